Context: an optimization exercise on an open-source flow, tuned for small area. The choices shown serve that exercise and are no tape-out recipe.
Where RTL was checked, it was by simulation tests only, not by an equivalence proof against the original.
Order is by start time. A run may have started before the one above it ended, and the first run may already hold edits.
Not every run is shown, and edits may drop behaviour that the tests do not exercise.
The RTL of runs 1, 2, 12 to 14, 23 and 24 was laid out without a check of its function.
Power figures rest on the tool's default switching activity, not on a simulated workload.

$ cat design/flow/design.v
`timescale 1ns / 1ps
module fpu_fetch(
    input clk,
    input [31:0] in_operand_a,
    input [31:0] in_operand_b,
    input [1:0] in_operator,
    output reg [31:0] operand_a,
    output reg [31:0] operand_b,
    output reg [1:0] operator
    );
    always @ (posedge clk) begin
        operand_a <= in_operand_a;
        operand_b <= in_operand_b;
        operator <= in_operator;
    end
endmodule
`timescale 1ns / 1ps
module fpu_unpack(
    input clk,
    input [31:0] in_operand_a,
    input [31:0] in_operand_b,
    input [1:0] in_operator,
    output reg sign_1,
    output reg sign_2,
    output reg [7:0] exponent_1,
    output reg [7:0] exponent_2,
    output reg [23:0] mantissa_1,
    output reg [23:0] mantissa_2,
    output reg [1:0] operator
    );
    reg larger_sign;
    reg smaller_sign;
    reg [7:0] larger_exponent;
    reg [7:0] smaller_exponent;
    reg [23:0] larger_mantissa;
    reg [23:0] smaller_mantissa;
    wire sign_a, sign_b;
    wire [7:0] exponent_a, exponent_b;
    wire [22:0] mantissa_a, mantissa_b;
    assign sign_a = in_operand_a[31];
    assign sign_b = in_operand_b[31];
    assign exponent_a = in_operand_a[30:23];
    assign exponent_b = in_operand_b[30:23];
    assign mantissa_a = in_operand_a[22:0];
    assign mantissa_b = in_operand_b[22:0];
    always @ (*) begin
        case (in_operator)
            2'b00: begin
                if ((exponent_a < exponent_b) || ((exponent_a == exponent_b) && (mantissa_a < mantissa_b))) begin
                    larger_sign = sign_b;
                    larger_exponent = exponent_b;
                    larger_mantissa = {1'b1, mantissa_b};
                    smaller_sign = sign_a;
                    smaller_exponent = exponent_a;
                    smaller_mantissa = {1'b1, mantissa_a};
                end else begin
                    larger_sign = sign_a;
                    larger_exponent = exponent_a;
                    larger_mantissa = {1'b1, mantissa_a};
                    smaller_sign = sign_b;
                    smaller_exponent = exponent_b;
                    smaller_mantissa = {1'b1, mantissa_b};
                end
            end
            2'b01 : begin
                if ((exponent_a < exponent_b) || ((exponent_a == exponent_b) && (mantissa_a < mantissa_b))) begin
                    larger_sign = ~sign_b;
                    larger_exponent = exponent_b;
                    larger_mantissa = {1'b1, mantissa_b};
                    smaller_sign = sign_a;
                    smaller_exponent = exponent_a;
                    smaller_mantissa = {1'b1, mantissa_a};
                end else begin
                    larger_sign = sign_a;
                    larger_exponent = exponent_a;
                    larger_mantissa = {1'b1, mantissa_a};
                    smaller_sign = ~sign_b;
                    smaller_exponent = exponent_b;
                    smaller_mantissa = {1'b1, mantissa_b};
                end
            end
            default : begin
                larger_sign = sign_a;
                larger_exponent = exponent_a;
                larger_mantissa = {1'b1, mantissa_a};
                smaller_sign = sign_b;
                smaller_exponent = exponent_b;
                smaller_mantissa = {1'b1, mantissa_b};
            end
        endcase
    end
    always @ (posedge clk) begin
        sign_1 <= larger_sign;
        exponent_1 <= larger_exponent;
        mantissa_1 <= larger_mantissa;
        sign_2 <= smaller_sign;
        exponent_2 <= smaller_exponent;
        mantissa_2 <= smaller_mantissa;
        operator <= in_operator;
    end
endmodule
`timescale 1ns / 1ps
module fpu_align(
    input clk,
    input in_sign_1,
    input in_sign_2,
    input [7:0] in_exponent_1,
    input [7:0] in_exponent_2,
    input [23:0] in_mantissa_1,
    input [23:0] in_mantissa_2,
    input [1:0] in_operator,
    output reg sign_1,
    output reg sign_2,
    output reg [7:0] exponent,
    output reg [23:0] mantissa_1,
    output reg [23:0] mantissa_2,
    output reg [1:0] operator
    );
    reg [23:0] shifted_mantissa;
    reg [7:0] modified_exponent;
    always @ (*) begin
        case (in_operator)
            2'b00, 2'b01 : begin
                shifted_mantissa = in_mantissa_2 >> (in_exponent_1 - in_exponent_2);
                modified_exponent = in_exponent_1;
            end
            2'b10 : begin
                shifted_mantissa = in_mantissa_2;
                modified_exponent = in_exponent_1 + in_exponent_2 - 8'd127;
            end
            default: begin
                shifted_mantissa = 0;
                modified_exponent = 0;
            end
        endcase
    end
    always @ (posedge clk) begin
        sign_1 <= in_sign_1;
        sign_2 <= in_sign_2;
        exponent <= modified_exponent;
        mantissa_1 <= in_mantissa_1;
        mantissa_2 <= shifted_mantissa;
        operator <= in_operator;
    end
endmodule
`timescale 1ns / 1ps
module fpu_compute(
    input clk,
    input in_sign_1,
    input in_sign_2,
    input [7:0] in_exponent,
    input [23:0] in_mantissa_1,
    input [23:0] in_mantissa_2,
    input [1:0] in_operator,
    output reg sign,
    output reg [7:0] exponent,
    output reg [47:0] mantissa,
    output reg [1:0] operator
    );
    reg [47:0] computed_mantissa;
    reg computed_sign;
    always @ (*) begin
        case (in_operator)
            2'b00, 2'b01 : begin
                case ({in_sign_1, in_sign_2})
                    2'b00 : begin
                        computed_mantissa = in_mantissa_1 + in_mantissa_2;
                        computed_sign = 0;
                    end
                    2'b01 : begin
                        computed_mantissa = in_mantissa_1 - in_mantissa_2;
                        computed_sign = 0;
                    end
                    2'b10 : begin
                        computed_mantissa = in_mantissa_1 - in_mantissa_2;
                        computed_sign = 1;
                    end
                    2'b11 : begin
                        computed_mantissa = in_mantissa_1 + in_mantissa_2;
                        computed_sign = 1;
                    end
                endcase
            end
            2'b10 : begin
                computed_mantissa = in_mantissa_1 * in_mantissa_2;
                computed_sign =  in_sign_1 ^ in_sign_2;
            end
            default : begin
                computed_mantissa = 0;
                computed_sign = 0;
            end
        endcase
    end
    always @ (posedge clk) begin
        sign <= computed_sign;
        exponent <= in_exponent;
        mantissa <= computed_mantissa;
        operator <= in_operator;
    end
endmodule
`timescale 1ns / 1ps
module fpu_normalize(
    input clk,
    input in_sign,
    input [7:0] in_exponent,
    input [47:0] in_mantissa,
    input [1:0] in_operator,
    output reg sign,
    output reg [7:0] exponent,
    output reg [22:0] mantissa
    );
    reg [47:0] temp_mantissa;
    reg [22:0] output_mantissa;
    reg [7:0] modified_exponent;
    reg [4:0] shift_amount;
    always @ (*) begin
        temp_mantissa = 0;
        shift_amount = 0;
        case (in_operator)
            2'b00, 2'b01 : begin
                if (in_mantissa == 0) begin
                    output_mantissa = 0;
                    modified_exponent = 0;
                end else if (in_mantissa[24]) begin
                    temp_mantissa = in_mantissa >> 1;
                    output_mantissa = temp_mantissa [22:0];
                    modified_exponent = in_exponent + 1'b1;
                end else begin
                    casez (in_mantissa[23:0])
                        24'b1??????????????????????? : shift_amount = 0;
                        24'b01?????????????????????? : shift_amount = 1;
                        24'b001????????????????????? : shift_amount = 2;
                        24'b0001???????????????????? : shift_amount = 3;
                        24'b00001??????????????????? : shift_amount = 4;
                        24'b000001?????????????????? : shift_amount = 5;
                        24'b0000001????????????????? : shift_amount = 6;
                        24'b00000001???????????????? : shift_amount = 7;
                        24'b000000001??????????????? : shift_amount = 8;
                        24'b0000000001?????????????? : shift_amount = 9;
                        24'b00000000001????????????? : shift_amount = 10;
                        24'b000000000001???????????? : shift_amount = 11;
                        24'b0000000000001??????????? : shift_amount = 12;
                        24'b00000000000001?????????? : shift_amount = 13;
                        24'b000000000000001????????? : shift_amount = 14;
                        24'b0000000000000001???????? : shift_amount = 15;
                        24'b00000000000000001??????? : shift_amount = 16;
                        24'b000000000000000001?????? : shift_amount = 17;
                        24'b0000000000000000001????? : shift_amount = 18;
                        24'b00000000000000000001???? : shift_amount = 19;
                        24'b000000000000000000001??? : shift_amount = 20;
                        24'b0000000000000000000001?? : shift_amount = 21;
                        24'b00000000000000000000001? : shift_amount = 22;
                        24'b000000000000000000000001 : shift_amount = 23;
                        default: shift_amount = 0;
                    endcase
                    temp_mantissa = in_mantissa << shift_amount;
                    output_mantissa = temp_mantissa[22:0];
                    modified_exponent = in_exponent - shift_amount;
                end
            end
            2'b10 : begin
                if (in_mantissa[47]) begin
                    output_mantissa = in_mantissa[47:24];
                    modified_exponent = in_exponent + 1;
                end else begin
                    output_mantissa = in_mantissa[46:23];
                    modified_exponent = in_exponent;
                end
            end
            default: begin
                modified_exponent = 0;
                output_mantissa = 0;
            end
        endcase
    end
    always @ (posedge clk) begin
        sign <= in_sign;
        exponent <= modified_exponent;
        mantissa <= output_mantissa;
    end
endmodule
`timescale 1ns / 1ps
module fpu_top(
    input clk,
    input [31:0] a,
    input [31:0] b,
    input [1:0] op,
    output [31:0] out
    );
    wire [31:0] operand_a_S1, operand_b_S1;
    wire [1:0] operator_S1;
    fpu_fetch fetch (.clk(clk),
                     .in_operand_a(a),
                     .in_operand_b(b),
                     .in_operator(op),
                     .operand_a(operand_a_S1),
                     .operand_b(operand_b_S1),
                     .operator(operator_S1));
    wire sign_1_S2, sign_2_S2;
    wire [7:0] exponent_1_S2, exponent_2_S2;
    wire [23:0] mantissa_1_S2, mantissa_2_S2;
    wire [1:0] operator_S2;
    fpu_unpack unpack (.clk(clk),
                       .in_operand_a(operand_a_S1),
                       .in_operand_b(operand_b_S1),
                       .in_operator(operator_S1),
                       .sign_1(sign_1_S2),
                       .sign_2(sign_2_S2),
                       .exponent_1(exponent_1_S2),
                       .exponent_2(exponent_2_S2),
                       .mantissa_1(mantissa_1_S2),
                       .mantissa_2(mantissa_2_S2),
                       .operator(operator_S2));
    wire sign_1_S3, sign_2_S3;
    wire [7:0] exponent_S3;
    wire [23:0] mantissa_1_S3, mantissa_2_S3;
    wire [1:0] operator_S3;
    fpu_align align (.clk(clk),
                     .in_sign_1(sign_1_S2),
                     .in_sign_2(sign_2_S2),
                     .in_exponent_1(exponent_1_S2),
                     .in_exponent_2(exponent_2_S2),
                     .in_mantissa_1(mantissa_1_S2),
                     .in_mantissa_2(mantissa_2_S2),
                     .in_operator(operator_S2),
                     .sign_1(sign_1_S3),
                     .sign_2(sign_2_S3),
                     .exponent(exponent_S3),
                     .mantissa_1(mantissa_1_S3),
                     .mantissa_2(mantissa_2_S3),
                     .operator(operator_S3));
    wire sign_S4;
    wire [7:0] exponent_S4;
    wire [47:0] mantissa_S4;
    wire [1:0] operator_S4;
    fpu_compute compute (.clk(clk),
                         .in_sign_1(sign_1_S3),
                         .in_sign_2(sign_2_S3),
                         .in_exponent(exponent_S3),
                         .in_mantissa_1(mantissa_1_S3),
                         .in_mantissa_2(mantissa_2_S3),
                         .in_operator(operator_S3),
                         .sign(sign_S4),
                         .exponent(exponent_S4),
                         .mantissa(mantissa_S4),
                         .operator(operator_S4));
    wire out_sign;
    wire [7:0] out_exponent;
    wire [22:0] out_mantissa;
    fpu_normalize normalize (.clk(clk),
                             .in_sign(sign_S4),
                             .in_exponent(exponent_S4),
                             .in_mantissa(mantissa_S4),
                             .in_operator(operator_S4),
                             .sign(out_sign),
                             .exponent(out_exponent),
                             .mantissa(out_mantissa));
    assign out = {out_sign, out_exponent, out_mantissa};
endmodule
$ cat design/flow/run.sh
#!/bin/bash
# synth_recipe.tcl (not shown) runs the flow's synth.tcl, then flattens the netlist and writes it again
# the make line also repeats each setting of config.mk as NAME=value (left out here)
make -C /OpenROAD-flow-scripts/flow DESIGN_CONFIG=/design/flow/config.mk WORK_HOME=/design/flow/orfs CLKGATE_MAP_FILE= SYNTH_SCRIPT=/design/flow/synth_recipe.tcl finish
$ cat design/flow/config.mk
export PLATFORM = sky130hd
export DESIGN_NAME = fpu_top
export DESIGN_NICKNAME = fpu_top
export VERILOG_FILES = /design/flow/design.v
export SDC_FILE = /design/flow/constraint.sdc
export NUM_CORES = 4
export LEC_CHECK = 0
export CAP_MARGIN = 20
export CORE_MARGIN = 2
export CORE_UTILIZATION = 40
export SLEW_MARGIN = 20
$ cat design/flow/constraint.sdc
create_clock -name core_clock -period 7.5 [get_ports {clk}]
set_input_delay 1.5000 -clock core_clock [delete_from_list [all_inputs] [get_ports {clk}]]
set_output_delay 1.5000 -clock core_clock [all_outputs]
set_load 0.01 [all_outputs]
==> summary.md, run 1 <==
| Metric | Value |
|---|---|
| Status | `complete, no violations` |
| Largest net degree at the start of global routing | `55` |
| Final Hold Viols | `0` |
| Power Dens Cells | `416 nW/um^2` |
| Yosys cell types | `84` |
| Worst setup SP type | `flop` |
| Final #Nets | `4,546` |
| CP Class | `reg -> reg` |
| Crit path cell chain | `buf_4 > nand2_1 > fa_1 > fa_1 > inv_1 > fa_1 > fa_1 > fa_1 > fa_1 > inv_1 > fa_1 > inv_1 > ha_1 > and3_1 > a221o_1 > a211o_1 > o21ai_0 > a31oi_1 > or2_4 > buf_4 > a21o_1 > a21oi_1 > xor2_1 > o21ai_0` |
| Worst Path Required | `7.95 ns` |
| Worst r2r src | `align.mantissa_2[5]$_DFF_P_` |
| Port bufs | `98` |
| Worst Hold End | `align.mantissa_1[10]$_DFF_P_` |
| Site Rows | `104` |
| VDD IR max | `0.409 mV` |
| Clk root buf | `clkbuf_16` |
| Sw Ratio | `0.506` |
| R2R Setup Slk | `0.24 ns` |
| Final wirelength | `94.2 mm` |
| Initial Util | `0.405` |
| DR WL/cell | `19.6 um` |
| Syn_area_per_cell | `9.02 sq um` |
| Worst Path Arrival | `7.71 ns` |
| Register area | `5670 sq um` |
| Setup TNS | `0 ns` |
| HP Class | `reg -> reg` |
| Maxcap violations | `0` |
| Crit path max fanout | `10` |
| Most common cell after layout, fill and taps aside | `inv_1` |
| Vias per std cell | `5.24` |
| Dominant synthesized flop cell | `dfxtp_1` |
| Hold Path Depth | `0` |
| Initial antenna violation count | `0` |
| Critical hold path startpoint | `unpack.mantissa_1[10]$_DFF_P_` |
| Most frequent cells in the layout | `inv_1, fa_1, nand2_1, ha_1, dfxtp_1` |
| Slew at the pin with the worst max-slew slack | `1.03 ns` |
| Rel. slew slack | `0.313` |
| Clock group share of total power | `0.106` |
| CP dominant cell by count | `fa_1` |
| Unrepaired setup endpoints after global routing | `yes` |
| Grt total ovfl | `0` |
| Yosys Warn Count | `5` |
| CTS tree | `built` |
| Crit path time final | `7.26 ns` |
| Post-synthesis cell count | `3,627` |
| Clock Skew | `0.0153 ns` |
| First-pass GRT wire length | `151 mm` |
| Max stage delay on crit path | `0.55 ns` |
| Worst path slowest cell | `dfxtp_1` |
| Gpl congestion | `0.943` |
| DR pass1 iterations | `6` |
| Dpl cell area | `35,400 sq um` |
| DR DRC count | `0` |
| Max clock buf depth | `3` |
| Reg2Reg Depth | `24` |
| Post-synthesis sequential area ratio | `0.173` |
| Post-synth EDFFs | `0` |
| Leakage power total | `17.4 nW` |
| Post-route antenna net violation count | `0` |
| Clk latency of the worst-skew pair | `0.58 ns` |
| DIE WIDTH | `290 um` |
| Sw power | `7.71 mW` |
| Worst-path clk slew | `0.07 ns` |
| Logic gate share of total power | `0.756` |
| Int Power | `7.53 mW` |
| Setup crit end kind | `flop` |
| Multi-input gate area | `23,900 sq um` |
| HPWL Detailed | `78.4 mm` |
| Reg2reg end | `compute.mantissa[31]$_DFF_P_` |
| Core Footprint | `80,800 sq um` |
| Detailed-route via count | `25,100` |
| Seq cells post-synth | `282` |
| Fill cells | `7,810` |
| Register share of total power | `0.138` |
| Die Footprint | `84,100 sq um` |
| Fmax achieved | `138 MHz` |
| Final Instance Area | `36,600 sq um` |
| IO Pins | `99` |
| Chip Height | `290 um` |
| Initial DRC count | `1,801` |
| Crit share post-route | `0.968` |
| Gr usage total | `0.226` |
| Share of cells above drive strength 1 | `0.0824` |
| CTS sink count | `282` |
| Post-synth ARST share | `0` |
| H-tree depth | `1` |
| Final setup viols | `0` |
| Vias in the first global route | `26,000` |
| Fin. max-slew vios | `0` |
| Synthesis-to-layout area growth | `11.9%` |
| Cell Area, Synth | `32,700 sq um` |
| TritonCTS buffer count | `31` |
-- through the flow --
step                       util  setup slack (ns)  hold slack [ns]  total power [mW]  std cells
after detailed placement  0.438             0.141            0.312              13.5       4740
after CTS                 0.452             0.119            0.327              15.1       4797
final                     0.453             0.242            0.325              15.2       4799
after global routing      0.453           -0.0162            0.332              16.8       4798
after floorplan               -             0.541            0.310              9.83       3627
after global placement    0.438             0.127            0.311              13.4       4740
-- cells by family after synthesis --
kind of cell | synth area share
compound gates | 0.110
flops | 0.173
fa+ha+maj | 0.404
mux | 0.0522
buf+inv | 0.0988
xor+xnor | 0.0222
simple gates | 0.140
-- cell type report --
cell class | instances | area share
inverter | 685 | 0.0703
antenna | 1 | 0.0000684
clock buffer | 36 | 0.0231
sequential | 282 | 0.155
timing repair buffer | 221 | 0.0557
multi-input combinational | 2493 | 0.653
tap | 1060 | 0.0362
clock inverter | 21 | 0.00707
-- worst max-delay path, delay by kind of cell, from the launching register on --
kind	cells	cell delay (ns)
AOI/OAI and AO/OA	7	1.60
xor gates and xnor gates	1	0.15
adders and majority gates	8	3.68
buffers and inverters	5	0.57
DFF	1	0.55
and+or+nand+nor	3	0.58
-- power by group through the flow --
stage	registers, mW	logic [mW]	clock network [mW]
floorplan	2.01	7.81	0
global placement	2.13	11.3	0
detailed placement	2.13	11.3	0
CTS	2.10	11.4	1.66
global route	2.14	12.9	1.72
finish	2.11	11.5	1.62
-- cells in the mapped netlist, types with 12 or more instances --
cell type	count	area [sq um]
xnor2_1	50	438
a211oi_1	35	263
mux2i_1	85	851
clkbuf_1	151	567
o31ai_1	12	90.1
inv_1	679	2550
a22oi_1	16	120
a21oi_1	125	626
mux2_2	70	788
o21ai_0	123	616
o22ai_1	36	225
o221ai_1	13	114
a22o_1	14	123
nor2b_1	25	156
dfxtp_1	282	5650
a31oi_1	17	106
nand3_1	27	135
xor2_1	33	289
nand2_1	380	1430
fa_1	487	9750
ha_1	278	3480
nand2b_1	22	138
a21o_1	54	405
nor3_1	25	125
nor2_1	128	480
and2_1	260	1630
nor4_1	16	100
-- per-layer routing --
metal  wire (um)  up-vias  GRT usage  share of wire
li1            -    11700          -              -
met1       43500    12500      0.324           0.46
met2       42300      845      0.361           0.45
met3        6080      118     0.0317          0.065
met4        2340        0     0.0525          0.025
met5           0        -          0              0
-- timing repair --
action	CTS	global route
setup endpoints to repair	0	11
resized for setup	0	41
setup buffers	0	1
hold buffers	0	0
-- worst max-delay path by stage --
stage,start,to,slack [ns],cells after the start
floorplan,align.mantissa_1[13]$_DFF_P_,compute.mantissa[41]$_DFF_P_,0.54,27
global placement,align.mantissa_1[11]$_DFF_P_,compute.mantissa[46]$_DFF_P_,0.13,25
detailed placement,align.mantissa_1[10]$_DFF_P_,compute.mantissa[41]$_DFF_P_,0.14,24
CTS,align.mantissa_1[10]$_DFF_P_,compute.mantissa[41]$_DFF_P_,0.12,24
global route,align.mantissa_1[8]$_DFF_P_,compute.mantissa[35]$_DFF_P_,-0.02,26
finish,align.mantissa_2[5]$_DFF_P_,compute.mantissa[31]$_DFF_P_,0.24,24
-- state kept, by name, summed over array words and instances, names as in the netlist, 2 cells and up --
name,count
align.exponent,8
unpack.mantissa_2,23
compute.mantissa,48
align.mantissa_1,23
fetch.operand_b,32
unpack.exponent_2,8
compute.exponent,8
unpack.operator,2
fetch.operand_a,32
normalize.exponent,8
align.mantissa_2,24
unpack.exponent_1,8
unpack.mantissa_1,23
fetch.operator,2
align.operator,2
compute.operator,2
normalize.mantissa,23
==> run 2, diff against run 1 <==
==> design/flow/design.v (replaced) <==
`timescale 1ns / 1ps
module fpu_fetch(
    input clk,
    input [22:0] in_f1,
    input [22:0] in_f2,
    input [7:0] in_e,
    input [4:0] in_d,
    input in_s,
    input in_sub,
    input in_is_mul,
    input in_is_add,
    output reg [22:0] f1,
    output reg [22:0] f2,
    output reg [7:0] e,
    output reg [4:0] d,
    output reg s,
    output reg sub,
    output reg is_mul,
    output reg is_add
    );
    always @ (posedge clk) begin
        f1 <= in_f1;
        f2 <= in_f2;
        e <= in_e;
        d <= in_d;
        s <= in_s;
        sub <= in_sub;
        is_mul <= in_is_mul;
        is_add <= in_is_add;
    end
endmodule
`timescale 1ns / 1ps
module fpu_unpack(
    input [31:0] a,
    input [31:0] b,
    input [1:0] op,
    output [22:0] f1,
    output [22:0] f2,
    output [7:0] e,
    output [4:0] d,
    output s,
    output sub,
    output is_mul,
    output is_add
    );
    wire sa = a[31];
    wire sb = b[31] ^ (op == 2'b01);
    wire swap = a[30:0] < b[30:0];
    wire [7:0] el = swap ? b[30:23] : a[30:23];
    wire [7:0] es = swap ? a[30:23] : b[30:23];
    assign f1 = swap ? b[22:0] : a[22:0];
    assign f2 = swap ? a[22:0] : b[22:0];
    wire [7:0] diff = el - es;
    assign d = diff[4:0] | {5{|diff[7:5]}};
    wire [7:0] em = a[30:23] + b[30:23] + 8'd129;
    assign is_mul = (op == 2'b10);
    assign is_add = ~op[1];
    assign e = is_mul ? em : el;
    assign s = is_add ? (swap ? sb : sa) : (is_mul & (a[31] ^ b[31]));
    assign sub = is_add & (sa ^ sb);
endmodule
`timescale 1ns / 1ps
module fpu_align(
    input clk,
    input [31:0] in_result,
    output reg [31:0] result
    );
    always @ (posedge clk) begin
        result <= in_result;
    end
endmodule
`timescale 1ns / 1ps
module fpu_compute(
    input [22:0] f1,
    input [22:0] f2,
    input [4:0] d,
    input is_mul,
    input is_add,
    input sub,
    output [24:0] u
    );
    wire [23:0] onehot;
    genvar k;
    generate for (k = 0; k < 24; k = k + 1) begin : g_dec
        assign onehot[k] = is_add & (d == 5'd23 - k);
    end endgenerate
    wire [23:0] A = ({24{is_mul}} & {1'b1, f1}) | onehot;
    wire [24:0] R = {25{is_add}} & ({2'b01, f1} ^ {25{sub}});
    wire neg0 = f2[1];
    wire one0 = f2[0] ^ 1'b0;
    wire two0 = f2[1] ? (~f2[0] & ~1'b0) : (f2[0] & 1'b0);
    wire pp0_0 = ((one0 & A[0]) | (two0 & 1'b0)) ^ neg0;
    wire pp0_1 = ((one0 & A[1]) | (two0 & A[0])) ^ neg0;
    wire pp0_2 = ((one0 & A[2]) | (two0 & A[1])) ^ neg0;
    wire pp0_3 = ((one0 & A[3]) | (two0 & A[2])) ^ neg0;
    wire pp0_4 = ((one0 & A[4]) | (two0 & A[3])) ^ neg0;
    wire pp0_5 = ((one0 & A[5]) | (two0 & A[4])) ^ neg0;
    wire pp0_6 = ((one0 & A[6]) | (two0 & A[5])) ^ neg0;
    wire pp0_7 = ((one0 & A[7]) | (two0 & A[6])) ^ neg0;
    wire pp0_8 = ((one0 & A[8]) | (two0 & A[7])) ^ neg0;
    wire pp0_9 = ((one0 & A[9]) | (two0 & A[8])) ^ neg0;
    wire pp0_10 = ((one0 & A[10]) | (two0 & A[9])) ^ neg0;
    wire pp0_11 = ((one0 & A[11]) | (two0 & A[10])) ^ neg0;
    wire pp0_12 = ((one0 & A[12]) | (two0 & A[11])) ^ neg0;
    wire pp0_13 = ((one0 & A[13]) | (two0 & A[12])) ^ neg0;
    wire pp0_14 = ((one0 & A[14]) | (two0 & A[13])) ^ neg0;
    wire pp0_15 = ((one0 & A[15]) | (two0 & A[14])) ^ neg0;
    wire pp0_16 = ((one0 & A[16]) | (two0 & A[15])) ^ neg0;
    wire pp0_17 = ((one0 & A[17]) | (two0 & A[16])) ^ neg0;
    wire pp0_18 = ((one0 & A[18]) | (two0 & A[17])) ^ neg0;
    wire pp0_19 = ((one0 & A[19]) | (two0 & A[18])) ^ neg0;
    wire pp0_20 = ((one0 & A[20]) | (two0 & A[19])) ^ neg0;
    wire pp0_21 = ((one0 & A[21]) | (two0 & A[20])) ^ neg0;
    wire pp0_22 = ((one0 & A[22]) | (two0 & A[21])) ^ neg0;
    wire pp0_23 = ((one0 & A[23]) | (two0 & A[22])) ^ neg0;
    wire pp0_24 = ((one0 & 1'b0) | (two0 & A[23])) ^ neg0;
    wire nneg0 = ~neg0;
    wire neg1 = f2[3];
    wire one1 = f2[2] ^ f2[1];
    wire two1 = f2[3] ? (~f2[2] & ~f2[1]) : (f2[2] & f2[1]);
    wire pp1_0 = ((one1 & A[0]) | (two1 & 1'b0)) ^ neg1;
    wire pp1_1 = ((one1 & A[1]) | (two1 & A[0])) ^ neg1;
    wire pp1_2 = ((one1 & A[2]) | (two1 & A[1])) ^ neg1;
    wire pp1_3 = ((one1 & A[3]) | (two1 & A[2])) ^ neg1;
    wire pp1_4 = ((one1 & A[4]) | (two1 & A[3])) ^ neg1;
    wire pp1_5 = ((one1 & A[5]) | (two1 & A[4])) ^ neg1;
    wire pp1_6 = ((one1 & A[6]) | (two1 & A[5])) ^ neg1;
    wire pp1_7 = ((one1 & A[7]) | (two1 & A[6])) ^ neg1;
    wire pp1_8 = ((one1 & A[8]) | (two1 & A[7])) ^ neg1;
    wire pp1_9 = ((one1 & A[9]) | (two1 & A[8])) ^ neg1;
    wire pp1_10 = ((one1 & A[10]) | (two1 & A[9])) ^ neg1;
    wire pp1_11 = ((one1 & A[11]) | (two1 & A[10])) ^ neg1;
    wire pp1_12 = ((one1 & A[12]) | (two1 & A[11])) ^ neg1;
    wire pp1_13 = ((one1 & A[13]) | (two1 & A[12])) ^ neg1;
    wire pp1_14 = ((one1 & A[14]) | (two1 & A[13])) ^ neg1;
    wire pp1_15 = ((one1 & A[15]) | (two1 & A[14])) ^ neg1;
    wire pp1_16 = ((one1 & A[16]) | (two1 & A[15])) ^ neg1;
    wire pp1_17 = ((one1 & A[17]) | (two1 & A[16])) ^ neg1;
    wire pp1_18 = ((one1 & A[18]) | (two1 & A[17])) ^ neg1;
    wire pp1_19 = ((one1 & A[19]) | (two1 & A[18])) ^ neg1;
    wire pp1_20 = ((one1 & A[20]) | (two1 & A[19])) ^ neg1;
    wire pp1_21 = ((one1 & A[21]) | (two1 & A[20])) ^ neg1;
    wire pp1_22 = ((one1 & A[22]) | (two1 & A[21])) ^ neg1;
    wire pp1_23 = ((one1 & A[23]) | (two1 & A[22])) ^ neg1;
    wire pp1_24 = ((one1 & 1'b0) | (two1 & A[23])) ^ neg1;
    wire nneg1 = ~neg1;
    wire neg2 = f2[5];
    wire one2 = f2[4] ^ f2[3];
    wire two2 = f2[5] ? (~f2[4] & ~f2[3]) : (f2[4] & f2[3]);
    wire pp2_0 = ((one2 & A[0]) | (two2 & 1'b0)) ^ neg2;
    wire pp2_1 = ((one2 & A[1]) | (two2 & A[0])) ^ neg2;
    wire pp2_2 = ((one2 & A[2]) | (two2 & A[1])) ^ neg2;
    wire pp2_3 = ((one2 & A[3]) | (two2 & A[2])) ^ neg2;
    wire pp2_4 = ((one2 & A[4]) | (two2 & A[3])) ^ neg2;
    wire pp2_5 = ((one2 & A[5]) | (two2 & A[4])) ^ neg2;
    wire pp2_6 = ((one2 & A[6]) | (two2 & A[5])) ^ neg2;
    wire pp2_7 = ((one2 & A[7]) | (two2 & A[6])) ^ neg2;
    wire pp2_8 = ((one2 & A[8]) | (two2 & A[7])) ^ neg2;
    wire pp2_9 = ((one2 & A[9]) | (two2 & A[8])) ^ neg2;
    wire pp2_10 = ((one2 & A[10]) | (two2 & A[9])) ^ neg2;
    wire pp2_11 = ((one2 & A[11]) | (two2 & A[10])) ^ neg2;
    wire pp2_12 = ((one2 & A[12]) | (two2 & A[11])) ^ neg2;
    wire pp2_13 = ((one2 & A[13]) | (two2 & A[12])) ^ neg2;
    wire pp2_14 = ((one2 & A[14]) | (two2 & A[13])) ^ neg2;
    wire pp2_15 = ((one2 & A[15]) | (two2 & A[14])) ^ neg2;
    wire pp2_16 = ((one2 & A[16]) | (two2 & A[15])) ^ neg2;
    wire pp2_17 = ((one2 & A[17]) | (two2 & A[16])) ^ neg2;
    wire pp2_18 = ((one2 & A[18]) | (two2 & A[17])) ^ neg2;
    wire pp2_19 = ((one2 & A[19]) | (two2 & A[18])) ^ neg2;
    wire pp2_20 = ((one2 & A[20]) | (two2 & A[19])) ^ neg2;
    wire pp2_21 = ((one2 & A[21]) | (two2 & A[20])) ^ neg2;
    wire pp2_22 = ((one2 & A[22]) | (two2 & A[21])) ^ neg2;
    wire pp2_23 = ((one2 & A[23]) | (two2 & A[22])) ^ neg2;
    wire pp2_24 = ((one2 & 1'b0) | (two2 & A[23])) ^ neg2;
    wire nneg2 = ~neg2;
    wire neg3 = f2[7];
    wire one3 = f2[6] ^ f2[5];
    wire two3 = f2[7] ? (~f2[6] & ~f2[5]) : (f2[6] & f2[5]);
    wire pp3_0 = ((one3 & A[0]) | (two3 & 1'b0)) ^ neg3;
    wire pp3_1 = ((one3 & A[1]) | (two3 & A[0])) ^ neg3;
    wire pp3_2 = ((one3 & A[2]) | (two3 & A[1])) ^ neg3;
    wire pp3_3 = ((one3 & A[3]) | (two3 & A[2])) ^ neg3;
    wire pp3_4 = ((one3 & A[4]) | (two3 & A[3])) ^ neg3;
    wire pp3_5 = ((one3 & A[5]) | (two3 & A[4])) ^ neg3;
    wire pp3_6 = ((one3 & A[6]) | (two3 & A[5])) ^ neg3;
    wire pp3_7 = ((one3 & A[7]) | (two3 & A[6])) ^ neg3;
    wire pp3_8 = ((one3 & A[8]) | (two3 & A[7])) ^ neg3;
    wire pp3_9 = ((one3 & A[9]) | (two3 & A[8])) ^ neg3;
    wire pp3_10 = ((one3 & A[10]) | (two3 & A[9])) ^ neg3;
    wire pp3_11 = ((one3 & A[11]) | (two3 & A[10])) ^ neg3;
    wire pp3_12 = ((one3 & A[12]) | (two3 & A[11])) ^ neg3;
    wire pp3_13 = ((one3 & A[13]) | (two3 & A[12])) ^ neg3;
    wire pp3_14 = ((one3 & A[14]) | (two3 & A[13])) ^ neg3;
    wire pp3_15 = ((one3 & A[15]) | (two3 & A[14])) ^ neg3;
    wire pp3_16 = ((one3 & A[16]) | (two3 & A[15])) ^ neg3;
    wire pp3_17 = ((one3 & A[17]) | (two3 & A[16])) ^ neg3;
    wire pp3_18 = ((one3 & A[18]) | (two3 & A[17])) ^ neg3;
    wire pp3_19 = ((one3 & A[19]) | (two3 & A[18])) ^ neg3;
    wire pp3_20 = ((one3 & A[20]) | (two3 & A[19])) ^ neg3;
    wire pp3_21 = ((one3 & A[21]) | (two3 & A[20])) ^ neg3;
    wire pp3_22 = ((one3 & A[22]) | (two3 & A[21])) ^ neg3;
    wire pp3_23 = ((one3 & A[23]) | (two3 & A[22])) ^ neg3;
    wire pp3_24 = ((one3 & 1'b0) | (two3 & A[23])) ^ neg3;
    wire nneg3 = ~neg3;
    wire neg4 = f2[9];
    wire one4 = f2[8] ^ f2[7];
    wire two4 = f2[9] ? (~f2[8] & ~f2[7]) : (f2[8] & f2[7]);
    wire pp4_0 = ((one4 & A[0]) | (two4 & 1'b0)) ^ neg4;
    wire pp4_1 = ((one4 & A[1]) | (two4 & A[0])) ^ neg4;
    wire pp4_2 = ((one4 & A[2]) | (two4 & A[1])) ^ neg4;
    wire pp4_3 = ((one4 & A[3]) | (two4 & A[2])) ^ neg4;
    wire pp4_4 = ((one4 & A[4]) | (two4 & A[3])) ^ neg4;
    wire pp4_5 = ((one4 & A[5]) | (two4 & A[4])) ^ neg4;
    wire pp4_6 = ((one4 & A[6]) | (two4 & A[5])) ^ neg4;
    wire pp4_7 = ((one4 & A[7]) | (two4 & A[6])) ^ neg4;
    wire pp4_8 = ((one4 & A[8]) | (two4 & A[7])) ^ neg4;
    wire pp4_9 = ((one4 & A[9]) | (two4 & A[8])) ^ neg4;
    wire pp4_10 = ((one4 & A[10]) | (two4 & A[9])) ^ neg4;
    wire pp4_11 = ((one4 & A[11]) | (two4 & A[10])) ^ neg4;
    wire pp4_12 = ((one4 & A[12]) | (two4 & A[11])) ^ neg4;
    wire pp4_13 = ((one4 & A[13]) | (two4 & A[12])) ^ neg4;
    wire pp4_14 = ((one4 & A[14]) | (two4 & A[13])) ^ neg4;
    wire pp4_15 = ((one4 & A[15]) | (two4 & A[14])) ^ neg4;
    wire pp4_16 = ((one4 & A[16]) | (two4 & A[15])) ^ neg4;
    wire pp4_17 = ((one4 & A[17]) | (two4 & A[16])) ^ neg4;
    wire pp4_18 = ((one4 & A[18]) | (two4 & A[17])) ^ neg4;
    wire pp4_19 = ((one4 & A[19]) | (two4 & A[18])) ^ neg4;
    wire pp4_20 = ((one4 & A[20]) | (two4 & A[19])) ^ neg4;
    wire pp4_21 = ((one4 & A[21]) | (two4 & A[20])) ^ neg4;
    wire pp4_22 = ((one4 & A[22]) | (two4 & A[21])) ^ neg4;
    wire pp4_23 = ((one4 & A[23]) | (two4 & A[22])) ^ neg4;
    wire pp4_24 = ((one4 & 1'b0) | (two4 & A[23])) ^ neg4;
    wire nneg4 = ~neg4;
    wire neg5 = f2[11];
    wire one5 = f2[10] ^ f2[9];
    wire two5 = f2[11] ? (~f2[10] & ~f2[9]) : (f2[10] & f2[9]);
    wire pp5_0 = ((one5 & A[0]) | (two5 & 1'b0)) ^ neg5;
    wire pp5_1 = ((one5 & A[1]) | (two5 & A[0])) ^ neg5;
    wire pp5_2 = ((one5 & A[2]) | (two5 & A[1])) ^ neg5;
    wire pp5_3 = ((one5 & A[3]) | (two5 & A[2])) ^ neg5;
    wire pp5_4 = ((one5 & A[4]) | (two5 & A[3])) ^ neg5;
    wire pp5_5 = ((one5 & A[5]) | (two5 & A[4])) ^ neg5;
    wire pp5_6 = ((one5 & A[6]) | (two5 & A[5])) ^ neg5;
    wire pp5_7 = ((one5 & A[7]) | (two5 & A[6])) ^ neg5;
    wire pp5_8 = ((one5 & A[8]) | (two5 & A[7])) ^ neg5;
    wire pp5_9 = ((one5 & A[9]) | (two5 & A[8])) ^ neg5;
    wire pp5_10 = ((one5 & A[10]) | (two5 & A[9])) ^ neg5;
    wire pp5_11 = ((one5 & A[11]) | (two5 & A[10])) ^ neg5;
    wire pp5_12 = ((one5 & A[12]) | (two5 & A[11])) ^ neg5;
    wire pp5_13 = ((one5 & A[13]) | (two5 & A[12])) ^ neg5;
    wire pp5_14 = ((one5 & A[14]) | (two5 & A[13])) ^ neg5;
    wire pp5_15 = ((one5 & A[15]) | (two5 & A[14])) ^ neg5;
    wire pp5_16 = ((one5 & A[16]) | (two5 & A[15])) ^ neg5;
    wire pp5_17 = ((one5 & A[17]) | (two5 & A[16])) ^ neg5;
    wire pp5_18 = ((one5 & A[18]) | (two5 & A[17])) ^ neg5;
    wire pp5_19 = ((one5 & A[19]) | (two5 & A[18])) ^ neg5;
    wire pp5_20 = ((one5 & A[20]) | (two5 & A[19])) ^ neg5;
    wire pp5_21 = ((one5 & A[21]) | (two5 & A[20])) ^ neg5;
    wire pp5_22 = ((one5 & A[22]) | (two5 & A[21])) ^ neg5;
    wire pp5_23 = ((one5 & A[23]) | (two5 & A[22])) ^ neg5;
    wire pp5_24 = ((one5 & 1'b0) | (two5 & A[23])) ^ neg5;
    wire nneg5 = ~neg5;
    wire neg6 = f2[13];
    wire one6 = f2[12] ^ f2[11];
    wire two6 = f2[13] ? (~f2[12] & ~f2[11]) : (f2[12] & f2[11]);
    wire pp6_0 = ((one6 & A[0]) | (two6 & 1'b0)) ^ neg6;
    wire pp6_1 = ((one6 & A[1]) | (two6 & A[0])) ^ neg6;
    wire pp6_2 = ((one6 & A[2]) | (two6 & A[1])) ^ neg6;
    wire pp6_3 = ((one6 & A[3]) | (two6 & A[2])) ^ neg6;
    wire pp6_4 = ((one6 & A[4]) | (two6 & A[3])) ^ neg6;
    wire pp6_5 = ((one6 & A[5]) | (two6 & A[4])) ^ neg6;
    wire pp6_6 = ((one6 & A[6]) | (two6 & A[5])) ^ neg6;
    wire pp6_7 = ((one6 & A[7]) | (two6 & A[6])) ^ neg6;
    wire pp6_8 = ((one6 & A[8]) | (two6 & A[7])) ^ neg6;
    wire pp6_9 = ((one6 & A[9]) | (two6 & A[8])) ^ neg6;
    wire pp6_10 = ((one6 & A[10]) | (two6 & A[9])) ^ neg6;
    wire pp6_11 = ((one6 & A[11]) | (two6 & A[10])) ^ neg6;
    wire pp6_12 = ((one6 & A[12]) | (two6 & A[11])) ^ neg6;
    wire pp6_13 = ((one6 & A[13]) | (two6 & A[12])) ^ neg6;
    wire pp6_14 = ((one6 & A[14]) | (two6 & A[13])) ^ neg6;
    wire pp6_15 = ((one6 & A[15]) | (two6 & A[14])) ^ neg6;
    wire pp6_16 = ((one6 & A[16]) | (two6 & A[15])) ^ neg6;
    wire pp6_17 = ((one6 & A[17]) | (two6 & A[16])) ^ neg6;
    wire pp6_18 = ((one6 & A[18]) | (two6 & A[17])) ^ neg6;
    wire pp6_19 = ((one6 & A[19]) | (two6 & A[18])) ^ neg6;
    wire pp6_20 = ((one6 & A[20]) | (two6 & A[19])) ^ neg6;
    wire pp6_21 = ((one6 & A[21]) | (two6 & A[20])) ^ neg6;
    wire pp6_22 = ((one6 & A[22]) | (two6 & A[21])) ^ neg6;
    wire pp6_23 = ((one6 & A[23]) | (two6 & A[22])) ^ neg6;
    wire pp6_24 = ((one6 & 1'b0) | (two6 & A[23])) ^ neg6;
    wire nneg6 = ~neg6;
    wire neg7 = f2[15];
    wire one7 = f2[14] ^ f2[13];
    wire two7 = f2[15] ? (~f2[14] & ~f2[13]) : (f2[14] & f2[13]);
    wire pp7_0 = ((one7 & A[0]) | (two7 & 1'b0)) ^ neg7;
    wire pp7_1 = ((one7 & A[1]) | (two7 & A[0])) ^ neg7;
    wire pp7_2 = ((one7 & A[2]) | (two7 & A[1])) ^ neg7;
    wire pp7_3 = ((one7 & A[3]) | (two7 & A[2])) ^ neg7;
    wire pp7_4 = ((one7 & A[4]) | (two7 & A[3])) ^ neg7;
    wire pp7_5 = ((one7 & A[5]) | (two7 & A[4])) ^ neg7;
    wire pp7_6 = ((one7 & A[6]) | (two7 & A[5])) ^ neg7;
    wire pp7_7 = ((one7 & A[7]) | (two7 & A[6])) ^ neg7;
    wire pp7_8 = ((one7 & A[8]) | (two7 & A[7])) ^ neg7;
    wire pp7_9 = ((one7 & A[9]) | (two7 & A[8])) ^ neg7;
    wire pp7_10 = ((one7 & A[10]) | (two7 & A[9])) ^ neg7;
    wire pp7_11 = ((one7 & A[11]) | (two7 & A[10])) ^ neg7;
    wire pp7_12 = ((one7 & A[12]) | (two7 & A[11])) ^ neg7;
    wire pp7_13 = ((one7 & A[13]) | (two7 & A[12])) ^ neg7;
    wire pp7_14 = ((one7 & A[14]) | (two7 & A[13])) ^ neg7;
    wire pp7_15 = ((one7 & A[15]) | (two7 & A[14])) ^ neg7;
    wire pp7_16 = ((one7 & A[16]) | (two7 & A[15])) ^ neg7;
    wire pp7_17 = ((one7 & A[17]) | (two7 & A[16])) ^ neg7;
    wire pp7_18 = ((one7 & A[18]) | (two7 & A[17])) ^ neg7;
    wire pp7_19 = ((one7 & A[19]) | (two7 & A[18])) ^ neg7;
    wire pp7_20 = ((one7 & A[20]) | (two7 & A[19])) ^ neg7;
    wire pp7_21 = ((one7 & A[21]) | (two7 & A[20])) ^ neg7;
    wire pp7_22 = ((one7 & A[22]) | (two7 & A[21])) ^ neg7;
    wire pp7_23 = ((one7 & A[23]) | (two7 & A[22])) ^ neg7;
    wire pp7_24 = ((one7 & 1'b0) | (two7 & A[23])) ^ neg7;
    wire nneg7 = ~neg7;
    wire neg8 = f2[17];
    wire one8 = f2[16] ^ f2[15];
    wire two8 = f2[17] ? (~f2[16] & ~f2[15]) : (f2[16] & f2[15]);
    wire pp8_0 = ((one8 & A[0]) | (two8 & 1'b0)) ^ neg8;
    wire pp8_1 = ((one8 & A[1]) | (two8 & A[0])) ^ neg8;
    wire pp8_2 = ((one8 & A[2]) | (two8 & A[1])) ^ neg8;
    wire pp8_3 = ((one8 & A[3]) | (two8 & A[2])) ^ neg8;
    wire pp8_4 = ((one8 & A[4]) | (two8 & A[3])) ^ neg8;
    wire pp8_5 = ((one8 & A[5]) | (two8 & A[4])) ^ neg8;
    wire pp8_6 = ((one8 & A[6]) | (two8 & A[5])) ^ neg8;
    wire pp8_7 = ((one8 & A[7]) | (two8 & A[6])) ^ neg8;
    wire pp8_8 = ((one8 & A[8]) | (two8 & A[7])) ^ neg8;
    wire pp8_9 = ((one8 & A[9]) | (two8 & A[8])) ^ neg8;
    wire pp8_10 = ((one8 & A[10]) | (two8 & A[9])) ^ neg8;
    wire pp8_11 = ((one8 & A[11]) | (two8 & A[10])) ^ neg8;
    wire pp8_12 = ((one8 & A[12]) | (two8 & A[11])) ^ neg8;
    wire pp8_13 = ((one8 & A[13]) | (two8 & A[12])) ^ neg8;
    wire pp8_14 = ((one8 & A[14]) | (two8 & A[13])) ^ neg8;
    wire pp8_15 = ((one8 & A[15]) | (two8 & A[14])) ^ neg8;
    wire pp8_16 = ((one8 & A[16]) | (two8 & A[15])) ^ neg8;
    wire pp8_17 = ((one8 & A[17]) | (two8 & A[16])) ^ neg8;
    wire pp8_18 = ((one8 & A[18]) | (two8 & A[17])) ^ neg8;
    wire pp8_19 = ((one8 & A[19]) | (two8 & A[18])) ^ neg8;
    wire pp8_20 = ((one8 & A[20]) | (two8 & A[19])) ^ neg8;
    wire pp8_21 = ((one8 & A[21]) | (two8 & A[20])) ^ neg8;
    wire pp8_22 = ((one8 & A[22]) | (two8 & A[21])) ^ neg8;
    wire pp8_23 = ((one8 & A[23]) | (two8 & A[22])) ^ neg8;
    wire pp8_24 = ((one8 & 1'b0) | (two8 & A[23])) ^ neg8;
    wire nneg8 = ~neg8;
    wire neg9 = f2[19];
    wire one9 = f2[18] ^ f2[17];
    wire two9 = f2[19] ? (~f2[18] & ~f2[17]) : (f2[18] & f2[17]);
    wire pp9_0 = ((one9 & A[0]) | (two9 & 1'b0)) ^ neg9;
    wire pp9_1 = ((one9 & A[1]) | (two9 & A[0])) ^ neg9;
    wire pp9_2 = ((one9 & A[2]) | (two9 & A[1])) ^ neg9;
    wire pp9_3 = ((one9 & A[3]) | (two9 & A[2])) ^ neg9;
    wire pp9_4 = ((one9 & A[4]) | (two9 & A[3])) ^ neg9;
    wire pp9_5 = ((one9 & A[5]) | (two9 & A[4])) ^ neg9;
    wire pp9_6 = ((one9 & A[6]) | (two9 & A[5])) ^ neg9;
    wire pp9_7 = ((one9 & A[7]) | (two9 & A[6])) ^ neg9;
    wire pp9_8 = ((one9 & A[8]) | (two9 & A[7])) ^ neg9;
    wire pp9_9 = ((one9 & A[9]) | (two9 & A[8])) ^ neg9;
    wire pp9_10 = ((one9 & A[10]) | (two9 & A[9])) ^ neg9;
    wire pp9_11 = ((one9 & A[11]) | (two9 & A[10])) ^ neg9;
    wire pp9_12 = ((one9 & A[12]) | (two9 & A[11])) ^ neg9;
    wire pp9_13 = ((one9 & A[13]) | (two9 & A[12])) ^ neg9;
    wire pp9_14 = ((one9 & A[14]) | (two9 & A[13])) ^ neg9;
    wire pp9_15 = ((one9 & A[15]) | (two9 & A[14])) ^ neg9;
    wire pp9_16 = ((one9 & A[16]) | (two9 & A[15])) ^ neg9;
    wire pp9_17 = ((one9 & A[17]) | (two9 & A[16])) ^ neg9;
    wire pp9_18 = ((one9 & A[18]) | (two9 & A[17])) ^ neg9;
    wire pp9_19 = ((one9 & A[19]) | (two9 & A[18])) ^ neg9;
    wire pp9_20 = ((one9 & A[20]) | (two9 & A[19])) ^ neg9;
    wire pp9_21 = ((one9 & A[21]) | (two9 & A[20])) ^ neg9;
    wire pp9_22 = ((one9 & A[22]) | (two9 & A[21])) ^ neg9;
    wire pp9_23 = ((one9 & A[23]) | (two9 & A[22])) ^ neg9;
    wire pp9_24 = ((one9 & 1'b0) | (two9 & A[23])) ^ neg9;
    wire nneg9 = ~neg9;
    wire neg10 = f2[21];
    wire one10 = f2[20] ^ f2[19];
    wire two10 = f2[21] ? (~f2[20] & ~f2[19]) : (f2[20] & f2[19]);
    wire pp10_0 = ((one10 & A[0]) | (two10 & 1'b0)) ^ neg10;
    wire pp10_1 = ((one10 & A[1]) | (two10 & A[0])) ^ neg10;
    wire pp10_2 = ((one10 & A[2]) | (two10 & A[1])) ^ neg10;
    wire pp10_3 = ((one10 & A[3]) | (two10 & A[2])) ^ neg10;
    wire pp10_4 = ((one10 & A[4]) | (two10 & A[3])) ^ neg10;
    wire pp10_5 = ((one10 & A[5]) | (two10 & A[4])) ^ neg10;
    wire pp10_6 = ((one10 & A[6]) | (two10 & A[5])) ^ neg10;
    wire pp10_7 = ((one10 & A[7]) | (two10 & A[6])) ^ neg10;
    wire pp10_8 = ((one10 & A[8]) | (two10 & A[7])) ^ neg10;
    wire pp10_9 = ((one10 & A[9]) | (two10 & A[8])) ^ neg10;
    wire pp10_10 = ((one10 & A[10]) | (two10 & A[9])) ^ neg10;
    wire pp10_11 = ((one10 & A[11]) | (two10 & A[10])) ^ neg10;
    wire pp10_12 = ((one10 & A[12]) | (two10 & A[11])) ^ neg10;
    wire pp10_13 = ((one10 & A[13]) | (two10 & A[12])) ^ neg10;
    wire pp10_14 = ((one10 & A[14]) | (two10 & A[13])) ^ neg10;
    wire pp10_15 = ((one10 & A[15]) | (two10 & A[14])) ^ neg10;
    wire pp10_16 = ((one10 & A[16]) | (two10 & A[15])) ^ neg10;
    wire pp10_17 = ((one10 & A[17]) | (two10 & A[16])) ^ neg10;
    wire pp10_18 = ((one10 & A[18]) | (two10 & A[17])) ^ neg10;
    wire pp10_19 = ((one10 & A[19]) | (two10 & A[18])) ^ neg10;
    wire pp10_20 = ((one10 & A[20]) | (two10 & A[19])) ^ neg10;
    wire pp10_21 = ((one10 & A[21]) | (two10 & A[20])) ^ neg10;
    wire pp10_22 = ((one10 & A[22]) | (two10 & A[21])) ^ neg10;
    wire pp10_23 = ((one10 & A[23]) | (two10 & A[22])) ^ neg10;
    wire pp10_24 = ((one10 & 1'b0) | (two10 & A[23])) ^ neg10;
    wire nneg10 = ~neg10;
    wire neg11 = 1'b1;
    wire one11 = f2[22] ^ f2[21];
    wire two11 = 1'b1 ? (~f2[22] & ~f2[21]) : (f2[22] & f2[21]);
    wire pp11_0 = ((one11 & A[0]) | (two11 & 1'b0)) ^ neg11;
    wire pp11_1 = ((one11 & A[1]) | (two11 & A[0])) ^ neg11;
    wire pp11_2 = ((one11 & A[2]) | (two11 & A[1])) ^ neg11;
    wire pp11_3 = ((one11 & A[3]) | (two11 & A[2])) ^ neg11;
    wire pp11_4 = ((one11 & A[4]) | (two11 & A[3])) ^ neg11;
    wire pp11_5 = ((one11 & A[5]) | (two11 & A[4])) ^ neg11;
    wire pp11_6 = ((one11 & A[6]) | (two11 & A[5])) ^ neg11;
    wire pp11_7 = ((one11 & A[7]) | (two11 & A[6])) ^ neg11;
    wire pp11_8 = ((one11 & A[8]) | (two11 & A[7])) ^ neg11;
    wire pp11_9 = ((one11 & A[9]) | (two11 & A[8])) ^ neg11;
    wire pp11_10 = ((one11 & A[10]) | (two11 & A[9])) ^ neg11;
    wire pp11_11 = ((one11 & A[11]) | (two11 & A[10])) ^ neg11;
    wire pp11_12 = ((one11 & A[12]) | (two11 & A[11])) ^ neg11;
    wire pp11_13 = ((one11 & A[13]) | (two11 & A[12])) ^ neg11;
    wire pp11_14 = ((one11 & A[14]) | (two11 & A[13])) ^ neg11;
    wire pp11_15 = ((one11 & A[15]) | (two11 & A[14])) ^ neg11;
    wire pp11_16 = ((one11 & A[16]) | (two11 & A[15])) ^ neg11;
    wire pp11_17 = ((one11 & A[17]) | (two11 & A[16])) ^ neg11;
    wire pp11_18 = ((one11 & A[18]) | (two11 & A[17])) ^ neg11;
    wire pp11_19 = ((one11 & A[19]) | (two11 & A[18])) ^ neg11;
    wire pp11_20 = ((one11 & A[20]) | (two11 & A[19])) ^ neg11;
    wire pp11_21 = ((one11 & A[21]) | (two11 & A[20])) ^ neg11;
    wire pp11_22 = ((one11 & A[22]) | (two11 & A[21])) ^ neg11;
    wire pp11_23 = ((one11 & A[23]) | (two11 & A[22])) ^ neg11;
    wire pp11_24 = ((one11 & 1'b0) | (two11 & A[23])) ^ neg11;
    wire w1, w2;
    fpu_ha ha1 (.a(neg1), .b(pp0_2), .s(w1), .co(w2));
    wire w3, w4;
    fpu_ha ha2 (.a(pp0_3), .b(pp1_1), .s(w3), .co(w4));
    wire w5, w6;
    fpu_fa fa1 (.a(neg2), .b(pp0_4), .c(pp1_2), .s(w5), .co(w6));
    wire w7, w8;
    fpu_ha ha3 (.a(pp2_0), .b(w4), .s(w7), .co(w8));
    wire w9, w10;
    fpu_fa fa2 (.a(pp0_5), .b(pp1_3), .c(pp2_1), .s(w9), .co(w10));
    wire w11, w12;
    fpu_ha ha4 (.a(w8), .b(w6), .s(w11), .co(w12));
    wire w13, w14;
    fpu_fa fa3 (.a(neg3), .b(pp0_6), .c(pp1_4), .s(w13), .co(w14));
    wire w15, w16;
    fpu_fa fa4 (.a(pp2_2), .b(pp3_0), .c(w10), .s(w15), .co(w16));
    wire w17, w18;
    fpu_ha ha5 (.a(w13), .b(w12), .s(w17), .co(w18));
    wire w19, w20;
    fpu_fa fa5 (.a(pp0_7), .b(pp1_5), .c(pp2_3), .s(w19), .co(w20));
    wire w21, w22;
    fpu_fa fa6 (.a(pp3_1), .b(w14), .c(w19), .s(w21), .co(w22));
    wire w23, w24;
    fpu_ha ha6 (.a(w16), .b(w18), .s(w23), .co(w24));
    wire w25, w26;
    fpu_fa fa7 (.a(neg4), .b(pp0_8), .c(pp1_6), .s(w25), .co(w26));
    wire w27, w28;
    fpu_fa fa8 (.a(pp2_4), .b(pp3_2), .c(pp4_0), .s(w27), .co(w28));
    wire w29, w30;
    fpu_fa fa9 (.a(w20), .b(w25), .c(w27), .s(w29), .co(w30));
    wire w31, w32;
    fpu_ha ha7 (.a(w22), .b(w24), .s(w31), .co(w32));
    wire w33, w34;
    fpu_fa fa10 (.a(pp0_9), .b(pp1_7), .c(pp2_5), .s(w33), .co(w34));
    wire w35, w36;
    fpu_fa fa11 (.a(pp3_3), .b(pp4_1), .c(w26), .s(w35), .co(w36));
    wire w37, w38;
    fpu_fa fa12 (.a(w28), .b(w33), .c(w30), .s(w37), .co(w38));
    wire w39, w40;
    fpu_ha ha8 (.a(w35), .b(w32), .s(w39), .co(w40));
    wire w41, w42;
    fpu_fa fa13 (.a(neg5), .b(pp0_10), .c(pp1_8), .s(w41), .co(w42));
    wire w43, w44;
    fpu_fa fa14 (.a(pp2_6), .b(pp3_4), .c(pp4_2), .s(w43), .co(w44));
    wire w45, w46;
    fpu_fa fa15 (.a(pp5_0), .b(w34), .c(w41), .s(w45), .co(w46));
    wire w47, w48;
    fpu_fa fa16 (.a(w43), .b(w36), .c(w45), .s(w47), .co(w48));
    wire w49, w50;
    fpu_ha ha9 (.a(w38), .b(w40), .s(w49), .co(w50));
    wire w51, w52;
    fpu_fa fa17 (.a(pp0_11), .b(pp1_9), .c(pp2_7), .s(w51), .co(w52));
    wire w53, w54;
    fpu_fa fa18 (.a(pp3_5), .b(pp4_3), .c(pp5_1), .s(w53), .co(w54));
    wire w55, w56;
    fpu_fa fa19 (.a(w42), .b(w44), .c(w51), .s(w55), .co(w56));
    wire w57, w58;
    fpu_fa fa20 (.a(w53), .b(w46), .c(w55), .s(w57), .co(w58));
    wire w59, w60;
    fpu_ha ha10 (.a(w48), .b(w57), .s(w59), .co(w60));
    wire w61, w62;
    fpu_fa fa21 (.a(neg6), .b(pp0_12), .c(pp1_10), .s(w61), .co(w62));
    wire w63, w64;
    fpu_fa fa22 (.a(pp2_8), .b(pp3_6), .c(pp4_4), .s(w63), .co(w64));
    wire w65, w66;
    fpu_fa fa23 (.a(pp5_2), .b(pp6_0), .c(w52), .s(w65), .co(w66));
    wire w67, w68;
    fpu_fa fa24 (.a(w54), .b(w61), .c(w63), .s(w67), .co(w68));
    wire w69, w70;
    fpu_fa fa25 (.a(w56), .b(w65), .c(w67), .s(w69), .co(w70));
    wire w71, w72;
    fpu_ha ha11 (.a(w58), .b(w69), .s(w71), .co(w72));
    wire w73, w74;
    fpu_fa fa26 (.a(pp0_13), .b(pp1_11), .c(pp2_9), .s(w73), .co(w74));
    wire w75, w76;
    fpu_fa fa27 (.a(pp3_7), .b(pp4_5), .c(pp5_3), .s(w75), .co(w76));
    wire w77, w78;
    fpu_fa fa28 (.a(pp6_1), .b(w62), .c(w64), .s(w77), .co(w78));
    wire w79, w80;
    fpu_fa fa29 (.a(w73), .b(w75), .c(w66), .s(w79), .co(w80));
    wire w81, w82;
    fpu_fa fa30 (.a(w68), .b(w77), .c(w79), .s(w81), .co(w82));
    wire w83, w84;
    fpu_ha ha12 (.a(w70), .b(w72), .s(w83), .co(w84));
    wire w85, w86;
    fpu_fa fa31 (.a(neg7), .b(pp0_14), .c(pp1_12), .s(w85), .co(w86));
    wire w87, w88;
    fpu_fa fa32 (.a(pp2_10), .b(pp3_8), .c(pp4_6), .s(w87), .co(w88));
    wire w89, w90;
    fpu_fa fa33 (.a(pp5_4), .b(pp6_2), .c(pp7_0), .s(w89), .co(w90));
    wire w91, w92;
    fpu_fa fa34 (.a(w74), .b(w76), .c(w85), .s(w91), .co(w92));
    wire w93, w94;
    fpu_fa fa35 (.a(w87), .b(w89), .c(w78), .s(w93), .co(w94));
    wire w95, w96;
    fpu_fa fa36 (.a(w91), .b(w80), .c(w93), .s(w95), .co(w96));
    wire w97, w98;
    fpu_ha ha13 (.a(w82), .b(w95), .s(w97), .co(w98));
    wire w99, w100;
    fpu_fa fa37 (.a(pp0_15), .b(pp1_13), .c(pp2_11), .s(w99), .co(w100));
    wire w101, w102;
    fpu_fa fa38 (.a(pp3_9), .b(pp4_7), .c(pp5_5), .s(w101), .co(w102));
    wire w103, w104;
    fpu_fa fa39 (.a(pp6_3), .b(pp7_1), .c(w86), .s(w103), .co(w104));
    wire w105, w106;
    fpu_fa fa40 (.a(w88), .b(w90), .c(w99), .s(w105), .co(w106));
    wire w107, w108;
    fpu_fa fa41 (.a(w101), .b(w92), .c(w103), .s(w107), .co(w108));
    wire w109, w110;
    fpu_fa fa42 (.a(w105), .b(w94), .c(w107), .s(w109), .co(w110));
    wire w111, w112;
    fpu_ha ha14 (.a(w96), .b(w109), .s(w111), .co(w112));
    wire w113, w114;
    fpu_fa fa43 (.a(neg8), .b(pp0_16), .c(pp1_14), .s(w113), .co(w114));
    wire w115, w116;
    fpu_fa fa44 (.a(pp2_12), .b(pp3_10), .c(pp4_8), .s(w115), .co(w116));
    wire w117, w118;
    fpu_fa fa45 (.a(pp5_6), .b(pp6_4), .c(pp7_2), .s(w117), .co(w118));
    wire w119, w120;
    fpu_fa fa46 (.a(pp8_0), .b(w100), .c(w102), .s(w119), .co(w120));
    wire w121, w122;
    fpu_fa fa47 (.a(w113), .b(w115), .c(w117), .s(w121), .co(w122));
    wire w123, w124;
    fpu_fa fa48 (.a(w104), .b(w106), .c(w119), .s(w123), .co(w124));
    wire w125, w126;
    fpu_fa fa49 (.a(w121), .b(w108), .c(w123), .s(w125), .co(w126));
    wire w127, w128;
    fpu_ha ha15 (.a(w110), .b(w125), .s(w127), .co(w128));
    wire w129, w130;
    fpu_fa fa50 (.a(pp0_17), .b(pp1_15), .c(pp2_13), .s(w129), .co(w130));
    wire w131, w132;
    fpu_fa fa51 (.a(pp3_11), .b(pp4_9), .c(pp5_7), .s(w131), .co(w132));
    wire w133, w134;
    fpu_fa fa52 (.a(pp6_5), .b(pp7_3), .c(pp8_1), .s(w133), .co(w134));
    wire w135, w136;
    fpu_fa fa53 (.a(w114), .b(w116), .c(w118), .s(w135), .co(w136));
    wire w137, w138;
    fpu_fa fa54 (.a(w129), .b(w131), .c(w133), .s(w137), .co(w138));
    wire w139, w140;
    fpu_fa fa55 (.a(w120), .b(w122), .c(w135), .s(w139), .co(w140));
    wire w141, w142;
    fpu_fa fa56 (.a(w137), .b(w124), .c(w139), .s(w141), .co(w142));
    wire w143, w144;
    fpu_ha ha16 (.a(w126), .b(w141), .s(w143), .co(w144));
    wire w145, w146;
    fpu_fa fa57 (.a(neg9), .b(pp0_18), .c(pp1_16), .s(w145), .co(w146));
    wire w147, w148;
    fpu_fa fa58 (.a(pp2_14), .b(pp3_12), .c(pp4_10), .s(w147), .co(w148));
    wire w149, w150;
    fpu_fa fa59 (.a(pp5_8), .b(pp6_6), .c(pp7_4), .s(w149), .co(w150));
    wire w151, w152;
    fpu_fa fa60 (.a(pp8_2), .b(pp9_0), .c(w130), .s(w151), .co(w152));
    wire w153, w154;
    fpu_fa fa61 (.a(w132), .b(w134), .c(w145), .s(w153), .co(w154));
    wire w155, w156;
    fpu_fa fa62 (.a(w147), .b(w149), .c(w136), .s(w155), .co(w156));
    wire w157, w158;
    fpu_fa fa63 (.a(w138), .b(w151), .c(w153), .s(w157), .co(w158));
    wire w159, w160;
    fpu_fa fa64 (.a(w140), .b(w155), .c(w157), .s(w159), .co(w160));
    wire w161, w162;
    fpu_ha ha17 (.a(w142), .b(w159), .s(w161), .co(w162));
    wire w163, w164;
    fpu_fa fa65 (.a(pp0_19), .b(pp1_17), .c(pp2_15), .s(w163), .co(w164));
    wire w165, w166;
    fpu_fa fa66 (.a(pp3_13), .b(pp4_11), .c(pp5_9), .s(w165), .co(w166));
    wire w167, w168;
    fpu_fa fa67 (.a(pp6_7), .b(pp7_5), .c(pp8_3), .s(w167), .co(w168));
    wire w169, w170;
    fpu_fa fa68 (.a(pp9_1), .b(w146), .c(w148), .s(w169), .co(w170));
    wire w171, w172;
    fpu_fa fa69 (.a(w150), .b(w163), .c(w165), .s(w171), .co(w172));
    wire w173, w174;
    fpu_fa fa70 (.a(w167), .b(w152), .c(w154), .s(w173), .co(w174));
    wire w175, w176;
    fpu_fa fa71 (.a(w169), .b(w171), .c(w156), .s(w175), .co(w176));
    wire w177, w178;
    fpu_fa fa72 (.a(w158), .b(w173), .c(w175), .s(w177), .co(w178));
    wire w179, w180;
    fpu_ha ha18 (.a(w160), .b(w162), .s(w179), .co(w180));
    wire w181, w182;
    fpu_fa fa73 (.a(neg10), .b(pp0_20), .c(pp1_18), .s(w181), .co(w182));
    wire w183, w184;
    fpu_fa fa74 (.a(pp2_16), .b(pp3_14), .c(pp4_12), .s(w183), .co(w184));
    wire w185, w186;
    fpu_fa fa75 (.a(pp5_10), .b(pp6_8), .c(pp7_6), .s(w185), .co(w186));
    wire w187, w188;
    fpu_fa fa76 (.a(pp8_4), .b(pp9_2), .c(pp10_0), .s(w187), .co(w188));
    wire w189, w190;
    fpu_fa fa77 (.a(w164), .b(w166), .c(w168), .s(w189), .co(w190));
    wire w191, w192;
    fpu_fa fa78 (.a(w181), .b(w183), .c(w185), .s(w191), .co(w192));
    wire w193, w194;
    fpu_fa fa79 (.a(w187), .b(w170), .c(w172), .s(w193), .co(w194));
    wire w195, w196;
    fpu_fa fa80 (.a(w189), .b(w191), .c(w174), .s(w195), .co(w196));
    wire w197, w198;
    fpu_fa fa81 (.a(w193), .b(w176), .c(w195), .s(w197), .co(w198));
    wire w199, w200;
    fpu_ha ha19 (.a(w178), .b(w197), .s(w199), .co(w200));
    wire w201, w202;
    fpu_fa fa82 (.a(pp0_21), .b(pp1_19), .c(pp2_17), .s(w201), .co(w202));
    wire w203, w204;
    fpu_fa fa83 (.a(pp3_15), .b(pp4_13), .c(pp5_11), .s(w203), .co(w204));
    wire w205, w206;
    fpu_fa fa84 (.a(pp6_9), .b(pp7_7), .c(pp8_5), .s(w205), .co(w206));
    wire w207, w208;
    fpu_fa fa85 (.a(pp9_3), .b(pp10_1), .c(w182), .s(w207), .co(w208));
    wire w209, w210;
    fpu_fa fa86 (.a(w184), .b(w186), .c(w188), .s(w209), .co(w210));
    wire w211, w212;
    fpu_fa fa87 (.a(w201), .b(w203), .c(w205), .s(w211), .co(w212));
    wire w213, w214;
    fpu_fa fa88 (.a(w190), .b(w192), .c(w207), .s(w213), .co(w214));
    wire w215, w216;
    fpu_fa fa89 (.a(w209), .b(w211), .c(w194), .s(w215), .co(w216));
    wire w217, w218;
    fpu_fa fa90 (.a(w213), .b(w196), .c(w215), .s(w217), .co(w218));
    wire w219, w220;
    fpu_ha ha20 (.a(w198), .b(w217), .s(w219), .co(w220));
    wire w221, w222;
    fpu_fa fa91 (.a(1'b1), .b(pp0_22), .c(pp1_20), .s(w221), .co(w222));
    wire w223, w224;
    fpu_fa fa92 (.a(pp2_18), .b(pp3_16), .c(pp4_14), .s(w223), .co(w224));
    wire w225, w226;
    fpu_fa fa93 (.a(pp5_12), .b(pp6_10), .c(pp7_8), .s(w225), .co(w226));
    wire w227, w228;
    fpu_fa fa94 (.a(pp8_6), .b(pp9_4), .c(pp10_2), .s(w227), .co(w228));
    wire w229, w230;
    fpu_fa fa95 (.a(pp11_0), .b(w202), .c(w204), .s(w229), .co(w230));
    wire w231, w232;
    fpu_fa fa96 (.a(w206), .b(w221), .c(w223), .s(w231), .co(w232));
    wire w233, w234;
    fpu_fa fa97 (.a(w225), .b(w227), .c(w208), .s(w233), .co(w234));
    wire w235, w236;
    fpu_fa fa98 (.a(w210), .b(w212), .c(w229), .s(w235), .co(w236));
    wire w237, w238;
    fpu_fa fa99 (.a(w231), .b(w214), .c(w233), .s(w237), .co(w238));
    wire w239, w240;
    fpu_fa fa100 (.a(w235), .b(w216), .c(w237), .s(w239), .co(w240));
    wire w241, w242;
    fpu_ha ha21 (.a(w218), .b(w239), .s(w241), .co(w242));
    wire w243, w244;
    fpu_fa fa101 (.a(R[0]), .b(pp0_23), .c(pp1_21), .s(w243), .co(w244));
    wire w245, w246;
    fpu_fa fa102 (.a(pp2_19), .b(pp3_17), .c(pp4_15), .s(w245), .co(w246));
    wire w247, w248;
    fpu_fa fa103 (.a(pp5_13), .b(pp6_11), .c(pp7_9), .s(w247), .co(w248));
    wire w249, w250;
    fpu_fa fa104 (.a(pp8_7), .b(pp9_5), .c(pp10_3), .s(w249), .co(w250));
    wire w251, w252;
    fpu_fa fa105 (.a(pp11_1), .b(w222), .c(w224), .s(w251), .co(w252));
    wire w253, w254;
    fpu_fa fa106 (.a(w226), .b(w228), .c(w243), .s(w253), .co(w254));
    wire w255, w256;
    fpu_fa fa107 (.a(w245), .b(w247), .c(w249), .s(w255), .co(w256));
    wire w257, w258;
    fpu_fa fa108 (.a(w230), .b(w232), .c(w251), .s(w257), .co(w258));
    wire w259, w260;
    fpu_fa fa109 (.a(w253), .b(w255), .c(w234), .s(w259), .co(w260));
    wire w261, w262;
    fpu_fa fa110 (.a(w236), .b(w257), .c(w238), .s(w261), .co(w262));
    wire w263, w264;
    fpu_fa fa111 (.a(w259), .b(w240), .c(w261), .s(w263), .co(w264));
    wire w265, w266;
    fpu_fa fa112 (.a(R[1]), .b(A[0]), .c(pp0_24), .s(w265), .co(w266));
    wire w267, w268;
    fpu_fa fa113 (.a(pp1_22), .b(pp2_20), .c(pp3_18), .s(w267), .co(w268));
    wire w269, w270;
    fpu_fa fa114 (.a(pp4_16), .b(pp5_14), .c(pp6_12), .s(w269), .co(w270));
    wire w271, w272;
    fpu_fa fa115 (.a(pp7_10), .b(pp8_8), .c(pp9_6), .s(w271), .co(w272));
    wire w273, w274;
    fpu_fa fa116 (.a(pp10_4), .b(pp11_2), .c(w244), .s(w273), .co(w274));
    wire w275, w276;
    fpu_fa fa117 (.a(w246), .b(w248), .c(w250), .s(w275), .co(w276));
    wire w277, w278;
    fpu_fa fa118 (.a(w265), .b(w267), .c(w269), .s(w277), .co(w278));
    wire w279, w280;
    fpu_fa fa119 (.a(w271), .b(w252), .c(w254), .s(w279), .co(w280));
    wire w281, w282;
    fpu_fa fa120 (.a(w256), .b(w273), .c(w275), .s(w281), .co(w282));
    wire w283, w284;
    fpu_fa fa121 (.a(w277), .b(w258), .c(w279), .s(w283), .co(w284));
    wire w285, w286;
    fpu_fa fa122 (.a(w281), .b(w260), .c(w283), .s(w285), .co(w286));
    wire w287, w288;
    fpu_ha ha22 (.a(w262), .b(w285), .s(w287), .co(w288));
    wire w289, w290;
    fpu_fa fa123 (.a(1'b1), .b(R[2]), .c(A[1]), .s(w289), .co(w290));
    wire w291, w292;
    fpu_fa fa124 (.a(nneg0), .b(pp1_23), .c(pp2_21), .s(w291), .co(w292));
    wire w293, w294;
    fpu_fa fa125 (.a(pp3_19), .b(pp4_17), .c(pp5_15), .s(w293), .co(w294));
    wire w295, w296;
    fpu_fa fa126 (.a(pp6_13), .b(pp7_11), .c(pp8_9), .s(w295), .co(w296));
    wire w297, w298;
    fpu_fa fa127 (.a(pp9_7), .b(pp10_5), .c(pp11_3), .s(w297), .co(w298));
    wire w299, w300;
    fpu_fa fa128 (.a(w289), .b(w266), .c(w268), .s(w299), .co(w300));
    wire w301, w302;
    fpu_fa fa129 (.a(w270), .b(w272), .c(w291), .s(w301), .co(w302));
    wire w303, w304;
    fpu_fa fa130 (.a(w293), .b(w295), .c(w297), .s(w303), .co(w304));
    wire w305, w306;
    fpu_fa fa131 (.a(w274), .b(w276), .c(w278), .s(w305), .co(w306));
    wire w307, w308;
    fpu_fa fa132 (.a(w299), .b(w301), .c(w303), .s(w307), .co(w308));
    wire w309, w310;
    fpu_fa fa133 (.a(w280), .b(w282), .c(w305), .s(w309), .co(w310));
    wire w311, w312;
    fpu_fa fa134 (.a(w307), .b(w284), .c(w309), .s(w311), .co(w312));
    wire w313, w314;
    fpu_ha ha23 (.a(w286), .b(w311), .s(w313), .co(w314));
    wire w315, w316;
    fpu_fa fa135 (.a(1'b1), .b(R[3]), .c(A[2]), .s(w315), .co(w316));
    wire w317, w318;
    fpu_fa fa136 (.a(pp1_24), .b(pp2_22), .c(pp3_20), .s(w317), .co(w318));
    wire w319, w320;
    fpu_fa fa137 (.a(pp4_18), .b(pp5_16), .c(pp6_14), .s(w319), .co(w320));
    wire w321, w322;
    fpu_fa fa138 (.a(pp7_12), .b(pp8_10), .c(pp9_8), .s(w321), .co(w322));
    wire w323, w324;
    fpu_fa fa139 (.a(pp10_6), .b(pp11_4), .c(w290), .s(w323), .co(w324));
    wire w325, w326;
    fpu_fa fa140 (.a(w315), .b(w292), .c(w294), .s(w325), .co(w326));
    wire w327, w328;
    fpu_fa fa141 (.a(w296), .b(w298), .c(w317), .s(w327), .co(w328));
    wire w329, w330;
    fpu_fa fa142 (.a(w319), .b(w321), .c(w323), .s(w329), .co(w330));
    wire w331, w332;
    fpu_fa fa143 (.a(w300), .b(w302), .c(w304), .s(w331), .co(w332));
    wire w333, w334;
    fpu_fa fa144 (.a(w325), .b(w327), .c(w329), .s(w333), .co(w334));
    wire w335, w336;
    fpu_fa fa145 (.a(w306), .b(w308), .c(w331), .s(w335), .co(w336));
    wire w337, w338;
    fpu_fa fa146 (.a(w333), .b(w310), .c(w335), .s(w337), .co(w338));
    wire w339, w340;
    fpu_ha ha24 (.a(w312), .b(w337), .s(w339), .co(w340));
    wire w341, w342;
    fpu_fa fa147 (.a(R[4]), .b(A[3]), .c(nneg1), .s(w341), .co(w342));
    wire w343, w344;
    fpu_fa fa148 (.a(pp2_23), .b(pp3_21), .c(pp4_19), .s(w343), .co(w344));
    wire w345, w346;
    fpu_fa fa149 (.a(pp5_17), .b(pp6_15), .c(pp7_13), .s(w345), .co(w346));
    wire w347, w348;
    fpu_fa fa150 (.a(pp8_11), .b(pp9_9), .c(pp10_7), .s(w347), .co(w348));
    wire w349, w350;
    fpu_fa fa151 (.a(pp11_5), .b(w316), .c(w341), .s(w349), .co(w350));
    wire w351, w352;
    fpu_fa fa152 (.a(w318), .b(w320), .c(w322), .s(w351), .co(w352));
    wire w353, w354;
    fpu_fa fa153 (.a(w324), .b(w343), .c(w345), .s(w353), .co(w354));
    wire w355, w356;
    fpu_fa fa154 (.a(w347), .b(w349), .c(w326), .s(w355), .co(w356));
    wire w357, w358;
    fpu_fa fa155 (.a(w328), .b(w351), .c(w330), .s(w357), .co(w358));
    wire w359, w360;
    fpu_fa fa156 (.a(w353), .b(w332), .c(w355), .s(w359), .co(w360));
    wire w361, w362;
    fpu_fa fa157 (.a(w334), .b(w357), .c(w336), .s(w361), .co(w362));
    wire w363, w364;
    fpu_fa fa158 (.a(w359), .b(w338), .c(w361), .s(w363), .co(w364));
    wire w365, w366;
    fpu_fa fa159 (.a(1'b1), .b(R[5]), .c(A[4]), .s(w365), .co(w366));
    wire w367, w368;
    fpu_fa fa160 (.a(pp2_24), .b(pp3_22), .c(pp4_20), .s(w367), .co(w368));
    wire w369, w370;
    fpu_fa fa161 (.a(pp5_18), .b(pp6_16), .c(pp7_14), .s(w369), .co(w370));
    wire w371, w372;
    fpu_fa fa162 (.a(pp8_12), .b(pp9_10), .c(pp10_8), .s(w371), .co(w372));
    wire w373, w374;
    fpu_fa fa163 (.a(pp11_6), .b(w342), .c(w365), .s(w373), .co(w374));
    wire w375, w376;
    fpu_fa fa164 (.a(w344), .b(w346), .c(w348), .s(w375), .co(w376));
    wire w377, w378;
    fpu_fa fa165 (.a(w367), .b(w369), .c(w371), .s(w377), .co(w378));
    wire w379, w380;
    fpu_fa fa166 (.a(w350), .b(w373), .c(w352), .s(w379), .co(w380));
    wire w381, w382;
    fpu_fa fa167 (.a(w354), .b(w375), .c(w377), .s(w381), .co(w382));
    wire w383, w384;
    fpu_fa fa168 (.a(w356), .b(w379), .c(w358), .s(w383), .co(w384));
    wire w385, w386;
    fpu_fa fa169 (.a(w381), .b(w360), .c(w383), .s(w385), .co(w386));
    wire w387, w388;
    fpu_ha ha25 (.a(w362), .b(w385), .s(w387), .co(w388));
    wire w389, w390;
    fpu_fa fa170 (.a(R[6]), .b(A[5]), .c(nneg2), .s(w389), .co(w390));
    wire w391, w392;
    fpu_fa fa171 (.a(pp3_23), .b(pp4_21), .c(pp5_19), .s(w391), .co(w392));
    wire w393, w394;
    fpu_fa fa172 (.a(pp6_17), .b(pp7_15), .c(pp8_13), .s(w393), .co(w394));
    wire w395, w396;
    fpu_fa fa173 (.a(pp9_11), .b(pp10_9), .c(pp11_7), .s(w395), .co(w396));
    wire w397, w398;
    fpu_fa fa174 (.a(w366), .b(w389), .c(w368), .s(w397), .co(w398));
    wire w399, w400;
    fpu_fa fa175 (.a(w370), .b(w372), .c(w391), .s(w399), .co(w400));
    wire w401, w402;
    fpu_fa fa176 (.a(w393), .b(w395), .c(w374), .s(w401), .co(w402));
    wire w403, w404;
    fpu_fa fa177 (.a(w376), .b(w378), .c(w397), .s(w403), .co(w404));
    wire w405, w406;
    fpu_fa fa178 (.a(w399), .b(w401), .c(w380), .s(w405), .co(w406));
    wire w407, w408;
    fpu_fa fa179 (.a(w382), .b(w403), .c(w405), .s(w407), .co(w408));
    wire w409, w410;
    fpu_fa fa180 (.a(w384), .b(w407), .c(w386), .s(w409), .co(w410));
    wire w411, w412;
    fpu_fa fa181 (.a(1'b1), .b(R[7]), .c(A[6]), .s(w411), .co(w412));
    wire w413, w414;
    fpu_fa fa182 (.a(pp3_24), .b(pp4_22), .c(pp5_20), .s(w413), .co(w414));
    wire w415, w416;
    fpu_fa fa183 (.a(pp6_18), .b(pp7_16), .c(pp8_14), .s(w415), .co(w416));
    wire w417, w418;
    fpu_fa fa184 (.a(pp9_12), .b(pp10_10), .c(pp11_8), .s(w417), .co(w418));
    wire w419, w420;
    fpu_fa fa185 (.a(w390), .b(w411), .c(w392), .s(w419), .co(w420));
    wire w421, w422;
    fpu_fa fa186 (.a(w394), .b(w396), .c(w413), .s(w421), .co(w422));
    wire w423, w424;
    fpu_fa fa187 (.a(w415), .b(w417), .c(w398), .s(w423), .co(w424));
    wire w425, w426;
    fpu_fa fa188 (.a(w400), .b(w419), .c(w402), .s(w425), .co(w426));
    wire w427, w428;
    fpu_fa fa189 (.a(w421), .b(w404), .c(w423), .s(w427), .co(w428));
    wire w429, w430;
    fpu_fa fa190 (.a(w425), .b(w406), .c(w427), .s(w429), .co(w430));
    wire w431, w432;
    fpu_ha ha26 (.a(w408), .b(w429), .s(w431), .co(w432));
    wire w433, w434;
    fpu_fa fa191 (.a(R[8]), .b(A[7]), .c(nneg3), .s(w433), .co(w434));
    wire w435, w436;
    fpu_fa fa192 (.a(pp4_23), .b(pp5_21), .c(pp6_19), .s(w435), .co(w436));
    wire w437, w438;
    fpu_fa fa193 (.a(pp7_17), .b(pp8_15), .c(pp9_13), .s(w437), .co(w438));
    wire w439, w440;
    fpu_fa fa194 (.a(pp10_11), .b(pp11_9), .c(w412), .s(w439), .co(w440));
    wire w441, w442;
    fpu_fa fa195 (.a(w433), .b(w414), .c(w416), .s(w441), .co(w442));
    wire w443, w444;
    fpu_fa fa196 (.a(w418), .b(w435), .c(w437), .s(w443), .co(w444));
    wire w445, w446;
    fpu_fa fa197 (.a(w439), .b(w420), .c(w422), .s(w445), .co(w446));
    wire w447, w448;
    fpu_fa fa198 (.a(w441), .b(w443), .c(w424), .s(w447), .co(w448));
    wire w449, w450;
    fpu_fa fa199 (.a(w426), .b(w445), .c(w428), .s(w449), .co(w450));
    wire w451, w452;
    fpu_fa fa200 (.a(w447), .b(w430), .c(w449), .s(w451), .co(w452));
    wire w453, w454;
    fpu_fa fa201 (.a(1'b1), .b(R[9]), .c(A[8]), .s(w453), .co(w454));
    wire w455, w456;
    fpu_fa fa202 (.a(pp4_24), .b(pp5_22), .c(pp6_20), .s(w455), .co(w456));
    wire w457, w458;
    fpu_fa fa203 (.a(pp7_18), .b(pp8_16), .c(pp9_14), .s(w457), .co(w458));
    wire w459, w460;
    fpu_fa fa204 (.a(pp10_12), .b(pp11_10), .c(w434), .s(w459), .co(w460));
    wire w461, w462;
    fpu_fa fa205 (.a(w453), .b(w436), .c(w438), .s(w461), .co(w462));
    wire w463, w464;
    fpu_fa fa206 (.a(w440), .b(w455), .c(w457), .s(w463), .co(w464));
    wire w465, w466;
    fpu_fa fa207 (.a(w459), .b(w442), .c(w444), .s(w465), .co(w466));
    wire w467, w468;
    fpu_fa fa208 (.a(w461), .b(w463), .c(w446), .s(w467), .co(w468));
    wire w469, w470;
    fpu_fa fa209 (.a(w465), .b(w448), .c(w467), .s(w469), .co(w470));
    wire w471, w472;
    fpu_ha ha27 (.a(w450), .b(w469), .s(w471), .co(w472));
    wire w473, w474;
    fpu_fa fa210 (.a(R[10]), .b(A[9]), .c(nneg4), .s(w473), .co(w474));
    wire w475, w476;
    fpu_fa fa211 (.a(pp5_23), .b(pp6_21), .c(pp7_19), .s(w475), .co(w476));
    wire w477, w478;
    fpu_fa fa212 (.a(pp8_17), .b(pp9_15), .c(pp10_13), .s(w477), .co(w478));
    wire w479, w480;
    fpu_fa fa213 (.a(pp11_11), .b(w454), .c(w473), .s(w479), .co(w480));
    wire w481, w482;
    fpu_fa fa214 (.a(w456), .b(w458), .c(w475), .s(w481), .co(w482));
    wire w483, w484;
    fpu_fa fa215 (.a(w477), .b(w460), .c(w479), .s(w483), .co(w484));
    wire w485, w486;
    fpu_fa fa216 (.a(w462), .b(w464), .c(w481), .s(w485), .co(w486));
    wire w487, w488;
    fpu_fa fa217 (.a(w483), .b(w466), .c(w485), .s(w487), .co(w488));
    wire w489, w490;
    fpu_fa fa218 (.a(w468), .b(w487), .c(w470), .s(w489), .co(w490));
    wire w491, w492;
    fpu_fa fa219 (.a(1'b1), .b(R[11]), .c(A[10]), .s(w491), .co(w492));
    wire w493, w494;
    fpu_fa fa220 (.a(pp5_24), .b(pp6_22), .c(pp7_20), .s(w493), .co(w494));
    wire w495, w496;
    fpu_fa fa221 (.a(pp8_18), .b(pp9_16), .c(pp10_14), .s(w495), .co(w496));
    wire w497, w498;
    fpu_fa fa222 (.a(pp11_12), .b(w474), .c(w491), .s(w497), .co(w498));
    wire w499, w500;
    fpu_fa fa223 (.a(w476), .b(w478), .c(w493), .s(w499), .co(w500));
    wire w501, w502;
    fpu_fa fa224 (.a(w495), .b(w480), .c(w497), .s(w501), .co(w502));
    wire w503, w504;
    fpu_fa fa225 (.a(w482), .b(w499), .c(w484), .s(w503), .co(w504));
    wire w505, w506;
    fpu_fa fa226 (.a(w501), .b(w486), .c(w503), .s(w505), .co(w506));
    wire w507, w508;
    fpu_ha ha28 (.a(w488), .b(w505), .s(w507), .co(w508));
    wire w509, w510;
    fpu_fa fa227 (.a(R[12]), .b(A[11]), .c(nneg5), .s(w509), .co(w510));
    wire w511, w512;
    fpu_fa fa228 (.a(pp6_23), .b(pp7_21), .c(pp8_19), .s(w511), .co(w512));
    wire w513, w514;
    fpu_fa fa229 (.a(pp9_17), .b(pp10_15), .c(pp11_13), .s(w513), .co(w514));
    wire w515, w516;
    fpu_fa fa230 (.a(w492), .b(w509), .c(w494), .s(w515), .co(w516));
    wire w517, w518;
    fpu_fa fa231 (.a(w496), .b(w511), .c(w513), .s(w517), .co(w518));
    wire w519, w520;
    fpu_fa fa232 (.a(w498), .b(w500), .c(w515), .s(w519), .co(w520));
    wire w521, w522;
    fpu_fa fa233 (.a(w517), .b(w502), .c(w519), .s(w521), .co(w522));
    wire w523, w524;
    fpu_fa fa234 (.a(w504), .b(w521), .c(w506), .s(w523), .co(w524));
    wire w525, w526;
    fpu_fa fa235 (.a(1'b1), .b(R[13]), .c(A[12]), .s(w525), .co(w526));
    wire w527, w528;
    fpu_fa fa236 (.a(pp6_24), .b(pp7_22), .c(pp8_20), .s(w527), .co(w528));
    wire w529, w530;
    fpu_fa fa237 (.a(pp9_18), .b(pp10_16), .c(pp11_14), .s(w529), .co(w530));
    wire w531, w532;
    fpu_fa fa238 (.a(w510), .b(w525), .c(w512), .s(w531), .co(w532));
    wire w533, w534;
    fpu_fa fa239 (.a(w514), .b(w527), .c(w529), .s(w533), .co(w534));
    wire w535, w536;
    fpu_fa fa240 (.a(w516), .b(w518), .c(w531), .s(w535), .co(w536));
    wire w537, w538;
    fpu_fa fa241 (.a(w533), .b(w520), .c(w535), .s(w537), .co(w538));
    wire w539, w540;
    fpu_ha ha29 (.a(w522), .b(w537), .s(w539), .co(w540));
    wire w541, w542;
    fpu_fa fa242 (.a(R[14]), .b(A[13]), .c(nneg6), .s(w541), .co(w542));
    wire w543, w544;
    fpu_fa fa243 (.a(pp7_23), .b(pp8_21), .c(pp9_19), .s(w543), .co(w544));
    wire w545, w546;
    fpu_fa fa244 (.a(pp10_17), .b(pp11_15), .c(w526), .s(w545), .co(w546));
    wire w547, w548;
    fpu_fa fa245 (.a(w541), .b(w528), .c(w530), .s(w547), .co(w548));
    wire w549, w550;
    fpu_fa fa246 (.a(w543), .b(w545), .c(w532), .s(w549), .co(w550));
    wire w551, w552;
    fpu_fa fa247 (.a(w534), .b(w547), .c(w536), .s(w551), .co(w552));
    wire w553, w554;
    fpu_fa fa248 (.a(w549), .b(w538), .c(w551), .s(w553), .co(w554));
    wire w555, w556;
    fpu_fa fa249 (.a(1'b1), .b(R[15]), .c(A[14]), .s(w555), .co(w556));
    wire w557, w558;
    fpu_fa fa250 (.a(pp7_24), .b(pp8_22), .c(pp9_20), .s(w557), .co(w558));
    wire w559, w560;
    fpu_fa fa251 (.a(pp10_18), .b(pp11_16), .c(w542), .s(w559), .co(w560));
    wire w561, w562;
    fpu_fa fa252 (.a(w555), .b(w544), .c(w546), .s(w561), .co(w562));
    wire w563, w564;
    fpu_fa fa253 (.a(w557), .b(w559), .c(w548), .s(w563), .co(w564));
    wire w565, w566;
    fpu_fa fa254 (.a(w561), .b(w550), .c(w563), .s(w565), .co(w566));
    wire w567, w568;
    fpu_ha ha30 (.a(w552), .b(w565), .s(w567), .co(w568));
    wire w569, w570;
    fpu_fa fa255 (.a(R[16]), .b(A[15]), .c(nneg7), .s(w569), .co(w570));
    wire w571, w572;
    fpu_fa fa256 (.a(pp8_23), .b(pp9_21), .c(pp10_19), .s(w571), .co(w572));
    wire w573, w574;
    fpu_fa fa257 (.a(pp11_17), .b(w556), .c(w569), .s(w573), .co(w574));
    wire w575, w576;
    fpu_fa fa258 (.a(w558), .b(w571), .c(w560), .s(w575), .co(w576));
    wire w577, w578;
    fpu_fa fa259 (.a(w573), .b(w562), .c(w575), .s(w577), .co(w578));
    wire w579, w580;
    fpu_fa fa260 (.a(w564), .b(w577), .c(w566), .s(w579), .co(w580));
    wire w581, w582;
    fpu_fa fa261 (.a(1'b1), .b(R[17]), .c(A[16]), .s(w581), .co(w582));
    wire w583, w584;
    fpu_fa fa262 (.a(pp8_24), .b(pp9_22), .c(pp10_20), .s(w583), .co(w584));
    wire w585, w586;
    fpu_fa fa263 (.a(pp11_18), .b(w570), .c(w581), .s(w585), .co(w586));
    wire w587, w588;
    fpu_fa fa264 (.a(w572), .b(w583), .c(w574), .s(w587), .co(w588));
    wire w589, w590;
    fpu_fa fa265 (.a(w585), .b(w576), .c(w587), .s(w589), .co(w590));
    wire w591, w592;
    fpu_ha ha31 (.a(w578), .b(w589), .s(w591), .co(w592));
    wire w593, w594;
    fpu_fa fa266 (.a(R[18]), .b(A[17]), .c(nneg8), .s(w593), .co(w594));
    wire w595, w596;
    fpu_fa fa267 (.a(pp9_23), .b(pp10_21), .c(pp11_19), .s(w595), .co(w596));
    wire w597, w598;
    fpu_fa fa268 (.a(w582), .b(w593), .c(w584), .s(w597), .co(w598));
    wire w599, w600;
    fpu_fa fa269 (.a(w595), .b(w586), .c(w597), .s(w599), .co(w600));
    wire w601, w602;
    fpu_fa fa270 (.a(w588), .b(w599), .c(w590), .s(w601), .co(w602));
    wire w603, w604;
    fpu_fa fa271 (.a(1'b1), .b(R[19]), .c(A[18]), .s(w603), .co(w604));
    wire w605, w606;
    fpu_fa fa272 (.a(pp9_24), .b(pp10_22), .c(pp11_20), .s(w605), .co(w606));
    wire w607, w608;
    fpu_fa fa273 (.a(w594), .b(w603), .c(w596), .s(w607), .co(w608));
    wire w609, w610;
    fpu_fa fa274 (.a(w605), .b(w598), .c(w607), .s(w609), .co(w610));
    wire w611, w612;
    fpu_ha ha32 (.a(w600), .b(w609), .s(w611), .co(w612));
    wire w613, w614;
    fpu_fa fa275 (.a(R[20]), .b(A[19]), .c(nneg9), .s(w613), .co(w614));
    wire w615, w616;
    fpu_fa fa276 (.a(pp10_23), .b(pp11_21), .c(w604), .s(w615), .co(w616));
    wire w617, w618;
    fpu_fa fa277 (.a(w613), .b(w606), .c(w615), .s(w617), .co(w618));
    wire w619, w620;
    fpu_fa fa278 (.a(w608), .b(w617), .c(w610), .s(w619), .co(w620));
    wire w621, w622;
    fpu_fa fa279 (.a(1'b1), .b(R[21]), .c(A[20]), .s(w621), .co(w622));
    wire w623, w624;
    fpu_fa fa280 (.a(pp10_24), .b(pp11_22), .c(w614), .s(w623), .co(w624));
    wire w625, w626;
    fpu_fa fa281 (.a(w621), .b(w616), .c(w623), .s(w625), .co(w626));
    wire w627, w628;
    fpu_ha ha33 (.a(w618), .b(w625), .s(w627), .co(w628));
    wire w629, w630;
    fpu_fa fa282 (.a(R[22]), .b(A[21]), .c(nneg10), .s(w629), .co(w630));
    wire w631, w632;
    fpu_fa fa283 (.a(pp11_23), .b(w622), .c(w629), .s(w631), .co(w632));
    wire w633, w634;
    fpu_fa fa284 (.a(w624), .b(w631), .c(w626), .s(w633), .co(w634));
    wire w635, w636;
    fpu_fa fa285 (.a(1'b1), .b(R[23]), .c(A[22]), .s(w635), .co(w636));
    wire w637, w638;
    fpu_fa fa286 (.a(pp11_24), .b(w630), .c(w635), .s(w637), .co(w638));
    wire w639, w640;
    fpu_ha ha34 (.a(w632), .b(w637), .s(w639), .co(w640));
    wire w641 = R[24] ^ A[23];
    wire w642 = w641 ^ w636;
    wire w643 = w642 ^ w638;
    wire [47:0] X = {w640, w634, w628, w620, w612, w602, w592, w580, w568, w554, w540, w524, w508, w490, w472, w452, w432, w410, w388, w364, w340, w314, w288, w264, w242, w220, w200, w180, w177, w144, w128, w112, w98, w84, w81, w60, w50, w47, w37, w29, w21, w15, w9, w5, w2, pp1_0, pp0_1, pp0_0};
    wire [47:0] Y = {w643, w639, w633, w627, w619, w611, w601, w591, w579, w567, w553, w539, w523, w507, w489, w471, w451, w431, w409, w387, w363, w339, w313, w287, w263, w241, w219, w199, w179, w161, w143, w127, w111, w97, w83, w71, w59, w49, w39, w31, w23, w17, w11, w7, w3, w1, 1'b0, neg0};
    wire [22:0] gl = X[22:0] & Y[22:0];
    wire [22:0] pl = X[22:0] | Y[22:0];
    wire w644 = gl[1] | (pl[1] & gl[0]);
    wire w645 = pl[1] & pl[0];
    wire w646 = gl[3] | (pl[3] & gl[2]);
    wire w647 = pl[3] & pl[2];
    wire w648 = gl[5] | (pl[5] & gl[4]);
    wire w649 = pl[5] & pl[4];
    wire w650 = gl[7] | (pl[7] & gl[6]);
    wire w651 = pl[7] & pl[6];
    wire w652 = gl[9] | (pl[9] & gl[8]);
    wire w653 = pl[9] & pl[8];
    wire w654 = gl[11] | (pl[11] & gl[10]);
    wire w655 = pl[11] & pl[10];
    wire w656 = gl[13] | (pl[13] & gl[12]);
    wire w657 = pl[13] & pl[12];
    wire w658 = gl[15] | (pl[15] & gl[14]);
    wire w659 = pl[15] & pl[14];
    wire w660 = gl[17] | (pl[17] & gl[16]);
    wire w661 = pl[17] & pl[16];
    wire w662 = gl[19] | (pl[19] & gl[18]);
    wire w663 = pl[19] & pl[18];
    wire w664 = gl[21] | (pl[21] & gl[20]);
    wire w665 = pl[21] & pl[20];
    wire w666 = w646 | (w647 & w644);
    wire w667 = w647 & w645;
    wire w668 = w650 | (w651 & w648);
    wire w669 = w651 & w649;
    wire w670 = w654 | (w655 & w652);
    wire w671 = w655 & w653;
    wire w672 = w658 | (w659 & w656);
    wire w673 = w659 & w657;
    wire w674 = w662 | (w663 & w660);
    wire w675 = w663 & w661;
    wire w676 = gl[22] | (pl[22] & w664);
    wire w677 = pl[22] & w665;
    wire w678 = w668 | (w669 & w666);
    wire w679 = w669 & w667;
    wire w680 = w672 | (w673 & w670);
    wire w681 = w673 & w671;
    wire w682 = w676 | (w677 & w674);
    wire w683 = w677 & w675;
    wire w684 = w680 | (w681 & w678);
    wire w685 = w681 & w679;
    wire w686 = w682 | (w683 & w684);
    wire w687 = w683 & w685;
    wire [24:0] gh = X[47:23] & Y[47:23];
    wire [24:0] ph = X[47:23] ^ Y[47:23];
    wire w688 = gh[0] | (ph[0] & w686);
    wire w689 = gh[1] | (ph[1] & w688);
    wire w690 = ph[1] & ph[0];
    wire w691 = gh[3] | (ph[3] & gh[2]);
    wire w692 = ph[3] & ph[2];
    wire w693 = gh[5] | (ph[5] & gh[4]);
    wire w694 = ph[5] & ph[4];
    wire w695 = gh[7] | (ph[7] & gh[6]);
    wire w696 = ph[7] & ph[6];
    wire w697 = gh[9] | (ph[9] & gh[8]);
    wire w698 = ph[9] & ph[8];
    wire w699 = gh[11] | (ph[11] & gh[10]);
    wire w700 = ph[11] & ph[10];
    wire w701 = gh[13] | (ph[13] & gh[12]);
    wire w702 = ph[13] & ph[12];
    wire w703 = gh[15] | (ph[15] & gh[14]);
    wire w704 = ph[15] & ph[14];
    wire w705 = gh[17] | (ph[17] & gh[16]);
    wire w706 = ph[17] & ph[16];
    wire w707 = gh[19] | (ph[19] & gh[18]);
    wire w708 = ph[19] & ph[18];
    wire w709 = gh[21] | (ph[21] & gh[20]);
    wire w710 = ph[21] & ph[20];
    wire w711 = gh[23] | (ph[23] & gh[22]);
    wire w712 = ph[23] & ph[22];
    wire w713 = w691 | (w692 & w689);
    wire w714 = w692 & w690;
    wire w715 = w695 | (w696 & w693);
    wire w716 = w696 & w694;
    wire w717 = w699 | (w700 & w697);
    wire w718 = w700 & w698;
    wire w719 = w703 | (w704 & w701);
    wire w720 = w704 & w702;
    wire w721 = w707 | (w708 & w705);
    wire w722 = w708 & w706;
    wire w723 = w711 | (w712 & w709);
    wire w724 = w712 & w710;
    wire w725 = w715 | (w716 & w713);
    wire w726 = w716 & w714;
    wire w727 = w719 | (w720 & w717);
    wire w728 = w720 & w718;
    wire w729 = w723 | (w724 & w721);
    wire w730 = w724 & w722;
    wire w731 = w727 | (w728 & w725);
    wire w732 = w728 & w726;
    wire w733 = w729 | (w730 & w731);
    wire w734 = w730 & w732;
    wire w735 = w717 | (w718 & w725);
    wire w736 = w718 & w726;
    wire w737 = w721 | (w722 & w731);
    wire w738 = w722 & w732;
    wire w739 = w693 | (w694 & w713);
    wire w740 = w694 & w714;
    wire w741 = w697 | (w698 & w725);
    wire w742 = w698 & w726;
    wire w743 = w701 | (w702 & w735);
    wire w744 = w702 & w736;
    wire w745 = w705 | (w706 & w731);
    wire w746 = w706 & w732;
    wire w747 = w709 | (w710 & w737);
    wire w748 = w710 & w738;
    wire w749 = gh[2] | (ph[2] & w689);
    wire w750 = ph[2] & w690;
    wire w751 = gh[4] | (ph[4] & w713);
    wire w752 = ph[4] & w714;
    wire w753 = gh[6] | (ph[6] & w739);
    wire w754 = ph[6] & w740;
    wire w755 = gh[8] | (ph[8] & w725);
    wire w756 = ph[8] & w726;
    wire w757 = gh[10] | (ph[10] & w741);
    wire w758 = ph[10] & w742;
    wire w759 = gh[12] | (ph[12] & w735);
    wire w760 = ph[12] & w736;
    wire w761 = gh[14] | (ph[14] & w743);
    wire w762 = ph[14] & w744;
    wire w763 = gh[16] | (ph[16] & w731);
    wire w764 = ph[16] & w732;
    wire w765 = gh[18] | (ph[18] & w745);
    wire w766 = ph[18] & w746;
    wire w767 = gh[20] | (ph[20] & w737);
    wire w768 = ph[20] & w738;
    wire w769 = gh[22] | (ph[22] & w747);
    wire w770 = ph[22] & w748;
    wire w771 = gh[24] | (ph[24] & w733);
    wire w772 = ph[24] & w734;
    wire [24:0] ci = {w733, w769, w747, w767, w737, w765, w745, w763, w731, w761, w743, w759, w735, w757, w741, w755, w725, w753, w739, w751, w713, w749, w689, w688, w686};
    assign u = ph ^ ci;
endmodule
module fpu_fa(input a, input b, input c, output s, output co);
    assign s = c ^ (a ^ b);
    assign co = (a & b) | (c & (a ^ b));
endmodule
module fpu_ha(input a, input b, output s, output co);
    assign s = a ^ b;
    assign co = a & b;
endmodule
`timescale 1ns / 1ps
module fpu_normalize(
    input [24:0] u,
    input sub,
    input [7:0] e,
    output [30:0] res
    );
    wire [24:0] x0 = u ^ {25{sub}};
    wire z16 = ~|x0[24:9];
    wire [24:0] x1 = z16 ? {x0[8:0], 16'b0} : x0;
    wire z8 = ~|x1[24:17];
    wire [24:0] x2 = z8 ? {x1[16:0], 8'b0} : x1;
    wire z4 = ~|x2[24:21];
    wire [24:0] x3 = z4 ? {x2[20:0], 4'b0} : x2;
    wire z2 = ~|x3[24:23];
    wire [24:0] x4 = z2 ? {x3[22:0], 2'b0} : x3;
    wire z1 = ~x4[24];
    wire [23:0] x5 = z1 ? {x4[22:0], 1'b0} : x4[23:0];
    wire [7:0] ex = e + 8'd1 - {3'b0, z16, z8, z4, z2, z1};
    assign res = {ex & {8{x4[24] | x4[23]}}, x5[23:1]};
endmodule
`timescale 1ns / 1ps
module fpu_top(
    input clk,
    input [31:0] a,
    input [31:0] b,
    input [1:0] op,
    output [31:0] out
    );
    wire [22:0] f1_S0, f2_S0;
    wire [7:0] e_S0;
    wire [4:0] d_S0;
    wire s_S0, sub_S0, is_mul_S0, is_add_S0;
    fpu_unpack unpack (.a(a), .b(b), .op(op),
                       .f1(f1_S0), .f2(f2_S0), .e(e_S0), .d(d_S0), .s(s_S0),
                       .sub(sub_S0), .is_mul(is_mul_S0), .is_add(is_add_S0));
    wire [22:0] f1_S1, f2_S1;
    wire [7:0] e_S1;
    wire [4:0] d_S1;
    wire s_S1, sub_S1, is_mul_S1, is_add_S1;
    fpu_fetch fetch (.clk(clk),
                     .in_f1(f1_S0), .in_f2(f2_S0), .in_e(e_S0), .in_d(d_S0), .in_s(s_S0),
                     .in_sub(sub_S0), .in_is_mul(is_mul_S0), .in_is_add(is_add_S0),
                     .f1(f1_S1), .f2(f2_S1), .e(e_S1), .d(d_S1), .s(s_S1),
                     .sub(sub_S1), .is_mul(is_mul_S1), .is_add(is_add_S1));
    wire [24:0] u_S1;
    fpu_compute compute (.f1(f1_S1), .f2(f2_S1), .d(d_S1), .is_mul(is_mul_S1),
                         .is_add(is_add_S1), .sub(sub_S1), .u(u_S1));
    reg [24:0] u_S2;
    reg [7:0] e_S2;
    reg s_S2, sub_S2;
    always @ (posedge clk) begin
        u_S2 <= u_S1;
        e_S2 <= e_S1;
        s_S2 <= s_S1;
        sub_S2 <= sub_S1;
    end
    wire [30:0] res_S2;
    fpu_normalize normalize (.u(u_S2), .sub(sub_S2), .e(e_S2), .res(res_S2));
    wire [31:0] r3, r4, r5;
    fpu_align delay3 (.clk(clk), .in_result({s_S2, res_S2}), .result(r3));
    fpu_align delay4 (.clk(clk), .in_result(r3), .result(r4));
    fpu_align delay5 (.clk(clk), .in_result(r4), .result(r5));
    assign out = r5;
endmodule
--- a/design/flow/config.mk
+++ b/design/flow/config.mk
@@ -9,3 +9,5 @@
 export CORE_MARGIN = 2
 export CORE_UTILIZATION = 40
 export SLEW_MARGIN = 20
+export SYNTH_HIERARCHICAL = 1
+export SYNTH_MINIMUM_KEEP_SIZE = 0
==> summary.md, run 2 <==
| Metric | Value |
|---|---|
| Rel. slew slack | `0.310` |
| Setup crit end kind | `flop` |
| Unrepaired setup endpoints after global routing | `yes` |
| Most common cell in the netlist | `fa_1` |
| Post-synthesis compound-gate area fraction | `0.189` |
| Multi-input gate area | `17,900 sq um` |
| DR WL/cell | `22.1 um` |
| Post-synthesis cell count | `2,209` |
| Area leader, netlist | `fa_1` |
| Area contributors post-synth | `fa_1, dfxtp_1, xnor2_1` |
| Clock Skew | `0.0263 ns` |
| IO Pins | `99` |
| Post-synth EDFFs | `0` |
| Core Footprint | `55,200 sq um` |
| Largest family of logic cells by synthesized area | `adder cells` |
| Ant diodes | `0` |
| Max clock buf depth | `2` |
| Initial antenna violation count | `1` |
| DR DRC count | `0` |
| Post-Synth Simple-Gate Area | `0.0677` |
| Fmax achieved | `135 MHz` |
| Top flop regs | `delay3.result: 32 flops, delay4.result: 32 flops, delay5.result: 32 flops` |
| Maxcap violations | `0` |
| Dominant synthesized flop cell | `dfxtp_1` |
| Placed Instances | `3,078` |
| Worst Path Arrival | `7.73 ns` |
| TritonCTS buffer count | `17` |
| Syn_area_per_cell | `10.1 sq um` |
| Post-synthesis adder-cell area fraction | `0.343` |
| Non-Filler Instances | `3,123` |
| Gpl congestion | `0.960` |
| Top Family by Delay on Critical Path | `adder cells` |
| Seq cells post-synth | `194` |
| Register area | `3890 sq um` |
| Vias per std cell | `5.75` |
| Share of cells above drive strength 1 | `0.189` |
| Post-synth top area share | `0.269` |
| Status | `complete, no violations` |
| Worst path slowest cell | `fa_2` |
| Largest net degree at the start of global routing | `60` |
| Cell Area, Synth | `22,400 sq um` |
| Post-synthesis sequential area ratio | `0.173` |
| Final setup viols | `0` |
| Post-route antenna net violation count | `0` |
| Port bufs | `98` |
| Final #Nets | `2,862` |
| Gr usage total | `0.239` |
| Top cells by count, synth | `fa_1, xnor2_1, a22oi_1, dfxtp_1, ha_1` |
| Initial DRC count | `1,640` |
| HPWL Detailed | `55.3 mm` |
| Final Hold Viols | `0` |
| Die Footprint | `57,900 sq um` |
| Worst-path clk slew | `0.07 ns` |
| Initial Util | `0.406` |
| Site Rows | `86` |
| Post-Synth XOR/XNOR Area | `0.121` |
| CTS tree | `built` |
| Slew at the pin with the worst max-slew slack | `1.03 ns` |
| CP bufs+invs | `4` |
| HP Class | `reg -> reg` |
| Mux cell area share after synthesis | `0.0526` |
| Worst setup SP type | `flop` |
| Yosys cell types | `97` |
| Most common cell after layout, fill and taps aside | `fa_1` |
| Grt total ovfl | `0` |
| Final wirelength | `69.1 mm` |
| DIE WIDTH | `241 um` |
| Crit path max fanout | `6` |
| CP Class | `reg -> reg` |
| Clk latency of the worst-skew pair | `0.46 ns` |
| Clk root buf | `clkbuf_16` |
| Crit share post-route | `0.988` |
| Worst Path Required | `7.83 ns` |
| Fill cells | `5,077` |
| Yosys Warn Count | `9` |
| Chip Height | `241 um` |
| H-tree depth | `4` |
| Most frequent cells in the layout | `fa_1, xnor2_1, a22oi_1, buf_4, dfxtp_1` |
| Vias in the first global route | `18,100` |
| Synthesis-to-layout area growth | `17.9%` |
| Fin. max-slew vios | `0` |
| Crit path time final | `7.41 ns` |
| CTS sink count | `194` |
| Max stage delay on crit path | `0.58 ns` |
| Post-synth ARST share | `0` |
| Detailed-route via count | `18,000` |
| DR pass1 iterations | `7` |
| CP dominant cell by count | `a21o_1` |
| First-pass GRT wire length | `106 mm` |
run 2: cell types whose count changed in the layout (fill, tap and decap cells not counted), moves of 61 or more:
cell / previous run / this run
inv_1: 678 / 75
nand2_1: 379 / 94
and2_1: 260 / 30
fa_1: 487 / 261
a22oi_1: 16 / 234
xnor2_1: 49 / 257
ha_1: 277 / 120
buf_4: 108 / 207
dfxtp_1: 262 / 186
nor2_1: 125 / 61
a21oi_1: 125 / 64
run 2: final timing paths:
kind,startpoint,to,slack (ns),cells after the start
setup reg to reg,fetch.d[4]$_DFF_P_,u_S2[15]$_DFF_P_,0.09,31
hold reg to reg,delay3.result[31]$_DFF_P_,delay4.result[31]$_DFF_P_,0.33,0
hold / removal,delay3.result[31]$_DFF_P_,delay4.result[31]$_DFF_P_,0.33,0
setup / recovery,fetch.d[4]$_DFF_P_,u_S2[15]$_DFF_P_,0.09,31
run 2: timing repair:
action,4_1_cts,5_1_grt
hold buffers,0,0
setup buffers,1,13
pin swaps,10,43
setup endpoints to repair,7,10
resized for setup,44,107
run 2: stage by stage:
stage / instance area [sq um] / hold slack (ns) / util / setup slack [ns] / TNS [ns]
finish: 26400 / 0.327 / 0.478 / 0.0933 / 0
global route: 26400 / 0.330 / 0.478 / -0.100 / -0.299
CTS: 25800 / 0.327 / 0.468 / 0.00195 / 0
detailed placement: 25100 / 0.312 / 0.455 / -0.251 / -0.881
global placement: 25100 / 0.310 / 0.455 / -0.182 / -0.491
floorplan: 22500 / 0.310 / - / 0.0123 / 0
run 2: final cells by class:
class | count | area share
Multi-Input combinational cell | 1750 | 0.679
Sequential cell | 194 | 0.148
Tap cell | 748 | 0.0355
Clock inverter | 13 | 0.00450
Inverter | 79 | 0.0114
Timing Repair Buffer | 321 | 0.105
Clock buffer | 18 | 0.0166
run 2: worst register-to-register path, delay by kind of cell (launching register included):
family	cells	cell delay (ns)
xor gates and xnor gates	1	0.14
buffers and inverters	4	0.55
DFF	1	0.32
muxes	1	0.08
adders and majority gates	8	3.25
and+or+nand+nor	3	0.42
AOI/OAI and AO/OA	14	2.52
run 2: per-layer routing:
metal | global-route usage | vias to the layer above | wire, um
li1 | - | 8054 | -
met1 | 0.340 | 8923 | 30600
met2 | 0.369 | 861 | 30600
met3 | 0.0540 | 116 | 6050
met4 | 0.0595 | 2 | 1750
met5 | 0 | - | 12
run 2: cell families (layout without fill, tap and decap cells):
| family | count (synthesis) | in the layout |
|---|---|---|
| simple gates | 300 | 300 |
| xor+xnor | 308 | 308 |
| flops | 194 | 194 |
| mux | 112 | 112 |
| compound gates | 584 | 584 |
| other cells | 1 | 13 |
| buf+inv | 277 | 431 |
| fa+ha+maj | 433 | 433 |
run 2: Yosys stat by module (local to each module, per instance):
module	times used	cell area, sq um	cells inside	flops+latches
fpu_compute	1	7770	1032	0
fpu_normalize	1	2320	344	0
fpu_unpack	1	2260	319	0
fpu_fetch	1	1260	63	63
fpu_top	1	701	35	35
fpu_align	3	641	32	32
fpu_fa	286	20.0	1	0
fpu_ha	34	12.5	1	0
Power of run 2 is not shown: default switching activity piles up to over one toggle a cycle in this logic, so the estimate is an artifact.
==> run 3, diff against run 2 <==
--- a/design/flow/design.v
+++ b/design/flow/design.v
@@ -1,33 +1,11 @@
 `timescale 1ns / 1ps
-module fpu_fetch(
-    input clk,
-    input [22:0] in_f1,
-    input [22:0] in_f2,
-    input [7:0] in_e,
-    input [4:0] in_d,
-    input in_s,
-    input in_sub,
-    input in_is_mul,
-    input in_is_add,
-    output reg [22:0] f1,
-    output reg [22:0] f2,
-    output reg [7:0] e,
-    output reg [4:0] d,
-    output reg s,
-    output reg sub,
-    output reg is_mul,
-    output reg is_add
-    );
-    always @ (posedge clk) begin
-        f1 <= in_f1;
-        f2 <= in_f2;
-        e <= in_e;
-        d <= in_d;
-        s <= in_s;
-        sub <= in_sub;
-        is_mul <= in_is_mul;
-        is_add <= in_is_add;
-    end
+module fpu_fa(input a, input b, input c, output s, output co);
+    assign s = c ^ (a ^ b);
+    assign co = (a & b) | (c & (a ^ b));
+endmodule
+module fpu_ha(input a, input b, output s, output co);
+    assign s = a ^ b;
+    assign co = a & b;
 endmodule
 `timescale 1ns / 1ps
 module fpu_unpack(
@@ -60,14 +38,193 @@
     assign sub = is_add & (sa ^ sb);
 endmodule
 `timescale 1ns / 1ps
-module fpu_align(
-    input clk,
-    input [31:0] in_result,
-    output reg [31:0] result
+module fpu_cpa(
+    input [47:0] x,
+    input [47:0] y,
+    output [24:0] u
     );
-    always @ (posedge clk) begin
-        result <= in_result;
-    end
+    wire [22:0] gl = x[22:0] & y[22:0];
+    wire [22:0] pl = x[22:0] | y[22:0];
+    wire [24:0] gh = x[47:23] & y[47:23];
+    wire [24:0] ph = x[47:23] ^ y[47:23];
+    wire c1 = gl[1] | (pl[1] & gl[0]);
+    wire c2 = pl[1] & pl[0];
+    wire c3 = gl[3] | (pl[3] & gl[2]);
+    wire c4 = pl[3] & pl[2];
+    wire c5 = gl[5] | (pl[5] & gl[4]);
+    wire c6 = pl[5] & pl[4];
+    wire c7 = gl[7] | (pl[7] & gl[6]);
+    wire c8 = pl[7] & pl[6];
+    wire c9 = gl[9] | (pl[9] & gl[8]);
+    wire c10 = pl[9] & pl[8];
+    wire c11 = gl[11] | (pl[11] & gl[10]);
+    wire c12 = pl[11] & pl[10];
+    wire c13 = gl[13] | (pl[13] & gl[12]);
+    wire c14 = pl[13] & pl[12];
+    wire c15 = gl[15] | (pl[15] & gl[14]);
+    wire c16 = pl[15] & pl[14];
+    wire c17 = gl[17] | (pl[17] & gl[16]);
+    wire c18 = pl[17] & pl[16];
+    wire c19 = gl[19] | (pl[19] & gl[18]);
+    wire c20 = pl[19] & pl[18];
+    wire c21 = gl[21] | (pl[21] & gl[20]);
+    wire c22 = pl[21] & pl[20];
+    wire c23 = c3 | (c4 & c1);
+    wire c24 = c4 & c2;
+    wire c25 = c7 | (c8 & c5);
+    wire c26 = c8 & c6;
+    wire c27 = c11 | (c12 & c9);
+    wire c28 = c12 & c10;
+    wire c29 = c15 | (c16 & c13);
+    wire c30 = c16 & c14;
+    wire c31 = c19 | (c20 & c17);
+    wire c32 = c20 & c18;
+    wire c33 = gl[22] | (pl[22] & c21);
+    wire c34 = pl[22] & c22;
+    wire c35 = c25 | (c26 & c23);
+    wire c36 = c26 & c24;
+    wire c37 = c29 | (c30 & c27);
+    wire c38 = c30 & c28;
+    wire c39 = c33 | (c34 & c31);
+    wire c40 = c34 & c32;
+    wire c41 = c37 | (c38 & c35);
+    wire c42 = c38 & c36;
+    wire c43 = c39 | (c40 & c41);
+    wire c44 = c40 & c42;
+    wire c45 = gh[1] | (ph[1] & gh[0]);
+    wire c46 = ph[1] & ph[0];
+    wire c47 = gh[3] | (ph[3] & gh[2]);
+    wire c48 = ph[3] & ph[2];
+    wire c49 = gh[5] | (ph[5] & gh[4]);
+    wire c50 = ph[5] & ph[4];
+    wire c51 = gh[7] | (ph[7] & gh[6]);
+    wire c52 = ph[7] & ph[6];
+    wire c53 = gh[9] | (ph[9] & gh[8]);
+    wire c54 = ph[9] & ph[8];
+    wire c55 = gh[11] | (ph[11] & gh[10]);
+    wire c56 = ph[11] & ph[10];
+    wire c57 = gh[13] | (ph[13] & gh[12]);
+    wire c58 = ph[13] & ph[12];
+    wire c59 = gh[15] | (ph[15] & gh[14]);
+    wire c60 = ph[15] & ph[14];
+    wire c61 = gh[17] | (ph[17] & gh[16]);
+    wire c62 = ph[17] & ph[16];
+    wire c63 = gh[19] | (ph[19] & gh[18]);
+    wire c64 = ph[19] & ph[18];
+    wire c65 = gh[21] | (ph[21] & gh[20]);
+    wire c66 = ph[21] & ph[20];
+    wire c67 = gh[23] | (ph[23] & gh[22]);
+    wire c68 = ph[23] & ph[22];
+    wire c69 = gh[2] | (ph[2] & c45);
+    wire c70 = ph[2] & c46;
+    wire c71 = c47 | (c48 & c45);
+    wire c72 = c48 & c46;
+    wire c73 = gh[6] | (ph[6] & c49);
+    wire c74 = ph[6] & c50;
+    wire c75 = c51 | (c52 & c49);
+    wire c76 = c52 & c50;
+    wire c77 = gh[10] | (ph[10] & c53);
+    wire c78 = ph[10] & c54;
+    wire c79 = c55 | (c56 & c53);
+    wire c80 = c56 & c54;
+    wire c81 = gh[14] | (ph[14] & c57);
+    wire c82 = ph[14] & c58;
+    wire c83 = c59 | (c60 & c57);
+    wire c84 = c60 & c58;
+    wire c85 = gh[18] | (ph[18] & c61);
+    wire c86 = ph[18] & c62;
+    wire c87 = c63 | (c64 & c61);
+    wire c88 = c64 & c62;
+    wire c89 = gh[22] | (ph[22] & c65);
+    wire c90 = ph[22] & c66;
+    wire c91 = c67 | (c68 & c65);
+    wire c92 = c68 & c66;
+    wire c93 = gh[4] | (ph[4] & c71);
+    wire c94 = ph[4] & c72;
+    wire c95 = c49 | (c50 & c71);
+    wire c96 = c50 & c72;
+    wire c97 = c73 | (c74 & c71);
+    wire c98 = c74 & c72;
+    wire c99 = c75 | (c76 & c71);
+    wire c100 = c76 & c72;
+    wire c101 = gh[12] | (ph[12] & c79);
+    wire c102 = ph[12] & c80;
+    wire c103 = c57 | (c58 & c79);
+    wire c104 = c58 & c80;
+    wire c105 = c81 | (c82 & c79);
+    wire c106 = c82 & c80;
+    wire c107 = c83 | (c84 & c79);
+    wire c108 = c84 & c80;
+    wire c109 = gh[20] | (ph[20] & c87);
+    wire c110 = ph[20] & c88;
+    wire c111 = c65 | (c66 & c87);
+    wire c112 = c66 & c88;
+    wire c113 = c89 | (c90 & c87);
+    wire c114 = c90 & c88;
+    wire c115 = c91 | (c92 & c87);
+    wire c116 = c92 & c88;
+    wire c117 = gh[8] | (ph[8] & c99);
+    wire c118 = ph[8] & c100;
+    wire c119 = c53 | (c54 & c99);
+    wire c120 = c54 & c100;
+    wire c121 = c77 | (c78 & c99);
+    wire c122 = c78 & c100;
+    wire c123 = c79 | (c80 & c99);
+    wire c124 = c80 & c100;
+    wire c125 = c101 | (c102 & c99);
+    wire c126 = c102 & c100;
+    wire c127 = c103 | (c104 & c99);
+    wire c128 = c104 & c100;
+    wire c129 = c105 | (c106 & c99);
+    wire c130 = c106 & c100;
+    wire c131 = c107 | (c108 & c99);
+    wire c132 = c108 & c100;
+    wire c133 = gh[24] | (ph[24] & c115);
+    wire c134 = ph[24] & c116;
+    wire c135 = gh[16] | (ph[16] & c131);
+    wire c136 = ph[16] & c132;
+    wire c137 = c61 | (c62 & c131);
+    wire c138 = c62 & c132;
+    wire c139 = c85 | (c86 & c131);
+    wire c140 = c86 & c132;
+    wire c141 = c87 | (c88 & c131);
+    wire c142 = c88 & c132;
+    wire c143 = c109 | (c110 & c131);
+    wire c144 = c110 & c132;
+    wire c145 = c111 | (c112 & c131);
+    wire c146 = c112 & c132;
+    wire c147 = c113 | (c114 & c131);
+    wire c148 = c114 & c132;
+    wire c149 = c115 | (c116 & c131);
+    wire c150 = c116 & c132;
+    wire c151 = c133 | (c134 & c131);
+    wire c152 = c134 & c132;
+    wire c153 = gh[0] | (ph[0] & c43);
+    wire c154 = c45 | (c46 & c43);
+    wire c155 = c69 | (c70 & c43);
+    wire c156 = c71 | (c72 & c43);
+    wire c157 = c93 | (c94 & c43);
+    wire c158 = c95 | (c96 & c43);
+    wire c159 = c97 | (c98 & c43);
+    wire c160 = c99 | (c100 & c43);
+    wire c161 = c117 | (c118 & c43);
+    wire c162 = c119 | (c120 & c43);
+    wire c163 = c121 | (c122 & c43);
+    wire c164 = c123 | (c124 & c43);
+    wire c165 = c125 | (c126 & c43);
+    wire c166 = c127 | (c128 & c43);
+    wire c167 = c129 | (c130 & c43);
+    wire c168 = c131 | (c132 & c43);
+    wire c169 = c135 | (c136 & c43);
+    wire c170 = c137 | (c138 & c43);
+    wire c171 = c139 | (c140 & c43);
+    wire c172 = c141 | (c142 & c43);
+    wire c173 = c143 | (c144 & c43);
+    wire c174 = c145 | (c146 & c43);
+    wire c175 = c147 | (c148 & c43);
+    wire c176 = c149 | (c150 & c43);
+    wire [24:0] ci = {c176, c175, c174, c173, c172, c171, c170, c169, c168, c167, c166, c165, c164, c163, c162, c161, c160, c159, c158, c157, c156, c155, c154, c153, c43};
+    assign u = ph ^ ci;
 endmodule
 `timescale 1ns / 1ps
 module fpu_compute(
@@ -1078,149 +1235,7 @@
     wire w643 = w642 ^ w638;
     wire [47:0] X = {w640, w634, w628, w620, w612, w602, w592, w580, w568, w554, w540, w524, w508, w490, w472, w452, w432, w410, w388, w364, w340, w314, w288, w264, w242, w220, w200, w180, w177, w144, w128, w112, w98, w84, w81, w60, w50, w47, w37, w29, w21, w15, w9, w5, w2, pp1_0, pp0_1, pp0_0};
     wire [47:0] Y = {w643, w639, w633, w627, w619, w611, w601, w591, w579, w567, w553, w539, w523, w507, w489, w471, w451, w431, w409, w387, w363, w339, w313, w287, w263, w241, w219, w199, w179, w161, w143, w127, w111, w97, w83, w71, w59, w49, w39, w31, w23, w17, w11, w7, w3, w1, 1'b0, neg0};
-    wire [22:0] gl = X[22:0] & Y[22:0];
-    wire [22:0] pl = X[22:0] | Y[22:0];
-    wire w644 = gl[1] | (pl[1] & gl[0]);
-    wire w645 = pl[1] & pl[0];
-    wire w646 = gl[3] | (pl[3] & gl[2]);
-    wire w647 = pl[3] & pl[2];
-    wire w648 = gl[5] | (pl[5] & gl[4]);
-    wire w649 = pl[5] & pl[4];
-    wire w650 = gl[7] | (pl[7] & gl[6]);
-    wire w651 = pl[7] & pl[6];
-    wire w652 = gl[9] | (pl[9] & gl[8]);
-    wire w653 = pl[9] & pl[8];
-    wire w654 = gl[11] | (pl[11] & gl[10]);
-    wire w655 = pl[11] & pl[10];
-    wire w656 = gl[13] | (pl[13] & gl[12]);
-    wire w657 = pl[13] & pl[12];
-    wire w658 = gl[15] | (pl[15] & gl[14]);
-    wire w659 = pl[15] & pl[14];
-    wire w660 = gl[17] | (pl[17] & gl[16]);
-    wire w661 = pl[17] & pl[16];
-    wire w662 = gl[19] | (pl[19] & gl[18]);
-    wire w663 = pl[19] & pl[18];
-    wire w664 = gl[21] | (pl[21] & gl[20]);
-    wire w665 = pl[21] & pl[20];
-    wire w666 = w646 | (w647 & w644);
-    wire w667 = w647 & w645;
-    wire w668 = w650 | (w651 & w648);
-    wire w669 = w651 & w649;
-    wire w670 = w654 | (w655 & w652);
-    wire w671 = w655 & w653;
-    wire w672 = w658 | (w659 & w656);
-    wire w673 = w659 & w657;
-    wire w674 = w662 | (w663 & w660);
-    wire w675 = w663 & w661;
-    wire w676 = gl[22] | (pl[22] & w664);
-    wire w677 = pl[22] & w665;
-    wire w678 = w668 | (w669 & w666);
-    wire w679 = w669 & w667;
-    wire w680 = w672 | (w673 & w670);
-    wire w681 = w673 & w671;
-    wire w682 = w676 | (w677 & w674);
-    wire w683 = w677 & w675;
-    wire w684 = w680 | (w681 & w678);
-    wire w685 = w681 & w679;
-    wire w686 = w682 | (w683 & w684);
-    wire w687 = w683 & w685;
-    wire [24:0] gh = X[47:23] & Y[47:23];
-    wire [24:0] ph = X[47:23] ^ Y[47:23];
-    wire w688 = gh[0] | (ph[0] & w686);
-    wire w689 = gh[1] | (ph[1] & w688);
-    wire w690 = ph[1] & ph[0];
-    wire w691 = gh[3] | (ph[3] & gh[2]);
-    wire w692 = ph[3] & ph[2];
-    wire w693 = gh[5] | (ph[5] & gh[4]);
-    wire w694 = ph[5] & ph[4];
-    wire w695 = gh[7] | (ph[7] & gh[6]);
-    wire w696 = ph[7] & ph[6];
-    wire w697 = gh[9] | (ph[9] & gh[8]);
-    wire w698 = ph[9] & ph[8];
-    wire w699 = gh[11] | (ph[11] & gh[10]);
-    wire w700 = ph[11] & ph[10];
-    wire w701 = gh[13] | (ph[13] & gh[12]);
-    wire w702 = ph[13] & ph[12];
-    wire w703 = gh[15] | (ph[15] & gh[14]);
-    wire w704 = ph[15] & ph[14];
-    wire w705 = gh[17] | (ph[17] & gh[16]);
-    wire w706 = ph[17] & ph[16];
-    wire w707 = gh[19] | (ph[19] & gh[18]);
-    wire w708 = ph[19] & ph[18];
-    wire w709 = gh[21] | (ph[21] & gh[20]);
-    wire w710 = ph[21] & ph[20];
-    wire w711 = gh[23] | (ph[23] & gh[22]);
-    wire w712 = ph[23] & ph[22];
-    wire w713 = w691 | (w692 & w689);
-    wire w714 = w692 & w690;
-    wire w715 = w695 | (w696 & w693);
-    wire w716 = w696 & w694;
-    wire w717 = w699 | (w700 & w697);
-    wire w718 = w700 & w698;
-    wire w719 = w703 | (w704 & w701);
-    wire w720 = w704 & w702;
-    wire w721 = w707 | (w708 & w705);
-    wire w722 = w708 & w706;
-    wire w723 = w711 | (w712 & w709);
-    wire w724 = w712 & w710;
-    wire w725 = w715 | (w716 & w713);
-    wire w726 = w716 & w714;
-    wire w727 = w719 | (w720 & w717);
-    wire w728 = w720 & w718;
-    wire w729 = w723 | (w724 & w721);
-    wire w730 = w724 & w722;
-    wire w731 = w727 | (w728 & w725);
-    wire w732 = w728 & w726;
-    wire w733 = w729 | (w730 & w731);
-    wire w734 = w730 & w732;
-    wire w735 = w717 | (w718 & w725);
-    wire w736 = w718 & w726;
-    wire w737 = w721 | (w722 & w731);
-    wire w738 = w722 & w732;
-    wire w739 = w693 | (w694 & w713);
-    wire w740 = w694 & w714;
-    wire w741 = w697 | (w698 & w725);
-    wire w742 = w698 & w726;
-    wire w743 = w701 | (w702 & w735);
-    wire w744 = w702 & w736;
-    wire w745 = w705 | (w706 & w731);
-    wire w746 = w706 & w732;
-    wire w747 = w709 | (w710 & w737);
-    wire w748 = w710 & w738;
-    wire w749 = gh[2] | (ph[2] & w689);
-    wire w750 = ph[2] & w690;
-    wire w751 = gh[4] | (ph[4] & w713);
-    wire w752 = ph[4] & w714;
-    wire w753 = gh[6] | (ph[6] & w739);
-    wire w754 = ph[6] & w740;
-    wire w755 = gh[8] | (ph[8] & w725);
-    wire w756 = ph[8] & w726;
-    wire w757 = gh[10] | (ph[10] & w741);
-    wire w758 = ph[10] & w742;
-    wire w759 = gh[12] | (ph[12] & w735);
-    wire w760 = ph[12] & w736;
-    wire w761 = gh[14] | (ph[14] & w743);
-    wire w762 = ph[14] & w744;
-    wire w763 = gh[16] | (ph[16] & w731);
-    wire w764 = ph[16] & w732;
-    wire w765 = gh[18] | (ph[18] & w745);
-    wire w766 = ph[18] & w746;
-    wire w767 = gh[20] | (ph[20] & w737);
-    wire w768 = ph[20] & w738;
-    wire w769 = gh[22] | (ph[22] & w747);
-    wire w770 = ph[22] & w748;
-    wire w771 = gh[24] | (ph[24] & w733);
-    wire w772 = ph[24] & w734;
-    wire [24:0] ci = {w733, w769, w747, w767, w737, w765, w745, w763, w731, w761, w743, w759, w735, w757, w741, w755, w725, w753, w739, w751, w713, w749, w689, w688, w686};
-    assign u = ph ^ ci;
-endmodule
-module fpu_fa(input a, input b, input c, output s, output co);
-    assign s = c ^ (a ^ b);
-    assign co = (a & b) | (c & (a ^ b));
-endmodule
-module fpu_ha(input a, input b, output s, output co);
-    assign s = a ^ b;
-    assign co = a & b;
+    fpu_cpa cpa (.x(X), .y(Y), .u(u));
 endmodule
 `timescale 1ns / 1ps
 module fpu_normalize(
@@ -1258,15 +1273,20 @@
     fpu_unpack unpack (.a(a), .b(b), .op(op),
                        .f1(f1_S0), .f2(f2_S0), .e(e_S0), .d(d_S0), .s(s_S0),
                        .sub(sub_S0), .is_mul(is_mul_S0), .is_add(is_add_S0));
-    wire [22:0] f1_S1, f2_S1;
-    wire [7:0] e_S1;
-    wire [4:0] d_S1;
-    wire s_S1, sub_S1, is_mul_S1, is_add_S1;
-    fpu_fetch fetch (.clk(clk),
-                     .in_f1(f1_S0), .in_f2(f2_S0), .in_e(e_S0), .in_d(d_S0), .in_s(s_S0),
-                     .in_sub(sub_S0), .in_is_mul(is_mul_S0), .in_is_add(is_add_S0),
-                     .f1(f1_S1), .f2(f2_S1), .e(e_S1), .d(d_S1), .s(s_S1),
-                     .sub(sub_S1), .is_mul(is_mul_S1), .is_add(is_add_S1));
+    reg [22:0] f1_S1, f2_S1;
+    reg [7:0] e_S1;
+    reg [4:0] d_S1;
+    reg s_S1, sub_S1, is_mul_S1, is_add_S1;
+    always @ (posedge clk) begin
+        f1_S1 <= f1_S0;
+        f2_S1 <= f2_S0;
+        e_S1 <= e_S0;
+        d_S1 <= d_S0;
+        s_S1 <= s_S0;
+        sub_S1 <= sub_S0;
+        is_mul_S1 <= is_mul_S0;
+        is_add_S1 <= is_add_S0;
+    end
     wire [24:0] u_S1;
     fpu_compute compute (.f1(f1_S1), .f2(f2_S1), .d(d_S1), .is_mul(is_mul_S1),
                          .is_add(is_add_S1), .sub(sub_S1), .u(u_S1));
@@ -1281,9 +1301,11 @@
     end
     wire [30:0] res_S2;
     fpu_normalize normalize (.u(u_S2), .sub(sub_S2), .e(e_S2), .res(res_S2));
-    wire [31:0] r3, r4, r5;
-    fpu_align delay3 (.clk(clk), .in_result({s_S2, res_S2}), .result(r3));
-    fpu_align delay4 (.clk(clk), .in_result(r3), .result(r4));
-    fpu_align delay5 (.clk(clk), .in_result(r4), .result(r5));
+    reg [31:0] r3, r4, r5;
+    always @ (posedge clk) begin
+        r3 <= {s_S2, res_S2};
+        r4 <= r3;
+        r5 <= r4;
+    end
     assign out = r5;
 endmodule
==> summary.md, run 3 <==
| Metric | Value |
|---|---|
| Status | `complete, no violations` |
| First-pass GRT wire length | `103 mm` |
| Post-synth top area share | `0.257` |
| DR WL met3 | `5.50 mm` |
| Clock Skew | `0.0166 ns` |
| Worst-path clk slew | `0.08 ns` |
| Setup crit end kind | `flop` |
| Ant diodes | `0` |
| Grt total ovfl | `0` |
| CTS sink count | `194` |
| Final wirelength | `66.0 mm` |
| Rel. slew slack | `0.377` |
| Share of cells above drive strength 1 | `0.0978` |
| HP Class | `reg -> reg` |
| TritonCTS buffer count | `17` |
| Post-synth EDFFs | `0` |
| Crit path time final | `7.27 ns` |
| Fin. max-slew vios | `0` |
| Clk root buf | `clkbuf_16` |
| Yosys cell types | `98` |
| DR DRC count | `0` |
| Initial Util | `0.407` |
| Final Hold Viols | `0` |
| Unrepaired setup endpoints after global routing | `no` |
| R2R Setup Slk | `0.23 ns` |
| Chip Height | `241 um` |
| Crit path max fanout | `13` |
| Worst Path Required | `7.87 ns` |
| Gpl congestion | `0.962` |
| Worst setup SP type | `flop` |
| Dominant synthesized flop cell | `dfxtp_1` |
| Initial antenna violation count | `0` |
| Max clock buf depth | `2` |
| Most frequent cells in the layout | `fa_1, xnor2_1, a22oi_1, dfxtp_1, nand2_1` |
| Fill cells | `5,238` |
| Syn_area_per_cell | `9.93 sq um` |
| Die Footprint | `58,200 sq um` |
| H-tree depth | `4` |
| M1 WL | `29.7 mm` |
| Top cells by count, synth | `fa_1, xnor2_1, a22oi_1, dfxtp_1, nand2_1` |
| Area contributors post-synth | `fa_1, dfxtp_1, xnor2_1` |
| Slew at the pin with the worst max-slew slack | `0.932 ns` |
| Initial DRC count | `1,513` |
| DR WL/cell | `21.5 um` |
| Most common cell in the netlist | `fa_1` |
| Vias per std cell | `5.73` |
| DR pass1 iterations | `6` |
| Cell Area, Synth | `22,500 sq um` |
| DIE WIDTH | `241 um` |
| Final #Nets | `2,796` |
| Maxcap violations | `0` |
| Vias in the first global route | `17,800` |
| Most common cell after layout, fill and taps aside | `fa_1` |
| Placed Instances | `3,031` |
| Final Instance Area | `25,000 sq um` |
| Synthesis-to-layout area growth | `11.2%` |
| Gr usage total | `0.230` |
| Port bufs | `98` |
| Fmax achieved | `138 MHz` |
| Area leader, netlist | `fa_1` |
| Seq cells post-synth | `194` |
| Dpl cell area | `24,300 sq um` |
| Non-Filler Instances | `3,068` |
| Top flop regs | `r3: 32 flops, r4: 32 flops, r5: 32 flops` |
| Post-route antenna net violation count | `0` |
| CTS tree | `built` |
| Final setup viols | `0` |
| Core Footprint | `55,400 sq um` |
| Worst Path Arrival | `7.64 ns` |
| Setup TNS | `0 ns` |
| Post-synth ARST share | `0` |
| Yosys Warn Count | `7` |
| Largest net degree at the start of global routing | `92` |
| Met2 WL | `29.3 mm` |
| CP Class | `reg -> reg` |
| Detailed-route via count | `17,600` |
| Top Layer Used | `met4` |
| Crit share post-route | `0.970` |
| Post-synthesis cell count | `2,268` |
| Cts hold-fix bufs | `0` |
| Clk latency of the worst-skew pair | `0.46 ns` |
| HPWL Detailed | `51.0 mm` |
| IO Pins | `99` |
| Site Rows | `86` |
| Post-synthesis sequential area ratio | `0.172` |
==> run 3: cell count changes in the layout (fill, tap and decap cells not counted), sizes merged, moves of 8 or more <==
cell    change
fa         -12
buf       -131
mux2i      -21
nand2      +48
o221ai     +23
inv        +11
a21o       -10
o21ai      +28
a22o       -35
xnor2      +11
o21bai      +8
==> run 3: final timing paths <==
kind / depth (start not counted) / end / start
min: 0 / r5[26]$_DFF_P_ / r4[26]$_DFF_P_
max reg2reg: 22 / u_S2[24]$_DFF_P_ / is_add_S1$_DFF_P_
max: 22 / u_S2[24]$_DFF_P_ / is_add_S1$_DFF_P_
min reg2reg: 0 / r5[26]$_DFF_P_ / r4[26]$_DFF_P_
==> run 3: what timing repair did <==
action | in CTS | in global routing
resized for setup | 0 | 8
endpoints found under the setup margin | 0 | 4
buffers inserted | 0 | 5
==> run 3: layout make-up <==
| type | count | area [sq um] | share of cell area |
|---|---|---|---|
| multi-input cells | 1814 | 17600 | 0.702 |
| inverters | 90 | 343 | 0.0137 |
| well taps | 748 | 936 | 0.0374 |
| repair buffers | 190 | 1670 | 0.0667 |
| flip-flops and latches | 194 | 3880 | 0.155 |
| clock buffers | 17 | 425 | 0.0170 |
| clock inverters | 15 | 196 | 0.00784 |
==> run 3: logic make-up after synthesis <==
kind of cell | synth area share
other cells | 0.000333
simple gates | 0.0816
compound gates | 0.194
mux | 0.0429
fa+ha+maj | 0.331
buf+inv | 0.0533
flops | 0.172
xor+xnor | 0.124
==> run 3: stage by stage <==
stage	setup slack [ns]	utilization	hold slack (ns)
finish	0.228	0.452	0.325
global route	0.0213	0.452	0.333
detailed placement	0.138	0.439	0.312
CTS	0.117	0.450	0.327
global placement	0.211	0.439	0.310
floorplan	0.304	-	0.310
==> run 3: worst max-delay path, cell delays in order, from the launching register on <==
cell      delay [ns]
dfxtp_1         0.40
buf_4           0.20
nand4b_1        0.29
buf_4           0.25
o21ai_4         0.30
a22oi_1         0.16
xnor2_1         0.19
fa_1            0.48
fa_1            0.41
fa_1            0.43
fa_1            0.53
fa_1            0.44
fa_1            0.51
ha_1            0.36
and2_1          0.18
a221o_1         0.37
a221oi_2        0.39
o21ai_1         0.18
a221oi_2        0.29
o21ai_2         0.15
o41ai_4         0.40
nor2_1          0.09
a211oi_1        0.20
==> run 3: routing by layer <==
layer  GRT usage  vias to the layer above
met1       0.321                     8702
met5           0                        -
met2       0.354                      748
met4      0.0718                        0
li1            -                     8042
met3      0.0545                      102
==> run 3: per-module statistics from Yosys, one instance, submodules excluded <==
| module | flip-flops and latches | times used | cells inside | area (sq um) |
|---|---|---|---|---|
| fpu_compute | 0 | 1 | 889 | 6390 |
| fpu_cpa | 0 | 1 | 202 | 1520 |
| fpu_fa | 0 | 286 | 1 | 20.0 |
| fpu_normalize | 0 | 1 | 344 | 2320 |
| fpu_ha | 0 | 34 | 1 | 12.5 |
| fpu_top | 194 | 1 | 194 | 3880 |
| fpu_unpack | 0 | 1 | 319 | 2260 |
Power of run 3 is left out for the same reason.
==> run 4, diff against run 3 <==
==> design/flow/config.mk (replaced) <==
export PLATFORM = sky130hd
export DESIGN_NAME = fpu_top
export DESIGN_NICKNAME = fpu_top
export VERILOG_FILES = /design/flow/design.v
export SDC_FILE = /design/flow/constraint.sdc
export NUM_CORES = 4
export LEC_CHECK = 0
export CAP_MARGIN = 5
export CORE_MARGIN = 2
export CORE_UTILIZATION = 60
export SLEW_MARGIN = 5
export SYNTH_HIERARCHICAL = 1
export SYNTH_MINIMUM_KEEP_SIZE = 0
==> summary.md, run 4 <==
| Metric | Value |
|---|---|
| Vias in the first global route | `18,200` |
| Top flop regs | `r3: 32 flops, r4: 32 flops, r5: 32 flops` |
| Setup TNS | `0 ns` |
| CP bufs+invs | `1` |
| Final Hold Viols | `0` |
| Worst Path Arrival | `7.62 ns` |
| Maxcap violations | `0` |
| Cell Area, Synth | `22,500 sq um` |
| Initial antenna violation count | `1` |
| Worst setup SP type | `flop` |
| H-tree depth | `4` |
| Most common cell after layout, fill and taps aside | `fa_1` |
| Most frequent cells in the layout | `fa_1, xnor2_1, a22oi_1, dfxtp_1, nand2_1` |
| Fin. max-slew vios | `0` |
| Dominant synthesized flop cell | `dfxtp_1` |
| Fmax achieved | `137 MHz` |
| Synthesis-to-layout area growth | `10.9%` |
| Area contributors post-synth | `fa_1, dfxtp_1, xnor2_1` |
| Max clock buf depth | `2` |
| Final #Nets | `2,805` |
| Vias per std cell | `6.46` |
| Cts hold-fix bufs | `0` |
| Post-synth ARST share | `0` |
| Port bufs | `98` |
| IO Pins | `99` |
| Clk latency of the worst-skew pair | `0.44 ns` |
| HP Class | `reg -> reg` |
| Crit path time final | `7.27 ns` |
| Status | `complete, no violations` |
| Post-route antenna net violation count | `0` |
| Slew at the pin with the worst max-slew slack | `0.969 ns` |
| Post-synth top area share | `0.257` |
| Yosys Warn Count | `7` |
| Clk root buf | `clkbuf_16` |
| Crit share post-route | `0.970` |
| Crit path cell chain | `or4b_4 > o21ai_4 > buf_4 > a22oi_1 > xnor2_1 > fa_1 > fa_1 > fa_1 > fa_1 > fa_1 > fa_1 > ha_1 > a21oi_1 > o21ai_0 > a221oi_1 > o21ai_1 > a221oi_2 > o21ai_1 > o41ai_4 > nor2_1 > a211oi_2` |
| DIE WIDTH | `198 um` |
| Max stage delay on crit path | `0.63 ns` |
| Largest family of logic cells by synthesized area | `adder cells` |
| CTS sink count | `194` |
| DR DRC count | `0` |
| Post-synthesis adder-cell area fraction | `0.331` |
| Top cells by count, synth | `fa_1, xnor2_1, a22oi_1, dfxtp_1, nand2_1` |
| Post-Synth XOR/XNOR Area | `0.124` |
| Placed Instances | `2,742` |
| Top Family by Delay on Critical Path | `adder cells` |
| HPWL Detailed | `50.2 mm` |
| Post-synth EDFFs | `0` |
| Mux cell area share after synthesis | `0.0429` |
| Gr usage total | `0.340` |
| Detailed-route via count | `18,100` |
| Non-Filler Instances | `2,798` |
| TritonCTS buffer count | `17` |
| DR pass1 iterations | `7` |
| Seq cells post-synth | `194` |
| Post-synthesis compound-gate area fraction | `0.194` |
| CP Class | `reg -> reg` |
| Most common cell in the netlist | `fa_1` |
| CTS tree | `built` |
| Area leader, netlist | `fa_1` |
| Crit path max fanout | `17` |
| First-pass GRT wire length | `102 mm` |
| Chip Height | `198 um` |
| Post-synthesis cell count | `2,268` |
| Rel. slew slack | `0.354` |
| DR WL/cell | `23.5 um` |
| Grt total ovfl | `0` |
| Final setup viols | `0` |
| CP dominant cell by count | `fa_1` |
| Post-Synth Simple-Gate Area | `0.0816` |
| Yosys cell types | `98` |
| Syn_area_per_cell | `9.93 sq um` |
| Largest net degree at the start of global routing | `71` |
| Worst Path Required | `7.84 ns` |
| Share of cells above drive strength 1 | `0.104` |
| Die Footprint | `39,100 sq um` |
| Site Rows | `70` |
| Clock Skew | `0.0102 ns` |
| Gpl congestion | `0.975` |
| Initial DRC count | `1,705` |
| Setup crit end kind | `flop` |
| Core Footprint | `36,800 sq um` |
| Worst path slowest cell | `or4b_4` |
| Worst-path clk slew | `0.07 ns` |
| Final wirelength | `65.8 mm` |
| Post-synthesis sequential area ratio | `0.172` |
| Initial Util | `0.612` |
[run 4: cell counts after synthesis]
No cell type changed its count.
[run 4: worst paths after layout]
check / startpoint / end / slack (ns) / cells past startpoint
max: d_S1[0]$_DFF_P_ / u_S2[24]$_DFF_P_ / 0.23 / 21
min: e_S1[3]$_DFF_P_ / e_S2[3]$_DFF_P_ / 0.32 / 0
max reg2reg: d_S1[0]$_DFF_P_ / u_S2[24]$_DFF_P_ / 0.23 / 21
min reg2reg: e_S1[3]$_DFF_P_ / e_S2[3]$_DFF_P_ / 0.32 / 0
[run 4: cells by family (layout without fill, tap and decap cells)]
kind of cell	count (synthesis)	in the layout
flops	194	194
buf+inv	272	321
xor+xnor	319	319
fa+ha+maj	423	423
compound gates	602	602
simple gates	365	365
other cells	2	15
mux	91	91
[run 4: modules after synthesis (local to each module, per instance)]
module         times used  area [sq um]  flip-flops and latches  cells inside
fpu_compute             1          6390                       0           889
fpu_cpa                 1          1520                       0           202
fpu_fa                286          20.0                       0             1
fpu_ha                 34          12.5                       0             1
fpu_normalize           1          2320                       0           344
fpu_top                 1          3880                     194           194
fpu_unpack              1          2260                       0           319
[run 4: layer usage]
| layer | track usage | vias up | wire length [um] |
|---|---|---|---|
| li1 | - | 8068 | - |
| met4 | 0.135 | 0 | 2610 |
| met3 | 0.0801 | 172 | 6330 |
| met1 | 0.456 | 8891 | 27000 |
| met5 | 0 | - | 0 |
| met2 | 0.533 | 934 | 29800 |
[run 4: repair_timing]
action	CTS	global route
endpoints found under the hold margin	0	0
gates resized for setup	0	29
setup buffers	0	23
setup endpoints to repair	0	6
[run 4: area by class of cell]
| class | instances | area (sq um) |
|---|---|---|
| multi-input cells | 1814 | 17700 |
| fillers | 2987 | 11800 |
| flip-flops and latches | 194 | 3890 |
| repair buffers | 199 | 1870 |
| well taps | 468 | 586 |
| clock buffers | 17 | 425 |
| inverters | 90 | 343 |
| clock inverters | 15 | 168 |
| diodes | 1 | 2.50 |
[run 4: through the flow]
stage          cell area (sq um)  hold WS, ns  utilization  setup WS (ns)
2_1_floorplan              22600        0.310            -          0.304
3_3_place_gp               23900        0.310        0.650          0.225
3_5_place_dp               23900        0.312        0.650          0.114
4_1_cts                    24500        0.323        0.666         0.0384
5_1_grt                    25000        0.328        0.679       -0.00375
6_report                   25000        0.324        0.679          0.227
Power of run 4 is left out for the same reason.
## Run 5: large edit since run 4, in outline
design/flow/design.v: 1311 -> 1415 lines; modules unchanged: 5
  fpu_compute: edited, 1010 -> 1302 lines, shown in part
  removed: fpu_cpa
==> module fpu_compute as of run 5, first 40 of 1302 lines <==
module fpu_compute(
    input [22:0] f1,
    input [22:0] f2,
    input [4:0] d,
    input is_mul,
    input is_add,
    input sub,
    output [24:0] u
    );
    wire [23:0] onehot;
    genvar k;
    generate for (k = 0; k < 24; k = k + 1) begin : g_dec
        assign onehot[k] = is_add & (d == 5'd23 - k);
    end endgenerate
    wire [23:0] A = ({24{is_mul}} & {1'b1, f1}) | onehot;
    wire [24:0] R = {25{is_add}} & ({2'b01, f1} ^ {25{sub}});
    wire neg0 = f2[1];
    wire one0 = f2[0] ^ 1'b0;
    wire two0 = f2[1] ? (~f2[0] & ~1'b0) : (f2[0] & 1'b0);
    wire pp0_0 = ((one0 & A[0]) | (two0 & 1'b0)) ^ neg0;
    wire pp0_1 = ((one0 & A[1]) | (two0 & A[0])) ^ neg0;
    wire pp0_2 = ((one0 & A[2]) | (two0 & A[1])) ^ neg0;
    wire pp0_3 = ((one0 & A[3]) | (two0 & A[2])) ^ neg0;
    wire pp0_4 = ((one0 & A[4]) | (two0 & A[3])) ^ neg0;
    wire pp0_5 = ((one0 & A[5]) | (two0 & A[4])) ^ neg0;
    wire pp0_6 = ((one0 & A[6]) | (two0 & A[5])) ^ neg0;
    wire pp0_7 = ((one0 & A[7]) | (two0 & A[6])) ^ neg0;
    wire pp0_8 = ((one0 & A[8]) | (two0 & A[7])) ^ neg0;
    wire pp0_9 = ((one0 & A[9]) | (two0 & A[8])) ^ neg0;
    wire pp0_10 = ((one0 & A[10]) | (two0 & A[9])) ^ neg0;
    wire pp0_11 = ((one0 & A[11]) | (two0 & A[10])) ^ neg0;
    wire pp0_12 = ((one0 & A[12]) | (two0 & A[11])) ^ neg0;
    wire pp0_13 = ((one0 & A[13]) | (two0 & A[12])) ^ neg0;
    wire pp0_14 = ((one0 & A[14]) | (two0 & A[13])) ^ neg0;
    wire pp0_15 = ((one0 & A[15]) | (two0 & A[14])) ^ neg0;
    wire pp0_16 = ((one0 & A[16]) | (two0 & A[15])) ^ neg0;
    wire pp0_17 = ((one0 & A[17]) | (two0 & A[16])) ^ neg0;
    wire pp0_18 = ((one0 & A[18]) | (two0 & A[17])) ^ neg0;
    wire pp0_19 = ((one0 & A[19]) | (two0 & A[18])) ^ neg0;
    wire pp0_20 = ((one0 & A[20]) | (two0 & A[19])) ^ neg0;
==> design/flow/config.mk (replaced) <==
export PLATFORM = sky130hd
export DESIGN_NAME = fpu_top
export DESIGN_NICKNAME = fpu_top
export VERILOG_FILES = /design/flow/design.v
export SDC_FILE = /design/flow/constraint.sdc
export NUM_CORES = 4
export LEC_CHECK = 0
export CAP_MARGIN = 20
export CORE_MARGIN = 2
export CORE_UTILIZATION = 40
export SLEW_MARGIN = 20
export SYNTH_HIERARCHICAL = 1
export SYNTH_MINIMUM_KEEP_SIZE = 0
==> summary.md, run 5 <==
| Metric | Value |
|---|---|
| Die Footprint | `57,600 sq um` |
| Top cells by count, synth | `fa_1, xnor2_1, a22oi_1, dfxtp_1, clkbuf_1` |
| Final Hold Viols | `0` |
| Post-synth ARST share | `0` |
| Cell Area, Synth | `22,300 sq um` |
| Worst path slowest cell | `a22o_1` |
| Gr usage total | `0.239` |
| Clk latency of the worst-skew pair | `0.46 ns` |
| Post-route antenna net violation count | `0` |
| Worst Path Required | `7.89 ns` |
| DIE WIDTH | `240 um` |
| Yosys cell types | `91` |
| Synthesis-to-layout area growth | `11.1%` |
| Dpl cell area | `24,100 sq um` |
| Fmax achieved | `140 MHz` |
| Final #Nets | `2,778` |
| First-pass GRT wire length | `106 mm` |
| Slew at the pin with the worst max-slew slack | `0.947 ns` |
| Reg2reg end | `u_S2[21]$_DFF_P_` |
| Grt total ovfl | `0` |
| Top flop regs | `r3: 32 flops, r4: 32 flops, r5: 32 flops` |
| CP Class | `reg -> reg` |
| HP Class | `reg -> reg` |
| Initial DRC count | `1,862` |
| Clock Skew | `0.0166 ns` |
| DR DRC count | `0` |
| Port bufs | `98` |
| Max clock buf depth | `2` |
| Post-synthesis cell count | `2,277` |
| Final Instance Area | `24,700 sq um` |
| CTS tree | `built` |
| R2R Setup Slk | `0.38 ns` |
| Initial antenna violation count | `1` |
| Crit path time final | `7.12 ns` |
| Share of cells above drive strength 1 | `0.0843` |
| Hold Path Depth | `0` |
| Site Rows | `86` |
| Worst r2r src | `is_mul_S1$_DFF_P_` |
| Placed Instances | `3,017` |
| Final setup margin | `0.376 ns` |
| Critical path launch point | `is_mul_S1$_DFF_P_` |
| Yosys Warn Count | `7` |
| Cts hold-fix bufs | `0` |
| CTS resizes | `0` |
| Largest net degree at the start of global routing | `92` |
| Core Footprint | `55,100 sq um` |
| DR pass1 iterations | `6` |
| Vias in the first global route | `17,800` |
| Final wirelength | `68.4 mm` |
| Post-synthesis sequential area ratio | `0.174` |
| Crit share post-route | `0.950` |
| Reg2Reg Depth | `21` |
| Setup crit end kind | `flop` |
| Area leader, netlist | `fa_1` |
| Max stage delay on crit path | `0.72 ns` |
| Detailed-route via count | `17,500` |
| IO Pins | `99` |
| Crit path max fanout | `16` |
| Fin. max-slew vios | `0` |
| CTS sink count | `194` |
| Fill cells | `5,242` |
| Dominant synthesized flop cell | `dfxtp_1` |
| Clk root buf | `clkbuf_16` |
| Ant diodes | `0` |
| Critical hold path startpoint | `r3[16]$_DFF_P_` |
| Setup TNS | `0 ns` |
| Most frequent cells in the layout | `xnor2_1, fa_1, a22oi_1, dfxtp_1, ha_1` |
| Post-synth EDFFs | `0` |
| Syn_area_per_cell | `9.78 sq um` |
| Chip Height | `240 um` |
| Crit path cell chain | `buf_4 > a22o_1 > a22oi_1 > xnor2_1 > fa_1 > fa_1 > fa_1 > fa_1 > fa_1 > ha_1 > o22ai_1 > nor3_2 > o211a_1 > o21ai_2 > a211oi_2 > o21ai_2 > a21boi_2 > o211ai_4 > o31ai_1 > a211oi_1 > nor2_1` |
| TritonCTS buffer count | `17` |
| H-tree depth | `4` |
| Non-Filler Instances | `3,049` |
| DR WL/cell | `22.4 um` |
| Maxcap violations | `0` |
| Worst Hold End | `r4[16]$_DFF_P_` |
| Status | `complete, no violations` |
| CP bufs+invs | `1` |
| Area contributors post-synth | `fa_1, dfxtp_1, xnor2_1` |
| Vias per std cell | `5.74` |
| CP dominant cell by count | `fa_1` |
| HPWL Detailed | `54.1 mm` |
| Worst Path Arrival | `7.52 ns` |
| Gpl congestion | `0.973` |
| Top Family by Delay on Critical Path | `compound AO/OA/AOI/OAI gates` |
| Worst setup SP type | `flop` |
| Final setup viols | `0` |
| Worst-path clk slew | `0.08 ns` |
| Post-CTS Setup Inserts | `0` |
| Rel. slew slack | `0.369` |
| Initial Util | `0.404` |
| Seq cells post-synth | `194` |
| Post-synth top area share | `0.247` |
| Setup WS pre-CTS | `0.282 ns` |
-- run 5: changes by cell type in the layout (fill, tap and decap cells not counted), sizes merged, moves of 14 or more --
cell | previous run | this run
fa | 289 | 275
inv | 96 | 124
a22o | 4 | 45
buf | 101 | 87
nand2 | 142 | 118
ha | 133 | 148
conb | 14 | 0
and2 | 34 | 19
o221ai | 25 | 3
-- run 5: modules after synthesis (local to each module, per instance) --
| module | flip-flops and latches | area (sq um) |
|---|---|---|
| fpu_compute | 0 | 7600 |
| fpu_fa | 0 | 20.0 |
| fpu_ha | 0 | 12.5 |
| fpu_normalize | 0 | 2320 |
| fpu_top | 194 | 3880 |
| fpu_unpack | 0 | 2260 |
-- run 5: worst max path at each step --
stage                            end  cells past startpoint  slack [ns]
finish              u_S2[21]$_DFF_P_                     21        0.38
global route        u_S2[21]$_DFF_P_                     25       -0.04
CTS                 u_S2[20]$_DFF_P_                     21        0.22
detailed placement  u_S2[20]$_DFF_P_                     22        0.28
global placement    u_S2[21]$_DFF_P_                     23        0.38
floorplan           u_S2[17]$_DFF_P_                     24        0.54
-- run 5: stage by stage --
| stage | utilization | hold WS (ns) |
|---|---|---|
| global placement | 0.437 | 0.310 |
| detailed placement | 0.437 | 0.312 |
| floorplan | - | 0.310 |
| CTS | 0.449 | 0.326 |
| global route | 0.449 | 0.326 |
| finish | 0.449 | 0.323 |
-- run 5: final cells by class --
type | instances | area (sq um) | area share
Tap cell | 748 | 936 | 0.0378
Sequential cell | 194 | 3880 | 0.157
Clock inverter | 15 | 231 | 0.00935
Inverter | 118 | 448 | 0.0181
Timing Repair Buffer | 185 | 1650 | 0.0665
Multi-Input combinational cell | 1772 | 17200 | 0.694
Clock buffer | 17 | 425 | 0.0172
-- run 5: routing by layer --
metal | wire length, um | track usage
met1 | 30500 | 0.334
met2 | 30900 | 0.374
met3 | 5640 | 0.0532
met4 | 1440 | 0.0597
met5 | 10 | 0
-- run 5: kinds of logic (layout without fill, tap and decap cells) --
group / count (synthesis) / count (layout) / synth area share
AOI/OAI and AO/OA: 616 / 616 / 0.198
xor gates and xnor gates: 316 / 316 / 0.124
adders and majority gates: 423 / 423 / 0.330
buffers and inverters: 311 / 335 / 0.0552
DFF: 194 / 194 / 0.174
muxes: 103 / 103 / 0.0491
and+or+nand+nor: 314 / 314 / 0.0682
Power of run 5 is left out for the same reason.
==> run 6, diff against run 5 <==
--- a/design/flow/config.mk
+++ b/design/flow/config.mk
@@ -8,6 +8,8 @@
 export CAP_MARGIN = 20
 export CORE_MARGIN = 2
 export CORE_UTILIZATION = 40
+export CTS_BUF_LIST = sky130_fd_sc_hd__clkbuf_4 sky130_fd_sc_hd__clkbuf_8
+export CTS_CLUSTER_SIZE = 8
 export SLEW_MARGIN = 20
 export SYNTH_HIERARCHICAL = 1
 export SYNTH_MINIMUM_KEEP_SIZE = 0
==> summary.md, run 6 <==
| Metric | Value |
|---|---|
| Status | `complete, no violations` |
| Final #Nets | `2,778` |
| Post-synth top area share | `0.247` |
| Top cells by count, synth | `fa_1, xnor2_1, a22oi_1, dfxtp_1, clkbuf_1` |
| Post-synth EDFFs | `0` |
| H-tree depth | `4` |
| Crit path max fanout | `25` |
| Ant diodes | `0` |
| Max clock buf depth | `2` |
| Synthesis-to-layout area growth | `10.3%` |
| Clock Skew | `0.0245 ns` |
| TritonCTS buffer count | `17` |
| CP Class | `reg -> reg` |
| DR DRC count | `0` |
| Slew at the pin with the worst max-slew slack | `0.948 ns` |
| Core Footprint | `55,100 sq um` |
| Grt total ovfl | `0` |
| Vias in the first global route | `17,700` |
| Rel. slew slack | `0.368` |
| Gpl congestion | `0.973` |
| Clk latency of the worst-skew pair | `0.51 ns` |
| Dominant synthesized flop cell | `dfxtp_1` |
| Initial Util | `0.404` |
| Worst setup SP type | `flop` |
| Clk root buf | `clkbuf_8` |
| Worst Path Arrival | `7.57 ns` |
| DIE WIDTH | `240 um` |
| Max stage delay on crit path | `0.51 ns` |
| HPWL Detailed | `54.1 mm` |
| Post-synthesis sequential area ratio | `0.174` |
| DR WL/cell | `22.4 um` |
| DR pass1 iterations | `6` |
| Worst-path clk slew | `0.11 ns` |
| Chip Height | `240 um` |
| Die Footprint | `57,600 sq um` |
| Setup crit end kind | `flop` |
| CTS tree | `built` |
| Site Rows | `86` |
| Post-synthesis cell count | `2,277` |
| Detailed-route via count | `17,600` |
| Worst Path Required | `7.95 ns` |
| Yosys cell types | `91` |
| Final setup viols | `0` |
| First-pass GRT wire length | `106 mm` |
| Cts hold-fix bufs | `0` |
| Top flop regs | `r3: 32 flops, r4: 32 flops, r5: 32 flops` |
| Maxcap violations | `0` |
| Worst path slowest cell | `fa_1` |
| Cell Area, Synth | `22,300 sq um` |
| Fmax achieved | `140 MHz` |
| Share of cells above drive strength 1 | `0.0847` |
| Final Hold Viols | `0` |
| Multi-input gate area | `17,200 sq um` |
| Register area | `3880 sq um` |
| Vias per std cell | `5.76` |
| HP Class | `reg -> reg` |
| Fill cells | `5,265` |
| Gr usage total | `0.239` |
| Crit share post-route | `0.950` |
| Post-route antenna net violation count | `0` |
| IO Pins | `99` |
| Post-synth ARST share | `0` |
| Initial DRC count | `1,704` |
| Largest net degree at the start of global routing | `92` |
| Crit path time final | `7.12 ns` |
| Final wirelength | `68.2 mm` |
| CP dominant cell by count | `fa_1` |
| Seq cells post-synth | `194` |
| Syn_area_per_cell | `9.78 sq um` |
| Area leader, netlist | `fa_1` |
| Port bufs | `98` |
| Fin. max-slew vios | `0` |
| Final Core Density | `0.446` |
| Area contributors post-synth | `fa_1, dfxtp_1, xnor2_1` |
| CTS sink count | `194` |
| Initial antenna violation count | `0` |
| Most frequent cells in the layout | `xnor2_1, fa_1, a22oi_1, dfxtp_1, ha_1` |
| Yosys Warn Count | `7` |
==> run 6: cell types whose count changed in the layout (fill, tap and decap cells not counted) <==
cell / before / now
clkbuf_8: 0 / 17
a22o_1: 42 / 41
a22o_2: 3 / 4
clkbuf_16: 17 / 0
==> run 6: logic make-up (layout without fill, tap and decap cells) <==
kind of cell               Yosys count  after routing  synth area share
muxes                              103            103            0.0491
AOI/OAI and AO/OA                  616            616             0.198
adders and majority gates          423            423             0.330
buffers and inverters              311            335            0.0552
xor gates and xnor gates           316            316             0.124
and+or+nand+nor                    314            314            0.0682
DFF                                194            194             0.174
==> run 6: critical path, delay by kind of cell (launching register included) <==
| kind | cells | cell delay [ns] |
|---|---|---|
| adders and majority gates | 6 | 2.63 |
| DFF | 1 | 0.40 |
| AOI/OAI and AO/OA | 12 | 2.41 |
| buffers and inverters | 2 | 0.50 |
| and+or+nand+nor | 5 | 1.08 |
==> run 6: per-module statistics from Yosys, one instance, submodules excluded <==
module	cells inside	cell area, sq um	flops+latches	copies in the design
fpu_compute	1088	7600	0	1
fpu_fa	1	20.0	0	273
fpu_ha	1	12.5	0	59
fpu_normalize	344	2320	0	1
fpu_top	194	3880	194	1
fpu_unpack	319	2260	0	1
==> run 6: layout make-up <==
type	instances	share of cell area
clock buffer	17	0.00953
clock inverter	15	0.00943
inverter	118	0.0182
multi-input combinational	1772	0.699
sequential	194	0.158
tap	748	0.0381
timing repair buffer	185	0.0671
==> run 6: path summary, 6_finish.rpt <==
check,slack (ns),startpoint,end,depth (start not counted)
setup reg to reg,0.38,is_add_S1$_DFF_P_,u_S2[21]$_DFF_P_,25
hold / removal,0.32,r4[31]$_DFF_P_,r5[31]$_DFF_P_,0
setup / recovery,0.38,is_add_S1$_DFF_P_,u_S2[21]$_DFF_P_,25
hold reg to reg,0.32,r4[31]$_DFF_P_,r5[31]$_DFF_P_,0
==> run 6: timing repair <==
item / CTS / global route
buffers inserted: 0 / 0
gates resized for setup: 0 / 6
setup endpoints to repair: 0 / 14
==> run 6: metal layers <==
metal  part of all wire  routed length (um)  global-route usage
met5                  0                   0                   0
met4              0.024                1660              0.0640
met3              0.085                5810              0.0557
met2               0.45               30500               0.370
met1               0.44               30200               0.334
==> run 6: per-stage QoR <==
step           setup slack [ns]  setup TNS [ns]  std cells  hold WS, ns  cell area (sq um)
2_1_floorplan             0.543               0       2277        0.310              22300
3_3_place_gp              0.377               0       3017        0.310              24100
3_5_place_dp              0.282               0       3017        0.312              24100
4_1_cts                   0.217               0       3049        0.327              24500
5_1_grt                 -0.0367         -0.0655       3049        0.327              24600
6_report                  0.377               0       3049        0.325              24600
Power of run 6 is left out for the same reason.
==> run 7, diff against run 6 <==
--- a/design/flow/config.mk
+++ b/design/flow/config.mk
@@ -8,8 +8,7 @@
 export CAP_MARGIN = 20
 export CORE_MARGIN = 2
 export CORE_UTILIZATION = 40
-export CTS_BUF_LIST = sky130_fd_sc_hd__clkbuf_4 sky130_fd_sc_hd__clkbuf_8
-export CTS_CLUSTER_SIZE = 8
+export CTS_BUF_LIST = sky130_fd_sc_hd__clkbuf_8
 export SLEW_MARGIN = 20
 export SYNTH_HIERARCHICAL = 1
 export SYNTH_MINIMUM_KEEP_SIZE = 0
==> summary.md, run 7 <==
| Metric | Value |
|---|---|
| Status | `complete, no violations` |
| Crit path time final | `7.12 ns` |
| Worst r2r src | `is_add_S1$_DFF_P_` |
| Setup WS pre-CTS | `0.282 ns` |
| Hold Path Depth | `0` |
| Post-synth ARST share | `0` |
| Fmax achieved | `140 MHz` |
| Clk latency of the worst-skew pair | `0.51 ns` |
| Area leader, netlist | `fa_1` |
| Maxcap violations | `0` |
| Reg2reg end | `u_S2[21]$_DFF_P_` |
| Worst setup SP type | `flop` |
| Initial Util | `0.404` |
| Worst Hold End | `r5[31]$_DFF_P_` |
| Post-synth EDFFs | `0` |
| Initial DRC count | `1,704` |
| Post-route antenna net violation count | `0` |
| Critical hold path startpoint | `r4[31]$_DFF_P_` |
| CP Class | `reg -> reg` |
| Gr usage total | `0.239` |
| Cell Area, Synth | `22,300 sq um` |
| Clk root buf | `clkbuf_8` |
| Share of cells above drive strength 1 | `0.0847` |
| Area contributors post-synth | `fa_1, dfxtp_1, xnor2_1` |
| Core Footprint | `55,100 sq um` |
| Vias in the first global route | `17,700` |
| Post-synthesis sequential area ratio | `0.174` |
| HPWL Detailed | `54.1 mm` |
| Initial antenna violation count | `0` |
| Largest net degree at the start of global routing | `92` |
| CTS tree | `built` |
| Post-synth top area share | `0.247` |
| Yosys Warn Count | `7` |
| Crit path max fanout | `25` |
| Detailed-route via count | `17,600` |
| Worst Path Required | `7.95 ns` |
| Setup crit end kind | `flop` |
| Final setup margin | `0.377 ns` |
| Clock Skew | `0.0245 ns` |
| Yosys cell types | `91` |
| Chip Height | `240 um` |
| Port bufs | `98` |
| TritonCTS buffer count | `17` |
| Gpl congestion | `0.973` |
| Top flop regs | `r3: 32 flops, r4: 32 flops, r5: 32 flops` |
| Dominant synthesized flop cell | `dfxtp_1` |
| Worst-path clk slew | `0.11 ns` |
| H-tree depth | `4` |
| Slew at the pin with the worst max-slew slack | `0.948 ns` |
| CTS sink count | `194` |
| IO Pins | `99` |
| Top cells by count, synth | `fa_1, xnor2_1, a22oi_1, dfxtp_1, clkbuf_1` |
| Final Hold Viols | `0` |
| Most frequent cells in the layout | `xnor2_1, fa_1, a22oi_1, dfxtp_1, ha_1` |
| Worst hold slack | `0.325 ns` |
| Post-synthesis cell count | `2,277` |
| Site Rows | `86` |
| Synthesis-to-layout area growth | `10.3%` |
| Die Footprint | `57,600 sq um` |
| Final setup viols | `0` |
| R2R Setup Slk | `0.38 ns` |
| Final #Nets | `2,778` |
| Crit share post-route | `0.950` |
| DR WL/cell | `22.4 um` |
| HP Class | `reg -> reg` |
| Reg2Reg Depth | `25` |
| DR DRC count | `0` |
| Fill cells | `5,265` |
| Grt total ovfl | `0` |
| Syn_area_per_cell | `9.78 sq um` |
| Cts hold-fix bufs | `0` |
| Max clock buf depth | `2` |
| Fin. max-slew vios | `0` |
| Ant diodes | `0` |
| Vias per std cell | `5.76` |
| Final wirelength | `68.2 mm` |
| Rel. slew slack | `0.368` |
| Placed Instances | `3,017` |
| Worst Path Arrival | `7.57 ns` |
| DR pass1 iterations | `6` |
| Non-Filler Instances | `3,049` |
| First-pass GRT wire length | `106 mm` |
| Seq cells post-synth | `194` |
| DIE WIDTH | `240 um` |
[run 7: cell counts in the layout (fill, tap and decap cells not counted)]
Identical to the previous run, type by type.
[run 7: cells by family after synthesis]
| group | synth area share |
|---|---|
| DFF | 0.174 |
| buffers and inverters | 0.0552 |
| adders and majority gates | 0.330 |
| and+or+nand+nor | 0.0682 |
| xor gates and xnor gates | 0.124 |
| muxes | 0.0491 |
| AOI/OAI and AO/OA | 0.198 |
[run 7: worst max-delay path by stage]
stage | from | end | slack (ns) | depth (start not counted)
CTS | d_S1[2]$_DFF_P_ | u_S2[20]$_DFF_P_ | 0.22 | 21
floorplan | f2_S1[5]$_DFF_P_ | u_S2[17]$_DFF_P_ | 0.54 | 24
finish | is_add_S1$_DFF_P_ | u_S2[21]$_DFF_P_ | 0.38 | 25
global route | is_add_S1$_DFF_P_ | u_S2[21]$_DFF_P_ | -0.04 | 25
detailed placement | is_add_S1$_DFF_P_ | u_S2[20]$_DFF_P_ | 0.28 | 22
global placement | is_add_S1$_DFF_P_ | u_S2[21]$_DFF_P_ | 0.38 | 23
[run 7: stage by stage]
step,util,cell area [sq um],setup TNS [ns]
floorplan,-,22300,0
global route,0.446,24600,-0.0655
finish,0.446,24600,0
global placement,0.437,24100,0
CTS,0.445,24500,0
detailed placement,0.437,24100,0
[run 7: metal layers]
metal / track usage / part of all wire
met3: 0.0557 / 0.085
met2: 0.370 / 0.45
met5: 0 / 0
met1: 0.334 / 0.44
met4: 0.0640 / 0.024
[run 7: layout make-up]
cell class | count | area, sq um | share of cell area
multi-input combinational | 1772 | 17200 | 0.699
inverter | 118 | 448 | 0.0182
tap | 748 | 936 | 0.0381
sequential | 194 | 3880 | 0.158
timing repair buffer | 185 | 1650 | 0.0671
clock buffer | 17 | 234 | 0.00953
clock inverter | 15 | 231 | 0.00943
[run 7: per-module statistics from Yosys, one instance, submodules excluded]
module / cells inside / area [sq um]
fpu_compute: 1088 / 7600
fpu_fa: 1 / 20.0
fpu_ha: 1 / 12.5
fpu_normalize: 344 / 2320
fpu_top: 194 / 3880
fpu_unpack: 319 / 2260
[run 7: critical path, cell delays in order, from the launching register on]
cell	delay, ns
dfxtp_1	0.40
nand2_1	0.10
nor3_1	0.38
a22o_1	0.20
buf_4	0.33
inv_1	0.17
nand2_1	0.10
o21ai_0	0.07
a22o_1	0.21
fa_1	0.44
fa_1	0.48
fa_1	0.46
fa_1	0.51
fa_1	0.42
ha_1	0.32
o22ai_1	0.14
nor3_2	0.41
o211a_1	0.26
o21ai_2	0.13
a211oi_2	0.31
o21ai_2	0.14
a21boi_2	0.26
o211ai_4	0.16
o31ai_1	0.40
a211oi_1	0.13
nor2_1	0.09
[run 7: repair_timing]
| action | CTS | global route |
|---|---|---|
| gates resized for setup | 0 | 6 |
| buffers inserted | 0 | 0 |
| setup endpoints to repair | 0 | 14 |
Power of run 7 is left out for the same reason.
==> run 8, diff against run 7 <==
==> design/flow/flow/run.sh (new file) <==
#!/bin/bash
# Standard ORFS layout; the input and output ports are buffered with the
# smallest buffer (sky130_fd_sc_hd__buf_1) instead of the delay buffer that
# buffer_ports picks by default, and after global routing the cells off the
# critical paths are downsized (ORFS's RECOVER_POWER step).
# make's full output goes to flow.log.
bash standard.sh "BUFFER_PORTS_ARGS=-buffer_cell sky130_fd_sc_hd__buf_1" RECOVER_POWER=100 finish > flow.log 2>&1
==> design/flow/standard.sh (new file) <==
#!/bin/bash
# synth_recipe.tcl (not shown) runs the flow's synth.tcl, then flattens the netlist and writes it again
# the make line also repeats each setting of config.mk as NAME=value (left out here)
make -C /OpenROAD-flow-scripts/flow DESIGN_CONFIG=/design/flow/config.mk WORK_HOME=/design/flow/orfs CLKGATE_MAP_FILE= SYNTH_SCRIPT=/design/flow/synth_recipe.tcl "${@:-finish}"
--- a/design/flow/config.mk
+++ b/design/flow/config.mk
@@ -8,7 +8,6 @@
 export CAP_MARGIN = 20
 export CORE_MARGIN = 2
 export CORE_UTILIZATION = 40
-export CTS_BUF_LIST = sky130_fd_sc_hd__clkbuf_8
 export SLEW_MARGIN = 20
 export SYNTH_HIERARCHICAL = 1
 export SYNTH_MINIMUM_KEEP_SIZE = 0
removed: design/flow/run.sh
==> summary.md, run 8 <==
| Metric | Value |
|---|---|
| Status | `failed layout checks` |
| Layout check fault list | `capacitance limit, slew limit` |
| Gr busiest metal | `met2` |
| Area leader, netlist | `fa_1` |
| Post-synthesis cell count | `2,277` |
| Met1 Usage GRT | `0.332` |
| DR DRC count | `0` |
| Crit path time final | `7.20 ns` |
| Detailed-route via count | `17,600` |
| HP Class | `reg -> reg` |
| Yosys Warn Count | `7` |
| Met2 usage | `0.366` |
| DR pass1 iterations | `6` |
| Gpl congestion | `0.987` |
| Worst-path clk slew | `0.09 ns` |
| Global-route met3 utilization | `0.0569` |
| Slew at the pin with the worst max-slew slack | `2.61 ns` |
| Crit path max fanout | `11` |
| Fmax achieved | `139 MHz` |
| Initial Util | `0.404` |
| Initial DRC count | `1,565` |
| Most common cell after layout, fill and taps aside | `fa_1` |
| Crit path capture | `u_S2[19]$_DFF_P_` |
| Share of cells above drive strength 1 | `0.0822` |
| Die Footprint | `57,600 sq um` |
| Grt total ovfl | `0` |
| Yosys cell types | `91` |
| Setup TNS | `0 ns` |
| DR WL/cell | `22.3 um` |
| Most frequent cells in the layout | `fa_1, xnor2_1, a22oi_1, dfxtp_1, ha_1` |
| DIE WIDTH | `240 um` |
| Syn_area_per_cell | `9.78 sq um` |
| Initial antenna violation count | `0` |
| Crit share post-route | `0.961` |
| Fill cells | `5,368` |
| Worst Path Required | `7.84 ns` |
| Seq cells post-synth | `194` |
| Gr usage total | `0.236` |
| Setup WS pre-CTS | `0.133 ns` |
| Final Hold Viols | `0` |
| Top cells by count, synth | `fa_1, xnor2_1, a22oi_1, dfxtp_1, clkbuf_1` |
| Clk latency of the worst-skew pair | `0.46 ns` |
| Dominant synthesized flop cell | `dfxtp_1` |
| Clk root buf | `clkbuf_16` |
| H-tree depth | `4` |
| Post-synth ARST share | `0` |
| Area contributors post-synth | `fa_1, dfxtp_1, xnor2_1` |
| IO Pins | `99` |
| CTS sink count | `194` |
| Largest net degree at the start of global routing | `64` |
| Clock Skew | `0.0128 ns` |
| Setup crit end kind | `flop` |
| HPWL Detailed | `53.4 mm` |
| Rel. slew slack | `-0.742` |
| Reg2Reg Depth | `22` |
| Post-CTS Setup Inserts | `0` |
| Port bufs | `98` |
| Synthesis-to-layout area growth | `7.95%` |
| Vias in the first global route | `17,600` |
| R2R Setup Slk | `0.30 ns` |
| Post-route antenna net violation count | `0` |
| Top flop regs | `r3: 32 flops, r4: 32 flops, r5: 32 flops` |
| Ant diodes | `0` |
| CP Class | `reg -> reg` |
| Worst setup SP type | `flop` |
| Fin. max-slew vios | `88` |
| Final wirelength | `67.8 mm` |
| Worst r2r src | `d_S1[1]$_DFF_P_` |
| Post-synth EDFFs | `0` |
| Unrepaired setup endpoints after global routing | `no` |
| Post-synthesis sequential area ratio | `0.174` |
| First-pass GRT wire length | `105 mm` |
| CTS tree | `built` |
| Maxcap violations | `3` |
| Critical path launch point | `d_S1[1]$_DFF_P_` |
| Vias per std cell | `5.78` |
| Max clock buf depth | `2` |
| Final #Nets | `2,776` |
| Final setup viols | `0` |
| Chip Height | `240 um` |
| Core Footprint | `55,100 sq um` |
| Reg2reg end | `u_S2[19]$_DFF_P_` |
| Worst Path Arrival | `7.54 ns` |
| TritonCTS buffer count | `17` |
| Post-synth top area share | `0.247` |
| Final setup margin | `0.296 ns` |
| Cell Area, Synth | `22,300 sq um` |
| Site Rows | `86` |
[run 8: routing by layer]
metal  routed length (um)  vias up
met5                    0        -
met4                 1390        0
met3                 5860       80
met2                30000      798
met1                30600     8733
li1                     -     7997
[run 8: critical path, stage by stage (launching register included)]
cell      delay (ns)
dfxtp_1         0.44
nor2b_1         0.49
a22o_1          0.62
buf_4           0.30
a22oi_1         0.11
xnor2_1         0.18
fa_1            0.46
fa_1            0.43
fa_1            0.42
fa_1            0.52
fa_1            0.43
ha_1            0.33
o22ai_1         0.14
nor3_2          0.39
o211a_1         0.25
o21ai_2         0.14
a211oi_2        0.32
o21ai_2         0.15
a21boi_2        0.25
o211ai_4        0.16
o21ai_1         0.28
a21oi_1         0.12
xnor2_1         0.14
[run 8: per-stage QoR]
| step | cells | cell area [sq um] | util | hold WS (ns) |
|---|---|---|---|---|
| after floorplan | 2277 | 22300 | - | 0.310 |
| after global placement | 3015 | 23400 | 0.425 | 0.310 |
| after detailed placement | 3015 | 23400 | 0.425 | 0.312 |
| after CTS | 3047 | 24100 | 0.437 | 0.312 |
| after global routing | 3047 | 24000 | 0.436 | 0.316 |
| final | 3047 | 24000 | 0.436 | 0.315 |
[run 8: timing repair]
item                                    4_1_cts  5_1_grt
hold buffers                                  0        0
resized for setup                             0       11
endpoints found under the setup margin        0       16
[run 8: kinds of logic after synthesis]
logic type,share of synthesized area
buffers and inverters,0.0552
adders and majority gates,0.330
DFF,0.174
AOI/OAI and AO/OA,0.198
and+or+nand+nor,0.0682
muxes,0.0491
xor gates and xnor gates,0.124
[run 8: Yosys stat by module, one instance, submodules excluded]
| module | times used | cells inside | cell area, sq um |
|---|---|---|---|
| fpu_top | 1 | 194 | 3880 |
| fpu_fa | 273 | 1 | 20.0 |
| fpu_compute | 1 | 1088 | 7600 |
| fpu_ha | 59 | 1 | 12.5 |
| fpu_normalize | 1 | 344 | 2320 |
| fpu_unpack | 1 | 319 | 2260 |
[run 8: worst min path at each step]
stage | start | end | slack [ns] | depth (start not counted)
after floorplan | e_S1[0]$_DFF_P_ | e_S2[0]$_DFF_P_ | 0.31 | 0
after global placement | r4[31]$_DFF_P_ | r5[31]$_DFF_P_ | 0.31 | 0
after detailed placement | s_S2$_DFF_P_ | r3[31]$_DFF_P_ | 0.31 | 0
after CTS | r3[15]$_DFF_P_ | r4[15]$_DFF_P_ | 0.31 | 0
after global routing | r3[16]$_DFF_P_ | r4[16]$_DFF_P_ | 0.32 | 0
final | r3[14]$_DFF_P_ | r4[14]$_DFF_P_ | 0.32 | 0
[run 8: area by class of cell]
type	count	area, sq um	share of cell area
multi-input cells	1772	17100	0.713
flip-flops and latches	194	3880	0.162
repair buffers	183	996	0.0414
well taps	748	936	0.0389
inverters	118	448	0.0186
clock buffers	17	425	0.0177
clock inverters	15	211	0.00880
Power of run 8 is left out for the same reason.
==> run 9, diff against run 8 <==
==> design/flow/flow/run.sh (replaced) <==
#!/bin/bash
# Standard ORFS layout; the input and output ports are buffered with the
# smallest buffer (sky130_fd_sc_hd__buf_1) instead of the delay buffer that
# buffer_ports picks by default. make's full output goes to flow.log.
bash standard.sh "BUFFER_PORTS_ARGS=-buffer_cell sky130_fd_sc_hd__buf_1" finish > flow.log 2>&1
==> summary.md, run 9 <==
| Metric | Value |
|---|---|
| Clk root buf | `clkbuf_16` |
| Worst-path clk slew | `0.09 ns` |
| Setup crit end kind | `flop` |
| CP Class | `reg -> reg` |
| Vias per std cell | `5.77` |
| Unrepaired setup endpoints after global routing | `no` |
| Maxcap violations | `0` |
| First-pass GRT wire length | `105 mm` |
| Slew at the pin with the worst max-slew slack | `0.909 ns` |
| DR WL/cell | `22.2 um` |
| Final setup viols | `0` |
| Post-synth top area share | `0.247` |
| Fmax achieved | `139 MHz` |
| Crit share post-route | `0.960` |
| Final setup margin | `0.297 ns` |
| Area leader, netlist | `fa_1` |
| TritonCTS buffer count | `17` |
| Ant diodes | `0` |
| Post-synthesis sequential area ratio | `0.174` |
| Dominant synthesized flop cell | `dfxtp_1` |
| Cts hold-fix bufs | `0` |
| Final wirelength | `67.8 mm` |
| Share of cells above drive strength 1 | `0.0861` |
| Initial DRC count | `1,673` |
| Initial antenna violation count | `0` |
| Syn_area_per_cell | `9.78 sq um` |
| Status | `complete, no violations` |
| Post-synth EDFFs | `0` |
| Worst Path Arrival | `7.54 ns` |
| Largest net degree at the start of global routing | `64` |
| Post-route antenna net violation count | `0` |
| Clk latency of the worst-skew pair | `0.45 ns` |
| Final Hold Viols | `0` |
| Grt total ovfl | `0` |
| Critical path launch point | `d_S1[1]$_DFF_P_` |
| Most frequent cells in the layout | `fa_1, xnor2_1, a22oi_1, dfxtp_1, ha_1` |
| DR pass1 iterations | `6` |
| HPWL Detailed | `53.4 mm` |
| Final #Nets | `2,776` |
| Yosys Warn Count | `7` |
| Worst Path Required | `7.84 ns` |
| Top flop regs | `r3: 32 flops, r4: 32 flops, r5: 32 flops` |
| Vias in the first global route | `17,600` |
| Fin. max-slew vios | `0` |
| Synthesis-to-layout area growth | `8.22%` |
| H-tree depth | `4` |
| Rel. slew slack | `0.392` |
| Cell Area, Synth | `22,300 sq um` |
| Max clock buf depth | `2` |
| Chip Height | `240 um` |
| DIE WIDTH | `240 um` |
| Non-Filler Instances | `3,047` |
| Worst setup SP type | `flop` |
| Crit path time final | `7.20 ns` |
| Critical hold path startpoint | `r3[15]$_DFF_P_` |
| Gpl congestion | `0.987` |
| Most common cell after layout, fill and taps aside | `fa_1` |
| CTS sink count | `194` |
| Top cells by count, synth | `fa_1, xnor2_1, a22oi_1, dfxtp_1, clkbuf_1` |
| Seq cells post-synth | `194` |
| Yosys cell types | `91` |
| Setup WS pre-CTS | `0.133 ns` |
| HP Class | `reg -> reg` |
| Core Footprint | `55,100 sq um` |
| CTS tree | `built` |
| Post-synth ARST share | `0` |
| Port bufs | `98` |
| IO Pins | `99` |
| DR DRC count | `0` |
| Initial Util | `0.404` |
| Worst r2r src | `d_S1[1]$_DFF_P_` |
| Gr usage total | `0.236` |
| Detailed-route via count | `17,600` |
| Clock Skew | `0.0143 ns` |
| Die Footprint | `57,600 sq um` |
| Placed Instances | `3,015` |
| Area contributors post-synth | `fa_1, dfxtp_1, xnor2_1` |
| Site Rows | `86` |
| Crit path max fanout | `11` |
| Setup TNS | `0 ns` |
| Post-synthesis cell count | `2,277` |
-- run 9: cell types whose count changed in the layout (fill, tap and decap cells not counted), moves of 2 or more --
| cell | delta |
|---|---|
| o21ai_0 | -2 |
| o21ai_1 | +2 |
| clkbuf_1 | -2 |
| a21oi_1 | -2 |
| a221oi_1 | -2 |
| buf_4 | +3 |
-- run 9: path summary, 6_finish.rpt --
path / endpoint / slack (ns) / cells after the start
setup / recovery: u_S2[19]$_DFF_P_ / 0.30 / 22
hold / removal: r4[15]$_DFF_P_ / 0.31 / 0
setup reg to reg: u_S2[19]$_DFF_P_ / 0.30 / 22
hold reg to reg: r4[15]$_DFF_P_ / 0.31 / 0
-- run 9: metal layers --
layer,vias up,global-route usage,routed length [um]
met4,0,0.0538,1430
met1,8771,0.332,30500
met3,85,0.0569,5990
met2,749,0.366,29900
li1,7991,-,-
met5,-,0,0
-- run 9: layout make-up --
| type | instances | area (sq um) |
|---|---|---|
| fillers | 5359 | 31000 |
| multi-input cells | 1772 | 17200 |
| flip-flops and latches | 194 | 3880 |
| repair buffers | 183 | 1010 |
| well taps | 748 | 936 |
| inverters | 118 | 448 |
| clock buffers | 17 | 425 |
| clock inverters | 15 | 211 |
-- run 9: cells by family (layout without fill, tap and decap cells) --
kind of cell	Yosys count	in the layout	share of synthesized area
AO/OA/AOI/OAI	616	616	0.198
multiplexers	103	103	0.0491
buffers and inverters	311	333	0.0552
AND/OR/NAND/NOR	314	314	0.0682
flip-flops	194	194	0.174
XOR/XNOR	316	316	0.124
adder cells (fa/ha/maj)	423	423	0.330
-- run 9: worst max-delay path, stage by stage (launching register included) --
cell      delay, ns
dfxtp_1        0.44
nor2b_1        0.49
a22o_1         0.61
buf_4          0.30
a22oi_1        0.11
xnor2_1        0.19
fa_1           0.46
fa_1           0.43
fa_1           0.42
fa_1           0.52
fa_1           0.43
ha_1           0.33
o22ai_1        0.14
nor3_2         0.39
o211a_1        0.25
o21ai_2        0.14
a211oi_2       0.32
o21ai_2        0.15
a21boi_2       0.25
o211ai_4       0.16
o21ai_1        0.28
a21oi_1        0.12
xnor2_1        0.15
-- run 9: stage by stage --
step / util / hold WS (ns) / area (sq um)
floorplan: - / 0.310 / 22300
global placement: 0.425 / 0.310 / 23400
detailed placement: 0.425 / 0.312 / 23400
CTS: 0.437 / 0.312 / 24100
global route: 0.437 / 0.316 / 24100
finish: 0.437 / 0.312 / 24100
-- run 9: Yosys stat by module, one instance, submodules excluded --
module | flops+latches | area, sq um | cells | times used
fpu_unpack | 0 | 2260 | 319 | 1
fpu_fa | 0 | 20.0 | 1 | 273
fpu_ha | 0 | 12.5 | 1 | 59
fpu_top | 194 | 3880 | 194 | 1
fpu_normalize | 0 | 2320 | 344 | 1
fpu_compute | 0 | 7600 | 1088 | 1
-- run 9: timing repair --
action                                  CTS  global route
gates resized for setup                   0            11
buffers inserted                          0             0
endpoints found under the setup margin    0            16
Power of run 9 is left out for the same reason.
==> run 10, diff against run 9 <==
==> design/flow/flow/run.sh (replaced) <==
#!/bin/bash
# Standard ORFS layout with two changes:
#  - synthesis runs flow/synth.tcl: the standard flow's synthesis script, except that the
#    final ABC mapping of the modules outside the multiplier stage uses an
#    area-oriented ABC script (flow/area.abc);
#  - the input and output ports are buffered with sky130_fd_sc_hd__buf_1
#    instead of the delay buffer that buffer_ports picks by default.
# make's full output goes to flow.log (ORFS's per-step logs are in orfs/logs).
bash standard.sh SYNTH_SCRIPT=$PWD/flow/synth.tcl "BUFFER_PORTS_ARGS=-buffer_cell sky130_fd_sc_hd__buf_1" finish > flow.log 2>&1
==> design/flow/flow/area.abc (new file) <==
strash
dch
map -a
topo
stime -c
==> design/flow/flow/synth.tcl (new file) <==
# The standard flow's synthesis script (synth_recipe.tcl), with one change: the final ABC
# mapping of the modules outside the multiplier stage (fpu_compute) uses an
# area-oriented ABC script (area.abc, next to this file) instead of ORFS's
# speed script. Everything else, registers included, is as in synth_recipe.tcl.
proc synth {args} { yosys synth -nofsm -noshare {*}$args }
set my_area_abc [file join [file dirname [file normalize [info script]]] area.abc]
set my_speed_modules {fpu_compute}
set my_area_modules {fpu_top fpu_unpack fpu_normalize fpu_fa fpu_ha}
proc abc {args} {
  set i [lsearch -exact $args -script]
  set area_args [lreplace $args [expr {$i + 1}] [expr {$i + 1}] $::my_area_abc]
  yosys abc {*}$args {*}$::my_speed_modules
  yosys abc {*}$area_args {*}$::my_area_modules
}
source $::env(SCRIPTS_DIR)/synth.tcl
# left out here: clear keep_hierarchy, flatten, clean up, hide names made inside functions, write 1_2_yosys.v
==> summary.md, run 10 <==
| Metric | Value |
|---|---|
| Setup crit end kind | `flop` |
| Largest net degree at the start of global routing | `85` |
| Mux cell area share after synthesis | `0.0136` |
| Vias per std cell | `5.71` |
| Post-synthesis cell count | `2,241` |
| H-tree depth | `4` |
| Rel. slew slack | `0.376` |
| Vias in the first global route | `16,700` |
| CTS tree | `built` |
| Most common cell in the netlist | `fa_1` |
| Slew at the pin with the worst max-slew slack | `0.932 ns` |
| Final setup margin | `0.409 ns` |
| Placed Instances | `2,958` |
| Crit path max fanout | `11` |
| Worst-path clk slew | `0.08 ns` |
| Syn_area_per_cell | `9.45 sq um` |
| Clk root buf | `clkbuf_16` |
| Crit path cell chain | `nor2b_1 > a22o_1 > a22oi_1 > xnor2_1 > fa_1 > fa_1 > fa_1 > fa_1 > fa_1 > ha_1 > o22ai_1 > nor3_2 > o211a_1 > o21ai_2 > a211oi_2 > o21ai_2 > a21boi_2 > o211ai_4 > o31ai_1 > a211oi_1 > nor2_1` |
| Final #Nets | `2,781` |
| Port bufs | `98` |
| Top flop regs | `r3: 32 flops, r4: 32 flops, r5: 32 flops` |
| Crit path time final | `7.09 ns` |
| Worst path slowest cell | `a22o_1` |
| Status | `complete, no violations` |
| Fmax achieved | `141 MHz` |
| CTS sink count | `194` |
| Dpl cell area | `22,500 sq um` |
| Crit share post-route | `0.945` |
| Post-route antenna net violation count | `0` |
| Post-Synth Simple-Gate Area | `0.0705` |
| CP dominant cell by count | `fa_1` |
| Largest family of logic cells by synthesized area | `adder cells` |
| Non-Filler Instances | `2,992` |
| CP Class | `reg -> reg` |
| Setup WS pre-CTS | `0.0989 ns` |
| Die Footprint | `54,800 sq um` |
| Grt total ovfl | `0` |
| Final setup viols | `0` |
| Gpl congestion | `0.976` |
| Worst setup SP type | `flop` |
| Gr usage total | `0.241` |
| Area contributors post-synth | `fa_1, dfxtp_1, xnor2_1` |
| First-pass GRT wire length | `101 mm` |
| TritonCTS buffer count | `17` |
| Yosys cell types | `64` |
| Chip Height | `234 um` |
| Post-synth top area share | `0.260` |
| Most common cell after layout, fill and taps aside | `fa_1` |
| Fin. max-slew vios | `0` |
| Area leader, netlist | `fa_1` |
| Final Instance Area | `23,200 sq um` |
| Post-synth EDFFs | `0` |
| Post-synthesis compound-gate area fraction | `0.197` |
| Unrepaired setup endpoints after global routing | `no` |
| Met1 Usage GRT | `0.346` |
| Site Rows | `84` |
| Initial antenna violation count | `0` |
| Worst Path Arrival | `7.48 ns` |
| Global-route met3 utilization | `0.0474` |
| IO Pins | `99` |
| Share of cells above drive strength 1 | `0.0694` |
| Initial Util | `0.404` |
| Post-synthesis sequential area ratio | `0.183` |
| Met2 usage | `0.372` |
| Max stage delay on crit path | `0.61 ns` |
| Detailed-route via count | `17,100` |
| Post-synthesis adder-cell area fraction | `0.347` |
| Ant diodes | `0` |
| DR WL/cell | `21.8 um` |
| Initial DRC count | `1,751` |
| Clock Skew | `0.0165 ns` |
| Gr busiest metal | `met2` |
| Top cells by count, synth | `fa_1, xnor2_1, a22oi_1, dfxtp_1, nand2_1` |
| Max clock buf depth | `2` |
| HP Class | `reg -> reg` |
| DR DRC count | `0` |
| Dominant synthesized flop cell | `dfxtp_1` |
| HPWL Detailed | `51.5 mm` |
| Yosys Warn Count | `7` |
| Post-synth ARST share | `0` |
| Clk latency of the worst-skew pair | `0.46 ns` |
| Final Hold Viols | `0` |
| Final wirelength | `65.3 mm` |
| Post-Synth XOR/XNOR Area | `0.134` |
| Cell Area, Synth | `21,200 sq um` |
| Maxcap violations | `0` |
| Most frequent cells in the layout | `fa_1, xnor2_1, a22oi_1, dfxtp_1, nand2_1` |
| Worst Path Required | `7.89 ns` |
| DR pass1 iterations | `7` |
| Synthesis-to-layout area growth | `9.31%` |
| Setup TNS | `0 ns` |
| DIE WIDTH | `234 um` |
| Seq cells post-synth | `194` |
| Core Footprint | `52,400 sq um` |
-- run 10: kinds of logic after synthesis --
group | count (synthesis)
AO/OA/AOI/OAI | 617
XOR/XNOR | 325
adder cells (fa/ha/maj) | 423
buffers and inverters | 303
flip-flops | 194
multiplexers | 27
AND/OR/NAND/NOR | 352
-- run 10: worst paths after layout --
check,startpoint,endpoint,slack (ns),cells after the start
worst max-delay path,d_S1[0]$_DFF_P_,u_S2[21]$_DFF_P_,0.41,21
worst min-delay path,r4[28]$_DFF_P_,r5[28]$_DFF_P_,0.32,0
worst max register to register,d_S1[0]$_DFF_P_,u_S2[21]$_DFF_P_,0.41,21
worst min register to register,r4[28]$_DFF_P_,r5[28]$_DFF_P_,0.32,0
-- run 10: per-module statistics from Yosys (local to each module, per instance) --
module / flops+latches / cells / times used / area (sq um)
fpu_compute: 0 / 1088 / 1 / 7600
fpu_fa: 0 / 1 / 273 / 20.0
fpu_unpack: 0 / 333 / 1 / 1940
fpu_normalize: 0 / 294 / 1 / 1570
fpu_ha: 0 / 1 / 59 / 12.5
fpu_top: 194 / 194 / 1 / 3880
-- run 10: layer usage --
metal / up-vias / share of wire
met3: 84 / 0.085
met1: 8418 / 0.45
met2: 770 / 0.44
met5: - / 0
li1: 7801 / -
met4: 0 / 0.024
-- run 10: final cells by class --
type,count,area (sq um)
fillers,5092,29300
multi-input cells,1744,16200
flip-flops and latches,194,3880
repair buffers,186,1030
well taps,688,861
inverters,148,556
clock buffers,17,425
clock inverters,15,220
-- run 10: stage by stage --
step | hold slack [ns] | utilization
CTS | 0.321 | 0.441
global placement | 0.310 | 0.429
detailed placement | 0.312 | 0.429
global route | 0.329 | 0.442
floorplan | 0.310 | -
finish | 0.320 | 0.442
-- run 10: critical path: cells and delay by family, from the launching register on --
kind                     cells  cell delay [ns]
flip-flops                   1             0.38
AO/OA/AOI/OAI               11             2.75
adder cells (fa/ha/maj)      6             2.67
AND/OR/NAND/NOR              3             0.97
XOR/XNOR                     1             0.23
-- run 10: what timing repair did --
| item | 4_1_cts | 5_1_grt |
|---|---|---|
| setup endpoints to repair | 0 | 17 |
| gates resized for setup | 0 | 10 |
| buffers inserted | 0 | 2 |
| hold buffers | 0 | 0 |
Power of run 10 is left out for the same reason.
==> run 11, diff against run 10 <==
==> design/flow/flow/synth.tcl (replaced) <==
# The standard flow's synthesis script (synth_recipe.tcl), with one change: the final ABC
# mapping of the modules outside the multiplier stage (fpu_compute) uses an
# area-oriented ABC script (area.abc, next to this file) instead of ORFS's
# speed script. Everything else, registers included, is as in synth_recipe.tcl.
proc synth {args} { yosys synth -nofsm -noshare {*}$args }
set my_area_abc [file join [file dirname [file normalize [info script]]] area.abc]
set my_speed_modules {}
set my_area_modules {fpu_compute fpu_top fpu_unpack fpu_normalize fpu_fa fpu_ha}
proc abc {args} {
  set i [lsearch -exact $args -script]
  set area_args [lreplace $args [expr {$i + 1}] [expr {$i + 1}] $::my_area_abc]
  if {[llength $::my_speed_modules]} { yosys abc {*}$args {*}$::my_speed_modules }
  if {[llength $::my_area_modules]} { yosys abc {*}$area_args {*}$::my_area_modules }
}
source $::env(SCRIPTS_DIR)/synth.tcl
# left out here: clear keep_hierarchy, flatten, clean up, hide names made inside functions, write 1_2_yosys.v
==> summary.md, run 11 <==
| Metric | Value |
|---|---|
| Non-Filler Instances | `3,096` |
| Worst-path clk slew | `0.08 ns` |
| Post-synthesis cell count | `2,172` |
| Most frequent cells in the layout | `xor2_1, fa_1, o22ai_1, clkinv_1, dfxtp_1` |
| HP Class | `reg -> reg` |
| Most common cell in the netlist | `xor2_1` |
| Top flop regs | `r3: 32 flops, r4: 32 flops, r5: 32 flops` |
| Initial DRC count | `1,333` |
| Post-synthesis sequential area ratio | `0.192` |
| Gr usage total | `0.250` |
| DR pass1 iterations | `5` |
| Port bufs | `98` |
| Fmax achieved | `143 MHz` |
| CP bufs+invs | `6` |
| Core Footprint | `50,100 sq um` |
| HPWL Detailed | `52.4 mm` |
| Synthesis-to-layout area growth | `14.4%` |
| First-pass GRT wire length | `101 mm` |
| Post-synth ARST share | `0` |
| Post-synth top area share | `0.272` |
| Gpl congestion | `0.933` |
| Top Family by Delay on Critical Path | `adder cells` |
| Detailed-route via count | `17,100` |
| Final setup viols | `0` |
| Vias per std cell | `5.53` |
| Slew at the pin with the worst max-slew slack | `0.997 ns` |
| CTS sink count | `194` |
| Crit share post-route | `0.932` |
| CTS tree | `built` |
| Crit path max fanout | `13` |
| Yosys Warn Count | `7` |
| Crit path time final | `6.99 ns` |
| IO Pins | `99` |
| Maxcap violations | `0` |
| Largest net degree at the start of global routing | `65` |
| Clk latency of the worst-skew pair | `0.48 ns` |
| Most common cell after layout, fill and taps aside | `xor2_1` |
| TritonCTS buffer count | `17` |
| Cell Area, Synth | `20,300 sq um` |
| Chip Height | `229 um` |
| H-tree depth | `4` |
| Rel. slew slack | `0.322` |
| Die Footprint | `52,500 sq um` |
| Ant diodes | `0` |
| Dominant synthesized flop cell | `dfxtp_1` |
| Top cells by count, synth | `xor2_1, fa_1, o22ai_1, clkinv_1, dfxtp_1` |
| CP dominant cell by count | `fa_1` |
| Vias in the first global route | `17,400` |
| Worst setup SP type | `flop` |
| Clock Skew | `0.00976 ns` |
| Fin. max-slew vios | `0` |
| Placed Instances | `3,064` |
| Worst Path Arrival | `7.35 ns` |
| Status | `complete, no violations` |
| DR DRC count | `0` |
| Final #Nets | `2,901` |
| Post-route antenna net violation count | `0` |
| Worst path slowest cell | `fa_1` |
| Max stage delay on crit path | `0.53 ns` |
| Yosys cell types | `36` |
| Final wirelength | `64.9 mm` |
| Max clock buf depth | `2` |
| DR WL/cell | `21.0 um` |
| Share of cells above drive strength 1 | `0.0792` |
| Syn_area_per_cell | `9.33 sq um` |
| Area contributors post-synth | `fa_1, dfxtp_1, xor2_1` |
| Grt total ovfl | `0` |
| Post-synth EDFFs | `0` |
| Initial antenna violation count | `0` |
| Setup crit end kind | `flop` |
| Worst Path Required | `7.86 ns` |
| CP Class | `reg -> reg` |
| Initial Util | `0.405` |
| Site Rows | `82` |
| Final Hold Viols | `0` |
| Crit path cell chain | `clkinv_1 > ha_1 > clkinvlp_4 > buf_4 > o22ai_1 > xor2_1 > fa_1 > fa_1 > fa_1 > fa_1 > fa_1 > fa_1 > ha_1 > clkinv_1 > nor2_1 > clkinv_1 > o21ai_0 > a21oi_1 > nor2_1 > a211oi_1 > buf_4 > o21ai_0 > a31oi_1 > xor2_1` |
| Area leader, netlist | `fa_1` |
| DIE WIDTH | `229 um` |
| Clk root buf | `clkbuf_16` |
| Seq cells post-synth | `194` |
| Fill cells | `4,955` |
[run 11: path summary, 6_finish.rpt]
| kind | end | depth (start not counted) | from | slack, ns |
|---|---|---|---|---|
| worst min-delay path | r4[13]$_DFF_P_ | 0 | r3[13]$_DFF_P_ | 0.32 |
| worst max-delay path | u_S2[14]$_DFF_P_ | 24 | f2_S1[9]$_DFF_P_ | 0.51 |
| worst min register to register | r4[13]$_DFF_P_ | 0 | r3[13]$_DFF_P_ | 0.32 |
| worst max register to register | u_S2[14]$_DFF_P_ | 24 | f2_S1[9]$_DFF_P_ | 0.51 |
[run 11: metal layers]
layer  track usage  routed length, um  share of wire  vias up
met4        0.0791               1800          0.028        0
met3        0.0463               4610          0.071      120
li1              -                  -              -     7996
met1         0.326              27800           0.43     8291
met5             0                  0              0        -
met2         0.419              30700           0.47      699
[run 11: timing repair]
item,4_1_cts,5_1_grt
setup buffers,0,0
hold buffers,0,0
endpoints found under the hold margin,0,0
setup endpoints to repair,0,11
gates resized for setup,0,22
[run 11: modules after synthesis, one instance, submodules excluded]
module | flops+latches | times used | area [sq um] | cells inside
fpu_normalize | 0 | 1 | 1570 | 294
fpu_ha | 0 | 59 | 12.5 | 1
fpu_compute | 0 | 1 | 6670 | 1019
fpu_unpack | 0 | 1 | 1940 | 333
fpu_fa | 0 | 273 | 20.0 | 1
fpu_top | 194 | 1 | 3880 | 194
[run 11: kinds of logic after synthesis]
kind of cell               count (synthesis)  share of synthesized area
AOI/OAI and AO/OA                        604                      0.176
adders and majority gates                423                      0.363
and+or+nand+nor                          366                     0.0728
xor gates and xnor gates                 339                      0.147
buffers and inverters                    231                     0.0428
DFF                                      194                      0.192
muxes                                     15                    0.00741
[run 11: cell type report]
type | instances | area (sq um) | area share
multi-input cells | 1747 | 15600 | 0.673
flip-flops and latches | 194 | 3890 | 0.168
repair buffers | 220 | 1340 | 0.0577
inverters | 231 | 875 | 0.0377
well taps | 672 | 841 | 0.0363
clock buffers | 17 | 425 | 0.0184
clock inverters | 15 | 223 | 0.00961
[run 11: per-stage QoR]
stage	utilization	hold slack [ns]	cell area [sq um]	TNS (ns)	worst slack, ns
finish	0.463	0.320	23200	0	0.508
global placement	0.449	0.310	22500	0	0.151
detailed placement	0.449	0.312	22500	0	0.201
global route	0.463	0.330	23200	-0.00585	-0.00585
CTS	0.462	0.321	23100	0	0.203
floorplan	-	0.310	20300	0	0.0138
Power of run 11 is left out for the same reason.
==> run 12, diff against run 11 <==
--- a/design/flow/design.v
+++ b/design/flow/design.v
@@ -1045,301 +1045,307 @@
     wire w27 = R[24] ^ A[23];
     wire w28 = w26 ^ w27;
     wire w29 = w28 ^ fc273;
-    wire w30 = neg0 & pp0_0;
-    wire w31 = neg0 | pp0_0;
-    wire w32 = pp1_0 & hs1;
-    wire w33 = pp1_0 | hs1;
-    wire w34 = hc1 & hs2;
-    wire w35 = hc1 | hs2;
-    wire w36 = fs1 & hs3;
-    wire w37 = fs1 | hs3;
-    wire w38 = fs2 & hs4;
-    wire w39 = fs2 | hs4;
-    wire w40 = fs4 & hs5;
-    wire w41 = fs4 | hs5;
-    wire w42 = fs6 & hs6;
-    wire w43 = fs6 | hs6;
-    wire w44 = hc6 & hs7;
-    wire w45 = hc6 | hs7;
-    wire w46 = fs12 & hs8;
-    wire w47 = fs12 | hs8;
-    wire w48 = fs16 & hs9;
-    wire w49 = fs16 | hs9;
-    wire w50 = hc9 & hs10;
-    wire w51 = hc9 | hs10;
-    wire w52 = hc10 & hs11;
-    wire w53 = hc10 | hs11;
-    wire w54 = fs30 & hs12;
-    wire w55 = fs30 | hs12;
-    wire w56 = hc12 & hs13;
-    wire w57 = hc12 | hs13;
-    wire w58 = hc13 & hs14;
-    wire w59 = hc13 | hs14;
-    wire w60 = hc14 & hs15;
-    wire w61 = hc14 | hs15;
-    wire w62 = hc15 & hs16;
-    wire w63 = hc15 | hs16;
-    wire w64 = hc16 & hs17;
-    wire w65 = hc16 | hs17;
-    wire w66 = fs72 & hs18;
-    wire w67 = fs72 | hs18;
-    wire w68 = hc18 & hs19;
-    wire w69 = hc18 | hs19;
-    wire w70 = hc19 & hs20;
-    wire w71 = hc19 | hs20;
-    wire w72 = hc20 & hs21;
-    wire w73 = hc20 | hs21;
-    wire w74 = 1'b0 | (pp0_1 & w30);
-    wire w75 = pp0_1 & w31;
-    wire w76 = w32 | (w33 & w74);
-    wire w77 = w33 & w75;
-    wire w78 = w34 | (w35 & w76);
-    wire w79 = w35 & w77;
-    wire w80 = w36 | (w37 & w78);
-    wire w81 = w37 & w79;
-    wire w82 = w38 | (w39 & w80);
-    wire w83 = w39 & w81;
-    wire w84 = w40 | (w41 & w82);
-    wire w85 = w41 & w83;
-    wire w86 = w44 | (w45 & w42);
-    wire w87 = w45 & w43;
-    wire w88 = w86 | (w87 & w84);
-    wire w89 = w87 & w85;
-    wire w90 = w46 | (w47 & w88);
-    wire w91 = w47 & w89;
-    wire w92 = w50 | (w51 & w48);
-    wire w93 = w51 & w49;
-    wire w94 = w92 | (w93 & w90);
-    wire w95 = w93 & w91;
-    wire w96 = w54 | (w55 & w52);
-    wire w97 = w55 & w53;
-    wire w98 = w96 | (w97 & w94);
-    wire w99 = w97 & w95;
-    wire w100 = w58 | (w59 & w56);
-    wire w101 = w59 & w57;
-    wire w102 = w62 | (w63 & w60);
-    wire w103 = w63 & w61;
-    wire w104 = w100 | (w101 & w98);
-    wire w105 = w101 & w99;
-    wire w106 = w64 | (w65 & w102);
-    wire w107 = w65 & w103;
-    wire w108 = w106 | (w107 & w104);
-    wire w109 = w107 & w105;
-    wire w110 = w68 | (w69 & w66);
-    wire w111 = w69 & w67;
-    wire w112 = w72 | (w73 & w70);
-    wire w113 = w73 & w71;
-    wire w114 = w110 | (w111 & w108);
-    wire w115 = w111 & w109;
-    wire w116 = w112 | (w113 & w114);
-    wire w117 = w113 & w115;
-    wire hs35, hc35;
-    fpu_ha ha35 (.a(hc21), .b(fs110), .s(hs35), .co(hc35));
-    wire hs36, hc36;
-    fpu_ha ha36 (.a(fc110), .b(hs22), .s(hs36), .co(hc36));
-    wire hs37, hc37;
-    fpu_ha ha37 (.a(hc22), .b(hs23), .s(hs37), .co(hc37));
-    wire hs38, hc38;
-    fpu_ha ha38 (.a(hc23), .b(hs24), .s(hs38), .co(hc38));
-    wire hs39, hc39;
-    fpu_ha ha39 (.a(hc24), .b(fs155), .s(hs39), .co(hc39));
-    wire hs40, hc40;
-    fpu_ha ha40 (.a(hs25), .b(fc155), .s(hs40), .co(hc40));
-    wire hs41, hc41;
-    fpu_ha ha41 (.a(hc25), .b(fs176), .s(hs41), .co(hc41));
-    wire hs42, hc42;
-    fpu_ha ha42 (.a(hs26), .b(fc176), .s(hs42), .co(hc42));
-    wire hs43, hc43;
-    fpu_ha ha43 (.a(hc26), .b(fs195), .s(hs43), .co(hc43));
-    wire hs44, hc44;
-    fpu_ha ha44 (.a(hs27), .b(fc195), .s(hs44), .co(hc44));
-    wire hs45, hc45;
-    fpu_ha ha45 (.a(hc27), .b(fs212), .s(hs45), .co(hc45));
-    wire hs46, hc46;
-    fpu_ha ha46 (.a(hs28), .b(fc212), .s(hs46), .co(hc46));
-    wire hs47, hc47;
-    fpu_ha ha47 (.a(hc28), .b(fs227), .s(hs47), .co(hc47));
-    wire hs48, hc48;
-    fpu_ha ha48 (.a(hs29), .b(fc227), .s(hs48), .co(hc48));
-    wire hs49, hc49;
-    fpu_ha ha49 (.a(hc29), .b(fs240), .s(hs49), .co(hc49));
-    wire hs50, hc50;
-    fpu_ha ha50 (.a(hs30), .b(fc240), .s(hs50), .co(hc50));
-    wire hs51, hc51;
-    fpu_ha ha51 (.a(hc30), .b(fs251), .s(hs51), .co(hc51));
-    wire hs52, hc52;
-    fpu_ha ha52 (.a(hs31), .b(fc251), .s(hs52), .co(hc52));
-    wire hs53, hc53;
-    fpu_ha ha53 (.a(hc31), .b(fs260), .s(hs53), .co(hc53));
-    wire hs54, hc54;
-    fpu_ha ha54 (.a(hs32), .b(fc260), .s(hs54), .co(hc54));
-    wire hs55, hc55;
-    fpu_ha ha55 (.a(hc32), .b(fs267), .s(hs55), .co(hc55));
-    wire hs56, hc56;
-    fpu_ha ha56 (.a(hs33), .b(fc267), .s(hs56), .co(hc56));
-    wire hs57, hc57;
-    fpu_ha ha57 (.a(hc33), .b(fs272), .s(hs57), .co(hc57));
-    wire hs58, hc58;
-    fpu_ha ha58 (.a(hs34), .b(fc272), .s(hs58), .co(hc58));
-    wire hs59, hc59;
-    fpu_ha ha59 (.a(hc34), .b(w29), .s(hs59), .co(hc59));
-    wire w118 = hc36 | (hs36 & hc35);
-    wire w119 = hs36 & hs35;
-    wire w120 = hc38 | (hs38 & hc37);
-    wire w121 = hs38 & hs37;
-    wire w122 = hc40 | (hs40 & hc39);
-    wire w123 = hs40 & hs39;
-    wire w124 = hc42 | (hs42 & hc41);
-    wire w125 = hs42 & hs41;
-    wire w126 = hc44 | (hs44 & hc43);
-    wire w127 = hs44 & hs43;
-    wire w128 = hc46 | (hs46 & hc45);
-    wire w129 = hs46 & hs45;
-    wire w130 = hc48 | (hs48 & hc47);
-    wire w131 = hs48 & hs47;
-    wire w132 = hc50 | (hs50 & hc49);
-    wire w133 = hs50 & hs49;
-    wire w134 = hc52 | (hs52 & hc51);
-    wire w135 = hs52 & hs51;
-    wire w136 = hc54 | (hs54 & hc53);
-    wire w137 = hs54 & hs53;
-    wire w138 = hc56 | (hs56 & hc55);
-    wire w139 = hs56 & hs55;
-    wire w140 = hc58 | (hs58 & hc57);
-    wire w141 = hs58 & hs57;
-    wire w142 = hc37 | (hs37 & w118);
-    wire w143 = hs37 & w119;
-    wire w144 = w120 | (w121 & w118);
-    wire w145 = w121 & w119;
-    wire w146 = hc41 | (hs41 & w122);
-    wire w147 = hs41 & w123;
-    wire w148 = w124 | (w125 & w122);
-    wire w149 = w125 & w123;
-    wire w150 = hc45 | (hs45 & w126);
-    wire w151 = hs45 & w127;
-    wire w152 = w128 | (w129 & w126);
-    wire w153 = w129 & w127;
-    wire w154 = hc49 | (hs49 & w130);
-    wire w155 = hs49 & w131;
-    wire w156 = w132 | (w133 & w130);
-    wire w157 = w133 & w131;
-    wire w158 = hc53 | (hs53 & w134);
-    wire w159 = hs53 & w135;
-    wire w160 = w136 | (w137 & w134);
-    wire w161 = w137 & w135;
-    wire w162 = hc57 | (hs57 & w138);
-    wire w163 = hs57 & w139;
-    wire w164 = w140 | (w141 & w138);
-    wire w165 = w141 & w139;
-    wire w166 = hc39 | (hs39 & w144);
-    wire w167 = hs39 & w145;
-    wire w168 = w122 | (w123 & w144);
-    wire w169 = w123 & w145;
-    wire w170 = w146 | (w147 & w144);
-    wire w171 = w147 & w145;
-    wire w172 = w148 | (w149 & w144);
-    wire w173 = w149 & w145;
-    wire w174 = hc47 | (hs47 & w152);
-    wire w175 = hs47 & w153;
-    wire w176 = w130 | (w131 & w152);
-    wire w177 = w131 & w153;
-    wire w178 = w154 | (w155 & w152);
-    wire w179 = w155 & w153;
-    wire w180 = w156 | (w157 & w152);
-    wire w181 = w157 & w153;
-    wire w182 = hc55 | (hs55 & w160);
-    wire w183 = hs55 & w161;
-    wire w184 = w138 | (w139 & w160);
-    wire w185 = w139 & w161;
-    wire w186 = w162 | (w163 & w160);
-    wire w187 = w163 & w161;
-    wire w188 = w164 | (w165 & w160);
-    wire w189 = w165 & w161;
-    wire w190 = hc43 | (hs43 & w172);
-    wire w191 = hs43 & w173;
-    wire w192 = w126 | (w127 & w172);
-    wire w193 = w127 & w173;
-    wire w194 = w150 | (w151 & w172);
-    wire w195 = w151 & w173;
-    wire w196 = w152 | (w153 & w172);
-    wire w197 = w153 & w173;
-    wire w198 = w174 | (w175 & w172);
-    wire w199 = w175 & w173;
-    wire w200 = w176 | (w177 & w172);
-    wire w201 = w177 & w173;
-    wire w202 = w178 | (w179 & w172);
-    wire w203 = w179 & w173;
-    wire w204 = w180 | (w181 & w172);
-    wire w205 = w181 & w173;
-    wire w206 = hc59 | (hs59 & w188);
-    wire w207 = hs59 & w189;
-    wire w208 = hc51 | (hs51 & w204);
-    wire w209 = hs51 & w205;
-    wire w210 = w134 | (w135 & w204);
-    wire w211 = w135 & w205;
-    wire w212 = w158 | (w159 & w204);
-    wire w213 = w159 & w205;
-    wire w214 = w160 | (w161 & w204);
-    wire w215 = w161 & w205;
-    wire w216 = w182 | (w183 & w204);
-    wire w217 = w183 & w205;
-    wire w218 = w184 | (w185 & w204);
-    wire w219 = w185 & w205;
-    wire w220 = w186 | (w187 & w204);
-    wire w221 = w187 & w205;
-    wire w222 = w188 | (w189 & w204);
-    wire w223 = w189 & w205;
-    wire w224 = w206 | (w207 & w204);
-    wire w225 = w207 & w205;
-    wire w226 = hc35 | (hs35 & w116);
-    wire w227 = w118 | (w119 & w116);
-    wire w228 = w142 | (w143 & w116);
-    wire w229 = w144 | (w145 & w116);
-    wire w230 = w166 | (w167 & w116);
-    wire w231 = w168 | (w169 & w116);
-    wire w232 = w170 | (w171 & w116);
-    wire w233 = w172 | (w173 & w116);
-    wire w234 = w190 | (w191 & w116);
-    wire w235 = w192 | (w193 & w116);
-    wire w236 = w194 | (w195 & w116);
-    wire w237 = w196 | (w197 & w116);
-    wire w238 = w198 | (w199 & w116);
-    wire w239 = w200 | (w201 & w116);
-    wire w240 = w202 | (w203 & w116);
-    wire w241 = w204 | (w205 & w116);
-    wire w242 = w208 | (w209 & w116);
-    wire w243 = w210 | (w211 & w116);
-    wire w244 = w212 | (w213 & w116);
-    wire w245 = w214 | (w215 & w116);
-    wire w246 = w216 | (w217 & w116);
-    wire w247 = w218 | (w219 & w116);
-    wire w248 = w220 | (w221 & w116);
-    wire w249 = w222 | (w223 & w116);
-    assign u[0] = hs35 ^ w116;
-    assign u[1] = hs36 ^ w226;
-    assign u[2] = hs37 ^ w227;
-    assign u[3] = hs38 ^ w228;
-    assign u[4] = hs39 ^ w229;
-    assign u[5] = hs40 ^ w230;
-    assign u[6] = hs41 ^ w231;
-    assign u[7] = hs42 ^ w232;
-    assign u[8] = hs43 ^ w233;
-    assign u[9] = hs44 ^ w234;
-    assign u[10] = hs45 ^ w235;
-    assign u[11] = hs46 ^ w236;
-    assign u[12] = hs47 ^ w237;
-    assign u[13] = hs48 ^ w238;
-    assign u[14] = hs49 ^ w239;
-    assign u[15] = hs50 ^ w240;
-    assign u[16] = hs51 ^ w241;
-    assign u[17] = hs52 ^ w242;
-    assign u[18] = hs53 ^ w243;
-    assign u[19] = hs54 ^ w244;
-    assign u[20] = hs55 ^ w245;
-    assign u[21] = hs56 ^ w246;
-    assign u[22] = hs57 ^ w247;
-    assign u[23] = hs58 ^ w248;
-    assign u[24] = hs59 ^ w249;
+    fpu_cpa cpa (.v({w29, hc34, fc272, hs34, fs272, hc33, fc267, hs33, fs267, hc32, fc260, hs32, fs260, hc31, fc251, hs31, fs251, hc30, fc240, hs30, fs240, hc29, fc227, hs29, fs227, hc28, fc212, hs28, fs212, hc27, fc195, hs27, fs195, hc26, fc176, hs26, fs176, hc25, fc155, hs25, fs155, hc24, hs24, hc23, hs23, hc22, hs22, fc110, fs110, hc21, hs21, hc20, hs20, hc19, hs19, hc18, hs18, fs72, hs17, hc16, hs16, hc15, hs15, hc14, hs14, hc13, hs13, hc12, hs12, fs30, hs11, hc10, hs10, hc9, hs9, fs16, hs8, fs12, hs7, hc6, hs6, fs6, hs5, fs4, hs4, fs2, hs3, fs1, hs2, hc1, hs1, pp1_0, pp0_1, pp0_0, neg0}), .u(u));
+endmodule
+module fpu_cpa(
+    input [94:0] v,
+    output [24:0] u
+    );
+    wire w1 = v[0] & v[1];
+    wire w2 = v[0] | v[1];
+    wire w3 = v[3] & v[4];
+    wire w4 = v[3] | v[4];
+    wire w5 = v[5] & v[6];
+    wire w6 = v[5] | v[6];
+    wire w7 = v[7] & v[8];
+    wire w8 = v[7] | v[8];
+    wire w9 = v[9] & v[10];
+    wire w10 = v[9] | v[10];
+    wire w11 = v[11] & v[12];
+    wire w12 = v[11] | v[12];
+    wire w13 = v[13] & v[14];
+    wire w14 = v[13] | v[14];
+    wire w15 = v[15] & v[16];
+    wire w16 = v[15] | v[16];
+    wire w17 = v[17] & v[18];
+    wire w18 = v[17] | v[18];
+    wire w19 = v[19] & v[20];
+    wire w20 = v[19] | v[20];
+    wire w21 = v[21] & v[22];
+    wire w22 = v[21] | v[22];
+    wire w23 = v[23] & v[24];
+    wire w24 = v[23] | v[24];
+    wire w25 = v[25] & v[26];
+    wire w26 = v[25] | v[26];
+    wire w27 = v[27] & v[28];
+    wire w28 = v[27] | v[28];
+    wire w29 = v[29] & v[30];
+    wire w30 = v[29] | v[30];
+    wire w31 = v[31] & v[32];
+    wire w32 = v[31] | v[32];
+    wire w33 = v[33] & v[34];
+    wire w34 = v[33] | v[34];
+    wire w35 = v[35] & v[36];
+    wire w36 = v[35] | v[36];
+    wire w37 = v[37] & v[38];
+    wire w38 = v[37] | v[38];
+    wire w39 = v[39] & v[40];
+    wire w40 = v[39] | v[40];
+    wire w41 = v[41] & v[42];
+    wire w42 = v[41] | v[42];
+    wire w43 = v[43] & v[44];
+    wire w44 = v[43] | v[44];
+    wire w45 = 1'b0 | (v[2] & w1);
+    wire w46 = v[2] & w2;
+    wire w47 = w3 | (w4 & w45);
+    wire w48 = w4 & w46;
+    wire w49 = w5 | (w6 & w47);
+    wire w50 = w6 & w48;
+    wire w51 = w7 | (w8 & w49);
+    wire w52 = w8 & w50;
+    wire w53 = w9 | (w10 & w51);
+    wire w54 = w10 & w52;
+    wire w55 = w11 | (w12 & w53);
+    wire w56 = w12 & w54;
+    wire w57 = w15 | (w16 & w13);
+    wire w58 = w16 & w14;
+    wire w59 = w57 | (w58 & w55);
+    wire w60 = w58 & w56;
+    wire w61 = w17 | (w18 & w59);
+    wire w62 = w18 & w60;
+    wire w63 = w21 | (w22 & w19);
+    wire w64 = w22 & w20;
+    wire w65 = w63 | (w64 & w61);
+    wire w66 = w64 & w62;
+    wire w67 = w25 | (w26 & w23);
+    wire w68 = w26 & w24;
+    wire w69 = w67 | (w68 & w65);
+    wire w70 = w68 & w66;
+    wire w71 = w29 | (w30 & w27);
+    wire w72 = w30 & w28;
+    wire w73 = w33 | (w34 & w31);
+    wire w74 = w34 & w32;
+    wire w75 = w71 | (w72 & w69);
+    wire w76 = w72 & w70;
+    wire w77 = w35 | (w36 & w73);
+    wire w78 = w36 & w74;
+    wire w79 = w77 | (w78 & w75);
+    wire w80 = w78 & w76;
+    wire w81 = w39 | (w40 & w37);
+    wire w82 = w40 & w38;
+    wire w83 = w43 | (w44 & w41);
+    wire w84 = w44 & w42;
+    wire w85 = w81 | (w82 & w79);
+    wire w86 = w82 & w80;
+    wire w87 = w83 | (w84 & w85);
+    wire w88 = w84 & w86;
+    wire hs1, hc1;
+    fpu_ha ha1 (.a(v[45]), .b(v[46]), .s(hs1), .co(hc1));
+    wire hs2, hc2;
+    fpu_ha ha2 (.a(v[47]), .b(v[48]), .s(hs2), .co(hc2));
+    wire hs3, hc3;
+    fpu_ha ha3 (.a(v[49]), .b(v[50]), .s(hs3), .co(hc3));
+    wire hs4, hc4;
+    fpu_ha ha4 (.a(v[51]), .b(v[52]), .s(hs4), .co(hc4));
+    wire hs5, hc5;
+    fpu_ha ha5 (.a(v[53]), .b(v[54]), .s(hs5), .co(hc5));
+    wire hs6, hc6;
+    fpu_ha ha6 (.a(v[55]), .b(v[56]), .s(hs6), .co(hc6));
+    wire hs7, hc7;
+    fpu_ha ha7 (.a(v[57]), .b(v[58]), .s(hs7), .co(hc7));
+    wire hs8, hc8;
+    fpu_ha ha8 (.a(v[59]), .b(v[60]), .s(hs8), .co(hc8));
+    wire hs9, hc9;
+    fpu_ha ha9 (.a(v[61]), .b(v[62]), .s(hs9), .co(hc9));
+    wire hs10, hc10;
+    fpu_ha ha10 (.a(v[63]), .b(v[64]), .s(hs10), .co(hc10));
+    wire hs11, hc11;
+    fpu_ha ha11 (.a(v[65]), .b(v[66]), .s(hs11), .co(hc11));
+    wire hs12, hc12;
+    fpu_ha ha12 (.a(v[67]), .b(v[68]), .s(hs12), .co(hc12));
+    wire hs13, hc13;
+    fpu_ha ha13 (.a(v[69]), .b(v[70]), .s(hs13), .co(hc13));
+    wire hs14, hc14;
+    fpu_ha ha14 (.a(v[71]), .b(v[72]), .s(hs14), .co(hc14));
+    wire hs15, hc15;
+    fpu_ha ha15 (.a(v[73]), .b(v[74]), .s(hs15), .co(hc15));
+    wire hs16, hc16;
+    fpu_ha ha16 (.a(v[75]), .b(v[76]), .s(hs16), .co(hc16));
+    wire hs17, hc17;
+    fpu_ha ha17 (.a(v[77]), .b(v[78]), .s(hs17), .co(hc17));
+    wire hs18, hc18;
+    fpu_ha ha18 (.a(v[79]), .b(v[80]), .s(hs18), .co(hc18));
+    wire hs19, hc19;
+    fpu_ha ha19 (.a(v[81]), .b(v[82]), .s(hs19), .co(hc19));
+    wire hs20, hc20;
+    fpu_ha ha20 (.a(v[83]), .b(v[84]), .s(hs20), .co(hc20));
+    wire hs21, hc21;
+    fpu_ha ha21 (.a(v[85]), .b(v[86]), .s(hs21), .co(hc21));
+    wire hs22, hc22;
+    fpu_ha ha22 (.a(v[87]), .b(v[88]), .s(hs22), .co(hc22));
+    wire hs23, hc23;
+    fpu_ha ha23 (.a(v[89]), .b(v[90]), .s(hs23), .co(hc23));
+    wire hs24, hc24;
+    fpu_ha ha24 (.a(v[91]), .b(v[92]), .s(hs24), .co(hc24));
+    wire hs25, hc25;
+    fpu_ha ha25 (.a(v[93]), .b(v[94]), .s(hs25), .co(hc25));
+    wire w89 = hc2 | (hs2 & hc1);
+    wire w90 = hs2 & hs1;
+    wire w91 = hc4 | (hs4 & hc3);
+    wire w92 = hs4 & hs3;
+    wire w93 = hc6 | (hs6 & hc5);
+    wire w94 = hs6 & hs5;
+    wire w95 = hc8 | (hs8 & hc7);
+    wire w96 = hs8 & hs7;
+    wire w97 = hc10 | (hs10 & hc9);
+    wire w98 = hs10 & hs9;
+    wire w99 = hc12 | (hs12 & hc11);
+    wire w100 = hs12 & hs11;
+    wire w101 = hc14 | (hs14 & hc13);
+    wire w102 = hs14 & hs13;
+    wire w103 = hc16 | (hs16 & hc15);
+    wire w104 = hs16 & hs15;
+    wire w105 = hc18 | (hs18 & hc17);
+    wire w106 = hs18 & hs17;
+    wire w107 = hc20 | (hs20 & hc19);
+    wire w108 = hs20 & hs19;
+    wire w109 = hc22 | (hs22 & hc21);
+    wire w110 = hs22 & hs21;
+    wire w111 = hc24 | (hs24 & hc23);
+    wire w112 = hs24 & hs23;
+    wire w113 = hc3 | (hs3 & w89);
+    wire w114 = hs3 & w90;
+    wire w115 = w91 | (w92 & w89);
+    wire w116 = w92 & w90;
+    wire w117 = hc7 | (hs7 & w93);
+    wire w118 = hs7 & w94;
+    wire w119 = w95 | (w96 & w93);
+    wire w120 = w96 & w94;
+    wire w121 = hc11 | (hs11 & w97);
+    wire w122 = hs11 & w98;
+    wire w123 = w99 | (w100 & w97);
+    wire w124 = w100 & w98;
+    wire w125 = hc15 | (hs15 & w101);
+    wire w126 = hs15 & w102;
+    wire w127 = w103 | (w104 & w101);
+    wire w128 = w104 & w102;
+    wire w129 = hc19 | (hs19 & w105);
+    wire w130 = hs19 & w106;
+    wire w131 = w107 | (w108 & w105);
+    wire w132 = w108 & w106;
+    wire w133 = hc23 | (hs23 & w109);
+    wire w134 = hs23 & w110;
+    wire w135 = w111 | (w112 & w109);
+    wire w136 = w112 & w110;
+    wire w137 = hc5 | (hs5 & w115);
+    wire w138 = hs5 & w116;
+    wire w139 = w93 | (w94 & w115);
+    wire w140 = w94 & w116;
+    wire w141 = w117 | (w118 & w115);
+    wire w142 = w118 & w116;
+    wire w143 = w119 | (w120 & w115);
+    wire w144 = w120 & w116;
+    wire w145 = hc13 | (hs13 & w123);
+    wire w146 = hs13 & w124;
+    wire w147 = w101 | (w102 & w123);
+    wire w148 = w102 & w124;
+    wire w149 = w125 | (w126 & w123);
+    wire w150 = w126 & w124;
+    wire w151 = w127 | (w128 & w123);
+    wire w152 = w128 & w124;
+    wire w153 = hc21 | (hs21 & w131);
+    wire w154 = hs21 & w132;
+    wire w155 = w109 | (w110 & w131);
+    wire w156 = w110 & w132;
+    wire w157 = w133 | (w134 & w131);
+    wire w158 = w134 & w132;
+    wire w159 = w135 | (w136 & w131);
+    wire w160 = w136 & w132;
+    wire w161 = hc9 | (hs9 & w143);
+    wire w162 = hs9 & w144;
+    wire w163 = w97 | (w98 & w143);
+    wire w164 = w98 & w144;
+    wire w165 = w121 | (w122 & w143);
+    wire w166 = w122 & w144;
+    wire w167 = w123 | (w124 & w143);
+    wire w168 = w124 & w144;
+    wire w169 = w145 | (w146 & w143);
+    wire w170 = w146 & w144;
+    wire w171 = w147 | (w148 & w143);
+    wire w172 = w148 & w144;
+    wire w173 = w149 | (w150 & w143);
+    wire w174 = w150 & w144;
+    wire w175 = w151 | (w152 & w143);
+    wire w176 = w152 & w144;
+    wire w177 = hc25 | (hs25 & w159);
+    wire w178 = hs25 & w160;
+    wire w179 = hc17 | (hs17 & w175);
+    wire w180 = hs17 & w176;
+    wire w181 = w105 | (w106 & w175);
+    wire w182 = w106 & w176;
+    wire w183 = w129 | (w130 & w175);
+    wire w184 = w130 & w176;
+    wire w185 = w131 | (w132 & w175);
+    wire w186 = w132 & w176;
+    wire w187 = w153 | (w154 & w175);
+    wire w188 = w154 & w176;
+    wire w189 = w155 | (w156 & w175);
+    wire w190 = w156 & w176;
+    wire w191 = w157 | (w158 & w175);
+    wire w192 = w158 & w176;
+    wire w193 = w159 | (w160 & w175);
+    wire w194 = w160 & w176;
+    wire w195 = w177 | (w178 & w175);
+    wire w196 = w178 & w176;
+    wire w197 = hc1 | (hs1 & w87);
+    wire w198 = w89 | (w90 & w87);
+    wire w199 = w113 | (w114 & w87);
+    wire w200 = w115 | (w116 & w87);
+    wire w201 = w137 | (w138 & w87);
+    wire w202 = w139 | (w140 & w87);
+    wire w203 = w141 | (w142 & w87);
+    wire w204 = w143 | (w144 & w87);
+    wire w205 = w161 | (w162 & w87);
+    wire w206 = w163 | (w164 & w87);
+    wire w207 = w165 | (w166 & w87);
+    wire w208 = w167 | (w168 & w87);
+    wire w209 = w169 | (w170 & w87);
+    wire w210 = w171 | (w172 & w87);
+    wire w211 = w173 | (w174 & w87);
+    wire w212 = w175 | (w176 & w87);
+    wire w213 = w179 | (w180 & w87);
+    wire w214 = w181 | (w182 & w87);
+    wire w215 = w183 | (w184 & w87);
+    wire w216 = w185 | (w186 & w87);
+    wire w217 = w187 | (w188 & w87);
+    wire w218 = w189 | (w190 & w87);
+    wire w219 = w191 | (w192 & w87);
+    wire w220 = w193 | (w194 & w87);
+    assign u[0] = hs1 ^ w87;
+    assign u[1] = hs2 ^ w197;
+    assign u[2] = hs3 ^ w198;
+    assign u[3] = hs4 ^ w199;
+    assign u[4] = hs5 ^ w200;
+    assign u[5] = hs6 ^ w201;
+    assign u[6] = hs7 ^ w202;
+    assign u[7] = hs8 ^ w203;
+    assign u[8] = hs9 ^ w204;
+    assign u[9] = hs10 ^ w205;
+    assign u[10] = hs11 ^ w206;
+    assign u[11] = hs12 ^ w207;
+    assign u[12] = hs13 ^ w208;
+    assign u[13] = hs14 ^ w209;
+    assign u[14] = hs15 ^ w210;
+    assign u[15] = hs16 ^ w211;
+    assign u[16] = hs17 ^ w212;
+    assign u[17] = hs18 ^ w213;
+    assign u[18] = hs19 ^ w214;
+    assign u[19] = hs20 ^ w215;
+    assign u[20] = hs21 ^ w216;
+    assign u[21] = hs22 ^ w217;
+    assign u[22] = hs23 ^ w218;
+    assign u[23] = hs24 ^ w219;
+    assign u[24] = hs25 ^ w220;
 endmodule
 `timescale 1ns / 1ps
 module fpu_normalize(
--- a/design/flow/flow/synth.tcl
+++ b/design/flow/flow/synth.tcl
@@ -4,7 +4,7 @@
 # speed script. Everything else, registers included, is as in synth_recipe.tcl.
 proc synth {args} { yosys synth -nofsm -noshare {*}$args }
 set my_area_abc [file join [file dirname [file normalize [info script]]] area.abc]
-set my_speed_modules {}
+set my_speed_modules {fpu_cpa}
 set my_area_modules {fpu_compute fpu_top fpu_unpack fpu_normalize fpu_fa fpu_ha}
 proc abc {args} {
   set i [lsearch -exact $args -script]
==> summary.md, run 12 <==
| Metric | Value |
|---|---|
| Worst r2r src | `f2_S1[11]$_DFF_P_` |
| Initial DRC count | `1,426` |
| Initial antenna violation count | `1` |
| Area contributors post-synth | `fa_1, dfxtp_1, xor2_1` |
| Worst setup SP type | `flop` |
| Vias in the first global route | `17,500` |
| Most common cell in the netlist | `xor2_1` |
| Ant diodes | `0` |
| HP Class | `reg -> reg` |
| Clk latency of the worst-skew pair | `0.45 ns` |
| Yosys Warn Count | `7` |
| Gr usage total | `0.240` |
| Rel. slew slack | `0.463` |
| Post-route antenna net violation count | `0` |
| Setup WS pre-CTS | `0.307 ns` |
| Crit path cell chain | `clkinv_1 > ha_1 > clkinv_1 > buf_4 > o22ai_1 > xor2_1 > fa_1 > fa_1 > fa_1 > fa_1 > fa_1 > fa_1 > ha_1 > and3_1 > and4_4 > nand2_2 > or4_4 > o221ai_4 > o21ai_2 > a311o_1` |
| Post-synth top area share | `0.269` |
| Port bufs | `98` |
| Yosys cell types | `62` |
| Status | `complete, no violations` |
| Clk root buf | `clkbuf_16` |
| Initial Util | `0.407` |
| Critical path launch point | `f2_S1[11]$_DFF_P_` |
| Post-synthesis compound-gate area fraction | `0.185` |
| Vias per std cell | `5.64` |
| Post-CTS Setup Inserts | `0` |
| CTS sink count | `194` |
| Fmax achieved | `140 MHz` |
| Slew at the pin with the worst max-slew slack | `0.806 ns` |
| CTS tree | `built` |
| Syn_area_per_cell | `9.36 sq um` |
| Critical hold path startpoint | `r3[21]$_DFF_P_` |
| Synthesis-to-layout area growth | `12.9%` |
| Final #Nets | `2,886` |
| Final setup viols | `0` |
| DIE WIDTH | `230 um` |
| DR DRC count | `0` |
| Worst-path clk slew | `0.08 ns` |
| Unrepaired setup endpoints after global routing | `no` |
| Fill cells | `4,876` |
| Final Core Density | `0.459` |
| Cell Area, Synth | `20,500 sq um` |
| Detailed-route via count | `17,400` |
| Area leader, netlist | `fa_1` |
| HPWL Detailed | `48.7 mm` |
| Post-synthesis adder-cell area fraction | `0.355` |
| Crit share post-route | `0.951` |
| Cts hold-fix bufs | `0` |
| Share of cells above drive strength 1 | `0.0728` |
| Top cells by count, synth | `xor2_1, fa_1, o22ai_1, dfxtp_1, clkinv_1` |
| Final wirelength | `63.6 mm` |
| Post-Synth Simple-Gate Area | `0.0799` |
| Setup crit end kind | `flop` |
| Max stage delay on crit path | `0.59 ns` |
| Setup TNS | `0 ns` |
| Non-Filler Instances | `3,088` |
| Core Footprint | `50,400 sq um` |
| Max clock buf depth | `2` |
| Post-synth EDFFs | `0` |
| Crit path max fanout | `13` |
| Dominant synthesized flop cell | `dfxtp_1` |
| CP dominant cell by count | `fa_1` |
| Clock Skew | `0.0126 ns` |
| DR pass1 iterations | `6` |
| Seq cells post-synth | `194` |
| Gpl congestion | `0.953` |
| Crit path time final | `7.13 ns` |
| Post-Synth XOR/XNOR Area | `0.146` |
| Site Rows | `82` |
| Worst path slowest cell | `clkinv_1` |
| Final Hold Viols | `0` |
| Chip Height | `230 um` |
| Final setup margin | `0.367 ns` |
| Mux cell area share after synthesis | `0.00782` |
| Grt total ovfl | `0` |
| Post-synth ARST share | `0` |
| H-tree depth | `4` |
| Placed Instances | `3,056` |
| Largest net degree at the start of global routing | `73` |
| CTS resizes | `0` |
| Most common cell after layout, fill and taps aside | `xor2_1` |
| Worst Path Arrival | `7.47 ns` |
| Most frequent cells in the layout | `xor2_1, fa_1, o22ai_1, clkinv_1, dfxtp_1` |
| TritonCTS buffer count | `17` |
| Top flop regs | `r3: 32 flops, r4: 32 flops, r5: 32 flops` |
| CP Class | `reg -> reg` |
| Fin. max-slew vios | `0` |
| Post-synthesis cell count | `2,188` |
| First-pass GRT wire length | `99.2 mm` |
| Multi-input gate area | `15,900 sq um` |
| Die Footprint | `53,000 sq um` |
| Maxcap violations | `0` |
| Worst Path Required | `7.84 ns` |
| Post-synthesis sequential area ratio | `0.190` |
| DR WL/cell | `20.6 um` |
| Register area | `3890 sq um` |
| IO Pins | `99` |
| Largest family of logic cells by synthesized area | `adder cells` |
[run 12: cell types whose count changed in the layout (fill, tap and decap cells not counted), moves of 8 or more]
cell,before,now
clkinv_1,220,186
buf_4,117,99
xnor2_1,13,21
nand2_1,157,171
[run 12: worst max-delay path, delay by kind of cell, from the launching register on]
kind / cells / cell delay, ns
adders and majority gates: 8 / 3.41
and+or+nand+nor: 4 / 1.05
xor gates and xnor gates: 1 / 0.12
DFF: 1 / 0.33
buffers and inverters: 3 / 1.16
AOI/OAI and AO/OA: 4 / 0.96
[run 12: stage by stage]
step | hold WS [ns] | area [sq um]
3_3_place_gp | 0.310 | 22500
2_1_floorplan | 0.310 | 20500
5_1_grt | 0.329 | 23100
3_5_place_dp | 0.312 | 22500
4_1_cts | 0.327 | 23100
6_report | 0.325 | 23100
[run 12: worst paths after layout]
kind	to	slack (ns)	depth (start not counted)
hold reg to reg	r4[21]$_DFF_P_	0.32	0
hold / removal	r4[21]$_DFF_P_	0.32	0
setup / recovery	u_S2[21]$_DFF_P_	0.37	20
setup reg to reg	u_S2[21]$_DFF_P_	0.37	20
[run 12: modules after synthesis (local to each module, per instance)]
module	copies in the design	flip-flops and latches
fpu_top	1	194
fpu_normalize	1	0
fpu_cpa	1	0
fpu_unpack	1	0
fpu_fa	273	0
fpu_compute	1	0
fpu_ha	59	0
[run 12: layout make-up]
class / count / share of cell area
multi-input combinational: 1796 / 0.688
sequential: 194 / 0.168
timing repair buffer: 198 / 0.0489
tap: 672 / 0.0364
inverter: 196 / 0.0318
clock buffer: 17 / 0.0184
clock inverter: 15 / 0.00844
[run 12: kinds of logic after synthesis]
family | after synthesis
AOI/OAI and AO/OA | 628
muxes | 16
buffers and inverters | 198
adders and majority gates | 417
xor gates and xnor gates | 342
and+or+nand+nor | 393
DFF | 194
[run 12: layer usage]
layer / vias up / global-route usage / routed length (um)
met5: - / 0 / 0
met4: 0 / 0.0821 / 1990
met3: 131 / 0.0460 / 5200
met2: 801 / 0.380 / 28500
met1: 8399 / 0.329 / 27900
li1: 8092 / - / -
Power of run 12 is left out for the same reason.
==> run 13, diff against run 12 <==
--- a/design/flow/config.mk
+++ b/design/flow/config.mk
@@ -8,6 +8,7 @@
 export CAP_MARGIN = 20
 export CORE_MARGIN = 2
 export CORE_UTILIZATION = 40
+export GPL_TIMING_DRIVEN = 0
 export SLEW_MARGIN = 20
 export SYNTH_HIERARCHICAL = 1
 export SYNTH_MINIMUM_KEEP_SIZE = 0
==> summary.md, run 13 <==
| Metric | Value |
|---|---|
| Status | `complete, no violations` |
| Post-synth ARST share | `0` |
| Final Hold Viols | `0` |
| Detailed-route via count | `17,700` |
| CTS tree | `built` |
| Maxcap violations | `0` |
| Setup TNS | `0 ns` |
| Final setup viols | `0` |
| Fill cells | `4,836` |
| Port bufs | `98` |
| Worst r2r src | `is_mul_S1$_DFF_P_` |
| DR WL/cell | `20.9 um` |
| Chip Height | `230 um` |
| Most common cell in the netlist | `xor2_1` |
| Post-synth top area share | `0.269` |
| Crit path time final | `7.15 ns` |
| Worst setup SP type | `flop` |
| Ant diodes | `0` |
| Synthesis-to-layout area growth | `15.0%` |
| Final wirelength | `64.0 mm` |
| Initial DRC count | `1,615` |
| Vias per std cell | `5.79` |
| Most frequent cells in the layout | `xor2_1, fa_1, o22ai_1, dfxtp_1, nand2_1` |
| Cts hold-fix bufs | `0` |
| Crit share post-route | `0.954` |
| Most common cell after layout, fill and taps aside | `xor2_1` |
| Worst-path clk slew | `0.08 ns` |
| Critical path launch point | `is_mul_S1$_DFF_P_` |
| Top cells by count, synth | `xor2_1, fa_1, o22ai_1, dfxtp_1, clkinv_1` |
| Dpl cell area | `22,100 sq um` |
| DR pass1 iterations | `7` |
| Vias in the first global route | `17,800` |
| Post-synthesis sequential area ratio | `0.190` |
| Initial Util | `0.407` |
| Worst Path Required | `7.85 ns` |
| DR DRC count | `0` |
| Cell Area, Synth | `20,500 sq um` |
| Fmax achieved | `140 MHz` |
| Area leader, netlist | `fa_1` |
| Syn_area_per_cell | `9.36 sq um` |
| Setup crit end kind | `flop` |
| Rel. slew slack | `0.281` |
| Final Instance Area | `23,600 sq um` |
| Yosys cell types | `62` |
| Dominant synthesized flop cell | `dfxtp_1` |
| IO Pins | `99` |
| Clk root buf | `clkbuf_16` |
| TritonCTS buffer count | `17` |
| Seq cells post-synth | `194` |
| Core Footprint | `50,400 sq um` |
| Post-route antenna net violation count | `0` |
| Clock Skew | `0.0132 ns` |
| DIE WIDTH | `230 um` |
| Post-synthesis cell count | `2,188` |
| Share of cells above drive strength 1 | `0.0830` |
| Crit path max fanout | `23` |
| Final #Nets | `2,855` |
| Slew at the pin with the worst max-slew slack | `1.07 ns` |
| First-pass GRT wire length | `98.5 mm` |
| HPWL Detailed | `45.2 mm` |
| H-tree depth | `4` |
| Yosys Warn Count | `7` |
| Top flop regs | `r3: 32 flops, r4: 32 flops, r5: 32 flops` |
| HP Class | `reg -> reg` |
| Clk latency of the worst-skew pair | `0.46 ns` |
| Site Rows | `82` |
| Fin. max-slew vios | `0` |
| Worst Path Arrival | `7.51 ns` |
| Die Footprint | `53,000 sq um` |
| Post-synth EDFFs | `0` |
| Critical hold path startpoint | `s_S1$_DFF_P_` |
| Largest net degree at the start of global routing | `73` |
| CTS sink count | `194` |
| Grt total ovfl | `0` |
| Max clock buf depth | `2` |
| CP Class | `reg -> reg` |
| Initial antenna violation count | `0` |
| Area contributors post-synth | `fa_1, dfxtp_1, xor2_1` |
| Gpl congestion | `0.895` |
| Gr usage total | `0.237` |
[run 13: cell counts after synthesis]
Identical to the previous run, type by type.
[run 13: repair_timing]
| item | 4_1_cts | 5_1_grt |
|---|---|---|
| cloned | 9 | 5 |
| gates resized for setup | 102 | 15 |
| endpoints found under the setup margin | 33 | 21 |
| setup buffers | 21 | 17 |
| pin swaps | 0 | 3 |
[run 13: worst max-delay path, stage by stage (launching register included)]
cell and delay (ns):
dfxtp_1 0.39, clkinv_2 0.39, o21ai_1 0.58, clkinv_4 0.34
o22ai_1 0.27, xor2_1 0.21, fa_1 0.47, fa_1 0.42
fa_1 0.47, fa_1 0.49, fa_1 0.41, fa_1 0.42
ha_1 0.41, a211oi_1 0.40, o211ai_1 0.23, nand3_1 0.13
nand2_1 0.07, a21oi_2 0.25, o221ai_4 0.16, o211a_1 0.25
a311o_1 0.27
[run 13: stage by stage]
| step | instances | util | setup slack (ns) | hold slack [ns] |
|---|---|---|---|---|
| 6_report | 3057 | 0.468 | 0.347 | 0.325 |
| 5_1_grt | 3057 | 0.468 | -0.0124 | 0.325 |
| 4_1_cts | 3035 | 0.461 | 0.00115 | 0.326 |
| 3_5_place_dp | 2973 | 0.440 | -2.11 | 0.312 |
| 3_3_place_gp | 2958 | 0.432 | -2.04 | 0.310 |
| 2_1_floorplan | 2188 | - | 0.0214 | 0.310 |
[run 13: routing by layer]
metal  vias up  track usage  wire, um  share of wire
li1       8060            -         -              -
met3       205       0.0549      6090          0.095
met5         -            0         0              0
met2       946        0.367     28100           0.44
met1      8495        0.311     26600           0.42
met4         0        0.114      3290          0.051
[run 13: Yosys stat by module (local to each module, per instance), a selection]
module       cells inside  cell area [sq um]  copies in the design  flops+latches
fpu_ha                  1               12.5                    59              0
fpu_fa                  1               20.0                   273              0
fpu_unpack            333               1940                     1              0
fpu_cpa               186               1180                     1              0
fpu_compute           849               5720                     1              0
fpu_top               194               3880                     1            194
[run 13: final cells by class]
| type | count | area (sq um) | area share |
|---|---|---|---|
| plain buffers | 2 | 7.51 | 0.000319 |
| clock inverters | 15 | 220 | 0.00935 |
| well taps | 672 | 841 | 0.0357 |
| multi-input cells | 1800 | 16100 | 0.685 |
| clock buffers | 17 | 425 | 0.0181 |
| repair inverters | 10 | 45.0 | 0.00191 |
| repair buffers | 151 | 1090 | 0.0462 |
| flip-flops and latches | 194 | 3930 | 0.167 |
| inverters | 196 | 857 | 0.0364 |
[run 13: kinds of logic after synthesis]
family | Yosys count | share of synthesized area
AO/OA/AOI/OAI | 628 | 0.185
adder cells (fa/ha/maj) | 417 | 0.355
AND/OR/NAND/NOR | 393 | 0.0799
XOR/XNOR | 342 | 0.146
buffers and inverters | 198 | 0.0363
flip-flops | 194 | 0.190
multiplexers | 16 | 0.00782
[run 13: final timing paths]
kind | endpoint | slack, ns | cells past startpoint
max | u_S2[21]$_DFF_P_ | 0.35 | 20
min reg2reg | s_S2$_DFF_P_ | 0.33 | 0
max reg2reg | u_S2[21]$_DFF_P_ | 0.35 | 20
min | s_S2$_DFF_P_ | 0.33 | 0
Power of run 13 is left out for the same reason.
==> run 14, diff against run 13 <==
==> design/flow/config.mk (replaced) <==
export PLATFORM = sky130hd
export DESIGN_NAME = fpu_top
export DESIGN_NICKNAME = fpu_top
export VERILOG_FILES = /design/flow/design.v
export SDC_FILE = /design/flow/constraint.sdc
export NUM_CORES = 4
export LEC_CHECK = 0
export CAP_MARGIN = 0
export CORE_MARGIN = 2
export CORE_UTILIZATION = 40
export SLEW_MARGIN = 0
export SYNTH_HIERARCHICAL = 1
export SYNTH_MINIMUM_KEEP_SIZE = 0
==> summary.md, run 14 <==
| Metric | Value |
|---|---|
| Seq cells post-synth | `194` |
| Fill cells | `4,876` |
| Final #Nets | `2,886` |
| H-tree depth | `4` |
| Fmax achieved | `140 MHz` |
| Most common cell after layout, fill and taps aside | `xor2_1` |
| Cts hold-fix bufs | `0` |
| Top cells by count, synth | `xor2_1, fa_1, o22ai_1, dfxtp_1, clkinv_1` |
| Clock Skew | `0.0126 ns` |
| DR DRC count | `0` |
| Post-synth top area share | `0.269` |
| Max stage delay on crit path | `0.59 ns` |
| Worst Path Required | `7.84 ns` |
| CP dominant cell by count | `fa_1` |
| HP Class | `reg -> reg` |
| Status | `complete, no violations` |
| CTS sink count | `194` |
| Most frequent cells in the layout | `xor2_1, fa_1, o22ai_1, clkinv_1, dfxtp_1` |
| Setup WS pre-CTS | `0.307 ns` |
| Chip Height | `230 um` |
| Maxcap violations | `0` |
| Syn_area_per_cell | `9.36 sq um` |
| Synthesis-to-layout area growth | `12.9%` |
| Vias in the first global route | `17,500` |
| Yosys Warn Count | `7` |
| Die Footprint | `53,000 sq um` |
| Multi-input gate area | `15,900 sq um` |
| Worst setup SP type | `flop` |
| Post-synthesis cell count | `2,188` |
| Core Footprint | `50,400 sq um` |
| Initial DRC count | `1,418` |
| TritonCTS buffer count | `17` |
| Dominant synthesized flop cell | `dfxtp_1` |
| Register area | `3890 sq um` |
| Yosys cell types | `62` |
| Initial antenna violation count | `1` |
| Worst-path clk slew | `0.08 ns` |
| Ant diodes | `0` |
| Final setup margin | `0.380 ns` |
| Unrepaired setup endpoints after global routing | `no` |
| Detailed-route via count | `17,400` |
| Most common cell in the netlist | `xor2_1` |
| CTS tree | `built` |
| Area contributors post-synth | `fa_1, dfxtp_1, xor2_1` |
| Initial Util | `0.407` |
| Worst path slowest cell | `clkinv_1` |
| Site Rows | `82` |
| Crit path max fanout | `13` |
| Final Hold Viols | `0` |
| CP Class | `reg -> reg` |
| Vias per std cell | `5.64` |
| DIE WIDTH | `230 um` |
| Crit path time final | `7.12 ns` |
| Post-synthesis sequential area ratio | `0.190` |
| Gr usage total | `0.240` |
| Grt total ovfl | `0` |
| Crit share post-route | `0.949` |
| Crit path cell chain | `clkinv_1 > ha_1 > clkinv_1 > buf_4 > o22ai_1 > xor2_1 > fa_1 > fa_1 > fa_1 > fa_1 > fa_1 > fa_1 > ha_1 > and3_1 > and4_4 > nand2_2 > or4_4 > o221ai_4 > o21ai_2 > a311o_1` |
| Rel. slew slack | `0.247` |
| Final setup viols | `0` |
| IO Pins | `99` |
| Max clock buf depth | `2` |
| Final wirelength | `63.7 mm` |
| Port bufs | `98` |
| Clk latency of the worst-skew pair | `0.45 ns` |
| Fin. max-slew vios | `0` |
| Area leader, netlist | `fa_1` |
| Post-route antenna net violation count | `0` |
| First-pass GRT wire length | `99.2 mm` |
| DR pass1 iterations | `6` |
| Clk root buf | `clkbuf_16` |
| Largest net degree at the start of global routing | `73` |
| Setup crit end kind | `flop` |
| Post-synth EDFFs | `0` |
| Cell Area, Synth | `20,500 sq um` |
| Share of cells above drive strength 1 | `0.0724` |
| Top flop regs | `r3: 32 flops, r4: 32 flops, r5: 32 flops` |
| DR WL/cell | `20.6 um` |
| Gpl congestion | `0.953` |
| Setup TNS | `0 ns` |
| HPWL Detailed | `48.7 mm` |
| Slew at the pin with the worst max-slew slack | `1.13 ns` |
| Post-synth ARST share | `0` |
| Worst Path Arrival | `7.46 ns` |
[run 14: cell types whose count changed in the layout (fill, tap and decap cells not counted), moves of 11 or more]
cell	previous run	this run
clkinv_1	153	186
buf_4	27	99
o21ai_0	116	137
o21ai_2	13	1
clkinv_4	13	2
clkinv_2	24	1
[run 14: what timing repair did]
action                                  in CTS  in global routing
endpoints found under the setup margin       0                  7
buffers inserted                             0                  0
gates resized for setup                      0                  4
[run 14: per-module statistics from Yosys (local to each module, per instance), excerpt]
| module | cell area (sq um) | flip-flops and latches | copies in the design |
|---|---|---|---|
| fpu_compute | 5720 | 0 | 1 |
| fpu_top | 3880 | 194 | 1 |
| fpu_unpack | 1940 | 0 | 1 |
| fpu_normalize | 1570 | 0 | 1 |
| fpu_cpa | 1180 | 0 | 1 |
| fpu_ha | 12.5 | 0 | 59 |
[run 14: final cells by class]
class / instances / area share
clock buffer: 17 / 0.0184
clock inverter: 15 / 0.00844
inverter: 196 / 0.0318
multi-input combinational: 1796 / 0.688
sequential: 194 / 0.168
tap: 672 / 0.0364
timing repair buffer: 198 / 0.0489
[run 14: cell families after synthesis]
group,Yosys count,synth area share
AO/OA/AOI/OAI,628,0.185
adder cells (fa/ha/maj),417,0.355
AND/OR/NAND/NOR,393,0.0799
XOR/XNOR,342,0.146
buffers and inverters,198,0.0363
flip-flops,194,0.190
multiplexers,16,0.00782
[run 14: worst max-delay path, delay by kind of cell (launching register included)]
| kind | cells | cell delay [ns] |
|---|---|---|
| fa+ha+maj | 8 | 3.40 |
| simple gates | 4 | 1.05 |
| buf+inv | 3 | 1.16 |
| flops | 1 | 0.33 |
| compound gates | 4 | 0.95 |
| xor+xnor | 1 | 0.12 |
[run 14: per-stage QoR]
step	util	area (sq um)	std cells	hold slack [ns]
2_1_floorplan	-	20500	2188	0.310
4_1_cts	0.459	23100	3088	0.327
6_report	0.459	23100	3088	0.324
3_3_place_gp	0.447	22500	3056	0.310
3_5_place_dp	0.447	22500	3056	0.312
5_1_grt	0.459	23100	3088	0.329
[run 14: path summary, 6_finish.rpt]
check                         start                to  slack (ns)  cells after the start
hold reg to reg      r3[21]$_DFF_P_    r4[21]$_DFF_P_        0.32                      0
setup / recovery  f2_S1[11]$_DFF_P_  u_S2[21]$_DFF_P_        0.38                     20
hold / removal       r3[21]$_DFF_P_    r4[21]$_DFF_P_        0.32                      0
setup reg to reg  f2_S1[11]$_DFF_P_  u_S2[21]$_DFF_P_        0.38                     20
[run 14: layer usage]
layer,GRT usage,share of wire
met1,0.329,0.44
met2,0.380,0.45
met3,0.0460,0.084
met4,0.0821,0.029
met5,0,0
Power of run 14 is left out for the same reason.
==> run 15, diff against run 14 <==
--- a/design/flow/design.v
+++ b/design/flow/design.v
@@ -1187,165 +1187,164 @@
     fpu_ha ha23 (.a(v[89]), .b(v[90]), .s(hs23), .co(hc23));
     wire hs24, hc24;
     fpu_ha ha24 (.a(v[91]), .b(v[92]), .s(hs24), .co(hc24));
-    wire hs25, hc25;
-    fpu_ha ha25 (.a(v[93]), .b(v[94]), .s(hs25), .co(hc25));
-    wire w89 = hc2 | (hs2 & hc1);
-    wire w90 = hs2 & hs1;
-    wire w91 = hc4 | (hs4 & hc3);
-    wire w92 = hs4 & hs3;
-    wire w93 = hc6 | (hs6 & hc5);
-    wire w94 = hs6 & hs5;
-    wire w95 = hc8 | (hs8 & hc7);
-    wire w96 = hs8 & hs7;
-    wire w97 = hc10 | (hs10 & hc9);
-    wire w98 = hs10 & hs9;
-    wire w99 = hc12 | (hs12 & hc11);
-    wire w100 = hs12 & hs11;
-    wire w101 = hc14 | (hs14 & hc13);
-    wire w102 = hs14 & hs13;
-    wire w103 = hc16 | (hs16 & hc15);
-    wire w104 = hs16 & hs15;
-    wire w105 = hc18 | (hs18 & hc17);
-    wire w106 = hs18 & hs17;
-    wire w107 = hc20 | (hs20 & hc19);
-    wire w108 = hs20 & hs19;
-    wire w109 = hc22 | (hs22 & hc21);
-    wire w110 = hs22 & hs21;
-    wire w111 = hc24 | (hs24 & hc23);
-    wire w112 = hs24 & hs23;
-    wire w113 = hc3 | (hs3 & w89);
-    wire w114 = hs3 & w90;
-    wire w115 = w91 | (w92 & w89);
-    wire w116 = w92 & w90;
-    wire w117 = hc7 | (hs7 & w93);
-    wire w118 = hs7 & w94;
-    wire w119 = w95 | (w96 & w93);
-    wire w120 = w96 & w94;
-    wire w121 = hc11 | (hs11 & w97);
-    wire w122 = hs11 & w98;
-    wire w123 = w99 | (w100 & w97);
-    wire w124 = w100 & w98;
-    wire w125 = hc15 | (hs15 & w101);
-    wire w126 = hs15 & w102;
-    wire w127 = w103 | (w104 & w101);
-    wire w128 = w104 & w102;
-    wire w129 = hc19 | (hs19 & w105);
-    wire w130 = hs19 & w106;
-    wire w131 = w107 | (w108 & w105);
-    wire w132 = w108 & w106;
-    wire w133 = hc23 | (hs23 & w109);
-    wire w134 = hs23 & w110;
-    wire w135 = w111 | (w112 & w109);
-    wire w136 = w112 & w110;
-    wire w137 = hc5 | (hs5 & w115);
-    wire w138 = hs5 & w116;
-    wire w139 = w93 | (w94 & w115);
-    wire w140 = w94 & w116;
-    wire w141 = w117 | (w118 & w115);
-    wire w142 = w118 & w116;
-    wire w143 = w119 | (w120 & w115);
-    wire w144 = w120 & w116;
-    wire w145 = hc13 | (hs13 & w123);
-    wire w146 = hs13 & w124;
-    wire w147 = w101 | (w102 & w123);
-    wire w148 = w102 & w124;
-    wire w149 = w125 | (w126 & w123);
-    wire w150 = w126 & w124;
-    wire w151 = w127 | (w128 & w123);
-    wire w152 = w128 & w124;
-    wire w153 = hc21 | (hs21 & w131);
-    wire w154 = hs21 & w132;
-    wire w155 = w109 | (w110 & w131);
-    wire w156 = w110 & w132;
-    wire w157 = w133 | (w134 & w131);
-    wire w158 = w134 & w132;
-    wire w159 = w135 | (w136 & w131);
-    wire w160 = w136 & w132;
-    wire w161 = hc9 | (hs9 & w143);
-    wire w162 = hs9 & w144;
-    wire w163 = w97 | (w98 & w143);
-    wire w164 = w98 & w144;
-    wire w165 = w121 | (w122 & w143);
-    wire w166 = w122 & w144;
-    wire w167 = w123 | (w124 & w143);
-    wire w168 = w124 & w144;
-    wire w169 = w145 | (w146 & w143);
-    wire w170 = w146 & w144;
-    wire w171 = w147 | (w148 & w143);
-    wire w172 = w148 & w144;
-    wire w173 = w149 | (w150 & w143);
-    wire w174 = w150 & w144;
-    wire w175 = w151 | (w152 & w143);
-    wire w176 = w152 & w144;
-    wire w177 = hc25 | (hs25 & w159);
-    wire w178 = hs25 & w160;
-    wire w179 = hc17 | (hs17 & w175);
-    wire w180 = hs17 & w176;
-    wire w181 = w105 | (w106 & w175);
-    wire w182 = w106 & w176;
-    wire w183 = w129 | (w130 & w175);
-    wire w184 = w130 & w176;
-    wire w185 = w131 | (w132 & w175);
-    wire w186 = w132 & w176;
-    wire w187 = w153 | (w154 & w175);
-    wire w188 = w154 & w176;
-    wire w189 = w155 | (w156 & w175);
-    wire w190 = w156 & w176;
-    wire w191 = w157 | (w158 & w175);
-    wire w192 = w158 & w176;
-    wire w193 = w159 | (w160 & w175);
-    wire w194 = w160 & w176;
-    wire w195 = w177 | (w178 & w175);
-    wire w196 = w178 & w176;
-    wire w197 = hc1 | (hs1 & w87);
-    wire w198 = w89 | (w90 & w87);
-    wire w199 = w113 | (w114 & w87);
-    wire w200 = w115 | (w116 & w87);
-    wire w201 = w137 | (w138 & w87);
-    wire w202 = w139 | (w140 & w87);
-    wire w203 = w141 | (w142 & w87);
-    wire w204 = w143 | (w144 & w87);
-    wire w205 = w161 | (w162 & w87);
-    wire w206 = w163 | (w164 & w87);
-    wire w207 = w165 | (w166 & w87);
-    wire w208 = w167 | (w168 & w87);
-    wire w209 = w169 | (w170 & w87);
-    wire w210 = w171 | (w172 & w87);
-    wire w211 = w173 | (w174 & w87);
-    wire w212 = w175 | (w176 & w87);
-    wire w213 = w179 | (w180 & w87);
-    wire w214 = w181 | (w182 & w87);
-    wire w215 = w183 | (w184 & w87);
-    wire w216 = w185 | (w186 & w87);
-    wire w217 = w187 | (w188 & w87);
-    wire w218 = w189 | (w190 & w87);
-    wire w219 = w191 | (w192 & w87);
-    wire w220 = w193 | (w194 & w87);
+    wire w89 = v[93] ^ v[94];
+    wire w90 = hc2 | (hs2 & hc1);
+    wire w91 = hs2 & hs1;
+    wire w92 = hc4 | (hs4 & hc3);
+    wire w93 = hs4 & hs3;
+    wire w94 = hc6 | (hs6 & hc5);
+    wire w95 = hs6 & hs5;
+    wire w96 = hc8 | (hs8 & hc7);
+    wire w97 = hs8 & hs7;
+    wire w98 = hc10 | (hs10 & hc9);
+    wire w99 = hs10 & hs9;
+    wire w100 = hc12 | (hs12 & hc11);
+    wire w101 = hs12 & hs11;
+    wire w102 = hc14 | (hs14 & hc13);
+    wire w103 = hs14 & hs13;
+    wire w104 = hc16 | (hs16 & hc15);
+    wire w105 = hs16 & hs15;
+    wire w106 = hc18 | (hs18 & hc17);
+    wire w107 = hs18 & hs17;
+    wire w108 = hc20 | (hs20 & hc19);
+    wire w109 = hs20 & hs19;
+    wire w110 = hc22 | (hs22 & hc21);
+    wire w111 = hs22 & hs21;
+    wire w112 = hc24 | (hs24 & hc23);
+    wire w113 = hs24 & hs23;
+    wire w114 = hc3 | (hs3 & w90);
+    wire w115 = hs3 & w91;
+    wire w116 = w92 | (w93 & w90);
+    wire w117 = w93 & w91;
+    wire w118 = hc7 | (hs7 & w94);
+    wire w119 = hs7 & w95;
+    wire w120 = w96 | (w97 & w94);
+    wire w121 = w97 & w95;
+    wire w122 = hc11 | (hs11 & w98);
+    wire w123 = hs11 & w99;
+    wire w124 = w100 | (w101 & w98);
+    wire w125 = w101 & w99;
+    wire w126 = hc15 | (hs15 & w102);
+    wire w127 = hs15 & w103;
+    wire w128 = w104 | (w105 & w102);
+    wire w129 = w105 & w103;
+    wire w130 = hc19 | (hs19 & w106);
+    wire w131 = hs19 & w107;
+    wire w132 = w108 | (w109 & w106);
+    wire w133 = w109 & w107;
+    wire w134 = hc23 | (hs23 & w110);
+    wire w135 = hs23 & w111;
+    wire w136 = w112 | (w113 & w110);
+    wire w137 = w113 & w111;
+    wire w138 = hc5 | (hs5 & w116);
+    wire w139 = hs5 & w117;
+    wire w140 = w94 | (w95 & w116);
+    wire w141 = w95 & w117;
+    wire w142 = w118 | (w119 & w116);
+    wire w143 = w119 & w117;
+    wire w144 = w120 | (w121 & w116);
+    wire w145 = w121 & w117;
+    wire w146 = hc13 | (hs13 & w124);
+    wire w147 = hs13 & w125;
+    wire w148 = w102 | (w103 & w124);
+    wire w149 = w103 & w125;
+    wire w150 = w126 | (w127 & w124);
+    wire w151 = w127 & w125;
+    wire w152 = w128 | (w129 & w124);
+    wire w153 = w129 & w125;
+    wire w154 = hc21 | (hs21 & w132);
+    wire w155 = hs21 & w133;
+    wire w156 = w110 | (w111 & w132);
+    wire w157 = w111 & w133;
+    wire w158 = w134 | (w135 & w132);
+    wire w159 = w135 & w133;
+    wire w160 = w136 | (w137 & w132);
+    wire w161 = w137 & w133;
+    wire w162 = hc9 | (hs9 & w144);
+    wire w163 = hs9 & w145;
+    wire w164 = w98 | (w99 & w144);
+    wire w165 = w99 & w145;
+    wire w166 = w122 | (w123 & w144);
+    wire w167 = w123 & w145;
+    wire w168 = w124 | (w125 & w144);
+    wire w169 = w125 & w145;
+    wire w170 = w146 | (w147 & w144);
+    wire w171 = w147 & w145;
+    wire w172 = w148 | (w149 & w144);
+    wire w173 = w149 & w145;
+    wire w174 = w150 | (w151 & w144);
+    wire w175 = w151 & w145;
+    wire w176 = w152 | (w153 & w144);
+    wire w177 = w153 & w145;
+    wire w178 = 1'b0 | (w89 & w160);
+    wire w179 = w89 & w161;
+    wire w180 = hc17 | (hs17 & w176);
+    wire w181 = hs17 & w177;
+    wire w182 = w106 | (w107 & w176);
+    wire w183 = w107 & w177;
+    wire w184 = w130 | (w131 & w176);
+    wire w185 = w131 & w177;
+    wire w186 = w132 | (w133 & w176);
+    wire w187 = w133 & w177;
+    wire w188 = w154 | (w155 & w176);
+    wire w189 = w155 & w177;
+    wire w190 = w156 | (w157 & w176);
+    wire w191 = w157 & w177;
+    wire w192 = w158 | (w159 & w176);
+    wire w193 = w159 & w177;
+    wire w194 = w160 | (w161 & w176);
+    wire w195 = w161 & w177;
+    wire w196 = w178 | (w179 & w176);
+    wire w197 = w179 & w177;
+    wire w198 = hc1 | (hs1 & w87);
+    wire w199 = w90 | (w91 & w87);
+    wire w200 = w114 | (w115 & w87);
+    wire w201 = w116 | (w117 & w87);
+    wire w202 = w138 | (w139 & w87);
+    wire w203 = w140 | (w141 & w87);
+    wire w204 = w142 | (w143 & w87);
+    wire w205 = w144 | (w145 & w87);
+    wire w206 = w162 | (w163 & w87);
+    wire w207 = w164 | (w165 & w87);
+    wire w208 = w166 | (w167 & w87);
+    wire w209 = w168 | (w169 & w87);
+    wire w210 = w170 | (w171 & w87);
+    wire w211 = w172 | (w173 & w87);
+    wire w212 = w174 | (w175 & w87);
+    wire w213 = w176 | (w177 & w87);
+    wire w214 = w180 | (w181 & w87);
+    wire w215 = w182 | (w183 & w87);
+    wire w216 = w184 | (w185 & w87);
+    wire w217 = w186 | (w187 & w87);
+    wire w218 = w188 | (w189 & w87);
+    wire w219 = w190 | (w191 & w87);
+    wire w220 = w192 | (w193 & w87);
+    wire w221 = w194 | (w195 & w87);
     assign u[0] = hs1 ^ w87;
-    assign u[1] = hs2 ^ w197;
-    assign u[2] = hs3 ^ w198;
-    assign u[3] = hs4 ^ w199;
-    assign u[4] = hs5 ^ w200;
-    assign u[5] = hs6 ^ w201;
-    assign u[6] = hs7 ^ w202;
-    assign u[7] = hs8 ^ w203;
-    assign u[8] = hs9 ^ w204;
-    assign u[9] = hs10 ^ w205;
-    assign u[10] = hs11 ^ w206;
-    assign u[11] = hs12 ^ w207;
-    assign u[12] = hs13 ^ w208;
-    assign u[13] = hs14 ^ w209;
-    assign u[14] = hs15 ^ w210;
-    assign u[15] = hs16 ^ w211;
-    assign u[16] = hs17 ^ w212;
-    assign u[17] = hs18 ^ w213;
-    assign u[18] = hs19 ^ w214;
-    assign u[19] = hs20 ^ w215;
-    assign u[20] = hs21 ^ w216;
-    assign u[21] = hs22 ^ w217;
-    assign u[22] = hs23 ^ w218;
-    assign u[23] = hs24 ^ w219;
-    assign u[24] = hs25 ^ w220;
+    assign u[1] = hs2 ^ w198;
+    assign u[2] = hs3 ^ w199;
+    assign u[3] = hs4 ^ w200;
+    assign u[4] = hs5 ^ w201;
+    assign u[5] = hs6 ^ w202;
+    assign u[6] = hs7 ^ w203;
+    assign u[7] = hs8 ^ w204;
+    assign u[8] = hs9 ^ w205;
+    assign u[9] = hs10 ^ w206;
+    assign u[10] = hs11 ^ w207;
+    assign u[11] = hs12 ^ w208;
+    assign u[12] = hs13 ^ w209;
+    assign u[13] = hs14 ^ w210;
+    assign u[14] = hs15 ^ w211;
+    assign u[15] = hs16 ^ w212;
+    assign u[16] = hs17 ^ w213;
+    assign u[17] = hs18 ^ w214;
+    assign u[18] = hs19 ^ w215;
+    assign u[19] = hs20 ^ w216;
+    assign u[20] = hs21 ^ w217;
+    assign u[21] = hs22 ^ w218;
+    assign u[22] = hs23 ^ w219;
+    assign u[23] = hs24 ^ w220;
+    assign u[24] = w89 ^ w221;
 endmodule
 `timescale 1ns / 1ps
 module fpu_normalize(
--- a/design/flow/flow/synth.tcl
+++ b/design/flow/flow/synth.tcl
@@ -4,13 +4,15 @@
 # speed script. Everything else, registers included, is as in synth_recipe.tcl.
 proc synth {args} { yosys synth -nofsm -noshare {*}$args }
 set my_area_abc [file join [file dirname [file normalize [info script]]] area.abc]
-set my_speed_modules {fpu_cpa}
-set my_area_modules {fpu_compute fpu_top fpu_unpack fpu_normalize fpu_fa fpu_ha}
+set my_speed_modules {}
+set my_area_modules {fpu_cpa fpu_compute fpu_top fpu_unpack fpu_normalize fpu_fa fpu_ha}
 proc abc {args} {
   set i [lsearch -exact $args -script]
   set area_args [lreplace $args [expr {$i + 1}] [expr {$i + 1}] $::my_area_abc]
   if {[llength $::my_speed_modules]} { yosys abc {*}$args {*}$::my_speed_modules }
   if {[llength $::my_area_modules]} { yosys abc {*}$area_args {*}$::my_area_modules }
 }
+# full and half adder cells are taken only from the adder modules
+proc extract_fa {args} { yosys extract_fa {*}$args fpu_fa fpu_ha }
 source $::env(SCRIPTS_DIR)/synth.tcl
 # left out here: clear keep_hierarchy, flatten, clean up, hide names made inside functions, write 1_2_yosys.v
--- a/design/flow/config.mk
+++ b/design/flow/config.mk
@@ -5,9 +5,9 @@
 export SDC_FILE = /design/flow/constraint.sdc
 export NUM_CORES = 4
 export LEC_CHECK = 0
-export CAP_MARGIN = 0
+export CAP_MARGIN = 20
 export CORE_MARGIN = 2
 export CORE_UTILIZATION = 40
-export SLEW_MARGIN = 0
+export SLEW_MARGIN = 20
 export SYNTH_HIERARCHICAL = 1
 export SYNTH_MINIMUM_KEEP_SIZE = 0
==> summary.md, run 15 <==
| Metric | Value |
|---|---|
| Core Footprint | `49,100 sq um` |
| Share of cells above drive strength 1 | `0.125` |
| Final #Nets | `2,996` |
| Yosys cell types | `36` |
| Post-synthesis compound-gate area fraction | `0.192` |
| CTS tree | `built` |
| Initial antenna violation count | `0` |
| Area leader, netlist | `fa_1` |
| Gpl congestion | `0.975` |
| Most common cell after layout, fill and taps aside | `xor2_1` |
| Top flop regs | `r3: 32 flops, r4: 32 flops, r5: 32 flops` |
| Mux cell area share after synthesis | `0.00201` |
| Initial DRC count | `1,565` |
| Clock Skew | `0.0199 ns` |
| Grt total ovfl | `0` |
| HPWL Detailed | `54.8 mm` |
| H-tree depth | `4` |
| Yosys Warn Count | `7` |
| Ant diodes | `0` |
| Setup WS pre-CTS | `0.0861 ns` |
| Critical hold path startpoint | `r3[31]$_DFF_P_` |
| Dominant synthesized flop cell | `dfxtp_1` |
| Syn_area_per_cell | `8.72 sq um` |
| Clk latency of the worst-skew pair | `0.46 ns` |
| Vias in the first global route | `17,900` |
| Post-synthesis sequential area ratio | `0.195` |
| Post-synth ARST share | `0` |
| Max stage delay on crit path | `0.52 ns` |
| Post-synth EDFFs | `0` |
| Largest family of logic cells by synthesized area | `adder cells` |
| Final Core Density | `0.480` |
| Largest net degree at the start of global routing | `75` |
| Clk root buf | `clkbuf_16` |
| Cell Area, Synth | `19,900 sq um` |
| Fmax achieved | `141 MHz` |
| Post-Synth XOR/XNOR Area | `0.152` |
| DR DRC count | `0` |
| Crit share post-route | `0.944` |
| Setup crit end kind | `flop` |
| Worst-path clk slew | `0.08 ns` |
| Seq cells post-synth | `194` |
| Worst hold slack | `0.323 ns` |
| Post-synthesis cell count | `2,281` |
| Gr usage total | `0.264` |
| Top cells by count, synth | `xor2_1, o22ai_1, fa_1, nand2_1, clkinv_1` |
| CP Class | `reg -> reg` |
| Post-synth top area share | `0.275` |
| Worst setup SP type | `flop` |
| Final Instance Area | `23,600 sq um` |
| Chip Height | `227 um` |
| Cts hold-fix bufs | `0` |
| Crit path time final | `7.08 ns` |
| Worst Path Arrival | `7.47 ns` |
| HP Class | `reg -> reg` |
| Status | `complete, no violations` |
| Post-synthesis adder-cell area fraction | `0.311` |
| Maxcap violations | `0` |
| Rel. slew slack | `0.309` |
| Area contributors post-synth | `fa_1, dfxtp_1, xor2_1` |
| Final setup margin | `0.422 ns` |
| Critical path launch point | `d_S1[3]$_DFF_P_` |
| Worst r2r src | `d_S1[3]$_DFF_P_` |
| Unrepaired setup endpoints after global routing | `yes` |
| Worst path slowest cell | `fa_1` |
| Max clock buf depth | `2` |
| Slew at the pin with the worst max-slew slack | `1.03 ns` |
| Initial Util | `0.406` |
| Post-route antenna net violation count | `0` |
| DR pass1 iterations | `6` |
| Final wirelength | `67.2 mm` |
| Worst Path Required | `7.89 ns` |
| Most common cell in the netlist | `xor2_1` |
| Crit path max fanout | `12` |
| Post-Synth Simple-Gate Area | `0.104` |
| First-pass GRT wire length | `104 mm` |
| Port bufs | `98` |
| Die Footprint | `51,600 sq um` |
| CTS sink count | `194` |
| Final Hold Viols | `0` |
| Detailed-route via count | `18,100` |
| Final setup viols | `0` |
| Vias per std cell | `5.52` |
| Fin. max-slew vios | `0` |
| Site Rows | `81` |
| DIE WIDTH | `227 um` |
| Dpl cell area | `22,700 sq um` |
| Synthesis-to-layout area growth | `18.4%` |
| DR WL/cell | `20.5 um` |
| IO Pins | `99` |
| Most frequent cells in the layout | `xor2_1, o22ai_1, fa_1, nand2_1, clkinv_1` |
| TritonCTS buffer count | `17` |
-- run 15: cell count changes in the layout (fill, tap and decap cells not counted), sizes merged, moves of 9 or more --
cell and delta:
buf +100, ha -83, nor2 +83, nand2 +76
o21ai +50, clkinv +36, a21oi -34, nand3 -17
xor2 +16, mux2i -12, xnor2 -12, o31ai +9
-- run 15: final timing paths --
path                                         end  slack [ns]  cells past startpoint
worst max-delay path            u_S2[24]$_DFF_P_        0.42                     34
worst min register to register    r4[31]$_DFF_P_        0.32                      0
worst min-delay path              r4[31]$_DFF_P_        0.32                      0
worst max register to register  u_S2[24]$_DFF_P_        0.42                     34
-- run 15: cells by family after synthesis --
family          Yosys count
buf+inv                 233
xor+xnor                346
simple gates            526
mux                       4
flops                   194
fa+ha+maj               331
compound gates          647
-- run 15: final cells by class --
class	instances	area (sq um)
fillers	4830	25500
flip-flops and latches	194	3900
inverters	233	943
multi-input cells	1854	15400
clock inverters	15	214
clock buffers	17	425
well taps	664	831
repair buffers	298	1890
-- run 15: modules after synthesis (local to each module, per instance) --
module / times used / area [sq um] / flops+latches / cells
fpu_compute: 1 / 5480 / 0 / 853
fpu_cpa: 1 / 1020 / 0 / 201
fpu_fa: 273 / 20.0 / 0 / 1
fpu_ha: 58 / 12.5 / 0 / 1
fpu_normalize: 1 / 1590 / 0 / 329
fpu_top: 1 / 3880 / 194 / 194
fpu_unpack: 1 / 1740 / 0 / 373
-- run 15: routing by layer --
layer  wire length (um)  part of all wire  GRT usage  vias up
met5                  0                 0          0        -
met4               1550             0.023     0.0633        0
met3               4660             0.069     0.0467       89
met2              30500              0.45      0.423      716
met1              30500              0.45      0.372     8780
li1                   -                 -          -     8486
-- run 15: worst max-delay path, delay by kind of cell, from the launching register on --
kind            cells  cell delay [ns]
compound gates      8             1.05
simple gates        7             0.96
flops               1             0.32
xor+xnor            2             0.36
fa+ha+maj           7             3.03
buf+inv            10             1.26
-- run 15: what timing repair did --
| item | CTS | global route |
|---|---|---|
| endpoints found under the setup margin | 0 | 10 |
| buffers inserted | 0 | 2 |
| gates resized for setup | 0 | 72 |
-- run 15: stage by stage --
stage / setup TNS [ns] / instances
after global placement: 0 / 3241
after floorplan: 0 / 2281
after detailed placement: 0 / 3241
final: 0 / 3275
after CTS: 0 / 3273
after global routing: -0.0432 / 3275
Power of run 15 is left out for the same reason.
==> run 16, diff against run 15 <==
--- a/design/flow/flow/synth.tcl
+++ b/design/flow/flow/synth.tcl
@@ -4,8 +4,8 @@
 # speed script. Everything else, registers included, is as in synth_recipe.tcl.
 proc synth {args} { yosys synth -nofsm -noshare {*}$args }
 set my_area_abc [file join [file dirname [file normalize [info script]]] area.abc]
-set my_speed_modules {}
-set my_area_modules {fpu_cpa fpu_compute fpu_top fpu_unpack fpu_normalize fpu_fa fpu_ha}
+set my_speed_modules {fpu_cpa}
+set my_area_modules {fpu_compute fpu_top fpu_unpack fpu_normalize fpu_fa fpu_ha}
 proc abc {args} {
   set i [lsearch -exact $args -script]
   set area_args [lreplace $args [expr {$i + 1}] [expr {$i + 1}] $::my_area_abc]
==> summary.md, run 16 <==
| Metric | Value |
|---|---|
| Post-CTS Setup Inserts | `0` |
| Seq cells post-synth | `194` |
| Crit path time final | `7.20 ns` |
| Post-synth ARST share | `0` |
| Post-synth EDFFs | `0` |
| Final #Nets | `2,891` |
| IO Pins | `99` |
| Grt total ovfl | `0` |
| TritonCTS buffer count | `17` |
| CTS tree | `built` |
| Fin. max-slew vios | `0` |
| Multi-input gate area | `15,500 sq um` |
| Reg2reg end | `u_S2[13]$_DFF_P_` |
| Initial Util | `0.404` |
| Unrepaired setup endpoints after global routing | `no` |
| Post-synth top area share | `0.271` |
| Top flop regs | `r3: 32 flops, r4: 32 flops, r5: 32 flops` |
| Worst setup SP type | `flop` |
| CP dominant cell by count | `fa_1` |
| Core Footprint | `50,000 sq um` |
| Fill cells | `4,878` |
| Worst Path Required | `7.84 ns` |
| Final wirelength | `66.0 mm` |
| Maxcap violations | `0` |
| Post-synthesis cell count | `2,281` |
| Ant diodes | `0` |
| Yosys Warn Count | `7` |
| HPWL Detailed | `50.0 mm` |
| Vias per std cell | `5.72` |
| Clock Skew | `0.0145 ns` |
| Top Family by Delay on Critical Path | `adder cells` |
| Yosys cell types | `65` |
| Crit path max fanout | `12` |
| Most frequent cells in the layout | `xor2_1, o22ai_1, fa_1, nand2_1` |
| DR DRC count | `0` |
| Setup WS pre-CTS | `0.319 ns` |
| Clk root buf | `clkbuf_16` |
| DR pass1 iterations | `7` |
| Worst Path Arrival | `7.53 ns` |
| Fmax achieved | `139 MHz` |
| CTS sink count | `194` |
| DIE WIDTH | `229 um` |
| Max clock buf depth | `2` |
| Worst path slowest cell | `a31oi_4` |
| Reg2Reg Depth | `23` |
| Register area | `3880 sq um` |
| CP Class | `reg -> reg` |
| Die Footprint | `52,200 sq um` |
| Post-route antenna net violation count | `0` |
| Final setup viols | `0` |
| Most common cell after layout, fill and taps aside | `xor2_1` |
| CTS resizes | `0` |
| Crit path cell chain | `clkinv_1 > nor2_2 > nand2_1 > o21ai_0 > buf_4 > clkinv_1 > buf_4 > o22ai_1 > xor2_1 > fa_1 > fa_1 > fa_1 > fa_1 > fa_1 > ha_1 > o22ai_1 > nor2_1 > o2111ai_1 > a31oi_4 > o2111ai_4 > a21boi_2 > o21a_1 > o211ai_1` |
| Worst-path clk slew | `0.08 ns` |
| Crit path capture | `u_S2[13]$_DFF_P_` |
| R2R Setup Slk | `0.30 ns` |
| Rel. slew slack | `0.205` |
| Slew at the pin with the worst max-slew slack | `1.19 ns` |
| Area leader, netlist | `fa_1` |
| Detailed-route via count | `18,200` |
| Final Hold Viols | `0` |
| First-pass GRT wire length | `103 mm` |
| Dominant synthesized flop cell | `dfxtp_1` |
| Critical path launch point | `is_add_S1$_DFF_P_` |
| Vias in the first global route | `18,300` |
| Area contributors post-synth | `fa_1, dfxtp_1, xor2_1` |
| Setup TNS | `0 ns` |
| Gpl congestion | `0.949` |
| Setup crit end kind | `flop` |
| Port bufs | `98` |
| Initial DRC count | `1,742` |
| Crit share post-route | `0.960` |
| CP bufs+invs | `4` |
| Site Rows | `82` |
| Chip Height | `229 um` |
| Final Core Density | `0.456` |
| Top cells by count, synth | `xor2_1, o22ai_1, fa_1, nand2_1, nor2_1` |
| Largest net degree at the start of global routing | `69` |
| Max stage delay on crit path | `0.51 ns` |
| Syn_area_per_cell | `8.84 sq um` |
| Hold Path Depth | `0` |
| DR WL/cell | `20.8 um` |
| Final setup margin | `0.304 ns` |
| HP Class | `reg -> reg` |
| H-tree depth | `4` |
| Cell Area, Synth | `20,200 sq um` |
| Stages on worst setup path | `23` |
| Status | `complete, no violations` |
| Post-synthesis sequential area ratio | `0.193` |
| Share of cells above drive strength 1 | `0.0611` |
| Initial antenna violation count | `1` |
| Gr usage total | `0.251` |
| Worst r2r src | `is_add_S1$_DFF_P_` |
| Synthesis-to-layout area growth | `12.9%` |
| Cts hold-fix bufs | `0` |
| Most common cell in the netlist | `xor2_1` |
| Clk latency of the worst-skew pair | `0.47 ns` |
run 16: cell count changes in the layout (fill, tap and decap cells not counted), moves of 12 or more:
| cell | change |
|---|---|
| buf_4 | -104 |
| xnor2_1 | +12 |
| nor2_1 | -18 |
| clkinv_1 | -21 |
| dfxtp_1 | +13 |
| o21ai_2 | -16 |
| xor2_1 | -18 |
| inv_1 | +12 |
| dfxtp_2 | -13 |
run 16: modules after synthesis (local to each module, per instance):
module / cells / copies in the design
fpu_normalize: 329 / 1
fpu_top: 194 / 1
fpu_compute: 853 / 1
fpu_fa: 1 / 273
fpu_unpack: 373 / 1
fpu_ha: 1 / 58
fpu_cpa: 201 / 1
run 16: worst min path at each step:
stage | end | startpoint
after global placement | r5[17]$_DFF_P_ | r4[17]$_DFF_P_
after detailed placement | r4[1]$_DFF_P_ | r3[1]$_DFF_P_
after CTS | r4[8]$_DFF_P_ | r3[8]$_DFF_P_
after floorplan | e_S2[0]$_DFF_P_ | e_S1[0]$_DFF_P_
after global routing | r4[20]$_DFF_P_ | r3[20]$_DFF_P_
final | r4[18]$_DFF_P_ | r3[18]$_DFF_P_
run 16: layer usage:
| metal | share of wire | GRT usage | vias to the layer above |
|---|---|---|---|
| met3 | 0.095 | 0.0610 | 180 |
| met2 | 0.46 | 0.408 | 944 |
| met5 | 0 | 0 | - |
| li1 | - | - | 8382 |
| met4 | 0.039 | 0.103 | 0 |
| met1 | 0.40 | 0.319 | 8684 |
run 16: cell type report:
class / count / area share
Clock inverter: 15 / 0.0101
Multi-Input combinational cell: 1882 / 0.682
Inverter: 205 / 0.0338
Clock buffer: 17 / 0.0187
Tap cell: 672 / 0.0369
Sequential cell: 194 / 0.171
Timing Repair Buffer: 193 / 0.0480
run 16: cell families (layout without fill, tap and decap cells):
family / after synthesis / after routing / synth area share
AOI/OAI and AO/OA: 676 / 676 / 0.205
xor gates and xnor gates: 338 / 338 / 0.147
adders and majority gates: 332 / 332 / 0.308
buffers and inverters: 205 / 430 / 0.0382
DFF: 194 / 194 / 0.193
muxes: 6 / 6 / 0.00298
and+or+nand+nor: 530 / 530 / 0.107
run 16: stage by stage:
stage	cell area [sq um]	hold slack, ns	std cells
2_1_floorplan	20200	0.310	2281
3_3_place_gp	22100	0.310	3146
6_report	22800	0.327	3178
5_1_grt	22800	0.328	3178
3_5_place_dp	22100	0.312	3146
4_1_cts	22800	0.326	3178
Power of run 16 is left out for the same reason.
==> run 17, diff against run 16 <==
--- a/design/flow/flow/run.sh
+++ b/design/flow/flow/run.sh
@@ -6,4 +6,4 @@
 #  - the input and output ports are buffered with sky130_fd_sc_hd__buf_1
 #    instead of the delay buffer that buffer_ports picks by default.
 # make's full output goes to flow.log (ORFS's per-step logs are in orfs/logs).
-bash standard.sh SYNTH_SCRIPT=$PWD/flow/synth.tcl "BUFFER_PORTS_ARGS=-buffer_cell sky130_fd_sc_hd__buf_1" finish > flow.log 2>&1
+bash standard.sh SYNTH_SCRIPT=$PWD/flow/synth.tcl "BUFFER_PORTS_ARGS=-buffer_cell sky130_fd_sc_hd__buf_1" GPL_KEEP_OVERFLOW=0 finish > flow.log 2>&1
==> summary.md, run 17 <==
| Metric | Value |
|---|---|
| Site Rows | `82` |
| Core Footprint | `50,000 sq um` |
| Dominant synthesized flop cell | `dfxtp_1` |
| Port bufs | `98` |
| Syn_area_per_cell | `8.84 sq um` |
| Detailed-route via count | `18,300` |
| Clock Skew | `0.0176 ns` |
| Maxcap violations | `0` |
| Gr usage total | `0.252` |
| Placed Instances | `3,079` |
| Crit path time final | `7.20 ns` |
| Unrepaired setup endpoints after global routing | `no` |
| Synthesis-to-layout area growth | `15.1%` |
| Final Instance Area | `23,200 sq um` |
| Vias in the first global route | `18,200` |
| Setup crit end kind | `flop` |
| Top cells by count, synth | `xor2_1, o22ai_1, fa_1, nand2_1, nor2_1` |
| Post-synthesis sequential area ratio | `0.193` |
| DR DRC count | `0` |
| CTS sink count | `194` |
| Dpl cell area | `22,100 sq um` |
| Share of cells above drive strength 1 | `0.0765` |
| DR WL/cell | `21.2 um` |
| Area leader, netlist | `fa_1` |
| Most common cell in the netlist | `xor2_1` |
| First-pass GRT wire length | `103 mm` |
| Max clock buf depth | `2` |
| CTS tree | `built` |
| Post-synth top area share | `0.271` |
| Rel. slew slack | `0.188` |
| Slew at the pin with the worst max-slew slack | `1.22 ns` |
| Initial antenna violation count | `2` |
| Fin. max-slew vios | `0` |
| Chip Height | `229 um` |
| Yosys Warn Count | `7` |
| H-tree depth | `4` |
| CP Class | `reg -> reg` |
| Crit path max fanout | `17` |
| IO Pins | `99` |
| Area contributors post-synth | `fa_1, dfxtp_1, xor2_1` |
| Cts hold-fix bufs | `0` |
| HP Class | `reg -> reg` |
| Post-synth EDFFs | `0` |
| Gpl congestion | `0.921` |
| Initial DRC count | `1,788` |
| Yosys cell types | `65` |
| Grt total ovfl | `0` |
| Most frequent cells in the layout | `xor2_1, o22ai_1, fa_1, nand2_1, nor2_1` |
| DIE WIDTH | `229 um` |
| Initial Util | `0.404` |
| Largest net degree at the start of global routing | `84` |
| Final #Nets | `2,855` |
| Final setup viols | `0` |
| Clk root buf | `clkbuf_16` |
| Worst Path Arrival | `7.57 ns` |
| Post-route antenna net violation count | `0` |
| Worst-path clk slew | `0.09 ns` |
| Final wirelength | `66.7 mm` |
| Non-Filler Instances | `3,143` |
| Post-synth ARST share | `0` |
| Post-synthesis cell count | `2,281` |
| Worst setup SP type | `flop` |
| HPWL Detailed | `47.7 mm` |
| TritonCTS buffer count | `17` |
| Most common cell after layout, fill and taps aside | `xor2_1` |
| Cell Area, Synth | `20,200 sq um` |
| Die Footprint | `52,200 sq um` |
| Top flop regs | `r3: 32 flops, r4: 32 flops, r5: 32 flops` |
| Crit share post-route | `0.960` |
| Status | `complete, no violations` |
| Final Hold Viols | `0` |
| Seq cells post-synth | `194` |
| Worst Path Required | `7.87 ns` |
| Fmax achieved | `139 MHz` |
| Clk latency of the worst-skew pair | `0.47 ns` |
| Vias per std cell | `5.82` |
| DR pass1 iterations | `6` |
-- run 17: cell counts after synthesis --
Identical to the previous run, type by type.
-- run 17: cell families after synthesis --
family                     after synthesis  synth area share
and+or+nand+nor                        530             0.107
buffers and inverters                  205            0.0382
xor gates and xnor gates               338             0.147
adders and majority gates              332             0.308
DFF                                    194             0.193
AOI/OAI and AO/OA                      676             0.205
muxes                                    6           0.00298
-- run 17: repair_timing --
| action | in CTS | in global routing |
|---|---|---|
| pin swaps | 1 | 0 |
| cloned | 11 | 1 |
| buffers inserted | 16 | 2 |
| setup endpoints to repair | 25 | 26 |
| gates resized for setup | 86 | 12 |
-- run 17: area by class of cell --
type	count	area [sq um]
diodes	1	2.50
clock buffers	17	425
clock inverters	15	209
fillers	4812	26800
inverters	205	881
multi-input cells	1882	15800
flip-flops and latches	194	3900
well taps	672	841
repair buffers	145	1130
repair inverters	12	61.3
-- run 17: path summary, 6_finish.rpt --
kind | start | to | slack, ns | cells after the start
max | is_add_S1$_DFF_P_ | u_S2[23]$_DFF_P_ | 0.30 | 22
max reg2reg | is_add_S1$_DFF_P_ | u_S2[23]$_DFF_P_ | 0.30 | 22
min | r3[18]$_DFF_P_ | r4[18]$_DFF_P_ | 0.32 | 0
min reg2reg | r3[18]$_DFF_P_ | r4[18]$_DFF_P_ | 0.32 | 0
-- run 17: critical path, stage by stage (launching register included) --
cell      delay (ns)
dfxtp_2         0.42
inv_4           0.21
nor2_4          0.07
buf_4           0.15
buf_4           0.13
a21oi_4         0.57
clkinv_1        0.48
a21oi_1         0.31
fa_1            0.50
fa_1            0.48
fa_1            0.46
fa_1            0.52
fa_1            0.42
ha_1            0.29
ha_1            0.36
o21ai_0         0.23
o21ai_0         0.13
nor4b_1         0.18
o31a_1          0.31
o21ai_1         0.14
o211ai_1        0.17
or4_1           0.43
o311ai_1        0.10
-- run 17: per-module statistics from Yosys (local to each module, per instance) --
| module | flip-flops and latches | cells | times used |
|---|---|---|---|
| fpu_compute | 0 | 853 | 1 |
| fpu_top | 194 | 194 | 1 |
| fpu_unpack | 0 | 373 | 1 |
| fpu_normalize | 0 | 329 | 1 |
| fpu_cpa | 0 | 201 | 1 |
| fpu_fa | 0 | 1 | 273 |
| fpu_ha | 0 | 1 | 58 |
-- run 17: routing by layer --
layer	global-route usage	wire length [um]	vias up
met2	0.415	30600	1005
met5	0	0	-
met3	0.0614	6600	244
met1	0.311	26200	8715
met4	0.117	3280	0
li1	-	-	8322
-- run 17: per-stage QoR --
| step | setup TNS, ns | util | hold WS, ns | setup WS (ns) |
|---|---|---|---|---|
| 2_1_floorplan | 0 | - | 0.310 | 0.0119 |
| 3_3_place_gp | -86.89 | 0.428 | 0.310 | -2.37 |
| 3_5_place_dp | -36.23 | 0.443 | 0.312 | -1.70 |
| 4_1_cts | 0 | 0.463 | 0.323 | 0.00696 |
| 5_1_grt | 0 | 0.465 | 0.325 | 0.0140 |
| 6_report | 0 | 0.465 | 0.317 | 0.303 |
Power of run 17 is left out for the same reason.
==> run 18, diff against run 17 <==
--- a/design/flow/flow/run.sh
+++ b/design/flow/flow/run.sh
@@ -6,4 +6,4 @@
 #  - the input and output ports are buffered with sky130_fd_sc_hd__buf_1
 #    instead of the delay buffer that buffer_ports picks by default.
 # make's full output goes to flow.log (ORFS's per-step logs are in orfs/logs).
-bash standard.sh SYNTH_SCRIPT=$PWD/flow/synth.tcl "BUFFER_PORTS_ARGS=-buffer_cell sky130_fd_sc_hd__buf_1" GPL_KEEP_OVERFLOW=0 finish > flow.log 2>&1
+bash standard.sh SYNTH_SCRIPT=$PWD/flow/synth.tcl "BUFFER_PORTS_ARGS=-buffer_cell sky130_fd_sc_hd__buf_1" finish > flow.log 2>&1
--- a/design/flow/config.mk
+++ b/design/flow/config.mk
@@ -8,6 +8,8 @@
 export CAP_MARGIN = 20
 export CORE_MARGIN = 2
 export CORE_UTILIZATION = 40
+export CTS_CLUSTER_DIAMETER = 200
+export CTS_CLUSTER_SIZE = 40
 export SLEW_MARGIN = 20
 export SYNTH_HIERARCHICAL = 1
 export SYNTH_MINIMUM_KEEP_SIZE = 0
==> summary.md, run 18 <==
| Metric | Value |
|---|---|
| Ant diodes | `0` |
| Post-CTS Setup Inserts | `0` |
| Seq cells post-synth | `194` |
| Most common cell in the netlist | `xor2_1` |
| Yosys cell types | `65` |
| H-tree depth | `4` |
| IO Pins | `99` |
| HP Class | `reg -> reg` |
| DIE WIDTH | `229 um` |
| Initial DRC count | `1,742` |
| Synthesis-to-layout area growth | `12.9%` |
| Final Hold Viols | `0` |
| Largest net degree at the start of global routing | `69` |
| Core Footprint | `50,000 sq um` |
| Most frequent cells in the layout | `xor2_1, o22ai_1, fa_1, nand2_1` |
| Vias per std cell | `5.72` |
| Area contributors post-synth | `fa_1, dfxtp_1, xor2_1` |
| TritonCTS buffer count | `17` |
| Final wirelength | `66.0 mm` |
| Final #Nets | `2,891` |
| Post-route antenna net violation count | `0` |
| Gpl congestion | `0.949` |
| Worst r2r src | `is_add_S1$_DFF_P_` |
| CTS tree | `built` |
| Slew at the pin with the worst max-slew slack | `1.19 ns` |
| CTS sink count | `194` |
| Critical hold path startpoint | `r3[18]$_DFF_P_` |
| HPWL Detailed | `50.0 mm` |
| Setup crit end kind | `flop` |
| DR DRC count | `0` |
| Status | `complete, no violations` |
| Most common cell after layout, fill and taps aside | `xor2_1` |
| Site Rows | `82` |
| Chip Height | `229 um` |
| Worst setup SP type | `flop` |
| Top cells by count, synth | `xor2_1, o22ai_1, fa_1, nand2_1, nor2_1` |
| Dominant synthesized flop cell | `dfxtp_1` |
| Rel. slew slack | `0.205` |
| Share of cells above drive strength 1 | `0.0611` |
| Area leader, netlist | `fa_1` |
| Post-synthesis cell count | `2,281` |
| Maxcap violations | `0` |
| DR pass1 iterations | `7` |
| Crit path time final | `7.20 ns` |
| Gr usage total | `0.251` |
| Cell Area, Synth | `20,200 sq um` |
| Max clock buf depth | `2` |
| Vias in the first global route | `18,300` |
| Port bufs | `98` |
| R2R Setup Slk | `0.30 ns` |
| Critical path launch point | `is_add_S1$_DFF_P_` |
| Worst Path Required | `7.84 ns` |
| Fin. max-slew vios | `0` |
| Post-synth EDFFs | `0` |
| Clk root buf | `clkbuf_16` |
| Post-synthesis sequential area ratio | `0.193` |
| Worst-path clk slew | `0.08 ns` |
| DR WL/cell | `20.8 um` |
| Fmax achieved | `139 MHz` |
| Initial antenna violation count | `1` |
| Top flop regs | `r3: 32 flops, r4: 32 flops, r5: 32 flops` |
| Post-synth top area share | `0.271` |
| First-pass GRT wire length | `103 mm` |
| Clock Skew | `0.0145 ns` |
| Yosys Warn Count | `7` |
| Grt total ovfl | `0` |
| Fill cells | `4,878` |
| Final setup viols | `0` |
| Crit share post-route | `0.960` |
| Worst Path Arrival | `7.53 ns` |
| Post-synth ARST share | `0` |
| Die Footprint | `52,200 sq um` |
| CP Class | `reg -> reg` |
| Detailed-route via count | `18,200` |
| Cts hold-fix bufs | `0` |
| Setup TNS | `0 ns` |
| Syn_area_per_cell | `8.84 sq um` |
| Crit path max fanout | `12` |
| Clk latency of the worst-skew pair | `0.47 ns` |
| Unrepaired setup endpoints after global routing | `no` |
| Initial Util | `0.404` |
-- run 18: cell count changes in the layout (fill, tap and decap cells not counted), sizes merged --
cell | previous run | this run
diode | 1 | 0
clkinvlp | 3 | 0
clkinv | 205 | 196
buf | 145 | 193
-- run 18: kinds of logic after synthesis --
family / Yosys count / share of synthesized area
compound gates: 676 / 0.205
xor+xnor: 338 / 0.147
fa+ha+maj: 332 / 0.308
buf+inv: 205 / 0.0382
flops: 194 / 0.193
mux: 6 / 0.00298
simple gates: 530 / 0.107
-- run 18: area by class of cell --
class | count | area [sq um] | share of cell area
Clock inverter | 15 | 229 | 0.0101
Tap cell | 672 | 841 | 0.0369
Multi-Input combinational cell | 1882 | 15500 | 0.682
Inverter | 205 | 769 | 0.0338
Timing Repair Buffer | 193 | 1090 | 0.0480
Sequential cell | 194 | 3880 | 0.171
Clock buffer | 17 | 425 | 0.0187
-- run 18: layer usage --
metal,vias up,share of wire,track usage
li1,8382,-,-
met1,8684,0.40,0.319
met2,944,0.46,0.408
met3,180,0.095,0.0610
met4,0,0.039,0.103
met5,-,0,0
-- run 18: what timing repair did --
| item | 4_1_cts | 5_1_grt |
|---|---|---|
| endpoints found under the setup margin | 0 | 7 |
| hold endpoints to repair | 0 | 0 |
| resized for setup | 0 | 2 |
-- run 18: per-module statistics from Yosys, one instance, submodules excluded --
module | times used | cells | cell area, sq um
fpu_fa | 273 | 1 | 20.0
fpu_cpa | 1 | 201 | 1290
fpu_normalize | 1 | 329 | 1590
fpu_compute | 1 | 853 | 5480
fpu_ha | 58 | 1 | 12.5
fpu_top | 1 | 194 | 3880
fpu_unpack | 1 | 373 | 1740
-- run 18: worst paths after layout --
| check | endpoint | cells after the start |
|---|---|---|
| worst min register to register | r4[18]$_DFF_P_ | 0 |
| worst max register to register | u_S2[13]$_DFF_P_ | 23 |
| worst min-delay path | r4[18]$_DFF_P_ | 0 |
| worst max-delay path | u_S2[13]$_DFF_P_ | 23 |
-- run 18: stage by stage --
step,util,cell area [sq um],instances,setup slack [ns],hold WS [ns]
after floorplan,-,20200,2281,0.0119,0.310
after global routing,0.456,22800,3178,0.0194,0.328
after global placement,0.443,22100,3146,0.394,0.310
final,0.456,22800,3178,0.304,0.327
after detailed placement,0.443,22100,3146,0.319,0.312
after CTS,0.456,22800,3178,0.301,0.326
-- run 18: critical path, stage by stage (launching register included) --
cell and delay, ns:
dfxtp_1 0.33, clkinv_1 0.20, nor2_2 0.34, nand2_1 0.08, o21ai_0 0.09, buf_4 0.18, clkinv_1 0.42, buf_4 0.37
o22ai_1 0.24, xor2_1 0.13, fa_1 0.47, fa_1 0.46, fa_1 0.42, fa_1 0.42, fa_1 0.47, ha_1 0.33
o22ai_1 0.14, nor2_1 0.33, o2111ai_1 0.29, a31oi_4 0.51, o2111ai_4 0.19, a21boi_2 0.30, o21a_1 0.23, o211ai_1 0.11
Power of run 18 is left out for the same reason.
## Run 19: large edit since run 18, in outline
design/flow/design.v: 1420 -> 1398 lines; modules unchanged: 6
  fpu_compute: edited, 1008 -> 986 lines, shown in part
==> module fpu_compute as of run 19, first 38 of 986 lines <==
module fpu_compute(
    input [22:0] f1,
    input [22:0] f2,
    input [4:0] d,
    input is_mul,
    input is_add,
    input sub,
    output [24:0] u
    );
    wire [23:0] onehot;
    genvar k;
    generate for (k = 0; k < 24; k = k + 1) begin : g_dec
        assign onehot[k] = is_add & (d == 5'd23 - k);
    end endgenerate
    wire [24:0] R = {25{is_add}} & ({2'b01, f1} ^ {25{sub}});
    wire neg0 = is_mul & f1[1];
    wire one0 = is_mul ? (f1[0] ^ 1'b0) : onehot[0];
    wire two0 = is_mul ? (f1[1] ? (~f1[0] & ~1'b0) : (f1[0] & 1'b0)) : onehot[1];
    wire pp0_0 = ((one0 & f2[0]) | (two0 & 1'b0)) ^ neg0;
    wire pp0_1 = ((one0 & f2[1]) | (two0 & f2[0])) ^ neg0;
    wire pp0_2 = ((one0 & f2[2]) | (two0 & f2[1])) ^ neg0;
    wire pp0_3 = ((one0 & f2[3]) | (two0 & f2[2])) ^ neg0;
    wire pp0_4 = ((one0 & f2[4]) | (two0 & f2[3])) ^ neg0;
    wire pp0_5 = ((one0 & f2[5]) | (two0 & f2[4])) ^ neg0;
    wire pp0_6 = ((one0 & f2[6]) | (two0 & f2[5])) ^ neg0;
    wire pp0_7 = ((one0 & f2[7]) | (two0 & f2[6])) ^ neg0;
    wire pp0_8 = ((one0 & f2[8]) | (two0 & f2[7])) ^ neg0;
    wire pp0_9 = ((one0 & f2[9]) | (two0 & f2[8])) ^ neg0;
    wire pp0_10 = ((one0 & f2[10]) | (two0 & f2[9])) ^ neg0;
    wire pp0_11 = ((one0 & f2[11]) | (two0 & f2[10])) ^ neg0;
    wire pp0_12 = ((one0 & f2[12]) | (two0 & f2[11])) ^ neg0;
    wire pp0_13 = ((one0 & f2[13]) | (two0 & f2[12])) ^ neg0;
    wire pp0_14 = ((one0 & f2[14]) | (two0 & f2[13])) ^ neg0;
    wire pp0_15 = ((one0 & f2[15]) | (two0 & f2[14])) ^ neg0;
    wire pp0_16 = ((one0 & f2[16]) | (two0 & f2[15])) ^ neg0;
    wire pp0_17 = ((one0 & f2[17]) | (two0 & f2[16])) ^ neg0;
    wire pp0_18 = ((one0 & f2[18]) | (two0 & f2[17])) ^ neg0;
    wire pp0_19 = ((one0 & f2[19]) | (two0 & f2[18])) ^ neg0;
--- a/design/flow/config.mk
+++ b/design/flow/config.mk
@@ -8,8 +8,6 @@
 export CAP_MARGIN = 20
 export CORE_MARGIN = 2
 export CORE_UTILIZATION = 40
-export CTS_CLUSTER_DIAMETER = 200
-export CTS_CLUSTER_SIZE = 40
 export SLEW_MARGIN = 20
 export SYNTH_HIERARCHICAL = 1
 export SYNTH_MINIMUM_KEEP_SIZE = 0
==> summary.md, run 19 <==
| Metric | Value |
|---|---|
| Status | `complete, no violations` |
| Clock Skew | `0.0220 ns` |
| Dominant synthesized flop cell | `dfxtp_1` |
| Yosys Warn Count | `7` |
| Most frequent cells in the layout | `xor2_1, o22ai_1, fa_1, nand2_1, nor2_1` |
| Non-Filler Instances | `3,156` |
| Post-synthesis cell count | `2,270` |
| Post-synth ARST share | `0` |
| Final wirelength | `62.7 mm` |
| Slew at the pin with the worst max-slew slack | `0.982 ns` |
| Clk latency of the worst-skew pair | `0.46 ns` |
| CP dominant cell by count | `fa_1` |
| Critical hold path startpoint | `r4[27]$_DFF_P_` |
| DR pass1 iterations | `5` |
| Fin. max-slew vios | `0` |
| Post-synth EDFFs | `0` |
| Top cells by count, synth | `xor2_1, o22ai_1, nand2_1, fa_1, nor2_1` |
| Final Hold Viols | `0` |
| Area contributors post-synth | `fa_1, dfxtp_1, xor2_1` |
| CP Class | `reg -> reg` |
| Reg2Reg Depth | `22` |
| Seq cells post-synth | `194` |
| Hold Path Depth | `0` |
| Crit path time final | `7.11 ns` |
| Crit path max fanout | `13` |
| Worst Hold End | `r5[27]$_DFF_P_` |
| Post-synthesis sequential area ratio | `0.195` |
| R2R Setup Slk | `0.39 ns` |
| Max clock buf depth | `2` |
| CTS sink count | `194` |
| Site Rows | `81` |
| Synthesis-to-layout area growth | `13.4%` |
| Reg2reg end | `u_S2[23]$_DFF_P_` |
| DIE WIDTH | `227 um` |
| Vias per std cell | `5.76` |
| Die Footprint | `51,500 sq um` |
| Worst Path Required | `7.85 ns` |
| Worst r2r src | `is_add_S1$_DFF_P_` |
| Post-route antenna net violation count | `0` |
| Worst-path clk slew | `0.10 ns` |
| DR DRC count | `0` |
| Most common cell in the netlist | `xor2_1` |
| Ant diodes | `0` |
| Cell Area, Synth | `19,900 sq um` |
| Detailed-route via count | `18,200` |
| Cts hold-fix bufs | `0` |
| First-pass GRT wire length | `97.5 mm` |
| Vias in the first global route | `17,800` |
| Port bufs | `98` |
| Setup crit end kind | `flop` |
| Largest net degree at the start of global routing | `93` |
| Post-synth top area share | `0.254` |
| Core Footprint | `49,100 sq um` |
| Initial Util | `0.405` |
| HPWL Detailed | `48.7 mm` |
| Crit share post-route | `0.948` |
| Placed Instances | `3,124` |
| DR WL/cell | `19.9 um` |
| Top flop regs | `r3: 32 flops, r4: 32 flops, r5: 32 flops` |
| Crit path cell chain | `clkinv_1 > nor2_1 > nand2_1 > o21ai_0 > nand2_1 > o22ai_1 > xor2_1 > fa_1 > fa_1 > fa_1 > fa_1 > fa_1 > fa_1 > ha_1 > a211oi_2 > o21ai_0 > nor4b_1 > o31a_1 > o21ai_1 > o211ai_1 > or4_1 > o311ai_1` |
| Fmax achieved | `141 MHz` |
| Yosys cell types | `67` |
| Worst path slowest cell | `fa_1` |
| Max stage delay on crit path | `0.50 ns` |
| H-tree depth | `4` |
| Initial antenna violation count | `1` |
| Area leader, netlist | `fa_1` |
| Grt total ovfl | `0` |
| Worst setup SP type | `flop` |
| Rel. slew slack | `0.344` |
| Gpl congestion | `0.974` |
| Post-CTS Setup Inserts | `0` |
| Maxcap violations | `0` |
| IO Pins | `99` |
| HP Class | `reg -> reg` |
| Chip Height | `227 um` |
| Unrepaired setup endpoints after global routing | `no` |
| Final setup viols | `0` |
| Setup TNS | `0 ns` |
| CTS tree | `built` |
| TritonCTS buffer count | `17` |
| Share of cells above drive strength 1 | `0.0678` |
| Gr usage total | `0.245` |
| Syn_area_per_cell | `8.76 sq um` |
| Initial DRC count | `1,701` |
| Final #Nets | `2,855` |
| Clk root buf | `clkbuf_16` |
| Most common cell after layout, fill and taps aside | `xor2_1` |
| Worst Path Arrival | `7.46 ns` |
run 19: changes by cell type in the layout (fill, tap and decap cells not counted), sizes merged, moves of 12 or more:
cell	delta
o22ai	+24
o221ai	+13
o21ai	-45
xor2	+12
a22oi	-23
fa	-21
a31oi	+17
nor2	+27
run 19: area by class of cell:
cell class / instances / area (sq um)
flip-flops and latches: 194 / 3890
clock buffers: 18 / 439
inverters: 194 / 741
well taps: 664 / 831
multi-input cells: 1882 / 15400
fillers: 4855 / 26500
repair buffers: 190 / 1060
clock inverters: 14 / 188
run 19: cell families after synthesis:
family                   count (synthesis)  share of synthesized area
multiplexers                             7                    0.00352
adder cells (fa/ha/maj)                310                      0.290
AO/OA/AOI/OAI                          655                      0.204
buffers and inverters                  194                     0.0366
XOR/XNOR                               360                      0.159
AND/OR/NAND/NOR                        550                      0.112
flip-flops                             194                      0.195
run 19: Yosys stat by module, one instance, submodules excluded:
module | cells | flip-flops and latches | cell area [sq um] | times used
fpu_ha | 1 | 0 | 12.5 | 57
fpu_cpa | 201 | 0 | 1290 | 1
fpu_fa | 1 | 0 | 20.0 | 252
fpu_unpack | 373 | 0 | 1740 | 1
fpu_normalize | 329 | 0 | 1590 | 1
fpu_top | 194 | 194 | 3880 | 1
fpu_compute | 864 | 0 | 5630 | 1
run 19: per-layer routing:
layer	global-route usage	vias to the layer above	share of wire
met5	0	-	0
li1	-	8371	-
met4	0.0883	0	0.038
met3	0.0561	166	0.096
met1	0.336	8725	0.43
met2	0.379	919	0.43
run 19: per-stage QoR:
stage,worst slack (ns),utilization,area (sq um),hold slack (ns)
final,0.388,0.460,22600,0.319
after global routing,0.0135,0.460,22600,0.318
after CTS,0.277,0.460,22500,0.318
after detailed placement,0.300,0.447,21900,0.312
after global placement,0.356,0.447,21900,0.310
after floorplan,0.0119,-,20000,0.310
run 19: worst max-delay path, delay by kind of cell, from the launching register on:
family                   cells  cell delay [ns]
AO/OA/AOI/OAI                8             1.77
XOR/XNOR                     1             0.23
adder cells (fa/ha/maj)      7             3.03
buffers and inverters        1             0.11
flip-flops                   1             0.35
AND/OR/NAND/NOR              5             1.49
run 19: worst max-delay path by stage:
stage                 startpoint          endpoint  cells after the start
6_report       is_add_S1$_DFF_P_  u_S2[23]$_DFF_P_                     22
5_1_grt        is_add_S1$_DFF_P_  u_S2[23]$_DFF_P_                     22
4_1_cts          d_S1[0]$_DFF_P_  u_S2[23]$_DFF_P_                     25
3_5_place_dp     d_S1[0]$_DFF_P_  u_S2[23]$_DFF_P_                     25
3_3_place_gp     d_S1[0]$_DFF_P_  u_S2[23]$_DFF_P_                     25
2_1_floorplan     sub_S2$_DFF_P_    r3[30]$_DFF_P_                     28
run 19: what timing repair did:
item | in CTS | in global routing
setup endpoints to repair | 0 | 1
gates resized for setup | 0 | 4
endpoints found under the hold margin | 0 | 0
Power of run 19 is not shown: the default activity estimate is doubtful for this run.
==> run 20, diff against run 19 <==
==> design/flow/flow/area.abc (replaced) <==
strash
dch -f
amap
==> summary.md, run 20 <==
| Metric | Value |
|---|---|
| Status | `complete, no violations` |
| Seq cells post-synth | `194` |
| Worst Path Required | `7.85 ns` |
| Area contributors post-synth | `fa_1, dfxtp_1, o21ai_0` |
| Maxcap violations | `0` |
| Crit path time final | `7.19 ns` |
| Gpl congestion | `0.988` |
| Port bufs | `98` |
| Max clock buf depth | `2` |
| Site Rows | `81` |
| Final setup viols | `0` |
| Largest net degree at the start of global routing | `62` |
| Final #Nets | `2,996` |
| Crit share post-route | `0.959` |
| Chip Height | `225 um` |
| Detailed-route via count | `19,800` |
| Post-synth EDFFs | `0` |
| Post-synth ARST share | `0` |
| Worst setup SP type | `flop` |
| Clk root buf | `clkbuf_16` |
| Gr usage total | `0.270` |
| Dominant synthesized flop cell | `dfxtp_1` |
| IO Pins | `99` |
| Setup TNS | `0 ns` |
| CP Class | `reg -> reg` |
| HP Class | `reg -> reg` |
| Initial DRC count | `2,135` |
| Clock Skew | `0.0145 ns` |
| Syn_area_per_cell | `8.14 sq um` |
| Rel. slew slack | `0.335` |
| Area leader, netlist | `fa_1` |
| Placed Instances | `3,222` |
| Crit path max fanout | `61` |
| Post-synthesis cell count | `2,402` |
| Final wirelength | `68.8 mm` |
| Grt total ovfl | `0` |
| CTS tree | `built` |
| HPWL Detailed | `53.3 mm` |
| Post-synth top area share | `0.258` |
| Share of cells above drive strength 1 | `0.0608` |
| Worst-path clk slew | `0.09 ns` |
| Top flop regs | `r3: 32 flops, r4: 32 flops, r5: 32 flops` |
| Yosys Warn Count | `7` |
| Ant diodes | `0` |
| Setup crit end kind | `flop` |
| Top cells by count, synth | `nand2_1, o21ai_0, o22ai_1, fa_1, nor2_1` |
| Die Footprint | `50,700 sq um` |
| First-pass GRT wire length | `106 mm` |
| Most common cell after layout, fill and taps aside | `nand2_1` |
| Cell Area, Synth | `19,600 sq um` |
| Vias per std cell | `6.08` |
| Post-route antenna net violation count | `0` |
| DR pass1 iterations | `6` |
| Vias in the first global route | `18,600` |
| Fmax achieved | `139 MHz` |
| Slew at the pin with the worst max-slew slack | `0.997 ns` |
| DIE WIDTH | `225 um` |
| Post-CTS Setup Inserts | `0` |
| CTS resizes | `0` |
| H-tree depth | `4` |
| CTS sink count | `194` |
| Worst Path Arrival | `7.55 ns` |
| Cts hold-fix bufs | `0` |
| Final Core Density | `0.457` |
| Clk latency of the worst-skew pair | `0.45 ns` |
| Yosys cell types | `70` |
| Fin. max-slew vios | `0` |
| DR DRC count | `0` |
| Core Footprint | `48,500 sq um` |
| Synthesis-to-layout area growth | `13.4%` |
| Unrepaired setup endpoints after global routing | `no` |
| Initial antenna violation count | `1` |
| Initial Util | `0.403` |
| Post-synthesis sequential area ratio | `0.199` |
| Most common cell in the netlist | `nand2_1` |
| Most frequent cells in the layout | `nand2_1, o21ai_0, o22ai_1, fa_1, nor2_1` |
| DR WL/cell | `21.2 um` |
| Non-Filler Instances | `3,255` |
| TritonCTS buffer count | `17` |
| Final Hold Viols | `0` |
| Worst hold slack | `0.324 ns` |
==> run 20: cell types whose count changed in the layout (fill, tap and decap cells not counted), moves of 19 or more <==
| cell | change |
|---|---|
| clkinv_1 | -53 |
| xor2_1 | -324 |
| o22a_1 | +66 |
| o21ai_0 | +251 |
| nand2_1 | +146 |
| xnor2_1 | -19 |
==> run 20: cells by family (layout without fill, tap and decap cells) <==
logic type	Yosys count	count (layout)	synth area share
fa+ha+maj	310	310	0.295
simple gates	713	713	0.148
flops	194	194	0.199
mux	2	2	0.00102
buf+inv	143	373	0.0275
xor+xnor	17	17	0.00761
compound gates	1023	1024	0.322
==> run 20: through the flow <==
step | cell area (sq um) | setup WS [ns]
6_report | 22200 | 0.307
3_5_place_dp | 21500 | 0.304
3_3_place_gp | 21500 | 0.243
5_1_grt | 22200 | 0.00231
2_1_floorplan | 19600 | 0.107
4_1_cts | 22200 | 0.268
==> run 20: layout make-up <==
cell class / count / area [sq um]
tap: 622 / 778
timing repair buffer: 198 / 1120
inverter: 143 / 544
clock buffer: 17 / 425
sequential: 194 / 3890
multi-input combinational: 2066 / 15200
fill: 4763 / 26400
clock inverter: 15 / 230
==> run 20: critical path: stages, from the launching register on <==
cell      delay (ns)
dfxtp_2         0.36
clkinv_4        0.31
nor2_1          0.22
buf_4           0.17
clkinv_1        0.60
buf_4           0.46
o21ai_0         0.28
fa_1            0.48
fa_1            0.39
fa_1            0.47
fa_1            0.47
fa_1            0.40
fa_1            0.38
ha_1            0.39
a211oi_1        0.26
o21ai_1         0.10
o211a_1         0.15
o31a_1          0.35
o21ai_1         0.13
o211ai_1        0.17
or4_1           0.44
o311ai_1        0.10
==> run 20: worst paths after layout <==
check / start / to / slack [ns] / cells after the start
max reg2reg: is_mul_S1$_DFF_P_ / u_S2[23]$_DFF_P_ / 0.31 / 21
min reg2reg: r4[15]$_DFF_P_ / r5[15]$_DFF_P_ / 0.32 / 0
min: r4[15]$_DFF_P_ / r5[15]$_DFF_P_ / 0.32 / 0
max: is_mul_S1$_DFF_P_ / u_S2[23]$_DFF_P_ / 0.31 / 21
==> run 20: layer usage <==
layer,track usage,up-vias,share of wire
met5,0,-,0
met4,0.116,0,0.042
met3,0.0528,145,0.097
met2,0.407,1054,0.43
met1,0.378,9241,0.43
li1,-,9361,-
==> run 20: per-module statistics from Yosys, one instance, submodules excluded <==
module	copies in the design	cells	cell area (sq um)	flip-flops and latches
fpu_cpa	1	201	1290	0
fpu_normalize	1	253	1430	0
fpu_fa	252	1	20.0	0
fpu_top	1	194	3880	194
fpu_ha	57	1	12.5	0
fpu_compute	1	1112	5550	0
fpu_unpack	1	333	1640	0
Power of run 20 is not shown: the default activity estimate is doubtful for this run.
==> run 21, diff against run 20 <==
==> design/flow/flow/cpa.abc (new file) <==
&get -n
&st
&dch
&nf
&put
buffer -c
topo
stime -c
upsize -c
dnsize -c
==> design/flow/flow/synth.tcl (replaced) <==
# The standard flow's synthesis script (synth_recipe.tcl) with two changes:
#  - the final ABC mapping uses ORFS's speed script only for the final adder
#    of the multiplier (fpu_cpa); the other modules are mapped with the
#    area-oriented scripts named below (files next to this one);
#  - full and half adder cells are extracted only in the adder cell modules
#    fpu_fa and fpu_ha (elsewhere ABC maps the logic).
# Everything else, registers included, is as in synth_recipe.tcl.
proc synth {args} { yosys synth -nofsm -noshare {*}$args }
set my_here [file dirname [file normalize [info script]]]
set my_abc_map [list \
  [list {fpu_cpa} cpa.abc] \
  [list {fpu_compute fpu_top fpu_unpack fpu_normalize fpu_fa fpu_ha} area.abc]]
proc abc {args} {
  foreach m $::my_abc_map {
    lassign $m mods script
    set a $args
    if {$script ne ""} {
      set i [lsearch -exact $a -script]
      set a [lreplace $a [expr {$i + 1}] [expr {$i + 1}] [file join $::my_here $script]]
    }
    yosys abc {*}$a {*}$mods
  }
}
proc extract_fa {args} { yosys extract_fa {*}$args fpu_fa fpu_ha }
source $::env(SCRIPTS_DIR)/synth.tcl
# left out here: clear keep_hierarchy, flatten, clean up, hide names made inside functions, write 1_2_yosys.v
==> summary.md, run 21 <==
| Metric | Value |
|---|---|
| Status | `complete, no violations` |
| Largest net degree at the start of global routing | `52` |
| Most common cell in the netlist | `nand2_1` |
| CTS sink count | `194` |
| Gpl congestion | `0.997` |
| Detailed-route via count | `19,400` |
| CTS tree | `built` |
| Worst hold slack | `0.319 ns` |
| IO Pins | `99` |
| Post-synth ARST share | `0` |
| Area contributors post-synth | `fa_1, dfxtp_1, o21ai_0` |
| Maxcap violations | `0` |
| Met1 Usage GRT | `0.385` |
| First-pass GRT wire length | `104 mm` |
| Top cells by count, synth | `nand2_1, o21ai_0, o22ai_1, fa_1, nor2_1` |
| Crit share post-route | `0.960` |
| Synthesis-to-layout area growth | `14.9%` |
| Clk root buf | `clkbuf_16` |
| DR DRC count | `0` |
| Worst Path Required | `7.83 ns` |
| Yosys Warn Count | `7` |
| Met2 usage | `0.405` |
| Yosys cell types | `60` |
| Mux cell area share after synthesis | `0` |
| DR WL/cell | `20.5 um` |
| Post-Synth Simple-Gate Area | `0.143` |
| H-tree depth | `4` |
| Post-synthesis cell count | `2,378` |
| Final Hold Viols | `0` |
| Post-synth EDFFs | `0` |
| HPWL Detailed | `53.0 mm` |
| Vias per std cell | `5.96` |
| Initial DRC count | `2,353` |
| HP Class | `reg -> reg` |
| Max clock buf depth | `2` |
| Global-route met3 utilization | `0.0568` |
| Final wirelength | `66.8 mm` |
| Setup crit end kind | `flop` |
| Unrepaired setup endpoints after global routing | `yes` |
| Slew at the pin with the worst max-slew slack | `0.869 ns` |
| Final #Nets | `2,998` |
| Largest family of logic cells by synthesized area | `compound AO/OA/AOI/OAI gates` |
| Rel. slew slack | `0.414` |
| Post-synthesis compound-gate area fraction | `0.319` |
| DIE WIDTH | `224 um` |
| Dominant synthesized flop cell | `dfxtp_1` |
| Clock Skew | `0.0275 ns` |
| Die Footprint | `50,200 sq um` |
| Most common cell after layout, fill and taps aside | `nand2_1` |
| Initial antenna violation count | `1` |
| Gr usage total | `0.266` |
| Final setup viols | `0` |
| Post-synthesis sequential area ratio | `0.201` |
| Syn_area_per_cell | `8.14 sq um` |
| Chip Height | `224 um` |
| Post-synth top area share | `0.260` |
| Post-route antenna net violation count | `0` |
| Cell Area, Synth | `19,400 sq um` |
| Seq cells post-synth | `194` |
| Site Rows | `80` |
| Fill cells | `4,689` |
| Worst Path Arrival | `7.53 ns` |
| Crit path max fanout | `40` |
| Grt total ovfl | `0` |
| Fmax achieved | `139 MHz` |
| Port bufs | `98` |
| Post-synthesis adder-cell area fraction | `0.297` |
| Worst-path clk slew | `0.08 ns` |
| Most frequent cells in the layout | `nand2_1, o21ai_0, o22ai_1, fa_1, nor2_1` |
| Top flop regs | `r3: 32 flops, r4: 32 flops, r5: 32 flops` |
| Core Footprint | `47,700 sq um` |
| TritonCTS buffer count | `17` |
| Ant diodes | `0` |
| DR pass1 iterations | `8` |
| CP Class | `reg -> reg` |
| Clk latency of the worst-skew pair | `0.47 ns` |
| Area leader, netlist | `fa_1` |
| Initial Util | `0.406` |
| Crit path time final | `7.20 ns` |
| Fin. max-slew vios | `0` |
| Gr busiest metal | `met2` |
| Post-Synth XOR/XNOR Area | `0.0118` |
| Share of cells above drive strength 1 | `0.0744` |
| Worst setup SP type | `flop` |
| Vias in the first global route | `18,000` |
[run 21: final cells by class]
type                    count  area (sq um)  share of cell area
flip-flops and latches    194          3890               0.175
repair buffers            226          1350              0.0609
inverters                 137           537              0.0241
well taps                 615           769              0.0346
clock buffers              17           425              0.0191
multi-input cells        2046         15000               0.676
clock inverters            15           228              0.0102
[run 21: worst paths after layout]
check             depth (start not counted)                to         startpoint  slack [ns]
setup reg to reg                         27  u_S2[24]$_DFF_P_  is_mul_S1$_DFF_P_        0.30
hold / removal                            0    r5[30]$_DFF_P_     r4[30]$_DFF_P_        0.32
hold reg to reg                           0    r5[30]$_DFF_P_     r4[30]$_DFF_P_        0.32
setup / recovery                         27  u_S2[24]$_DFF_P_  is_mul_S1$_DFF_P_        0.30
[run 21: stage by stage]
step | instance area [sq um] | std cells | TNS [ns] | worst slack (ns) | util
2_1_floorplan | 19400 | 2378 | 0 | 0.0929 | -
3_3_place_gp | 21500 | 3215 | 0 | 0.173 | 0.450
3_5_place_dp | 21500 | 3215 | 0 | 0.204 | 0.450
4_1_cts | 22200 | 3247 | 0 | 0.141 | 0.464
5_1_grt | 22200 | 3250 | -0.136 | -0.136 | 0.466
6_report | 22200 | 3250 | 0 | 0.298 | 0.466
[run 21: repair_timing]
| action | in CTS | in global routing |
|---|---|---|
| hold buffers | 0 | 0 |
| setup endpoints to repair | 0 | 12 |
| setup buffers | 0 | 2 |
| resized for setup | 0 | 25 |
[run 21: logic make-up (layout without fill, tap and decap cells)]
logic type,count (synthesis),count (layout)
AOI/OAI and AO/OA,1014,1015
buffers and inverters,139,395
adders and majority gates,309,309
and+or+nand+nor,696,696
DFF,194,194
xor gates and xnor gates,26,26
[run 21: metal layers]
layer | vias to the layer above | share of wire
met5 | - | 0
met4 | 0 | 0.024
met3 | 88 | 0.096
met2 | 924 | 0.43
met1 | 9060 | 0.45
li1 | 9296 | -
[run 21: critical path: stages (launching register included)]
cell and delay, ns:
dfxtp_4 0.47, clkinv_8 0.19, nor2_1 0.28, clkinv_1 0.55
buf_4 0.38, nand2_1 0.06, o21ai_0 0.11, fa_1 0.45
fa_1 0.44, fa_1 0.44, fa_1 0.43, fa_1 0.47
ha_1 0.29, ha_1 0.34, a21oi_1 0.15, o21ai_1 0.09
a21o_1 0.20, a21o_1 0.19, a21o_1 0.20, a21oi_2 0.21
o21ai_1 0.14, a21oi_2 0.19, nor2_1 0.08, nand2_1 0.06
nand3_1 0.11, a211oi_1 0.26, o2bb2ai_1 0.16, xnor2_1 0.09
[run 21: modules after synthesis, one instance, submodules excluded]
module | copies in the design | flip-flops and latches | cells inside | cell area [sq um]
fpu_top | 1 | 194 | 194 | 3880
fpu_ha | 57 | 0 | 1 | 12.5
fpu_compute | 1 | 0 | 1112 | 5550
fpu_normalize | 1 | 0 | 253 | 1430
fpu_cpa | 1 | 0 | 177 | 1100
fpu_unpack | 1 | 0 | 333 | 1640
fpu_fa | 252 | 0 | 1 | 20.0
Power of run 21 is not shown: the default activity estimate is doubtful for this run.
==> run 22, diff against run 21 <==
==> design/flow/flow/synth.tcl (replaced) <==
# The standard flow's synthesis script (synth_recipe.tcl), with one change: the final ABC
# mapping of the modules outside the multiplier stage (fpu_compute) uses an
# area-oriented ABC script (area.abc, next to this file) instead of ORFS's
# speed script. Everything else, registers included, is as in synth_recipe.tcl.
proc synth {args} { yosys synth -nofsm -noshare {*}$args }
set my_area_abc [file join [file dirname [file normalize [info script]]] area.abc]
set my_speed_modules {fpu_cpa}
set my_area_modules {fpu_compute fpu_top fpu_unpack fpu_normalize fpu_fa fpu_ha}
proc abc {args} {
  set i [lsearch -exact $args -script]
  set area_args [lreplace $args [expr {$i + 1}] [expr {$i + 1}] $::my_area_abc]
  if {[llength $::my_speed_modules]} { yosys abc {*}$args {*}$::my_speed_modules }
  if {[llength $::my_area_modules]} { yosys abc {*}$area_args {*}$::my_area_modules }
}
# full and half adder cells are taken only from the adder modules
proc extract_fa {args} { yosys extract_fa {*}$args fpu_fa fpu_ha }
source $::env(SCRIPTS_DIR)/synth.tcl
# left out here: clear keep_hierarchy, flatten, clean up, hide names made inside functions, write 1_2_yosys.v
--- a/design/flow/config.mk
+++ b/design/flow/config.mk
@@ -8,6 +8,7 @@
 export CAP_MARGIN = 20
 export CORE_MARGIN = 2
 export CORE_UTILIZATION = 40
+export PLACE_DENSITY = 0.75
 export SLEW_MARGIN = 20
 export SYNTH_HIERARCHICAL = 1
 export SYNTH_MINIMUM_KEEP_SIZE = 0
removed: design/flow/flow/cpa.abc
==> summary.md, run 22 <==
| Metric | Value |
|---|---|
| Status | `complete, no violations` |
| Most common cell in the netlist | `nand2_1` |
| Post-synth ARST share | `0` |
| CTS tree | `built` |
| Clock Skew | `0.0172 ns` |
| Final Instance Area | `22,100 sq um` |
| Max stage delay on crit path | `0.94 ns` |
| Slew at the pin with the worst max-slew slack | `1.13 ns` |
| Detailed-route via count | `20,200` |
| Initial Util | `0.403` |
| Fmax achieved | `139 MHz` |
| Port bufs | `98` |
| DIE WIDTH | `225 um` |
| Worst Path Required | `7.86 ns` |
| Gpl congestion | `1.04` |
| HPWL Detailed | `50.4 mm` |
| Register area | `3890 sq um` |
| Area leader, netlist | `fa_1` |
| Site Rows | `81` |
| Post-synth top area share | `0.258` |
| Worst-path clk slew | `0.09 ns` |
| Crit share post-route | `0.958` |
| Worst path slowest cell | `a22o_1` |
| Yosys Warn Count | `7` |
| Initial DRC count | `2,389` |
| Post-route antenna net violation count | `0` |
| Final wirelength | `66.5 mm` |
| Setup TNS | `0 ns` |
| Fin. max-slew vios | `0` |
| Dpl cell area | `21,400 sq um` |
| Top cells by count, synth | `nand2_1, o21ai_0, o22ai_1, fa_1, nor2_1` |
| CTS sink count | `194` |
| Yosys cell types | `70` |
| H-tree depth | `4` |
| Syn_area_per_cell | `8.14 sq um` |
| Crit path max fanout | `36` |
| Maxcap violations | `0` |
| Gr usage total | `0.261` |
| Area contributors post-synth | `fa_1, dfxtp_1, o21ai_0` |
| Rel. slew slack | `0.249` |
| Clk root buf | `clkbuf_16` |
| Worst setup SP type | `flop` |
| Largest net degree at the start of global routing | `51` |
| Most frequent cells in the layout | `nand2_1, o21ai_0, o22ai_1, fa_1, nor2_1` |
| Clk latency of the worst-skew pair | `0.46 ns` |
| Seq cells post-synth | `194` |
| Die Footprint | `50,700 sq um` |
| Synthesis-to-layout area growth | `13.0%` |
| Fill cells | `4,651` |
| Setup crit end kind | `flop` |
| Initial antenna violation count | `0` |
| Worst Path Arrival | `7.55 ns` |
| Vias in the first global route | `19,200` |
| Worst hold slack | `0.320 ns` |
| DR WL/cell | `20.5 um` |
| Crit path time final | `7.18 ns` |
| Post-synth EDFFs | `0` |
| Ant diodes | `0` |
| Crit path cell chain | `clkinv_4 > buf_4 > a22o_1 > o22ai_1 > nand2_1 > o21ai_0 > fa_1 > fa_1 > fa_1 > fa_1 > fa_1 > fa_1 > ha_1 > and4_1 > nand2_1 > nor3_1 > o211ai_2 > o211ai_1 > nor2_1 > o311ai_1` |
| Final Hold Viols | `0` |
| Max clock buf depth | `2` |
| Most common cell after layout, fill and taps aside | `nand2_1` |
| Post-synthesis cell count | `2,402` |
| CP dominant cell by count | `fa_1` |
| Dominant synthesized flop cell | `dfxtp_1` |
| Post-synthesis sequential area ratio | `0.199` |
| Cell Area, Synth | `19,600 sq um` |
| HP Class | `reg -> reg` |
| Chip Height | `225 um` |
| Multi-input gate area | `15,200 sq um` |
| Grt total ovfl | `0` |
| First-pass GRT wire length | `104 mm` |
| DR DRC count | `0` |
| Unrepaired setup endpoints after global routing | `no` |
| Vias per std cell | `6.21` |
| Top flop regs | `r3: 32 flops, r4: 32 flops, r5: 32 flops` |
| Final #Nets | `2,990` |
| CP Class | `reg -> reg` |
| DR pass1 iterations | `7` |
| TritonCTS buffer count | `17` |
| Share of cells above drive strength 1 | `0.0582` |
| Core Footprint | `48,500 sq um` |
| Final setup viols | `0` |
| IO Pins | `99` |
[run 22: cell types whose count changed in the layout (fill, tap and decap cells not counted), sizes merged, moves of 4 or more]
cell / change
a31oi: +4
inv: +6
nor3: +6
nor2: +10
buf: -34
nand3: -5
o311ai: +5
xnor2: -7
[run 22: cell type report]
cell class,instances,share of cell area
multi-input combinational,2066,0.687
tap,622,0.0352
clock buffer,17,0.0193
inverter,143,0.0246
clock inverter,15,0.00929
timing repair buffer,192,0.0486
sequential,194,0.176
[run 22: Yosys stat by module (local to each module, per instance)]
module         flops+latches  copies in the design  cell area [sq um]
fpu_compute                0                     1               5550
fpu_top                  194                     1               3880
fpu_unpack                 0                     1               1640
fpu_normalize              0                     1               1430
fpu_cpa                    0                     1               1290
fpu_fa                     0                   252               20.0
fpu_ha                     0                    57               12.5
[run 22: stage by stage]
stage	setup slack (ns)	util	instances
3_5_place_dp	0.435	0.442	3216
2_1_floorplan	0.107	-	2402
5_1_grt	0.0410	0.455	3249
6_report	0.317	0.455	3249
4_1_cts	0.406	0.455	3248
3_3_place_gp	0.390	0.442	3216
[run 22: logic make-up (layout without fill, tap and decap cells)]
logic type,count (synthesis),in the layout,synth area share
and+or+nand+nor,713,713,0.148
buffers and inverters,143,367,0.0275
AOI/OAI and AO/OA,1023,1024,0.322
xor gates and xnor gates,17,17,0.00761
muxes,2,2,0.00102
DFF,194,194,0.199
adders and majority gates,310,310,0.295
[run 22: path summary, 6_finish.rpt]
kind                            slack [ns]         startpoint                to  depth (start not counted)
worst max-delay path                  0.32  is_mul_S1$_DFF_P_  u_S2[23]$_DFF_P_                         20
worst min-delay path                  0.32    e_S1[4]$_DFF_P_   e_S2[4]$_DFF_P_                          0
worst max register to register        0.32  is_mul_S1$_DFF_P_  u_S2[23]$_DFF_P_                         20
worst min register to register        0.32    e_S1[4]$_DFF_P_   e_S2[4]$_DFF_P_                          0
[run 22: what timing repair did]
item	in CTS	in global routing
hold buffers	0	0
resized for setup	0	1
setup buffers	0	0
endpoints found under the setup margin	0	2
[run 22: critical path, delay by kind of cell (launching register included)]
family	cells	cell delay [ns]
fa+ha+maj	7	3.10
buf+inv	2	0.52
simple gates	5	1.13
compound gates	6	1.98
flops	1	0.34
[run 22: routing by layer]
metal  wire length (um)  GRT usage
met5                  0          0
met4               3600      0.133
met3               8080     0.0722
met2              28400      0.389
met1              26400      0.346
Power of run 22 is not shown: the default activity estimate is doubtful for this run.
==> run 23, diff against run 22 <==
--- a/design/flow/design.v
+++ b/design/flow/design.v
@@ -12,8 +12,8 @@
     input [31:0] a,
     input [31:0] b,
     input [1:0] op,
-    output [22:0] f1,
-    output [22:0] f2,
+    output [22:0] f1n,
+    output [22:0] f2n,
     output [7:0] e,
     output [4:0] d,
     output s,
@@ -26,8 +26,8 @@
     wire swap = a[30:0] < b[30:0];
     wire [7:0] el = swap ? b[30:23] : a[30:23];
     wire [7:0] es = swap ? a[30:23] : b[30:23];
-    assign f1 = swap ? b[22:0] : a[22:0];
-    assign f2 = swap ? a[22:0] : b[22:0];
+    assign f1n = ~(swap ? b[22:0] : a[22:0]);
+    assign f2n = ~(swap ? a[22:0] : b[22:0]);
     wire [7:0] diff = el - es;
     assign d = diff[4:0] | {5{|diff[7:5]}};
     wire [7:0] em = a[30:23] + b[30:23] + 8'd129;
@@ -40,14 +40,16 @@
 `timescale 1ns / 1ps
 `timescale 1ns / 1ps
 module fpu_compute(
-    input [22:0] f1,
-    input [22:0] f2,
+    input [22:0] f1n,
+    input [22:0] f2n,
     input [4:0] d,
     input is_mul,
     input is_add,
     input sub,
     output [24:0] u
     );
+    wire [22:0] f2 = ~f2n;
+    wire [22:0] f1 = ~f1n;
     wire [23:0] onehot;
     genvar k;
     generate for (k = 0; k < 24; k = k + 1) begin : g_dec
@@ -1353,20 +1355,20 @@
     input [1:0] op,
     output [31:0] out
     );
-    wire [22:0] f1_S0, f2_S0;
+    wire [22:0] f1n_S0, f2n_S0;
     wire [7:0] e_S0;
     wire [4:0] d_S0;
     wire s_S0, sub_S0, is_mul_S0, is_add_S0;
     fpu_unpack unpack (.a(a), .b(b), .op(op),
-                       .f1(f1_S0), .f2(f2_S0), .e(e_S0), .d(d_S0), .s(s_S0),
+                       .f1n(f1n_S0), .f2n(f2n_S0), .e(e_S0), .d(d_S0), .s(s_S0),
                        .sub(sub_S0), .is_mul(is_mul_S0), .is_add(is_add_S0));
-    reg [22:0] f1_S1, f2_S1;
+    reg [22:0] f1n_S1, f2n_S1;
     reg [7:0] e_S1;
     reg [4:0] d_S1;
     reg s_S1, sub_S1, is_mul_S1, is_add_S1;
     always @ (posedge clk) begin
-        f1_S1 <= f1_S0;
-        f2_S1 <= f2_S0;
+        f1n_S1 <= f1n_S0;
+        f2n_S1 <= f2n_S0;
         e_S1 <= e_S0;
         d_S1 <= d_S0;
         s_S1 <= s_S0;
@@ -1375,7 +1377,7 @@
         is_add_S1 <= is_add_S0;
     end
     wire [24:0] u_S1;
-    fpu_compute compute (.f1(f1_S1), .f2(f2_S1), .d(d_S1), .is_mul(is_mul_S1),
+    fpu_compute compute (.f1n(f1n_S1), .f2n(f2n_S1), .d(d_S1), .is_mul(is_mul_S1),
                          .is_add(is_add_S1), .sub(sub_S1), .u(u_S1));
     reg [24:0] u_S2;
     reg [7:0] e_S2;
--- a/design/flow/config.mk
+++ b/design/flow/config.mk
@@ -8,7 +8,6 @@
 export CAP_MARGIN = 20
 export CORE_MARGIN = 2
 export CORE_UTILIZATION = 40
-export PLACE_DENSITY = 0.75
 export SLEW_MARGIN = 20
 export SYNTH_HIERARCHICAL = 1
 export SYNTH_MINIMUM_KEEP_SIZE = 0
==> summary.md, run 23 <==
| Metric | Value |
|---|---|
| Post-synthesis cell count | `2,340` |
| Rel. slew slack | `0.348` |
| Unrepaired setup endpoints after global routing | `no` |
| Final setup viols | `0` |
| Post-synth ARST share | `0` |
| Area contributors post-synth | `fa_1, dfxtp_1, o22ai_1` |
| HPWL Detailed | `53.1 mm` |
| Setup crit end kind | `flop` |
| Fill cells | `4,634` |
| Worst r2r src | `f1n_S1[13]$_DFF_P_` |
| Reg2reg end | `u_S2[23]$_DFF_P_` |
| Dominant synthesized flop cell | `dfxtp_1` |
| Crit path cell chain | `clkinv_1 > o21ai_0 > o311ai_2 > buf_4 > o22ai_1 > nand2_1 > o21ai_0 > fa_1 > fa_1 > fa_1 > fa_1 > fa_1 > fa_1 > ha_1 > a211oi_2 > o21ai_0 > nor4b_1 > o31a_1 > o21ai_1 > o211ai_1 > or4_1 > o311ai_1` |
| Worst hold slack | `0.322 ns` |
| Yosys cell types | `72` |
| Final setup margin | `0.348 ns` |
| Initial DRC count | `2,409` |
| Clk root buf | `clkbuf_16` |
| Top cells by count, synth | `o21ai_0, nand2_1, o22ai_1, fa_1, dfxtp_1` |
| Worst Path Arrival | `7.50 ns` |
| CP Class | `reg -> reg` |
| Most frequent cells in the layout | `o21ai_0, nand2_1, o22ai_1, fa_1, dfxtp_1` |
| Most common cell in the netlist | `o21ai_0` |
| DR pass1 iterations | `6` |
| Status | `complete, no violations` |
| Initial antenna violation count | `1` |
| DR DRC count | `0` |
| Grt total ovfl | `0` |
| Dpl cell area | `21,400 sq um` |
| Worst path slowest cell | `o21ai_0` |
| Area leader, netlist | `fa_1` |
| Cell Area, Synth | `19,300 sq um` |
| Reg2Reg Depth | `22` |
| Max clock buf depth | `2` |
| Post-synth top area share | `0.261` |
| Detailed-route via count | `19,400` |
| First-pass GRT wire length | `105 mm` |
| Clock Skew | `0.0147 ns` |
| Post-synth EDFFs | `0` |
| Port bufs | `98` |
| Critical hold path startpoint | `r4[19]$_DFF_P_` |
| IO Pins | `99` |
| Initial Util | `0.405` |
| CTS tree | `built` |
| Crit path time final | `7.15 ns` |
| Setup WS pre-CTS | `0.354 ns` |
| CTS sink count | `194` |
| Worst setup SP type | `flop` |
| Top flop regs | `r3: 32 flops, r4: 32 flops, r5: 32 flops` |
| Largest net degree at the start of global routing | `52` |
| H-tree depth | `4` |
| Final Hold Viols | `0` |
| Vias per std cell | `6.07` |
| Core Footprint | `47,700 sq um` |
| Worst-path clk slew | `0.08 ns` |
| Setup TNS | `0 ns` |
| Worst Hold End | `r5[19]$_DFF_P_` |
| Final wirelength | `68.2 mm` |
| Gpl congestion | `0.964` |
| Register area | `3890 sq um` |
| Crit share post-route | `0.954` |
| TritonCTS buffer count | `17` |
| Gr usage total | `0.270` |
| Multi-input gate area | `15,100 sq um` |
| Max stage delay on crit path | `0.50 ns` |
| Site Rows | `80` |
| Post-route antenna net violation count | `0` |
| Synthesis-to-layout area growth | `14.2%` |
| Share of cells above drive strength 1 | `0.0692` |
| Chip Height | `224 um` |
| Vias in the first global route | `18,200` |
| Yosys Warn Count | `7` |
| R2R Setup Slk | `0.35 ns` |
| Hold Path Depth | `0` |
| DIE WIDTH | `224 um` |
| Worst Path Required | `7.85 ns` |
| Slew at the pin with the worst max-slew slack | `0.977 ns` |
| Syn_area_per_cell | `8.26 sq um` |
| Ant diodes | `0` |
| Post-synthesis sequential area ratio | `0.201` |
| Cts hold-fix bufs | `0` |
| Final #Nets | `2,936` |
| Crit path max fanout | `7` |
| Most common cell after layout, fill and taps aside | `o21ai_0` |
| Seq cells post-synth | `194` |
| DR WL/cell | `21.4 um` |
| Clk latency of the worst-skew pair | `0.45 ns` |
| Die Footprint | `50,100 sq um` |
| HP Class | `reg -> reg` |
| Fmax achieved | `140 MHz` |
| Fin. max-slew vios | `0` |
| CP dominant cell by count | `fa_1` |
| Final Instance Area | `22,100 sq um` |
| Maxcap violations | `0` |
==> run 23: cell types whose count changed after synthesis, moves of 13 or more <==
cell	delta
clkinv_1	-21
o21ai_0	+15
nor2_1	-47
o22ai_1	+51
a21oi_1	-30
o22a_1	-13
==> run 23: cell families (layout without fill, tap and decap cells) <==
family / count (synthesis) / after routing / synth area share
compound gates: 1039 / 1040 / 0.329
xor+xnor: 17 / 17 / 0.00771
fa+ha+maj: 310 / 310 / 0.299
buf+inv: 122 / 354 / 0.0237
flops: 194 / 194 / 0.201
mux: 2 / 2 / 0.00104
simple gates: 656 / 656 / 0.139
==> run 23: area by class of cell <==
| class | count | share of cell area |
|---|---|---|
| Multi-Input combinational cell | 2025 | 0.686 |
| Sequential cell | 194 | 0.176 |
| Timing Repair Buffer | 200 | 0.0519 |
| Tap cell | 615 | 0.0349 |
| Inverter | 122 | 0.0215 |
| Clock buffer | 17 | 0.0193 |
| Clock inverter | 15 | 0.0100 |
==> run 23: worst max-delay path by stage <==
stage	startpoint	to	cells after the start
after floorplan	is_mul_S1$_DFF_P_	u_S2[23]$_DFF_P_	22
after global placement	f1n_S1[11]$_DFF_P_	u_S2[23]$_DFF_P_	22
after detailed placement	f1n_S1[11]$_DFF_P_	u_S2[23]$_DFF_P_	22
after CTS	f1n_S1[11]$_DFF_P_	u_S2[23]$_DFF_P_	22
after global routing	d_S1[1]$_DFF_P_	u_S2[23]$_DFF_P_	23
final	f1n_S1[13]$_DFF_P_	u_S2[23]$_DFF_P_	22
==> run 23: per-module statistics from Yosys, one instance, submodules excluded <==
module,cell area [sq um],flops+latches
fpu_normalize,1430,0
fpu_fa,20.0,0
fpu_cpa,1290,0
fpu_unpack,1530,0
fpu_top,3880,194
fpu_ha,12.5,0
fpu_compute,5440,0
==> run 23: metrics by stage <==
stage | util | std cells
floorplan | - | 2340
global placement | 0.448 | 3155
detailed placement | 0.448 | 3155
CTS | 0.462 | 3187
global route | 0.462 | 3188
finish | 0.462 | 3188
==> run 23: repair_timing <==
item	CTS	global route
buffers inserted	0	0
resized for setup	0	4
setup endpoints to repair	0	4
==> run 23: critical path: cells and delay by family, from the launching register on <==
family,cells,cell delay [ns]
AOI/OAI and AO/OA,10,2.34
adders and majority gates,7,3.06
buffers and inverters,2,0.52
DFF,1,0.46
and+or+nand+nor,3,0.68
==> run 23: per-layer routing <==
| layer | track usage | wire (um) | up-vias | share of wire |
|---|---|---|---|---|
| li1 | - | - | 9234 | - |
| met1 | 0.382 | 29600 | 8940 | 0.43 |
| met2 | 0.406 | 28800 | 1054 | 0.42 |
| met3 | 0.0555 | 6900 | 137 | 0.10 |
| met4 | 0.106 | 2900 | 0 | 0.042 |
| met5 | 0 | 0 | - | 0 |
Power of run 23 is not shown: the default activity estimate is doubtful for this run.
==> run 24, diff against run 23 <==
--- a/design/flow/config.mk
+++ b/design/flow/config.mk
@@ -8,6 +8,7 @@
 export CAP_MARGIN = 20
 export CORE_MARGIN = 2
 export CORE_UTILIZATION = 40
+export PLACE_DENSITY = 0.75
 export SLEW_MARGIN = 20
 export SYNTH_HIERARCHICAL = 1
 export SYNTH_MINIMUM_KEEP_SIZE = 0
==> summary.md, run 24 <==
| Metric | Value |
|---|---|
| Status | `complete, no violations` |
| Largest net degree at the start of global routing | `52` |
| DR WL/cell | `20.6 um` |
| TritonCTS buffer count | `17` |
| Maxcap violations | `0` |
| Setup crit end kind | `flop` |
| Top cells by count, synth | `o21ai_0, nand2_1, o22ai_1, fa_1, dfxtp_1` |
| Crit path time final | `7.13 ns` |
| Rel. slew slack | `0.256` |
| Worst Path Arrival | `7.49 ns` |
| Most common cell after layout, fill and taps aside | `o21ai_0` |
| Final wirelength | `65.7 mm` |
| Max clock buf depth | `2` |
| Final Instance Area | `22,000 sq um` |
| Crit share post-route | `0.951` |
| Gr usage total | `0.259` |
| Die Footprint | `50,100 sq um` |
| Site Rows | `80` |
| Hold Path Depth | `0` |
| Critical hold path startpoint | `e_S1[2]$_DFF_P_` |
| Setup WS pre-CTS | `0.319 ns` |
| Max stage delay on crit path | `0.54 ns` |
| HP Class | `reg -> reg` |
| Top flop regs | `r3: 32 flops, r4: 32 flops, r5: 32 flops` |
| Ant diodes | `0` |
| CTS sink count | `194` |
| Post-synth top area share | `0.261` |
| Post-synthesis cell count | `2,340` |
| Crit path cell chain | `clkinv_4 > buf_4 > nor2_1 > buf_4 > clkinv_2 > o21ai_4 > buf_4 > o22ai_1 > o21ai_0 > fa_1 > fa_1 > fa_1 > fa_1 > fa_1 > ha_1 > or3_1 > o211a_1 > o31a_1 > nor2_2 > a21oi_1 > or4_1 > o311ai_1` |
| Register area | `3890 sq um` |
| Worst path slowest cell | `fa_1` |
| Worst setup SP type | `flop` |
| Final setup margin | `0.371 ns` |
| Reg2reg end | `u_S2[18]$_DFF_P_` |
| Final #Nets | `2,931` |
| Area contributors post-synth | `fa_1, dfxtp_1, o22ai_1` |
| Fin. max-slew vios | `0` |
| CP dominant cell by count | `fa_1` |
| Port bufs | `98` |
| Crit path max fanout | `39` |
| Seq cells post-synth | `194` |
| Final Hold Viols | `0` |
| Share of cells above drive strength 1 | `0.0670` |
| First-pass GRT wire length | `103 mm` |
| Top Family by Delay on Critical Path | `adder cells` |
| CP Class | `reg -> reg` |
| Post-synth ARST share | `0` |
| Area leader, netlist | `fa_1` |
| Gpl congestion | `1.02` |
| Worst r2r src | `is_mul_S1$_DFF_P_` |
| Most common cell in the netlist | `o21ai_0` |
| Stages on worst setup path | `22` |
| Clk latency of the worst-skew pair | `0.45 ns` |
| Final Core Density | `0.460` |
| Worst Hold End | `e_S2[2]$_DFF_P_` |
| Multi-input gate area | `15,100 sq um` |
| Initial DRC count | `2,412` |
| Grt total ovfl | `0` |
| Syn_area_per_cell | `8.26 sq um` |
| Cell Area, Synth | `19,300 sq um` |
| Vias in the first global route | `18,700` |
| Critical path launch point | `is_mul_S1$_DFF_P_` |
| Detailed-route via count | `19,800` |
| Slew at the pin with the worst max-slew slack | `1.11 ns` |
| Dominant synthesized flop cell | `dfxtp_1` |
| Post-synth EDFFs | `0` |
| DR DRC count | `0` |
| HPWL Detailed | `50.5 mm` |
| IO Pins | `99` |
| Fill cells | `4,599` |
| Core Footprint | `47,700 sq um` |
| Setup TNS | `0 ns` |
| CTS tree | `built` |
| Vias per std cell | `6.21` |
| Synthesis-to-layout area growth | `13.8%` |
| Clk root buf | `clkbuf_16` |
| Initial antenna violation count | `0` |
| Fmax achieved | `140 MHz` |
| Yosys cell types | `72` |
| Most frequent cells in the layout | `o21ai_0, nand2_1, o22ai_1, fa_1, dfxtp_1` |
| Chip Height | `224 um` |
| Worst Path Required | `7.86 ns` |
| DR pass1 iterations | `6` |
| Post-route antenna net violation count | `0` |
| Post-synthesis sequential area ratio | `0.201` |
| R2R Setup Slk | `0.37 ns` |
| CP bufs+invs | `5` |
| Clock Skew | `0.0146 ns` |
| Unrepaired setup endpoints after global routing | `no` |
| H-tree depth | `4` |
| DIE WIDTH | `224 um` |
| Reg2Reg Depth | `22` |
| Worst-path clk slew | `0.08 ns` |
| Final setup viols | `0` |
| Initial Util | `0.405` |
| Dpl cell area | `21,300 sq um` |
| Yosys Warn Count | `7` |
==> run 24: cell counts after synthesis <==
No cell type changed its count.
==> run 24: modules after synthesis, one instance, submodules excluded <==
module         cells inside  cell area, sq um  flops+latches
fpu_fa                    1              20.0              0
fpu_normalize           253              1430              0
fpu_unpack              289              1530              0
fpu_top                 194              3880            194
fpu_ha                    1              12.5              0
fpu_compute            1094              5440              0
fpu_cpa                 201              1290              0
==> run 24: cell families after synthesis <==
group,Yosys count,synth area share
xor gates and xnor gates,17,0.00771
AOI/OAI and AO/OA,1039,0.329
DFF,194,0.201
and+or+nand+nor,656,0.139
buffers and inverters,122,0.0237
adders and majority gates,310,0.299
muxes,2,0.00104
==> run 24: repair_timing <==
action                                  in CTS  in global routing
endpoints found under the hold margin        0                  0
gates resized for setup                      0                  3
hold buffers                                 0                  0
buffers inserted                             0                  2
endpoints found under the setup margin       0                 11
==> run 24: area by class of cell <==
class,instances,share of cell area
clock inverters,15,0.00888
repair buffers,195,0.0499
flip-flops and latches,194,0.177
well taps,615,0.0350
multi-input cells,2025,0.688
inverters,122,0.0216
clock buffers,17,0.0194
==> run 24: metrics by stage <==
| stage | instances | hold WS (ns) |
|---|---|---|
| final | 3183 | 0.321 |
| after global routing | 3183 | 0.326 |
| after CTS | 3180 | 0.324 |
| after detailed placement | 3148 | 0.312 |
| after global placement | 3148 | 0.310 |
| after floorplan | 2340 | 0.310 |
==> run 24: worst max-delay path by stage <==
| stage | end | slack [ns] |
|---|---|---|
| global route | u_S2[23]$_DFF_P_ | 0.02 |
| CTS | r3[29]$_DFF_P_ | 0.23 |
| detailed placement | r3[29]$_DFF_P_ | 0.32 |
| finish | u_S2[18]$_DFF_P_ | 0.37 |
| floorplan | u_S2[23]$_DFF_P_ | 0.02 |
| global placement | u_S2[18]$_DFF_P_ | 0.42 |
==> run 24: per-layer routing <==
metal	share of wire	GRT usage
met1	0.40	0.348
met4	0.050	0.124
met2	0.43	0.389
met3	0.12	0.0668
met5	0	0
Power of run 24 is not shown: the default activity estimate is doubtful for this run.
## Run 25: large edit since run 24, in outline
design/flow/design.v: 1400 -> 1394 lines; modules unchanged: 5
  fpu_compute: edited, 988 -> 982 lines, shown in part
  fpu_cpa: edited, 299 -> 299 lines
==> module fpu_compute, changes in run 25, first 38 of 934 lines <==
@@ -388,601 +388,595 @@
     wire M22 = is_mul ? f2[21] : R[22];
     wire M23 = is_mul ? f2[22] : R[23];
     wire M24 = is_mul ? 1'b1 : R[24];
+    wire w1 = ~nneg0;
+    wire w2 = ~M3;
     wire hs1, hc1;
-    fpu_ha ha1 (.a(neg1), .b(pp0_2), .s(hs1), .co(hc1));
+    fpu_ha ha1 (.a(neg8), .b(pp0_16), .s(hs1), .co(hc1));
     wire hs2, hc2;
-    fpu_ha ha2 (.a(pp0_3), .b(pp1_1), .s(hs2), .co(hc2));
+    fpu_ha ha2 (.a(pp0_17), .b(pp1_15), .s(hs2), .co(hc2));
     wire fs1, fc1;
-    fpu_fa fa1 (.a(neg2), .b(pp0_4), .c(pp1_2), .s(fs1), .co(fc1));
+    fpu_fa fa1 (.a(neg9), .b(pp0_18), .c(pp1_16), .s(fs1), .co(fc1));
     wire hs3, hc3;
-    fpu_ha ha3 (.a(pp2_0), .b(hc2), .s(hs3), .co(hc3));
+    fpu_ha ha3 (.a(pp2_14), .b(pp3_12), .s(hs3), .co(hc3));
     wire fs2, fc2;
-    fpu_fa fa2 (.a(pp0_5), .b(pp1_3), .c(pp2_1), .s(fs2), .co(fc2));
+    fpu_fa fa2 (.a(pp0_19), .b(pp1_17), .c(pp2_15), .s(fs2), .co(fc2));
     wire hs4, hc4;
-    fpu_ha ha4 (.a(fc1), .b(hc3), .s(hs4), .co(hc4));
+    fpu_ha ha4 (.a(pp3_13), .b(pp4_11), .s(hs4), .co(hc4));
     wire fs3, fc3;
-    fpu_fa fa3 (.a(neg3), .b(pp0_6), .c(pp1_4), .s(fs3), .co(fc3));
+    fpu_fa fa3 (.a(neg10), .b(pp0_20), .c(pp1_18), .s(fs3), .co(fc3));
     wire fs4, fc4;
-    fpu_fa fa4 (.a(pp2_2), .b(pp3_0), .c(fc2), .s(fs4), .co(fc4));
+    fpu_fa fa4 (.a(pp2_16), .b(pp3_14), .c(pp4_12), .s(fs4), .co(fc4));
     wire hs5, hc5;
-    fpu_ha ha5 (.a(fs3), .b(hc4), .s(hs5), .co(hc5));
+    fpu_ha ha5 (.a(pp5_10), .b(pp6_8), .s(hs5), .co(hc5));
     wire fs5, fc5;
-    fpu_fa fa5 (.a(pp0_7), .b(pp1_5), .c(pp2_3), .s(fs5), .co(fc5));
+    fpu_fa fa5 (.a(pp0_21), .b(pp1_19), .c(pp2_17), .s(fs5), .co(fc5));
     wire fs6, fc6;
-    fpu_fa fa6 (.a(pp3_1), .b(fc3), .c(fs5), .s(fs6), .co(fc6));
==> module fpu_cpa, changes in run 25 <==
@@ -54,42 +54,42 @@
     wire w50 = w6 & w48;
     wire w51 = w7 | (w8 & w49);
     wire w52 = w8 & w50;
-    wire w53 = w9 | (w10 & w51);
-    wire w54 = w10 & w52;
-    wire w55 = w11 | (w12 & w53);
-    wire w56 = w12 & w54;
+    wire w53 = w11 | (w12 & w9);
+    wire w54 = w12 & w10;
+    wire w55 = w53 | (w54 & w51);
+    wire w56 = w54 & w52;
     wire w57 = w15 | (w16 & w13);
     wire w58 = w16 & w14;
-    wire w59 = w57 | (w58 & w55);
-    wire w60 = w58 & w56;
-    wire w61 = w17 | (w18 & w59);
-    wire w62 = w18 & w60;
-    wire w63 = w21 | (w22 & w19);
-    wire w64 = w22 & w20;
-    wire w65 = w63 | (w64 & w61);
-    wire w66 = w64 & w62;
-    wire w67 = w25 | (w26 & w23);
-    wire w68 = w26 & w24;
-    wire w69 = w67 | (w68 & w65);
-    wire w70 = w68 & w66;
-    wire w71 = w29 | (w30 & w27);
-    wire w72 = w30 & w28;
-    wire w73 = w33 | (w34 & w31);
-    wire w74 = w34 & w32;
-    wire w75 = w71 | (w72 & w69);
-    wire w76 = w72 & w70;
-    wire w77 = w35 | (w36 & w73);
-    wire w78 = w36 & w74;
-    wire w79 = w77 | (w78 & w75);
-    wire w80 = w78 & w76;
-    wire w81 = w39 | (w40 & w37);
-    wire w82 = w40 & w38;
-    wire w83 = w43 | (w44 & w41);
-    wire w84 = w44 & w42;
+    wire w59 = w19 | (w20 & w17);
+    wire w60 = w20 & w18;
+    wire w61 = w57 | (w58 & w55);
+    wire w62 = w58 & w56;
+    wire w63 = w59 | (w60 & w61);
+    wire w64 = w60 & w62;
+    wire w65 = w23 | (w24 & w21);
+    wire w66 = w24 & w22;
+    wire w67 = w27 | (w28 & w25);
+    wire w68 = w28 & w26;
+    wire w69 = w31 | (w32 & w29);
+    wire w70 = w32 & w30;
+    wire w71 = w65 | (w66 & w63);
+    wire w72 = w66 & w64;
+    wire w73 = w69 | (w70 & w67);
+    wire w74 = w70 & w68;
+    wire w75 = w35 | (w36 & w33);
+    wire w76 = w36 & w34;
+    wire w77 = w73 | (w74 & w71);
+    wire w78 = w74 & w72;
+    wire w79 = w39 | (w40 & w37);
+    wire w80 = w40 & w38;
+    wire w81 = w43 | (w44 & w41);
+    wire w82 = w44 & w42;
+    wire w83 = w75 | (w76 & w77);
+    wire w84 = w76 & w78;
     wire w85 = w81 | (w82 & w79);
     wire w86 = w82 & w80;
-    wire w87 = w83 | (w84 & w85);
-    wire w88 = w84 & w86;
+    wire w87 = w85 | (w86 & w83);
+    wire w88 = w86 & w84;
     wire hs1, hc1;
     fpu_ha ha1 (.a(v[45]), .b(v[46]), .s(hs1), .co(hc1));
     wire hs2, hc2;
==> summary.md, run 25 <==
| Metric | Value |
|---|---|
| Post-route antenna net violation count | `0` |
| Initial DRC count | `2,426` |
| Area contributors post-synth | `fa_1, dfxtp_1, o22ai_1` |
| CP dominant cell by count | `fa_1` |
| Top Family by Delay on Critical Path | `adder cells` |
| Final setup viols | `0` |
| Grt total ovfl | `0` |
| TritonCTS buffer count | `17` |
| Vias in the first global route | `18,800` |
| Setup TNS | `0 ns` |
| Initial Util | `0.404` |
| Reg2reg end | `u_S2[21]$_DFF_P_` |
| CTS sink count | `194` |
| Core Footprint | `47,500 sq um` |
| Fmax achieved | `141 MHz` |
| Clk root buf | `clkbuf_16` |
| Dominant synthesized flop cell | `dfxtp_1` |
| Worst-path clk slew | `0.09 ns` |
| Crit share post-route | `0.949` |
| Final Hold Viols | `0` |
| Share of cells above drive strength 1 | `0.0632` |
| Initial antenna violation count | `0` |
| Yosys Warn Count | `7` |
| Yosys cell types | `63` |
| DR DRC count | `0` |
| Max stage delay on crit path | `0.78 ns` |
| DR pass1 iterations | `8` |
| CP bufs+invs | `2` |
| Syn_area_per_cell | `8.30 sq um` |
| Die Footprint | `49,800 sq um` |
| Post-synth EDFFs | `0` |
| Slew at the pin with the worst max-slew slack | `1.18 ns` |
| Post-synthesis sequential area ratio | `0.202` |
| Crit path cell chain | `clkinv_4 > nor2_1 > clkinv_1 > o21ai_0 > fa_1 > fa_1 > fa_1 > fa_1 > fa_1 > ha_1 > nand3_1 > nor3_2 > o211ai_1 > a311oi_1 > nor3_2 > o221a_2 > o211ai_1 > a21oi_1 > xnor2_1` |
| Reg2Reg Depth | `19` |
| HPWL Detailed | `49.4 mm` |
| Largest net degree at the start of global routing | `51` |
| DIE WIDTH | `223 um` |
| CP Class | `reg -> reg` |
| Worst path slowest cell | `clkinv_1` |
| Unrepaired setup endpoints after global routing | `no` |
| Rel. slew slack | `0.209` |
| Most frequent cells in the layout | `o21ai_0, nand2_1, o22ai_1, fa_1, dfxtp_1` |
| Stages on worst setup path | `19` |
| Post-synth ARST share | `0` |
| Final wirelength | `66.4 mm` |
| Post-synthesis cell count | `2,315` |
| Final Core Density | `0.461` |
| Crit path max fanout | `42` |
| Clk latency of the worst-skew pair | `0.47 ns` |
| Most common cell after layout, fill and taps aside | `o21ai_0` |
| Area leader, netlist | `fa_1` |
| Setup crit end kind | `flop` |
| Cts hold-fix bufs | `0` |
| Max clock buf depth | `2` |
| Final setup margin | `0.386 ns` |
| Final Instance Area | `21,900 sq um` |
| Dpl cell area | `21,200 sq um` |
| Cell Area, Synth | `19,200 sq um` |
| H-tree depth | `4` |
| Chip Height | `223 um` |
| Seq cells post-synth | `194` |
| Site Rows | `80` |
| Gr usage total | `0.263` |
| Fin. max-slew vios | `0` |
| Clock Skew | `0.0226 ns` |
| Crit path time final | `7.11 ns` |
| Synthesis-to-layout area growth | `14.0%` |
| Worst r2r src | `is_mul_S1$_DFF_P_` |
| DR WL/cell | `21.0 um` |
| Worst Path Arrival | `7.46 ns` |
| Most common cell in the netlist | `o21ai_0` |
| Port bufs | `98` |
| Maxcap violations | `0` |
| R2R Setup Slk | `0.39 ns` |
| Crit path capture | `u_S2[21]$_DFF_P_` |
| Final #Nets | `2,909` |
| HP Class | `reg -> reg` |
| Gpl congestion | `1.03` |
| Top flop regs | `r3: 32 flops, r4: 32 flops, r5: 32 flops` |
| Setup WS pre-CTS | `0.306 ns` |
| Top cells by count, synth | `o21ai_0, nand2_1, o22ai_1, fa_1, dfxtp_1` |
| Critical path launch point | `is_mul_S1$_DFF_P_` |
| First-pass GRT wire length | `103 mm` |
| Post-synth top area share | `0.269` |
| IO Pins | `99` |
| Ant diodes | `0` |
| Detailed-route via count | `19,600` |
| Status | `complete, no violations` |
| Vias per std cell | `6.20` |
| Fill cells | `4,506` |
| Worst Path Required | `7.84 ns` |
| CTS tree | `built` |
| Worst setup SP type | `flop` |
==> run 25: cell types whose count changed after synthesis, moves of 8 or more <==
cell,previous run,this run
o32ai_1,8,17
o22ai_1,362,348
o311ai_0,2,10
nand2_1,391,378
nand3_1,10,19
o21ai_0,407,393
a21oi_1,75,65
==> run 25: per-stage QoR <==
| step | instances | hold slack, ns |
|---|---|---|
| after floorplan | 2315 | 0.310 |
| after global placement | 3127 | 0.310 |
| after detailed placement | 3127 | 0.312 |
| after CTS | 3159 | 0.326 |
| after global routing | 3161 | 0.330 |
| final | 3161 | 0.326 |
==> run 25: layout make-up <==
cell class	instances	area [sq um]	share of cell area
Clock buffer	17	425	0.0194
Clock inverter	15	226	0.0103
Inverter	128	487	0.0222
Multi-Input combinational cell	1994	15000	0.684
Sequential cell	194	3890	0.177
Tap cell	615	769	0.0351
Timing Repair Buffer	198	1120	0.0511
==> run 25: worst reg2reg max path, delay by kind of cell (launching register included) <==
family,cells,cell delay [ns]
compound gates,6,1.74
flops,1,0.38
buf+inv,2,1.05
xor+xnor,1,0.13
simple gates,4,0.87
fa+ha+maj,6,2.85
==> run 25: repair_timing <==
action,in CTS,in global routing
buffers inserted,0,1
gates resized for setup,0,6
endpoints found under the setup margin,0,13
==> run 25: routing by layer <==
layer / global-route usage / vias to the layer above / part of all wire
li1: - / 9099 / -
met1: 0.346 / 9018 / 0.40
met2: 0.401 / 1266 / 0.43
met3: 0.0760 / 211 / 0.12
met4: 0.120 / 0 / 0.044
met5: 0 / - / 0
==> run 25: worst min-delay path by stage <==
stage	slack [ns]	cells past startpoint	startpoint	end
6_report	0.33	0	r4[31]$_DFF_P_	r5[31]$_DFF_P_
5_1_grt	0.33	0	r4[31]$_DFF_P_	r5[31]$_DFF_P_
4_1_cts	0.33	0	r4[31]$_DFF_P_	r5[31]$_DFF_P_
3_5_place_dp	0.31	0	r4[10]$_DFF_P_	r5[10]$_DFF_P_
3_3_place_gp	0.31	0	s_S1$_DFF_P_	s_S2$_DFF_P_
2_1_floorplan	0.31	0	e_S1[0]$_DFF_P_	e_S2[0]$_DFF_P_
==> run 25: per-module statistics from Yosys (local to each module, per instance), excerpt <==
module / times used / cells inside
fpu_compute: 1 / 1099
fpu_top: 1 / 194
fpu_unpack: 1 / 289
fpu_normalize: 1 / 253
fpu_fa: 258 / 1
fpu_ha: 51 / 1
==> run 25: cells by family after synthesis <==
group	share of synthesized area
AO/OA/AOI/OAI	0.324
XOR/XNOR	0.0105
adder cells (fa/ha/maj)	0.303
buffers and inverters	0.0250
flip-flops	0.202
multiplexers	0.000521
AND/OR/NAND/NOR	0.135
Power of run 25 is not shown: the default activity estimate is doubtful for this run.
==> run 26, diff against run 25 <==
--- a/design/flow/config.mk
+++ b/design/flow/config.mk
@@ -8,7 +8,7 @@
 export CAP_MARGIN = 20
 export CORE_MARGIN = 2
 export CORE_UTILIZATION = 40
-export PLACE_DENSITY = 0.75
+export PLACE_DENSITY = 0.9
 export SLEW_MARGIN = 20
 export SYNTH_HIERARCHICAL = 1
 export SYNTH_MINIMUM_KEEP_SIZE = 0
==> summary.md, run 26 <==
| Metric | Value |
|---|---|
| Status | `complete, no violations` |
| Maxcap violations | `0` |
| Area contributors post-synth | `fa_1, dfxtp_1, o22ai_1` |
| Gr usage total | `0.251` |
| Initial Util | `0.404` |
| Gpl congestion | `1.02` |
| Initial antenna violation count | `1` |
| Cts hold-fix bufs | `0` |
| Fmax achieved | `142 MHz` |
| Die Footprint | `49,800 sq um` |
| Final Instance Area | `21,800 sq um` |
| Clk latency of the worst-skew pair | `0.46 ns` |
| Rel. slew slack | `0.205` |
| Detailed-route via count | `19,900` |
| Fill cells | `4,296` |
| Share of cells above drive strength 1 | `0.0592` |
| Vias per std cell | `6.31` |
| H-tree depth | `4` |
| Area leader, netlist | `fa_1` |
| Cell Area, Synth | `19,200 sq um` |
| Post-synth top area share | `0.269` |
| TritonCTS buffer count | `17` |
| Top cells by count, synth | `o21ai_0, nand2_1, o22ai_1, fa_1, dfxtp_1` |
| CTS tree | `built` |
| Most frequent cells in the layout | `o21ai_0, nand2_1, o22ai_1, fa_1, dfxtp_1` |
| Port bufs | `98` |
| Clock Skew | `0.0191 ns` |
| Final wirelength | `62.8 mm` |
| Initial DRC count | `2,823` |
| Most common cell in the netlist | `o21ai_0` |
| Dominant synthesized flop cell | `dfxtp_1` |
| Post-route antenna net violation count | `0` |
| Post-synthesis cell count | `2,315` |
| Post-synth ARST share | `0` |
| Fin. max-slew vios | `0` |
| Worst setup SP type | `flop` |
| Crit path cell chain | `bufinv_8 > buf_4 > o32a_1 > buf_4 > o22ai_1 > o21ai_0 > fa_1 > fa_1 > fa_1 > fa_1 > fa_1 > ha_1 > nand3_1 > nor3_1 > o211ai_1 > a311oi_1 > nor3_2 > o221a_2 > o2111ai_1 > a21oi_1 > xnor2_1` |
| Worst-path clk slew | `0.08 ns` |
| Core Footprint | `47,500 sq um` |
| Top flop regs | `r3: 32 flops, r4: 32 flops, r5: 32 flops` |
| Max stage delay on crit path | `0.69 ns` |
| Yosys Warn Count | `7` |
| Most common cell after layout, fill and taps aside | `o21ai_0` |
| Setup TNS | `0 ns` |
| Setup crit end kind | `flop` |
| Unrepaired setup endpoints after global routing | `yes` |
| Synthesis-to-layout area growth | `13.5%` |
| Crit path time final | `7.06 ns` |
| DR DRC count | `0` |
| CTS sink count | `194` |
| Crit share post-route | `0.941` |
| Site Rows | `80` |
| Crit path max fanout | `47` |
| Final setup margin | `0.444 ns` |
| Final setup viols | `0` |
| HPWL Detailed | `47.2 mm` |
| IO Pins | `99` |
| DR WL/cell | `19.9 um` |
| Max clock buf depth | `2` |
| DR pass1 iterations | `6` |
| Worst Path Arrival | `7.39 ns` |
| Worst Path Required | `7.84 ns` |
| Slew at the pin with the worst max-slew slack | `1.19 ns` |
| Worst path slowest cell | `o32a_1` |
| First-pass GRT wire length | `101 mm` |
| CP Class | `reg -> reg` |
| Final #Nets | `2,897` |
| CP dominant cell by count | `fa_1` |
| Final Hold Viols | `0` |
| Seq cells post-synth | `194` |
| Setup WS pre-CTS | `0.411 ns` |
| HP Class | `reg -> reg` |
| Post-synth EDFFs | `0` |
| Dpl cell area | `21,100 sq um` |
| Chip Height | `223 um` |
| Grt total ovfl | `0` |
| Syn_area_per_cell | `8.30 sq um` |
| Largest net degree at the start of global routing | `62` |
| Ant diodes | `0` |
| Yosys cell types | `63` |
| Post-synthesis sequential area ratio | `0.202` |
| Vias in the first global route | `18,900` |
| Clk root buf | `clkbuf_16` |
| DIE WIDTH | `223 um` |
## run 26: what timing repair did
action / CTS / global route
setup buffers: 0 / 0
resized for setup: 0 / 10
endpoints found under the setup margin: 0 / 9
## run 26: per-layer routing
| metal | routed length (um) | track usage |
|---|---|---|
| met2 | 27600 | 0.392 |
| met1 | 23900 | 0.322 |
| met5 | 0 | 0 |
| met3 | 8200 | 0.0764 |
| met4 | 3040 | 0.108 |
## run 26: final timing paths
path	to	depth (start not counted)	slack, ns	startpoint
max reg2reg	u_S2[18]$_DFF_P_	21	0.44	is_mul_S1$_DFF_P_
min	r5[27]$_DFF_P_	0	0.33	r4[27]$_DFF_P_
max	u_S2[18]$_DFF_P_	21	0.44	is_mul_S1$_DFF_P_
min reg2reg	r5[27]$_DFF_P_	0	0.33	r4[27]$_DFF_P_
## run 26: cells by family (layout without fill, tap and decap cells)
logic type               Yosys count  after routing  synth area share
AO/OA/AOI/OAI                   1017           1017             0.324
XOR/XNOR                          23             23            0.0105
buffers and inverters            128            347            0.0250
flip-flops                       194            194             0.202
adder cells (fa/ha/maj)          310            310             0.303
multiplexers                       1              1          0.000521
AND/OR/NAND/NOR                  642            642             0.135
## run 26: critical path: cells and delay by family, from the launching register on
kind | cells | cell delay [ns]
AO/OA/AOI/OAI | 8 | 2.32
XOR/XNOR | 1 | 0.13
adder cells (fa/ha/maj) | 6 | 2.72
buffers and inverters | 3 | 0.97
flip-flops | 1 | 0.33
AND/OR/NAND/NOR | 3 | 0.47
## run 26: final cells by class
type	count	area, sq um	share of cell area
repair buffers	187	1050	0.0483
clock buffers	17	425	0.0195
inverters	128	499	0.0229
well taps	615	769	0.0353
clock inverters	15	198	0.00907
flip-flops and latches	194	3890	0.178
multi-input cells	1993	15000	0.687
## run 26: Yosys stat by module (local to each module, per instance), excerpt
module,flip-flops and latches,cell area (sq um),cells,times used
fpu_compute,0,5510,1099,1
fpu_top,194,3880,194,1
fpu_normalize,0,1430,253,1
fpu_cpa,0,1060,171,1
fpu_fa,0,20.0,1,258
fpu_ha,0,12.5,1,51
## run 26: metrics by stage
stage	cells	util	hold slack, ns
final	3149	0.459	0.326
after global routing	3149	0.459	0.333
after CTS	3149	0.458	0.328
after detailed placement	3117	0.445	0.312
after global placement	3117	0.445	0.310
after floorplan	2315	-	0.310
Power of run 26 is not shown: the default activity estimate is doubtful for this run.
==> run 27, diff against run 26 <==
==> design/flow/flow/area2.abc (new file) <==
strash
dc2
dch -f
amap
==> design/flow/flow/synth.tcl (replaced) <==
# The standard flow's synthesis script (synth_recipe.tcl) with two changes:
#  - the final ABC mapping uses ORFS's speed script only for the final adder
#    of the multiplier (fpu_cpa); the other modules are mapped with the
#    area-oriented ABC scripts named below (files next to this one);
#  - full and half adder cells are extracted only in the adder cell modules
#    fpu_fa and fpu_ha (elsewhere ABC maps the logic).
# Everything else, registers included, is as in synth_recipe.tcl.
proc synth {args} { yosys synth -nofsm -noshare {*}$args }
set my_here [file dirname [file normalize [info script]]]
set my_abc_map [list \
  [list {fpu_cpa} {}] \
  [list {fpu_compute fpu_top fpu_fa fpu_ha} area.abc] \
  [list {fpu_unpack fpu_normalize} area2.abc]]
proc abc {args} {
  foreach m $::my_abc_map {
    lassign $m mods script
    set a $args
    if {$script ne ""} {
      set i [lsearch -exact $a -script]
      set a [lreplace $a [expr {$i + 1}] [expr {$i + 1}] [file join $::my_here $script]]
    }
    yosys abc {*}$a {*}$mods
  }
}
proc extract_fa {args} { yosys extract_fa {*}$args fpu_fa fpu_ha }
source $::env(SCRIPTS_DIR)/synth.tcl
# left out here: clear keep_hierarchy, flatten, clean up, hide names made inside functions, write 1_2_yosys.v
==> summary.md, run 27 <==
| Metric | Value |
|---|---|
| Core Footprint | `47,400 sq um` |
| Reg2Reg Depth | `23` |
| Clk latency of the worst-skew pair | `0.46 ns` |
| Detailed-route via count | `19,600` |
| CTS tree | `built` |
| Critical hold path startpoint | `r3[23]$_DFF_P_` |
| Worst setup SP type | `flop` |
| Vias in the first global route | `18,400` |
| Post-Synth Simple-Gate Area | `0.142` |
| Site Rows | `80` |
| Most common cell in the netlist | `o21ai_0` |
| CTS sink count | `194` |
| Yosys cell types | `60` |
| H-tree depth | `4` |
| Slew at the pin with the worst max-slew slack | `1.08 ns` |
| Rel. slew slack | `0.277` |
| DR pass1 iterations | `10` |
| Post-synthesis cell count | `2,289` |
| Crit path time final | `7.16 ns` |
| Mux cell area share after synthesis | `0.000525` |
| Post-CTS Setup Inserts | `0` |
| Initial Util | `0.402` |
| Initial antenna violation count | `0` |
| Ant diodes | `0` |
| Crit share post-route | `0.954` |
| Initial DRC count | `2,889` |
| Share of cells above drive strength 1 | `0.0624` |
| Crit path max fanout | `10` |
| Fmax achieved | `140 MHz` |
| Largest family of logic cells by synthesized area | `compound AO/OA/AOI/OAI gates` |
| Final setup viols | `0` |
| Gr usage total | `0.243` |
| Final #Nets | `2,881` |
| Reg2reg end | `u_S2[18]$_DFF_P_` |
| Area leader, netlist | `fa_1` |
| Top flop regs | `r3: 32 flops, r4: 32 flops, r5: 32 flops` |
| Clk root buf | `clkbuf_16` |
| Post-Synth XOR/XNOR Area | `0.0106` |
| Grt total ovfl | `0` |
| Post-synthesis adder-cell area fraction | `0.305` |
| Post-route antenna net violation count | `0` |
| CP Class | `reg -> reg` |
| Final Hold Viols | `0` |
| HPWL Detailed | `45.4 mm` |
| Max clock buf depth | `2` |
| Syn_area_per_cell | `8.34 sq um` |
| Setup crit end kind | `flop` |
| Setup TNS | `0 ns` |
| Worst Path Required | `7.89 ns` |
| Port bufs | `98` |
| DR WL/cell | `19.6 um` |
| Status | `complete, no violations` |
| First-pass GRT wire length | `96.9 mm` |
| Die Footprint | `49,500 sq um` |
| Chip Height | `222 um` |
| DIE WIDTH | `222 um` |
| Post-synthesis sequential area ratio | `0.204` |
| Seq cells post-synth | `194` |
| Maxcap violations | `0` |
| Most common cell after layout, fill and taps aside | `o21ai_0` |
| Yosys Warn Count | `7` |
| R2R Setup Slk | `0.34 ns` |
| Gpl congestion | `0.981` |
| Dominant synthesized flop cell | `dfxtp_1` |
| Hold Path Depth | `0` |
| Cell Area, Synth | `19,100 sq um` |
| Final setup margin | `0.342 ns` |
| Worst-path clk slew | `0.09 ns` |
| Final wirelength | `61.4 mm` |
| Post-synthesis compound-gate area fraction | `0.316` |
| Top cells by count, synth | `o21ai_0, o22ai_1, nand2_1, fa_1, nor2_1` |
| Largest net degree at the start of global routing | `51` |
| Dpl cell area | `21,100 sq um` |
| IO Pins | `99` |
| HP Class | `reg -> reg` |
| Area contributors post-synth | `fa_1, dfxtp_1, o22ai_1` |
| Worst Hold End | `r4[23]$_DFF_P_` |
| DR DRC count | `0` |
| Synthesis-to-layout area growth | `13.9%` |
| Post-synth top area share | `0.271` |
| Clock Skew | `0.0149 ns` |
| Unrepaired setup endpoints after global routing | `no` |
| Worst r2r src | `d_S1[1]$_DFF_P_` |
| Worst hold slack | `0.319 ns` |
| TritonCTS buffer count | `17` |
| Final Instance Area | `21,700 sq um` |
| Fin. max-slew vios | `0` |
| Post-synth ARST share | `0` |
| Most frequent cells in the layout | `o21ai_0, o22ai_1, nand2_1, fa_1, nor2_1` |
| Worst Path Arrival | `7.55 ns` |
| Setup WS pre-CTS | `0.342 ns` |
| Vias per std cell | `6.26` |
| Post-synth EDFFs | `0` |
-- run 27: worst max path at each step --
stage,startpoint,endpoint,depth (start not counted)
final,d_S1[1]$_DFF_P_,u_S2[18]$_DFF_P_,23
after global routing,sub_S2$_DFF_P_,r3[30]$_DFF_P_,28
after CTS,sub_S2$_DFF_P_,r3[30]$_DFF_P_,27
after detailed placement,sub_S2$_DFF_P_,r3[30]$_DFF_P_,27
after global placement,is_add_S1$_DFF_P_,u_S2[18]$_DFF_P_,24
after floorplan,is_mul_S1$_DFF_P_,u_S2[18]$_DFF_P_,21
-- run 27: per-stage QoR --
stage / util / cells
finish: 0.458 / 3133
floorplan: - / 2289
global placement: 0.444 / 3100
detailed placement: 0.444 / 3100
global route: 0.458 / 3133
CTS: 0.458 / 3132
-- run 27: timing repair --
| item | 4_1_cts | 5_1_grt |
|---|---|---|
| hold buffers | 0 | 0 |
| setup endpoints to repair | 0 | 6 |
| resized for setup | 0 | 4 |
-- run 27: layout make-up --
class	instances	area, sq um
flip-flops and latches	194	3880
multi-input cells	1978	14900
well taps	615	769
clock inverters	15	220
fillers	4468	25700
inverters	117	452
repair buffers	197	1110
clock buffers	17	425
-- run 27: worst max-delay path, cell delays in order (launching register included) --
cell	delay (ns)
dfxtp_1	0.40
clkinv_1	0.20
nor2_1	0.21
nand3_1	0.12
o21ai_0	0.45
o311ai_2	0.40
buf_4	0.29
o22ai_1	0.14
o21ai_0	0.13
fa_1	0.49
fa_1	0.45
fa_1	0.44
fa_1	0.56
fa_1	0.41
ha_1	0.34
a21oi_1	0.21
o21ai_1	0.08
a21oi_1	0.23
a211oi_1	0.17
nor3_2	0.45
o221a_2	0.38
o2111ai_1	0.18
a21oi_1	0.20
xnor2_1	0.13
-- run 27: modules after synthesis (local to each module, per instance) --
module / cells / flip-flops and latches
fpu_normalize: 232 / 0
fpu_ha: 1 / 0
fpu_cpa: 171 / 0
fpu_fa: 1 / 0
fpu_top: 194 / 194
fpu_compute: 1099 / 0
fpu_unpack: 284 / 0
-- run 27: per-layer routing --
layer	global-route usage	routed length [um]	vias to the layer above
li1	-	-	9016
met1	0.309	23500	8956
met2	0.392	27300	1386
met3	0.0604	7680	244
met4	0.106	2890	0
met5	0	0	-
-- run 27: cells by family (layout without fill, tap and decap cells) --
family / count (synthesis) / in the layout
xor+xnor: 23 / 23
compound gates: 990 / 990
buf+inv: 117 / 346
simple gates: 654 / 654
mux: 1 / 1
flops: 194 / 194
fa+ha+maj: 310 / 310
Power of run 27 is not shown: the default activity estimate is doubtful for this run.
==> run 28, diff against run 27 <==
--- a/design/flow/config.mk
+++ b/design/flow/config.mk
@@ -8,7 +8,7 @@
 export CAP_MARGIN = 20
 export CORE_MARGIN = 2
 export CORE_UTILIZATION = 40
-export PLACE_DENSITY = 0.9
+export PLACE_DENSITY = 0.95
 export SLEW_MARGIN = 20
 export SYNTH_HIERARCHICAL = 1
 export SYNTH_MINIMUM_KEEP_SIZE = 0
==> summary.md, run 28 <==
| Metric | Value |
|---|---|
| Status | `complete, no violations` |
| Met1 Usage GRT | `0.316` |
| Top flop regs | `r3: 32 flops, r4: 32 flops, r5: 32 flops` |
| Vias in the first global route | `19,100` |
| Initial Util | `0.402` |
| Post-synth top area share | `0.271` |
| DIE WIDTH | `222 um` |
| Worst-path clk slew | `0.08 ns` |
| Slew at the pin with the worst max-slew slack | `1.04 ns` |
| Initial DRC count | `2,762` |
| Detailed-route via count | `20,000` |
| Port bufs | `98` |
| Dominant synthesized flop cell | `dfxtp_1` |
| Die Footprint | `49,500 sq um` |
| TritonCTS buffer count | `17` |
| Share of cells above drive strength 1 | `0.0614` |
| HP Class | `reg -> reg` |
| CP Class | `reg -> reg` |
| Most frequent cells in the layout | `o21ai_0, o22ai_1, nand2_1, fa_1, nor2_1` |
| Yosys cell types | `60` |
| Core Footprint | `47,400 sq um` |
| IO Pins | `99` |
| Synthesis-to-layout area growth | `13.7%` |
| HPWL Detailed | `47.9 mm` |
| Final setup viols | `0` |
| Gr busiest metal | `met2` |
| Placed Instances | `3,092` |
| Worst setup SP type | `flop` |
| Setup TNS | `0 ns` |
| Fmax achieved | `137 MHz` |
| Max clock buf depth | `2` |
| Post-CTS Setup Inserts | `0` |
| Clk latency of the worst-skew pair | `0.46 ns` |
| Most common cell in the netlist | `o21ai_0` |
| Final #Nets | `2,873` |
| Clk root buf | `clkbuf_16` |
| DR WL/cell | `20.8 um` |
| Rel. slew slack | `0.307` |
| Crit path time final | `7.30 ns` |
| Gr usage total | `0.260` |
| Site Rows | `80` |
| Area leader, netlist | `fa_1` |
| Final Instance Area | `21,700 sq um` |
| Initial antenna violation count | `0` |
| Non-Filler Instances | `3,125` |
| Syn_area_per_cell | `8.34 sq um` |
| CTS sink count | `194` |
| Post-synthesis cell count | `2,289` |
| Setup crit end kind | `flop` |
| Seq cells post-synth | `194` |
| Global-route met3 utilization | `0.0854` |
| Crit share post-route | `0.974` |
| Worst Path Arrival | `7.66 ns` |
| Maxcap violations | `0` |
| Cell Area, Synth | `19,100 sq um` |
| CTS tree | `built` |
| Largest net degree at the start of global routing | `74` |
| DR pass1 iterations | `8` |
| Yosys Warn Count | `7` |
| Post-synthesis sequential area ratio | `0.204` |
| Worst Path Required | `7.85 ns` |
| Chip Height | `222 um` |
| Clock Skew | `0.0146 ns` |
| Post-synth EDFFs | `0` |
| Vias per std cell | `6.39` |
| Grt total ovfl | `0` |
| Post-synth ARST share | `0` |
| Final Core Density | `0.457` |
| Crit path max fanout | `25` |
| First-pass GRT wire length | `102 mm` |
| Area contributors post-synth | `fa_1, dfxtp_1, o22ai_1` |
| Met2 usage | `0.403` |
| Gpl congestion | `1.02` |
| Post-route antenna net violation count | `0` |
| Final wirelength | `65.0 mm` |
| DR DRC count | `0` |
| Dpl cell area | `21,000 sq um` |
| Top cells by count, synth | `o21ai_0, o22ai_1, nand2_1, fa_1, nor2_1` |
| H-tree depth | `4` |
| Fill cells | `4,428` |
| Ant diodes | `0` |
| Most common cell after layout, fill and taps aside | `o21ai_0` |
| Fin. max-slew vios | `0` |
| Final Hold Viols | `0` |
==> run 28: cell counts after synthesis <==
Identical to the previous run, type by type.
==> run 28: worst paths after layout <==
| kind | slack [ns] | end | from | cells after the start |
|---|---|---|---|---|
| max | 0.20 | u_S2[21]$_DFF_P_ | is_mul_S1$_DFF_P_ | 21 |
| min | 0.32 | r4[24]$_DFF_P_ | r3[24]$_DFF_P_ | 0 |
| max reg2reg | 0.20 | u_S2[21]$_DFF_P_ | is_mul_S1$_DFF_P_ | 21 |
| min reg2reg | 0.32 | r4[24]$_DFF_P_ | r3[24]$_DFF_P_ | 0 |
==> run 28: routing by layer <==
| layer | wire [um] | vias to the layer above |
|---|---|---|
| met5 | 0 | - |
| met4 | 4360 | 0 |
| met3 | 8870 | 347 |
| met2 | 28300 | 1556 |
| met1 | 23400 | 9069 |
| li1 | - | 8986 |
==> run 28: repair_timing <==
action                                  CTS  global route
hold buffers                              0             0
endpoints found under the setup margin    0            11
resized for setup                         0            14
==> run 28: critical path: stages (launching register included) <==
cell	delay [ns]
dfxtp_1	0.40
clkinv_4	0.16
nor2_1	0.50
clkinv_1	0.72
buf_4	0.45
nand2_1	0.08
o21ai_0	0.12
fa_1	0.60
fa_1	0.45
fa_1	0.40
fa_1	0.52
fa_1	0.43
ha_1	0.37
nand3_1	0.13
nor3_1	0.26
o211ai_1	0.22
a311oi_2	0.38
nor3_2	0.12
o221a_2	0.32
o211ai_1	0.28
a21oi_1	0.14
xnor2_1	0.15
==> run 28: stage by stage <==
step                      hold WS (ns)  worst slack [ns]
after global routing             0.317          -0.00315
after floorplan                  0.310            0.0486
final                            0.320             0.195
after detailed placement         0.312             0.154
after global placement           0.310             0.543
after CTS                        0.323             0.107
==> run 28: Yosys stat by module (local to each module, per instance) <==
module         cell area, sq um  flip-flops and latches  cells
fpu_normalize              1340                       0    232
fpu_ha                     12.5                       0      1
fpu_compute                5510                       0   1099
fpu_top                    3880                     194    194
fpu_fa                     20.0                       0      1
fpu_unpack                 1480                       0    284
fpu_cpa                    1060                       0    171
==> run 28: logic make-up (layout without fill, tap and decap cells) <==
| kind of cell | after synthesis | in the layout | share of synthesized area |
|---|---|---|---|
| mux | 1 | 1 | 0.000525 |
| xor+xnor | 23 | 23 | 0.0106 |
| simple gates | 654 | 654 | 0.142 |
| buf+inv | 117 | 338 | 0.0230 |
| fa+ha+maj | 310 | 310 | 0.305 |
| compound gates | 990 | 990 | 0.316 |
| flops | 194 | 194 | 0.204 |
==> run 28: cell type report <==
cell class / instances / area, sq um / area share
clock buffers: 18 / 429 / 0.0198
inverters: 117 / 455 / 0.0210
flip-flops and latches: 194 / 3880 / 0.179
repair buffers: 189 / 1060 / 0.0490
multi-input cells: 1978 / 14900 / 0.688
clock inverters: 14 / 178 / 0.00819
well taps: 615 / 769 / 0.0355
Power of run 28 is not shown: the default activity estimate is doubtful for this run.
==> run 29, diff against run 28 <==
==> design/flow/flow/run.sh (replaced) <==
#!/bin/bash
# Standard ORFS layout (standard.sh) with two changes:
#  - synthesis runs flow/synth.tcl: the standard flow's synthesis script, except that the
#    final ABC mapping uses area-oriented ABC scripts (flow/area.abc,
#    flow/area2.abc) for every module but the multiplier's final adder, and
#    full/half adder cells are extracted only in the adder cell modules;
#  - the input and output ports are buffered with sky130_fd_sc_hd__buf_1
#    instead of the delay buffer that buffer_ports picks by default.
# make's full output goes to flow.log (ORFS's per-step logs are in orfs/logs).
bash standard.sh SYNTH_SCRIPT=$PWD/flow/synth.tcl "BUFFER_PORTS_ARGS=-buffer_cell sky130_fd_sc_hd__buf_1" finish > flow.log 2>&1
--- a/design/flow/config.mk
+++ b/design/flow/config.mk
@@ -8,7 +8,7 @@
 export CAP_MARGIN = 20
 export CORE_MARGIN = 2
 export CORE_UTILIZATION = 40
-export PLACE_DENSITY = 0.95
+export PLACE_DENSITY = 0.9
 export SLEW_MARGIN = 20
 export SYNTH_HIERARCHICAL = 1
 export SYNTH_MINIMUM_KEEP_SIZE = 0
==> summary.md, run 29 <==
| Metric | Value |
|---|---|
| Seq cells post-synth | `194` |
| Vias per std cell | `6.26` |
| Post-synthesis sequential area ratio | `0.204` |
| Dominant synthesized flop cell | `dfxtp_1` |
| Fmax achieved | `140 MHz` |
| Clk root buf | `clkbuf_16` |
| DR WL/cell | `19.6 um` |
| Final Hold Viols | `0` |
| Dpl cell area | `21,100 sq um` |
| Top flop regs | `r3: 32 flops, r4: 32 flops, r5: 32 flops` |
| Synthesis-to-layout area growth | `13.9%` |
| Final setup viols | `0` |
| Syn_area_per_cell | `8.34 sq um` |
| Area leader, netlist | `fa_1` |
| Rel. slew slack | `0.277` |
| Post-synth top area share | `0.271` |
| Top cells by count, synth | `o21ai_0, o22ai_1, nand2_1, fa_1, nor2_1` |
| Yosys cell types | `60` |
| Largest net degree at the start of global routing | `51` |
| Crit path max fanout | `10` |
| Post-synthesis adder-cell area fraction | `0.305` |
| CTS sink count | `194` |
| Detailed-route via count | `19,600` |
| DR DRC count | `0` |
| Max clock buf depth | `2` |
| Post-synth ARST share | `0` |
| Final Instance Area | `21,700 sq um` |
| Final #Nets | `2,881` |
| Maxcap violations | `0` |
| CP Class | `reg -> reg` |
| Most common cell after layout, fill and taps aside | `o21ai_0` |
| CTS tree | `built` |
| Gr usage total | `0.243` |
| Slew at the pin with the worst max-slew slack | `1.08 ns` |
| Yosys Warn Count | `7` |
| Crit share post-route | `0.954` |
| H-tree depth | `4` |
| Mux cell area share after synthesis | `0.000525` |
| Core Footprint | `47,400 sq um` |
| Gpl congestion | `0.981` |
| Post-synthesis cell count | `2,289` |
| HPWL Detailed | `45.4 mm` |
| Crit path time final | `7.16 ns` |
| Final wirelength | `61.4 mm` |
| HP Class | `reg -> reg` |
| Fin. max-slew vios | `0` |
| Largest family of logic cells by synthesized area | `compound AO/OA/AOI/OAI gates` |
| Clk latency of the worst-skew pair | `0.46 ns` |
| Post-Synth XOR/XNOR Area | `0.0106` |
| Worst-path clk slew | `0.09 ns` |
| Initial DRC count | `2,889` |
| Initial Util | `0.402` |
| Site Rows | `80` |
| DIE WIDTH | `222 um` |
| Final Core Density | `0.458` |
| Post-Synth Simple-Gate Area | `0.142` |
| Ant diodes | `0` |
| TritonCTS buffer count | `17` |
| Cell Area, Synth | `19,100 sq um` |
| Unrepaired setup endpoints after global routing | `no` |
| IO Pins | `99` |
| Worst setup SP type | `flop` |
| Worst Path Arrival | `7.55 ns` |
| Post-route antenna net violation count | `0` |
| Chip Height | `222 um` |
| Worst Path Required | `7.89 ns` |
| Setup TNS | `0 ns` |
| Initial antenna violation count | `0` |
| Share of cells above drive strength 1 | `0.0624` |
| Setup crit end kind | `flop` |
| Vias in the first global route | `18,400` |
| Die Footprint | `49,500 sq um` |
| Area contributors post-synth | `fa_1, dfxtp_1, o22ai_1` |
| Status | `complete, no violations` |
| Grt total ovfl | `0` |
| Post-CTS Setup Inserts | `0` |
| Clock Skew | `0.0149 ns` |
| Post-synth EDFFs | `0` |
| Post-synthesis compound-gate area fraction | `0.316` |
| R2R Setup Slk | `0.34 ns` |
| Most frequent cells in the layout | `o21ai_0, o22ai_1, nand2_1, fa_1, nor2_1` |
| DR pass1 iterations | `10` |
| Most common cell in the netlist | `o21ai_0` |
| Port bufs | `98` |
| First-pass GRT wire length | `96.9 mm` |
==> run 29: worst paths after layout <==
kind                   startpoint                to  depth (start not counted)
setup / recovery  d_S1[1]$_DFF_P_  u_S2[18]$_DFF_P_                         23
hold / removal     r3[23]$_DFF_P_    r4[23]$_DFF_P_                          0
setup reg to reg  d_S1[1]$_DFF_P_  u_S2[18]$_DFF_P_                         23
hold reg to reg    r3[23]$_DFF_P_    r4[23]$_DFF_P_                          0
==> run 29: worst max-delay path: stages, from the launching register on <==
cell and delay, ns:
dfxtp_1 0.40, clkinv_1 0.20, nor2_1 0.21, nand3_1 0.12, o21ai_0 0.45, o311ai_2 0.40, buf_4 0.29, o22ai_1 0.14
o21ai_0 0.13, fa_1 0.49, fa_1 0.45, fa_1 0.44, fa_1 0.56, fa_1 0.41, ha_1 0.34, a21oi_1 0.21
o21ai_1 0.08, a21oi_1 0.23, a211oi_1 0.17, nor3_2 0.45, o221a_2 0.38, o2111ai_1 0.18, a21oi_1 0.20, xnor2_1 0.13
==> run 29: cell families (layout without fill, tap and decap cells) <==
group                    count (synthesis)  in the layout
AO/OA/AOI/OAI                          990            990
AND/OR/NAND/NOR                        654            654
adder cells (fa/ha/maj)                310            310
flip-flops                             194            194
buffers and inverters                  117            346
XOR/XNOR                                23             23
multiplexers                             1              1
==> run 29: area by class of cell <==
class                   instances  area [sq um]
clock buffers                  17           425
clock inverters                15           220
fillers                      4468         25700
inverters                     117           452
multi-input cells            1978         14900
flip-flops and latches        194          3880
well taps                     615           769
repair buffers                197          1110
==> run 29: stage by stage <==
| step | std cells | setup WS, ns | hold WS (ns) |
|---|---|---|---|
| final | 3133 | 0.342 | 0.319 |
| after global routing | 3133 | 0.0218 | 0.327 |
| after CTS | 3132 | 0.112 | 0.320 |
| after detailed placement | 3100 | 0.342 | 0.312 |
| after global placement | 3100 | 0.460 | 0.310 |
| after floorplan | 2289 | 0.0486 | 0.310 |
==> run 29: layer usage <==
metal	wire length, um	GRT usage	share of wire	vias up
met1	23500	0.309	0.38	8956
met3	7680	0.0604	0.13	244
met5	0	0	0	-
met4	2890	0.106	0.047	0
met2	27300	0.392	0.44	1386
li1	-	-	-	9016
==> run 29: repair_timing <==
action	4_1_cts	5_1_grt
setup endpoints to repair	0	6
hold buffers	0	0
hold endpoints to repair	0	0
resized for setup	0	4
==> run 29: modules after synthesis (local to each module, per instance) <==
module	area, sq um	times used	flip-flops and latches
fpu_ha	12.5	51	0
fpu_normalize	1340	1	0
fpu_fa	20.0	258	0
fpu_compute	5510	1	0
fpu_unpack	1480	1	0
fpu_cpa	1060	1	0
fpu_top	3880	1	194
Power of run 29 is not shown: the default activity estimate is doubtful for this run.
==> run 30, diff against run 29 <==
--- a/design/flow/config.mk
+++ b/design/flow/config.mk
@@ -8,6 +8,7 @@
 export CAP_MARGIN = 20
 export CORE_MARGIN = 2
 export CORE_UTILIZATION = 40
+export GPL_ROUTABILITY_DRIVEN = 0
 export PLACE_DENSITY = 0.9
 export SLEW_MARGIN = 20
 export SYNTH_HIERARCHICAL = 1
==> summary.md, run 30 <==
| Metric | Value |
|---|---|
| Status | `complete, no violations` |
| Most common cell after layout, fill and taps aside | `o21ai_0` |
| Rel. slew slack | `0.252` |
| Ant diodes | `0` |
| Cts hold-fix bufs | `0` |
| Yosys Warn Count | `7` |
| Dominant synthesized flop cell | `dfxtp_1` |
| Slew at the pin with the worst max-slew slack | `1.12 ns` |
| Post-synth EDFFs | `0` |
| Chip Height | `222 um` |
| Most frequent cells in the layout | `o21ai_0, o22ai_1, nand2_1, fa_1, nor2_1` |
| Maxcap violations | `0` |
| Gr usage total | `0.242` |
| Fin. max-slew vios | `0` |
| Clk latency of the worst-skew pair | `0.47 ns` |
| Fmax achieved | `141 MHz` |
| Area contributors post-synth | `fa_1, dfxtp_1, o22ai_1` |
| Final setup viols | `0` |
| Core Footprint | `47,400 sq um` |
| HP Class | `reg -> reg` |
| IO Pins | `99` |
| Die Footprint | `49,500 sq um` |
| Worst Path Arrival | `7.48 ns` |
| Area leader, netlist | `fa_1` |
| Yosys cell types | `60` |
| Worst r2r src | `d_S1[2]$_DFF_P_` |
| Worst path slowest cell | `o32a_1` |
| Port bufs | `98` |
| CTS sink count | `194` |
| Initial antenna violation count | `0` |
| Seq cells post-synth | `194` |
| Crit path capture | `u_S2[18]$_DFF_P_` |
| Crit share post-route | `0.948` |
| DR DRC count | `0` |
| Post-synth top area share | `0.271` |
| First-pass GRT wire length | `96.5 mm` |
| Crit path time final | `7.11 ns` |
| Vias in the first global route | `18,400` |
| Initial DRC count | `3,127` |
| Reg2Reg Depth | `21` |
| Final wirelength | `61.7 mm` |
| Reg2reg end | `u_S2[18]$_DFF_P_` |
| Worst-path clk slew | `0.09 ns` |
| Crit path max fanout | `14` |
| Setup crit end kind | `flop` |
| DR WL/cell | `19.7 um` |
| Unrepaired setup endpoints after global routing | `no` |
| Top flop regs | `r3: 32 flops, r4: 32 flops, r5: 32 flops` |
| Clk root buf | `clkbuf_16` |
| Final Hold Viols | `0` |
| TritonCTS buffer count | `17` |
| Syn_area_per_cell | `8.34 sq um` |
| Worst setup SP type | `flop` |
| DR pass1 iterations | `8` |
| Setup TNS | `0 ns` |
| Largest net degree at the start of global routing | `57` |
| Post-synthesis cell count | `2,289` |
| Grt total ovfl | `0` |
| Max stage delay on crit path | `0.57 ns` |
| Site Rows | `80` |
| CP dominant cell by count | `fa_1` |
| Critical path launch point | `d_S1[2]$_DFF_P_` |
| Post-synth ARST share | `0` |
| Top cells by count, synth | `o21ai_0, o22ai_1, nand2_1, fa_1, nor2_1` |
| Detailed-route via count | `20,000` |
| H-tree depth | `4` |
| Cell Area, Synth | `19,100 sq um` |
| Vias per std cell | `6.40` |
| Final #Nets | `2,873` |
| Initial Util | `0.402` |
| R2R Setup Slk | `0.39 ns` |
| HPWL Detailed | `45.6 mm` |
| CP Class | `reg -> reg` |
| Clock Skew | `0.0185 ns` |
| DIE WIDTH | `222 um` |
| CTS tree | `built` |
| Synthesis-to-layout area growth | `13.9%` |
| Max clock buf depth | `2` |
| Worst Path Required | `7.87 ns` |
| Crit path cell chain | `clkinv_1 > nand4_1 > o32a_1 > buf_4 > o22ai_1 > o21ai_0 > fa_1 > fa_1 > fa_1 > fa_1 > fa_1 > ha_1 > nand3_1 > nor3_1 > o211ai_1 > a311oi_2 > nor3_2 > o221a_4 > o2111ai_1 > a21oi_1 > xnor2_1` |
| Most common cell in the netlist | `o21ai_0` |
| Share of cells above drive strength 1 | `0.0614` |
| Post-route antenna net violation count | `0` |
| Post-synthesis sequential area ratio | `0.204` |
run 30: worst min-delay path by stage:
stage / startpoint / end / slack, ns / cells past startpoint
after floorplan: e_S1[0]$_DFF_P_ / e_S2[0]$_DFF_P_ / 0.31 / 0
after global placement: e_S1[7]$_DFF_P_ / e_S2[7]$_DFF_P_ / 0.31 / 0
after detailed placement: r3[1]$_DFF_P_ / r4[1]$_DFF_P_ / 0.31 / 0
after CTS: e_S1[3]$_DFF_P_ / e_S2[3]$_DFF_P_ / 0.32 / 0
after global routing: r4[26]$_DFF_P_ / r5[26]$_DFF_P_ / 0.33 / 0
final: e_S1[3]$_DFF_P_ / e_S2[3]$_DFF_P_ / 0.33 / 0
run 30: stage by stage:
step	cells	util	setup WS [ns]	hold WS, ns	cell area [sq um]
after CTS	3125	0.457	0.295	0.323	21700
after global placement	3092	0.443	0.608	0.310	21000
after global routing	3125	0.458	0.0171	0.334	21700
final	3125	0.458	0.393	0.329	21700
after floorplan	2289	-	0.0486	0.310	19100
after detailed placement	3093	0.443	0.0693	0.312	21000
run 30: cell type report:
type / instances / area, sq um
Fill cell: 4399 / 25700
Multi-Input combinational cell: 1978 / 14900
Sequential cell: 194 / 3880
Timing Repair Buffer: 189 / 1070
Tap cell: 615 / 769
Inverter: 117 / 468
Clock buffer: 17 / 425
Clock inverter: 15 / 225
run 30: per-layer routing:
layer | wire (um) | up-vias | global-route usage
li1 | - | 8984 | -
met1 | 22600 | 9117 | 0.301
met2 | 26800 | 1543 | 0.380
met3 | 8600 | 343 | 0.0770
met4 | 3620 | 0 | 0.119
met5 | 0 | - | 0
run 30: logic make-up (layout without fill, tap and decap cells):
group / count (synthesis) / after routing / share of synthesized area
flip-flops: 194 / 194 / 0.204
buffers and inverters: 117 / 338 / 0.0230
AND/OR/NAND/NOR: 654 / 654 / 0.142
multiplexers: 1 / 1 / 0.000525
XOR/XNOR: 23 / 23 / 0.0106
adder cells (fa/ha/maj): 310 / 310 / 0.305
AO/OA/AOI/OAI: 990 / 990 / 0.316
run 30: worst max-delay path: cells and delay by family (launching register included):
kind / cells / cell delay (ns)
simple gates: 4 / 0.80
xor+xnor: 1 / 0.22
compound gates: 8 / 2.24
flops: 1 / 0.45
buf+inv: 2 / 0.51
fa+ha+maj: 6 / 2.78
run 30: Yosys stat by module (local to each module, per instance):
module         times used  area [sq um]  cells inside
fpu_normalize           1          1340           232
fpu_cpa                 1          1060           171
fpu_compute             1          5510          1099
fpu_unpack              1          1480           284
fpu_ha                 51          12.5             1
fpu_fa                258          20.0             1
fpu_top                 1          3880           194
run 30: timing repair:
action	CTS	global route
pin swaps	0	1
setup endpoints to repair	1	12
gates resized for setup	1	16
setup buffers	0	0
Power of run 30 is not shown: the default activity estimate is doubtful for this run.
==> run 31, diff against run 30 <==
--- a/design/flow/config.mk
+++ b/design/flow/config.mk
@@ -7,8 +7,7 @@
 export LEC_CHECK = 0
 export CAP_MARGIN = 20
 export CORE_MARGIN = 2
-export CORE_UTILIZATION = 40
-export GPL_ROUTABILITY_DRIVEN = 0
+export CORE_UTILIZATION = 60
 export PLACE_DENSITY = 0.9
 export SLEW_MARGIN = 20
 export SYNTH_HIERARCHICAL = 1
==> summary.md, run 31 <==
| Metric | Value |
|---|---|
| Status | `complete, no violations` |
| Initial antenna violation count | `0` |
| Final wirelength | `65.4 mm` |
| DR WL/cell | `22.4 um` |
| Gr usage total | `0.395` |
| CP Class | `reg -> reg` |
| Most frequent cells in the layout | `o21ai_0, o22ai_1, nand2_1, fa_1, nor2_1` |
| Area contributors post-synth | `fa_1, dfxtp_1, o22ai_1` |
| Post-synthesis adder-cell area fraction | `0.305` |
| Worst Path Required | `7.82 ns` |
| Yosys cell types | `60` |
| Largest family of logic cells by synthesized area | `compound AO/OA/AOI/OAI gates` |
| First-pass GRT wire length | `103 mm` |
| Top flop regs | `r3: 32 flops, r4: 32 flops, r5: 32 flops` |
| Post-synthesis sequential area ratio | `0.204` |
| Clock Skew | `0.0169 ns` |
| Dominant synthesized flop cell | `dfxtp_1` |
| DR pass1 iterations | `6` |
| Setup crit end kind | `flop` |
| Post-synthesis compound-gate area fraction | `0.316` |
| Final Hold Viols | `0` |
| TritonCTS buffer count | `17` |
| Cts hold-fix bufs | `0` |
| Most common cell after layout, fill and taps aside | `o21ai_0` |
| Top cells by count, synth | `o21ai_0, o22ai_1, nand2_1, fa_1, nor2_1` |
| Die Footprint | `33,200 sq um` |
| Syn_area_per_cell | `8.34 sq um` |
| H-tree depth | `4` |
| Chip Height | `182 um` |
| Vias in the first global route | `19,200` |
| Post-Synth XOR/XNOR Area | `0.0106` |
| Most common cell in the netlist | `o21ai_0` |
| Fin. max-slew vios | `0` |
| Post-Synth Simple-Gate Area | `0.142` |
| Setup TNS | `0 ns` |
| CTS resizes | `0` |
| Post-CTS Setup Inserts | `0` |
| CTS sink count | `194` |
| Port bufs | `98` |
| Ant diodes | `0` |
| Maxcap violations | `0` |
| Post-synth ARST share | `0` |
| Initial DRC count | `2,479` |
| Clk root buf | `clkbuf_16` |
| Yosys Warn Count | `7` |
| Final #Nets | `2,886` |
| Worst setup SP type | `flop` |
| Clk latency of the worst-skew pair | `0.44 ns` |
| IO Pins | `99` |
| HP Class | `reg -> reg` |
| Crit path max fanout | `31` |
| Fmax achieved | `139 MHz` |
| Crit share post-route | `0.958` |
| Max clock buf depth | `2` |
| Area leader, netlist | `fa_1` |
| DR DRC count | `0` |
| Worst-path clk slew | `0.08 ns` |
| Site Rows | `65` |
| CTS tree | `built` |
| Slew at the pin with the worst max-slew slack | `1.22 ns` |
| HPWL Detailed | `49.0 mm` |
| Cell Area, Synth | `19,100 sq um` |
| Grt total ovfl | `0` |
| Vias per std cell | `6.82` |
| Core Footprint | `31,500 sq um` |
| Detailed-route via count | `20,000` |
| DIE WIDTH | `182 um` |
| Mux cell area share after synthesis | `0.000525` |
| Unrepaired setup endpoints after global routing | `no` |
| Seq cells post-synth | `194` |
| Rel. slew slack | `0.184` |
| Initial Util | `0.606` |
| Gpl congestion | `1.00` |
| Post-synth EDFFs | `0` |
| Post-route antenna net violation count | `0` |
| Synthesis-to-layout area growth | `12.7%` |
| Crit path time final | `7.18 ns` |
| Post-synth top area share | `0.271` |
| Share of cells above drive strength 1 | `0.0638` |
| Largest net degree at the start of global routing | `60` |
| Worst Path Arrival | `7.50 ns` |
| Final setup viols | `0` |
| Post-synthesis cell count | `2,289` |
-- run 31: logic make-up (layout without fill, tap and decap cells) --
logic type,Yosys count,after routing
AOI/OAI and AO/OA,990,990
and+or+nand+nor,654,654
muxes,1,1
xor gates and xnor gates,23,23
DFF,194,194
adders and majority gates,310,310
buffers and inverters,117,351
-- run 31: final timing paths --
kind / start / endpoint / slack [ns] / cells past startpoint
min reg2reg: r3[31]$_DFF_P_ / r4[31]$_DFF_P_ / 0.32 / 0
min: r3[31]$_DFF_P_ / r4[31]$_DFF_P_ / 0.32 / 0
max reg2reg: is_mul_S1$_DFF_P_ / u_S2[18]$_DFF_P_ / 0.32 / 22
max: is_mul_S1$_DFF_P_ / u_S2[18]$_DFF_P_ / 0.32 / 22
-- run 31: stage by stage --
step | instances | utilization | hold WS (ns) | setup WS, ns | area (sq um)
4_1_cts | 2925 | 0.682 | 0.317 | 0.330 | 21500
3_5_place_dp | 2893 | 0.663 | 0.312 | 0.356 | 20900
5_1_grt | 2925 | 0.683 | 0.320 | 0.0203 | 21500
3_3_place_gp | 2893 | 0.662 | 0.310 | 0.545 | 20800
2_1_floorplan | 2289 | - | 0.310 | 0.0486 | 19100
6_report | 2925 | 0.683 | 0.321 | 0.317 | 21500
-- run 31: metal layers --
metal,vias up,wire (um),global-route usage
li1,9021,-,-
met5,-,0,0
met4,0,3330,0.177
met3,288,9850,0.142
met2,1522,27400,0.591
met1,9131,24900,0.516
-- run 31: Yosys stat by module (local to each module, per instance) --
module,area [sq um],flops+latches,times used
fpu_top,3880,194,1
fpu_unpack,1480,0,1
fpu_ha,12.5,0,51
fpu_compute,5510,0,1
fpu_cpa,1060,0,1
fpu_fa,20.0,0,258
fpu_normalize,1340,0,1
-- run 31: area by class of cell --
cell class	count	area [sq um]
Clock buffer	18	429
Clock inverter	14	188
Fill cell	2506	9970
Inverter	117	449
Multi-Input combinational cell	1978	14900
Sequential cell	194	3880
Tap cell	402	503
Timing Repair Buffer	202	1150
-- run 31: critical path, stage by stage (launching register included) --
cell and delay (ns):
dfxtp_1 0.42, clkinv_4 0.17, buf_4 0.28, o311ai_2 0.74
buf_6 0.32, o22ai_1 0.13, nand2_1 0.10, o21ai_0 0.22
fa_1 0.53, fa_1 0.47, fa_1 0.42, fa_1 0.51
fa_1 0.42, ha_1 0.38, nand3_1 0.12, nor3_1 0.25
o211ai_1 0.17, a311oi_1 0.35, nor3_2 0.12, o221a_2 0.33
o2111ai_1 0.32, a21oi_1 0.13, xnor2_1 0.15
Power of run 31 is not shown: the default activity estimate is doubtful for this run.
==> run 32, diff against run 31 <==
--- a/design/flow/config.mk
+++ b/design/flow/config.mk
@@ -7,8 +7,8 @@
 export LEC_CHECK = 0
 export CAP_MARGIN = 20
 export CORE_MARGIN = 2
-export CORE_UTILIZATION = 60
-export PLACE_DENSITY = 0.9
+export CORE_UTILIZATION = 50
+export PLACE_DENSITY = 0.85
 export SLEW_MARGIN = 20
 export SYNTH_HIERARCHICAL = 1
 export SYNTH_MINIMUM_KEEP_SIZE = 0
==> summary.md, run 32 <==
| Metric | Value |
|---|---|
| Crit share post-route | `0.936` |
| Worst r2r src | `d_S1[1]$_DFF_P_` |
| Die Footprint | `39,700 sq um` |
| DR WL/cell | `21.3 um` |
| Core Footprint | `37,700 sq um` |
| Gr usage total | `0.324` |
| Post-synth EDFFs | `0` |
| Clock Skew | `0.0119 ns` |
| Initial antenna violation count | `0` |
| CP Class | `reg -> reg` |
| Initial DRC count | `2,627` |
| Multi-input gate area | `14,900 sq um` |
| Detailed-route via count | `19,800` |
| DIE WIDTH | `199 um` |
| Post-synthesis sequential area ratio | `0.204` |
| Chip Height | `199 um` |
| Initial Util | `0.507` |
| Most common cell after layout, fill and taps aside | `o21ai_0` |
| Site Rows | `71` |
| IO Pins | `99` |
| Vias in the first global route | `18,900` |
| R2R Setup Slk | `0.48 ns` |
| Slew at the pin with the worst max-slew slack | `1.06 ns` |
| Share of cells above drive strength 1 | `0.0684` |
| Dominant synthesized flop cell | `dfxtp_1` |
| Post-synth top area share | `0.271` |
| Cell Area, Synth | `19,100 sq um` |
| Syn_area_per_cell | `8.34 sq um` |
| Fill cells | `3,287` |
| DR DRC count | `0` |
| Post-synth ARST share | `0` |
| Crit path time final | `7.02 ns` |
| Clk root buf | `clkbuf_16` |
| Largest net degree at the start of global routing | `51` |
| Final setup viols | `0` |
| HP Class | `reg -> reg` |
| Post-synthesis cell count | `2,289` |
| Fmax achieved | `143 MHz` |
| DR pass1 iterations | `9` |
| Most common cell in the netlist | `o21ai_0` |
| Worst setup SP type | `flop` |
| Synthesis-to-layout area growth | `14.1%` |
| Rel. slew slack | `0.293` |
| Clk latency of the worst-skew pair | `0.44 ns` |
| Hold Path Depth | `0` |
| TritonCTS buffer count | `17` |
| Top cells by count, synth | `o21ai_0, o22ai_1, nand2_1, fa_1, nor2_1` |
| Gpl congestion | `1.02` |
| Final wirelength | `64.9 mm` |
| Maxcap violations | `0` |
| Worst Path Arrival | `7.40 ns` |
| CTS tree | `built` |
| Crit path max fanout | `24` |
| Worst Path Required | `7.88 ns` |
| Yosys Warn Count | `7` |
| Reg2Reg Depth | `23` |
| Worst-path clk slew | `0.09 ns` |
| Vias per std cell | `6.52` |
| Top flop regs | `r3: 32 flops, r4: 32 flops, r5: 32 flops` |
| First-pass GRT wire length | `100 mm` |
| Yosys cell types | `60` |
| Status | `complete, no violations` |
| Final Instance Area | `21,800 sq um` |
| Worst Hold End | `r5[25]$_DFF_P_` |
| Area leader, netlist | `fa_1` |
| Most frequent cells in the layout | `o21ai_0, o22ai_1, nand2_1, fa_1, nor2_1` |
| Seq cells post-synth | `194` |
| Register area | `3880 sq um` |
| Cts hold-fix bufs | `0` |
| H-tree depth | `4` |
| Reg2reg end | `u_S2[18]$_DFF_P_` |
| Max clock buf depth | `2` |
| Port bufs | `98` |
| Fin. max-slew vios | `0` |
| Dpl cell area | `21,000 sq um` |
| Grt total ovfl | `0` |
| Post-route antenna net violation count | `0` |
| Critical hold path startpoint | `r4[25]$_DFF_P_` |
| Ant diodes | `0` |
| Area contributors post-synth | `fa_1, dfxtp_1, o22ai_1` |
| Setup crit end kind | `flop` |
| Final #Nets | `2,894` |
| CTS sink count | `194` |
| HPWL Detailed | `49.1 mm` |
| Final Hold Viols | `0` |
run 32: layer usage:
metal | GRT usage | share of wire | up-vias
li1 | - | - | 9031
met1 | 0.419 | 0.38 | 9148
met2 | 0.498 | 0.44 | 1415
met3 | 0.104 | 0.14 | 227
met4 | 0.140 | 0.043 | 0
met5 | 0 | 0 | -
run 32: final cells by class:
class,instances,share of cell area
multi-input combinational,1978,0.685
sequential,194,0.178
timing repair buffer,210,0.0561
tap,511,0.0294
inverter,117,0.0207
clock buffer,17,0.0195
clock inverter,15,0.0106
run 32: what timing repair did:
action / 4_1_cts / 5_1_grt
setup buffers: 0 / 5
setup endpoints to repair: 1 / 14
gates resized for setup: 1 / 10
pin swaps: 0 / 2
gates cloned: 0 / 0
run 32: how the worst max path moves through the flow:
stage	start	end	cells past startpoint
3_3_place_gp	is_mul_S1$_DFF_P_	u_S2[18]$_DFF_P_	19
2_1_floorplan	is_mul_S1$_DFF_P_	u_S2[18]$_DFF_P_	21
3_5_place_dp	sub_S2$_DFF_P_	r3[30]$_DFF_P_	28
6_report	d_S1[1]$_DFF_P_	u_S2[18]$_DFF_P_	23
4_1_cts	d_S1[1]$_DFF_P_	u_S2[18]$_DFF_P_	23
5_1_grt	sub_S2$_DFF_P_	r3[30]$_DFF_P_	31
run 32: cells by family after synthesis:
group / count (synthesis) / share of synthesized area
adders and majority gates: 310 / 0.305
and+or+nand+nor: 654 / 0.142
buffers and inverters: 117 / 0.0230
AOI/OAI and AO/OA: 990 / 0.316
muxes: 1 / 0.000525
xor gates and xnor gates: 23 / 0.0106
DFF: 194 / 0.204
run 32: per-module statistics from Yosys (local to each module, per instance), excerpt:
module / area (sq um) / flops+latches / copies in the design
fpu_fa: 20.0 / 0 / 258
fpu_unpack: 1480 / 0 / 1
fpu_ha: 12.5 / 0 / 51
fpu_top: 3880 / 194 / 1
fpu_cpa: 1060 / 0 / 1
fpu_compute: 5510 / 0 / 1
run 32: stage by stage:
step | utilization | setup slack, ns | cells | TNS, ns | hold slack [ns]
2_1_floorplan | - | 0.0486 | 2289 | 0 | 0.310
3_3_place_gp | 0.558 | 0.475 | 3005 | 0 | 0.310
3_5_place_dp | 0.558 | 0.172 | 3005 | 0 | 0.312
4_1_cts | 0.575 | 0.287 | 3037 | 0 | 0.326
5_1_grt | 0.578 | -0.0326 | 3042 | -0.0326 | 0.331
6_report | 0.578 | 0.484 | 3042 | 0 | 0.321
run 32: worst max-delay path, stage by stage, from the launching register on:
cell	delay, ns
dfxtp_1	0.38
clkinv_1	0.19
nor2_1	0.27
nand3_1	0.15
o21ai_0	0.33
o311ai_2	0.16
buf_4	0.26
o21ai_0	0.23
o21ai_0	0.15
fa_1	0.74
fa_1	0.46
fa_1	0.40
fa_1	0.52
fa_1	0.43
ha_1	0.35
o21ai_0	0.21
nand2b_1	0.08
a21oi_1	0.28
a211oi_1	0.11
nor3_2	0.38
o221a_4	0.33
o2111ai_1	0.19
a21oi_1	0.22
xnor2_1	0.13
Power of run 32 is not shown: the default activity estimate is doubtful for this run.

static timing again, ports no longer ideal:
In the flow no input, the clock included, has a driving cell. The finished layouts below were timed again as built, in two steps. Step 1, drivers: a clkbuf_16 drives clk and a buf_2 each remaining input, both assumed. Step 2 also shifts input and output timing later by t, the mid clock arrival at the registers, as if the neighbouring blocks saw the same clock. a / b / c = ideal / step 1 / step 2; a / b = the first two.
| run | shift t [ns] | setup WS [ns] | worst slew at a driven data input, ns |
|---|---|---|---|
| run 1 | 0.631 | 0.242 / 0.242 / 0.242 | 0.05 |
| run 2 | 0.495 | 0.093 / 0.093 / 0.093 | 0.05 |
| run 3 | 0.502 | 0.228 / 0.228 / 0.228 | 0.05 |
| run 4 | 0.491 | 0.227 / 0.227 / 0.227 | 0.07 |
| run 5 | 0.492 | 0.376 / 0.376 / 0.376 | 0.05 |
| run 6 | 0.542 | 0.377 / 0.377 / 0.377 | 0.05 |
| run 7 | 0.542 | 0.377 / 0.377 / 0.377 | 0.05 |
| run 8 | 0.499 | 0.296 / 0.296 / 0.296 | 0.05 |
| run 9 | 0.498 | 0.297 / 0.297 / 0.297 | 0.05 |
| run 10 | 0.504 | 0.409 / 0.409 / 0.409 | 0.06 |
| run 11 | 0.531 | 0.508 / 0.508 / 0.508 | 0.05 |
| run 12 | 0.493 | 0.367 / 0.367 / 0.367 | 0.06 |
| run 13 | 0.506 | 0.347 / 0.347 / 0.347 | 0.05 |
| run 14 | 0.493 | 0.380 / 0.380 / 0.380 | 0.06 |
| run 15 | 0.506 | 0.422 / 0.422 / 0.422 | 0.07 |
| run 16 | 0.512 | 0.304 / 0.304 / 0.304 | 0.04 |
| run 17 | 0.518 | 0.303 / 0.303 / 0.303 | 0.05 |
| run 18 | 0.512 | 0.304 / 0.304 / 0.304 | 0.04 |
| run 19 | 0.497 | 0.388 / 0.388 / 0.388 | 0.08 |
| run 20 | 0.496 | 0.307 / 0.307 / 0.307 | 0.06 |
| run 21 | 0.510 | 0.298 / 0.298 / 0.298 | 0.08 |
| run 22 | 0.501 | 0.317 / 0.317 / 0.317 | 0.06 |
| run 23 | 0.493 | 0.348 / 0.348 / 0.348 | 0.06 |
| run 24 | 0.493 | 0.371 / 0.371 / 0.371 | 0.06 |
| run 25 | 0.504 | 0.386 / 0.386 / 0.386 | 0.06 |
| run 26 | 0.502 | 0.444 / 0.444 / 0.444 | 0.06 |
| run 27 | 0.508 | 0.342 / 0.342 / 0.342 | 0.05 |
| run 28 | 0.500 | 0.195 / 0.195 / 0.195 | 0.05 |
| run 29 | 0.508 | 0.342 / 0.342 / 0.342 | 0.05 |
| run 30 | 0.508 | 0.393 / 0.393 / 0.393 | 0.05 |
| run 31 | 0.483 | 0.317 / 0.317 / 0.317 | 0.04 |
| run 32 | 0.489 | 0.484 / 0.484 / 0.484 | 0.06 |
